From an optimization exercise on the open Yosys and OpenROAD flow, aimed at small area and a short achievable clock period; shortcuts taken in it are not production practice.
At most, simulation tests tie the RTL to the original design; equivalence was not proved.
The runs stand in the order in which they began. Some may have run side by side, so a run need not build on the results above it, and the first need not be the original design.
Not every run is shown, and edits may drop behaviour that the tests do not exercise.
For runs 4 to 8, 12, 16, 24 and 25, only the layout was checked, not whether the RTL still works.
Power is estimated from default activity; no workload was simulated.

==> flow/design.v <==
module fir_15 #
  (
    parameter integer C_S00_AXIS_TDATA_WIDTH  = 32,
    parameter integer C_M00_AXIS_TDATA_WIDTH  = 32
  )
  (
  input wire  s00_axis_aclk, s00_axis_aresetn,
  input wire  s00_axis_tlast, s00_axis_tvalid,
  input wire [C_S00_AXIS_TDATA_WIDTH-1 : 0] s00_axis_tdata,
  input wire [(C_S00_AXIS_TDATA_WIDTH/8)-1: 0] s00_axis_tstrb,
  output logic  s00_axis_tready,
  input wire  m00_axis_tready,
  output logic  m00_axis_tvalid, m00_axis_tlast,
  output logic [C_M00_AXIS_TDATA_WIDTH-1 : 0] m00_axis_tdata,
  output logic [(C_M00_AXIS_TDATA_WIDTH/8)-1: 0] m00_axis_tstrb
  );
  localparam NUM_COEFFS = 15;
  logic signed [NUM_COEFFS-1 : 0][7:0] coeffs;
  logic signed [NUM_COEFFS - 1:0][C_S00_AXIS_TDATA_WIDTH - 1:0] intmdt_term;
  logic [NUM_COEFFS - 1:0] m00_axis_tvalid_reg;
  logic [NUM_COEFFS - 1:0] m00_axis_tlast_reg;
  logic [NUM_COEFFS - 1:0][(C_S00_AXIS_TDATA_WIDTH/8)-1: 0] m00_axis_tstrb_reg;
  assign s00_axis_tready = m00_axis_tready;
  assign m00_axis_tvalid = m00_axis_tvalid_reg[NUM_COEFFS-1];
  assign m00_axis_tlast = m00_axis_tlast_reg[NUM_COEFFS-1];
  assign m00_axis_tstrb = m00_axis_tstrb_reg[NUM_COEFFS-1];
  assign m00_axis_tdata = intmdt_term[NUM_COEFFS-1];
  assign coeffs[0] = -8'sd2;
  assign coeffs[1] = -8'sd3;
  assign coeffs[2] = -8'sd4;
  assign coeffs[3] = 8'sd0;
  assign coeffs[4] = 8'sd9;
  assign coeffs[5] = 8'sd21;
  assign coeffs[6] = 8'sd32;
  assign coeffs[7] = 8'sd36;
  assign coeffs[8] = 8'sd32;
  assign coeffs[9] = 8'sd21;
  assign coeffs[10] = 8'sd9;
  assign coeffs[11] = 8'sd0;
  assign coeffs[12] = -8'sd4;
  assign coeffs[13] = -8'sd3;
  assign coeffs[14] = -8'sd2;
  always_ff @(posedge s00_axis_aclk) begin
    if (s00_axis_aresetn == 0)begin
        m00_axis_tvalid_reg <= 0;
        m00_axis_tlast_reg <= 0;
        m00_axis_tstrb_reg <= 0;
        intmdt_term <= 0;
    end else begin
        for (int i = 0; i < NUM_COEFFS; i++) begin
            if (s00_axis_tvalid) begin
                intmdt_term[i] <= (i > 0 && m00_axis_tready)? $signed(intmdt_term[i-1]) + ($signed(s00_axis_tdata) * $signed(coeffs[i])): (i == 0 && m00_axis_tready)? ($signed(s00_axis_tdata) * $signed(coeffs[i])) : $signed(intmdt_term[i]);
            end else begin
                intmdt_term[i] <= (i > 0 && m00_axis_tready)? $signed(intmdt_term[i-1]) + (0 * $signed(coeffs[i])): (i == 0 && m00_axis_tready)? (0 * $signed(coeffs[i])) :intmdt_term[i];
            end
        end
        if (s00_axis_tvalid) begin
            intmdt_term[NUM_COEFFS-1] <= (m00_axis_tready)? $signed(intmdt_term[NUM_COEFFS-2]) + ($signed(s00_axis_tdata) * $signed(coeffs[NUM_COEFFS-1])): $signed(intmdt_term[NUM_COEFFS-1]);
        end else begin
            intmdt_term[NUM_COEFFS-1] <= (m00_axis_tready)? $signed(intmdt_term[NUM_COEFFS-2]) + (0 * $signed(coeffs[NUM_COEFFS-1])): $signed(intmdt_term[NUM_COEFFS-1]);
        end 
        m00_axis_tvalid_reg <= (m00_axis_tready)? {m00_axis_tvalid_reg[NUM_COEFFS-2:0], s00_axis_tvalid}: m00_axis_tvalid_reg;
        m00_axis_tlast_reg <= (m00_axis_tready)? {m00_axis_tlast_reg[NUM_COEFFS-2:0], s00_axis_tlast}: m00_axis_tlast_reg;
        m00_axis_tstrb_reg <= (m00_axis_tready)? {m00_axis_tstrb_reg[NUM_COEFFS-2:0], s00_axis_tstrb}: m00_axis_tstrb_reg;
    end
  end
endmodule
==> flow/run.sh <==
#!/bin/bash
# synth_recipe.tcl (not shown) runs the flow's synth.tcl, then flattens the netlist and writes it again
# the make line also repeats each setting of config.mk as NAME=value (left out here)
make -C /OpenROAD-flow-scripts/flow DESIGN_CONFIG=/design/flow/config.mk WORK_HOME=/design/flow/orfs CLKGATE_MAP_FILE= SYNTH_SCRIPT=/design/flow/synth_recipe.tcl finish
==> flow/config.mk <==
export PLATFORM = sky130hd
export DESIGN_NAME = fir_15
export DESIGN_NICKNAME = fir_15
export VERILOG_FILES = /design/flow/design.v
export SDC_FILE = /design/flow/constraint.sdc
export NUM_CORES = 4
export LEC_CHECK = 0
export CAP_MARGIN = 20
export CORE_MARGIN = 2
export CORE_UTILIZATION = 40
export SETUP_SLACK_MARGIN = 0.2
export SLEW_MARGIN = 20
==> flow/constraint.sdc <==
create_clock -name core_clock -period 7.5 [get_ports {s00_axis_aclk}]
set_input_delay 1.5000 -clock core_clock [delete_from_list [all_inputs] [get_ports {s00_axis_aclk}]]
set_output_delay 1.5000 -clock core_clock [all_outputs]
set_load 0.01 [all_outputs]
==> results of run 1 <==
-- layout make-up --
class / count / area, µm²
Fill cell: 11537 / 61500
Multi-Input combinational cell: 4635 / 33700
Sequential cell: 568 / 11400
Timing Repair Buffer: 698 / 5590
Clock buffer: 99 / 2030
Tap cell: 1536 / 1920
Inverter: 297 / 1130
Clock inverter: 34 / 422
-- final timing paths --
kind	from	end	slack [ns]	depth (start not counted)
worst max register to register	intmdt_term[291]	intmdt_term[351]	3.43	12
worst min register to register	m00_axis_tvalid_reg[0]	m00_axis_tvalid_reg[0]	0.47	2
worst min-delay path	m00_axis_tvalid_reg[0]	m00_axis_tvalid_reg[0]	0.47	2
worst max-delay path	s00_axis_tdata[6]	intmdt_term[319]	0.34	31
-- layout by cell type, fill, tap and decap left out, types with 36 or more instances in the layout --
cell type	count
nor2_1	647
buf_4	608
a21oi_1	593
ha_1	582
dfxtp_1	568
mux2i_1	373
o21ai_0	344
inv_1	292
xnor2_1	264
nand2_1	226
a21o_1	222
a211oi_1	183
xor2_1	129
nand3_1	93
nor3_1	89
clkdlybuf4s50_1	73
clkbuf_16	72
and3_1	67
nor2b_1	66
a31oi_1	66
nand2b_1	56
o21bai_1	53
o21a_1	47
or3_1	46
o211ai_1	46
fa_1	39
a22oi_1	36
-- layer usage --
layer / global-route usage (%) / vias to the layer above
met5: 0 / -
met4: 7.22 / 4
met3: 2.91 / 243
met2: 38.7 / 1117
met1: 34.7 / 20760
li1: - / 21965
-- logic make-up (layout without fill, tap and decap cells) --
kind of cell	after synthesis	count (layout)	share of synthesized area (%)
xor+xnor	397	397	7.43
flops	568	568	24.1
mux	375	375	7.96
buf+inv	595	1128	5.03
simple gates	1413	1413	13.8
fa+ha+maj	626	626	17.2
compound gates	1824	1824	24.5
-- power by group through the flow --
stage | clock (W) | sequential [W] | combinational, W
after floorplan | 0 | 0.00349 | 0.00485
after global placement | 0 | 0.00359 | 0.00755
after detailed placement | 0 | 0.00360 | 0.00763
after CTS | 0.00370 | 0.00353 | 0.00770
after global routing | 0.00381 | 0.00357 | 0.00858
final | 0.00361 | 0.00354 | 0.00785
-- metrics by stage --
step                setup WS (ns)  hold slack [ns]
finish                      0.345            0.467
global placement           -0.653            0.461
global route               0.0618            0.485
detailed placement         -0.690            0.461
CTS                         0.230            0.470
floorplan                   0.702            0.445
-- timing repair --
action,CTS,global route
endpoints found under the setup margin,5,16
buffers inserted,1,2
pin swaps,8,16
resized for setup,8,41
cloned,0,0
hold endpoints to repair,0,0
-- worst min-delay path, delay by kind of cell, from the launching register on --
family	cells	cell delay, ns
flip-flops	1	0.31
AND/OR/NAND/NOR	1	0.06
AO/OA/AOI/OAI	1	0.06
==> notes.md, run 1 <==
status finished clean; maximum clock frequency approximately 0.14 GHz; first-pass GRT wire length around 230000 µm; Required @ worst endpoint ~8.0 ns; CTS Buffer Depth 3; normalized max-slew margin 32.5%; Max-Cap Viols 0; Die H 348 µm; Hold Crit Class flip-flop to flip-flop; CTS tree done; Global Route Usage Sum between 20% and 30%; Post-synth top cells nor2_1 (650), a21oi_1 (596), ha_1 (585), dfxtp_1 (568), mux2i_1 (373); # diodes 0; largest cells by area after synthesis dfxtp_1 (24%), ha_1 (16%), mux2i_1 (7.9%); Worst VDD drop between 0.15 and 0.2 mV; Synth Warn # 3; number of detailed-route iterations in the first pass 5; fin crit period around 7.2 ns; Yosys cell types 85; drt total wl between 150000 and 200000 µm; initial antenna violation count 6; Startpoint Class primary input; max FFs per register about 480; met3 routed WL 9110 µm; nets@finish between 6000 and 7000; Seq/Total Area, Yosys 24.1%; most instantiated library cell after synthesis nor2_1; Max Used Layer met5; crit path max-delay cell type clkdlybuf4s50_1; Mapped Cells about 5800; ys flop type dfxtp_1; DR WL/cell ~19 µm; Flop pwr share a little under a quarter; CP Class primary input to flip-flop; Core Rows roughly 130; Avg Inst Size Synth between 8 and 9 µm²; CP Capture Type flip-flop; drt via density between 5 and 6; port bufs 79; Die ar. 121000 µm²; clock latency on the worst-skew pair 0.67 ns; gpl congestion between 0.9 and 1; Worst EP arrival around 7.7 ns; fin util 47.7%; Final Hold Fails 0; Int Pwr between 0.009 and 0.01 W; clk_skew approximately 0.033 ns; CTS sink cnt between 500 and 600; initial DRC count roughly 3100; Post-Route M1 WL 73700 µm; io pins 80; Root Driver clkbuf_16; Synth top area share between 20 and 25%; CP delay by family, top compound AO/OA/AOI/OAI gates; clock-pin slew on the worst setup and hold paths 0.06 ns; initial core utilization approximately 40%; Static Leak about 27 nW; Worst Path Buf+Inv 9; Antenna Violating Nets Remaining 0; DP Area ~53000 µm²; overflow left after global routing 0; hold_buf cts 0; Logic pwr share between 50% and 60%; final period utilization between 90% and 100%; post-synth top area cell dfxtp_1; largest net degree at the start of global routing 194; worst slew pin tran 1.01 ns; CTS HTree Levels 3; Post-DP HPWL roughly 110000 µm; Post-Layout Cell Count 7867; die width approximately 350 µm; number of flops mapped to enable cells by yosys 0; crit-path max FO 4; drt drc 0; Mapped Area approximately 47000 µm²; final setup fails 0; Sw Pwr between 0.005 and 0.006 W; layout cells sized above 1 13.0%; post-route setup TNS 0 ns; total power around 0.015 W; Clk pwr share between 20% and 30%; PD cells around 270 nW/µm²; Synth Register Bits about 570; P&R area growth vs syn 19.0%; RSZ-0062 raised after global routing true; Met2 Routed Length approximately 65000 µm; number of global-route vias before repair 42506; core area 118000 µm²; Max Slew Vio Count 0; total CTS buffers 72; Async S/R FF share, synth 0%; crit-path max cell delay approximately 0.53 ns; design area 56100 µm²; via count roughly 44000; placed cells roughly 7700; Sw Ratio about two fifths
## Run 2: large edit since run 1, in outline
flow/design.v: 67 -> 2155 lines; modules unchanged: 0
  fir_15: edited, 67 -> 2155 lines, shown in part
==> module fir_15, changes in run 2, first 44 of 2185 lines <==
@@ -16,50 +16,2138 @@
   );
-  localparam NUM_COEFFS = 15;
-  logic signed [NUM_COEFFS-1 : 0][7:0] coeffs;
-  logic signed [NUM_COEFFS - 1:0][C_S00_AXIS_TDATA_WIDTH - 1:0] intmdt_term;
-  logic [NUM_COEFFS - 1:0] m00_axis_tvalid_reg;
-  logic [NUM_COEFFS - 1:0] m00_axis_tlast_reg;
-  logic [NUM_COEFFS - 1:0][(C_S00_AXIS_TDATA_WIDTH/8)-1: 0] m00_axis_tstrb_reg;
+  wire en = m00_axis_tready;
+  wire [31:0] x = s00_axis_tvalid ? s00_axis_tdata : 32'd0;
+  logic [31:0] xr, xrr;
+  logic [14:0] v, l;
+  logic [14:0][3:0] s;
   assign s00_axis_tready = m00_axis_tready;
-  assign m00_axis_tvalid = m00_axis_tvalid_reg[NUM_COEFFS-1];
-  assign m00_axis_tlast = m00_axis_tlast_reg[NUM_COEFFS-1];
-  assign m00_axis_tstrb = m00_axis_tstrb_reg[NUM_COEFFS-1];
-  assign m00_axis_tdata = intmdt_term[NUM_COEFFS-1];
-  assign coeffs[0] = -8'sd2;
-  assign coeffs[1] = -8'sd3;
-  assign coeffs[2] = -8'sd4;
-  assign coeffs[3] = 8'sd0;
-  assign coeffs[4] = 8'sd9;
-  assign coeffs[5] = 8'sd21;
-  assign coeffs[6] = 8'sd32;
-  assign coeffs[7] = 8'sd36;
-  assign coeffs[8] = 8'sd32;
-  assign coeffs[9] = 8'sd21;
-  assign coeffs[10] = 8'sd9;
-  assign coeffs[11] = 8'sd0;
-  assign coeffs[12] = -8'sd4;
-  assign coeffs[13] = -8'sd3;
-  assign coeffs[14] = -8'sd2;
+  assign m00_axis_tvalid = v[14];
+  assign m00_axis_tlast  = l[14];
+  assign m00_axis_tstrb  = s[14];
+  logic [31:0] y1; wire [31:0] y1_d;
+  logic [6:0] c1; wire [6:0] c1_d;
+  wire f1_s = ~xrr[0] ^ ~xr[1] ^ ~xr[0];
+  wire f1_c = (~xrr[0] & ~xr[1]) | (~xrr[0] & ~xr[0]) | (~xr[1] & ~xr[0]);
+  wire f2_s = ~xrr[1] ^ ~xr[2] ^ ~xr[1];
+  wire f2_c = (~xrr[1] & ~xr[2]) | (~xrr[1] & ~xr[1]) | (~xr[2] & ~xr[1]);
+  wire f3_s = ~xrr[2] ^ ~xr[3] ^ ~xr[2];
+  wire f3_c = (~xrr[2] & ~xr[3]) | (~xrr[2] & ~xr[2]) | (~xr[3] & ~xr[2]);
--- a/flow/config.mk
+++ b/flow/config.mk
@@ -9,4 +9,4 @@
 export CORE_MARGIN = 2
-export CORE_UTILIZATION = 40
-export SETUP_SLACK_MARGIN = 0.2
+export CORE_UTILIZATION = 60
+export SETUP_SLACK_MARGIN = 4.0
 export SLEW_MARGIN = 20
==> run 2 against run 1 <==
  * Clock skew is 0.014 ns lower
  * Count of clock-buffer cells in the layout rose by 5
  * Cell area fell by 21%
  * Sequential power grew 16%
  * Via count fell by 45%
  * Critical path type is now flip-flop to primary output
==> notes.md, run 2 <==
most common cell after layout, fill and taps aside nor2_1; Startpoint Class flip-flop; gpl congestion ~0.8; clock latency on the worst-skew pair roughly 0.62 ns; layout cells sized above 1 around 8.6%; status finished clean; # diodes 0; final setup fails 0; Die H about 260 µm; CTS tree done; Seq/Total Area, Yosys between 30% and 40%; core area between 60000 and 70000 µm²; Synth Area in Compound Gates between 3 and 4%; crit-path max FO 3; Max-Cap Viols 0; Post-Synth XOR/XNOR Area under 10%; total CTS buffers 74; post-route setup TNS 0 ns; drt total wl between 70000 and 80000 µm; number of flops mapped to enable cells by yosys 0; CTS Buffer Depth 3; initial core utilization about three fifths; Logic pwr share between 20% and 30%; Avg Inst Size Synth around 11 µm²; io pins 80; clock-pin slew on the worst setup and hold paths ~0.060 ns; number of global-route vias before repair approximately 26000; Hold Crit Class flip-flop to flip-flop; Synth Area in Simple Gates approximately 7.4%; total power around 0.0099 W; crit path max-delay cell type a211oi_4; Post-synth top cells dfxtp_1 (667), nor2_1 (650), inv_1 (620), fa_1 (572), mux2i_1 (473); Synth top area share around a third; largest cells by area after synthesis dfxtp_1 (34%), fa_1 (29%), mux2i_1 (12%); Sw Pwr approximately 0.0029 W; drt via density between 5 and 6; CTS HTree Levels 3; Top reg by flops s; Flop pwr share between 40% and 50%; first-pass GRT wire length 134000 µm; post-synthesis mux area share 12.0%; CP Class flip-flop to primary output; clk_skew roughly 0.019 ns; final period utilization between 50% and 60%; area occupied by multi-input gates between 20000 and 25000 µm²; die width approximately 260 µm; max FFs per register 60; normalized max-slew margin a little under a third; number of detailed-route iterations in the first pass 5; Antenna Violating Nets Remaining 0; adder-cell area share of the yosys netlist between 30% and 40%; PD cells approximately 220 nW/µm²; Die ar. 67800 µm²; most frequent cells in the layout nor2_1 (649), dfxtp_1 (634), inv_1 (601); ys flop type dfxtp_1; Yosys cell types 30; crit-path max cell delay about 0.42 ns; Worst EP arrival between 2 and 3 ns; port bufs 79; Max Slew Vio Count 0; most frequent CP cell a31o_1; Static Leak approximately 20 nW; fin crit period about 4 ns; Clk pwr share about 37%; Post-DP HPWL approximately 56000 µm; CP Capture Type primary output; most instantiated library cell after synthesis dfxtp_1; Final Hold Fails 0; largest net degree at the start of global routing about 200; drt drc 0; combinational family with the most area after synthesis adder cells; nets@finish 4512; worst slew pin tran around 1.0 ns; Mapped Area 39400 µm²; Sw Ratio between 20 and 30%; Required @ worst endpoint about 6.0 ns; Global Route Usage Sum approximately a quarter; overflow left after global routing 0; fin util between 60% and 70%; Synth Warn # 1; Worst VDD drop ~0.18 mV; Core Rows 94; Critical Path, Cell by Cell a31oi_4 > a211oi_4 > buf_4 > buf_6 > a31o_1 > a31o_1 > ha_1 > xor2_1 > buf_2; post-synth top area cell dfxtp_1; Root Driver clkbuf_16; RSZ-0062 raised after global routing true; fillers 5162; Reg area 13400 µm²; Synth Register Bits 667; CTS sink cnt roughly 670; initial antenna violation count 0; DR WL/cell 17.1 µm; via count roughly 24000; Int Pwr around 0.007 W; Hold Slack 0.476 ns; P&R area growth vs syn 12.2%; Mapped Cells between 3000 and 4000; maximum clock frequency 0.250 GHz; Async S/R FF share, synth 0%; initial DRC count about 1100
run 2: cell count changes after synthesis, moves of 197 or more:
| cell | delta |
|---|---|
| ha_1 | -444 |
| a21oi_1 | -569 |
| fa_1 | +531 |
| xnor2_1 | -223 |
| a21o_1 | -221 |
| nand2_1 | -197 |
| inv_1 | +325 |
| o21ai_0 | -350 |
run 2: kinds of logic after synthesis:
| group | after synthesis |
|---|---|
| buffers and inverters | 805 |
| AND/OR/NAND/NOR | 745 |
| adder cells (fa/ha/maj) | 713 |
| flip-flops | 667 |
| multiplexers | 473 |
| AO/OA/AOI/OAI | 214 |
| XOR/XNOR | 59 |
run 2: final cells by class:
| type | count | share of cell area [%] |
|---|---|---|
| clock inverters | 26 | 0.670 |
| well taps | 864 | 2.44 |
| inverters | 621 | 5.44 |
| multi-input cells | 2204 | 52.3 |
| clock buffers | 104 | 4.83 |
| flip-flops and latches | 667 | 30.4 |
| repair buffers | 190 | 3.96 |
run 2: final timing paths:
| check | slack (ns) | end | start | depth (start not counted) |
|---|---|---|---|---|
| worst min-delay path | 0.48 | y2[17] | y2[17] | 2 |
| worst max-delay path | 3.50 | m00_axis_tdata[13] | oc[0] | 9 |
| worst min register to register | 0.48 | y2[17] | y2[17] | 2 |
| worst max register to register | 4.18 | y1[7] | xr[2] | 11 |
run 2: critical path, delay by kind of cell (launching register included):
family | cells | cell delay, ns
xor+xnor | 1 | 0.13
buf+inv | 3 | 0.42
flops | 1 | 0.35
fa+ha+maj | 1 | 0.15
compound gates | 4 | 0.85
run 2: metal layers:
layer	vias up	global-route usage [%]	share of wire [%]
met1	12171	29.4	39
met5	-	0	0
met2	238	46.2	54
met3	154	3.25	2.2
met4	0	8.94	4.0
li1	11654	-	-
run 2: per-stage QoR:
| step | setup WS, ns | cells | instance area, µm² |
|---|---|---|---|
| 4_1_cts | 3.49 | 4643 | 43900 |
| 6_report | 3.50 | 4676 | 44200 |
| 2_1_floorplan | 3.96 | 3676 | 39500 |
| 5_1_grt | 3.39 | 4676 | 44200 |
| 3_5_place_dp | 2.72 | 4461 | 40800 |
| 3_3_place_gp | 2.78 | 4461 | 40800 |
run 2: repair_timing:
action / CTS / global route
resized for setup: 178 / 42
gates cloned: 3 / 0
setup endpoints to repair: 485 / 120
pin swaps: 15 / 14
setup buffers: 49 / 33
hold buffers: 0 / 0
run 2: power groups by stage:
stage	Combinational, W	Sequential [W]	Clock (W)
final	0.00208	0.00409	0.00368
after detailed placement	0.00206	0.00416	0
after global routing	0.00241	0.00413	0.00390
after CTS	0.00209	0.00409	0.00377
after global placement	0.00201	0.00414	0
after floorplan	0.00148	0.00409	0
==> run 3, diff against run 2 <==
--- a/flow/config.mk
+++ b/flow/config.mk
@@ -9,3 +9,3 @@
 export CORE_MARGIN = 2
-export CORE_UTILIZATION = 60
+export CORE_UTILIZATION = 40
 export SETUP_SLACK_MARGIN = 4.0
==> run 3 against run 2 <==
  * Hold slack worse by 0.00059 ns
  * Routed wire length shrank 5.3%
  * Area after synthesis is the same
==> notes.md, run 3 <==
initial core utilization 40.2%; Logic pwr share ~20%; number of global-route vias before repair 24623; Die H 318 µm; fillers just over 9000; hold_buf cts 0; initial DRC count 1137; clk_skew around 0.034 ns; post-synth top area cell dfxtp_1; most instantiated library cell after synthesis dfxtp_1; PD cells 225 nW/µm²; status finished clean; RSZ-0062 raised after global routing true; # diodes 0; post-route setup TNS 0 ns; Synth top area share 33.9%; nets@finish 4515; via count approximately 24000; Core Rows ~120; number of flops mapped to enable cells by yosys 0; Met2 Routed Length approximately 40000 µm; DR WL/cell 14.8 µm; CP Capture Type primary output; Max Used Layer met4; Final Hold Fails 0; drt total wl ~76000 µm; most frequent cells in the layout nor2_1 (650), dfxtp_1 (629), inv_1 (596); placed cells 4882; Static Leak 19.9 nW; Worst VDD drop 0.176 mV; CTS sink cnt approximately 670; CP Class flip-flop to primary output; design area roughly 45000 µm²; layout cells sized above 1 roughly 9.0%; number of detailed-route iterations in the first pass 6; Post-DP HPWL ~51000 µm; Clk pwr share around 39%; io pins 80; Hold Crit Class flip-flop to flip-flop; Flop pwr share 40.5%; Mapped Area 39400 µm²; largest cells by area after synthesis dfxtp_1 (34%), fa_1 (29%), mux2i_1 (12%); Crit. Startpoint o[18]; clock latency on the worst-skew pair around 0.64 ns; DP Area slightly above 40000 µm²; Worst EP arrival roughly 2.5 ns; Startpoint Class flip-flop; Yosys cell types 30; Int Pwr between 0.007 and 0.008 W; fin crit period approximately 4.0 ns; Max-Cap Viols 0; Antenna Violating Nets Remaining 0; final setup fails 0; Sw Pwr between 0.002 and 0.003 W; first-pass GRT wire length 130000 µm; port bufs 79; final period utilization 53.1%; overflow left after global routing 0; Hold Path Origin y2[30]; Post-Layout Cell Count 5108; Sw Ratio between 20% and 30%; clock-pin slew on the worst setup and hold paths around 0.060 ns; die width between 300 and 400 µm; crit-path max FO 5; Synth Warn # 1; Worst Reg2Reg Path Length in Cells 10; most common cell after layout, fill and taps aside nor2_1; core area 98100 µm²; Avg Inst Size Synth approximately 11 µm²; worst slew pin tran 1.04 ns; P&R area growth vs syn 14.1%; Post-synth top cells dfxtp_1 (667), nor2_1 (650), inv_1 (620), fa_1 (572), mux2i_1 (473); maximum clock frequency roughly 0.25 GHz; RR Startpoint xr[17]; ys flop type dfxtp_1; Global Route Usage Sum 15.7%; CTS tree done; Hold Path Depth 2; Required @ worst endpoint about 6.0 ns; drt drc 0; drt via density ~4.6; Top reg by flops s; gpl congestion between 0.7 and 0.8; CTS Buffer Depth 3; Async S/R FF share, synth 0%; total CTS buffers 79; Seq/Total Area, Yosys 33.9%; Die ar. 101000 µm²; CTS HTree Levels 3; max FFs per register 60; Max Slew Vio Count 0; Min-Delay Endpoint y2[30]; Synth Register Bits between 600 and 700; met3 routed WL between 1500 and 2000 µm; setup slack, reg-to-reg roughly 4.2 ns; initial antenna violation count 1; FF-to-FF End y10[23]; Mapped Cells roughly 3700; Root Driver clkbuf_16; Post-Route M1 WL about 32000 µm; normalized max-slew margin 30.5%; largest net degree at the start of global routing 189
[run 3: cell counts after synthesis]
No cell type changed its count.
[run 3: critical path, cell delays in order (launching register included)]
cell and delay (ns):
dfxtp_4 0.36, a31o_4 0.24, a21oi_4 0.11, a21o_1 0.17, nand3_4 0.15, a211o_1 0.33
ha_4 0.17, xor2_1 0.16, buf_2 0.17
[run 3: logic make-up (layout without fill, tap and decap cells)]
logic type               count (synthesis)  in the layout  share of synthesized area (%)
adder cells (fa/ha/maj)                713            713                           33.5
AO/OA/AOI/OAI                          214            214                           3.97
multiplexers                           473            473                           12.0
flip-flops                             667            667                           33.9
XOR/XNOR                                59             59                           1.31
AND/OR/NAND/NOR                        745            745                           7.43
buffers and inverters                  805            950                           7.94
[run 3: power by group through the flow]
stage          clock, W  combinational [W]  sequential, W
6_report        0.00399            0.00203        0.00409
5_1_grt         0.00423            0.00238        0.00414
4_1_cts         0.00411            0.00205        0.00410
3_5_place_dp          0            0.00202        0.00416
3_3_place_gp          0            0.00199        0.00416
2_1_floorplan         0            0.00148        0.00409
[run 3: through the flow]
| step | setup WS, ns | hold slack [ns] | util [%] | power, W |
|---|---|---|---|---|
| 3_3_place_gp | 3.02 | 0.466 | 42.1 | 0.00615 |
| 4_1_cts | 3.46 | 0.478 | 45.6 | 0.0103 |
| 6_report | 3.51 | 0.475 | 45.9 | 0.0101 |
| 5_1_grt | 3.39 | 0.496 | 45.9 | 0.0108 |
| 3_5_place_dp | 3.01 | 0.471 | 42.1 | 0.00617 |
| 2_1_floorplan | 3.96 | 0.456 | - | 0.00557 |
[run 3: layout make-up]
type | instances | area [µm²] | area share (%)
Multi-Input combinational cell | 2204 | 23100 | 51.4
Sequential cell | 667 | 13500 | 29.9
Inverter | 621 | 2420 | 5.39
Clock buffer | 117 | 2370 | 5.27
Timing Repair Buffer | 188 | 1720 | 3.82
Tap cell | 1287 | 1610 | 3.58
Clock inverter | 24 | 320 | 0.711
[run 3: per-layer routing]
metal  vias up  global-route usage (%)
met3       116                    2.20
met4         0                    4.78
li1      11660                       -
met5         -                       0
met2       188                    28.1
met1     11608                    19.5
[run 3: worst max path at each step]
stage / to / slack [ns] / depth (start not counted)
floorplan: o[31] / 3.96 / 11
global placement: s00_axis_tready / 3.02 / 2
detailed placement: s00_axis_tready / 3.01 / 2
CTS: m00_axis_tdata[31] / 3.46 / 8
global route: m00_axis_tdata[31] / 3.39 / 8
finish: m00_axis_tdata[29] / 3.51 / 8
[run 3: repair_timing]
| action | in CTS | in global routing |
|---|---|---|
| gates cloned | 3 | 0 |
| buffers inserted | 62 | 20 |
| pin swaps | 21 | 11 |
| setup endpoints to repair | 432 | 67 |
| gates resized for setup | 193 | 35 |
==> run 4, diff against run 3 <==
--- a/flow/design.v
+++ b/flow/design.v
@@ -1706,4 +1706,4 @@
   assign y12_d[31] = r613_s;
-  logic [31:0] o; wire [31:0] o_d;
-  logic [14:0] oc; wire [14:0] oc_d;
+  logic [3:0][7:0] o0, o1; logic [3:0] og, op;
+  wire [3:0][7:0] o0_d, o1_d; wire [3:0] og_d, op_d;
   wire f614_s = y12[0] ^ ~xr[0] ^ 1'b1;
@@ -1901,243 +1901,236 @@
   wire f709_c = (h677_s & h676_c) | (h677_s & nx2[31]) | (h676_c & nx2[31]);
-  wire r710_s = h678_s ^ 1'b0 ^ 1'b0;
-  wire r710_c = (h678_s & 1'b0) | (h678_s & 1'b0) | (1'b0 & 1'b0);
-  assign o_d[0] = r710_s;
-  wire r711_s = f679_s ^ h678_c ^ r710_c;
-  wire r711_c = (f679_s & h678_c) | (f679_s & r710_c) | (h678_c & r710_c);
-  assign o_d[1] = r711_s;
-  assign oc_d[0] = r711_c;
-  wire r712_s = f680_s ^ f679_c ^ 1'b0;
-  wire r712_c = (f680_s & f679_c) | (f680_s & 1'b0) | (f679_c & 1'b0);
-  assign o_d[2] = r712_s;
-  wire r713_s = f681_s ^ f680_c ^ r712_c;
-  wire r713_c = (f681_s & f680_c) | (f681_s & r712_c) | (f680_c & r712_c);
-  assign o_d[3] = r713_s;
-  assign oc_d[1] = r713_c;
-  wire r714_s = f682_s ^ f681_c ^ 1'b0;
-  wire r714_c = (f682_s & f681_c) | (f682_s & 1'b0) | (f681_c & 1'b0);
-  assign o_d[4] = r714_s;
-  wire r715_s = f683_s ^ f682_c ^ r714_c;
-  wire r715_c = (f683_s & f682_c) | (f683_s & r714_c) | (f682_c & r714_c);
-  assign o_d[5] = r715_s;
-  assign oc_d[2] = r715_c;
-  wire r716_s = f684_s ^ f683_c ^ 1'b0;
-  wire r716_c = (f684_s & f683_c) | (f684_s & 1'b0) | (f683_c & 1'b0);
-  assign o_d[6] = r716_s;
-  wire r717_s = f685_s ^ f684_c ^ r716_c;
-  wire r717_c = (f685_s & f684_c) | (f685_s & r716_c) | (f684_c & r716_c);
-  assign o_d[7] = r717_s;
-  assign oc_d[3] = r717_c;
-  wire r718_s = f686_s ^ f685_c ^ 1'b0;
-  wire r718_c = (f686_s & f685_c) | (f686_s & 1'b0) | (f685_c & 1'b0);
-  assign o_d[8] = r718_s;
-  wire r719_s = f687_s ^ f686_c ^ r718_c;
-  wire r719_c = (f687_s & f686_c) | (f687_s & r718_c) | (f686_c & r718_c);
-  assign o_d[9] = r719_s;
-  assign oc_d[4] = r719_c;
-  wire r720_s = f688_s ^ f687_c ^ 1'b0;
-  wire r720_c = (f688_s & f687_c) | (f688_s & 1'b0) | (f687_c & 1'b0);
-  assign o_d[10] = r720_s;
-  wire r721_s = f689_s ^ f688_c ^ r720_c;
-  wire r721_c = (f689_s & f688_c) | (f689_s & r720_c) | (f688_c & r720_c);
-  assign o_d[11] = r721_s;
-  assign oc_d[5] = r721_c;
-  wire r722_s = f690_s ^ f689_c ^ 1'b0;
-  wire r722_c = (f690_s & f689_c) | (f690_s & 1'b0) | (f689_c & 1'b0);
-  assign o_d[12] = r722_s;
-  wire r723_s = f691_s ^ f690_c ^ r722_c;
-  wire r723_c = (f691_s & f690_c) | (f691_s & r722_c) | (f690_c & r722_c);
-  assign o_d[13] = r723_s;
-  assign oc_d[6] = r723_c;
-  wire r724_s = f692_s ^ f691_c ^ 1'b0;
-  wire r724_c = (f692_s & f691_c) | (f692_s & 1'b0) | (f691_c & 1'b0);
-  assign o_d[14] = r724_s;
-  wire r725_s = f693_s ^ f692_c ^ r724_c;
-  wire r725_c = (f693_s & f692_c) | (f693_s & r724_c) | (f692_c & r724_c);
-  assign o_d[15] = r725_s;
-  assign oc_d[7] = r725_c;
-  wire r726_s = f694_s ^ f693_c ^ 1'b0;
-  wire r726_c = (f694_s & f693_c) | (f694_s & 1'b0) | (f693_c & 1'b0);
-  assign o_d[16] = r726_s;
-  wire r727_s = f695_s ^ f694_c ^ r726_c;
-  wire r727_c = (f695_s & f694_c) | (f695_s & r726_c) | (f694_c & r726_c);
-  assign o_d[17] = r727_s;
-  assign oc_d[8] = r727_c;
-  wire r728_s = f696_s ^ f695_c ^ 1'b0;
-  wire r728_c = (f696_s & f695_c) | (f696_s & 1'b0) | (f695_c & 1'b0);
-  assign o_d[18] = r728_s;
-  wire r729_s = f697_s ^ f696_c ^ r728_c;
-  wire r729_c = (f697_s & f696_c) | (f697_s & r728_c) | (f696_c & r728_c);
-  assign o_d[19] = r729_s;
-  assign oc_d[9] = r729_c;
-  wire r730_s = f698_s ^ f697_c ^ 1'b0;
-  wire r730_c = (f698_s & f697_c) | (f698_s & 1'b0) | (f697_c & 1'b0);
-  assign o_d[20] = r730_s;
-  wire r731_s = f699_s ^ f698_c ^ r730_c;
-  wire r731_c = (f699_s & f698_c) | (f699_s & r730_c) | (f698_c & r730_c);
-  assign o_d[21] = r731_s;
-  assign oc_d[10] = r731_c;
-  wire r732_s = f700_s ^ f699_c ^ 1'b0;
-  wire r732_c = (f700_s & f699_c) | (f700_s & 1'b0) | (f699_c & 1'b0);
-  assign o_d[22] = r732_s;
-  wire r733_s = f701_s ^ f700_c ^ r732_c;
-  wire r733_c = (f701_s & f700_c) | (f701_s & r732_c) | (f700_c & r732_c);
-  assign o_d[23] = r733_s;
-  assign oc_d[11] = r733_c;
-  wire r734_s = f702_s ^ f701_c ^ 1'b0;
-  wire r734_c = (f702_s & f701_c) | (f702_s & 1'b0) | (f701_c & 1'b0);
-  assign o_d[24] = r734_s;
-  wire r735_s = f703_s ^ f702_c ^ r734_c;
-  wire r735_c = (f703_s & f702_c) | (f703_s & r734_c) | (f702_c & r734_c);
-  assign o_d[25] = r735_s;
-  assign oc_d[12] = r735_c;
-  wire r736_s = f704_s ^ f703_c ^ 1'b0;
-  wire r736_c = (f704_s & f703_c) | (f704_s & 1'b0) | (f703_c & 1'b0);
-  assign o_d[26] = r736_s;
-  wire r737_s = f705_s ^ f704_c ^ r736_c;
-  wire r737_c = (f705_s & f704_c) | (f705_s & r736_c) | (f704_c & r736_c);
-  assign o_d[27] = r737_s;
-  assign oc_d[13] = r737_c;
-  wire r738_s = f706_s ^ f705_c ^ 1'b0;
-  wire r738_c = (f706_s & f705_c) | (f706_s & 1'b0) | (f705_c & 1'b0);
-  assign o_d[28] = r738_s;
-  wire r739_s = f707_s ^ f706_c ^ r738_c;
-  wire r739_c = (f707_s & f706_c) | (f707_s & r738_c) | (f706_c & r738_c);
-  assign o_d[29] = r739_s;
-  assign oc_d[14] = r739_c;
-  wire r740_s = f708_s ^ f707_c ^ 1'b0;
-  wire r740_c = (f708_s & f707_c) | (f708_s & 1'b0) | (f707_c & 1'b0);
-  assign o_d[30] = r740_s;
-  wire r741_s = f709_s ^ f708_c ^ r740_c;
-  wire r741_c = (f709_s & f708_c) | (f709_s & r740_c) | (f708_c & r740_c);
-  assign o_d[31] = r741_s;
-  wire [15:0] cb;    
-  wire [15:0] ab;    
-  assign ab[0] = &o[1:0];
-  assign ab[1] = &o[3:2];
-  assign ab[2] = &o[5:4];
-  assign ab[3] = &o[7:6];
-  assign ab[4] = &o[9:8];
-  assign ab[5] = &o[11:10];
-  assign ab[6] = &o[13:12];
-  assign ab[7] = &o[15:14];
-  assign ab[8] = &o[17:16];
-  assign ab[9] = &o[19:18];
-  assign ab[10] = &o[21:20];
-  assign ab[11] = &o[23:22];
-  assign ab[12] = &o[25:24];
-  assign ab[13] = &o[27:26];
-  assign ab[14] = &o[29:28];
-  assign ab[15] = &o[31:30];
-  wire L742_g = oc[0] | (ab[0] & 1'b0);
-  wire L742_p = ab[0] & 1'b0;
-  wire L743_g = oc[2] | (ab[2] & oc[1]);
-  wire L743_p = ab[2] & ab[1];
-  wire L744_g = oc[4] | (ab[4] & oc[3]);
-  wire L744_p = ab[4] & ab[3];
-  wire L745_g = oc[6] | (ab[6] & oc[5]);
-  wire L745_p = ab[6] & ab[5];
-  wire L746_g = oc[8] | (ab[8] & oc[7]);
-  wire L746_p = ab[8] & ab[7];
-  wire L747_g = oc[10] | (ab[10] & oc[9]);
-  wire L747_p = ab[10] & ab[9];
-  wire L748_g = oc[12] | (ab[12] & oc[11]);
-  wire L748_p = ab[12] & ab[11];
-  wire L749_g = oc[14] | (ab[14] & oc[13]);
-  wire L749_p = ab[14] & ab[13];
-  wire L750_g = oc[1] | (ab[1] & L742_g);
-  wire L750_p = ab[1] & L742_p;
-  wire L751_g = L743_g | (L743_p & L742_g);
-  wire L751_p = L743_p & L742_p;
-  wire L752_g = oc[5] | (ab[5] & L744_g);
-  wire L752_p = ab[5] & L744_p;
-  wire L753_g = L745_g | (L745_p & L744_g);
-  wire L753_p = L745_p & L744_p;
-  wire L754_g = oc[9] | (ab[9] & L746_g);
-  wire L754_p = ab[9] & L746_p;
-  wire L755_g = L747_g | (L747_p & L746_g);
-  wire L755_p = L747_p & L746_p;
-  wire L756_g = oc[13] | (ab[13] & L748_g);
-  wire L756_p = ab[13] & L748_p;
-  wire L757_g = L749_g | (L749_p & L748_g);
-  wire L757_p = L749_p & L748_p;
-  wire L758_g = oc[3] | (ab[3] & L751_g);
-  wire L758_p = ab[3] & L751_p;
-  wire L759_g = L744_g | (L744_p & L751_g);
-  wire L759_p = L744_p & L751_p;
-  wire L760_g = L752_g | (L752_p & L751_g);
-  wire L760_p = L752_p & L751_p;
-  wire L761_g = L753_g | (L753_p & L751_g);
-  wire L761_p = L753_p & L751_p;
-  wire L762_g = oc[11] | (ab[11] & L755_g);
-  wire L762_p = ab[11] & L755_p;
-  wire L763_g = L748_g | (L748_p & L755_g);
-  wire L763_p = L748_p & L755_p;
-  wire L764_g = L756_g | (L756_p & L755_g);
-  wire L764_p = L756_p & L755_p;
-  wire L765_g = L757_g | (L757_p & L755_g);
-  wire L765_p = L757_p & L755_p;
-  wire L766_g = oc[7] | (ab[7] & L761_g);
-  wire L766_p = ab[7] & L761_p;
-  wire L767_g = L746_g | (L746_p & L761_g);
-  wire L767_p = L746_p & L761_p;
-  wire L768_g = L754_g | (L754_p & L761_g);
-  wire L768_p = L754_p & L761_p;
-  wire L769_g = L755_g | (L755_p & L761_g);
-  wire L769_p = L755_p & L761_p;
-  wire L770_g = L762_g | (L762_p & L761_g);
-  wire L770_p = L762_p & L761_p;
-  wire L771_g = L763_g | (L763_p & L761_g);
-  wire L771_p = L763_p & L761_p;
-  wire L772_g = L764_g | (L764_p & L761_g);
-  wire L772_p = L764_p & L761_p;
-  wire L773_g = L765_g | (L765_p & L761_g);
-  wire L773_p = L765_p & L761_p;
-  assign cb[0] = 1'b0;
-  assign cb[1] = L742_g;
-  assign cb[2] = L750_g;
-  assign cb[3] = L751_g;
-  assign cb[4] = L758_g;
-  assign cb[5] = L759_g;
-  assign cb[6] = L760_g;
-  assign cb[7] = L761_g;
-  assign cb[8] = L766_g;
-  assign cb[9] = L767_g;
-  assign cb[10] = L768_g;
-  assign cb[11] = L769_g;
-  assign cb[12] = L770_g;
-  assign cb[13] = L771_g;
-  assign cb[14] = L772_g;
-  assign cb[15] = L773_g;
-  assign m00_axis_tdata[0] = o[0];
-  assign m00_axis_tdata[1] = o[1];
-  assign m00_axis_tdata[2] = o[2] ^ cb[1];
-  assign m00_axis_tdata[3] = o[3] ^ (cb[1] & (&o[2:2]));
-  assign m00_axis_tdata[4] = o[4] ^ cb[2];
-  assign m00_axis_tdata[5] = o[5] ^ (cb[2] & (&o[4:4]));
-  assign m00_axis_tdata[6] = o[6] ^ cb[3];
-  assign m00_axis_tdata[7] = o[7] ^ (cb[3] & (&o[6:6]));
-  assign m00_axis_tdata[8] = o[8] ^ cb[4];
-  assign m00_axis_tdata[9] = o[9] ^ (cb[4] & (&o[8:8]));
-  assign m00_axis_tdata[10] = o[10] ^ cb[5];
-  assign m00_axis_tdata[11] = o[11] ^ (cb[5] & (&o[10:10]));
-  assign m00_axis_tdata[12] = o[12] ^ cb[6];
-  assign m00_axis_tdata[13] = o[13] ^ (cb[6] & (&o[12:12]));
-  assign m00_axis_tdata[14] = o[14] ^ cb[7];
-  assign m00_axis_tdata[15] = o[15] ^ (cb[7] & (&o[14:14]));
-  assign m00_axis_tdata[16] = o[16] ^ cb[8];
-  assign m00_axis_tdata[17] = o[17] ^ (cb[8] & (&o[16:16]));
-  assign m00_axis_tdata[18] = o[18] ^ cb[9];
-  assign m00_axis_tdata[19] = o[19] ^ (cb[9] & (&o[18:18]));
-  assign m00_axis_tdata[20] = o[20] ^ cb[10];
-  assign m00_axis_tdata[21] = o[21] ^ (cb[10] & (&o[20:20]));
-  assign m00_axis_tdata[22] = o[22] ^ cb[11];
-  assign m00_axis_tdata[23] = o[23] ^ (cb[11] & (&o[22:22]));
-  assign m00_axis_tdata[24] = o[24] ^ cb[12];
-  assign m00_axis_tdata[25] = o[25] ^ (cb[12] & (&o[24:24]));
-  assign m00_axis_tdata[26] = o[26] ^ cb[13];
-  assign m00_axis_tdata[27] = o[27] ^ (cb[13] & (&o[26:26]));
-  assign m00_axis_tdata[28] = o[28] ^ cb[14];
-  assign m00_axis_tdata[29] = o[29] ^ (cb[14] & (&o[28:28]));
-  assign m00_axis_tdata[30] = o[30] ^ cb[15];
-  assign m00_axis_tdata[31] = o[31] ^ (cb[15] & (&o[30:30]));
+  wire [7:0] k710_p, k710_g;
+  assign k710_p[0] = h678_s ^ 1'b0;
+  assign k710_g[0] = h678_s & 1'b0;
+  assign k710_p[1] = f679_s ^ h678_c;
+  assign k710_g[1] = f679_s & h678_c;
+  assign k710_p[2] = f680_s ^ f679_c;
+  assign k710_g[2] = f680_s & f679_c;
+  assign k710_p[3] = f681_s ^ f680_c;
+  assign k710_g[3] = f681_s & f680_c;
+  assign k710_p[4] = f682_s ^ f681_c;
+  assign k710_g[4] = f682_s & f681_c;
+  assign k710_p[5] = f683_s ^ f682_c;
+  assign k710_g[5] = f683_s & f682_c;
+  assign k710_p[6] = f684_s ^ f683_c;
+  assign k710_g[6] = f684_s & f683_c;
+  assign k710_p[7] = f685_s ^ f684_c;
+  assign k710_g[7] = f685_s & f684_c;
+  wire q711_g = k710_g[1] | (k710_p[1] & k710_g[0]);
+  wire q711_p = k710_p[1] & k710_p[0];
+  wire q712_g = k710_g[3] | (k710_p[3] & k710_g[2]);
+  wire q712_p = k710_p[3] & k710_p[2];
+  wire q713_g = k710_g[5] | (k710_p[5] & k710_g[4]);
+  wire q713_p = k710_p[5] & k710_p[4];
+  wire q714_g = k710_g[7] | (k710_p[7] & k710_g[6]);
+  wire q714_p = k710_p[7] & k710_p[6];
+  wire q715_g = k710_g[2] | (k710_p[2] & q711_g);
+  wire q715_p = k710_p[2] & q711_p;
+  wire q716_g = q712_g | (q712_p & q711_g);
+  wire q716_p = q712_p & q711_p;
+  wire q717_g = k710_g[6] | (k710_p[6] & q713_g);
+  wire q717_p = k710_p[6] & q713_p;
+  wire q718_g = q714_g | (q714_p & q713_g);
+  wire q718_p = q714_p & q713_p;
+  wire q719_g = k710_g[4] | (k710_p[4] & q716_g);
+  wire q719_p = k710_p[4] & q716_p;
+  wire q720_g = q713_g | (q713_p & q716_g);
+  wire q720_p = q713_p & q716_p;
+  wire q721_g = q717_g | (q717_p & q716_g);
+  wire q721_p = q717_p & q716_p;
+  wire q722_g = q718_g | (q718_p & q716_g);
+  wire q722_p = q718_p & q716_p;
+  assign o0_d[0][0] = k710_p[0];
+  assign o0_d[0][1] = k710_p[1] ^ k710_g[0];
+  assign o0_d[0][2] = k710_p[2] ^ q711_g;
+  assign o0_d[0][3] = k710_p[3] ^ q715_g;
+  assign o0_d[0][4] = k710_p[4] ^ q716_g;
+  assign o0_d[0][5] = k710_p[5] ^ q719_g;
+  assign o0_d[0][6] = k710_p[6] ^ q720_g;
+  assign o0_d[0][7] = k710_p[7] ^ q721_g;
+  assign og_d[0] = q722_g;
+  assign o1_d[0] = '0; assign op_d[0] = 1'b0;    
+  wire [7:0] k723_p, k723_g;
+  assign k723_p[0] = f686_s ^ f685_c;
+  assign k723_g[0] = f686_s & f685_c;
+  assign k723_p[1] = f687_s ^ f686_c;
+  assign k723_g[1] = f687_s & f686_c;
+  assign k723_p[2] = f688_s ^ f687_c;
+  assign k723_g[2] = f688_s & f687_c;
+  assign k723_p[3] = f689_s ^ f688_c;
+  assign k723_g[3] = f689_s & f688_c;
+  assign k723_p[4] = f690_s ^ f689_c;
+  assign k723_g[4] = f690_s & f689_c;
+  assign k723_p[5] = f691_s ^ f690_c;
+  assign k723_g[5] = f691_s & f690_c;
+  assign k723_p[6] = f692_s ^ f691_c;
+  assign k723_g[6] = f692_s & f691_c;
+  assign k723_p[7] = f693_s ^ f692_c;
+  assign k723_g[7] = f693_s & f692_c;
+  wire q724_g = k723_g[1] | (k723_p[1] & k723_g[0]);
+  wire q724_p = k723_p[1] & k723_p[0];
+  wire q725_g = k723_g[3] | (k723_p[3] & k723_g[2]);
+  wire q725_p = k723_p[3] & k723_p[2];
+  wire q726_g = k723_g[5] | (k723_p[5] & k723_g[4]);
+  wire q726_p = k723_p[5] & k723_p[4];
+  wire q727_g = k723_g[7] | (k723_p[7] & k723_g[6]);
+  wire q727_p = k723_p[7] & k723_p[6];
+  wire q728_g = k723_g[2] | (k723_p[2] & q724_g);
+  wire q728_p = k723_p[2] & q724_p;
+  wire q729_g = q725_g | (q725_p & q724_g);
+  wire q729_p = q725_p & q724_p;
+  wire q730_g = k723_g[6] | (k723_p[6] & q726_g);
+  wire q730_p = k723_p[6] & q726_p;
+  wire q731_g = q727_g | (q727_p & q726_g);
+  wire q731_p = q727_p & q726_p;
+  wire q732_g = k723_g[4] | (k723_p[4] & q729_g);
+  wire q732_p = k723_p[4] & q729_p;
+  wire q733_g = q726_g | (q726_p & q729_g);
+  wire q733_p = q726_p & q729_p;
+  wire q734_g = q730_g | (q730_p & q729_g);
+  wire q734_p = q730_p & q729_p;
+  wire q735_g = q731_g | (q731_p & q729_g);
+  wire q735_p = q731_p & q729_p;
+  assign o0_d[1][0] = k723_p[0];
+  assign o1_d[1][0] = ~k723_p[0];
+  assign o0_d[1][1] = k723_p[1] ^ k723_g[0];
+  assign o1_d[1][1] = k723_p[1] ^ (k723_g[0] | k723_p[0]);
+  assign o0_d[1][2] = k723_p[2] ^ q724_g;
+  assign o1_d[1][2] = k723_p[2] ^ (q724_g | q724_p);
+  assign o0_d[1][3] = k723_p[3] ^ q728_g;
+  assign o1_d[1][3] = k723_p[3] ^ (q728_g | q728_p);
+  assign o0_d[1][4] = k723_p[4] ^ q729_g;
+  assign o1_d[1][4] = k723_p[4] ^ (q729_g | q729_p);
+  assign o0_d[1][5] = k723_p[5] ^ q732_g;
+  assign o1_d[1][5] = k723_p[5] ^ (q732_g | q732_p);
+  assign o0_d[1][6] = k723_p[6] ^ q733_g;
+  assign o1_d[1][6] = k723_p[6] ^ (q733_g | q733_p);
+  assign o0_d[1][7] = k723_p[7] ^ q734_g;
+  assign o1_d[1][7] = k723_p[7] ^ (q734_g | q734_p);
+  assign og_d[1] = q735_g;
+  assign op_d[1] = q735_g | q735_p;
+  wire [7:0] k736_p, k736_g;
+  assign k736_p[0] = f694_s ^ f693_c;
+  assign k736_g[0] = f694_s & f693_c;
+  assign k736_p[1] = f695_s ^ f694_c;
+  assign k736_g[1] = f695_s & f694_c;
+  assign k736_p[2] = f696_s ^ f695_c;
+  assign k736_g[2] = f696_s & f695_c;
+  assign k736_p[3] = f697_s ^ f696_c;
+  assign k736_g[3] = f697_s & f696_c;
+  assign k736_p[4] = f698_s ^ f697_c;
+  assign k736_g[4] = f698_s & f697_c;
+  assign k736_p[5] = f699_s ^ f698_c;
+  assign k736_g[5] = f699_s & f698_c;
+  assign k736_p[6] = f700_s ^ f699_c;
+  assign k736_g[6] = f700_s & f699_c;
+  assign k736_p[7] = f701_s ^ f700_c;
+  assign k736_g[7] = f701_s & f700_c;
+  wire q737_g = k736_g[1] | (k736_p[1] & k736_g[0]);
+  wire q737_p = k736_p[1] & k736_p[0];
+  wire q738_g = k736_g[3] | (k736_p[3] & k736_g[2]);
+  wire q738_p = k736_p[3] & k736_p[2];
+  wire q739_g = k736_g[5] | (k736_p[5] & k736_g[4]);
+  wire q739_p = k736_p[5] & k736_p[4];
+  wire q740_g = k736_g[7] | (k736_p[7] & k736_g[6]);
+  wire q740_p = k736_p[7] & k736_p[6];
+  wire q741_g = k736_g[2] | (k736_p[2] & q737_g);
+  wire q741_p = k736_p[2] & q737_p;
+  wire q742_g = q738_g | (q738_p & q737_g);
+  wire q742_p = q738_p & q737_p;
+  wire q743_g = k736_g[6] | (k736_p[6] & q739_g);
+  wire q743_p = k736_p[6] & q739_p;
+  wire q744_g = q740_g | (q740_p & q739_g);
+  wire q744_p = q740_p & q739_p;
+  wire q745_g = k736_g[4] | (k736_p[4] & q742_g);
+  wire q745_p = k736_p[4] & q742_p;
+  wire q746_g = q739_g | (q739_p & q742_g);
+  wire q746_p = q739_p & q742_p;
+  wire q747_g = q743_g | (q743_p & q742_g);
+  wire q747_p = q743_p & q742_p;
+  wire q748_g = q744_g | (q744_p & q742_g);
+  wire q748_p = q744_p & q742_p;
+  assign o0_d[2][0] = k736_p[0];
+  assign o1_d[2][0] = ~k736_p[0];
+  assign o0_d[2][1] = k736_p[1] ^ k736_g[0];
+  assign o1_d[2][1] = k736_p[1] ^ (k736_g[0] | k736_p[0]);
+  assign o0_d[2][2] = k736_p[2] ^ q737_g;
+  assign o1_d[2][2] = k736_p[2] ^ (q737_g | q737_p);
+  assign o0_d[2][3] = k736_p[3] ^ q741_g;
+  assign o1_d[2][3] = k736_p[3] ^ (q741_g | q741_p);
+  assign o0_d[2][4] = k736_p[4] ^ q742_g;
+  assign o1_d[2][4] = k736_p[4] ^ (q742_g | q742_p);
+  assign o0_d[2][5] = k736_p[5] ^ q745_g;
+  assign o1_d[2][5] = k736_p[5] ^ (q745_g | q745_p);
+  assign o0_d[2][6] = k736_p[6] ^ q746_g;
+  assign o1_d[2][6] = k736_p[6] ^ (q746_g | q746_p);
+  assign o0_d[2][7] = k736_p[7] ^ q747_g;
+  assign o1_d[2][7] = k736_p[7] ^ (q747_g | q747_p);
+  assign og_d[2] = q748_g;
+  assign op_d[2] = q748_g | q748_p;
+  wire [7:0] k749_p, k749_g;
+  assign k749_p[0] = f702_s ^ f701_c;
+  assign k749_g[0] = f702_s & f701_c;
+  assign k749_p[1] = f703_s ^ f702_c;
+  assign k749_g[1] = f703_s & f702_c;
+  assign k749_p[2] = f704_s ^ f703_c;
+  assign k749_g[2] = f704_s & f703_c;
+  assign k749_p[3] = f705_s ^ f704_c;
+  assign k749_g[3] = f705_s & f704_c;
+  assign k749_p[4] = f706_s ^ f705_c;
+  assign k749_g[4] = f706_s & f705_c;
+  assign k749_p[5] = f707_s ^ f706_c;
+  assign k749_g[5] = f707_s & f706_c;
+  assign k749_p[6] = f708_s ^ f707_c;
+  assign k749_g[6] = f708_s & f707_c;
+  assign k749_p[7] = f709_s ^ f708_c;
+  assign k749_g[7] = f709_s & f708_c;
+  wire q750_g = k749_g[1] | (k749_p[1] & k749_g[0]);
+  wire q750_p = k749_p[1] & k749_p[0];
+  wire q751_g = k749_g[3] | (k749_p[3] & k749_g[2]);
+  wire q751_p = k749_p[3] & k749_p[2];
+  wire q752_g = k749_g[5] | (k749_p[5] & k749_g[4]);
+  wire q752_p = k749_p[5] & k749_p[4];
+  wire q753_g = k749_g[7] | (k749_p[7] & k749_g[6]);
+  wire q753_p = k749_p[7] & k749_p[6];
+  wire q754_g = k749_g[2] | (k749_p[2] & q750_g);
+  wire q754_p = k749_p[2] & q750_p;
+  wire q755_g = q751_g | (q751_p & q750_g);
+  wire q755_p = q751_p & q750_p;
+  wire q756_g = k749_g[6] | (k749_p[6] & q752_g);
+  wire q756_p = k749_p[6] & q752_p;
+  wire q757_g = q753_g | (q753_p & q752_g);
+  wire q757_p = q753_p & q752_p;
+  wire q758_g = k749_g[4] | (k749_p[4] & q755_g);
+  wire q758_p = k749_p[4] & q755_p;
+  wire q759_g = q752_g | (q752_p & q755_g);
+  wire q759_p = q752_p & q755_p;
+  wire q760_g = q756_g | (q756_p & q755_g);
+  wire q760_p = q756_p & q755_p;
+  wire q761_g = q757_g | (q757_p & q755_g);
+  wire q761_p = q757_p & q755_p;
+  assign o0_d[3][0] = k749_p[0];
+  assign o1_d[3][0] = ~k749_p[0];
+  assign o0_d[3][1] = k749_p[1] ^ k749_g[0];
+  assign o1_d[3][1] = k749_p[1] ^ (k749_g[0] | k749_p[0]);
+  assign o0_d[3][2] = k749_p[2] ^ q750_g;
+  assign o1_d[3][2] = k749_p[2] ^ (q750_g | q750_p);
+  assign o0_d[3][3] = k749_p[3] ^ q754_g;
+  assign o1_d[3][3] = k749_p[3] ^ (q754_g | q754_p);
+  assign o0_d[3][4] = k749_p[4] ^ q755_g;
+  assign o1_d[3][4] = k749_p[4] ^ (q755_g | q755_p);
+  assign o0_d[3][5] = k749_p[5] ^ q758_g;
+  assign o1_d[3][5] = k749_p[5] ^ (q758_g | q758_p);
+  assign o0_d[3][6] = k749_p[6] ^ q759_g;
+  assign o1_d[3][6] = k749_p[6] ^ (q759_g | q759_p);
+  assign o0_d[3][7] = k749_p[7] ^ q760_g;
+  assign o1_d[3][7] = k749_p[7] ^ (q760_g | q760_p);
+  assign og_d[3] = q761_g;
+  assign op_d[3] = q761_g | q761_p;
+  wire [3:0] ci;    
+  assign ci[0] = 1'b0;
+  assign ci[1] = (og[0]);
+  assign ci[2] = (og[1]) | (og[0] & op[1]);
+  assign ci[3] = (og[2]) | (og[1] & op[2]) | (og[0] & op[1] & op[2]);
+  assign m00_axis_tdata = {ci[3] ? o1[3] : o0[3], ci[2] ? o1[2] : o0[2], ci[1] ? o1[1] : o0[1], ci[0] ? o1[0] : o0[0]};
   always_ff @(posedge s00_axis_aclk) begin
@@ -2145,3 +2138,3 @@
       xr <= 0; xrr <= 0; v <= 0; l <= 0; s <= 0;
-      y1 <= 0; c1 <= 0; y2 <= 0; c2 <= 0; y3 <= 0; c3 <= 0; y4 <= 0; c4 <= 0; y5 <= 0; c5 <= 0; y6 <= 0; c6 <= 0; y7 <= 0; c7 <= 0; y8 <= 0; c8 <= 0; y9 <= 0; c9 <= 0; y10 <= 0; c10 <= 0; y11 <= 0; c11 <= 0; y12 <= 0; c12 <= 0; o <= 0; oc <= 0;
+      y1 <= 0; c1 <= 0; y2 <= 0; c2 <= 0; y3 <= 0; c3 <= 0; y4 <= 0; c4 <= 0; y5 <= 0; c5 <= 0; y6 <= 0; c6 <= 0; y7 <= 0; c7 <= 0; y8 <= 0; c8 <= 0; y9 <= 0; c9 <= 0; y10 <= 0; c10 <= 0; y11 <= 0; c11 <= 0; y12 <= 0; c12 <= 0; o0 <= 0; o1 <= 0; og <= 0; op <= 0;
     end else if (en) begin
@@ -2151,3 +2144,3 @@
       s <= {s[13:0], s00_axis_tstrb};
-      y1 <= y1_d; c1 <= c1_d; y2 <= y2_d; c2 <= c2_d; y3 <= y3_d; c3 <= c3_d; y4 <= y4_d; c4 <= c4_d; y5 <= y5_d; c5 <= c5_d; y6 <= y6_d; c6 <= c6_d; y7 <= y7_d; c7 <= c7_d; y8 <= y8_d; c8 <= c8_d; y9 <= y9_d; c9 <= c9_d; y10 <= y10_d; c10 <= c10_d; y11 <= y11_d; c11 <= c11_d; y12 <= y12_d; c12 <= c12_d; o <= o_d; oc <= oc_d;
+      y1 <= y1_d; c1 <= c1_d; y2 <= y2_d; c2 <= c2_d; y3 <= y3_d; c3 <= c3_d; y4 <= y4_d; c4 <= c4_d; y5 <= y5_d; c5 <= c5_d; y6 <= y6_d; c6 <= c6_d; y7 <= y7_d; c7 <= c7_d; y8 <= y8_d; c8 <= c8_d; y9 <= y9_d; c9 <= c9_d; y10 <= y10_d; c10 <= c10_d; y11 <= y11_d; c11 <= c11_d; y12 <= y12_d; c12 <= c12_d; o0 <= o0_d; o1 <= o1_d; og <= og_d; op <= op_d;
     end
--- a/flow/config.mk
+++ b/flow/config.mk
@@ -9,4 +9,4 @@
 export CORE_MARGIN = 2
-export CORE_UTILIZATION = 40
-export SETUP_SLACK_MARGIN = 4.0
+export CORE_UTILIZATION = 50
+export SETUP_SLACK_MARGIN = 4.2
 export SLEW_MARGIN = 20
==> run 4 against run 3 <==
  * Still clean
  * Non-clock buffer count grew 43
  * Sequential share of layout area shrank 1.7 points
  * Cell area grew 7.9%
  * Total power grew 17%
  * Die area shrank 14%
  * Global-route usage grew 4.4 points
  * Routed wire length grew 11%
  * Count of clock-buffer cells in the layout grew 3
  * First-iteration DRC count shrank 30%
  * Area after synthesis grew 7.4%
  * Critical path type is now flip-flop to flip-flop
  * Critical endpoint is now o1[11]
  * Largest power group unchanged
==> notes.md, run 4 <==
clk_skew 0.0279 ns; placed cells approximately 5000; post-synth top area cell dfxtp_1; clock-pin slew on the worst setup and hold paths ~0.06 ns; Async S/R FF share, synth 0%; initial DRC count roughly 800; clock latency on the worst-skew pair 0.63 ns; maximum clock frequency approximately 0.26 GHz; CP endpoint o1[11]; CP Capture Type flip-flop; Post-synth top cells dfxtp_1 (681), inv_1 (606), fa_1 (569), nor2b_1 (499), mux2i_1 (497); Clk pwr share between 30% and 40%; Crit. Startpoint xr[8]; Static Leak 22.6 nW; number of detailed-route iterations in the first pass 4; core area approximately 84000 µm²; Die H around 300 µm; Int Pwr a little over 0.008 W; most instantiated library cell after synthesis dfxtp_1; Hold Crit Class flip-flop to flip-flop; drt via density 4.80; FF-to-FF End o1[11]; drt drc 0; CP Class flip-flop to flip-flop; Flop pwr share about a third; Core Rows ~110; Max Slew Vio Count 0; worst slew pin tran 1.26 ns; PD cells approximately 240 nW/µm²; total CTS buffers 80; Top reg by flops s; fillers between 7000 and 8000; overflow left after global routing 0; Avg Inst Size Synth between 10 and 15 µm²; Worst Reg2Reg Path Length in Cells 13; Startpoint Class flip-flop; Yosys cell types 52; normalized max-slew margin between 15 and 20%; crit-path max FO 3; Logic pwr share between 30% and 40%; Synth Warn # 1; Sw Ratio a little under a third; final setup fails 0; io pins 80; nets@finish 4688; Post-Layout Cell Count 5128; max FFs per register 60; Hold Slack 0.459 ns; drt total wl 83800 µm; largest net degree at the start of global routing approximately 250; Worst EP arrival roughly 4.4 ns; Sw Pwr between 0.003 and 0.004 W; largest cells by area after synthesis dfxtp_1 (32%), fa_1 (27%), mux2i_1 (12%); ys flop type dfxtp_1; CTS tree done; Worst VDD drop 0.201 mV; Mapped Area 42400 µm²; P&R area growth vs syn 14.6%; Final Hold Fails 0; most frequent cells in the layout dfxtp_1 (661), inv_1 (581), fa_1 (549); initial core utilization approximately 50%; layout cells sized above 1 11.2%; post-route setup TNS 0 ns; CTS sink cnt slightly below 700; CTS HTree Levels 3; first-pass GRT wire length approximately 140000 µm; Die ar. between 80000 and 90000 µm²; RR Startpoint xr[8]; gpl congestion 0.743; Root Driver clkbuf_16; fin util between 50% and 60%; final period utilization 51.5%; Max-Cap Viols 0; die width 295 µm; RSZ-0062 raised after global routing true; hold_buf cts 0; Mapped Cells between 3000 and 4000; Synth Register Bits 681; port bufs slightly below 80; Post-DP HPWL 55600 µm; Global Route Usage Sum 20.0%; status finished clean; initial antenna violation count 0; number of flops mapped to enable cells by yosys 0; Required @ worst endpoint approximately 8.1 ns; setup slack, reg-to-reg roughly 3.6 ns; number of global-route vias before repair between 20000 and 30000; Seq/Total Area, Yosys 32.2%; most common cell after layout, fill and taps aside dfxtp_1; Antenna Violating Nets Remaining 0; total power roughly 0.012 W; CTS Buffer Depth 3; # diodes 0; fin crit period a little under 4 ns; DR WL/cell between 15 and 20 µm; Synth top area share about 32%; via count approximately 25000
[run 4: cell types whose count changed in the layout (fill, tap and decap cells not counted), sizes merged, moves of 23 or more]
cell | previous run | this run
a211oi | 172 | 3
and2 | 8 | 37
buf | 133 | 176
mux2 | 0 | 24
mux2i | 473 | 497
nand2 | 29 | 171
nand2b | 24 | 1
nor2 | 650 | 11
nor2b | 0 | 499
o211a | 0 | 126
o21ai | 0 | 54
[run 4: worst max-delay path: stages, from the launching register on]
cell	delay [ns]
dfxtp_4	0.37
clkinvlp_4	0.17
fa_1	0.55
fa_1	0.43
fa_1	0.47
ha_2	0.21
fa_2	0.40
buf_4	0.15
buf_6	0.11
fa_2	0.35
a31oi_1	0.21
xnor2_1	0.16
mux2i_1	0.10
nor2b_1	0.10
[run 4: worst min-delay path by stage]
stage            from      to  cells past startpoint
2_1_floorplan  o1[22]  o1[22]                      2
3_3_place_gp   o1[22]  o1[22]                      2
3_5_place_dp   o1[30]  o1[30]                      2
4_1_cts        o1[30]  o1[30]                      2
5_1_grt        o0[11]  o0[11]                      1
6_report       o1[22]  o1[22]                      2
[run 4: per-stage QoR]
step / setup WS, ns / cell area [µm²]
after floorplan: 3.38 / 42500
after global placement: 2.60 / 44000
after detailed placement: 2.58 / 44000
after CTS: 3.64 / 47900
after global routing: 3.51 / 48600
final: 3.64 / 48600
[run 4: area by class of cell]
type	count	area (µm²)	share of cell area [%]
Multi-Input combinational cell	2334	26000	53.6
Inverter	607	2360	4.85
Sequential cell	681	13700	28.2
Clock inverter	21	348	0.716
Tap cell	1134	1420	2.92
Clock buffer	120	2300	4.74
Timing Repair Buffer	231	2420	4.98
[run 4: power groups by stage]
stage               combinational [W]  clock [W]  sequential (W)
CTS                           0.00349    0.00405         0.00415
global placement              0.00312          0         0.00424
detailed placement            0.00315          0         0.00425
global route                  0.00424    0.00419         0.00419
finish                        0.00377    0.00394         0.00415
floorplan                     0.00246          0         0.00419
[run 4: layer usage]
metal / vias to the layer above / part of all wire [%] / GRT usage, %
met2: 167 / 55 / 38.3
met3: 117 / 1.8 / 2.32
met1: 12110 / 40 / 23.4
li1: 12220 / - / -
met4: 0 / 2.8 / 5.84
met5: - / 0 / 0
[run 4: kinds of logic after synthesis]
kind of cell	synth area share, %
buffers and inverters	7.68
and+or+nand+nor	10.5
adders and majority gates	31.1
DFF	32.2
muxes	12.4
AOI/OAI and AO/OA	4.67
xor gates and xnor gates	1.48
[run 4: repair_timing]
item / CTS / global route
buffers inserted: 80 / 37
endpoints found under the setup margin: 338 / 195
gates resized for setup: 243 / 88
pin swaps: 47 / 46
cloned: 3 / 0
--- run 5: outline of the changes from run 4 ---
flow/design.v: 2148 -> 2295 lines; modules unchanged: 0
  fir_15: edited, 2148 -> 2295 lines, shown in part
==> module fir_15, changes in run 5, first 42 of 1339 lines <==
@@ -1542,590 +1542,733 @@
   logic [31:0] y12; wire [31:0] y12_d;
-  logic [6:0] c12; wire [6:0] c12_d;
-  wire f552_s = y11[2] ^ ~xr[0] ^ 1'b1;
-  wire f552_c = (y11[2] & ~xr[0]) | (y11[2] & 1'b1) | (~xr[0] & 1'b1);
-  wire h553_s = y11[3] ^ ~xr[1];
-  wire h553_c = y11[3] & ~xr[1];
-  wire f554_s = y11[4] ^ c11[0] ^ ~xr[2];
-  wire f554_c = (y11[4] & c11[0]) | (y11[4] & ~xr[2]) | (c11[0] & ~xr[2]);
-  wire h555_s = y11[5] ^ ~xr[3];
-  wire h555_c = y11[5] & ~xr[3];
-  wire h556_s = y11[6] ^ ~xr[4];
-  wire h556_c = y11[6] & ~xr[4];
-  wire h557_s = y11[7] ^ ~xr[5];
-  wire h557_c = y11[7] & ~xr[5];
-  wire f558_s = y11[8] ^ c11[1] ^ ~xr[6];
-  wire f558_c = (y11[8] & c11[1]) | (y11[8] & ~xr[6]) | (c11[1] & ~xr[6]);
-  wire h559_s = y11[9] ^ ~xr[7];
-  wire h559_c = y11[9] & ~xr[7];
-  wire h560_s = y11[10] ^ ~xr[8];
-  wire h560_c = y11[10] & ~xr[8];
-  wire h561_s = y11[11] ^ ~xr[9];
-  wire h561_c = y11[11] & ~xr[9];
-  wire f562_s = y11[12] ^ c11[2] ^ ~xr[10];
-  wire f562_c = (y11[12] & c11[2]) | (y11[12] & ~xr[10]) | (c11[2] & ~xr[10]);
-  wire h563_s = y11[13] ^ ~xr[11];
-  wire h563_c = y11[13] & ~xr[11];
-  wire h564_s = y11[14] ^ ~xr[12];
-  wire h564_c = y11[14] & ~xr[12];
-  wire h565_s = y11[15] ^ ~xr[13];
-  wire h565_c = y11[15] & ~xr[13];
-  wire f566_s = y11[16] ^ c11[3] ^ ~xr[14];
-  wire f566_c = (y11[16] & c11[3]) | (y11[16] & ~xr[14]) | (c11[3] & ~xr[14]);
-  wire h567_s = y11[17] ^ ~xr[15];
-  wire h567_c = y11[17] & ~xr[15];
-  wire h568_s = y11[18] ^ ~xr[16];
-  wire h568_c = y11[18] & ~xr[16];
-  wire h569_s = y11[19] ^ ~xr[17];
-  wire h569_c = y11[19] & ~xr[17];
-  wire f570_s = y11[20] ^ c11[4] ^ ~xr[18];
-  wire f570_c = (y11[20] & c11[4]) | (y11[20] & ~xr[18]) | (c11[4] & ~xr[18]);
-  wire h571_s = y11[21] ^ ~xr[19];
--- a/flow/config.mk
+++ b/flow/config.mk
@@ -10,3 +10,3 @@
 export CORE_UTILIZATION = 50
-export SETUP_SLACK_MARGIN = 4.2
+export SETUP_SLACK_MARGIN = 3.9
 export SLEW_MARGIN = 20
==> run 5 against run 4 <==
  * Largest cell class unchanged
  * Routed wire length grew 0.58%
  * Sequential cell count grew 5
  * Critical path depth shrank 4
  * Synthesized cell count grew 5.2%
  * Via count grew 4.1%
  * Combinational power shrank 6.9%
  * Still clean on timing, DRC and antenna
==> notes.md, run 5 <==
status finished clean; Synth top area share a little under a third; Yosys cell types 50; Antenna Violating Nets Remaining 0; Die H 298 µm; post-route setup TNS 0 ns; # diodes 0; die width slightly below 300 µm; Post-Layout Cell Count 5286; CP Class flip-flop to primary output; Hold Path Depth 1; total CTS buffers 83; post-synth top area cell dfxtp_1; P&R area growth vs syn 12.4%; fin crit period 4.24 ns; Worst EP arrival ~2.7 ns; Startpoint Class flip-flop; port bufs between 70 and 80; DR WL/cell 16.0 µm; Async S/R FF share, synth 0%; via count approximately 26000; Root Driver clkbuf_16; most frequent CP cell a21o_4; CTS sink cnt roughly 700; io pins 80; Mapped Area 43100 µm²; CTS tree done; largest net degree at the start of global routing 163; Hold Slack roughly 0.47 ns; Synth Warn # 1; worst slew pin tran 1.20 ns; normalized max-slew margin 19.7%; Required @ worst endpoint 6.00 ns; CTS Buffer Depth 3; Min-Delay Endpoint y2[13]; initial DRC count slightly above 900; initial antenna violation count 0; Seq/Total Area, Yosys approximately a third; Max Slew Vio Count 0; setup slack, reg-to-reg 4.06 ns; nets@finish 4845; Final WS setup 3.26 ns; Global Route Usage Sum 19.7%; Hold Path Origin y2[13]; number of global-route vias before repair roughly 27000; most frequent cells in the layout inv_1 (693), dfxtp_1 (662), fa_1 (535); hold_buf cts 0; ys flop type dfxtp_1; Avg Inst Size Synth roughly 11 µm²; drt via density approximately 4.8; fin util between 50% and 60%; Hold Crit Class flip-flop to flip-flop; Worst VDD drop approximately 0.2 mV; initial core utilization 50.5%; drt drc 0; most instantiated library cell after synthesis inv_1; crit path max-delay cell type dfxtp_4; layout cells sized above 1 roughly 8.5%; Static Leak 22.5 nW; FF-to-FF End y12[16]; CP Capture Type primary output; maximum clock frequency between 0.2 and 0.25 GHz; PD cells 241 nW/µm²; first-pass GRT wire length 141000 µm; Worst Reg2Reg Path Length in Cells 14; Synth Register Bits roughly 690; Final Hold Fails 0; final period utilization between 50% and 60%; RR Startpoint xr[0]; CTS HTree Levels 3; Die ar. 88500 µm²; Post-DP HPWL about 58000 µm; RSZ-0062 raised after global routing true; max FFs per register 60; Post-synth top cells inv_1 (709), dfxtp_1 (686), fa_1 (549), mux2i_1 (460), nor2b_1 (455); Critical Path, Cell by Cell a21o_1 > a21o_4 > a21o_4 > a21o_4 > a21oi_4 > nor2b_2 > nor2_4 > mux2_4 > buf_6; Top reg by flops s; number of detailed-route iterations in the first pass 4; gpl congestion approximately 0.75; final setup fails 0; overflow left after global routing 0; most common cell after layout, fill and taps aside inv_1; clock latency on the worst-skew pair ~0.65 ns; Max-Cap Viols 0; largest cells by area after synthesis dfxtp_1 (32%), fa_1 (26%), mux2i_1 (11%); placed cells 5078; pre-CTS WS around 3.1 ns; Mapped Cells around 4000; Core Rows between 100 and 150; crit-path max cell delay about 0.35 ns; drt total wl 84300 µm; number of flops mapped to enable cells by yosys 0; crit-path max FO 4; clk_skew between 0.015 and 0.02 ns; clock-pin slew on the worst setup and hold paths 0.06 ns; core area 85300 µm²
[run 5: changes by cell type after synthesis, moves of 24 or more]
cell      change
buf_4        -34
mux2i_1      -37
xnor2_1      +24
ha_1         +32
o211a_1      +42
nand2_1      +53
nor2b_1      -44
buf_2        -53
inv_1       +103
nand3_1      -25
clkbuf_1     +81
[run 5: power breakdown]
group	switching (W)	total (W)	internal [W]	leakage, nW
combinational	0.00176	0.00351	0.00175	15.6
sequential	0.000231	0.00423	0.00400	5.63
clock	0.00165	0.00395	0.00230	1.31
total	0.00364	0.0117	0.00805	22.5
[run 5: worst max-delay path, delay by kind of cell (launching register included)]
kind	cells	cell delay [ns]
AND/OR/NAND/NOR	2	0.25
buffers and inverters	1	0.12
flip-flops	1	0.35
multiplexers	1	0.33
AO/OA/AOI/OAI	5	1.02
[run 5: cell families after synthesis]
logic type | Yosys count | synth area share, %
XOR/XNOR | 93 | 1.89
flip-flops | 686 | 31.9
AND/OR/NAND/NOR | 807 | 10.3
AO/OA/AOI/OAI | 321 | 6.06
buffers and inverters | 904 | 7.98
adder cells (fa/ha/maj) | 724 | 30.6
multiplexers | 483 | 11.3
[run 5: through the flow]
stage	power, W	area, µm²
after detailed placement	0.00769	44900
after global routing	0.0125	48400
after floorplan	0.00688	43200
after global placement	0.00766	44900
after CTS	0.0118	48000
final	0.0117	48400
[run 5: worst max path at each step]
stage                               start            endpoint  cells after the start
after floorplan           s00_axis_tvalid              o1[15]                     11
after global placement    m00_axis_tready               y2[0]                      5
after detailed placement  m00_axis_tready               c2[0]                      5
after CTS                           og[0]  m00_axis_tdata[29]                      9
after global routing                og[0]  m00_axis_tdata[30]                      9
final                               og[0]  m00_axis_tdata[31]                      9
[run 5: cell type report]
cell class | count | area (µm²)
clock buffer | 122 | 2400
clock inverter | 25 | 264
fill | 7531 | 36900
inverter | 709 | 2720
multi-input combinational | 2428 | 26100
sequential | 686 | 13800
tap | 1144 | 1430
timing repair buffer | 172 | 1690
[run 5: repair_timing]
item	4_1_cts	5_1_grt
endpoints found under the setup margin	211	43
setup buffers	27	31
gates resized for setup	155	45
pin swaps	7	18
cloned	2	0
[run 5: routing by layer]
layer,GRT usage (%),vias up,routed length [µm]
li1,-,12698,-
met1,23.5,12618,34800
met2,36.7,179,45300
met3,2.60,117,1830
met4,5.87,0,2290
met5,0,-,0
==> run 6, diff against run 5 <==
--- a/flow/config.mk
+++ b/flow/config.mk
@@ -10,3 +10,3 @@
 export CORE_UTILIZATION = 50
-export SETUP_SLACK_MARGIN = 3.9
+export SETUP_SLACK_MARGIN = 4.2
 export SLEW_MARGIN = 20
==> run 6 against run 5 <==
  * Still clean on timing, DRC and antenna
  * Maximum frequency fell by 0.19%
  * Routed wire length rose by 2.8%
  * Global-route usage rose by 0.36 points
  * Final cell count rose by 1.6%
  * Count of clock-buffer cells in the layout rose by 10
  * Critical path type unchanged
  * Critical endpoint unchanged
  * Largest cell class unchanged
==> notes.md, run 6 <==
status finished clean; final period utilization around 57%; Post-DP HPWL about 58000 µm; first-pass GRT wire length 143000 µm; DR WL/cell between 15 and 20 µm; fillers between 7000 and 8000; Hold Crit Class flip-flop to flip-flop; nets@finish 4931; initial antenna violation count 0; most frequent cells in the layout inv_1 (677), dfxtp_1 (654), fa_1 (528); ys flop type dfxtp_1; setup slack, reg-to-reg between 4 and 5 ns; die width just under 300 µm; CP Class flip-flop to primary output; RR Startpoint xr[20]; maximum clock frequency approximately 0.24 GHz; Max Slew Vio Count 0; largest net degree at the start of global routing about 180; drt drc 0; port bufs 79; P&R area growth vs syn 15.3%; Required @ worst endpoint around 6.0 ns; overflow left after global routing 0; Die ar. around 90000 µm²; design area just under 50000 µm²; number of global-route vias before repair about 27000; initial DRC count approximately 1100; Top reg by flops s; Synth Register Bits between 600 and 700; total CTS buffers between 80 and 90; DP Area 45000 µm²; fin crit period around 4.2 ns; Root Driver clkbuf_16; Hold Path Depth 1; CTS tree done; Final Hold Fails 0; largest cells by area after synthesis dfxtp_1 (32%), fa_1 (26%), mux2i_1 (11%); Die H between 200 and 300 µm; final setup fails 0; Sw Pwr between 0.003 and 0.004 W; normalized max-slew margin a little under a third; drt via density 4.82; Avg Inst Size Synth about 11 µm²; Startpoint Class flip-flop; placed cells ~5000; Hold Path Origin o0[7]; Sw Ratio between 30% and 40%; hold_buf cts 0; worst slew pin tran 1.03 ns; io pins 80; clock latency on the worst-skew pair 0.64 ns; FF-to-FF End o1[23]; total power roughly 0.012 W; Seq/Total Area, Yosys between 30% and 40%; Hold Slack 0.476 ns; Worst EP arrival 2.75 ns; post-route setup TNS 0 ns; CTS Buffer Depth 3; Post-synth top cells inv_1 (709), dfxtp_1 (686), fa_1 (549), mux2i_1 (460), nor2b_1 (455); Yosys cell types 50; Global Route Usage Sum approximately a fifth; Flop pwr share approximately a third; gpl congestion 0.746; post-synth top area cell dfxtp_1; most instantiated library cell after synthesis inv_1; PD cells 241 nW/µm²; number of flops mapped to enable cells by yosys 0; Synth Warn # 1; Post-Layout Cell Count about 5400; Worst Reg2Reg Path Length in Cells 12; Async S/R FF share, synth 0%; initial core utilization 50.5%; crit-path max FO 2; Mapped Area approximately 43000 µm²; CP Capture Type primary output; max FFs per register 60; Logic pwr share around a third; clk_skew 0.0192 ns; via count 25893; CTS sink cnt approximately 690; Mapped Cells 4018; Max-Cap Viols 0; RSZ-0062 raised after global routing true; Core Rows 107; Synth top area share between 30% and 40%; CTS HTree Levels 3; Worst VDD drop between 0.2 and 0.25 mV; number of detailed-route iterations in the first pass 4; core area around 85000 µm²; drt total wl a little under 90000 µm; Clk pwr share between 30% and 40%; most common cell after layout, fill and taps aside inv_1; Min-Delay Endpoint o0[7]; layout cells sized above 1 between 10% and 20%; # diodes 0; Int Pwr between 0.008 and 0.009 W; clock-pin slew on the worst setup and hold paths ~0.060 ns; Antenna Violating Nets Remaining 0; Static Leak about 23 nW
## run 6: cell counts after synthesis
No cell type changed its count.
## run 6: cell families after synthesis
group                    count (synthesis)  synth area share (%)
AO/OA/AOI/OAI                          321                  6.06
XOR/XNOR                                93                  1.89
adder cells (fa/ha/maj)                724                  30.6
buffers and inverters                  904                  7.98
flip-flops                             686                  31.9
multiplexers                           483                  11.3
AND/OR/NAND/NOR                        807                  10.3
## run 6: repair_timing
action / CTS / global route
endpoints found under the setup margin: 398 / 182
resized for setup: 216 / 77
hold endpoints to repair: 0 / 0
pin swaps: 42 / 36
cloned: 6 / 1
setup buffers: 96 / 54
## run 6: area by class of cell
class	instances	area [µm²]	share of cell area, %
flip-flops and latches	686	13800	27.9
multi-input cells	2428	26300	53.0
well taps	1144	1430	2.88
repair buffers	259	2630	5.30
clock buffers	132	2530	5.10
inverters	709	2760	5.55
clock inverters	14	133	0.267
## run 6: per-layer routing
layer,track usage (%),up-vias,wire [µm]
met5,0,-,0
met4,5.22,0,2010
met3,2.80,125,1850
met2,37.4,189,46600
met1,24.1,12711,36200
li1,-,12868,-
## run 6: how the worst max path moves through the flow
stage / endpoint / slack, ns / startpoint
after floorplan: o1[15] / 3.71 / s00_axis_tvalid
after global placement: l[10] / 3.17 / m00_axis_tready
after detailed placement: s[18] / 3.14 / m00_axis_tready
after CTS: m00_axis_tdata[29] / 3.15 / og[0]
after global routing: m00_axis_tdata[29] / 3.14 / op[1]
final: m00_axis_tdata[31] / 3.25 / og[0]
## run 6: through the flow
step | worst slack, ns | util, %
after detailed placement | 3.14 | 52.7
final | 3.25 | 58.2
after CTS | 3.15 | 57.3
after floorplan | 3.71 | -
after global routing | 3.14 | 58.2
after global placement | 3.17 | 52.7
## run 6: critical path, stage by stage (launching register included)
cell and delay (ns):
dfxtp_4 0.35, a21o_1 0.19, a21o_4 0.22, a21o_4 0.21
a21o_4 0.21, a21oi_4 0.19, nor2b_2 0.08, nor2_4 0.11
buf_6 0.12, mux2_4 0.30, buf_6 0.12
## run 6: power groups by stage
stage	logic [W]	clock network (W)	registers (W)
floorplan	0.00269	0	0.00425
global placement	0.00340	0	0.00431
detailed placement	0.00343	0	0.00431
CTS	0.00367	0.00406	0.00422
global route	0.00432	0.00419	0.00425
finish	0.00382	0.00393	0.00421
--- run 7: outline of the changes from run 6 ---
flow/design.v: 2295 -> 2277 lines; modules unchanged: 0
  fir_15: edited, 2295 -> 2269 lines, shown in part
  fa1: new, 4 lines
  ha1: new, 4 lines
==> module fir_15 as of run 7, first 46 of 2269 lines <==
module fir_15 #
  (
    parameter integer C_S00_AXIS_TDATA_WIDTH  = 32,
    parameter integer C_M00_AXIS_TDATA_WIDTH  = 32
  )
  (
  input wire  s00_axis_aclk, s00_axis_aresetn,
  input wire  s00_axis_tlast, s00_axis_tvalid,
  input wire [C_S00_AXIS_TDATA_WIDTH-1 : 0] s00_axis_tdata,
  input wire [(C_S00_AXIS_TDATA_WIDTH/8)-1: 0] s00_axis_tstrb,
  output logic  s00_axis_tready,
  input wire  m00_axis_tready,
  output logic  m00_axis_tvalid, m00_axis_tlast,
  output logic [C_M00_AXIS_TDATA_WIDTH-1 : 0] m00_axis_tdata,
  output logic [(C_M00_AXIS_TDATA_WIDTH/8)-1: 0] m00_axis_tstrb
  );
  wire en = m00_axis_tready;
  wire [31:0] x = s00_axis_tvalid ? s00_axis_tdata : 32'd0;
  logic [31:0] xr, xrr;
  logic [14:0] v, l;
  logic [14:0][3:0] s;
  assign s00_axis_tready = m00_axis_tready;
  assign m00_axis_tvalid = v[14];
  assign m00_axis_tlast  = l[14];
  assign m00_axis_tstrb  = s[14];
  logic [31:0] y1; wire [31:0] y1_d;
  logic [6:0] c1; wire [6:0] c1_d;
  wire f1_s, f1_c;
  fa1 f1 (.a(~xrr[0]), .b(~xr[1]), .c(~xr[0]), .s(f1_s), .co(f1_c));
  wire f2_s, f2_c;
  fa1 f2 (.a(~xrr[1]), .b(~xr[2]), .c(~xr[1]), .s(f2_s), .co(f2_c));
  wire f3_s, f3_c;
  fa1 f3 (.a(~xrr[2]), .b(~xr[3]), .c(~xr[2]), .s(f3_s), .co(f3_c));
  wire f4_s, f4_c;
  fa1 f4 (.a(~xrr[3]), .b(~xr[4]), .c(~xr[3]), .s(f4_s), .co(f4_c));
  wire f5_s, f5_c;
  fa1 f5 (.a(~xrr[4]), .b(~xr[5]), .c(~xr[4]), .s(f5_s), .co(f5_c));
  wire f6_s, f6_c;
  fa1 f6 (.a(~xrr[5]), .b(~xr[6]), .c(~xr[5]), .s(f6_s), .co(f6_c));
  wire f7_s, f7_c;
  fa1 f7 (.a(~xrr[6]), .b(~xr[7]), .c(~xr[6]), .s(f7_s), .co(f7_c));
  wire f8_s, f8_c;
  fa1 f8 (.a(~xrr[7]), .b(~xr[8]), .c(~xr[7]), .s(f8_s), .co(f8_c));
  wire f9_s, f9_c;
  fa1 f9 (.a(~xrr[8]), .b(~xr[9]), .c(~xr[8]), .s(f9_s), .co(f9_c));
  wire f10_s, f10_c;
==> module fa1 as of run 7 <==
module fa1 (input wire a, b, c, output wire s, co);
  assign s  = a ^ b ^ c;
  assign co = (a & b) | (a & c) | (b & c);
endmodule
==> module ha1 as of run 7 <==
module ha1 (input wire a, b, output wire s, co);
  assign s  = a ^ b;
  assign co = a & b;
endmodule
--- a/flow/config.mk
+++ b/flow/config.mk
@@ -10,3 +10,5 @@
 export CORE_UTILIZATION = 50
-export SETUP_SLACK_MARGIN = 4.2
+export SETUP_SLACK_MARGIN = 4.0
 export SLEW_MARGIN = 20
+export SYNTH_HIERARCHICAL = 1
+export SYNTH_MINIMUM_KEEP_SIZE = 0
==> run 7 against run 6 <==
  * Still clean
  * Critical path depth fell by 1
  * Routed wire length fell by 2.6%
  * Total power fell by 4.7%
  * Combinational power fell by 14%
  * Sequential cell count did not move
  * Die area fell by 7.8%
  * Register-to-register slack improved by 0.02 ns
  * Highest routed layer unchanged
==> notes.md, run 7 <==
drt total wl 84400 µm; Static Leak 20.8 nW; Mapped Area 39700 µm²; maximum clock frequency 0.242 GHz; largest net degree at the start of global routing slightly above 200; Worst VDD drop around 0.18 mV; number of global-route vias before repair 26857; first-pass GRT wire length roughly 140000 µm; clock latency on the worst-skew pair between 0.6 and 0.7 ns; most frequent cells in the layout dfxtp_1 (660), nor2_1 (641), mux2i_1 (590); Antenna Violating Nets Remaining 0; crit-path max FO 3; nets@finish approximately 4300; io pins 80; Worst Path Buf+Inv 2; Max-Cap Viols 0; CTS Buffer Depth 3; largest cells by area after synthesis dfxtp_1 (35%), fa_1 (29%), mux2i_1 (15%); drt drc 0; clk_skew a little over 0.02 ns; most instantiated library cell after synthesis dfxtp_1; fin crit period approximately 4.1 ns; Die ar. just over 80000 µm²; Seq/Total Area, Yosys between 30% and 40%; die width ~290 µm; clock-pin slew on the worst setup and hold paths ~0.060 ns; Max Slew Vio Count 0; worst slew pin tran ~1.1 ns; Root Driver clkbuf_16; Top reg by flops s; max FFs per register 60; number of flops mapped to enable cells by yosys 0; post-synth top area cell dfxtp_1; # diodes 0; ys flop type dfxtp_1; PD cells about 250 nW/µm²; port bufs 79; overflow left after global routing 0; CP Capture Type primary output; Post-DP HPWL between 50000 and 60000 µm; Final Hold Fails 0; CP Class flip-flop to primary output; total CTS buffers 79; Final WS setup 3.37 ns; Worst EP arrival about 2.6 ns; crit-path max cell delay 0.35 ns; most common cell after layout, fill and taps aside dfxtp_1; final setup fails 0; Post-synth top cells dfxtp_1 (686), nor2_1 (641), mux2i_1 (590), fa_1 (569), ha_1 (178); Async S/R FF share, synth 0%; CP delay by family, top compound AO/OA/AOI/OAI gates; Required @ worst endpoint 6.00 ns; Synth top area share between 30% and 40%; gpl congestion between 0.8 and 0.9; initial DRC count 931; CTS sink cnt 686; RSZ-0062 raised after global routing true; P&R area growth vs syn 14.8%; Synth Register Bits between 600 and 700; Mapped Cells ~3400; Hold Crit Class flip-flop to flip-flop; drt via density between 5 and 6; final period utilization between 50 and 60%; initial core utilization about half; Global Route Usage Sum between 20% and 30%; Synth Warn # 7; fillers 6537; most frequent CP cell a21o_1; number of detailed-route iterations in the first pass 5; DR WL/cell between 15 and 20 µm; CTS HTree Levels 3; Critical Path, Cell by Cell a21o_1 > a21o_1 > a21o_1 > a21oi_4 > o21bai_4 > a21oi_4 > buf_6 > mux2_4 > buf_6; via count 24332; layout cells sized above 1 between 10% and 20%; post-route setup TNS 0 ns; crit path max-delay cell type dfxtp_4; Startpoint Class flip-flop; normalized max-slew margin 25.9%; Die H 286 µm; Yosys cell types between 50 and 60; Avg Inst Size Synth approximately 12 µm²; core area slightly below 80000 µm²; Core Rows between 100 and 150; CTS tree done; initial antenna violation count 0; pre-CTS WS between 2 and 3 ns; status finished clean
-- run 7: cell types whose count changed after synthesis, moves of 51 or more --
cell and delta:
inv_1 -603, clkbuf_1 -59, nor2_1 +625, mux2i_1 +130, o211a_1 -164, and2_1 -51, xnor2_1 -59, nand2_1 -132
nor2b_1 -451
-- run 7: kinds of logic after synthesis --
logic type	count (synthesis)	share of synthesized area (%)
AND/OR/NAND/NOR	829	8.33
flip-flops	686	34.6
other	2	0.0189
buffers and inverters	289	2.82
adder cells (fa/ha/maj)	747	34.3
AO/OA/AOI/OAI	213	3.44
multiplexers	614	15.6
XOR/XNOR	39	0.861
-- run 7: Yosys stat by module (local to each module, per instance) --
module	cells	copies in the design	flops+latches	area [µm²]
fir_15	2761	1	686	27300
fa1	1	551	0	20.0
ha1	1	107	0	12.5
-- run 7: layout make-up --
| type | instances | area [µm²] | share of cell area [%] |
|---|---|---|---|
| Clock inverter | 29 | 292 | 0.640 |
| Inverter | 107 | 518 | 1.14 |
| Sequential cell | 686 | 13800 | 30.4 |
| Tap cell | 1050 | 1310 | 2.89 |
| Multi-Input combinational cell | 2444 | 25100 | 55.2 |
| Clock buffer | 116 | 2340 | 5.14 |
| Timing Repair Buffer | 212 | 2100 | 4.61 |
-- run 7: per-stage QoR --
step	hold WS (ns)	power, W	cells	utilization (%)	area (µm²)
finish	0.485	0.0114	4644	57.8	45500
global placement	0.469	0.00718	4388	52.5	41400
global route	0.506	0.0121	4644	57.8	45500
CTS	0.489	0.0113	4609	57.1	45000
detailed placement	0.480	0.00727	4388	52.5	41400
floorplan	0.453	0.00646	3419	-	39800
-- run 7: path summary, 6_finish.rpt --
kind | start | end | slack, ns | cells past startpoint
min | o0[7] | o0[7] | 0.48 | 2
max reg2reg | xr[6] | o1[11] | 4.10 | 12
max | og[0] | m00_axis_tdata[29] | 3.37 | 9
min reg2reg | o0[7] | o0[7] | 0.48 | 2
-- run 7: worst register-to-register path, cell delays in order (launching register included) --
cell,delay (ns)
dfxtp_4,0.36
clkinvlp_4,0.11
buf_6,0.14
fa_1,0.49
ha_4,0.18
fa_1,0.52
ha_4,0.20
fa_2,0.38
fa_2,0.43
a31oi_4,0.18
xnor2_2,0.08
mux2i_1,0.14
nor2_1,0.05
-- run 7: power by group --
part	internal (W)	total [W]	leakage (nW)	switching, W
clock	0.00234	0.00392	1.31	0.00158
combinational	0.00160	0.00327	13.9	0.00167
sequential	0.00397	0.00420	5.61	0.000232
total	0.00791	0.0114	20.8	0.00348
-- run 7: routing by layer --
metal,part of all wire (%),global-route usage (%),vias to the layer above,wire (µm)
met5,0,0,-,0
met2,54,39.7,293,45500
li1,-,-,11520,-
met1,39,25.2,12366,33300
met4,3.8,7.97,0,3170
met3,2.8,3.16,153,2400
-- run 7: repair_timing --
item | 4_1_cts | 5_1_grt
gates cloned | 4 | 2
gates resized for setup | 176 | 49
pin swaps | 9 | 33
hold buffers | 0 | 0
setup buffers | 72 | 33
setup endpoints to repair | 425 | 42
==> run 8: too many edits to list; what changed since run 7 <==
flow/design.v: 2277 -> 2287 lines; modules unchanged: 2
  fir_15: edited, 2269 -> 1600 lines, shown in part
  cpa32: new, 261 lines, not shown
  ost: new, 406 lines, not shown
  ores: new, 12 lines
==> module fir_15, changes in run 8, first 45 of 686 lines <==
@@ -1580,678 +1580,9 @@
   ha1 h570 (.a(y11[31]), .b(~xr[29]), .s(h570_s), .co(h570_c));
-  wire [31:0] k571_p, k571_g;
-  assign k571_p[0] = f539_s ^ 1'b0;
-  assign k571_g[0] = f539_s & 1'b0;
-  assign k571_p[1] = h540_s ^ f539_c;
-  assign k571_g[1] = h540_s & f539_c;
-  assign k571_p[2] = h541_s ^ h540_c;
-  assign k571_g[2] = h541_s & h540_c;
-  assign k571_p[3] = h542_s ^ h541_c;
-  assign k571_g[3] = h542_s & h541_c;
-  assign k571_p[4] = f543_s ^ h542_c;
-  assign k571_g[4] = f543_s & h542_c;
-  assign k571_p[5] = h544_s ^ f543_c;
-  assign k571_g[5] = h544_s & f543_c;
-  assign k571_p[6] = h545_s ^ h544_c;
-  assign k571_g[6] = h545_s & h544_c;
-  assign k571_p[7] = h546_s ^ h545_c;
-  assign k571_g[7] = h546_s & h545_c;
-  assign k571_p[8] = f547_s ^ h546_c;
-  assign k571_g[8] = f547_s & h546_c;
-  assign k571_p[9] = h548_s ^ f547_c;
-  assign k571_g[9] = h548_s & f547_c;
-  assign k571_p[10] = h549_s ^ h548_c;
-  assign k571_g[10] = h549_s & h548_c;
-  assign k571_p[11] = h550_s ^ h549_c;
-  assign k571_g[11] = h550_s & h549_c;
-  assign k571_p[12] = f551_s ^ h550_c;
-  assign k571_g[12] = f551_s & h550_c;
-  assign k571_p[13] = h552_s ^ f551_c;
-  assign k571_g[13] = h552_s & f551_c;
-  assign k571_p[14] = h553_s ^ h552_c;
-  assign k571_g[14] = h553_s & h552_c;
-  assign k571_p[15] = h554_s ^ h553_c;
-  assign k571_g[15] = h554_s & h553_c;
-  assign k571_p[16] = f555_s ^ h554_c;
-  assign k571_g[16] = f555_s & h554_c;
-  assign k571_p[17] = h556_s ^ f555_c;
-  assign k571_g[17] = h556_s & f555_c;
-  assign k571_p[18] = h557_s ^ h556_c;
-  assign k571_g[18] = h557_s & h556_c;
-  assign k571_p[19] = h558_s ^ h557_c;
-  assign k571_g[19] = h558_s & h557_c;
-  assign k571_p[20] = f559_s ^ h558_c;
-  assign k571_g[20] = f559_s & h558_c;
==> module ores as of run 8 <==
module ores (input wire [7:0][3:0] o0, input wire [7:1][3:0] o1, input wire [7:0] og, input wire [7:1] op, output wire [31:0] m00_axis_tdata);
  wire [7:0] ci;    
  assign ci[0] = 1'b0;    
  assign ci[1] = (og[0]);
  assign ci[2] = (og[1]) | (og[0] & op[1]);
  assign ci[3] = (og[2]) | (og[1] & op[2]) | (og[0] & op[1] & op[2]);
  assign ci[4] = (og[3]) | (og[2] & op[3]) | (og[1] & op[2] & op[3]) | (og[0] & op[1] & op[2] & op[3]);
  assign ci[5] = (og[4]) | (og[3] & op[4]) | (og[2] & op[3] & op[4]) | (og[1] & op[2] & op[3] & op[4]) | (og[0] & op[1] & op[2] & op[3] & op[4]);
  assign ci[6] = (og[5]) | (og[4] & op[5]) | (og[3] & op[4] & op[5]) | (og[2] & op[3] & op[4] & op[5]) | (og[1] & op[2] & op[3] & op[4] & op[5]) | (og[0] & op[1] & op[2] & op[3] & op[4] & op[5]);
  assign ci[7] = (og[6]) | (og[5] & op[6]) | (og[4] & op[5] & op[6]) | (og[3] & op[4] & op[5] & op[6]) | (og[2] & op[3] & op[4] & op[5] & op[6]) | (og[1] & op[2] & op[3] & op[4] & op[5] & op[6]) | (og[0] & op[1] & op[2] & op[3] & op[4] & op[5] & op[6]);
  assign m00_axis_tdata = {ci[7] ? o1[7] : o0[7], ci[6] ? o1[6] : o0[6], ci[5] ? o1[5] : o0[5], ci[4] ? o1[4] : o0[4], ci[3] ? o1[3] : o0[3], ci[2] ? o1[2] : o0[2], ci[1] ? o1[1] : o0[1], o0[0]};
endmodule
==> run 8 against run 7 <==
  * Area after synthesis up 6.7%
  * Sequential share of layout area down 1.8 points
  * Count of clock-buffer cells in the layout up 5
  * Register-to-register slack about the same
  * Critical endpoint is now m00_axis_tdata[31]
==> notes.md, run 8 <==
status finished clean; CTS tree done; post-route setup TNS 0 ns; crit-path max FO 4; most frequent cells in the layout nor2b_1 (694), dfxtp_1 (672), mux2i_1 (654); Worst VDD drop 0.191 mV; placed cells approximately 4500; CTS HTree Levels 3; Worst EP arrival about 2.3 ns; Reg area ~14000 µm²; total power 0.0123 W; Mapped Area approximately 42000 µm²; initial DRC count roughly 850; Synth Warn # 7; most frequent CP cell buf_6; fin crit period approximately 3.8 ns; layout cells sized above 1 between 10 and 15%; area occupied by multi-input gates roughly 27000 µm²; Root Driver clkbuf_16; fillers 6885; Levels on crit path 6; FF-to-FF End y1[11]; Hold Slack 0.493 ns; drt drc 0; Worst Reg2Reg Path Length in Cells 11; P&R area growth vs syn 13.7%; maximum clock frequency about 0.27 GHz; drt total wl 86400 µm; Top reg by flops s; clock latency on the worst-skew pair approximately 0.63 ns; nets@finish around 4400; overflow left after global routing 0; CTS Buffer Depth 3; number of global-route vias before repair about 27000; core area about 84000 µm²; Worst Path Buf+Inv 2; CP endpoint m00_axis_tdata[31]; CP Capture Type primary output; final setup fails 0; Global Route Usage Sum 20.8%; setup slack, reg-to-reg 4.09 ns; port bufs just under 80; Die ar. a little under 90000 µm²; initial antenna violation count 0; RR Startpoint xr[8]; Max-Cap Viols 0; Antenna Violating Nets Remaining 0; Post-DP HPWL 59500 µm; crit-path max cell delay ~0.38 ns; largest net degree at the start of global routing roughly 260; Max Slew Vio Count 0; Hold Crit Class flip-flop to flip-flop; Required @ worst endpoint about 6.0 ns; Static Leak roughly 21 nW; initial core utilization between 50% and 60%; fin util between 50 and 60%; normalized max-slew margin 30.5%; max FFs per register 60; first-pass GRT wire length approximately 140000 µm; number of detailed-route iterations in the first pass 4; Final Hold Fails 0; Avg Inst Size Synth 12.2 µm²; Core Rows approximately 110; clk_skew roughly 0.026 ns; via count 23866; CP delay by family, top compound AO/OA/AOI/OAI gates; Post-Layout Cell Count ~4800; Critical Path, Cell by Cell a21oi_4 > o221a_4 > o21ai_4 > buf_6 > mux2_4 > buf_6; crit path max-delay cell type dfxtp_4; RSZ-0062 raised after global routing true; gpl congestion between 0.8 and 0.9; die width between 200 and 300 µm; final period utilization between 50 and 60%; worst slew pin tran about 1.0 ns; Mapped Cells 3471; DR WL/cell between 15 and 20 µm; io pins 80; Die H 295 µm; clock-pin slew on the worst setup and hold paths ~0.060 ns; PD cells between 200 and 300 nW/µm²; CP Class flip-flop to primary output; Crit. Startpoint og[0]; most common cell after layout, fill and taps aside nor2b_1; total CTS buffers 83; drt via density 5.00; Startpoint Class flip-flop; CTS sink cnt 686
==> run 8: area by class of cell <==
type	instances	area share, %
clock buffer	121	5.05
antenna	1	0.00520
clock inverter	29	0.759
inverter	192	1.55
tap	1134	2.95
timing repair buffer	196	4.61
sequential	686	28.6
multi-input combinational	2417	56.5
==> run 8: what timing repair did <==
action / in CTS / in global routing
pin swaps: 30 / 30
hold buffers: 0 / 0
setup buffers: 39 / 38
gates cloned: 2 / 1
resized for setup: 242 / 72
endpoints found under the setup margin: 230 / 111
==> run 8: per-layer routing <==
metal,vias up,global-route usage [%],part of all wire [%]
li1,11480,-,-
met1,12013,24.7,41
met2,224,38.7,54
met3,149,2.70,2.4
met4,0,7.08,3.0
met5,-,0,0
==> run 8: how the worst min path moves through the flow <==
stage / from / to / slack [ns] / cells past startpoint
after CTS: y2[2] / y2[2] / 0.49 / 1
after global routing: y2[2] / y2[2] / 0.51 / 1
after floorplan: y2[2] / y2[2] / 0.45 / 1
after global placement: y2[2] / y2[2] / 0.47 / 1
final: y2[2] / y2[2] / 0.49 / 1
after detailed placement: y2[2] / y2[2] / 0.47 / 1
==> run 8: power breakdown <==
group          total [W]  internal (W)  switching, W
logic            0.00391       0.00196       0.00196
clock network    0.00410       0.00249       0.00161
registers        0.00426       0.00400      0.000262
==> run 8: worst register-to-register path, cell delays in order, from the launching register on <==
cell        delay [ns]
dfxtp_1           0.35
buf_12            0.11
buf_4             0.30
clkinvlp_4        0.22
buf_4             0.19
fa_1              0.46
ha_1              0.22
fa_1              0.39
fa_1              0.41
fa_1              0.50
mux2i_1           0.07
nor2b_1           0.13
==> run 8: metrics by stage <==
| stage | setup slack [ns] | cell area, µm² |
|---|---|---|
| after floorplan | 3.84 | 42400 |
| after global placement | 2.36 | 43900 |
| after detailed placement | 2.72 | 43900 |
| after CTS | 3.71 | 47500 |
| after global routing | 3.64 | 48100 |
| final | 3.74 | 48100 |
==> run 9: too many edits to list; what changed since run 8 <==
flow/design.v: 2287 -> 2353 lines; modules unchanged: 2
  fir_15: edited, 1600 -> 1913 lines, shown in part
  ost: edited, 406 -> 422 lines, not shown
  ores: edited, 12 -> 7 lines
  rg: new, 3 lines
  removed: cpa32
==> module fir_15, changes in run 9, first 41 of 469 lines <==
@@ -16,3 +16,4 @@
   );
-  wire en = m00_axis_tready;
+  wire en  = m00_axis_tready;
+  wire rst = ~s00_axis_aresetn;
   wire [31:0] x = s00_axis_tvalid ? s00_axis_tdata : 32'd0;
@@ -1516,84 +1517,396 @@
   logic [31:0] y12; wire [31:0] y12_d;
-  wire f539_s = y11[0] ^ 1'b1 ^ 1'b1;
-  wire f539_c = (y11[0] & 1'b1) | (y11[0] & 1'b1) | (1'b1 & 1'b1);
-  wire h540_s = y11[1] ^ 1'b1;
-  wire h540_c = y11[1] & 1'b1;
-  wire h541_s, h541_c;
-  ha1 h541 (.a(y11[2]), .b(~xr[0]), .s(h541_s), .co(h541_c));
+  logic [6:0] c12; wire [6:0] c12_d;
+  wire f539_s = y11[2] ^ ~xr[0] ^ 1'b1;
+  wire f539_c = (y11[2] & ~xr[0]) | (y11[2] & 1'b1) | (~xr[0] & 1'b1);
+  wire h540_s, h540_c;
+  ha1 h540 (.a(y11[3]), .b(~xr[1]), .s(h540_s), .co(h540_c));
+  wire f541_s, f541_c;
+  fa1 f541 (.a(y11[4]), .b(c11[0]), .c(~xr[2]), .s(f541_s), .co(f541_c));
   wire h542_s, h542_c;
-  ha1 h542 (.a(y11[3]), .b(~xr[1]), .s(h542_s), .co(h542_c));
-  wire f543_s, f543_c;
-  fa1 f543 (.a(y11[4]), .b(c11[0]), .c(~xr[2]), .s(f543_s), .co(f543_c));
+  ha1 h542 (.a(y11[5]), .b(~xr[3]), .s(h542_s), .co(h542_c));
+  wire h543_s, h543_c;
+  ha1 h543 (.a(y11[6]), .b(~xr[4]), .s(h543_s), .co(h543_c));
   wire h544_s, h544_c;
-  ha1 h544 (.a(y11[5]), .b(~xr[3]), .s(h544_s), .co(h544_c));
-  wire h545_s, h545_c;
-  ha1 h545 (.a(y11[6]), .b(~xr[4]), .s(h545_s), .co(h545_c));
+  ha1 h544 (.a(y11[7]), .b(~xr[5]), .s(h544_s), .co(h544_c));
+  wire f545_s, f545_c;
+  fa1 f545 (.a(y11[8]), .b(c11[1]), .c(~xr[6]), .s(f545_s), .co(f545_c));
   wire h546_s, h546_c;
-  ha1 h546 (.a(y11[7]), .b(~xr[5]), .s(h546_s), .co(h546_c));
-  wire f547_s, f547_c;
-  fa1 f547 (.a(y11[8]), .b(c11[1]), .c(~xr[6]), .s(f547_s), .co(f547_c));
+  ha1 h546 (.a(y11[9]), .b(~xr[7]), .s(h546_s), .co(h546_c));
+  wire h547_s, h547_c;
==> module ores as of run 9 <==
module ores (input wire [3:0][7:0] o0, input wire [3:1][7:0] o1, input wire [3:0] og, input wire [3:1] op, output wire [31:0] m00_axis_tdata);
  wire [3:1] ci;    
  assign ci[1] = (og[0]);
  assign ci[2] = (og[1]) | (og[0] & op[1]);
  assign ci[3] = (og[2]) | (og[1] & op[2]) | (og[0] & op[1] & op[2]);
  assign m00_axis_tdata = {ci[3] ? o1[3] : o0[3], ci[2] ? o1[2] : o0[2], ci[1] ? o1[1] : o0[1], o0[0]};
endmodule
==> module rg as of run 9 <==
module rg (input wire rst, en, n, q, output wire d);
  assign d = ~rst & (en ? n : q);
endmodule
removed: flow/run.sh
==> flow/flow/run.sh (new file) <==
#!/bin/bash
# The standard layout (standard.sh, unchanged synthesis and steps), except that
# the port buffers that global placement inserts are plain sky130_fd_sc_hd__buf_4 cells.
# make's full output goes to standard.log here; each ORFS step keeps its own log under orfs/logs/.
set -euo pipefail
export BUFFER_PORTS_ARGS="-buffer_cell sky130_fd_sc_hd__buf_4"
bash standard.sh > standard.log 2>&1
==> flow/standard.sh (new file) <==
#!/bin/bash
# synth_recipe.tcl (not shown) runs the flow's synth.tcl, then flattens the netlist and writes it again
# the make line also repeats each setting of config.mk as NAME=value (left out here)
make -C /OpenROAD-flow-scripts/flow DESIGN_CONFIG=/design/flow/config.mk WORK_HOME=/design/flow/orfs CLKGATE_MAP_FILE= SYNTH_SCRIPT=/design/flow/synth_recipe.tcl "${@:-finish}"
==> run 9 against run 8 <==
  * Still clean
  * Maximum frequency up 4.0%
  * Area after synthesis down 8.5%
  * Cell area down 8.0%
  * Combinational power down 19%
  * First-iteration DRC count up 35%
  * Core utilization about the same
  * Hold slack worse by 0.0016 ns
  * Register-to-register slack worse by 0.21 ns
  * Count of clock-buffer cells in the layout down 3
  * Global-route usage up 0.35 points
  * Largest power group unchanged
==> notes.md, run 9 <==
most common cell after layout, fill and taps aside nor2_1; Startpoint Class flip-flop; PD cells about 250 nW/µm²; clock-pin slew on the worst setup and hold paths approximately 0.060 ns; Worst EP arrival 4.15 ns; FF-to-FF End o1[11]; Clk pwr share approximately 35%; maximum clock frequency roughly 0.28 GHz; DP Area between 40000 and 50000 µm²; fin crit period ~3.6 ns; crit-path max FO 3; clk_skew 0.0188 ns; Crit. Startpoint xr[15]; initial core utilization between 50% and 60%; first-pass GRT wire length roughly 130000 µm; Root Driver clkbuf_16; Core Rows roughly 100; Worst VDD drop roughly 0.17 mV; CP Class flip-flop to flip-flop; Flop pwr share between 30% and 40%; CP Capture Type flip-flop; CTS Buffer Depth 3; Sw Pwr 0.00344 W; final period utilization 48.3%; drt total wl around 80000 µm; setup slack, reg-to-reg between 3 and 4 ns; Top reg by flops s; design area ~44000 µm²; Required @ worst endpoint approximately 8 ns; clock latency on the worst-skew pair roughly 0.62 ns; drt via density approximately 5.1; CTS sink cnt around 700; Die ar. roughly 80000 µm²; DR WL/cell approximately 18 µm; core area between 70000 and 80000 µm²; port bufs 79; Worst Reg2Reg Path Length in Cells 12; Logic pwr share around 28%; Die H ~280 µm; normalized max-slew margin around 24%; most frequent cells in the layout nor2_1 (686), mux2i_1 (683), dfxtp_1 (664); status finished clean; Post-Layout Cell Count roughly 4500; CTS HTree Levels 3; P&R area growth vs syn 14.4%; total CTS buffers 80; Sw Ratio about 31%; drt drc 0; layout cells sized above 1 12.0%; initial DRC count approximately 1100; CTS tree done; largest net degree at the start of global routing roughly 220; nets@finish 4138; fillers 6507; overflow left after global routing 0; Mapped Cells 3144; die width approximately 280 µm; Post-DP HPWL 55800 µm; RR Startpoint xr[15]; Avg Inst Size Synth 12.3 µm²; Max Slew Vio Count 0; io pins 80; Global Route Usage Sum 21.2%; Hold Crit Class flip-flop to flip-flop; Hold Slack a little under 0.5 ns; Int Pwr just under 0.008 W; placed cells between 4000 and 5000; Max-Cap Viols 0; hold_buf cts 0; Final Hold Fails 0; total power ~0.011 W; number of global-route vias before repair roughly 25000; Synth Warn # 7; worst slew pin tran between 1 and 1.5 ns; CP endpoint o1[11]; # diodes 0; Mapped Area a little under 40000 µm²; initial antenna violation count 3; number of detailed-route iterations in the first pass 6; Static Leak a little over 20 nW; gpl congestion ~0.8; final setup fails 0; RSZ-0062 raised after global routing true; via count between 20000 and 25000; Antenna Violating Nets Remaining 0; max FFs per register 60
-- run 9: worst max-delay path, cell delays in order (launching register included) --
cell     delay [ns]
dfxtp_2        0.34
inv_4          0.04
fa_1           0.56
fa_1           0.45
fa_1           0.52
ha_2           0.20
fa_2           0.37
buf_4          0.15
fa_2           0.36
a31oi_2        0.17
xnor2_1        0.15
mux2i_1        0.10
nor2_1         0.13
-- run 9: power by group through the flow --
stage	clock network [W]	registers [W]	logic, W
2_1_floorplan	0	0.00421	0.00209
3_3_place_gp	0	0.00423	0.00281
3_5_place_dp	0	0.00424	0.00289
4_1_cts	0.00397	0.00416	0.00309
5_1_grt	0.00412	0.00420	0.00356
6_report	0.00386	0.00415	0.00317
-- run 9: timing repair --
item	4_1_cts	5_1_grt
buffers inserted	25	18
endpoints found under the setup margin	86	36
gates cloned	1	0
pin swaps	23	25
gates resized for setup	116	34
-- run 9: worst min path at each step --
| stage | startpoint | end | cells after the start |
|---|---|---|---|
| floorplan | o0[24] | o0[24] | 2 |
| global placement | o0[25] | o0[25] | 2 |
| detailed placement | o1[0] | o1[0] | 2 |
| CTS | l[2] | l[3] | 2 |
| global route | y12[0] | y12[0] | 2 |
| finish | l[2] | l[3] | 2 |
-- run 9: area by class of cell --
class,instances,area (µm²),area share (%)
multi-input cells,2278,24600,55.4
flip-flops and latches,683,13700,31.0
clock buffers,118,2360,5.32
repair buffers,160,1520,3.42
well taps,1040,1300,2.94
inverters,158,607,1.37
clock inverters,23,244,0.551
-- run 9: routing by layer --
layer | GRT usage (%) | vias up | wire (µm)
met3 | 2.99 | 104 | 2430
met5 | 0 | - | 0
met2 | 36.7 | 229 | 41200
met4 | 4.92 | 0 | 1550
li1 | - | 10751 | -
met1 | 28.2 | 11547 | 35200
-- run 9: metrics by stage --
| step | setup WS [ns] | utilization, % | setup TNS, ns |
|---|---|---|---|
| final | 3.88 | 57.5 | 0 |
| after global placement | 2.92 | 53.0 | 0 |
| after CTS | 3.93 | 57.1 | 0 |
| after global routing | 3.79 | 57.5 | 0 |
| after detailed placement | 2.83 | 53.0 | 0 |
| after floorplan | -0.502 | - | -342.84 |
==> run 10, diff against run 9 <==
==> flow/run.sh (new file) <==
#!/bin/bash
# synth_recipe.tcl (not shown) runs the flow's synth.tcl, then flattens the netlist and writes it again
# the make line also repeats each setting of config.mk as NAME=value (left out here)
make -C /OpenROAD-flow-scripts/flow DESIGN_CONFIG=/design/flow/config.mk WORK_HOME=/design/flow/orfs CLKGATE_MAP_FILE= SYNTH_SCRIPT=/design/flow/synth_recipe.tcl finish
removed: flow/flow/run.sh
removed: flow/standard.sh
==> run 10 against run 9 <==
  * Routed wire length increased by 0.59%
  * Core utilization up 0.80 points
  * Sequential cell count unchanged
  * Sequential share of layout area down 0.43 points
  * Cell area rose by 1.4%
  * Clock skew is 0.0032 ns higher
  * Via count rose by 0.27%
  * Critical path type is now primary input to flip-flop
  * Largest power group unchanged
==> notes.md, run 10 <==
Mapped Area just under 40000 µm²; first-pass GRT wire length roughly 130000 µm; Root Driver clkbuf_16; via count around 23000; Max-Cap Viols 0; Worst Reg2Reg Path Length in Cells 12; Top reg by flops s; number of global-route vias before repair around 25000; most frequent cells in the layout nor2_1 (686), mux2i_1 (683), dfxtp_1 (664); fillers between 6000 and 7000; nets@finish around 4100; largest net degree at the start of global routing 231; DR WL/cell 18.1 µm; port bufs 79; initial core utilization between 50% and 60%; clk_skew roughly 0.022 ns; Worst VDD drop about 0.16 mV; Worst EP arrival between 4 and 5 ns; normalized max-slew margin ~22%; RSZ-0062 raised after global routing true; total power 0.0116 W; crit-path max cell delay ~0.52 ns; CTS sink cnt 683; status finished clean; Mapped Cells between 3000 and 4000; crit path max-delay cell type fa_1; setup slack, reg-to-reg roughly 3.9 ns; Antenna Violating Nets Remaining 0; number of detailed-route iterations in the first pass 5; core area 77100 µm²; max FFs per register 60; gpl congestion approximately 0.80; Core Rows approximately 100; final period utilization between 40% and 50%; crit-path max FO 3; drt via density around 5.1; clock latency on the worst-skew pair roughly 0.63 ns; Required @ worst endpoint about 8.0 ns; Worst Path Buf+Inv 3; PD cells ~260 nW/µm²; drt drc 0; Avg Inst Size Synth approximately 12 µm²; initial antenna violation count 1; Global Route Usage Sum about a fifth; Post-DP HPWL approximately 55000 µm; CTS Buffer Depth 3; Die ar. 79700 µm²; die width between 200 and 300 µm; fin crit period about 3.6 ns; io pins 80; maximum clock frequency approximately 0.28 GHz; worst slew pin tran about 1.2 ns; Hold Crit Class flip-flop to flip-flop; Max Slew Vio Count 0; initial DRC count around 900; CTS tree done; FF-to-FF End o1[19]; final setup fails 0; Final Hold Fails 0; Hold Slack 0.487 ns; Hold Path Origin y2[4]; clock-pin slew on the worst setup and hold paths about 0.060 ns; CP Class primary input to flip-flop; most common cell after layout, fill and taps aside nor2_1; Hold Path Depth 2; P&R area growth vs syn 16.0%; CP delay by family, top adder cells; most frequent CP cell fa_2; overflow left after global routing 0; total CTS buffers between 80 and 90; Min-Delay Endpoint y3[4]; Critical Path, Cell by Cell dlygate4sd2_1 > and2_2 > inv_1 > fa_1 > ha_2 > fa_2 > buf_4 > fa_2 > a31oi_1 > xnor2_1 > mux2i_1 > nor2_1; Die H between 200 and 300 µm; Static Leak between 20 and 25 nW; layout cells sized above 1 11.3%; RR Startpoint xr[24]; drt total wl approximately 81000 µm; Startpoint Class primary input; CP Capture Type flip-flop; Synth Warn # 7; CTS HTree Levels 3
-- run 10: cell count changes in the layout (fill, tap and decap cells not counted), moves of 7 or more --
| cell | previous run | this run |
|---|---|---|
| buf_4 | 129 | 60 |
| clkdlybuf4s50_1 | 0 | 31 |
| dlygate4sd2_1 | 0 | 30 |
| ha_1 | 135 | 126 |
| ha_4 | 3 | 12 |
| clkbuf_1 | 18 | 11 |
-- run 10: area by class of cell --
cell class,count,area [µm²],area share [%]
well taps,1040,1300,2.90
repair buffers,169,1790,3.98
clock inverters,31,360,0.802
flip-flops and latches,683,13700,30.5
multi-input cells,2278,24700,55.1
inverters,158,612,1.36
clock buffers,116,2410,5.36
diodes,1,2.50,0.00557
-- run 10: per-stage QoR --
stage	std cells	util, %	setup TNS [ns]	area, µm²	setup WS (ns)
floorplan	3144	-	-342.84	38700	-0.502
CTS	4450	57.7	0	44400	3.83
finish	4476	58.3	0	44900	3.90
global placement	4272	53.2	0	41000	2.73
detailed placement	4272	53.2	0	41000	2.70
global route	4475	58.3	0	44900	3.79
-- run 10: repair_timing --
| action | 4_1_cts | 5_1_grt |
|---|---|---|
| pin swaps | 26 | 44 |
| resized for setup | 191 | 78 |
| buffers inserted | 29 | 25 |
| gates cloned | 2 | 0 |
| endpoints found under the setup margin | 252 | 47 |
| hold buffers | 0 | 0 |
-- run 10: routing by layer --
| metal | track usage (%) | wire [µm] | share of wire (%) | up-vias |
|---|---|---|---|---|
| met4 | 5.63 | 1530 | 1.9 | 0 |
| met2 | 37.4 | 41500 | 51 | 237 |
| met1 | 27.7 | 35100 | 43 | 11559 |
| met3 | 3.32 | 2780 | 3.4 | 94 |
| li1 | - | - | - | 10802 |
| met5 | 0 | 0 | 0 | - |
-- run 10: worst max-delay path by stage --
| stage | startpoint | to | slack (ns) | depth (start not counted) |
|---|---|---|---|---|
| 5_1_grt | xr[14] | o1[13] | 3.79 | 14 |
| 3_3_place_gp | s00_axis_tvalid | o1[5] | 2.73 | 13 |
| 3_5_place_dp | s00_axis_tvalid | o1[5] | 2.70 | 13 |
| 4_1_cts | og[0] | m00_axis_tdata[25] | 3.83 | 5 |
| 6_report | s00_axis_tdata[23] | o1[19] | 3.90 | 12 |
| 2_1_floorplan | s00_axis_aresetn | c10[0] | -0.50 | 2 |
-- run 10: worst reg2reg max path: stages, from the launching register on --
cell,delay [ns]
dfxtp_2,0.32
inv_1,0.10
fa_1,0.45
fa_1,0.53
fa_1,0.45
ha_2,0.21
fa_2,0.40
buf_4,0.16
fa_2,0.34
a31oi_1,0.18
xnor2_1,0.10
mux2i_1,0.13
nor2_1,0.05
-- run 10: power breakdown --
group	total, W	internal, W	leakage (nW)	switching (W)
Clock	0.00405	0.00244	1.37	0.00161
Combinational	0.00334	0.00163	13.9	0.00171
Sequential	0.00416	0.00394	5.58	0.000217
==> run 11, diff against run 10 <==
==> flow/flow/run.sh (new file) <==
#!/bin/bash
# The standard layout (standard.sh, unchanged synthesis and steps), except that
# the port buffers that global placement inserts are plain sky130_fd_sc_hd__buf_4 cells.
# make's full output goes to standard.log here; each ORFS step keeps its own log under orfs/logs/.
set -euo pipefail
export BUFFER_PORTS_ARGS="-buffer_cell sky130_fd_sc_hd__buf_4"
bash standard.sh > standard.log 2>&1
==> flow/standard.sh (new file) <==
#!/bin/bash
# synth_recipe.tcl (not shown) runs the flow's synth.tcl, then flattens the netlist and writes it again
# the make line also repeats each setting of config.mk as NAME=value (left out here)
make -C /OpenROAD-flow-scripts/flow DESIGN_CONFIG=/design/flow/config.mk WORK_HOME=/design/flow/orfs CLKGATE_MAP_FILE= SYNTH_SCRIPT=/design/flow/synth_recipe.tcl "${@:-finish}"
--- a/flow/config.mk
+++ b/flow/config.mk
@@ -10,2 +10,3 @@
 export CORE_UTILIZATION = 50
+export CTS_BUF_LIST = sky130_fd_sc_hd__clkbuf_8
 export SETUP_SLACK_MARGIN = 4.0
removed: flow/run.sh
==> run 11 against run 10 <==
  * Total power decreased by 6.9%
  * Sequential cell count unchanged
  * Clock power decreased by 16%
  * Non-clock buffer count decreased by 8
  * Global-route usage decreased by 0.17 points
  * Sequential power about the same
  * Synthesized cell count unchanged
  * Area after synthesis unchanged
  * Sequential share of layout area increased by 0.54 points
  * Highest routed layer unchanged
==> notes.md, run 11 <==
status finished clean; drt total wl roughly 80000 µm; Avg Inst Size Synth about 12 µm²; largest net degree at the start of global routing between 200 and 250; Die H around 280 µm; first-pass GRT wire length roughly 130000 µm; total power between 0.01 and 0.015 W; most common cell after layout, fill and taps aside nor2_1; die width between 200 and 300 µm; Mapped Cells 3144; layout cells sized above 1 a little over an eighth; worst slew pin tran ~1.1 ns; Hold Crit Class flip-flop to flip-flop; final period utilization about 48%; Final WS setup 3.93 ns; DP Area 40800 µm²; Static Leak between 20 and 25 nW; io pins 80; P&R area growth vs syn 14.0%; clk_skew between 0.02 and 0.03 ns; Final Hold Fails 0; number of detailed-route iterations in the first pass 5; via count between 20000 and 25000; Post-DP HPWL 55800 µm; Max Slew Vio Count 0; CTS HTree Levels 3; Worst EP arrival approximately 2.1 ns; total CTS buffers 120; max FFs per register 60; Mapped Area about 39000 µm²; fin crit period 3.57 ns; nets@finish around 4200; fillers between 6000 and 7000; clock latency on the worst-skew pair approximately 0.73 ns; CTS tree done; drt via density approximately 5; RSZ-0062 raised after global routing true; PD cells about 240 nW/µm²; gpl congestion ~0.8; overflow left after global routing 0; core area between 70000 and 80000 µm²; pre-CTS WS ~2.8 ns; Root Driver clkbuf_8; Global Route Usage Sum around a fifth; normalized max-slew margin roughly 25%; Max-Cap Viols 0; port bufs between 70 and 80; most frequent cells in the layout nor2_1 (686), mux2i_1 (683), dfxtp_1 (662); CP Class flip-flop to primary output; maximum clock frequency 0.280 GHz; number of global-route vias before repair around 25000; Reg area between 10000 and 15000 µm²; Core Rows between 100 and 150; area occupied by multi-input gates between 20000 and 25000 µm²; crit-path max FO 8; design area approximately 44000 µm²; Top reg by flops s; drt drc 0; Startpoint Class flip-flop; initial core utilization 50.3%; hold_buf cts 0; Synth Warn # 7; initial antenna violation count 4; final setup fails 0; Worst VDD drop roughly 0.17 mV; Die ar. 79700 µm²; clock-pin slew on the worst setup and hold paths roughly 0.06 ns; CP Capture Type primary output; DR WL/cell between 15 and 20 µm; CTS Buffer Depth 3; Antenna Violating Nets Remaining 0; Required @ worst endpoint approximately 6 ns; initial DRC count 1087; CTS sink cnt about 700
-- run 11: area by class of cell --
type | count | area share, %
sequential | 683 | 31.1
timing repair buffer | 161 | 3.44
antenna | 2 | 0.0113
multi-input combinational | 2278 | 55.7
tap | 1040 | 2.95
clock inverter | 59 | 0.646
clock buffer | 156 | 4.86
inverter | 158 | 1.37
-- run 11: power breakdown --
| group | internal [W] | leakage (nW) | total [W] | switching [W] |
|---|---|---|---|---|
| logic | 0.00153 | 13.7 | 0.00317 | 0.00164 |
| clock network | 0.00186 | 1.42 | 0.00342 | 0.00157 |
| registers | 0.00394 | 5.58 | 0.00416 | 0.000215 |
-- run 11: stage by stage --
step	instances	setup TNS [ns]	hold WS (ns)	utilization, %
after CTS	4515	0	0.495	56.9
after global placement	4275	0	0.468	53.0
final	4537	0	0.491	57.3
after detailed placement	4275	0	0.479	53.0
after floorplan	3144	-342.84	0.454	-
after global routing	4536	0	0.511	57.3
-- run 11: path summary, 6_finish.rpt --
path	startpoint	end	slack, ns	cells after the start
worst max-delay path	og[0]	m00_axis_tdata[25]	3.93	5
worst min-delay path	y2[10]	y2[10]	0.49	2
worst max register to register	xr[16]	o1[11]	3.95	12
worst min register to register	y2[10]	y2[10]	0.49	2
-- run 11: what timing repair did --
action / in CTS / in global routing
gates cloned: 1 / 0
endpoints found under the setup margin: 93 / 46
pin swaps: 24 / 16
setup buffers: 24 / 20
resized for setup: 116 / 39
-- run 11: worst max-delay path, cell delays in order, from the launching register on --
cell and delay (ns):
dfxtp_4 0.37, a21o_4 0.23, a21oi_4 0.14, buf_12 0.15
mux2_4 0.32, buf_6 0.13
-- run 11: layer usage --
metal	up-vias	routed length [µm]	share of wire, %	GRT usage [%]
li1	10849	-	-	-
met1	11615	35200	44	27.9
met2	259	41200	51	36.7
met3	122	2520	3.1	3.30
met4	0	1590	2.0	5.40
met5	-	0	0	0
==> run 12, diff against run 11 <==
--- a/flow/design.v
+++ b/flow/design.v
@@ -1675,4 +1675,4 @@
   assign y12_d[31] = r597_s;
-  logic [3:0][7:0] o0; logic [3:1][7:0] o1; logic [3:0] og; logic [3:1] op;
-  wire [3:0][7:0] o0_d; wire [3:1][7:0] o1_d; wire [3:0] og_d; wire [3:1] op_d;
+  logic [7:0][3:0] o0; logic [7:1][3:0] o1; logic [7:0] og; logic [7:1] op;
+  wire [7:0][3:0] o0_d; wire [7:1][3:0] o1_d; wire [7:0] og_d; wire [7:1] op_d;
   ost u_ost (.y12(y12), .c12(c12), .xr(xr), .x(x), .o0_d(o0_d), .o1_d(o1_d), .og_d(og_d), .op_d(op_d));
@@ -1859,18 +1859,18 @@
   end
-  wire [23:0] o1_n = o1_d;
-  wire [23:0] o1_q = o1;
-  wire [23:0] o1_r;
-  for (genvar i = 0; i < 24; i++) begin : g_o1
+  wire [27:0] o1_n = o1_d;
+  wire [27:0] o1_q = o1;
+  wire [27:0] o1_r;
+  for (genvar i = 0; i < 28; i++) begin : g_o1
     rg u (.rst(rst), .en(en), .n(o1_n[i]), .q(o1_q[i]), .d(o1_r[i]));
   end
-  wire [3:0] og_n = og_d;
-  wire [3:0] og_q = og;
-  wire [3:0] og_r;
-  for (genvar i = 0; i < 4; i++) begin : g_og
+  wire [7:0] og_n = og_d;
+  wire [7:0] og_q = og;
+  wire [7:0] og_r;
+  for (genvar i = 0; i < 8; i++) begin : g_og
     rg u (.rst(rst), .en(en), .n(og_n[i]), .q(og_q[i]), .d(og_r[i]));
   end
-  wire [2:0] op_n = op_d;
-  wire [2:0] op_q = op;
-  wire [2:0] op_r;
-  for (genvar i = 0; i < 3; i++) begin : g_op
+  wire [6:0] op_n = op_d;
+  wire [6:0] op_q = op;
+  wire [6:0] op_r;
+  for (genvar i = 0; i < 7; i++) begin : g_op
     rg u (.rst(rst), .en(en), .n(op_n[i]), .q(op_q[i]), .d(op_r[i]));
@@ -1913,3 +1913,3 @@
 endmodule
-module ost (input wire [31:0] y12, input wire [6:0] c12, input wire [31:0] xr, x, output wire [3:0][7:0] o0_d, output wire [3:1][7:0] o1_d, output wire [3:0] og_d, output wire [3:1] op_d);
+module ost (input wire [31:0] y12, input wire [6:0] c12, input wire [31:0] xr, x, output wire [7:0][3:0] o0_d, output wire [7:1][3:0] o1_d, output wire [7:0] og_d, output wire [7:1] op_d);
   wire f1_s = y12[0] ^ ~xr[0] ^ 1'b1;
@@ -2107,3 +2107,3 @@
   fa1 f96 (.a(h64_s), .b(h63_c), .c(nx2[31]), .s(f96_s), .co(f96_c));
-  wire [7:0] k97_p, k97_g;
+  wire [3:0] k97_p, k97_g;
   assign k97_p[0] = h65_s ^ 1'b0;
@@ -2116,10 +2116,2 @@
   assign k97_g[3] = f68_s & f67_c;
-  assign k97_p[4] = f69_s ^ f68_c;
-  assign k97_g[4] = f69_s & f68_c;
-  assign k97_p[5] = f70_s ^ f69_c;
-  assign k97_g[5] = f70_s & f69_c;
-  assign k97_p[6] = f71_s ^ f70_c;
-  assign k97_g[6] = f71_s & f70_c;
-  assign k97_p[7] = f72_s ^ f71_c;
-  assign k97_g[7] = f72_s & f71_c;
   wire q98_g = k97_g[1] | (k97_p[1] & k97_g[0]);
@@ -2128,22 +2120,6 @@
   wire q99_p = k97_p[3] & k97_p[2];
-  wire q100_g = k97_g[5] | (k97_p[5] & k97_g[4]);
-  wire q100_p = k97_p[5] & k97_p[4];
-  wire q101_g = k97_g[7] | (k97_p[7] & k97_g[6]);
-  wire q101_p = k97_p[7] & k97_p[6];
-  wire q102_g = k97_g[2] | (k97_p[2] & q98_g);
-  wire q102_p = k97_p[2] & q98_p;
-  wire q103_g = q99_g | (q99_p & q98_g);
-  wire q103_p = q99_p & q98_p;
-  wire q104_g = k97_g[6] | (k97_p[6] & q100_g);
-  wire q104_p = k97_p[6] & q100_p;
-  wire q105_g = q101_g | (q101_p & q100_g);
-  wire q105_p = q101_p & q100_p;
-  wire q106_g = k97_g[4] | (k97_p[4] & q103_g);
-  wire q106_p = k97_p[4] & q103_p;
-  wire q107_g = q100_g | (q100_p & q103_g);
-  wire q107_p = q100_p & q103_p;
-  wire q108_g = q104_g | (q104_p & q103_g);
-  wire q108_p = q104_p & q103_p;
-  wire q109_g = q105_g | (q105_p & q103_g);
-  wire q109_p = q105_p & q103_p;
+  wire q100_g = k97_g[2] | (k97_p[2] & q98_g);
+  wire q100_p = k97_p[2] & q98_p;
+  wire q101_g = q99_g | (q99_p & q98_g);
+  wire q101_p = q99_p & q98_p;
   assign o0_d[0][0] = k97_p[0];
@@ -2151,188 +2127,196 @@
   assign o0_d[0][2] = k97_p[2] ^ q98_g;
-  assign o0_d[0][3] = k97_p[3] ^ q102_g;
-  assign o0_d[0][4] = k97_p[4] ^ q103_g;
-  assign o0_d[0][5] = k97_p[5] ^ q106_g;
-  assign o0_d[0][6] = k97_p[6] ^ q107_g;
-  assign o0_d[0][7] = k97_p[7] ^ q108_g;
-  assign og_d[0] = q109_g;
-  wire [7:0] k110_p, k110_g;
-  assign k110_p[0] = f73_s ^ f72_c;
-  assign k110_g[0] = f73_s & f72_c;
-  assign k110_p[1] = f74_s ^ f73_c;
-  assign k110_g[1] = f74_s & f73_c;
-  assign k110_p[2] = f75_s ^ f74_c;
-  assign k110_g[2] = f75_s & f74_c;
-  assign k110_p[3] = f76_s ^ f75_c;
-  assign k110_g[3] = f76_s & f75_c;
-  assign k110_p[4] = f77_s ^ f76_c;
-  assign k110_g[4] = f77_s & f76_c;
-  assign k110_p[5] = f78_s ^ f77_c;
-  assign k110_g[5] = f78_s & f77_c;
-  assign k110_p[6] = f79_s ^ f78_c;
-  assign k110_g[6] = f79_s & f78_c;
-  assign k110_p[7] = f80_s ^ f79_c;
-  assign k110_g[7] = f80_s & f79_c;
-  wire q111_g = k110_g[1] | (k110_p[1] & k110_g[0]);
-  wire q111_p = k110_p[1] & k110_p[0];
-  wire q112_g = k110_g[3] | (k110_p[3] & k110_g[2]);
-  wire q112_p = k110_p[3] & k110_p[2];
-  wire q113_g = k110_g[5] | (k110_p[5] & k110_g[4]);
-  wire q113_p = k110_p[5] & k110_p[4];
-  wire q114_g = k110_g[7] | (k110_p[7] & k110_g[6]);
-  wire q114_p = k110_p[7] & k110_p[6];
-  wire q115_g = k110_g[2] | (k110_p[2] & q111_g);
-  wire q115_p = k110_p[2] & q111_p;
-  wire q116_g = q112_g | (q112_p & q111_g);
-  wire q116_p = q112_p & q111_p;
-  wire q117_g = k110_g[6] | (k110_p[6] & q113_g);
-  wire q117_p = k110_p[6] & q113_p;
-  wire q118_g = q114_g | (q114_p & q113_g);
-  wire q118_p = q114_p & q113_p;
-  wire q119_g = k110_g[4] | (k110_p[4] & q116_g);
-  wire q119_p = k110_p[4] & q116_p;
-  wire q120_g = q113_g | (q113_p & q116_g);
-  wire q120_p = q113_p & q116_p;
-  wire q121_g = q117_g | (q117_p & q116_g);
-  wire q121_p = q117_p & q116_p;
-  wire q122_g = q118_g | (q118_p & q116_g);
-  wire q122_p = q118_p & q116_p;
-  assign o0_d[1][0] = k110_p[0];
-  assign o1_d[1][0] = ~k110_p[0];
-  assign o0_d[1][1] = k110_p[1] ^ k110_g[0];
-  assign o1_d[1][1] = k110_p[1] ^ (k110_g[0] | k110_p[0]);
-  assign o0_d[1][2] = k110_p[2] ^ q111_g;
-  assign o1_d[1][2] = k110_p[2] ^ (q111_g | q111_p);
-  assign o0_d[1][3] = k110_p[3] ^ q115_g;
-  assign o1_d[1][3] = k110_p[3] ^ (q115_g | q115_p);
-  assign o0_d[1][4] = k110_p[4] ^ q116_g;
-  assign o1_d[1][4] = k110_p[4] ^ (q116_g | q116_p);
-  assign o0_d[1][5] = k110_p[5] ^ q119_g;
-  assign o1_d[1][5] = k110_p[5] ^ (q119_g | q119_p);
-  assign o0_d[1][6] = k110_p[6] ^ q120_g;
-  assign o1_d[1][6] = k110_p[6] ^ (q120_g | q120_p);
-  assign o0_d[1][7] = k110_p[7] ^ q121_g;
-  assign o1_d[1][7] = k110_p[7] ^ (q121_g | q121_p);
-  assign og_d[1] = q122_g;
-  assign op_d[1] = q122_g | q122_p;
-  wire [7:0] k123_p, k123_g;
-  assign k123_p[0] = f81_s ^ f80_c;
-  assign k123_g[0] = f81_s & f80_c;
-  assign k123_p[1] = f82_s ^ f81_c;
-  assign k123_g[1] = f82_s & f81_c;
-  assign k123_p[2] = f83_s ^ f82_c;
-  assign k123_g[2] = f83_s & f82_c;
-  assign k123_p[3] = f84_s ^ f83_c;
-  assign k123_g[3] = f84_s & f83_c;
-  assign k123_p[4] = f85_s ^ f84_c;
-  assign k123_g[4] = f85_s & f84_c;
-  assign k123_p[5] = f86_s ^ f85_c;
-  assign k123_g[5] = f86_s & f85_c;
-  assign k123_p[6] = f87_s ^ f86_c;
-  assign k123_g[6] = f87_s & f86_c;
-  assign k123_p[7] = f88_s ^ f87_c;
-  assign k123_g[7] = f88_s & f87_c;
-  wire q124_g = k123_g[1] | (k123_p[1] & k123_g[0]);
-  wire q124_p = k123_p[1] & k123_p[0];
-  wire q125_g = k123_g[3] | (k123_p[3] & k123_g[2]);
-  wire q125_p = k123_p[3] & k123_p[2];
-  wire q126_g = k123_g[5] | (k123_p[5] & k123_g[4]);
-  wire q126_p = k123_p[5] & k123_p[4];
-  wire q127_g = k123_g[7] | (k123_p[7] & k123_g[6]);
-  wire q127_p = k123_p[7] & k123_p[6];
-  wire q128_g = k123_g[2] | (k123_p[2] & q124_g);
-  wire q128_p = k123_p[2] & q124_p;
-  wire q129_g = q125_g | (q125_p & q124_g);
-  wire q129_p = q125_p & q124_p;
-  wire q130_g = k123_g[6] | (k123_p[6] & q126_g);
-  wire q130_p = k123_p[6] & q126_p;
-  wire q131_g = q127_g | (q127_p & q126_g);
-  wire q131_p = q127_p & q126_p;
-  wire q132_g = k123_g[4] | (k123_p[4] & q129_g);
-  wire q132_p = k123_p[4] & q129_p;
-  wire q133_g = q126_g | (q126_p & q129_g);
-  wire q133_p = q126_p & q129_p;
-  wire q134_g = q130_g | (q130_p & q129_g);
-  wire q134_p = q130_p & q129_p;
-  wire q135_g = q131_g | (q131_p & q129_g);
-  wire q135_p = q131_p & q129_p;
-  assign o0_d[2][0] = k123_p[0];
-  assign o1_d[2][0] = ~k123_p[0];
-  assign o0_d[2][1] = k123_p[1] ^ k123_g[0];
-  assign o1_d[2][1] = k123_p[1] ^ (k123_g[0] | k123_p[0]);
-  assign o0_d[2][2] = k123_p[2] ^ q124_g;
-  assign o1_d[2][2] = k123_p[2] ^ (q124_g | q124_p);
-  assign o0_d[2][3] = k123_p[3] ^ q128_g;
-  assign o1_d[2][3] = k123_p[3] ^ (q128_g | q128_p);
-  assign o0_d[2][4] = k123_p[4] ^ q129_g;
-  assign o1_d[2][4] = k123_p[4] ^ (q129_g | q129_p);
-  assign o0_d[2][5] = k123_p[5] ^ q132_g;
-  assign o1_d[2][5] = k123_p[5] ^ (q132_g | q132_p);
-  assign o0_d[2][6] = k123_p[6] ^ q133_g;
-  assign o1_d[2][6] = k123_p[6] ^ (q133_g | q133_p);
-  assign o0_d[2][7] = k123_p[7] ^ q134_g;
-  assign o1_d[2][7] = k123_p[7] ^ (q134_g | q134_p);
-  assign og_d[2] = q135_g;
-  assign op_d[2] = q135_g | q135_p;
-  wire [7:0] k136_p, k136_g;
-  assign k136_p[0] = f89_s ^ f88_c;
-  assign k136_g[0] = f89_s & f88_c;
-  assign k136_p[1] = f90_s ^ f89_c;
-  assign k136_g[1] = f90_s & f89_c;
-  assign k136_p[2] = f91_s ^ f90_c;
-  assign k136_g[2] = f91_s & f90_c;
-  assign k136_p[3] = f92_s ^ f91_c;
-  assign k136_g[3] = f92_s & f91_c;
-  assign k136_p[4] = f93_s ^ f92_c;
-  assign k136_g[4] = f93_s & f92_c;
-  assign k136_p[5] = f94_s ^ f93_c;
-  assign k136_g[5] = f94_s & f93_c;
-  assign k136_p[6] = f95_s ^ f94_c;
-  assign k136_g[6] = f95_s & f94_c;
-  assign k136_p[7] = f96_s ^ f95_c;
-  assign k136_g[7] = f96_s & f95_c;
-  wire q137_g = k136_g[1] | (k136_p[1] & k136_g[0]);
-  wire q137_p = k136_p[1] & k136_p[0];
-  wire q138_g = k136_g[3] | (k136_p[3] & k136_g[2]);
-  wire q138_p = k136_p[3] & k136_p[2];
-  wire q139_g = k136_g[5] | (k136_p[5] & k136_g[4]);
-  wire q139_p = k136_p[5] & k136_p[4];
-  wire q140_g = k136_g[7] | (k136_p[7] & k136_g[6]);
-  wire q140_p = k136_p[7] & k136_p[6];
-  wire q141_g = k136_g[2] | (k136_p[2] & q137_g);
-  wire q141_p = k136_p[2] & q137_p;
-  wire q142_g = q138_g | (q138_p & q137_g);
-  wire q142_p = q138_p & q137_p;
-  wire q143_g = k136_g[6] | (k136_p[6] & q139_g);
-  wire q143_p = k136_p[6] & q139_p;
-  wire q144_g = q140_g | (q140_p & q139_g);
-  wire q144_p = q140_p & q139_p;
-  wire q145_g = k136_g[4] | (k136_p[4] & q142_g);
-  wire q145_p = k136_p[4] & q142_p;
-  wire q146_g = q139_g | (q139_p & q142_g);
-  wire q146_p = q139_p & q142_p;
-  wire q147_g = q143_g | (q143_p & q142_g);
-  wire q147_p = q143_p & q142_p;
-  wire q148_g = q144_g | (q144_p & q142_g);
-  wire q148_p = q144_p & q142_p;
-  assign o0_d[3][0] = k136_p[0];
-  assign o1_d[3][0] = ~k136_p[0];
-  assign o0_d[3][1] = k136_p[1] ^ k136_g[0];
-  assign o1_d[3][1] = k136_p[1] ^ (k136_g[0] | k136_p[0]);
-  assign o0_d[3][2] = k136_p[2] ^ q137_g;
-  assign o1_d[3][2] = k136_p[2] ^ (q137_g | q137_p);
-  assign o0_d[3][3] = k136_p[3] ^ q141_g;
-  assign o1_d[3][3] = k136_p[3] ^ (q141_g | q141_p);
-  assign o0_d[3][4] = k136_p[4] ^ q142_g;
-  assign o1_d[3][4] = k136_p[4] ^ (q142_g | q142_p);
-  assign o0_d[3][5] = k136_p[5] ^ q145_g;
-  assign o1_d[3][5] = k136_p[5] ^ (q145_g | q145_p);
-  assign o0_d[3][6] = k136_p[6] ^ q146_g;
-  assign o1_d[3][6] = k136_p[6] ^ (q146_g | q146_p);
-  assign o0_d[3][7] = k136_p[7] ^ q147_g;
-  assign o1_d[3][7] = k136_p[7] ^ (q147_g | q147_p);
-  assign og_d[3] = q148_g;
-  assign op_d[3] = q148_g | q148_p;
+  assign o0_d[0][3] = k97_p[3] ^ q100_g;
+  assign og_d[0] = q101_g;
+  wire [3:0] k102_p, k102_g;
+  assign k102_p[0] = f69_s ^ f68_c;
+  assign k102_g[0] = f69_s & f68_c;
+  assign k102_p[1] = f70_s ^ f69_c;
+  assign k102_g[1] = f70_s & f69_c;
+  assign k102_p[2] = f71_s ^ f70_c;
+  assign k102_g[2] = f71_s & f70_c;
+  assign k102_p[3] = f72_s ^ f71_c;
+  assign k102_g[3] = f72_s & f71_c;
+  wire q103_g = k102_g[1] | (k102_p[1] & k102_g[0]);
+  wire q103_p = k102_p[1] & k102_p[0];
+  wire q104_g = k102_g[3] | (k102_p[3] & k102_g[2]);
+  wire q104_p = k102_p[3] & k102_p[2];
+  wire q105_g = k102_g[2] | (k102_p[2] & q103_g);
+  wire q105_p = k102_p[2] & q103_p;
+  wire q106_g = q104_g | (q104_p & q103_g);
+  wire q106_p = q104_p & q103_p;
+  assign o0_d[1][0] = k102_p[0];
+  assign o1_d[1][0] = ~k102_p[0];
+  assign o0_d[1][1] = k102_p[1] ^ k102_g[0];
+  assign o1_d[1][1] = k102_p[1] ^ (k102_g[0] | k102_p[0]);
+  assign o0_d[1][2] = k102_p[2] ^ q103_g;
+  assign o1_d[1][2] = k102_p[2] ^ (q103_g | q103_p);
+  assign o0_d[1][3] = k102_p[3] ^ q105_g;
+  assign o1_d[1][3] = k102_p[3] ^ (q105_g | q105_p);
+  assign og_d[1] = q106_g;
+  assign op_d[1] = q106_g | q106_p;
+  wire [3:0] k107_p, k107_g;
+  assign k107_p[0] = f73_s ^ f72_c;
+  assign k107_g[0] = f73_s & f72_c;
+  assign k107_p[1] = f74_s ^ f73_c;
+  assign k107_g[1] = f74_s & f73_c;
+  assign k107_p[2] = f75_s ^ f74_c;
+  assign k107_g[2] = f75_s & f74_c;
+  assign k107_p[3] = f76_s ^ f75_c;
+  assign k107_g[3] = f76_s & f75_c;
+  wire q108_g = k107_g[1] | (k107_p[1] & k107_g[0]);
+  wire q108_p = k107_p[1] & k107_p[0];
+  wire q109_g = k107_g[3] | (k107_p[3] & k107_g[2]);
+  wire q109_p = k107_p[3] & k107_p[2];
+  wire q110_g = k107_g[2] | (k107_p[2] & q108_g);
+  wire q110_p = k107_p[2] & q108_p;
+  wire q111_g = q109_g | (q109_p & q108_g);
+  wire q111_p = q109_p & q108_p;
+  assign o0_d[2][0] = k107_p[0];
+  assign o1_d[2][0] = ~k107_p[0];
+  assign o0_d[2][1] = k107_p[1] ^ k107_g[0];
+  assign o1_d[2][1] = k107_p[1] ^ (k107_g[0] | k107_p[0]);
+  assign o0_d[2][2] = k107_p[2] ^ q108_g;
+  assign o1_d[2][2] = k107_p[2] ^ (q108_g | q108_p);
+  assign o0_d[2][3] = k107_p[3] ^ q110_g;
+  assign o1_d[2][3] = k107_p[3] ^ (q110_g | q110_p);
+  assign og_d[2] = q111_g;
+  assign op_d[2] = q111_g | q111_p;
+  wire [3:0] k112_p, k112_g;
+  assign k112_p[0] = f77_s ^ f76_c;
+  assign k112_g[0] = f77_s & f76_c;
+  assign k112_p[1] = f78_s ^ f77_c;
+  assign k112_g[1] = f78_s & f77_c;
+  assign k112_p[2] = f79_s ^ f78_c;
+  assign k112_g[2] = f79_s & f78_c;
+  assign k112_p[3] = f80_s ^ f79_c;
+  assign k112_g[3] = f80_s & f79_c;
+  wire q113_g = k112_g[1] | (k112_p[1] & k112_g[0]);
+  wire q113_p = k112_p[1] & k112_p[0];
+  wire q114_g = k112_g[3] | (k112_p[3] & k112_g[2]);
+  wire q114_p = k112_p[3] & k112_p[2];
+  wire q115_g = k112_g[2] | (k112_p[2] & q113_g);
+  wire q115_p = k112_p[2] & q113_p;
+  wire q116_g = q114_g | (q114_p & q113_g);
+  wire q116_p = q114_p & q113_p;
+  assign o0_d[3][0] = k112_p[0];
+  assign o1_d[3][0] = ~k112_p[0];
+  assign o0_d[3][1] = k112_p[1] ^ k112_g[0];
+  assign o1_d[3][1] = k112_p[1] ^ (k112_g[0] | k112_p[0]);
+  assign o0_d[3][2] = k112_p[2] ^ q113_g;
+  assign o1_d[3][2] = k112_p[2] ^ (q113_g | q113_p);
+  assign o0_d[3][3] = k112_p[3] ^ q115_g;
+  assign o1_d[3][3] = k112_p[3] ^ (q115_g | q115_p);
+  assign og_d[3] = q116_g;
+  assign op_d[3] = q116_g | q116_p;
+  wire [3:0] k117_p, k117_g;
+  assign k117_p[0] = f81_s ^ f80_c;
+  assign k117_g[0] = f81_s & f80_c;
+  assign k117_p[1] = f82_s ^ f81_c;
+  assign k117_g[1] = f82_s & f81_c;
+  assign k117_p[2] = f83_s ^ f82_c;
+  assign k117_g[2] = f83_s & f82_c;
+  assign k117_p[3] = f84_s ^ f83_c;
+  assign k117_g[3] = f84_s & f83_c;
+  wire q118_g = k117_g[1] | (k117_p[1] & k117_g[0]);
+  wire q118_p = k117_p[1] & k117_p[0];
+  wire q119_g = k117_g[3] | (k117_p[3] & k117_g[2]);
+  wire q119_p = k117_p[3] & k117_p[2];
+  wire q120_g = k117_g[2] | (k117_p[2] & q118_g);
+  wire q120_p = k117_p[2] & q118_p;
+  wire q121_g = q119_g | (q119_p & q118_g);
+  wire q121_p = q119_p & q118_p;
+  assign o0_d[4][0] = k117_p[0];
+  assign o1_d[4][0] = ~k117_p[0];
+  assign o0_d[4][1] = k117_p[1] ^ k117_g[0];
+  assign o1_d[4][1] = k117_p[1] ^ (k117_g[0] | k117_p[0]);
+  assign o0_d[4][2] = k117_p[2] ^ q118_g;
+  assign o1_d[4][2] = k117_p[2] ^ (q118_g | q118_p);
+  assign o0_d[4][3] = k117_p[3] ^ q120_g;
+  assign o1_d[4][3] = k117_p[3] ^ (q120_g | q120_p);
+  assign og_d[4] = q121_g;
+  assign op_d[4] = q121_g | q121_p;
+  wire [3:0] k122_p, k122_g;
+  assign k122_p[0] = f85_s ^ f84_c;
+  assign k122_g[0] = f85_s & f84_c;
+  assign k122_p[1] = f86_s ^ f85_c;
+  assign k122_g[1] = f86_s & f85_c;
+  assign k122_p[2] = f87_s ^ f86_c;
+  assign k122_g[2] = f87_s & f86_c;
+  assign k122_p[3] = f88_s ^ f87_c;
+  assign k122_g[3] = f88_s & f87_c;
+  wire q123_g = k122_g[1] | (k122_p[1] & k122_g[0]);
+  wire q123_p = k122_p[1] & k122_p[0];
+  wire q124_g = k122_g[3] | (k122_p[3] & k122_g[2]);
+  wire q124_p = k122_p[3] & k122_p[2];
+  wire q125_g = k122_g[2] | (k122_p[2] & q123_g);
+  wire q125_p = k122_p[2] & q123_p;
+  wire q126_g = q124_g | (q124_p & q123_g);
+  wire q126_p = q124_p & q123_p;
+  assign o0_d[5][0] = k122_p[0];
+  assign o1_d[5][0] = ~k122_p[0];
+  assign o0_d[5][1] = k122_p[1] ^ k122_g[0];
+  assign o1_d[5][1] = k122_p[1] ^ (k122_g[0] | k122_p[0]);
+  assign o0_d[5][2] = k122_p[2] ^ q123_g;
+  assign o1_d[5][2] = k122_p[2] ^ (q123_g | q123_p);
+  assign o0_d[5][3] = k122_p[3] ^ q125_g;
+  assign o1_d[5][3] = k122_p[3] ^ (q125_g | q125_p);
+  assign og_d[5] = q126_g;
+  assign op_d[5] = q126_g | q126_p;
+  wire [3:0] k127_p, k127_g;
+  assign k127_p[0] = f89_s ^ f88_c;
+  assign k127_g[0] = f89_s & f88_c;
+  assign k127_p[1] = f90_s ^ f89_c;
+  assign k127_g[1] = f90_s & f89_c;
+  assign k127_p[2] = f91_s ^ f90_c;
+  assign k127_g[2] = f91_s & f90_c;
+  assign k127_p[3] = f92_s ^ f91_c;
+  assign k127_g[3] = f92_s & f91_c;
+  wire q128_g = k127_g[1] | (k127_p[1] & k127_g[0]);
+  wire q128_p = k127_p[1] & k127_p[0];
+  wire q129_g = k127_g[3] | (k127_p[3] & k127_g[2]);
+  wire q129_p = k127_p[3] & k127_p[2];
+  wire q130_g = k127_g[2] | (k127_p[2] & q128_g);
+  wire q130_p = k127_p[2] & q128_p;
+  wire q131_g = q129_g | (q129_p & q128_g);
+  wire q131_p = q129_p & q128_p;
+  assign o0_d[6][0] = k127_p[0];
+  assign o1_d[6][0] = ~k127_p[0];
+  assign o0_d[6][1] = k127_p[1] ^ k127_g[0];
+  assign o1_d[6][1] = k127_p[1] ^ (k127_g[0] | k127_p[0]);
+  assign o0_d[6][2] = k127_p[2] ^ q128_g;
+  assign o1_d[6][2] = k127_p[2] ^ (q128_g | q128_p);
+  assign o0_d[6][3] = k127_p[3] ^ q130_g;
+  assign o1_d[6][3] = k127_p[3] ^ (q130_g | q130_p);
+  assign og_d[6] = q131_g;
+  assign op_d[6] = q131_g | q131_p;
+  wire [3:0] k132_p, k132_g;
+  assign k132_p[0] = f93_s ^ f92_c;
+  assign k132_g[0] = f93_s & f92_c;
+  assign k132_p[1] = f94_s ^ f93_c;
+  assign k132_g[1] = f94_s & f93_c;
+  assign k132_p[2] = f95_s ^ f94_c;
+  assign k132_g[2] = f95_s & f94_c;
+  assign k132_p[3] = f96_s ^ f95_c;
+  assign k132_g[3] = f96_s & f95_c;
+  wire q133_g = k132_g[1] | (k132_p[1] & k132_g[0]);
+  wire q133_p = k132_p[1] & k132_p[0];
+  wire q134_g = k132_g[3] | (k132_p[3] & k132_g[2]);
+  wire q134_p = k132_p[3] & k132_p[2];
+  wire q135_g = k132_g[2] | (k132_p[2] & q133_g);
+  wire q135_p = k132_p[2] & q133_p;
+  wire q136_g = q134_g | (q134_p & q133_g);
+  wire q136_p = q134_p & q133_p;
+  assign o0_d[7][0] = k132_p[0];
+  assign o1_d[7][0] = ~k132_p[0];
+  assign o0_d[7][1] = k132_p[1] ^ k132_g[0];
+  assign o1_d[7][1] = k132_p[1] ^ (k132_g[0] | k132_p[0]);
+  assign o0_d[7][2] = k132_p[2] ^ q133_g;
+  assign o1_d[7][2] = k132_p[2] ^ (q133_g | q133_p);
+  assign o0_d[7][3] = k132_p[3] ^ q135_g;
+  assign o1_d[7][3] = k132_p[3] ^ (q135_g | q135_p);
+  assign og_d[7] = q136_g;
+  assign op_d[7] = q136_g | q136_p;
 endmodule
-module ores (input wire [3:0][7:0] o0, input wire [3:1][7:0] o1, input wire [3:0] og, input wire [3:1] op, output wire [31:0] m00_axis_tdata);
-  wire [3:1] ci;    
+module ores (input wire [7:0][3:0] o0, input wire [7:1][3:0] o1, input wire [7:0] og, input wire [7:1] op, output wire [31:0] m00_axis_tdata);
+  wire [7:1] ci;    
   assign ci[1] = (og[0]);
@@ -2340,3 +2324,7 @@
   assign ci[3] = (og[2]) | (og[1] & op[2]) | (og[0] & op[1] & op[2]);
-  assign m00_axis_tdata = {ci[3] ? o1[3] : o0[3], ci[2] ? o1[2] : o0[2], ci[1] ? o1[1] : o0[1], o0[0]};
+  assign ci[4] = (og[3]) | (og[2] & op[3]) | (og[1] & op[2] & op[3]) | (og[0] & op[1] & op[2] & op[3]);
+  assign ci[5] = (og[4]) | (og[3] & op[4]) | (og[2] & op[3] & op[4]) | (og[1] & op[2] & op[3] & op[4]) | (og[0] & op[1] & op[2] & op[3] & op[4]);
+  assign ci[6] = (og[5]) | (og[4] & op[5]) | (og[3] & op[4] & op[5]) | (og[2] & op[3] & op[4] & op[5]) | (og[1] & op[2] & op[3] & op[4] & op[5]) | (og[0] & op[1] & op[2] & op[3] & op[4] & op[5]);
+  assign ci[7] = (og[6]) | (og[5] & op[6]) | (og[4] & op[5] & op[6]) | (og[3] & op[4] & op[5] & op[6]) | (og[2] & op[3] & op[4] & op[5] & op[6]) | (og[1] & op[2] & op[3] & op[4] & op[5] & op[6]) | (og[0] & op[1] & op[2] & op[3] & op[4] & op[5] & op[6]);
+  assign m00_axis_tdata = {ci[7] ? o1[7] : o0[7], ci[6] ? o1[6] : o0[6], ci[5] ? o1[5] : o0[5], ci[4] ? o1[4] : o0[4], ci[3] ? o1[3] : o0[3], ci[2] ? o1[2] : o0[2], ci[1] ? o1[1] : o0[1], o0[0]};
 endmodule
--- a/flow/config.mk
+++ b/flow/config.mk
@@ -10,3 +10,2 @@
 export CORE_UTILIZATION = 50
-export CTS_BUF_LIST = sky130_fd_sc_hd__clkbuf_8
 export SETUP_SLACK_MARGIN = 4.0
==> run 12 against run 11 <==
  * Sequential share of layout area is 0.058 points higher
  * Core utilization is 0.54 points higher
  * Count of clock-buffer cells in the layout is 39 lower
  * Clock skew is 0.012 ns lower
  * Non-clock buffer count is 3 lower
  * Routed wire length hardly changed
  * Total power is 5.5% higher
  * Die area is 1.3% higher
  * Synthesized cell count is 1.3% higher
  * Register-to-register slack better by 0.08 ns
  * Via count hardly changed
  * Critical endpoint is now m00_axis_tdata[31]
  * Largest cell class unchanged
==> notes.md, run 12 <==
gpl congestion about 0.8; crit-path max FO 4; clock-pin slew on the worst setup and hold paths approximately 0.06 ns; initial DRC count 1084; CTS sink cnt 695; initial antenna violation count 5; Final Hold Fails 0; Worst VDD drop 0.157 mV; DP Area about 41000 µm²; maximum clock frequency about 0.27 GHz; Static Leak between 20 and 25 nW; Max-Cap Viols 0; worst slew pin tran about 1.1 ns; Required @ worst endpoint 6.00 ns; CTS Buffer Depth 3; CP Capture Type primary output; clock latency on the worst-skew pair between 0.6 and 0.7 ns; post-route setup TNS 0 ns; Top reg by flops s; PD cells around 250 nW/µm²; Global Route Usage Sum 20.8%; via count ~23000; Final WS setup between 3 and 4 ns; drt total wl about 81000 µm; nets@finish 4191; Die ar. between 80000 and 90000 µm²; port bufs 79; CTS HTree Levels 3; first-pass GRT wire length ~130000 µm; Antenna Violating Nets Remaining 0; final setup fails 0; fin crit period 3.64 ns; P&R area growth vs syn 14.4%; final period utilization 48.5%; normalized max-slew margin 25.7%; io pins 80; Startpoint Class flip-flop; RSZ-0062 raised after global routing true; most frequent cells in the layout mux2i_1 (695), nor2_1 (695), dfxtp_1 (672); Die H 284 µm; Mapped Cells about 3200; Worst EP arrival roughly 2.1 ns; design area roughly 45000 µm²; Hold Crit Class flip-flop to flip-flop; Post-DP HPWL between 50000 and 60000 µm; total power approximately 0.011 W; drt drc 0; fin util between 50 and 60%; initial core utilization between 50% and 60%; layout cells sized above 1 between 10% and 20%; overflow left after global routing 0; core area around 78000 µm²; largest net degree at the start of global routing approximately 210; pre-CTS WS about 3.0 ns; die width between 200 and 300 µm; drt via density slightly above 5; clk_skew 0.0175 ns; CTS tree done; DR WL/cell about 18 µm; Synth Warn # 7; Core Rows roughly 100; CP Class flip-flop to primary output; Mapped Area about 39000 µm²; number of global-route vias before repair 25145; total CTS buffers just over 80; Avg Inst Size Synth between 10 and 15 µm²; Root Driver clkbuf_16; Max Slew Vio Count 0; number of detailed-route iterations in the first pass 5; max FFs per register 60; status finished clean
## run 12: path summary, 6_finish.rpt
kind | from | to | slack [ns] | cells past startpoint
min reg2reg | o1[2] | o1[2] | 0.49 | 2
max reg2reg | xr[20] | o1[19] | 4.03 | 11
max | og[0] | m00_axis_tdata[31] | 3.86 | 5
min | o1[2] | o1[2] | 0.49 | 2
## run 12: per-stage QoR
step                hold WS, ns  instances
global placement          0.467       4321
global route              0.513       4509
CTS                       0.496       4495
floorplan                 0.454       3184
finish                    0.490       4509
detailed placement        0.480       4321
## run 12: area by class of cell
cell class                      count  area [µm²]
Timing Repair Buffer              158        1510
Clock buffer                      117        2310
Sequential cell                   695       14000
Multi-Input combinational cell   2299       24800
Antenna cell                        1        2.50
Clock inverter                     29         360
Fill cell                        6557       32700
Tap cell                         1040        1300
Inverter                          170         651
## run 12: where the power goes
part | switching (W) | internal, W
Clock | 0.00163 | 0.00234
Sequential | 0.000245 | 0.00404
Combinational | 0.00160 | 0.00148
Total | 0.00348 | 0.00786
## run 12: repair_timing
| action | in CTS | in global routing |
|---|---|---|
| setup buffers | 28 | 13 |
| hold buffers | 0 | 0 |
| pin swaps | 30 | 17 |
| setup endpoints to repair | 94 | 35 |
| resized for setup | 123 | 32 |
## run 12: critical path: stages (launching register included)
cell and delay (ns):
dfxtp_4 0.38, a21oi_4 0.09, o221a_4 0.29, o21ai_4 0.27, mux2_4 0.35, buf_6 0.12
## run 12: metal layers
| metal | wire length, µm | part of all wire [%] | global-route usage (%) | vias to the layer above |
|---|---|---|---|---|
| met1 | 35500 | 44 | 28.1 | 11574 |
| met2 | 40700 | 51 | 35.1 | 256 |
| met4 | 1840 | 2.3 | 6.12 | 0 |
| li1 | - | - | - | 10903 |
| met5 | 0 | 0 | 0 | - |
| met3 | 2550 | 3.2 | 2.69 | 102 |
==> run 13, diff against run 12 <==
==> flow/design.v: back to that of run 9 <==
--- a/flow/config.mk
+++ b/flow/config.mk
@@ -10,3 +10,4 @@
 export CORE_UTILIZATION = 50
-export SETUP_SLACK_MARGIN = 4.0
+export CTS_BUF_LIST = sky130_fd_sc_hd__clkbuf_8
+export SETUP_SLACK_MARGIN = 3.7
 export SLEW_MARGIN = 20
==> run 13 against run 12 <==
  * Still clean on timing, DRC and antenna
  * Worst setup slack worse by 0.044 ns
  * Non-clock buffer count decreased by 36
  * Routed wire length down 0.84%
  * Critical path depth unchanged
  * Critical endpoint is now m00_axis_tdata[25]
  * Largest cell class unchanged
  * Highest routed layer unchanged
==> notes.md, run 13 <==
worst slew pin tran roughly 1.1 ns; normalized max-slew margin about a quarter; layout cells sized above 1 between 10% and 20%; number of detailed-route iterations in the first pass 5; maximum clock frequency roughly 0.27 GHz; RSZ-0062 raised after global routing true; FF-to-FF End o1[21]; CP Capture Type primary output; CP endpoint m00_axis_tdata[25]; Hold Crit Class flip-flop to flip-flop; max FFs per register 60; Post-Route M1 WL around 35000 µm; most common cell after layout, fill and taps aside nor2_1; die width ~280 µm; Final WS setup roughly 3.8 ns; initial antenna violation count 4; Core Rows 102; final period utilization slightly below 50%; total CTS buffers 120; Die ar. about 80000 µm²; overflow left after global routing 0; status finished clean; P&R area growth vs syn 12.3%; core area just under 80000 µm²; setup slack, reg-to-reg 3.83 ns; CTS tree done; final setup fails 0; crit-path max FO 11; Mapped Cells about 3100; CTS HTree Levels 3; Global Route Usage Sum about a fifth; most frequent cells in the layout nor2_1 (686), mux2i_1 (683), dfxtp_1 (676); met3 routed WL 2440 µm; Synth Warn # 7; clock-pin slew on the worst setup and hold paths ~0.06 ns; Post-DP HPWL 55800 µm; Worst VDD drop 0.165 mV; clock latency on the worst-skew pair roughly 0.74 ns; Startpoint Class flip-flop; Post-Layout Cell Count approximately 4500; Reg area around 14000 µm²; fin crit period roughly 3.7 ns; Worst EP arrival 2.18 ns; Max-Cap Viols 0; Met2 Routed Length 40600 µm; number of global-route vias before repair around 25000; Antenna Violating Nets Remaining 0; largest net degree at the start of global routing approximately 220; initial core utilization between 50% and 60%; placed cells 4275; clk_skew around 0.032 ns; Mapped Area slightly below 40000 µm²; nets@finish just over 4000; PD cells around 240 nW/µm²; fillers between 6000 and 7000; fin util about 56%; Top reg by flops s; Max Slew Vio Count 0; total power roughly 0.011 W; Max Used Layer met4; Final Hold Fails 0; Hold Path Depth 2; drt total wl 79900 µm; port bufs 79; initial DRC count 1009; first-pass GRT wire length ~130000 µm; io pins 80; CTS Buffer Depth 3; area occupied by multi-input gates around 24000 µm²; DR WL/cell ~18 µm; Worst Reg2Reg Path Length in Cells 13; CTS sink cnt between 600 and 700; drt via density about 5.0; Crit. Startpoint og[0]; Required @ worst endpoint 6.00 ns; via count approximately 23000; Avg Inst Size Synth approximately 12 µm²; RR Startpoint xr[24]; Die H 282 µm; Static Leak just over 20 nW; post-route setup TNS 0 ns; pre-CTS WS around 2.8 ns; drt drc 0; CP Class flip-flop to primary output; Root Driver clkbuf_8; gpl congestion between 0.7 and 0.8
[run 13: changes by cell type in the layout (fill, tap and decap cells not counted), moves of 13 or more]
cell	delta
clkbuf_1	-22
buf_4	-13
buf_6	-16
fa_2	-13
mux2_4	-16
inv_1	+38
clkbuf_16	-82
a31oi_1	+13
clkbuf_8	+143
[run 13: metal layers]
layer | GRT usage (%) | vias up
li1 | - | 10770
met1 | 27.7 | 11479
met2 | 36.3 | 231
met3 | 3.38 | 132
met4 | 5.36 | 0
met5 | 0 | -
[run 13: cell type report]
cell class	count	share of cell area [%]
Antenna cell	2	0.0115
Clock buffer	156	4.94
Clock inverter	59	0.656
Inverter	158	1.37
Multi-Input combinational cell	2278	56.0
Sequential cell	683	31.5
Tap cell	1040	2.99
Timing Repair Buffer	122	2.50
[run 13: what timing repair did]
action                                  4_1_cts  5_1_grt
endpoints found under the setup margin       51       16
hold buffers                                  0        0
gates cloned                                  0        0
setup buffers                                 5        1
resized for setup                            27       29
pin swaps                                     3        5
hold endpoints to repair                      0        0
[run 13: where the power goes]
group	internal, W	switching [W]	total [W]
clock network	0.00186	0.00157	0.00342
logic	0.00137	0.00156	0.00293
registers	0.00394	0.000221	0.00416
[run 13: worst min path at each step]
stage                     slack, ns   start     end
after floorplan                0.45  o0[24]  o0[24]
after global placement         0.47  o0[25]  o0[25]
after detailed placement       0.48   o1[0]   o1[0]
after CTS                      0.50  y2[10]  y2[10]
after global routing           0.51  y12[0]  y12[0]
final                          0.49  y2[10]  y2[10]
[run 13: through the flow]
| stage | area [µm²] | hold slack [ns] |
|---|---|---|
| final | 43500 | 0.491 |
| after global routing | 43500 | 0.511 |
| after CTS | 43400 | 0.495 |
| after detailed placement | 40800 | 0.479 |
| after global placement | 40800 | 0.468 |
| after floorplan | 38700 | 0.454 |
[run 13: worst max-delay path, cell delays in order, from the launching register on]
cell     delay, ns
dfxtp_4       0.41
a21o_4        0.24
a21oi_4       0.14
buf_12        0.14
mux2_2        0.36
buf_4         0.16
==> run 14, diff against run 13 <==
--- a/flow/design.v
+++ b/flow/design.v
@@ -1517,163 +1517,72 @@
   logic [31:0] y12; wire [31:0] y12_d;
-  logic [6:0] c12; wire [6:0] c12_d;
-  wire f539_s = y11[2] ^ ~xr[0] ^ 1'b1;
-  wire f539_c = (y11[2] & ~xr[0]) | (y11[2] & 1'b1) | (~xr[0] & 1'b1);
-  wire h540_s, h540_c;
-  ha1 h540 (.a(y11[3]), .b(~xr[1]), .s(h540_s), .co(h540_c));
-  wire f541_s, f541_c;
-  fa1 f541 (.a(y11[4]), .b(c11[0]), .c(~xr[2]), .s(f541_s), .co(f541_c));
+  wire f539_s = y11[0] ^ 1'b1 ^ 1'b1;
+  wire f539_c = (y11[0] & 1'b1) | (y11[0] & 1'b1) | (1'b1 & 1'b1);
+  wire h540_s = y11[1] ^ 1'b1;
+  wire h540_c = y11[1] & 1'b1;
+  wire h541_s, h541_c;
+  ha1 h541 (.a(y11[2]), .b(~xr[0]), .s(h541_s), .co(h541_c));
   wire h542_s, h542_c;
-  ha1 h542 (.a(y11[5]), .b(~xr[3]), .s(h542_s), .co(h542_c));
-  wire h543_s, h543_c;
-  ha1 h543 (.a(y11[6]), .b(~xr[4]), .s(h543_s), .co(h543_c));
+  ha1 h542 (.a(y11[3]), .b(~xr[1]), .s(h542_s), .co(h542_c));
+  wire f543_s, f543_c;
+  fa1 f543 (.a(y11[4]), .b(c11[0]), .c(~xr[2]), .s(f543_s), .co(f543_c));
   wire h544_s, h544_c;
-  ha1 h544 (.a(y11[7]), .b(~xr[5]), .s(h544_s), .co(h544_c));
-  wire f545_s, f545_c;
-  fa1 f545 (.a(y11[8]), .b(c11[1]), .c(~xr[6]), .s(f545_s), .co(f545_c));
+  ha1 h544 (.a(y11[5]), .b(~xr[3]), .s(h544_s), .co(h544_c));
+  wire h545_s, h545_c;
+  ha1 h545 (.a(y11[6]), .b(~xr[4]), .s(h545_s), .co(h545_c));
   wire h546_s, h546_c;
-  ha1 h546 (.a(y11[9]), .b(~xr[7]), .s(h546_s), .co(h546_c));
-  wire h547_s, h547_c;
-  ha1 h547 (.a(y11[10]), .b(~xr[8]), .s(h547_s), .co(h547_c));
+  ha1 h546 (.a(y11[7]), .b(~xr[5]), .s(h546_s), .co(h546_c));
+  wire f547_s, f547_c;
+  fa1 f547 (.a(y11[8]), .b(c11[1]), .c(~xr[6]), .s(f547_s), .co(f547_c));
   wire h548_s, h548_c;
-  ha1 h548 (.a(y11[11]), .b(~xr[9]), .s(h548_s), .co(h548_c));
-  wire f549_s, f549_c;
-  fa1 f549 (.a(y11[12]), .b(c11[2]), .c(~xr[10]), .s(f549_s), .co(f549_c));
+  ha1 h548 (.a(y11[9]), .b(~xr[7]), .s(h548_s), .co(h548_c));
+  wire h549_s, h549_c;
+  ha1 h549 (.a(y11[10]), .b(~xr[8]), .s(h549_s), .co(h549_c));
   wire h550_s, h550_c;
-  ha1 h550 (.a(y11[13]), .b(~xr[11]), .s(h550_s), .co(h550_c));
-  wire h551_s, h551_c;
-  ha1 h551 (.a(y11[14]), .b(~xr[12]), .s(h551_s), .co(h551_c));
+  ha1 h550 (.a(y11[11]), .b(~xr[9]), .s(h550_s), .co(h550_c));
+  wire f551_s, f551_c;
+  fa1 f551 (.a(y11[12]), .b(c11[2]), .c(~xr[10]), .s(f551_s), .co(f551_c));
   wire h552_s, h552_c;
-  ha1 h552 (.a(y11[15]), .b(~xr[13]), .s(h552_s), .co(h552_c));
-  wire f553_s, f553_c;
-  fa1 f553 (.a(y11[16]), .b(c11[3]), .c(~xr[14]), .s(f553_s), .co(f553_c));
+  ha1 h552 (.a(y11[13]), .b(~xr[11]), .s(h552_s), .co(h552_c));
+  wire h553_s, h553_c;
+  ha1 h553 (.a(y11[14]), .b(~xr[12]), .s(h553_s), .co(h553_c));
   wire h554_s, h554_c;
-  ha1 h554 (.a(y11[17]), .b(~xr[15]), .s(h554_s), .co(h554_c));
-  wire h555_s, h555_c;
-  ha1 h555 (.a(y11[18]), .b(~xr[16]), .s(h555_s), .co(h555_c));
+  ha1 h554 (.a(y11[15]), .b(~xr[13]), .s(h554_s), .co(h554_c));
+  wire f555_s, f555_c;
+  fa1 f555 (.a(y11[16]), .b(c11[3]), .c(~xr[14]), .s(f555_s), .co(f555_c));
   wire h556_s, h556_c;
-  ha1 h556 (.a(y11[19]), .b(~xr[17]), .s(h556_s), .co(h556_c));
-  wire f557_s, f557_c;
-  fa1 f557 (.a(y11[20]), .b(c11[4]), .c(~xr[18]), .s(f557_s), .co(f557_c));
+  ha1 h556 (.a(y11[17]), .b(~xr[15]), .s(h556_s), .co(h556_c));
+  wire h557_s, h557_c;
+  ha1 h557 (.a(y11[18]), .b(~xr[16]), .s(h557_s), .co(h557_c));
   wire h558_s, h558_c;
-  ha1 h558 (.a(y11[21]), .b(~xr[19]), .s(h558_s), .co(h558_c));
-  wire h559_s, h559_c;
-  ha1 h559 (.a(y11[22]), .b(~xr[20]), .s(h559_s), .co(h559_c));
+  ha1 h558 (.a(y11[19]), .b(~xr[17]), .s(h558_s), .co(h558_c));
+  wire f559_s, f559_c;
+  fa1 f559 (.a(y11[20]), .b(c11[4]), .c(~xr[18]), .s(f559_s), .co(f559_c));
   wire h560_s, h560_c;
-  ha1 h560 (.a(y11[23]), .b(~xr[21]), .s(h560_s), .co(h560_c));
-  wire f561_s, f561_c;
-  fa1 f561 (.a(y11[24]), .b(c11[5]), .c(~xr[22]), .s(f561_s), .co(f561_c));
+  ha1 h560 (.a(y11[21]), .b(~xr[19]), .s(h560_s), .co(h560_c));
+  wire h561_s, h561_c;
+  ha1 h561 (.a(y11[22]), .b(~xr[20]), .s(h561_s), .co(h561_c));
   wire h562_s, h562_c;
-  ha1 h562 (.a(y11[25]), .b(~xr[23]), .s(h562_s), .co(h562_c));
-  wire h563_s, h563_c;
-  ha1 h563 (.a(y11[26]), .b(~xr[24]), .s(h563_s), .co(h563_c));
+  ha1 h562 (.a(y11[23]), .b(~xr[21]), .s(h562_s), .co(h562_c));
+  wire f563_s, f563_c;
+  fa1 f563 (.a(y11[24]), .b(c11[5]), .c(~xr[22]), .s(f563_s), .co(f563_c));
   wire h564_s, h564_c;
-  ha1 h564 (.a(y11[27]), .b(~xr[25]), .s(h564_s), .co(h564_c));
-  wire f565_s, f565_c;
-  fa1 f565 (.a(y11[28]), .b(c11[6]), .c(~xr[26]), .s(f565_s), .co(f565_c));
+  ha1 h564 (.a(y11[25]), .b(~xr[23]), .s(h564_s), .co(h564_c));
+  wire h565_s, h565_c;
+  ha1 h565 (.a(y11[26]), .b(~xr[24]), .s(h565_s), .co(h565_c));
   wire h566_s, h566_c;
-  ha1 h566 (.a(y11[29]), .b(~xr[27]), .s(h566_s), .co(h566_c));
-  wire h567_s, h567_c;
-  ha1 h567 (.a(y11[30]), .b(~xr[28]), .s(h567_s), .co(h567_c));
+  ha1 h566 (.a(y11[27]), .b(~xr[25]), .s(h566_s), .co(h566_c));
+  wire f567_s, f567_c;
+  fa1 f567 (.a(y11[28]), .b(c11[6]), .c(~xr[26]), .s(f567_s), .co(f567_c));
   wire h568_s, h568_c;
-  ha1 h568 (.a(y11[31]), .b(~xr[29]), .s(h568_s), .co(h568_c));
-  assign y12_d[0] = y11[0];
-  assign y12_d[1] = y11[1];
-  assign y12_d[2] = f539_s;
-  wire r569_s, r569_c;
-  ha1 r569 (.a(f539_c), .b(h540_s), .s(r569_s), .co(r569_c));
-  assign y12_d[3] = r569_s;
-  assign c12_d[0] = r569_c;
-  wire r570_s, r570_c;
-  ha1 r570 (.a(h540_c), .b(f541_s), .s(r570_s), .co(r570_c));
-  assign y12_d[4] = r570_s;
-  wire r571_s, r571_c;
-  fa1 r571 (.a(f541_c), .b(h542_s), .c(r570_c), .s(r571_s), .co(r571_c));
-  assign y12_d[5] = r571_s;
-  wire r572_s, r572_c;
-  fa1 r572 (.a(h542_c), .b(h543_s), .c(r571_c), .s(r572_s), .co(r572_c));
-  assign y12_d[6] = r572_s;
-  wire r573_s, r573_c;
-  fa1 r573 (.a(h543_c), .b(h544_s), .c(r572_c), .s(r573_s), .co(r573_c));
-  assign y12_d[7] = r573_s;
-  assign c12_d[1] = r573_c;
-  wire r574_s, r574_c;
-  ha1 r574 (.a(h544_c), .b(f545_s), .s(r574_s), .co(r574_c));
-  assign y12_d[8] = r574_s;
-  wire r575_s, r575_c;
-  fa1 r575 (.a(f545_c), .b(h546_s), .c(r574_c), .s(r575_s), .co(r575_c));
-  assign y12_d[9] = r575_s;
-  wire r576_s, r576_c;
-  fa1 r576 (.a(h546_c), .b(h547_s), .c(r575_c), .s(r576_s), .co(r576_c));
-  assign y12_d[10] = r576_s;
-  wire r577_s, r577_c;
-  fa1 r577 (.a(h547_c), .b(h548_s), .c(r576_c), .s(r577_s), .co(r577_c));
-  assign y12_d[11] = r577_s;
-  assign c12_d[2] = r577_c;
-  wire r578_s, r578_c;
-  ha1 r578 (.a(h548_c), .b(f549_s), .s(r578_s), .co(r578_c));
-  assign y12_d[12] = r578_s;
-  wire r579_s, r579_c;
-  fa1 r579 (.a(f549_c), .b(h550_s), .c(r578_c), .s(r579_s), .co(r579_c));
-  assign y12_d[13] = r579_s;
-  wire r580_s, r580_c;
-  fa1 r580 (.a(h550_c), .b(h551_s), .c(r579_c), .s(r580_s), .co(r580_c));
-  assign y12_d[14] = r580_s;
-  wire r581_s, r581_c;
-  fa1 r581 (.a(h551_c), .b(h552_s), .c(r580_c), .s(r581_s), .co(r581_c));
-  assign y12_d[15] = r581_s;
-  assign c12_d[3] = r581_c;
-  wire r582_s, r582_c;
-  ha1 r582 (.a(h552_c), .b(f553_s), .s(r582_s), .co(r582_c));
-  assign y12_d[16] = r582_s;
-  wire r583_s, r583_c;
-  fa1 r583 (.a(f553_c), .b(h554_s), .c(r582_c), .s(r583_s), .co(r583_c));
-  assign y12_d[17] = r583_s;
-  wire r584_s, r584_c;
-  fa1 r584 (.a(h554_c), .b(h555_s), .c(r583_c), .s(r584_s), .co(r584_c));
-  assign y12_d[18] = r584_s;
-  wire r585_s, r585_c;
-  fa1 r585 (.a(h555_c), .b(h556_s), .c(r584_c), .s(r585_s), .co(r585_c));
-  assign y12_d[19] = r585_s;
-  assign c12_d[4] = r585_c;
-  wire r586_s, r586_c;
-  ha1 r586 (.a(h556_c), .b(f557_s), .s(r586_s), .co(r586_c));
-  assign y12_d[20] = r586_s;
-  wire r587_s, r587_c;
-  fa1 r587 (.a(f557_c), .b(h558_s), .c(r586_c), .s(r587_s), .co(r587_c));
-  assign y12_d[21] = r587_s;
-  wire r588_s, r588_c;
-  fa1 r588 (.a(h558_c), .b(h559_s), .c(r587_c), .s(r588_s), .co(r588_c));
-  assign y12_d[22] = r588_s;
-  wire r589_s, r589_c;
-  fa1 r589 (.a(h559_c), .b(h560_s), .c(r588_c), .s(r589_s), .co(r589_c));
-  assign y12_d[23] = r589_s;
-  assign c12_d[5] = r589_c;
-  wire r590_s, r590_c;
-  ha1 r590 (.a(h560_c), .b(f561_s), .s(r590_s), .co(r590_c));
-  assign y12_d[24] = r590_s;
-  wire r591_s, r591_c;
-  fa1 r591 (.a(f561_c), .b(h562_s), .c(r590_c), .s(r591_s), .co(r591_c));
-  assign y12_d[25] = r591_s;
-  wire r592_s, r592_c;
-  fa1 r592 (.a(h562_c), .b(h563_s), .c(r591_c), .s(r592_s), .co(r592_c));
-  assign y12_d[26] = r592_s;
-  wire r593_s, r593_c;
-  fa1 r593 (.a(h563_c), .b(h564_s), .c(r592_c), .s(r593_s), .co(r593_c));
-  assign y12_d[27] = r593_s;
-  assign c12_d[6] = r593_c;
-  wire r594_s, r594_c;
-  ha1 r594 (.a(h564_c), .b(f565_s), .s(r594_s), .co(r594_c));
-  assign y12_d[28] = r594_s;
-  wire r595_s, r595_c;
-  fa1 r595 (.a(f565_c), .b(h566_s), .c(r594_c), .s(r595_s), .co(r595_c));
-  assign y12_d[29] = r595_s;
-  wire r596_s, r596_c;
-  fa1 r596 (.a(h566_c), .b(h567_s), .c(r595_c), .s(r596_s), .co(r596_c));
-  assign y12_d[30] = r596_s;
-  wire r597_s, r597_c;
-  fa1 r597 (.a(h567_c), .b(h568_s), .c(r596_c), .s(r597_s), .co(r597_c));
-  assign y12_d[31] = r597_s;
+  ha1 h568 (.a(y11[29]), .b(~xr[27]), .s(h568_s), .co(h568_c));
+  wire h569_s, h569_c;
+  ha1 h569 (.a(y11[30]), .b(~xr[28]), .s(h569_s), .co(h569_c));
+  wire h570_s, h570_c;
+  ha1 h570 (.a(y11[31]), .b(~xr[29]), .s(h570_s), .co(h570_c));
+  wire [31:0] y12_a = {h570_s, h569_s, h568_s, f567_s, h566_s, h565_s, h564_s, f563_s, h562_s, h561_s, h560_s, f559_s, h558_s, h557_s, h556_s, f555_s, h554_s, h553_s, h552_s, f551_s, h550_s, h549_s, h548_s, f547_s, h546_s, h545_s, h544_s, f543_s, h542_s, h541_s, h540_s, f539_s};
+  wire [31:0] y12_b = {h569_c, h568_c, f567_c, h566_c, h565_c, h564_c, f563_c, h562_c, h561_c, h560_c, f559_c, h558_c, h557_c, h556_c, f555_c, h554_c, h553_c, h552_c, f551_c, h550_c, h549_c, h548_c, f547_c, h546_c, h545_c, h544_c, f543_c, h542_c, h541_c, h540_c, f539_c, 1'b0};
+  cpa32 u_y12 (.a(y12_a), .b(y12_b), .s(y12_d));
   logic [3:0][7:0] o0; logic [3:1][7:0] o1; logic [3:0] og; logic [3:1] op;
   wire [3:0][7:0] o0_d; wire [3:1][7:0] o1_d; wire [3:0] og_d; wire [3:1] op_d;
-  ost u_ost (.y12(y12), .c12(c12), .xr(xr), .x(x), .o0_d(o0_d), .o1_d(o1_d), .og_d(og_d), .op_d(op_d));
+  ost u_ost (.y12(y12), .xr(xr), .x(x), .o0_d(o0_d), .o1_d(o1_d), .og_d(og_d), .op_d(op_d));
   ores u_ores (.o0(o0), .o1(o1), .og(og), .op(op), .m00_axis_tdata(m00_axis_tdata));
@@ -1847,8 +1756,2 @@
   end
-  wire [6:0] c12_n = c12_d;
-  wire [6:0] c12_q = c12;
-  wire [6:0] c12_r;
-  for (genvar i = 0; i < 7; i++) begin : g_c12
-    rg u (.rst(rst), .en(en), .n(c12_n[i]), .q(c12_q[i]), .d(c12_r[i]));
-  end
   wire [31:0] o0_n = o0_d;
@@ -1906,3 +1809,2 @@
     y12 <= y12_r;
-    c12 <= c12_r;
     o0 <= o0_r;
@@ -1913,3 +1815,264 @@
 endmodule
-module ost (input wire [31:0] y12, input wire [6:0] c12, input wire [31:0] xr, x, output wire [3:0][7:0] o0_d, output wire [3:1][7:0] o1_d, output wire [3:0] og_d, output wire [3:1] op_d);
+module cpa32 (input wire [31:0] a, b, output wire [31:0] s);
+  wire co;
+  wire [31:0] k1_p, k1_g;
+  assign k1_p[0] = a[0] ^ b[0];
+  assign k1_g[0] = a[0] & b[0];
+  assign k1_p[1] = a[1] ^ b[1];
+  assign k1_g[1] = a[1] & b[1];
+  assign k1_p[2] = a[2] ^ b[2];
+  assign k1_g[2] = a[2] & b[2];
+  assign k1_p[3] = a[3] ^ b[3];
+  assign k1_g[3] = a[3] & b[3];
+  assign k1_p[4] = a[4] ^ b[4];
+  assign k1_g[4] = a[4] & b[4];
+  assign k1_p[5] = a[5] ^ b[5];
+  assign k1_g[5] = a[5] & b[5];
+  assign k1_p[6] = a[6] ^ b[6];
+  assign k1_g[6] = a[6] & b[6];
+  assign k1_p[7] = a[7] ^ b[7];
+  assign k1_g[7] = a[7] & b[7];
+  assign k1_p[8] = a[8] ^ b[8];
+  assign k1_g[8] = a[8] & b[8];
+  assign k1_p[9] = a[9] ^ b[9];
+  assign k1_g[9] = a[9] & b[9];
+  assign k1_p[10] = a[10] ^ b[10];
+  assign k1_g[10] = a[10] & b[10];
+  assign k1_p[11] = a[11] ^ b[11];
+  assign k1_g[11] = a[11] & b[11];
+  assign k1_p[12] = a[12] ^ b[12];
+  assign k1_g[12] = a[12] & b[12];
+  assign k1_p[13] = a[13] ^ b[13];
+  assign k1_g[13] = a[13] & b[13];
+  assign k1_p[14] = a[14] ^ b[14];
+  assign k1_g[14] = a[14] & b[14];
+  assign k1_p[15] = a[15] ^ b[15];
+  assign k1_g[15] = a[15] & b[15];
+  assign k1_p[16] = a[16] ^ b[16];
+  assign k1_g[16] = a[16] & b[16];
+  assign k1_p[17] = a[17] ^ b[17];
+  assign k1_g[17] = a[17] & b[17];
+  assign k1_p[18] = a[18] ^ b[18];
+  assign k1_g[18] = a[18] & b[18];
+  assign k1_p[19] = a[19] ^ b[19];
+  assign k1_g[19] = a[19] & b[19];
+  assign k1_p[20] = a[20] ^ b[20];
+  assign k1_g[20] = a[20] & b[20];
+  assign k1_p[21] = a[21] ^ b[21];
+  assign k1_g[21] = a[21] & b[21];
+  assign k1_p[22] = a[22] ^ b[22];
+  assign k1_g[22] = a[22] & b[22];
+  assign k1_p[23] = a[23] ^ b[23];
+  assign k1_g[23] = a[23] & b[23];
+  assign k1_p[24] = a[24] ^ b[24];
+  assign k1_g[24] = a[24] & b[24];
+  assign k1_p[25] = a[25] ^ b[25];
+  assign k1_g[25] = a[25] & b[25];
+  assign k1_p[26] = a[26] ^ b[26];
+  assign k1_g[26] = a[26] & b[26];
+  assign k1_p[27] = a[27] ^ b[27];
+  assign k1_g[27] = a[27] & b[27];
+  assign k1_p[28] = a[28] ^ b[28];
+  assign k1_g[28] = a[28] & b[28];
+  assign k1_p[29] = a[29] ^ b[29];
+  assign k1_g[29] = a[29] & b[29];
+  assign k1_p[30] = a[30] ^ b[30];
+  assign k1_g[30] = a[30] & b[30];
+  assign k1_p[31] = a[31] ^ b[31];
+  assign k1_g[31] = a[31] & b[31];
+  wire q2_g = k1_g[1] | (k1_p[1] & k1_g[0]);
+  wire q2_p = k1_p[1] & k1_p[0];
+  wire q3_g = k1_g[3] | (k1_p[3] & k1_g[2]);
+  wire q3_p = k1_p[3] & k1_p[2];
+  wire q4_g = k1_g[5] | (k1_p[5] & k1_g[4]);
+  wire q4_p = k1_p[5] & k1_p[4];
+  wire q5_g = k1_g[7] | (k1_p[7] & k1_g[6]);
+  wire q5_p = k1_p[7] & k1_p[6];
+  wire q6_g = k1_g[9] | (k1_p[9] & k1_g[8]);
+  wire q6_p = k1_p[9] & k1_p[8];
+  wire q7_g = k1_g[11] | (k1_p[11] & k1_g[10]);
+  wire q7_p = k1_p[11] & k1_p[10];
+  wire q8_g = k1_g[13] | (k1_p[13] & k1_g[12]);
+  wire q8_p = k1_p[13] & k1_p[12];
+  wire q9_g = k1_g[15] | (k1_p[15] & k1_g[14]);
+  wire q9_p = k1_p[15] & k1_p[14];
+  wire q10_g = k1_g[17] | (k1_p[17] & k1_g[16]);
+  wire q10_p = k1_p[17] & k1_p[16];
+  wire q11_g = k1_g[19] | (k1_p[19] & k1_g[18]);
+  wire q11_p = k1_p[19] & k1_p[18];
+  wire q12_g = k1_g[21] | (k1_p[21] & k1_g[20]);
+  wire q12_p = k1_p[21] & k1_p[20];
+  wire q13_g = k1_g[23] | (k1_p[23] & k1_g[22]);
+  wire q13_p = k1_p[23] & k1_p[22];
+  wire q14_g = k1_g[25] | (k1_p[25] & k1_g[24]);
+  wire q14_p = k1_p[25] & k1_p[24];
+  wire q15_g = k1_g[27] | (k1_p[27] & k1_g[26]);
+  wire q15_p = k1_p[27] & k1_p[26];
+  wire q16_g = k1_g[29] | (k1_p[29] & k1_g[28]);
+  wire q16_p = k1_p[29] & k1_p[28];
+  wire q17_g = k1_g[31] | (k1_p[31] & k1_g[30]);
+  wire q17_p = k1_p[31] & k1_p[30];
+  wire q18_g = k1_g[2] | (k1_p[2] & q2_g);
+  wire q18_p = k1_p[2] & q2_p;
+  wire q19_g = q3_g | (q3_p & q2_g);
+  wire q19_p = q3_p & q2_p;
+  wire q20_g = k1_g[6] | (k1_p[6] & q4_g);
+  wire q20_p = k1_p[6] & q4_p;
+  wire q21_g = q5_g | (q5_p & q4_g);
+  wire q21_p = q5_p & q4_p;
+  wire q22_g = k1_g[10] | (k1_p[10] & q6_g);
+  wire q22_p = k1_p[10] & q6_p;
+  wire q23_g = q7_g | (q7_p & q6_g);
+  wire q23_p = q7_p & q6_p;
+  wire q24_g = k1_g[14] | (k1_p[14] & q8_g);
+  wire q24_p = k1_p[14] & q8_p;
+  wire q25_g = q9_g | (q9_p & q8_g);
+  wire q25_p = q9_p & q8_p;
+  wire q26_g = k1_g[18] | (k1_p[18] & q10_g);
+  wire q26_p = k1_p[18] & q10_p;
+  wire q27_g = q11_g | (q11_p & q10_g);
+  wire q27_p = q11_p & q10_p;
+  wire q28_g = k1_g[22] | (k1_p[22] & q12_g);
+  wire q28_p = k1_p[22] & q12_p;
+  wire q29_g = q13_g | (q13_p & q12_g);
+  wire q29_p = q13_p & q12_p;
+  wire q30_g = k1_g[26] | (k1_p[26] & q14_g);
+  wire q30_p = k1_p[26] & q14_p;
+  wire q31_g = q15_g | (q15_p & q14_g);
+  wire q31_p = q15_p & q14_p;
+  wire q32_g = k1_g[30] | (k1_p[30] & q16_g);
+  wire q32_p = k1_p[30] & q16_p;
+  wire q33_g = q17_g | (q17_p & q16_g);
+  wire q33_p = q17_p & q16_p;
+  wire q34_g = k1_g[4] | (k1_p[4] & q19_g);
+  wire q34_p = k1_p[4] & q19_p;
+  wire q35_g = q4_g | (q4_p & q19_g);
+  wire q35_p = q4_p & q19_p;
+  wire q36_g = q20_g | (q20_p & q19_g);
+  wire q36_p = q20_p & q19_p;
+  wire q37_g = q21_g | (q21_p & q19_g);
+  wire q37_p = q21_p & q19_p;
+  wire q38_g = k1_g[12] | (k1_p[12] & q23_g);
+  wire q38_p = k1_p[12] & q23_p;
+  wire q39_g = q8_g | (q8_p & q23_g);
+  wire q39_p = q8_p & q23_p;
+  wire q40_g = q24_g | (q24_p & q23_g);
+  wire q40_p = q24_p & q23_p;
+  wire q41_g = q25_g | (q25_p & q23_g);
+  wire q41_p = q25_p & q23_p;
+  wire q42_g = k1_g[20] | (k1_p[20] & q27_g);
+  wire q42_p = k1_p[20] & q27_p;
+  wire q43_g = q12_g | (q12_p & q27_g);
+  wire q43_p = q12_p & q27_p;
+  wire q44_g = q28_g | (q28_p & q27_g);
+  wire q44_p = q28_p & q27_p;
+  wire q45_g = q29_g | (q29_p & q27_g);
+  wire q45_p = q29_p & q27_p;
+  wire q46_g = k1_g[28] | (k1_p[28] & q31_g);
+  wire q46_p = k1_p[28] & q31_p;
+  wire q47_g = q16_g | (q16_p & q31_g);
+  wire q47_p = q16_p & q31_p;
+  wire q48_g = q32_g | (q32_p & q31_g);
+  wire q48_p = q32_p & q31_p;
+  wire q49_g = q33_g | (q33_p & q31_g);
+  wire q49_p = q33_p & q31_p;
+  wire q50_g = k1_g[8] | (k1_p[8] & q37_g);
+  wire q50_p = k1_p[8] & q37_p;
+  wire q51_g = q6_g | (q6_p & q37_g);
+  wire q51_p = q6_p & q37_p;
+  wire q52_g = q22_g | (q22_p & q37_g);
+  wire q52_p = q22_p & q37_p;
+  wire q53_g = q23_g | (q23_p & q37_g);
+  wire q53_p = q23_p & q37_p;
+  wire q54_g = q38_g | (q38_p & q37_g);
+  wire q54_p = q38_p & q37_p;
+  wire q55_g = q39_g | (q39_p & q37_g);
+  wire q55_p = q39_p & q37_p;
+  wire q56_g = q40_g | (q40_p & q37_g);
+  wire q56_p = q40_p & q37_p;
+  wire q57_g = q41_g | (q41_p & q37_g);
+  wire q57_p = q41_p & q37_p;
+  wire q58_g = k1_g[24] | (k1_p[24] & q45_g);
+  wire q58_p = k1_p[24] & q45_p;
+  wire q59_g = q14_g | (q14_p & q45_g);
+  wire q59_p = q14_p & q45_p;
+  wire q60_g = q30_g | (q30_p & q45_g);
+  wire q60_p = q30_p & q45_p;
+  wire q61_g = q31_g | (q31_p & q45_g);
+  wire q61_p = q31_p & q45_p;
+  wire q62_g = q46_g | (q46_p & q45_g);
+  wire q62_p = q46_p & q45_p;
+  wire q63_g = q47_g | (q47_p & q45_g);
+  wire q63_p = q47_p & q45_p;
+  wire q64_g = q48_g | (q48_p & q45_g);
+  wire q64_p = q48_p & q45_p;
+  wire q65_g = q49_g | (q49_p & q45_g);
+  wire q65_p = q49_p & q45_p;
+  wire q66_g = k1_g[16] | (k1_p[16] & q57_g);
+  wire q66_p = k1_p[16] & q57_p;
+  wire q67_g = q10_g | (q10_p & q57_g);
+  wire q67_p = q10_p & q57_p;
+  wire q68_g = q26_g | (q26_p & q57_g);
+  wire q68_p = q26_p & q57_p;
+  wire q69_g = q27_g | (q27_p & q57_g);
+  wire q69_p = q27_p & q57_p;
+  wire q70_g = q42_g | (q42_p & q57_g);
+  wire q70_p = q42_p & q57_p;
+  wire q71_g = q43_g | (q43_p & q57_g);
+  wire q71_p = q43_p & q57_p;
+  wire q72_g = q44_g | (q44_p & q57_g);
+  wire q72_p = q44_p & q57_p;
+  wire q73_g = q45_g | (q45_p & q57_g);
+  wire q73_p = q45_p & q57_p;
+  wire q74_g = q58_g | (q58_p & q57_g);
+  wire q74_p = q58_p & q57_p;
+  wire q75_g = q59_g | (q59_p & q57_g);
+  wire q75_p = q59_p & q57_p;
+  wire q76_g = q60_g | (q60_p & q57_g);
+  wire q76_p = q60_p & q57_p;
+  wire q77_g = q61_g | (q61_p & q57_g);
+  wire q77_p = q61_p & q57_p;
+  wire q78_g = q62_g | (q62_p & q57_g);
+  wire q78_p = q62_p & q57_p;
+  wire q79_g = q63_g | (q63_p & q57_g);
+  wire q79_p = q63_p & q57_p;
+  wire q80_g = q64_g | (q64_p & q57_g);
+  wire q80_p = q64_p & q57_p;
+  wire q81_g = q65_g | (q65_p & q57_g);
+  wire q81_p = q65_p & q57_p;
+  assign s[0] = k1_p[0];
+  assign s[1] = k1_p[1] ^ k1_g[0];
+  assign s[2] = k1_p[2] ^ q2_g;
+  assign s[3] = k1_p[3] ^ q18_g;
+  assign s[4] = k1_p[4] ^ q19_g;
+  assign s[5] = k1_p[5] ^ q34_g;
+  assign s[6] = k1_p[6] ^ q35_g;
+  assign s[7] = k1_p[7] ^ q36_g;
+  assign s[8] = k1_p[8] ^ q37_g;
+  assign s[9] = k1_p[9] ^ q50_g;
+  assign s[10] = k1_p[10] ^ q51_g;
+  assign s[11] = k1_p[11] ^ q52_g;
+  assign s[12] = k1_p[12] ^ q53_g;
+  assign s[13] = k1_p[13] ^ q54_g;
+  assign s[14] = k1_p[14] ^ q55_g;
+  assign s[15] = k1_p[15] ^ q56_g;
+  assign s[16] = k1_p[16] ^ q57_g;
+  assign s[17] = k1_p[17] ^ q66_g;
+  assign s[18] = k1_p[18] ^ q67_g;
+  assign s[19] = k1_p[19] ^ q68_g;
+  assign s[20] = k1_p[20] ^ q69_g;
+  assign s[21] = k1_p[21] ^ q70_g;
+  assign s[22] = k1_p[22] ^ q71_g;
+  assign s[23] = k1_p[23] ^ q72_g;
+  assign s[24] = k1_p[24] ^ q73_g;
+  assign s[25] = k1_p[25] ^ q74_g;
+  assign s[26] = k1_p[26] ^ q75_g;
+  assign s[27] = k1_p[27] ^ q76_g;
+  assign s[28] = k1_p[28] ^ q77_g;
+  assign s[29] = k1_p[29] ^ q78_g;
+  assign s[30] = k1_p[30] ^ q79_g;
+  assign s[31] = k1_p[31] ^ q80_g;
+  assign co = q81_g;
+endmodule
+module ost (input wire [31:0] y12, input wire [31:0] xr, x, output wire [3:0][7:0] o0_d, output wire [3:1][7:0] o1_d, output wire [3:0] og_d, output wire [3:1] op_d);
   wire f1_s = y12[0] ^ ~xr[0] ^ 1'b1;
@@ -1986,4 +2149,4 @@
   ha1 h36 (.a(f4_s), .b(f3_c), .s(h36_s), .co(h36_c));
-  wire f37_s, f37_c;
-  fa1 f37 (.a(f5_s), .b(f4_c), .c(c12[0]), .s(f37_s), .co(f37_c));
+  wire h37_s, h37_c;
+  ha1 h37 (.a(f5_s), .b(f4_c), .s(h37_s), .co(h37_c));
   wire h38_s, h38_c;
@@ -1994,4 +2157,4 @@
   ha1 h40 (.a(f8_s), .b(f7_c), .s(h40_s), .co(h40_c));
-  wire f41_s, f41_c;
-  fa1 f41 (.a(f9_s), .b(f8_c), .c(c12[1]), .s(f41_s), .co(f41_c));
+  wire h41_s, h41_c;
+  ha1 h41 (.a(f9_s), .b(f8_c), .s(h41_s), .co(h41_c));
   wire h42_s, h42_c;
@@ -2002,4 +2165,4 @@
   ha1 h44 (.a(f12_s), .b(f11_c), .s(h44_s), .co(h44_c));
-  wire f45_s, f45_c;
-  fa1 f45 (.a(f13_s), .b(f12_c), .c(c12[2]), .s(f45_s), .co(f45_c));
+  wire h45_s, h45_c;
+  ha1 h45 (.a(f13_s), .b(f12_c), .s(h45_s), .co(h45_c));
   wire h46_s, h46_c;
@@ -2010,4 +2173,4 @@
   ha1 h48 (.a(f16_s), .b(f15_c), .s(h48_s), .co(h48_c));
-  wire f49_s, f49_c;
-  fa1 f49 (.a(f17_s), .b(f16_c), .c(c12[3]), .s(f49_s), .co(f49_c));
+  wire h49_s, h49_c;
+  ha1 h49 (.a(f17_s), .b(f16_c), .s(h49_s), .co(h49_c));
   wire h50_s, h50_c;
@@ -2018,4 +2181,4 @@
   ha1 h52 (.a(f20_s), .b(f19_c), .s(h52_s), .co(h52_c));
-  wire f53_s, f53_c;
-  fa1 f53 (.a(f21_s), .b(f20_c), .c(c12[4]), .s(f53_s), .co(f53_c));
+  wire h53_s, h53_c;
+  ha1 h53 (.a(f21_s), .b(f20_c), .s(h53_s), .co(h53_c));
   wire h54_s, h54_c;
@@ -2026,4 +2189,4 @@
   ha1 h56 (.a(f24_s), .b(f23_c), .s(h56_s), .co(h56_c));
-  wire f57_s, f57_c;
-  fa1 f57 (.a(f25_s), .b(f24_c), .c(c12[5]), .s(f57_s), .co(f57_c));
+  wire h57_s, h57_c;
+  ha1 h57 (.a(f25_s), .b(f24_c), .s(h57_s), .co(h57_c));
   wire h58_s, h58_c;
@@ -2034,4 +2197,4 @@
   ha1 h60 (.a(f28_s), .b(f27_c), .s(h60_s), .co(h60_c));
-  wire f61_s, f61_c;
-  fa1 f61 (.a(f29_s), .b(f28_c), .c(c12[6]), .s(f61_s), .co(f61_c));
+  wire h61_s, h61_c;
+  ha1 h61 (.a(f29_s), .b(f28_c), .s(h61_s), .co(h61_c));
   wire h62_s, h62_c;
@@ -2052,5 +2215,5 @@
   wire f69_s, f69_c;
-  fa1 f69 (.a(f37_s), .b(h36_c), .c(nx2[4]), .s(f69_s), .co(f69_c));
+  fa1 f69 (.a(h37_s), .b(h36_c), .c(nx2[4]), .s(f69_s), .co(f69_c));
   wire f70_s, f70_c;
-  fa1 f70 (.a(h38_s), .b(f37_c), .c(nx2[5]), .s(f70_s), .co(f70_c));
+  fa1 f70 (.a(h38_s), .b(h37_c), .c(nx2[5]), .s(f70_s), .co(f70_c));
   wire f71_s, f71_c;
@@ -2060,5 +2223,5 @@
   wire f73_s, f73_c;
-  fa1 f73 (.a(f41_s), .b(h40_c), .c(nx2[8]), .s(f73_s), .co(f73_c));
+  fa1 f73 (.a(h41_s), .b(h40_c), .c(nx2[8]), .s(f73_s), .co(f73_c));
   wire f74_s, f74_c;
-  fa1 f74 (.a(h42_s), .b(f41_c), .c(nx2[9]), .s(f74_s), .co(f74_c));
+  fa1 f74 (.a(h42_s), .b(h41_c), .c(nx2[9]), .s(f74_s), .co(f74_c));
   wire f75_s, f75_c;
@@ -2068,5 +2231,5 @@
   wire f77_s, f77_c;
-  fa1 f77 (.a(f45_s), .b(h44_c), .c(nx2[12]), .s(f77_s), .co(f77_c));
+  fa1 f77 (.a(h45_s), .b(h44_c), .c(nx2[12]), .s(f77_s), .co(f77_c));
   wire f78_s, f78_c;
-  fa1 f78 (.a(h46_s), .b(f45_c), .c(nx2[13]), .s(f78_s), .co(f78_c));
+  fa1 f78 (.a(h46_s), .b(h45_c), .c(nx2[13]), .s(f78_s), .co(f78_c));
   wire f79_s, f79_c;
@@ -2076,5 +2239,5 @@
   wire f81_s, f81_c;
-  fa1 f81 (.a(f49_s), .b(h48_c), .c(nx2[16]), .s(f81_s), .co(f81_c));
+  fa1 f81 (.a(h49_s), .b(h48_c), .c(nx2[16]), .s(f81_s), .co(f81_c));
   wire f82_s, f82_c;
-  fa1 f82 (.a(h50_s), .b(f49_c), .c(nx2[17]), .s(f82_s), .co(f82_c));
+  fa1 f82 (.a(h50_s), .b(h49_c), .c(nx2[17]), .s(f82_s), .co(f82_c));
   wire f83_s, f83_c;
@@ -2084,5 +2247,5 @@
   wire f85_s, f85_c;
-  fa1 f85 (.a(f53_s), .b(h52_c), .c(nx2[20]), .s(f85_s), .co(f85_c));
+  fa1 f85 (.a(h53_s), .b(h52_c), .c(nx2[20]), .s(f85_s), .co(f85_c));
   wire f86_s, f86_c;
-  fa1 f86 (.a(h54_s), .b(f53_c), .c(nx2[21]), .s(f86_s), .co(f86_c));
+  fa1 f86 (.a(h54_s), .b(h53_c), .c(nx2[21]), .s(f86_s), .co(f86_c));
   wire f87_s, f87_c;
@@ -2092,5 +2255,5 @@
   wire f89_s, f89_c;
-  fa1 f89 (.a(f57_s), .b(h56_c), .c(nx2[24]), .s(f89_s), .co(f89_c));
+  fa1 f89 (.a(h57_s), .b(h56_c), .c(nx2[24]), .s(f89_s), .co(f89_c));
   wire f90_s, f90_c;
-  fa1 f90 (.a(h58_s), .b(f57_c), .c(nx2[25]), .s(f90_s), .co(f90_c));
+  fa1 f90 (.a(h58_s), .b(h57_c), .c(nx2[25]), .s(f90_s), .co(f90_c));
   wire f91_s, f91_c;
@@ -2100,5 +2263,5 @@
   wire f93_s, f93_c;
-  fa1 f93 (.a(f61_s), .b(h60_c), .c(nx2[28]), .s(f93_s), .co(f93_c));
+  fa1 f93 (.a(h61_s), .b(h60_c), .c(nx2[28]), .s(f93_s), .co(f93_c));
   wire f94_s, f94_c;
-  fa1 f94 (.a(h62_s), .b(f61_c), .c(nx2[29]), .s(f94_s), .co(f94_c));
+  fa1 f94 (.a(h62_s), .b(h61_c), .c(nx2[29]), .s(f94_s), .co(f94_c));
   wire f95_s, f95_c;
--- a/flow/config.mk
+++ b/flow/config.mk
@@ -11,3 +11,3 @@
 export CTS_BUF_LIST = sky130_fd_sc_hd__clkbuf_8
-export SETUP_SLACK_MARGIN = 3.7
+export SETUP_SLACK_MARGIN = 4.0
 export SLEW_MARGIN = 20
==> run 14 against run 13 <==
  * Clock power decreased by 1%
  * Routed wire length increased by 5.9%
  * Register-to-register slack gained 0.23 ns
  * Global-route usage up 0.45 points
  * Worst setup slack improved by 0.13 ns
  * Non-clock buffer count increased by 41
  * Largest cell class unchanged
==> notes.md, run 14 <==
status finished clean; initial DRC count ~1200; Die H between 200 and 300 µm; hold_buf cts 0; clk_skew just over 0.02 ns; CTS HTree Levels 3; core area just under 80000 µm²; setup slack, reg-to-reg between 4 and 5 ns; maximum clock frequency roughly 0.28 GHz; fin crit period between 3 and 4 ns; max FFs per register 60; RSZ-0062 raised after global routing true; placed cells 4434; drt drc 0; largest net degree at the start of global routing roughly 190; clock-pin slew on the worst setup and hold paths 0.05 ns; Mapped Area 39500 µm²; Die ar. about 80000 µm²; PD cells 250 nW/µm²; initial antenna violation count 3; port bufs just under 80; Worst VDD drop ~0.14 mV; Hold Crit Class flip-flop to flip-flop; Static Leak 21.3 nW; io pins 80; Max-Cap Viols 0; gpl congestion about 0.8; Antenna Violating Nets Remaining 0; final period utilization a little under half; overflow left after global routing 0; total CTS buffers about 120; Final Hold Fails 0; CTS Buffer Depth 3; normalized max-slew margin between 10% and 20%; met3 Track Usage GR roughly 3.3%; Hold Path Depth 2; most common cell after layout, fill and taps aside nor2_1; via count between 20000 and 25000; clock latency on the worst-skew pair 0.74 ns; first-pass GRT wire length about 140000 µm; P&R area growth vs syn 14.3%; DR WL/cell ~18 µm; most frequent cells in the layout nor2_1 (693), mux2i_1 (676), dfxtp_1 (659); Avg Inst Size Synth roughly 12 µm²; Startpoint Class flip-flop; Required @ worst endpoint 6.00 ns; Hold Path Origin v[11]; number of global-route vias before repair approximately 26000; fin util between 50 and 60%; Global Route Usage Sum a little over a fifth; CP Capture Type primary output; Min-Delay Endpoint v[12]; layout cells sized above 1 between 10% and 20%; drt via density slightly above 5; Post-DP HPWL 57900 µm; Top reg by flops s; RR Startpoint xr[7]; worst slew pin tran 1.28 ns; Core Rows between 100 and 150; CP Class flip-flop to primary output; Root Driver clkbuf_8; initial core utilization about half; CTS tree done; Worst EP arrival 2.05 ns; Synth Warn # 7; final setup fails 0; FF-to-FF End o1[5]; met2 GRT Util 37.4%; Max Slew Vio Count 0; met1 usage between 20% and 30%; number of detailed-route iterations in the first pass 5; Mapped Cells 3294; die width between 200 and 300 µm; Worst Reg2Reg Path Length in Cells 14; crit-path max FO 8; drt total wl 84600 µm; Post-Layout Cell Count 4703; nets@finish approximately 4300; grt peak-use layer met2; CTS sink cnt about 680
-- run 14: changes by cell type in the layout (fill, tap and decap cells not counted), sizes merged, moves of 6 or more --
| cell | delta |
|---|---|
| mux2i | -7 |
| inv | +27 |
| xnor2 | +14 |
| nand2 | +11 |
| a21oi | +19 |
| nor3 | +8 |
| nor2 | +7 |
| ha | +29 |
| fa | -23 |
| nand3 | +7 |
| clkinvlp | +6 |
| dfxtp | -7 |
| buf | +40 |
-- run 14: report_power, final --
| part | internal (W) | switching (W) |
|---|---|---|
| sequential | 0.00392 | 0.000228 |
| combinational | 0.00179 | 0.00196 |
| clock | 0.00180 | 0.00158 |
| total | 0.00752 | 0.00377 |
-- run 14: how the worst max path moves through the flow --
stage / end / startpoint / slack, ns
final: m00_axis_tdata[26] / og[0] / 3.95
after detailed placement: o1[13] / s00_axis_tvalid / 2.88
after floorplan: c10[0] / s00_axis_aresetn / -0.44
after global routing: m00_axis_tdata[25] / op[1] / 3.84
after CTS: m00_axis_tdata[26] / og[0] / 3.87
after global placement: o1[13] / s00_axis_tvalid / 2.94
-- run 14: critical path: stages (launching register included) --
cell	delay, ns
dfxtp_4	0.36
a21o_4	0.21
a21oi_4	0.14
buf_12	0.16
mux2_4	0.32
buf_6	0.13
-- run 14: what timing repair did --
action	4_1_cts	5_1_grt
pin swaps	8	35
hold endpoints to repair	0	0
setup buffers	29	19
gates cloned	1	0
endpoints found under the setup margin	121	57
gates resized for setup	110	72
-- run 14: per-layer routing --
layer / vias up / wire (µm)
li1: 11466 / -
met1: 12169 / 37500
met2: 298 / 43000
met3: 133 / 2380
met4: 0 / 1730
met5: - / 0
-- run 14: final cells by class --
cell class                      instances  area [µm²]
Tap cell                             1050        1310
Fill cell                            6692       33500
Inverter                              181         704
Antenna cell                            3        7.51
Multi-Input combinational cell       2413       25400
Clock buffer                          151        2080
Clock inverter                         66         310
Timing Repair Buffer                  163        1740
Sequential cell                       676       13600
-- run 14: per-stage QoR --
stage | instance area, µm² | power [W] | setup WS (ns) | hold slack, ns | TNS, ns
finish | 45100 | 0.0113 | 3.95 | 0.488 | 0
global placement | 41600 | 0.00754 | 2.94 | 0.470 | 0
detailed placement | 41600 | 0.00766 | 2.88 | 0.480 | 0
global route | 45100 | 0.0121 | 3.84 | 0.511 | 0
CTS | 44700 | 0.0113 | 3.87 | 0.496 | 0
floorplan | 39500 | 0.00675 | -0.439 | 0.454 | -296.49
==> run 15, diff against run 14 <==
--- a/flow/config.mk
+++ b/flow/config.mk
@@ -11,3 +11,3 @@
 export CTS_BUF_LIST = sky130_fd_sc_hd__clkbuf_8
-export SETUP_SLACK_MARGIN = 4.0
+export SETUP_SLACK_MARGIN = 4.25
 export SLEW_MARGIN = 20
==> run 15 against run 14 <==
  * Sequential share of layout area is 1.2 points lower
  * Critical path depth stayed put
  * Core utilization is 2.5 points higher
  * Combinational power is 22% higher
  * Area after synthesis stayed put
  * Sequential cell count stayed put
  * Synthesized cell count stayed put
  * Final cell count is 1.6% higher
  * Routed wire length is 3.3% higher
  * Still clean on timing, DRC and antenna
==> notes.md, run 15 <==
status finished clean; post-route setup TNS 0 ns; number of global-route vias before repair 26652; CTS Buffer Depth 3; die width ~280 µm; Global Route Usage Sum ~22%; fin crit period 3.55 ns; Worst Reg2Reg Path Length in Cells 14; max FFs per register 60; worst slew pin tran ~1.2 ns; maximum clock frequency approximately 0.28 GHz; drt via density 5.11; initial antenna violation count 2; Die H ~280 µm; gpl congestion 0.805; hold_buf cts 0; RR Startpoint xr[23]; CP Capture Type primary output; Synth Warn # 7; core area just under 80000 µm²; Startpoint Class flip-flop; Required @ worst endpoint 6.00 ns; most frequent cells in the layout nor2_1 (689), mux2i_1 (676), dfxtp_1 (646); Worst VDD drop about 0.17 mV; clk_skew approximately 0.021 ns; initial core utilization 50.2%; Max-Cap Viols 0; CTS HTree Levels 3; Mapped Cells ~3300; Core Rows ~100; Critical Path, Cell by Cell a21o_4 > a21oi_4 > buf_12 > mux2_4 > buf_6; final setup fails 0; nets@finish around 4400; Antenna Violating Nets Remaining 0; fin util approximately three fifths; Worst EP arrival between 2 and 2.5 ns; Sw Ratio roughly a third; Hold Crit Class flip-flop to flip-flop; most common cell after layout, fill and taps aside nor2_1; final period utilization ~47%; clock-pin slew on the worst setup and hold paths approximately 0.05 ns; Max Slew Vio Count 0; Final WS setup around 3.9 ns; Top reg by flops s; layout cells sized above 1 between 10% and 20%; CTS tree done; port bufs between 70 and 80; Hold Path Depth 2; CP delay by family, top flip-flops; total CTS buffers 121; drt total wl approximately 87000 µm; io pins 80; CTS sink cnt between 600 and 700; normalized max-slew margin 18.0%; CP Class flip-flop to primary output; number of detailed-route iterations in the first pass 5; DR WL/cell between 15 and 20 µm; Post-DP HPWL slightly below 60000 µm; Sw Pwr 0.00410 W; Root Driver clkbuf_8; drt drc 0; DP Area 41600 µm²; Crit. Startpoint og[0]; Flop pwr share around a third; Static Leak around 22 nW; overflow left after global routing 0; crit-path max FO 8; Int Pwr between 0.008 and 0.009 W; Worst Path Buf+Inv 2; initial DRC count ~1100; via count between 20000 and 25000; RSZ-0062 raised after global routing true; Mapped Area a little under 40000 µm²; clock latency on the worst-skew pair between 0.7 and 0.8 ns; Final Hold Fails 0; Clk pwr share between 20 and 30%; crit path max-delay cell type dfxtp_4; crit-path max cell delay between 0.3 and 0.4 ns; Logic pwr share roughly 38%; first-pass GRT wire length about 140000 µm; Hold Path Origin v[11]; P&R area growth vs syn 19.2%; Levels on crit path 5; design area ~47000 µm²; Die ar. 81200 µm²; Avg Inst Size Synth 12.0 µm²; PD cells 258 nW/µm²; pre-CTS WS around 2.9 ns; largest net degree at the start of global routing 191
==> run 15: power groups by stage <==
stage	clock, W	sequential, W	combinational [W]
after detailed placement	0	0.00423	0.00343
after global placement	0	0.00421	0.00333
after CTS	0.00350	0.00415	0.00398
after global routing	0.00366	0.00420	0.00507
after floorplan	0	0.00419	0.00257
final	0.00338	0.00415	0.00459
==> run 15: final timing paths <==
path	to	slack [ns]
worst max-delay path	m00_axis_tdata[27]	3.95
worst min-delay path	v[12]	0.49
worst max register to register	o1[21]	4.07
worst min register to register	v[12]	0.49
==> run 15: metrics by stage <==
stage / power, W / std cells / hold WS, ns
after floorplan: 0.00675 / 3295 / 0.454
after global placement: 0.00754 / 4434 / 0.470
after detailed placement: 0.00766 / 4434 / 0.480
after CTS: 0.0116 / 4726 / 0.496
after global routing: 0.0129 / 4778 / 0.511
final: 0.0121 / 4778 / 0.488
==> run 15: cell type report <==
cell class | instances | area (µm²)
Clock buffer | 151 | 2080
Clock inverter | 66 | 310
Antenna cell | 2 | 5.00
Sequential cell | 676 | 13600
Inverter | 181 | 758
Tap cell | 1050 | 1310
Timing Repair Buffer | 239 | 2680
Fill cell | 6428 | 31600
Multi-Input combinational cell | 2413 | 26300
==> run 15: worst reg2reg max path, cell delays in order, from the launching register on <==
cell     delay (ns)
dfxtp_2        0.34
buf_12         0.10
inv_6          0.03
fa_1           0.53
ha_4           0.22
fa_1           0.47
ha_2           0.19
fa_2           0.39
nand3_2        0.11
nand2_2        0.08
fa_2           0.37
a21oi_2        0.15
xnor2_1        0.13
mux2i_1        0.09
nor2_1         0.13
==> run 15: timing repair <==
action,CTS,global route
resized for setup,267,225
setup endpoints to repair,210,131
setup buffers,73,50
hold endpoints to repair,0,0
cloned,2,0
pin swaps,70,103
==> run 15: layer usage <==
metal | share of wire, % | global-route usage [%] | vias up
met3 | 2.7 | 3.11 | 145
met4 | 2.3 | 5.47 | 0
met2 | 51 | 38.3 | 320
li1 | - | - | 11602
met1 | 44 | 28.7 | 12361
met5 | 0 | 0 | -
==> run 16, diff against run 15 <==
--- a/flow/design.v
+++ b/flow/design.v
@@ -1581,9 +1581,135 @@
   ha1 h570 (.a(y11[31]), .b(~xr[29]), .s(h570_s), .co(h570_c));
-  wire [31:0] y12_a = {h570_s, h569_s, h568_s, f567_s, h566_s, h565_s, h564_s, f563_s, h562_s, h561_s, h560_s, f559_s, h558_s, h557_s, h556_s, f555_s, h554_s, h553_s, h552_s, f551_s, h550_s, h549_s, h548_s, f547_s, h546_s, h545_s, h544_s, f543_s, h542_s, h541_s, h540_s, f539_s};
-  wire [31:0] y12_b = {h569_c, h568_c, f567_c, h566_c, h565_c, h564_c, f563_c, h562_c, h561_c, h560_c, f559_c, h558_c, h557_c, h556_c, f555_c, h554_c, h553_c, h552_c, f551_c, h550_c, h549_c, h548_c, f547_c, h546_c, h545_c, h544_c, f543_c, h542_c, h541_c, h540_c, f539_c, 1'b0};
-  cpa32 u_y12 (.a(y12_a), .b(y12_b), .s(y12_d));
-  logic [3:0][7:0] o0; logic [3:1][7:0] o1; logic [3:0] og; logic [3:1] op;
-  wire [3:0][7:0] o0_d; wire [3:1][7:0] o1_d; wire [3:0] og_d; wire [3:1] op_d;
-  ost u_ost (.y12(y12), .xr(xr), .x(x), .o0_d(o0_d), .o1_d(o1_d), .og_d(og_d), .op_d(op_d));
-  ores u_ores (.o0(o0), .o1(o1), .og(og), .op(op), .m00_axis_tdata(m00_axis_tdata));
+  wire [31:0] y12_p, y12_g; wire y12_co;
+  assign y12_p[0] = f539_s;
+  assign y12_g[0] = 1'b0;
+  wire h571_s, h571_c;
+  ha1 h571 (.a(h540_s), .b(f539_c), .s(h571_s), .co(h571_c));
+  assign y12_p[1] = h571_s;
+  assign y12_g[1] = h571_c;
+  wire h572_s, h572_c;
+  ha1 h572 (.a(h541_s), .b(h540_c), .s(h572_s), .co(h572_c));
+  assign y12_p[2] = h572_s;
+  assign y12_g[2] = h572_c;
+  wire h573_s, h573_c;
+  ha1 h573 (.a(h542_s), .b(h541_c), .s(h573_s), .co(h573_c));
+  assign y12_p[3] = h573_s;
+  assign y12_g[3] = h573_c;
+  wire h574_s, h574_c;
+  ha1 h574 (.a(f543_s), .b(h542_c), .s(h574_s), .co(h574_c));
+  assign y12_p[4] = h574_s;
+  assign y12_g[4] = h574_c;
+  wire h575_s, h575_c;
+  ha1 h575 (.a(h544_s), .b(f543_c), .s(h575_s), .co(h575_c));
+  assign y12_p[5] = h575_s;
+  assign y12_g[5] = h575_c;
+  wire h576_s, h576_c;
+  ha1 h576 (.a(h545_s), .b(h544_c), .s(h576_s), .co(h576_c));
+  assign y12_p[6] = h576_s;
+  assign y12_g[6] = h576_c;
+  wire h577_s, h577_c;
+  ha1 h577 (.a(h546_s), .b(h545_c), .s(h577_s), .co(h577_c));
+  assign y12_p[7] = h577_s;
+  assign y12_g[7] = h577_c;
+  wire h578_s, h578_c;
+  ha1 h578 (.a(f547_s), .b(h546_c), .s(h578_s), .co(h578_c));
+  assign y12_p[8] = h578_s;
+  assign y12_g[8] = h578_c;
+  wire h579_s, h579_c;
+  ha1 h579 (.a(h548_s), .b(f547_c), .s(h579_s), .co(h579_c));
+  assign y12_p[9] = h579_s;
+  assign y12_g[9] = h579_c;
+  wire h580_s, h580_c;
+  ha1 h580 (.a(h549_s), .b(h548_c), .s(h580_s), .co(h580_c));
+  assign y12_p[10] = h580_s;
+  assign y12_g[10] = h580_c;
+  wire h581_s, h581_c;
+  ha1 h581 (.a(h550_s), .b(h549_c), .s(h581_s), .co(h581_c));
+  assign y12_p[11] = h581_s;
+  assign y12_g[11] = h581_c;
+  wire h582_s, h582_c;
+  ha1 h582 (.a(f551_s), .b(h550_c), .s(h582_s), .co(h582_c));
+  assign y12_p[12] = h582_s;
+  assign y12_g[12] = h582_c;
+  wire h583_s, h583_c;
+  ha1 h583 (.a(h552_s), .b(f551_c), .s(h583_s), .co(h583_c));
+  assign y12_p[13] = h583_s;
+  assign y12_g[13] = h583_c;
+  wire h584_s, h584_c;
+  ha1 h584 (.a(h553_s), .b(h552_c), .s(h584_s), .co(h584_c));
+  assign y12_p[14] = h584_s;
+  assign y12_g[14] = h584_c;
+  wire h585_s, h585_c;
+  ha1 h585 (.a(h554_s), .b(h553_c), .s(h585_s), .co(h585_c));
+  assign y12_p[15] = h585_s;
+  assign y12_g[15] = h585_c;
+  wire h586_s, h586_c;
+  ha1 h586 (.a(f555_s), .b(h554_c), .s(h586_s), .co(h586_c));
+  assign y12_p[16] = h586_s;
+  assign y12_g[16] = h586_c;
+  wire h587_s, h587_c;
+  ha1 h587 (.a(h556_s), .b(f555_c), .s(h587_s), .co(h587_c));
+  assign y12_p[17] = h587_s;
+  assign y12_g[17] = h587_c;
+  wire h588_s, h588_c;
+  ha1 h588 (.a(h557_s), .b(h556_c), .s(h588_s), .co(h588_c));
+  assign y12_p[18] = h588_s;
+  assign y12_g[18] = h588_c;
+  wire h589_s, h589_c;
+  ha1 h589 (.a(h558_s), .b(h557_c), .s(h589_s), .co(h589_c));
+  assign y12_p[19] = h589_s;
+  assign y12_g[19] = h589_c;
+  wire h590_s, h590_c;
+  ha1 h590 (.a(f559_s), .b(h558_c), .s(h590_s), .co(h590_c));
+  assign y12_p[20] = h590_s;
+  assign y12_g[20] = h590_c;
+  wire h591_s, h591_c;
+  ha1 h591 (.a(h560_s), .b(f559_c), .s(h591_s), .co(h591_c));
+  assign y12_p[21] = h591_s;
+  assign y12_g[21] = h591_c;
+  wire h592_s, h592_c;
+  ha1 h592 (.a(h561_s), .b(h560_c), .s(h592_s), .co(h592_c));
+  assign y12_p[22] = h592_s;
+  assign y12_g[22] = h592_c;
+  wire h593_s, h593_c;
+  ha1 h593 (.a(h562_s), .b(h561_c), .s(h593_s), .co(h593_c));
+  assign y12_p[23] = h593_s;
+  assign y12_g[23] = h593_c;
+  wire h594_s, h594_c;
+  ha1 h594 (.a(f563_s), .b(h562_c), .s(h594_s), .co(h594_c));
+  assign y12_p[24] = h594_s;
+  assign y12_g[24] = h594_c;
+  wire h595_s, h595_c;
+  ha1 h595 (.a(h564_s), .b(f563_c), .s(h595_s), .co(h595_c));
+  assign y12_p[25] = h595_s;
+  assign y12_g[25] = h595_c;
+  wire h596_s, h596_c;
+  ha1 h596 (.a(h565_s), .b(h564_c), .s(h596_s), .co(h596_c));
+  assign y12_p[26] = h596_s;
+  assign y12_g[26] = h596_c;
+  wire h597_s, h597_c;
+  ha1 h597 (.a(h566_s), .b(h565_c), .s(h597_s), .co(h597_c));
+  assign y12_p[27] = h597_s;
+  assign y12_g[27] = h597_c;
+  wire h598_s, h598_c;
+  ha1 h598 (.a(f567_s), .b(h566_c), .s(h598_s), .co(h598_c));
+  assign y12_p[28] = h598_s;
+  assign y12_g[28] = h598_c;
+  wire h599_s, h599_c;
+  ha1 h599 (.a(h568_s), .b(f567_c), .s(h599_s), .co(h599_c));
+  assign y12_p[29] = h599_s;
+  assign y12_g[29] = h599_c;
+  wire h600_s, h600_c;
+  ha1 h600 (.a(h569_s), .b(h568_c), .s(h600_s), .co(h600_c));
+  assign y12_p[30] = h600_s;
+  assign y12_g[30] = h600_c;
+  wire h601_s, h601_c;
+  ha1 h601 (.a(h570_s), .b(h569_c), .s(h601_s), .co(h601_c));
+  assign y12_p[31] = h601_s;
+  assign y12_g[31] = h601_c;
+  pfx32 u_y12 (.p(y12_p), .g(y12_g), .s0(y12_d), .co0(y12_co));
+  logic [3:0][7:0] o0; logic [3:1][7:0] o1; logic [3:1] ci;
+  wire [3:0][7:0] o0_d; wire [3:1][7:0] o1_d; wire [3:1] ci_d;
+  wire [31:0] nx2 = ~{x[30:0], 1'b0};   
+  ost u_ost (.y12(y12), .xr(xr), .nx2(nx2), .o0_d(o0_d), .o1_d(o1_d), .ci_d(ci_d));
+  assign m00_axis_tdata = {ci[3] ? o1[3] : o0[3], ci[2] ? o1[2] : o0[2], ci[1] ? o1[1] : o0[1], o0[0]};
   wire [31:0] xr_n = x;
@@ -1768,13 +1894,7 @@
   end
-  wire [3:0] og_n = og_d;
-  wire [3:0] og_q = og;
-  wire [3:0] og_r;
-  for (genvar i = 0; i < 4; i++) begin : g_og
-    rg u (.rst(rst), .en(en), .n(og_n[i]), .q(og_q[i]), .d(og_r[i]));
-  end
-  wire [2:0] op_n = op_d;
-  wire [2:0] op_q = op;
-  wire [2:0] op_r;
-  for (genvar i = 0; i < 3; i++) begin : g_op
-    rg u (.rst(rst), .en(en), .n(op_n[i]), .q(op_q[i]), .d(op_r[i]));
+  wire [2:0] ci_n = ci_d;
+  wire [2:0] ci_q = ci;
+  wire [2:0] ci_r;
+  for (genvar i = 0; i < 3; i++) begin : g_ci
+    rg u (.rst(rst), .en(en), .n(ci_n[i]), .q(ci_q[i]), .d(ci_r[i]));
   end
@@ -1811,268 +1931,201 @@
     o1 <= o1_r;
-    og <= og_r;
-    op <= op_r;
+    ci <= ci_r;
   end
 endmodule
-module cpa32 (input wire [31:0] a, b, output wire [31:0] s);
-  wire co;
-  wire [31:0] k1_p, k1_g;
-  assign k1_p[0] = a[0] ^ b[0];
-  assign k1_g[0] = a[0] & b[0];
-  assign k1_p[1] = a[1] ^ b[1];
-  assign k1_g[1] = a[1] & b[1];
-  assign k1_p[2] = a[2] ^ b[2];
-  assign k1_g[2] = a[2] & b[2];
-  assign k1_p[3] = a[3] ^ b[3];
-  assign k1_g[3] = a[3] & b[3];
-  assign k1_p[4] = a[4] ^ b[4];
-  assign k1_g[4] = a[4] & b[4];
-  assign k1_p[5] = a[5] ^ b[5];
-  assign k1_g[5] = a[5] & b[5];
-  assign k1_p[6] = a[6] ^ b[6];
-  assign k1_g[6] = a[6] & b[6];
-  assign k1_p[7] = a[7] ^ b[7];
-  assign k1_g[7] = a[7] & b[7];
-  assign k1_p[8] = a[8] ^ b[8];
-  assign k1_g[8] = a[8] & b[8];
-  assign k1_p[9] = a[9] ^ b[9];
-  assign k1_g[9] = a[9] & b[9];
-  assign k1_p[10] = a[10] ^ b[10];
-  assign k1_g[10] = a[10] & b[10];
-  assign k1_p[11] = a[11] ^ b[11];
-  assign k1_g[11] = a[11] & b[11];
-  assign k1_p[12] = a[12] ^ b[12];
-  assign k1_g[12] = a[12] & b[12];
-  assign k1_p[13] = a[13] ^ b[13];
-  assign k1_g[13] = a[13] & b[13];
-  assign k1_p[14] = a[14] ^ b[14];
-  assign k1_g[14] = a[14] & b[14];
-  assign k1_p[15] = a[15] ^ b[15];
-  assign k1_g[15] = a[15] & b[15];
-  assign k1_p[16] = a[16] ^ b[16];
-  assign k1_g[16] = a[16] & b[16];
-  assign k1_p[17] = a[17] ^ b[17];
-  assign k1_g[17] = a[17] & b[17];
-  assign k1_p[18] = a[18] ^ b[18];
-  assign k1_g[18] = a[18] & b[18];
-  assign k1_p[19] = a[19] ^ b[19];
-  assign k1_g[19] = a[19] & b[19];
-  assign k1_p[20] = a[20] ^ b[20];
-  assign k1_g[20] = a[20] & b[20];
-  assign k1_p[21] = a[21] ^ b[21];
-  assign k1_g[21] = a[21] & b[21];
-  assign k1_p[22] = a[22] ^ b[22];
-  assign k1_g[22] = a[22] & b[22];
-  assign k1_p[23] = a[23] ^ b[23];
-  assign k1_g[23] = a[23] & b[23];
-  assign k1_p[24] = a[24] ^ b[24];
-  assign k1_g[24] = a[24] & b[24];
-  assign k1_p[25] = a[25] ^ b[25];
-  assign k1_g[25] = a[25] & b[25];
-  assign k1_p[26] = a[26] ^ b[26];
-  assign k1_g[26] = a[26] & b[26];
-  assign k1_p[27] = a[27] ^ b[27];
-  assign k1_g[27] = a[27] & b[27];
-  assign k1_p[28] = a[28] ^ b[28];
-  assign k1_g[28] = a[28] & b[28];
-  assign k1_p[29] = a[29] ^ b[29];
-  assign k1_g[29] = a[29] & b[29];
-  assign k1_p[30] = a[30] ^ b[30];
-  assign k1_g[30] = a[30] & b[30];
-  assign k1_p[31] = a[31] ^ b[31];
-  assign k1_g[31] = a[31] & b[31];
-  wire q2_g = k1_g[1] | (k1_p[1] & k1_g[0]);
-  wire q2_p = k1_p[1] & k1_p[0];
-  wire q3_g = k1_g[3] | (k1_p[3] & k1_g[2]);
-  wire q3_p = k1_p[3] & k1_p[2];
-  wire q4_g = k1_g[5] | (k1_p[5] & k1_g[4]);
-  wire q4_p = k1_p[5] & k1_p[4];
-  wire q5_g = k1_g[7] | (k1_p[7] & k1_g[6]);
-  wire q5_p = k1_p[7] & k1_p[6];
-  wire q6_g = k1_g[9] | (k1_p[9] & k1_g[8]);
-  wire q6_p = k1_p[9] & k1_p[8];
-  wire q7_g = k1_g[11] | (k1_p[11] & k1_g[10]);
-  wire q7_p = k1_p[11] & k1_p[10];
-  wire q8_g = k1_g[13] | (k1_p[13] & k1_g[12]);
-  wire q8_p = k1_p[13] & k1_p[12];
-  wire q9_g = k1_g[15] | (k1_p[15] & k1_g[14]);
-  wire q9_p = k1_p[15] & k1_p[14];
-  wire q10_g = k1_g[17] | (k1_p[17] & k1_g[16]);
-  wire q10_p = k1_p[17] & k1_p[16];
-  wire q11_g = k1_g[19] | (k1_p[19] & k1_g[18]);
-  wire q11_p = k1_p[19] & k1_p[18];
-  wire q12_g = k1_g[21] | (k1_p[21] & k1_g[20]);
-  wire q12_p = k1_p[21] & k1_p[20];
-  wire q13_g = k1_g[23] | (k1_p[23] & k1_g[22]);
-  wire q13_p = k1_p[23] & k1_p[22];
-  wire q14_g = k1_g[25] | (k1_p[25] & k1_g[24]);
-  wire q14_p = k1_p[25] & k1_p[24];
-  wire q15_g = k1_g[27] | (k1_p[27] & k1_g[26]);
-  wire q15_p = k1_p[27] & k1_p[26];
-  wire q16_g = k1_g[29] | (k1_p[29] & k1_g[28]);
-  wire q16_p = k1_p[29] & k1_p[28];
-  wire q17_g = k1_g[31] | (k1_p[31] & k1_g[30]);
-  wire q17_p = k1_p[31] & k1_p[30];
-  wire q18_g = k1_g[2] | (k1_p[2] & q2_g);
-  wire q18_p = k1_p[2] & q2_p;
-  wire q19_g = q3_g | (q3_p & q2_g);
-  wire q19_p = q3_p & q2_p;
-  wire q20_g = k1_g[6] | (k1_p[6] & q4_g);
-  wire q20_p = k1_p[6] & q4_p;
-  wire q21_g = q5_g | (q5_p & q4_g);
-  wire q21_p = q5_p & q4_p;
-  wire q22_g = k1_g[10] | (k1_p[10] & q6_g);
-  wire q22_p = k1_p[10] & q6_p;
-  wire q23_g = q7_g | (q7_p & q6_g);
-  wire q23_p = q7_p & q6_p;
-  wire q24_g = k1_g[14] | (k1_p[14] & q8_g);
-  wire q24_p = k1_p[14] & q8_p;
-  wire q25_g = q9_g | (q9_p & q8_g);
-  wire q25_p = q9_p & q8_p;
-  wire q26_g = k1_g[18] | (k1_p[18] & q10_g);
-  wire q26_p = k1_p[18] & q10_p;
-  wire q27_g = q11_g | (q11_p & q10_g);
-  wire q27_p = q11_p & q10_p;
-  wire q28_g = k1_g[22] | (k1_p[22] & q12_g);
-  wire q28_p = k1_p[22] & q12_p;
-  wire q29_g = q13_g | (q13_p & q12_g);
-  wire q29_p = q13_p & q12_p;
-  wire q30_g = k1_g[26] | (k1_p[26] & q14_g);
-  wire q30_p = k1_p[26] & q14_p;
-  wire q31_g = q15_g | (q15_p & q14_g);
-  wire q31_p = q15_p & q14_p;
-  wire q32_g = k1_g[30] | (k1_p[30] & q16_g);
-  wire q32_p = k1_p[30] & q16_p;
-  wire q33_g = q17_g | (q17_p & q16_g);
-  wire q33_p = q17_p & q16_p;
-  wire q34_g = k1_g[4] | (k1_p[4] & q19_g);
-  wire q34_p = k1_p[4] & q19_p;
-  wire q35_g = q4_g | (q4_p & q19_g);
-  wire q35_p = q4_p & q19_p;
-  wire q36_g = q20_g | (q20_p & q19_g);
-  wire q36_p = q20_p & q19_p;
-  wire q37_g = q21_g | (q21_p & q19_g);
-  wire q37_p = q21_p & q19_p;
-  wire q38_g = k1_g[12] | (k1_p[12] & q23_g);
-  wire q38_p = k1_p[12] & q23_p;
-  wire q39_g = q8_g | (q8_p & q23_g);
-  wire q39_p = q8_p & q23_p;
-  wire q40_g = q24_g | (q24_p & q23_g);
-  wire q40_p = q24_p & q23_p;
-  wire q41_g = q25_g | (q25_p & q23_g);
-  wire q41_p = q25_p & q23_p;
-  wire q42_g = k1_g[20] | (k1_p[20] & q27_g);
-  wire q42_p = k1_p[20] & q27_p;
-  wire q43_g = q12_g | (q12_p & q27_g);
-  wire q43_p = q12_p & q27_p;
-  wire q44_g = q28_g | (q28_p & q27_g);
-  wire q44_p = q28_p & q27_p;
-  wire q45_g = q29_g | (q29_p & q27_g);
-  wire q45_p = q29_p & q27_p;
-  wire q46_g = k1_g[28] | (k1_p[28] & q31_g);
-  wire q46_p = k1_p[28] & q31_p;
-  wire q47_g = q16_g | (q16_p & q31_g);
-  wire q47_p = q16_p & q31_p;
-  wire q48_g = q32_g | (q32_p & q31_g);
-  wire q48_p = q32_p & q31_p;
-  wire q49_g = q33_g | (q33_p & q31_g);
-  wire q49_p = q33_p & q31_p;
-  wire q50_g = k1_g[8] | (k1_p[8] & q37_g);
-  wire q50_p = k1_p[8] & q37_p;
-  wire q51_g = q6_g | (q6_p & q37_g);
-  wire q51_p = q6_p & q37_p;
-  wire q52_g = q22_g | (q22_p & q37_g);
-  wire q52_p = q22_p & q37_p;
-  wire q53_g = q23_g | (q23_p & q37_g);
-  wire q53_p = q23_p & q37_p;
-  wire q54_g = q38_g | (q38_p & q37_g);
-  wire q54_p = q38_p & q37_p;
-  wire q55_g = q39_g | (q39_p & q37_g);
-  wire q55_p = q39_p & q37_p;
-  wire q56_g = q40_g | (q40_p & q37_g);
-  wire q56_p = q40_p & q37_p;
-  wire q57_g = q41_g | (q41_p & q37_g);
-  wire q57_p = q41_p & q37_p;
-  wire q58_g = k1_g[24] | (k1_p[24] & q45_g);
-  wire q58_p = k1_p[24] & q45_p;
-  wire q59_g = q14_g | (q14_p & q45_g);
-  wire q59_p = q14_p & q45_p;
-  wire q60_g = q30_g | (q30_p & q45_g);
-  wire q60_p = q30_p & q45_p;
-  wire q61_g = q31_g | (q31_p & q45_g);
-  wire q61_p = q31_p & q45_p;
-  wire q62_g = q46_g | (q46_p & q45_g);
-  wire q62_p = q46_p & q45_p;
-  wire q63_g = q47_g | (q47_p & q45_g);
-  wire q63_p = q47_p & q45_p;
-  wire q64_g = q48_g | (q48_p & q45_g);
-  wire q64_p = q48_p & q45_p;
-  wire q65_g = q49_g | (q49_p & q45_g);
-  wire q65_p = q49_p & q45_p;
-  wire q66_g = k1_g[16] | (k1_p[16] & q57_g);
-  wire q66_p = k1_p[16] & q57_p;
-  wire q67_g = q10_g | (q10_p & q57_g);
-  wire q67_p = q10_p & q57_p;
-  wire q68_g = q26_g | (q26_p & q57_g);
-  wire q68_p = q26_p & q57_p;
-  wire q69_g = q27_g | (q27_p & q57_g);
-  wire q69_p = q27_p & q57_p;
-  wire q70_g = q42_g | (q42_p & q57_g);
-  wire q70_p = q42_p & q57_p;
-  wire q71_g = q43_g | (q43_p & q57_g);
-  wire q71_p = q43_p & q57_p;
-  wire q72_g = q44_g | (q44_p & q57_g);
-  wire q72_p = q44_p & q57_p;
-  wire q73_g = q45_g | (q45_p & q57_g);
-  wire q73_p = q45_p & q57_p;
-  wire q74_g = q58_g | (q58_p & q57_g);
-  wire q74_p = q58_p & q57_p;
-  wire q75_g = q59_g | (q59_p & q57_g);
-  wire q75_p = q59_p & q57_p;
-  wire q76_g = q60_g | (q60_p & q57_g);
-  wire q76_p = q60_p & q57_p;
-  wire q77_g = q61_g | (q61_p & q57_g);
-  wire q77_p = q61_p & q57_p;
-  wire q78_g = q62_g | (q62_p & q57_g);
-  wire q78_p = q62_p & q57_p;
-  wire q79_g = q63_g | (q63_p & q57_g);
-  wire q79_p = q63_p & q57_p;
-  wire q80_g = q64_g | (q64_p & q57_g);
-  wire q80_p = q64_p & q57_p;
-  wire q81_g = q65_g | (q65_p & q57_g);
-  wire q81_p = q65_p & q57_p;
-  assign s[0] = k1_p[0];
-  assign s[1] = k1_p[1] ^ k1_g[0];
-  assign s[2] = k1_p[2] ^ q2_g;
-  assign s[3] = k1_p[3] ^ q18_g;
-  assign s[4] = k1_p[4] ^ q19_g;
-  assign s[5] = k1_p[5] ^ q34_g;
-  assign s[6] = k1_p[6] ^ q35_g;
-  assign s[7] = k1_p[7] ^ q36_g;
-  assign s[8] = k1_p[8] ^ q37_g;
-  assign s[9] = k1_p[9] ^ q50_g;
-  assign s[10] = k1_p[10] ^ q51_g;
-  assign s[11] = k1_p[11] ^ q52_g;
-  assign s[12] = k1_p[12] ^ q53_g;
-  assign s[13] = k1_p[13] ^ q54_g;
-  assign s[14] = k1_p[14] ^ q55_g;
-  assign s[15] = k1_p[15] ^ q56_g;
-  assign s[16] = k1_p[16] ^ q57_g;
-  assign s[17] = k1_p[17] ^ q66_g;
-  assign s[18] = k1_p[18] ^ q67_g;
-  assign s[19] = k1_p[19] ^ q68_g;
-  assign s[20] = k1_p[20] ^ q69_g;
-  assign s[21] = k1_p[21] ^ q70_g;
-  assign s[22] = k1_p[22] ^ q71_g;
-  assign s[23] = k1_p[23] ^ q72_g;
-  assign s[24] = k1_p[24] ^ q73_g;
-  assign s[25] = k1_p[25] ^ q74_g;
-  assign s[26] = k1_p[26] ^ q75_g;
-  assign s[27] = k1_p[27] ^ q76_g;
-  assign s[28] = k1_p[28] ^ q77_g;
-  assign s[29] = k1_p[29] ^ q78_g;
-  assign s[30] = k1_p[30] ^ q79_g;
-  assign s[31] = k1_p[31] ^ q80_g;
-  assign co = q81_g;
+module pfx32 (input wire [31:0] p, g, output wire [31:0] s0, output wire co0);
+  wire q1_g = g[1] | (p[1] & g[0]);
+  wire q1_p = p[1] & p[0];
+  wire q2_g = g[3] | (p[3] & g[2]);
+  wire q2_p = p[3] & p[2];
+  wire q3_g = g[5] | (p[5] & g[4]);
+  wire q3_p = p[5] & p[4];
+  wire q4_g = g[7] | (p[7] & g[6]);
+  wire q4_p = p[7] & p[6];
+  wire q5_g = g[9] | (p[9] & g[8]);
+  wire q5_p = p[9] & p[8];
+  wire q6_g = g[11] | (p[11] & g[10]);
+  wire q6_p = p[11] & p[10];
+  wire q7_g = g[13] | (p[13] & g[12]);
+  wire q7_p = p[13] & p[12];
+  wire q8_g = g[15] | (p[15] & g[14]);
+  wire q8_p = p[15] & p[14];
+  wire q9_g = g[17] | (p[17] & g[16]);
+  wire q9_p = p[17] & p[16];
+  wire q10_g = g[19] | (p[19] & g[18]);
+  wire q10_p = p[19] & p[18];
+  wire q11_g = g[21] | (p[21] & g[20]);
+  wire q11_p = p[21] & p[20];
+  wire q12_g = g[23] | (p[23] & g[22]);
+  wire q12_p = p[23] & p[22];
+  wire q13_g = g[25] | (p[25] & g[24]);
+  wire q13_p = p[25] & p[24];
+  wire q14_g = g[27] | (p[27] & g[26]);
+  wire q14_p = p[27] & p[26];
+  wire q15_g = g[29] | (p[29] & g[28]);
+  wire q15_p = p[29] & p[28];
+  wire q16_g = g[31] | (p[31] & g[30]);
+  wire q16_p = p[31] & p[30];
+  wire q17_g = g[2] | (p[2] & q1_g);
+  wire q17_p = p[2] & q1_p;
+  wire q18_g = q2_g | (q2_p & q1_g);
+  wire q18_p = q2_p & q1_p;
+  wire q19_g = g[6] | (p[6] & q3_g);
+  wire q19_p = p[6] & q3_p;
+  wire q20_g = q4_g | (q4_p & q3_g);
+  wire q20_p = q4_p & q3_p;
+  wire q21_g = g[10] | (p[10] & q5_g);
+  wire q21_p = p[10] & q5_p;
+  wire q22_g = q6_g | (q6_p & q5_g);
+  wire q22_p = q6_p & q5_p;
+  wire q23_g = g[14] | (p[14] & q7_g);
+  wire q23_p = p[14] & q7_p;
+  wire q24_g = q8_g | (q8_p & q7_g);
+  wire q24_p = q8_p & q7_p;
+  wire q25_g = g[18] | (p[18] & q9_g);
+  wire q25_p = p[18] & q9_p;
+  wire q26_g = q10_g | (q10_p & q9_g);
+  wire q26_p = q10_p & q9_p;
+  wire q27_g = g[22] | (p[22] & q11_g);
+  wire q27_p = p[22] & q11_p;
+  wire q28_g = q12_g | (q12_p & q11_g);
+  wire q28_p = q12_p & q11_p;
+  wire q29_g = g[26] | (p[26] & q13_g);
+  wire q29_p = p[26] & q13_p;
+  wire q30_g = q14_g | (q14_p & q13_g);
+  wire q30_p = q14_p & q13_p;
+  wire q31_g = g[30] | (p[30] & q15_g);
+  wire q31_p = p[30] & q15_p;
+  wire q32_g = q16_g | (q16_p & q15_g);
+  wire q32_p = q16_p & q15_p;
+  wire q33_g = g[4] | (p[4] & q18_g);
+  wire q33_p = p[4] & q18_p;
+  wire q34_g = q3_g | (q3_p & q18_g);
+  wire q34_p = q3_p & q18_p;
+  wire q35_g = q19_g | (q19_p & q18_g);
+  wire q35_p = q19_p & q18_p;
+  wire q36_g = q20_g | (q20_p & q18_g);
+  wire q36_p = q20_p & q18_p;
+  wire q37_g = g[12] | (p[12] & q22_g);
+  wire q37_p = p[12] & q22_p;
+  wire q38_g = q7_g | (q7_p & q22_g);
+  wire q38_p = q7_p & q22_p;
+  wire q39_g = q23_g | (q23_p & q22_g);
+  wire q39_p = q23_p & q22_p;
+  wire q40_g = q24_g | (q24_p & q22_g);
+  wire q40_p = q24_p & q22_p;
+  wire q41_g = g[20] | (p[20] & q26_g);
+  wire q41_p = p[20] & q26_p;
+  wire q42_g = q11_g | (q11_p & q26_g);
+  wire q42_p = q11_p & q26_p;
+  wire q43_g = q27_g | (q27_p & q26_g);
+  wire q43_p = q27_p & q26_p;
+  wire q44_g = q28_g | (q28_p & q26_g);
+  wire q44_p = q28_p & q26_p;
+  wire q45_g = g[28] | (p[28] & q30_g);
+  wire q45_p = p[28] & q30_p;
+  wire q46_g = q15_g | (q15_p & q30_g);
+  wire q46_p = q15_p & q30_p;
+  wire q47_g = q31_g | (q31_p & q30_g);
+  wire q47_p = q31_p & q30_p;
+  wire q48_g = q32_g | (q32_p & q30_g);
+  wire q48_p = q32_p & q30_p;
+  wire q49_g = g[8] | (p[8] & q36_g);
+  wire q49_p = p[8] & q36_p;
+  wire q50_g = q5_g | (q5_p & q36_g);
+  wire q50_p = q5_p & q36_p;
+  wire q51_g = q21_g | (q21_p & q36_g);
+  wire q51_p = q21_p & q36_p;
+  wire q52_g = q22_g | (q22_p & q36_g);
+  wire q52_p = q22_p & q36_p;
+  wire q53_g = q37_g | (q37_p & q36_g);
+  wire q53_p = q37_p & q36_p;
+  wire q54_g = q38_g | (q38_p & q36_g);
+  wire q54_p = q38_p & q36_p;
+  wire q55_g = q39_g | (q39_p & q36_g);
+  wire q55_p = q39_p & q36_p;
+  wire q56_g = q40_g | (q40_p & q36_g);
+  wire q56_p = q40_p & q36_p;
+  wire q57_g = g[24] | (p[24] & q44_g);
+  wire q57_p = p[24] & q44_p;
+  wire q58_g = q13_g | (q13_p & q44_g);
+  wire q58_p = q13_p & q44_p;
+  wire q59_g = q29_g | (q29_p & q44_g);
+  wire q59_p = q29_p & q44_p;
+  wire q60_g = q30_g | (q30_p & q44_g);
+  wire q60_p = q30_p & q44_p;
+  wire q61_g = q45_g | (q45_p & q44_g);
+  wire q61_p = q45_p & q44_p;
+  wire q62_g = q46_g | (q46_p & q44_g);
+  wire q62_p = q46_p & q44_p;
+  wire q63_g = q47_g | (q47_p & q44_g);
+  wire q63_p = q47_p & q44_p;
+  wire q64_g = q48_g | (q48_p & q44_g);
+  wire q64_p = q48_p & q44_p;
+  wire q65_g = g[16] | (p[16] & q56_g);
+  wire q65_p = p[16] & q56_p;
+  wire q66_g = q9_g | (q9_p & q56_g);
+  wire q66_p = q9_p & q56_p;
+  wire q67_g = q25_g | (q25_p & q56_g);
+  wire q67_p = q25_p & q56_p;
+  wire q68_g = q26_g | (q26_p & q56_g);
+  wire q68_p = q26_p & q56_p;
+  wire q69_g = q41_g | (q41_p & q56_g);
+  wire q69_p = q41_p & q56_p;
+  wire q70_g = q42_g | (q42_p & q56_g);
+  wire q70_p = q42_p & q56_p;
+  wire q71_g = q43_g | (q43_p & q56_g);
+  wire q71_p = q43_p & q56_p;
+  wire q72_g = q44_g | (q44_p & q56_g);
+  wire q72_p = q44_p & q56_p;
+  wire q73_g = q57_g | (q57_p & q56_g);
+  wire q73_p = q57_p & q56_p;
+  wire q74_g = q58_g | (q58_p & q56_g);
+  wire q74_p = q58_p & q56_p;
+  wire q75_g = q59_g | (q59_p & q56_g);
+  wire q75_p = q59_p & q56_p;
+  wire q76_g = q60_g | (q60_p & q56_g);
+  wire q76_p = q60_p & q56_p;
+  wire q77_g = q61_g | (q61_p & q56_g);
+  wire q77_p = q61_p & q56_p;
+  wire q78_g = q62_g | (q62_p & q56_g);
+  wire q78_p = q62_p & q56_p;
+  wire q79_g = q63_g | (q63_p & q56_g);
+  wire q79_p = q63_p & q56_p;
+  wire q80_g = q64_g | (q64_p & q56_g);
+  wire q80_p = q64_p & q56_p;
+  assign s0[0] = p[0];
+  assign s0[1] = p[1] ^ g[0];
+  assign s0[2] = p[2] ^ q1_g;
+  assign s0[3] = p[3] ^ q17_g;
+  assign s0[4] = p[4] ^ q18_g;
+  assign s0[5] = p[5] ^ q33_g;
+  assign s0[6] = p[6] ^ q34_g;
+  assign s0[7] = p[7] ^ q35_g;
+  assign s0[8] = p[8] ^ q36_g;
+  assign s0[9] = p[9] ^ q49_g;
+  assign s0[10] = p[10] ^ q50_g;
+  assign s0[11] = p[11] ^ q51_g;
+  assign s0[12] = p[12] ^ q52_g;
+  assign s0[13] = p[13] ^ q53_g;
+  assign s0[14] = p[14] ^ q54_g;
+  assign s0[15] = p[15] ^ q55_g;
+  assign s0[16] = p[16] ^ q56_g;
+  assign s0[17] = p[17] ^ q65_g;
+  assign s0[18] = p[18] ^ q66_g;
+  assign s0[19] = p[19] ^ q67_g;
+  assign s0[20] = p[20] ^ q68_g;
+  assign s0[21] = p[21] ^ q69_g;
+  assign s0[22] = p[22] ^ q70_g;
+  assign s0[23] = p[23] ^ q71_g;
+  assign s0[24] = p[24] ^ q72_g;
+  assign s0[25] = p[25] ^ q73_g;
+  assign s0[26] = p[26] ^ q74_g;
+  assign s0[27] = p[27] ^ q75_g;
+  assign s0[28] = p[28] ^ q76_g;
+  assign s0[29] = p[29] ^ q77_g;
+  assign s0[30] = p[30] ^ q78_g;
+  assign s0[31] = p[31] ^ q79_g;
+  assign co0 = q80_g;
 endmodule
-module ost (input wire [31:0] y12, input wire [31:0] xr, x, output wire [3:0][7:0] o0_d, output wire [3:1][7:0] o1_d, output wire [3:0] og_d, output wire [3:1] op_d);
+module ost (input wire [31:0] y12, input wire [31:0] xr, nx2, output wire [3:0][7:0] o0_d, output wire [3:1][7:0] o1_d, output wire [3:1] ci_d);
   wire f1_s = y12[0] ^ ~xr[0] ^ 1'b1;
@@ -2205,297 +2258,267 @@
   ha1 h64 (.a(f32_s), .b(f31_c), .s(h64_s), .co(h64_c));
-  wire [31:0] nx2 = ~{x[30:0], 1'b0};   
+  wire [31:0] ep, eg, et, ls, lc;    
+  assign ep[0] = h33_s ^ 1'b0;
+  assign eg[0] = h33_s & 1'b0;
+  assign et[0] = h33_s | 1'b0;
+  lfa u_l0 (.p(ep[0]), .g(eg[0]), .t(et[0]), .x(nx2[0]), .s(ls[0]), .c(lc[0]));
+  assign ep[1] = f34_s ^ h33_c;
+  assign eg[1] = f34_s & h33_c;
+  assign et[1] = f34_s | h33_c;
+  lfa u_l1 (.p(ep[1]), .g(eg[1]), .t(et[1]), .x(nx2[1]), .s(ls[1]), .c(lc[1]));
+  assign ep[2] = h35_s ^ f34_c;
+  assign eg[2] = h35_s & f34_c;
+  assign et[2] = h35_s | f34_c;
+  lfa u_l2 (.p(ep[2]), .g(eg[2]), .t(et[2]), .x(nx2[2]), .s(ls[2]), .c(lc[2]));
+  assign ep[3] = h36_s ^ h35_c;
+  assign eg[3] = h36_s & h35_c;
+  assign et[3] = h36_s | h35_c;
+  lfa u_l3 (.p(ep[3]), .g(eg[3]), .t(et[3]), .x(nx2[3]), .s(ls[3]), .c(lc[3]));
+  assign ep[4] = h37_s ^ h36_c;
+  assign eg[4] = h37_s & h36_c;
+  assign et[4] = h37_s | h36_c;
+  lfa u_l4 (.p(ep[4]), .g(eg[4]), .t(et[4]), .x(nx2[4]), .s(ls[4]), .c(lc[4]));
+  assign ep[5] = h38_s ^ h37_c;
+  assign eg[5] = h38_s & h37_c;
+  assign et[5] = h38_s | h37_c;
+  lfa u_l5 (.p(ep[5]), .g(eg[5]), .t(et[5]), .x(nx2[5]), .s(ls[5]), .c(lc[5]));
+  assign ep[6] = h39_s ^ h38_c;
+  assign eg[6] = h39_s & h38_c;
+  assign et[6] = h39_s | h38_c;
+  lfa u_l6 (.p(ep[6]), .g(eg[6]), .t(et[6]), .x(nx2[6]), .s(ls[6]), .c(lc[6]));
+  assign ep[7] = h40_s ^ h39_c;
+  assign eg[7] = h40_s & h39_c;
+  assign et[7] = h40_s | h39_c;
+  lfa u_l7 (.p(ep[7]), .g(eg[7]), .t(et[7]), .x(nx2[7]), .s(ls[7]), .c(lc[7]));
+  assign ep[8] = h41_s ^ h40_c;
+  assign eg[8] = h41_s & h40_c;
+  assign et[8] = h41_s | h40_c;
+  lfa u_l8 (.p(ep[8]), .g(eg[8]), .t(et[8]), .x(nx2[8]), .s(ls[8]), .c(lc[8]));
+  assign ep[9] = h42_s ^ h41_c;
+  assign eg[9] = h42_s & h41_c;
+  assign et[9] = h42_s | h41_c;
+  lfa u_l9 (.p(ep[9]), .g(eg[9]), .t(et[9]), .x(nx2[9]), .s(ls[9]), .c(lc[9]));
+  assign ep[10] = h43_s ^ h42_c;
+  assign eg[10] = h43_s & h42_c;
+  assign et[10] = h43_s | h42_c;
+  lfa u_l10 (.p(ep[10]), .g(eg[10]), .t(et[10]), .x(nx2[10]), .s(ls[10]), .c(lc[10]));
+  assign ep[11] = h44_s ^ h43_c;
+  assign eg[11] = h44_s & h43_c;
+  assign et[11] = h44_s | h43_c;
+  lfa u_l11 (.p(ep[11]), .g(eg[11]), .t(et[11]), .x(nx2[11]), .s(ls[11]), .c(lc[11]));
+  assign ep[12] = h45_s ^ h44_c;
+  assign eg[12] = h45_s & h44_c;
+  assign et[12] = h45_s | h44_c;
+  lfa u_l12 (.p(ep[12]), .g(eg[12]), .t(et[12]), .x(nx2[12]), .s(ls[12]), .c(lc[12]));
+  assign ep[13] = h46_s ^ h45_c;
+  assign eg[13] = h46_s & h45_c;
+  assign et[13] = h46_s | h45_c;
+  lfa u_l13 (.p(ep[13]), .g(eg[13]), .t(et[13]), .x(nx2[13]), .s(ls[13]), .c(lc[13]));
+  assign ep[14] = h47_s ^ h46_c;
+  assign eg[14] = h47_s & h46_c;
+  assign et[14] = h47_s | h46_c;
+  lfa u_l14 (.p(ep[14]), .g(eg[14]), .t(et[14]), .x(nx2[14]), .s(ls[14]), .c(lc[14]));
+  assign ep[15] = h48_s ^ h47_c;
+  assign eg[15] = h48_s & h47_c;
+  assign et[15] = h48_s | h47_c;
+  lfa u_l15 (.p(ep[15]), .g(eg[15]), .t(et[15]), .x(nx2[15]), .s(ls[15]), .c(lc[15]));
+  assign ep[16] = h49_s ^ h48_c;
+  assign eg[16] = h49_s & h48_c;
+  assign et[16] = h49_s | h48_c;
+  lfa u_l16 (.p(ep[16]), .g(eg[16]), .t(et[16]), .x(nx2[16]), .s(ls[16]), .c(lc[16]));
+  assign ep[17] = h50_s ^ h49_c;
+  assign eg[17] = h50_s & h49_c;
+  assign et[17] = h50_s | h49_c;
+  lfa u_l17 (.p(ep[17]), .g(eg[17]), .t(et[17]), .x(nx2[17]), .s(ls[17]), .c(lc[17]));
+  assign ep[18] = h51_s ^ h50_c;
+  assign eg[18] = h51_s & h50_c;
+  assign et[18] = h51_s | h50_c;
+  lfa u_l18 (.p(ep[18]), .g(eg[18]), .t(et[18]), .x(nx2[18]), .s(ls[18]), .c(lc[18]));
+  assign ep[19] = h52_s ^ h51_c;
+  assign eg[19] = h52_s & h51_c;
+  assign et[19] = h52_s | h51_c;
+  lfa u_l19 (.p(ep[19]), .g(eg[19]), .t(et[19]), .x(nx2[19]), .s(ls[19]), .c(lc[19]));
+  assign ep[20] = h53_s ^ h52_c;
+  assign eg[20] = h53_s & h52_c;
+  assign et[20] = h53_s | h52_c;
+  lfa u_l20 (.p(ep[20]), .g(eg[20]), .t(et[20]), .x(nx2[20]), .s(ls[20]), .c(lc[20]));
+  assign ep[21] = h54_s ^ h53_c;
+  assign eg[21] = h54_s & h53_c;
+  assign et[21] = h54_s | h53_c;
+  lfa u_l21 (.p(ep[21]), .g(eg[21]), .t(et[21]), .x(nx2[21]), .s(ls[21]), .c(lc[21]));
+  assign ep[22] = h55_s ^ h54_c;
+  assign eg[22] = h55_s & h54_c;
+  assign et[22] = h55_s | h54_c;
+  lfa u_l22 (.p(ep[22]), .g(eg[22]), .t(et[22]), .x(nx2[22]), .s(ls[22]), .c(lc[22]));
+  assign ep[23] = h56_s ^ h55_c;
+  assign eg[23] = h56_s & h55_c;
+  assign et[23] = h56_s | h55_c;
+  lfa u_l23 (.p(ep[23]), .g(eg[23]), .t(et[23]), .x(nx2[23]), .s(ls[23]), .c(lc[23]));
+  assign ep[24] = h57_s ^ h56_c;
+  assign eg[24] = h57_s & h56_c;
+  assign et[24] = h57_s | h56_c;
+  lfa u_l24 (.p(ep[24]), .g(eg[24]), .t(et[24]), .x(nx2[24]), .s(ls[24]), .c(lc[24]));
+  assign ep[25] = h58_s ^ h57_c;
+  assign eg[25] = h58_s & h57_c;
+  assign et[25] = h58_s | h57_c;
+  lfa u_l25 (.p(ep[25]), .g(eg[25]), .t(et[25]), .x(nx2[25]), .s(ls[25]), .c(lc[25]));
+  assign ep[26] = h59_s ^ h58_c;
+  assign eg[26] = h59_s & h58_c;
+  assign et[26] = h59_s | h58_c;
+  lfa u_l26 (.p(ep[26]), .g(eg[26]), .t(et[26]), .x(nx2[26]), .s(ls[26]), .c(lc[26]));
+  assign ep[27] = h60_s ^ h59_c;
+  assign eg[27] = h60_s & h59_c;
+  assign et[27] = h60_s | h59_c;
+  lfa u_l27 (.p(ep[27]), .g(eg[27]), .t(et[27]), .x(nx2[27]), .s(ls[27]), .c(lc[27]));
+  assign ep[28] = h61_s ^ h60_c;
+  assign eg[28] = h61_s & h60_c;
+  assign et[28] = h61_s | h60_c;
+  lfa u_l28 (.p(ep[28]), .g(eg[28]), .t(et[28]), .x(nx2[28]), .s(ls[28]), .c(lc[28]));
+  assign ep[29] = h62_s ^ h61_c;
+  assign eg[29] = h62_s & h61_c;
+  assign et[29] = h62_s | h61_c;
+  lfa u_l29 (.p(ep[29]), .g(eg[29]), .t(et[29]), .x(nx2[29]), .s(ls[29]), .c(lc[29]));
+  assign ep[30] = h63_s ^ h62_c;
+  assign eg[30] = h63_s & h62_c;
+  assign et[30] = h63_s | h62_c;
+  lfa u_l30 (.p(ep[30]), .g(eg[30]), .t(et[30]), .x(nx2[30]), .s(ls[30]), .c(lc[30]));
+  assign ep[31] = h64_s ^ h63_c;
+  assign eg[31] = h64_s & h63_c;
+  assign et[31] = h64_s | h63_c;
+  lfa u_l31 (.p(ep[31]), .g(eg[31]), .t(et[31]), .x(nx2[31]), .s(ls[31]), .c(lc[31]));
+  wire [31:0] bp, bg;    
+  assign bp[0] = ls[0];
+  assign bg[0] = 1'b0;
   wire h65_s, h65_c;
-  ha1 h65 (.a(h33_s), .b(nx2[0]), .s(h65_s), .co(h65_c));
-  wire f66_s, f66_c;
-  fa1 f66 (.a(f34_s), .b(h33_c), .c(nx2[1]), .s(f66_s), .co(f66_c));
-  wire f67_s, f67_c;
-  fa1 f67 (.a(h35_s), .b(f34_c), .c(nx2[2]), .s(f67_s), .co(f67_c));
-  wire f68_s, f68_c;
-  fa1 f68 (.a(h36_s), .b(h35_c), .c(nx2[3]), .s(f68_s), .co(f68_c));
-  wire f69_s, f69_c;
-  fa1 f69 (.a(h37_s), .b(h36_c), .c(nx2[4]), .s(f69_s), .co(f69_c));
-  wire f70_s, f70_c;
-  fa1 f70 (.a(h38_s), .b(h37_c), .c(nx2[5]), .s(f70_s), .co(f70_c));
-  wire f71_s, f71_c;
-  fa1 f71 (.a(h39_s), .b(h38_c), .c(nx2[6]), .s(f71_s), .co(f71_c));
-  wire f72_s, f72_c;
-  fa1 f72 (.a(h40_s), .b(h39_c), .c(nx2[7]), .s(f72_s), .co(f72_c));
-  wire f73_s, f73_c;
-  fa1 f73 (.a(h41_s), .b(h40_c), .c(nx2[8]), .s(f73_s), .co(f73_c));
-  wire f74_s, f74_c;
-  fa1 f74 (.a(h42_s), .b(h41_c), .c(nx2[9]), .s(f74_s), .co(f74_c));
-  wire f75_s, f75_c;
-  fa1 f75 (.a(h43_s), .b(h42_c), .c(nx2[10]), .s(f75_s), .co(f75_c));
-  wire f76_s, f76_c;
-  fa1 f76 (.a(h44_s), .b(h43_c), .c(nx2[11]), .s(f76_s), .co(f76_c));
-  wire f77_s, f77_c;
-  fa1 f77 (.a(h45_s), .b(h44_c), .c(nx2[12]), .s(f77_s), .co(f77_c));
-  wire f78_s, f78_c;
-  fa1 f78 (.a(h46_s), .b(h45_c), .c(nx2[13]), .s(f78_s), .co(f78_c));
-  wire f79_s, f79_c;
-  fa1 f79 (.a(h47_s), .b(h46_c), .c(nx2[14]), .s(f79_s), .co(f79_c));
-  wire f80_s, f80_c;
-  fa1 f80 (.a(h48_s), .b(h47_c), .c(nx2[15]), .s(f80_s), .co(f80_c));
-  wire f81_s, f81_c;
-  fa1 f81 (.a(h49_s), .b(h48_c), .c(nx2[16]), .s(f81_s), .co(f81_c));
-  wire f82_s, f82_c;
-  fa1 f82 (.a(h50_s), .b(h49_c), .c(nx2[17]), .s(f82_s), .co(f82_c));
-  wire f83_s, f83_c;
-  fa1 f83 (.a(h51_s), .b(h50_c), .c(nx2[18]), .s(f83_s), .co(f83_c));
-  wire f84_s, f84_c;
-  fa1 f84 (.a(h52_s), .b(h51_c), .c(nx2[19]), .s(f84_s), .co(f84_c));
-  wire f85_s, f85_c;
-  fa1 f85 (.a(h53_s), .b(h52_c), .c(nx2[20]), .s(f85_s), .co(f85_c));
-  wire f86_s, f86_c;
-  fa1 f86 (.a(h54_s), .b(h53_c), .c(nx2[21]), .s(f86_s), .co(f86_c));
-  wire f87_s, f87_c;
-  fa1 f87 (.a(h55_s), .b(h54_c), .c(nx2[22]), .s(f87_s), .co(f87_c));
-  wire f88_s, f88_c;
-  fa1 f88 (.a(h56_s), .b(h55_c), .c(nx2[23]), .s(f88_s), .co(f88_c));
-  wire f89_s, f89_c;
-  fa1 f89 (.a(h57_s), .b(h56_c), .c(nx2[24]), .s(f89_s), .co(f89_c));
-  wire f90_s, f90_c;
-  fa1 f90 (.a(h58_s), .b(h57_c), .c(nx2[25]), .s(f90_s), .co(f90_c));
-  wire f91_s, f91_c;
-  fa1 f91 (.a(h59_s), .b(h58_c), .c(nx2[26]), .s(f91_s), .co(f91_c));
-  wire f92_s, f92_c;
-  fa1 f92 (.a(h60_s), .b(h59_c), .c(nx2[27]), .s(f92_s), .co(f92_c));
-  wire f93_s, f93_c;
-  fa1 f93 (.a(h61_s), .b(h60_c), .c(nx2[28]), .s(f93_s), .co(f93_c));
-  wire f94_s, f94_c;
-  fa1 f94 (.a(h62_s), .b(h61_c), .c(nx2[29]), .s(f94_s), .co(f94_c));
-  wire f95_s, f95_c;
-  fa1 f95 (.a(h63_s), .b(h62_c), .c(nx2[30]), .s(f95_s), .co(f95_c));
-  wire f96_s, f96_c;
-  fa1 f96 (.a(h64_s), .b(h63_c), .c(nx2[31]), .s(f96_s), .co(f96_c));
-  wire [7:0] k97_p, k97_g;
-  assign k97_p[0] = h65_s ^ 1'b0;
-  assign k97_g[0] = h65_s & 1'b0;
-  assign k97_p[1] = f66_s ^ h65_c;
-  assign k97_g[1] = f66_s & h65_c;
-  assign k97_p[2] = f67_s ^ f66_c;
-  assign k97_g[2] = f67_s & f66_c;
-  assign k97_p[3] = f68_s ^ f67_c;
-  assign k97_g[3] = f68_s & f67_c;
-  assign k97_p[4] = f69_s ^ f68_c;
-  assign k97_g[4] = f69_s & f68_c;
-  assign k97_p[5] = f70_s ^ f69_c;
-  assign k97_g[5] = f70_s & f69_c;
-  assign k97_p[6] = f71_s ^ f70_c;
-  assign k97_g[6] = f71_s & f70_c;
-  assign k97_p[7] = f72_s ^ f71_c;
-  assign k97_g[7] = f72_s & f71_c;
-  wire q98_g = k97_g[1] | (k97_p[1] & k97_g[0]);
-  wire q98_p = k97_p[1] & k97_p[0];
-  wire q99_g = k97_g[3] | (k97_p[3] & k97_g[2]);
-  wire q99_p = k97_p[3] & k97_p[2];
-  wire q100_g = k97_g[5] | (k97_p[5] & k97_g[4]);
-  wire q100_p = k97_p[5] & k97_p[4];
-  wire q101_g = k97_g[7] | (k97_p[7] & k97_g[6]);
-  wire q101_p = k97_p[7] & k97_p[6];
-  wire q102_g = k97_g[2] | (k97_p[2] & q98_g);
-  wire q102_p = k97_p[2] & q98_p;
-  wire q103_g = q99_g | (q99_p & q98_g);
-  wire q103_p = q99_p & q98_p;
-  wire q104_g = k97_g[6] | (k97_p[6] & q100_g);
-  wire q104_p = k97_p[6] & q100_p;
-  wire q105_g = q101_g | (q101_p & q100_g);
-  wire q105_p = q101_p & q100_p;
-  wire q106_g = k97_g[4] | (k97_p[4] & q103_g);
-  wire q106_p = k97_p[4] & q103_p;
-  wire q107_g = q100_g | (q100_p & q103_g);
-  wire q107_p = q100_p & q103_p;
-  wire q108_g = q104_g | (q104_p & q103_g);
-  wire q108_p = q104_p & q103_p;
-  wire q109_g = q105_g | (q105_p & q103_g);
-  wire q109_p = q105_p & q103_p;
-  assign o0_d[0][0] = k97_p[0];
-  assign o0_d[0][1] = k97_p[1] ^ k97_g[0];
-  assign o0_d[0][2] = k97_p[2] ^ q98_g;
-  assign o0_d[0][3] = k97_p[3] ^ q102_g;
-  assign o0_d[0][4] = k97_p[4] ^ q103_g;
-  assign o0_d[0][5] = k97_p[5] ^ q106_g;
-  assign o0_d[0][6] = k97_p[6] ^ q107_g;
-  assign o0_d[0][7] = k97_p[7] ^ q108_g;
-  assign og_d[0] = q109_g;
-  wire [7:0] k110_p, k110_g;
-  assign k110_p[0] = f73_s ^ f72_c;
-  assign k110_g[0] = f73_s & f72_c;
-  assign k110_p[1] = f74_s ^ f73_c;
-  assign k110_g[1] = f74_s & f73_c;
-  assign k110_p[2] = f75_s ^ f74_c;
-  assign k110_g[2] = f75_s & f74_c;
-  assign k110_p[3] = f76_s ^ f75_c;
-  assign k110_g[3] = f76_s & f75_c;
-  assign k110_p[4] = f77_s ^ f76_c;
-  assign k110_g[4] = f77_s & f76_c;
-  assign k110_p[5] = f78_s ^ f77_c;
-  assign k110_g[5] = f78_s & f77_c;
-  assign k110_p[6] = f79_s ^ f78_c;
-  assign k110_g[6] = f79_s & f78_c;
-  assign k110_p[7] = f80_s ^ f79_c;
-  assign k110_g[7] = f80_s & f79_c;
-  wire q111_g = k110_g[1] | (k110_p[1] & k110_g[0]);
-  wire q111_p = k110_p[1] & k110_p[0];
-  wire q112_g = k110_g[3] | (k110_p[3] & k110_g[2]);
-  wire q112_p = k110_p[3] & k110_p[2];
-  wire q113_g = k110_g[5] | (k110_p[5] & k110_g[4]);
-  wire q113_p = k110_p[5] & k110_p[4];
-  wire q114_g = k110_g[7] | (k110_p[7] & k110_g[6]);
-  wire q114_p = k110_p[7] & k110_p[6];
-  wire q115_g = k110_g[2] | (k110_p[2] & q111_g);
-  wire q115_p = k110_p[2] & q111_p;
-  wire q116_g = q112_g | (q112_p & q111_g);
-  wire q116_p = q112_p & q111_p;
-  wire q117_g = k110_g[6] | (k110_p[6] & q113_g);
-  wire q117_p = k110_p[6] & q113_p;
-  wire q118_g = q114_g | (q114_p & q113_g);
-  wire q118_p = q114_p & q113_p;
-  wire q119_g = k110_g[4] | (k110_p[4] & q116_g);
-  wire q119_p = k110_p[4] & q116_p;
-  wire q120_g = q113_g | (q113_p & q116_g);
-  wire q120_p = q113_p & q116_p;
-  wire q121_g = q117_g | (q117_p & q116_g);
-  wire q121_p = q117_p & q116_p;
-  wire q122_g = q118_g | (q118_p & q116_g);
-  wire q122_p = q118_p & q116_p;
-  assign o0_d[1][0] = k110_p[0];
-  assign o1_d[1][0] = ~k110_p[0];
-  assign o0_d[1][1] = k110_p[1] ^ k110_g[0];
-  assign o1_d[1][1] = k110_p[1] ^ (k110_g[0] | k110_p[0]);
-  assign o0_d[1][2] = k110_p[2] ^ q111_g;
-  assign o1_d[1][2] = k110_p[2] ^ (q111_g | q111_p);
-  assign o0_d[1][3] = k110_p[3] ^ q115_g;
-  assign o1_d[1][3] = k110_p[3] ^ (q115_g | q115_p);
-  assign o0_d[1][4] = k110_p[4] ^ q116_g;
-  assign o1_d[1][4] = k110_p[4] ^ (q116_g | q116_p);
-  assign o0_d[1][5] = k110_p[5] ^ q119_g;
-  assign o1_d[1][5] = k110_p[5] ^ (q119_g | q119_p);
-  assign o0_d[1][6] = k110_p[6] ^ q120_g;
-  assign o1_d[1][6] = k110_p[6] ^ (q120_g | q120_p);
-  assign o0_d[1][7] = k110_p[7] ^ q121_g;
-  assign o1_d[1][7] = k110_p[7] ^ (q121_g | q121_p);
-  assign og_d[1] = q122_g;
-  assign op_d[1] = q122_g | q122_p;
-  wire [7:0] k123_p, k123_g;
-  assign k123_p[0] = f81_s ^ f80_c;
-  assign k123_g[0] = f81_s & f80_c;
-  assign k123_p[1] = f82_s ^ f81_c;
-  assign k123_g[1] = f82_s & f81_c;
-  assign k123_p[2] = f83_s ^ f82_c;
-  assign k123_g[2] = f83_s & f82_c;
-  assign k123_p[3] = f84_s ^ f83_c;
-  assign k123_g[3] = f84_s & f83_c;
-  assign k123_p[4] = f85_s ^ f84_c;
-  assign k123_g[4] = f85_s & f84_c;
-  assign k123_p[5] = f86_s ^ f85_c;
-  assign k123_g[5] = f86_s & f85_c;
-  assign k123_p[6] = f87_s ^ f86_c;
-  assign k123_g[6] = f87_s & f86_c;
-  assign k123_p[7] = f88_s ^ f87_c;
-  assign k123_g[7] = f88_s & f87_c;
-  wire q124_g = k123_g[1] | (k123_p[1] & k123_g[0]);
-  wire q124_p = k123_p[1] & k123_p[0];
-  wire q125_g = k123_g[3] | (k123_p[3] & k123_g[2]);
-  wire q125_p = k123_p[3] & k123_p[2];
-  wire q126_g = k123_g[5] | (k123_p[5] & k123_g[4]);
-  wire q126_p = k123_p[5] & k123_p[4];
-  wire q127_g = k123_g[7] | (k123_p[7] & k123_g[6]);
-  wire q127_p = k123_p[7] & k123_p[6];
-  wire q128_g = k123_g[2] | (k123_p[2] & q124_g);
-  wire q128_p = k123_p[2] & q124_p;
-  wire q129_g = q125_g | (q125_p & q124_g);
-  wire q129_p = q125_p & q124_p;
-  wire q130_g = k123_g[6] | (k123_p[6] & q126_g);
-  wire q130_p = k123_p[6] & q126_p;
-  wire q131_g = q127_g | (q127_p & q126_g);
-  wire q131_p = q127_p & q126_p;
-  wire q132_g = k123_g[4] | (k123_p[4] & q129_g);
-  wire q132_p = k123_p[4] & q129_p;
-  wire q133_g = q126_g | (q126_p & q129_g);
-  wire q133_p = q126_p & q129_p;
-  wire q134_g = q130_g | (q130_p & q129_g);
-  wire q134_p = q130_p & q129_p;
-  wire q135_g = q131_g | (q131_p & q129_g);
-  wire q135_p = q131_p & q129_p;
-  assign o0_d[2][0] = k123_p[0];
-  assign o1_d[2][0] = ~k123_p[0];
-  assign o0_d[2][1] = k123_p[1] ^ k123_g[0];
-  assign o1_d[2][1] = k123_p[1] ^ (k123_g[0] | k123_p[0]);
-  assign o0_d[2][2] = k123_p[2] ^ q124_g;
-  assign o1_d[2][2] = k123_p[2] ^ (q124_g | q124_p);
-  assign o0_d[2][3] = k123_p[3] ^ q128_g;
-  assign o1_d[2][3] = k123_p[3] ^ (q128_g | q128_p);
-  assign o0_d[2][4] = k123_p[4] ^ q129_g;
-  assign o1_d[2][4] = k123_p[4] ^ (q129_g | q129_p);
-  assign o0_d[2][5] = k123_p[5] ^ q132_g;
-  assign o1_d[2][5] = k123_p[5] ^ (q132_g | q132_p);
-  assign o0_d[2][6] = k123_p[6] ^ q133_g;
-  assign o1_d[2][6] = k123_p[6] ^ (q133_g | q133_p);
-  assign o0_d[2][7] = k123_p[7] ^ q134_g;
-  assign o1_d[2][7] = k123_p[7] ^ (q134_g | q134_p);
-  assign og_d[2] = q135_g;
-  assign op_d[2] = q135_g | q135_p;
-  wire [7:0] k136_p, k136_g;
-  assign k136_p[0] = f89_s ^ f88_c;
-  assign k136_g[0] = f89_s & f88_c;
-  assign k136_p[1] = f90_s ^ f89_c;
-  assign k136_g[1] = f90_s & f89_c;
-  assign k136_p[2] = f91_s ^ f90_c;
-  assign k136_g[2] = f91_s & f90_c;
-  assign k136_p[3] = f92_s ^ f91_c;
-  assign k136_g[3] = f92_s & f91_c;
-  assign k136_p[4] = f93_s ^ f92_c;
-  assign k136_g[4] = f93_s & f92_c;
-  assign k136_p[5] = f94_s ^ f93_c;
-  assign k136_g[5] = f94_s & f93_c;
-  assign k136_p[6] = f95_s ^ f94_c;
-  assign k136_g[6] = f95_s & f94_c;
-  assign k136_p[7] = f96_s ^ f95_c;
-  assign k136_g[7] = f96_s & f95_c;
-  wire q137_g = k136_g[1] | (k136_p[1] & k136_g[0]);
-  wire q137_p = k136_p[1] & k136_p[0];
-  wire q138_g = k136_g[3] | (k136_p[3] & k136_g[2]);
-  wire q138_p = k136_p[3] & k136_p[2];
-  wire q139_g = k136_g[5] | (k136_p[5] & k136_g[4]);
-  wire q139_p = k136_p[5] & k136_p[4];
-  wire q140_g = k136_g[7] | (k136_p[7] & k136_g[6]);
-  wire q140_p = k136_p[7] & k136_p[6];
-  wire q141_g = k136_g[2] | (k136_p[2] & q137_g);
-  wire q141_p = k136_p[2] & q137_p;
-  wire q142_g = q138_g | (q138_p & q137_g);
-  wire q142_p = q138_p & q137_p;
-  wire q143_g = k136_g[6] | (k136_p[6] & q139_g);
-  wire q143_p = k136_p[6] & q139_p;
-  wire q144_g = q140_g | (q140_p & q139_g);
-  wire q144_p = q140_p & q139_p;
-  wire q145_g = k136_g[4] | (k136_p[4] & q142_g);
-  wire q145_p = k136_p[4] & q142_p;
-  wire q146_g = q139_g | (q139_p & q142_g);
-  wire q146_p = q139_p & q142_p;
-  wire q147_g = q143_g | (q143_p & q142_g);
-  wire q147_p = q143_p & q142_p;
-  wire q148_g = q144_g | (q144_p & q142_g);
-  wire q148_p = q144_p & q142_p;
-  assign o0_d[3][0] = k136_p[0];
-  assign o1_d[3][0] = ~k136_p[0];
-  assign o0_d[3][1] = k136_p[1] ^ k136_g[0];
-  assign o1_d[3][1] = k136_p[1] ^ (k136_g[0] | k136_p[0]);
-  assign o0_d[3][2] = k136_p[2] ^ q137_g;
-  assign o1_d[3][2] = k136_p[2] ^ (q137_g | q137_p);
-  assign o0_d[3][3] = k136_p[3] ^ q141_g;
-  assign o1_d[3][3] = k136_p[3] ^ (q141_g | q141_p);
-  assign o0_d[3][4] = k136_p[4] ^ q142_g;
-  assign o1_d[3][4] = k136_p[4] ^ (q142_g | q142_p);
-  assign o0_d[3][5] = k136_p[5] ^ q145_g;
-  assign o1_d[3][5] = k136_p[5] ^ (q145_g | q145_p);
-  assign o0_d[3][6] = k136_p[6] ^ q146_g;
-  assign o1_d[3][6] = k136_p[6] ^ (q146_g | q146_p);
-  assign o0_d[3][7] = k136_p[7] ^ q147_g;
-  assign o1_d[3][7] = k136_p[7] ^ (q147_g | q147_p);
-  assign og_d[3] = q148_g;
-  assign op_d[3] = q148_g | q148_p;
+  ha1 h65 (.a(ls[1]), .b(lc[0]), .s(h65_s), .co(h65_c));
+  assign bp[1] = h65_s;
+  assign bg[1] = h65_c;
+  wire h66_s, h66_c;
+  ha1 h66 (.a(ls[2]), .b(lc[1]), .s(h66_s), .co(h66_c));
+  assign bp[2] = h66_s;
+  assign bg[2] = h66_c;
+  wire h67_s, h67_c;
+  ha1 h67 (.a(ls[3]), .b(lc[2]), .s(h67_s), .co(h67_c));
+  assign bp[3] = h67_s;
+  assign bg[3] = h67_c;
+  wire h68_s, h68_c;
+  ha1 h68 (.a(ls[4]), .b(lc[3]), .s(h68_s), .co(h68_c));
+  assign bp[4] = h68_s;
+  assign bg[4] = h68_c;
+  wire h69_s, h69_c;
+  ha1 h69 (.a(ls[5]), .b(lc[4]), .s(h69_s), .co(h69_c));
+  assign bp[5] = h69_s;
+  assign bg[5] = h69_c;
+  wire h70_s, h70_c;
+  ha1 h70 (.a(ls[6]), .b(lc[5]), .s(h70_s), .co(h70_c));
+  assign bp[6] = h70_s;
+  assign bg[6] = h70_c;
+  wire h71_s, h71_c;
+  ha1 h71 (.a(ls[7]), .b(lc[6]), .s(h71_s), .co(h71_c));
+  assign bp[7] = h71_s;
+  assign bg[7] = h71_c;
+  wire h72_s, h72_c;
+  ha1 h72 (.a(ls[8]), .b(lc[7]), .s(h72_s), .co(h72_c));
+  assign bp[8] = h72_s;
+  assign bg[8] = h72_c;
+  wire h73_s, h73_c;
+  ha1 h73 (.a(ls[9]), .b(lc[8]), .s(h73_s), .co(h73_c));
+  assign bp[9] = h73_s;
+  assign bg[9] = h73_c;
+  wire h74_s, h74_c;
+  ha1 h74 (.a(ls[10]), .b(lc[9]), .s(h74_s), .co(h74_c));
+  assign bp[10] = h74_s;
+  assign bg[10] = h74_c;
+  wire h75_s, h75_c;
+  ha1 h75 (.a(ls[11]), .b(lc[10]), .s(h75_s), .co(h75_c));
+  assign bp[11] = h75_s;
+  assign bg[11] = h75_c;
+  wire h76_s, h76_c;
+  ha1 h76 (.a(ls[12]), .b(lc[11]), .s(h76_s), .co(h76_c));
+  assign bp[12] = h76_s;
+  assign bg[12] = h76_c;
+  wire h77_s, h77_c;
+  ha1 h77 (.a(ls[13]), .b(lc[12]), .s(h77_s), .co(h77_c));
+  assign bp[13] = h77_s;
+  assign bg[13] = h77_c;
+  wire h78_s, h78_c;
+  ha1 h78 (.a(ls[14]), .b(lc[13]), .s(h78_s), .co(h78_c));
+  assign bp[14] = h78_s;
+  assign bg[14] = h78_c;
+  wire h79_s, h79_c;
+  ha1 h79 (.a(ls[15]), .b(lc[14]), .s(h79_s), .co(h79_c));
+  assign bp[15] = h79_s;
+  assign bg[15] = h79_c;
+  wire h80_s, h80_c;
+  ha1 h80 (.a(ls[16]), .b(lc[15]), .s(h80_s), .co(h80_c));
+  assign bp[16] = h80_s;
+  assign bg[16] = h80_c;
+  wire h81_s, h81_c;
+  ha1 h81 (.a(ls[17]), .b(lc[16]), .s(h81_s), .co(h81_c));
+  assign bp[17] = h81_s;
+  assign bg[17] = h81_c;
+  wire h82_s, h82_c;
+  ha1 h82 (.a(ls[18]), .b(lc[17]), .s(h82_s), .co(h82_c));
+  assign bp[18] = h82_s;
+  assign bg[18] = h82_c;
+  wire h83_s, h83_c;
+  ha1 h83 (.a(ls[19]), .b(lc[18]), .s(h83_s), .co(h83_c));
+  assign bp[19] = h83_s;
+  assign bg[19] = h83_c;
+  wire h84_s, h84_c;
+  ha1 h84 (.a(ls[20]), .b(lc[19]), .s(h84_s), .co(h84_c));
+  assign bp[20] = h84_s;
+  assign bg[20] = h84_c;
+  wire h85_s, h85_c;
+  ha1 h85 (.a(ls[21]), .b(lc[20]), .s(h85_s), .co(h85_c));
+  assign bp[21] = h85_s;
+  assign bg[21] = h85_c;
+  wire h86_s, h86_c;
+  ha1 h86 (.a(ls[22]), .b(lc[21]), .s(h86_s), .co(h86_c));
+  assign bp[22] = h86_s;
+  assign bg[22] = h86_c;
+  wire h87_s, h87_c;
+  ha1 h87 (.a(ls[23]), .b(lc[22]), .s(h87_s), .co(h87_c));
+  assign bp[23] = h87_s;
+  assign bg[23] = h87_c;
+  wire h88_s, h88_c;
+  ha1 h88 (.a(ls[24]), .b(lc[23]), .s(h88_s), .co(h88_c));
+  assign bp[24] = h88_s;
+  assign bg[24] = h88_c;
+  wire h89_s, h89_c;
+  ha1 h89 (.a(ls[25]), .b(lc[24]), .s(h89_s), .co(h89_c));
+  assign bp[25] = h89_s;
+  assign bg[25] = h89_c;
+  wire h90_s, h90_c;
+  ha1 h90 (.a(ls[26]), .b(lc[25]), .s(h90_s), .co(h90_c));
+  assign bp[26] = h90_s;
+  assign bg[26] = h90_c;
+  wire h91_s, h91_c;
+  ha1 h91 (.a(ls[27]), .b(lc[26]), .s(h91_s), .co(h91_c));
+  assign bp[27] = h91_s;
+  assign bg[27] = h91_c;
+  wire h92_s, h92_c;
+  ha1 h92 (.a(ls[28]), .b(lc[27]), .s(h92_s), .co(h92_c));
+  assign bp[28] = h92_s;
+  assign bg[28] = h92_c;
+  wire h93_s, h93_c;
+  ha1 h93 (.a(ls[29]), .b(lc[28]), .s(h93_s), .co(h93_c));
+  assign bp[29] = h93_s;
+  assign bg[29] = h93_c;
+  wire h94_s, h94_c;
+  ha1 h94 (.a(ls[30]), .b(lc[29]), .s(h94_s), .co(h94_c));
+  assign bp[30] = h94_s;
+  assign bg[30] = h94_c;
+  wire h95_s, h95_c;
+  ha1 h95 (.a(ls[31]), .b(lc[30]), .s(h95_s), .co(h95_c));
+  assign bp[31] = h95_s;
+  assign bg[31] = h95_c;
+  wire [3:0] og, op;    
+  pfx8 u_b0 (.p(bp[7:0]), .g(bg[7:0]), .s0(o0_d[0]), .co0(og[0]));
+  assign op[0] = og[0];
+  pfx8d u_b1 (.p(bp[15:8]), .g(bg[15:8]), .s0(o0_d[1]), .s1(o1_d[1]), .co0(og[1]), .co1(op[1]));
+  pfx8d u_b2 (.p(bp[23:16]), .g(bg[23:16]), .s0(o0_d[2]), .s1(o1_d[2]), .co0(og[2]), .co1(op[2]));
+  pfx8d u_b3 (.p(bp[31:24]), .g(bg[31:24]), .s0(o0_d[3]), .s1(o1_d[3]), .co0(og[3]), .co1(op[3]));
+  look u_look (.og(og), .op(op), .ci(ci_d));
 endmodule
-module ores (input wire [3:0][7:0] o0, input wire [3:1][7:0] o1, input wire [3:0] og, input wire [3:1] op, output wire [31:0] m00_axis_tdata);
-  wire [3:1] ci;    
+module look (input wire [3:0] og, op, output wire [3:1] ci);    
   assign ci[1] = (og[0]);
@@ -2503,3 +2526,81 @@
   assign ci[3] = (og[2]) | (og[1] & op[2]) | (og[0] & op[1] & op[2]);
-  assign m00_axis_tdata = {ci[3] ? o1[3] : o0[3], ci[2] ? o1[2] : o0[2], ci[1] ? o1[1] : o0[1], o0[0]};
+endmodule
+module pfx8 (input wire [7:0] p, g, output wire [7:0] s0, output wire co0);
+  wire q1_g = g[1] | (p[1] & g[0]);
+  wire q1_p = p[1] & p[0];
+  wire q2_g = g[3] | (p[3] & g[2]);
+  wire q2_p = p[3] & p[2];
+  wire q3_g = g[5] | (p[5] & g[4]);
+  wire q3_p = p[5] & p[4];
+  wire q4_g = g[7] | (p[7] & g[6]);
+  wire q4_p = p[7] & p[6];
+  wire q5_g = g[2] | (p[2] & q1_g);
+  wire q5_p = p[2] & q1_p;
+  wire q6_g = q2_g | (q2_p & q1_g);
+  wire q6_p = q2_p & q1_p;
+  wire q7_g = g[6] | (p[6] & q3_g);
+  wire q7_p = p[6] & q3_p;
+  wire q8_g = q4_g | (q4_p & q3_g);
+  wire q8_p = q4_p & q3_p;
+  wire q9_g = g[4] | (p[4] & q6_g);
+  wire q9_p = p[4] & q6_p;
+  wire q10_g = q3_g | (q3_p & q6_g);
+  wire q10_p = q3_p & q6_p;
+  wire q11_g = q7_g | (q7_p & q6_g);
+  wire q11_p = q7_p & q6_p;
+  wire q12_g = q8_g | (q8_p & q6_g);
+  wire q12_p = q8_p & q6_p;
+  assign s0[0] = p[0];
+  assign s0[1] = p[1] ^ g[0];
+  assign s0[2] = p[2] ^ q1_g;
+  assign s0[3] = p[3] ^ q5_g;
+  assign s0[4] = p[4] ^ q6_g;
+  assign s0[5] = p[5] ^ q9_g;
+  assign s0[6] = p[6] ^ q10_g;
+  assign s0[7] = p[7] ^ q11_g;
+  assign co0 = q12_g;
+endmodule
+module pfx8d (input wire [7:0] p, g, output wire [7:0] s0, s1, output wire co0, co1);
+  wire q1_g = g[1] | (p[1] & g[0]);
+  wire q1_p = p[1] & p[0];
+  wire q2_g = g[3] | (p[3] & g[2]);
+  wire q2_p = p[3] & p[2];
+  wire q3_g = g[5] | (p[5] & g[4]);
+  wire q3_p = p[5] & p[4];
+  wire q4_g = g[7] | (p[7] & g[6]);
+  wire q4_p = p[7] & p[6];
+  wire q5_g = g[2] | (p[2] & q1_g);
+  wire q5_p = p[2] & q1_p;
+  wire q6_g = q2_g | (q2_p & q1_g);
+  wire q6_p = q2_p & q1_p;
+  wire q7_g = g[6] | (p[6] & q3_g);
+  wire q7_p = p[6] & q3_p;
+  wire q8_g = q4_g | (q4_p & q3_g);
+  wire q8_p = q4_p & q3_p;
+  wire q9_g = g[4] | (p[4] & q6_g);
+  wire q9_p = p[4] & q6_p;
+  wire q10_g = q3_g | (q3_p & q6_g);
+  wire q10_p = q3_p & q6_p;
+  wire q11_g = q7_g | (q7_p & q6_g);
+  wire q11_p = q7_p & q6_p;
+  wire q12_g = q8_g | (q8_p & q6_g);
+  wire q12_p = q8_p & q6_p;
+  assign s0[0] = p[0];
+  assign s1[0] = p[0] ^ 1'b1;
+  assign s0[1] = p[1] ^ g[0];
+  assign s1[1] = p[1] ^ (g[0] | p[0]);
+  assign s0[2] = p[2] ^ q1_g;
+  assign s1[2] = p[2] ^ (q1_g | q1_p);
+  assign s0[3] = p[3] ^ q5_g;
+  assign s1[3] = p[3] ^ (q5_g | q5_p);
+  assign s0[4] = p[4] ^ q6_g;
+  assign s1[4] = p[4] ^ (q6_g | q6_p);
+  assign s0[5] = p[5] ^ q9_g;
+  assign s1[5] = p[5] ^ (q9_g | q9_p);
+  assign s0[6] = p[6] ^ q10_g;
+  assign s1[6] = p[6] ^ (q10_g | q10_p);
+  assign s0[7] = p[7] ^ q11_g;
+  assign s1[7] = p[7] ^ (q11_g | q11_p);
+  assign co0 = q12_g;
+  assign co1 = q12_g | q12_p;
 endmodule
@@ -2508,2 +2609,6 @@
 endmodule
+module lfa (input wire p, g, t, x, output wire s, c);
+  assign s = p ^ x;
+  assign c = x ? t : g;
+endmodule
 module fa1 (input wire a, b, c, output wire s, co);
--- a/flow/config.mk
+++ b/flow/config.mk
@@ -9,5 +9,5 @@
 export CORE_MARGIN = 2
-export CORE_UTILIZATION = 50
+export CORE_UTILIZATION = 65
 export CTS_BUF_LIST = sky130_fd_sc_hd__clkbuf_8
-export SETUP_SLACK_MARGIN = 4.25
+export SETUP_SLACK_MARGIN = 4.0
 export SLEW_MARGIN = 20
==> run 16 against run 15 <==
  * Still clean on timing, DRC and antenna
  * Total power is 0.71% lower
  * Cell area is 2.3% lower
  * Non-clock buffer count is 68 lower
  * Critical path depth is 13 higher
==> notes.md, run 16 <==
status finished clean; Clk pwr share slightly below 30%; overflow left after global routing 0; met1 usage between 30% and 40%; first-pass GRT wire length 138000 µm; total CTS buffers between 100 and 150; Worst EP arrival about 4.3 ns; Sw Pwr roughly 0.004 W; port bufs about 80; core area around 62000 µm²; CP Capture Type flip-flop; Post-Layout Cell Count between 4000 and 5000; crit-path max FO 2; clk_skew between 0.04 and 0.05 ns; clock latency on the worst-skew pair roughly 0.75 ns; final period utilization about half; DP Area between 40000 and 50000 µm²; Root Driver clkbuf_8; Final Hold Fails 0; gpl congestion around 0.86; largest net degree at the start of global routing roughly 210; Static Leak ~22 nW; max FFs per register 60; Logic pwr share 36.3%; Core Rows 91; grt peak-use layer met2; Synth Warn # 7; layout cells sized above 1 14.1%; most frequent CP cell ha_4; Mapped Cells about 3400; crit-path max cell delay between 0.5 and 0.6 ns; CTS HTree Levels 3; CTS sink cnt between 600 and 700; PD cells about 260 nW/µm²; Die H around 250 µm; RSZ-0062 raised after global routing true; post-route setup TNS 0 ns; normalized max-slew margin 22.2%; final setup fails 0; clock-pin slew on the worst setup and hold paths 0.06 ns; maximum clock frequency ~0.27 GHz; met2 GRT Util a little under half; Required @ worst endpoint between 8 and 9 ns; CP Class flip-flop to flip-flop; Reg area about 14000 µm²; most frequent cells in the layout nor2_1 (696), mux2i_1 (676), dfxtp_1 (655); Top reg by flops s; Max Slew Vio Count 0; Sw Ratio roughly a third; worst slew pin tran between 1 and 1.5 ns; Hold Slack 0.476 ns; Die ar. approximately 64000 µm²; number of detailed-route iterations in the first pass 6; number of global-route vias before repair ~27000; P&R area growth vs syn 13.6%; fin crit period roughly 3.7 ns; Int Pwr 0.00800 W; Antenna Violating Nets Remaining 0; DR WL/cell between 15 and 20 µm; initial DRC count ~1200; Mapped Area just over 40000 µm²; drt via density 5.42; drt drc 0; placed cells around 4300; Global Route Usage Sum between 20% and 30%; Hold Crit Class flip-flop to flip-flop; crit path max-delay cell type fa_1; nets@finish between 4000 and 5000; via count between 20000 and 25000; initial antenna violation count 1; CP delay by family, top adder cells; CTS Buffer Depth 3; Worst Path Buf+Inv 4; io pins 80; met3 Track Usage GR 3.83%; fillers ~4200; most common cell after layout, fill and taps aside nor2_1; Critical Path, Cell by Cell buf_12 > inv_6 > fa_1 > ha_4 > inv_4 > ha_4 > inv_2 > mux2_4 > ha_4 > ha_4 > o211ai_1 > nand3_2 > a41o_1 > a21o_1 > a21o_4 > a21o_1 > mux2i_1 > nor2_1; area occupied by multi-input gates approximately 26000 µm²; Startpoint Class flip-flop; die width 253 µm; Max-Cap Viols 0; Post-DP HPWL 57700 µm; CTS tree done; Worst VDD drop roughly 0.18 mV; drt total wl 84300 µm; fin util around three quarters; Flop pwr share approximately a third; design area approximately 46000 µm²; Avg Inst Size Synth roughly 12 µm²; initial core utilization about 66%
[run 16: path summary, 6_finish.rpt]
| kind | startpoint | endpoint | slack (ns) | cells past startpoint |
|---|---|---|---|---|
| worst max-delay path | xr[7] | ci[3] | 3.82 | 18 |
| worst min-delay path | y2[27] | y3[27] | 0.48 | 2 |
| worst max register to register | xr[7] | ci[3] | 3.82 | 18 |
| worst min register to register | y2[27] | y3[27] | 0.48 | 2 |
[run 16: cell type report]
cell class	count	area share (%)
clock buffer	155	4.64
antenna	1	0.00545
timing repair buffer	171	3.61
clock inverter	53	0.776
tap	837	2.28
sequential	674	29.4
multi-input combinational	2509	57.5
inverter	209	1.78
[run 16: repair_timing]
| action | in CTS | in global routing |
|---|---|---|
| cloned | 2 | 0 |
| setup buffers | 19 | 32 |
| pin swaps | 24 | 32 |
| resized for setup | 90 | 96 |
| hold buffers | 0 | 0 |
| setup endpoints to repair | 70 | 58 |
[run 16: tightest hold or removal path, cell delays in order (launching register included)]
cell and delay (ns):
dfxtp_1 0.33, mux2i_1 0.07, nor2_1 0.07
[run 16: through the flow]
step	setup WS (ns)	power, W
5_1_grt	3.69	0.0128
6_report	3.82	0.0120
3_5_place_dp	2.67	0.00810
4_1_cts	3.86	0.0118
2_1_floorplan	-0.420	0.00715
3_3_place_gp	2.66	0.00794
[run 16: metal layers]
layer	vias up	wire length (µm)
li1	11848	-
met1	12721	36500
met2	288	43200
met3	140	2210
met4	0	2430
met5	-	0
[run 16: power groups by stage]
stage	Combinational, W	Clock (W)	Sequential (W)
after floorplan	0.00298	0	0.00417
after global placement	0.00372	0	0.00422
after detailed placement	0.00387	0	0.00423
after CTS	0.00408	0.00359	0.00416
after global routing	0.00485	0.00374	0.00420
final	0.00437	0.00351	0.00415
==> run 17, diff against run 16 <==
==> flow/design.v: back to that of run 14 <==
--- a/flow/config.mk
+++ b/flow/config.mk
@@ -9,3 +9,3 @@
 export CORE_MARGIN = 2
-export CORE_UTILIZATION = 65
+export CORE_UTILIZATION = 75
 export CTS_BUF_LIST = sky130_fd_sc_hd__clkbuf_8
==> run 17 against run 16 <==
  * Register-to-register slack improved by 0.16 ns
  * Critical path depth fell by 13
  * Area after synthesis fell by 2.4%
  * Final cell count fell by 6.4%
  * Sequential power barely moved
  * Cell area fell by 3.4%
  * Critical path type is now flip-flop to primary output
==> notes.md, run 17 <==
gpl congestion ~0.83; # diodes 0; Max Slew Vio Count 0; most common cell after layout, fill and taps aside nor2_1; Crit. Startpoint og[0]; maximum clock frequency roughly 0.28 GHz; Worst Path Buf+Inv 2; via count ~25000; Worst Reg2Reg Path Length in Cells 12; Min-Delay Endpoint y3[27]; layout cells sized above 1 roughly an eighth; CP Capture Type primary output; Post-DP HPWL 56800 µm; FF-to-FF End o1[11]; fin crit period around 3.6 ns; core area ~52000 µm²; Mapped Cells between 3000 and 4000; hold_buf cts 0; Top reg by flops s; fin util 85.0%; total CTS buffers between 100 and 150; Hold Path Depth 2; max FFs per register 60; CTS HTree Levels 3; Hold Crit Class flip-flop to flip-flop; Die H roughly 230 µm; CP Class flip-flop to primary output; P&R area growth vs syn 12.5%; drt via density between 5 and 6; Synth Warn # 7; port bufs 79; drt total wl 86200 µm; clock latency on the worst-skew pair 0.73 ns; Antenna Violating Nets Remaining 0; Hold Path Origin y2[27]; setup slack, reg-to-reg a little under 4 ns; nets@finish approximately 4300; most frequent cells in the layout nor2_1 (693), mux2i_1 (676), dfxtp_1 (655); number of detailed-route iterations in the first pass 5; Avg Inst Size Synth 12.0 µm²; Root Driver clkbuf_8; initial core utilization 75.5%; Global Route Usage Sum 32.7%; first-pass GRT wire length 139000 µm; Startpoint Class flip-flop; final setup fails 0; die width roughly 230 µm; Required @ worst endpoint about 6.0 ns; normalized max-slew margin approximately a fifth; RR Startpoint xr[15]; Worst VDD drop 0.198 mV; clock-pin slew on the worst setup and hold paths around 0.06 ns; CTS tree done; Worst EP arrival 2.07 ns; Mapped Area 39500 µm²; RSZ-0062 raised after global routing true; design area around 44000 µm²; Core Rows 84; number of global-route vias before repair around 27000; initial DRC count around 1400; Die ar. around 54000 µm²; DR WL/cell 20.0 µm; drt drc 0; CP delay by family, top flip-flops; Max-Cap Viols 0; io pins 80; status finished clean; Static Leak 21.1 nW; clk_skew around 0.033 ns; Critical Path, Cell by Cell a21o_4 > a21oi_4 > buf_12 > mux2_4 > buf_6; final period utilization roughly 48%; largest net degree at the start of global routing 214; worst slew pin tran about 1.2 ns; PD cells about 260 nW/µm²; Levels on crit path 5; overflow left after global routing 0; crit-path max FO 8; Final Hold Fails 0; crit path max-delay cell type dfxtp_4; initial antenna violation count 1; CTS Buffer Depth 3; crit-path max cell delay ~0.38 ns; CTS sink cnt ~680; DP Area 41000 µm²
-- run 17: where the power goes --
part | internal [W] | leakage [nW] | switching [W] | total (W)
Clock | 0.00182 | 1.34 | 0.00152 | 0.00334
Combinational | 0.00181 | 14.2 | 0.00207 | 0.00387
Sequential | 0.00391 | 5.52 | 0.000233 | 0.00414
Total | 0.00754 | 21.1 | 0.00382 | 0.0114
-- run 17: area by class of cell --
cell class / count / area (µm²)
multi-input cells: 2413 / 25400
flip-flops and latches: 676 / 13600
fillers: 2704 / 7840
clock buffers: 151 / 2080
repair buffers: 152 / 1540
well taps: 688 / 861
inverters: 181 / 696
clock inverters: 51 / 263
-- run 17: worst register-to-register path: cells and delay by family, from the launching register on --
family | cells | cell delay [ns]
flip-flops | 1 | 0.35
adder cells (fa/ha/maj) | 6 | 2.30
multiplexers | 1 | 0.17
AND/OR/NAND/NOR | 1 | 0.07
XOR/XNOR | 1 | 0.11
AO/OA/AOI/OAI | 1 | 0.24
buffers and inverters | 2 | 0.15
-- run 17: timing repair --
item,4_1_cts,5_1_grt
gates cloned,2,1
pin swaps,10,35
setup endpoints to repair,200,50
resized for setup,101,62
setup buffers,31,11
-- run 17: metal layers --
layer	GRT usage [%]	share of wire, %	vias up
li1	-	-	11433
met1	40.5	40	12813
met2	58.3	53	559
met3	4.71	3.7	217
met4	12.0	3.7	0
met5	0	0	-
-- run 17: worst max-delay path by stage --
| stage | end | slack, ns |
|---|---|---|
| after floorplan | c10[0] | -0.44 |
| after global routing | o1[13] | 3.88 |
| final | m00_axis_tdata[25] | 3.93 |
| after detailed placement | o1[21] | 2.90 |
| after CTS | m00_axis_tdata[25] | 3.89 |
| after global placement | o1[13] | 3.01 |
-- run 17: per-stage QoR --
step	TNS (ns)	hold slack (ns)	std cells	total power (W)	setup slack, ns
after detailed placement	0	0.481	4065	0.00765	2.90
after floorplan	-296.49	0.454	3295	0.00675	-0.439
final	0	0.487	4312	0.0114	3.93
after global placement	0	0.467	4065	0.00745	3.01
after global routing	0	0.511	4312	0.0120	3.88
after CTS	0	0.490	4300	0.0112	3.89
==> run 18, diff against run 17 <==
--- a/flow/config.mk
+++ b/flow/config.mk
@@ -9,3 +9,3 @@
 export CORE_MARGIN = 2
-export CORE_UTILIZATION = 75
+export CORE_UTILIZATION = 65
 export CTS_BUF_LIST = sky130_fd_sc_hd__clkbuf_8
==> run 18 against run 17 <==
  * Worst setup slack improved by 0.027 ns
  * Via count fell by 2.9%
  * Clock skew rose by 0.0051 ns
  * Total power shrank 2.1%
  * Still clean
  * Global-route usage decreased by 5.4 points
==> notes.md, run 18 <==
maximum clock frequency around 0.28 GHz; Hold Crit Class flip-flop to flip-flop; CTS Buffer Depth 3; drt via density ~5.5; initial antenna violation count 4; Global Route Usage Sum a little over a quarter; final period utilization 47.2%; die width approximately 250 µm; DR WL/cell 18.6 µm; Root Driver clkbuf_8; total power about 0.011 W; Int Pwr ~0.0075 W; Mapped Area 39500 µm²; crit-path max FO 8; most common cell after layout, fill and taps aside nor2_1; Flop pwr share around 37%; clk_skew between 0.03 and 0.04 ns; Clk pwr share approximately 29%; Required @ worst endpoint approximately 6 ns; Avg Inst Size Synth around 12 µm²; crit-path max cell delay 0.34 ns; layout cells sized above 1 12.7%; Mapped Cells between 3000 and 4000; Die H 250 µm; via count between 20000 and 25000; CTS sink cnt 676; Worst EP arrival roughly 2.0 ns; Max Slew Vio Count 0; Synth Warn # 7; number of detailed-route iterations in the first pass 5; Final Hold Fails 0; overflow left after global routing 0; normalized max-slew margin 16.7%; Static Leak around 21 nW; Worst VDD drop around 0.18 mV; max FFs per register 60; CP Class flip-flop to primary output; post-route setup TNS 0 ns; drt total wl a little over 80000 µm; Critical Path, Cell by Cell a21o_4 > a21oi_4 > buf_12 > mux2_4 > buf_6; fin crit period between 3 and 4 ns; Worst Path Buf+Inv 2; PD cells around 250 nW/µm²; largest net degree at the start of global routing about 250; status finished clean; first-pass GRT wire length ~140000 µm; Top reg by flops s; clock-pin slew on the worst setup and hold paths 0.06 ns; P&R area growth vs syn 12.9%; Startpoint Class flip-flop; Sw Pwr roughly 0.0037 W; number of global-route vias before repair around 26000; CP delay by family, top compound AO/OA/AOI/OAI gates; Max-Cap Viols 0; drt drc 0; core area roughly 60000 µm²; Die ar. 62700 µm²; initial core utilization about two thirds; most frequent cells in the layout nor2_1 (693), mux2i_1 (676), dfxtp_1 (657); CTS tree done; final setup fails 0; Antenna Violating Nets Remaining 0; total CTS buffers ~110; clock latency on the worst-skew pair ~0.72 ns; Core Rows 90; Sw Ratio between 30% and 40%; port bufs between 70 and 80; hold_buf cts 0; io pins 80; nets@finish 4328; CTS HTree Levels 3; gpl congestion 0.792; Logic pwr share about 33%; initial DRC count 1225; crit path max-delay cell type dfxtp_2; Post-DP HPWL about 56000 µm; RSZ-0062 raised after global routing true; worst slew pin tran about 1.2 ns; CP Capture Type primary output
-- run 18: changes by cell type in the layout (fill, tap and decap cells not counted), moves of 4 or more --
cell	change
ha_2	+5
buf_12	+4
clkbuf_8	-10
clkinv_2	-6
ha_1	-5
buf_4	+5
dfxtp_4	-5
-- run 18: worst paths after layout --
path / to / depth (start not counted) / slack, ns / from
worst max-delay path: m00_axis_tdata[25] / 5 / 3.96 / op[1]
worst min register to register: c3[1] / 2 / 0.49 / c2[1]
worst min-delay path: c3[1] / 2 / 0.49 / c2[1]
worst max register to register: o0[7] / 12 / 4.07 / xr[4]
-- run 18: worst register-to-register path: stages, from the launching register on --
cell,delay [ns]
dfxtp_2,0.35
buf_12,0.10
inv_2,0.04
fa_1,0.48
ha_1,0.32
fa_1,0.54
ha_4,0.22
and2_4,0.16
a221o_1,0.32
a221o_1,0.38
xor2_1,0.16
mux2i_1,0.14
nor2_1,0.06
-- run 18: layer usage --
| metal | global-route usage, % | share of wire [%] | up-vias |
|---|---|---|---|
| met1 | 35.8 | 43 | 12369 |
| li1 | - | - | 11440 |
| met3 | 3.78 | 3.2 | 142 |
| met5 | 0 | 0 | - |
| met4 | 6.76 | 2.3 | 0 |
| met2 | 47.7 | 52 | 356 |
-- run 18: cell type report --
class                           count  area (µm²)
Fill cell                        4234       15600
Multi-Input combinational cell   2413       25400
Sequential cell                   676       13600
Antenna cell                        1        2.50
Inverter                          181         698
Clock buffer                      141        1940
Timing Repair Buffer              161        1640
Clock inverter                     52         310
Tap cell                          782         978
-- run 18: repair_timing --
action,CTS,global route
setup buffers,22,23
endpoints found under the setup margin,116,46
resized for setup,109,73
cloned,1,1
pin swaps,7,30
-- run 18: power by group through the flow --
stage	combinational, W	clock [W]	sequential, W
after floorplan	0.00257	0	0.00419
after global placement	0.00326	0	0.00421
after detailed placement	0.00339	0	0.00423
after CTS	0.00359	0.00334	0.00415
after global routing	0.00417	0.00351	0.00419
final	0.00371	0.00327	0.00414
-- run 18: stage by stage --
step	cells	hold WS [ns]	setup slack (ns)	util [%]	instance area [µm²]
finish	4407	0.492	3.96	74.1	44600
CTS	4382	0.496	3.91	73.3	44100
global placement	4166	0.466	2.98	68.5	41200
global route	4407	0.512	3.88	74.1	44600
floorplan	3295	0.454	-0.439	-	39500
detailed placement	4166	0.482	2.91	68.5	41200
==> run 19, diff against run 18 <==
--- a/flow/config.mk
+++ b/flow/config.mk
@@ -10,3 +10,4 @@
 export CORE_UTILIZATION = 65
-export CTS_BUF_LIST = sky130_fd_sc_hd__clkbuf_8
+export CTS_CLUSTER_DIAMETER = 80
+export CTS_CLUSTER_SIZE = 32
 export SETUP_SLACK_MARGIN = 4.0
==> run 19 against run 18 <==
  * Still clean on timing, DRC and antenna
  * Worst setup slack improved by 0.054 ns
  * Routed wire length down 0.87%
  * Die area stayed put
  * Sequential power is essentially flat
  * Critical endpoint is now o1[13]
  * Largest cell class unchanged
  * Highest routed layer unchanged
==> notes.md, run 19 <==
final setup fails 0; PD cells roughly 240 nW/µm²; CTS sink cnt about 680; final period utilization a little under half; number of global-route vias before repair between 20000 and 30000; clk_skew around 0.024 ns; port bufs 79; max FFs per register 60; Reg area 13600 µm²; DR WL/cell between 15 and 20 µm; first-pass GRT wire length about 130000 µm; Max Slew Vio Count 0; normalized max-slew margin about 17%; Required @ worst endpoint around 8.0 ns; most frequent CP cell fa_2; total CTS buffers 37; fin util between 70% and 80%; layout cells sized above 1 a little under an eighth; io pins 80; gpl congestion slightly below 0.8; Worst VDD drop 0.176 mV; Flop pwr share about two fifths; Die H 250 µm; via count ~24000; initial core utilization 65.6%; Mapped Area just under 40000 µm²; Crit. Startpoint s00_axis_tvalid; CP endpoint o1[13]; most common cell after layout, fill and taps aside nor2_1; Clk pwr share 23.7%; Static Leak a little over 20 nW; Int Pwr just under 0.007 W; CP Capture Type flip-flop; # diodes 0; Worst EP arrival 3.95 ns; Hold Path Depth 2; total power ~0.010 W; Post-DP HPWL 56100 µm; core area ~60000 µm²; fillers ~4300; nets@finish ~4300; Logic pwr share a little over a third; area occupied by multi-input gates ~25000 µm²; setup slack, reg-to-reg 4.02 ns; largest net degree at the start of global routing around 250; die width about 250 µm; Global Route Usage Sum 26.8%; number of detailed-route iterations in the first pass 5; worst slew pin tran 1.24 ns; Avg Inst Size Synth between 10 and 15 µm²; RR Startpoint xr[2]; Die ar. 62700 µm²; Core Rows 90; clock-pin slew on the worst setup and hold paths roughly 0.10 ns; RSZ-0062 raised after global routing true; Critical Path, Cell by Cell buf_16 > and2_4 > inv_1 > fa_1 > ha_2 > fa_2 > nand3_4 > nand2_2 > fa_2 > a21oi_2 > xnor2_1 > mux2i_1 > nor2_1; CTS Buffer Depth 3; overflow left after global routing 0; crit path max-delay cell type fa_1; CP Class primary input to flip-flop; Startpoint Class primary input; FF-to-FF End y12[30]; Sw Ratio 34.4%; Final Hold Fails 0; Root Driver clkbuf_16; CTS tree done; fin crit period roughly 3.5 ns; initial DRC count roughly 1200; drt total wl approximately 81000 µm; drt via density 5.53; Top reg by flops s; maximum clock frequency 0.287 GHz; initial antenna violation count 2; Mapped Cells ~3300; CTS HTree Levels 2; Sw Pwr 0.00358 W; status finished clean; crit-path max FO 8; P&R area growth vs syn 11.3%; Synth Warn # 7; Worst Reg2Reg Path Length in Cells 16; most frequent cells in the layout nor2_1 (693), mux2i_1 (676), dfxtp_1 (654); clock latency on the worst-skew pair 0.61 ns; Hold Crit Class flip-flop to flip-flop; crit-path max cell delay 0.50 ns; drt drc 0; Max-Cap Viols 0; Antenna Violating Nets Remaining 0
==> run 19: how the worst min path moves through the flow <==
stage	start	end	slack, ns
floorplan	o0[24]	o0[24]	0.45
global placement	o1[4]	o1[4]	0.47
detailed placement	o1[7]	o1[7]	0.48
CTS	o1[7]	o1[7]	0.51
global route	s[45]	s[45]	0.52
finish	c2[1]	c2[1]	0.50
==> run 19: what timing repair did <==
action / 4_1_cts / 5_1_grt
resized for setup: 104 / 92
buffers inserted: 27 / 43
endpoints found under the hold margin: 0 / 0
cloned: 2 / 1
hold buffers: 0 / 0
endpoints found under the setup margin: 171 / 48
pin swaps: 8 / 51
==> run 19: power by group through the flow <==
stage	combinational [W]	sequential [W]	clock, W
finish	0.00381	0.00413	0.00247
global route	0.00427	0.00418	0.00265
CTS	0.00360	0.00414	0.00254
detailed placement	0.00339	0.00423	0
global placement	0.00326	0.00421	0
floorplan	0.00257	0.00419	0
==> run 19: area by class of cell <==
cell class,instances,share of cell area [%]
Tap cell,782,2.23
Clock buffer,39,2.22
Timing Repair Buffer,187,4.28
Inverter,181,1.61
Clock inverter,27,0.803
Multi-Input combinational cell,2413,57.9
Sequential cell,676,30.9
==> run 19: through the flow <==
| step | instance area [µm²] | setup WS, ns | setup TNS (ns) | hold slack [ns] | instances |
|---|---|---|---|---|---|
| final | 43900 | 4.01 | 0 | 0.504 | 4305 |
| after global routing | 43900 | 3.87 | 0 | 0.524 | 4305 |
| after CTS | 43200 | 3.93 | 0 | 0.507 | 4261 |
| after detailed placement | 41200 | 2.91 | 0 | 0.482 | 4166 |
| after global placement | 41200 | 2.98 | 0 | 0.466 | 4166 |
| after floorplan | 39500 | -0.439 | -296.49 | 0.454 | 3295 |
==> run 19: routing by layer <==
metal / up-vias / wire length [µm] / part of all wire (%) / global-route usage [%]
met1: 12113 / 34900 / 43 / 35.6
met4: 0 / 1960 / 2.4 / 6.54
li1: 11287 / - / - / -
met3: 106 / 2510 / 3.1 / 3.16
met2: 281 / 41900 / 52 / 47.2
met5: - / 0 / 0 / 0
==> run 19: worst max-delay path, delay by kind of cell <==
kind,cells,cell delay (ns)
muxes,1,0.15
xor gates and xnor gates,1,0.07
AOI/OAI and AO/OA,1,0.13
buffers and inverters,2,0.17
adders and majority gates,4,1.50
and+or+nand+nor,4,0.39
==> run 20, diff against run 19 <==
--- a/flow/design.v
+++ b/flow/design.v
@@ -26,2 +26,3 @@
   assign m00_axis_tstrb  = s[14];
+  logic [31:0] xrrr;
   logic [31:0] y1; wire [31:0] y1_d;
@@ -29,63 +30,63 @@
   wire f1_s, f1_c;
-  fa1 f1 (.a(~xrr[0]), .b(~xr[1]), .c(~xr[0]), .s(f1_s), .co(f1_c));
+  fa1 f1 (.a(~xrrr[0]), .b(~xrr[1]), .c(~xrr[0]), .s(f1_s), .co(f1_c));
   wire f2_s, f2_c;
-  fa1 f2 (.a(~xrr[1]), .b(~xr[2]), .c(~xr[1]), .s(f2_s), .co(f2_c));
+  fa1 f2 (.a(~xrrr[1]), .b(~xrr[2]), .c(~xrr[1]), .s(f2_s), .co(f2_c));
   wire f3_s, f3_c;
-  fa1 f3 (.a(~xrr[2]), .b(~xr[3]), .c(~xr[2]), .s(f3_s), .co(f3_c));
+  fa1 f3 (.a(~xrrr[2]), .b(~xrr[3]), .c(~xrr[2]), .s(f3_s), .co(f3_c));
   wire f4_s, f4_c;
-  fa1 f4 (.a(~xrr[3]), .b(~xr[4]), .c(~xr[3]), .s(f4_s), .co(f4_c));
+  fa1 f4 (.a(~xrrr[3]), .b(~xrr[4]), .c(~xrr[3]), .s(f4_s), .co(f4_c));
   wire f5_s, f5_c;
-  fa1 f5 (.a(~xrr[4]), .b(~xr[5]), .c(~xr[4]), .s(f5_s), .co(f5_c));
+  fa1 f5 (.a(~xrrr[4]), .b(~xrr[5]), .c(~xrr[4]), .s(f5_s), .co(f5_c));
   wire f6_s, f6_c;
-  fa1 f6 (.a(~xrr[5]), .b(~xr[6]), .c(~xr[5]), .s(f6_s), .co(f6_c));
+  fa1 f6 (.a(~xrrr[5]), .b(~xrr[6]), .c(~xrr[5]), .s(f6_s), .co(f6_c));
   wire f7_s, f7_c;
-  fa1 f7 (.a(~xrr[6]), .b(~xr[7]), .c(~xr[6]), .s(f7_s), .co(f7_c));
+  fa1 f7 (.a(~xrrr[6]), .b(~xrr[7]), .c(~xrr[6]), .s(f7_s), .co(f7_c));
   wire f8_s, f8_c;
-  fa1 f8 (.a(~xrr[7]), .b(~xr[8]), .c(~xr[7]), .s(f8_s), .co(f8_c));
+  fa1 f8 (.a(~xrrr[7]), .b(~xrr[8]), .c(~xrr[7]), .s(f8_s), .co(f8_c));
   wire f9_s, f9_c;
-  fa1 f9 (.a(~xrr[8]), .b(~xr[9]), .c(~xr[8]), .s(f9_s), .co(f9_c));
+  fa1 f9 (.a(~xrrr[8]), .b(~xrr[9]), .c(~xrr[8]), .s(f9_s), .co(f9_c));
   wire f10_s, f10_c;
-  fa1 f10 (.a(~xrr[9]), .b(~xr[10]), .c(~xr[9]), .s(f10_s), .co(f10_c));
+  fa1 f10 (.a(~xrrr[9]), .b(~xrr[10]), .c(~xrr[9]), .s(f10_s), .co(f10_c));
   wire f11_s, f11_c;
-  fa1 f11 (.a(~xrr[10]), .b(~xr[11]), .c(~xr[10]), .s(f11_s), .co(f11_c));
+  fa1 f11 (.a(~xrrr[10]), .b(~xrr[11]), .c(~xrr[10]), .s(f11_s), .co(f11_c));
   wire f12_s, f12_c;
-  fa1 f12 (.a(~xrr[11]), .b(~xr[12]), .c(~xr[11]), .s(f12_s), .co(f12_c));
+  fa1 f12 (.a(~xrrr[11]), .b(~xrr[12]), .c(~xrr[11]), .s(f12_s), .co(f12_c));
   wire f13_s, f13_c;
-  fa1 f13 (.a(~xrr[12]), .b(~xr[13]), .c(~xr[12]), .s(f13_s), .co(f13_c));
+  fa1 f13 (.a(~xrrr[12]), .b(~xrr[13]), .c(~xrr[12]), .s(f13_s), .co(f13_c));
   wire f14_s, f14_c;
-  fa1 f14 (.a(~xrr[13]), .b(~xr[14]), .c(~xr[13]), .s(f14_s), .co(f14_c));
+  fa1 f14 (.a(~xrrr[13]), .b(~xrr[14]), .c(~xrr[13]), .s(f14_s), .co(f14_c));
   wire f15_s, f15_c;
-  fa1 f15 (.a(~xrr[14]), .b(~xr[15]), .c(~xr[14]), .s(f15_s), .co(f15_c));
+  fa1 f15 (.a(~xrrr[14]), .b(~xrr[15]), .c(~xrr[14]), .s(f15_s), .co(f15_c));
   wire f16_s, f16_c;
-  fa1 f16 (.a(~xrr[15]), .b(~xr[16]), .c(~xr[15]), .s(f16_s), .co(f16_c));
+  fa1 f16 (.a(~xrrr[15]), .b(~xrr[16]), .c(~xrr[15]), .s(f16_s), .co(f16_c));
   wire f17_s, f17_c;
-  fa1 f17 (.a(~xrr[16]), .b(~xr[17]), .c(~xr[16]), .s(f17_s), .co(f17_c));
+  fa1 f17 (.a(~xrrr[16]), .b(~xrr[17]), .c(~xrr[16]), .s(f17_s), .co(f17_c));
   wire f18_s, f18_c;
-  fa1 f18 (.a(~xrr[17]), .b(~xr[18]), .c(~xr[17]), .s(f18_s), .co(f18_c));
+  fa1 f18 (.a(~xrrr[17]), .b(~xrr[18]), .c(~xrr[17]), .s(f18_s), .co(f18_c));
   wire f19_s, f19_c;
-  fa1 f19 (.a(~xrr[18]), .b(~xr[19]), .c(~xr[18]), .s(f19_s), .co(f19_c));
+  fa1 f19 (.a(~xrrr[18]), .b(~xrr[19]), .c(~xrr[18]), .s(f19_s), .co(f19_c));
   wire f20_s, f20_c;
-  fa1 f20 (.a(~xrr[19]), .b(~xr[20]), .c(~xr[19]), .s(f20_s), .co(f20_c));
+  fa1 f20 (.a(~xrrr[19]), .b(~xrr[20]), .c(~xrr[19]), .s(f20_s), .co(f20_c));
   wire f21_s, f21_c;
-  fa1 f21 (.a(~xrr[20]), .b(~xr[21]), .c(~xr[20]), .s(f21_s), .co(f21_c));
+  fa1 f21 (.a(~xrrr[20]), .b(~xrr[21]), .c(~xrr[20]), .s(f21_s), .co(f21_c));
   wire f22_s, f22_c;
-  fa1 f22 (.a(~xrr[21]), .b(~xr[22]), .c(~xr[21]), .s(f22_s), .co(f22_c));
+  fa1 f22 (.a(~xrrr[21]), .b(~xrr[22]), .c(~xrr[21]), .s(f22_s), .co(f22_c));
   wire f23_s, f23_c;
-  fa1 f23 (.a(~xrr[22]), .b(~xr[23]), .c(~xr[22]), .s(f23_s), .co(f23_c));
+  fa1 f23 (.a(~xrrr[22]), .b(~xrr[23]), .c(~xrr[22]), .s(f23_s), .co(f23_c));
   wire f24_s, f24_c;
-  fa1 f24 (.a(~xrr[23]), .b(~xr[24]), .c(~xr[23]), .s(f24_s), .co(f24_c));
+  fa1 f24 (.a(~xrrr[23]), .b(~xrr[24]), .c(~xrr[23]), .s(f24_s), .co(f24_c));
   wire f25_s, f25_c;
-  fa1 f25 (.a(~xrr[24]), .b(~xr[25]), .c(~xr[24]), .s(f25_s), .co(f25_c));
+  fa1 f25 (.a(~xrrr[24]), .b(~xrr[25]), .c(~xrr[24]), .s(f25_s), .co(f25_c));
   wire f26_s, f26_c;
-  fa1 f26 (.a(~xrr[25]), .b(~xr[26]), .c(~xr[25]), .s(f26_s), .co(f26_c));
+  fa1 f26 (.a(~xrrr[25]), .b(~xrr[26]), .c(~xrr[25]), .s(f26_s), .co(f26_c));
   wire f27_s, f27_c;
-  fa1 f27 (.a(~xrr[26]), .b(~xr[27]), .c(~xr[26]), .s(f27_s), .co(f27_c));
+  fa1 f27 (.a(~xrrr[26]), .b(~xrr[27]), .c(~xrr[26]), .s(f27_s), .co(f27_c));
   wire f28_s, f28_c;
-  fa1 f28 (.a(~xrr[27]), .b(~xr[28]), .c(~xr[27]), .s(f28_s), .co(f28_c));
+  fa1 f28 (.a(~xrrr[27]), .b(~xrr[28]), .c(~xrr[27]), .s(f28_s), .co(f28_c));
   wire f29_s, f29_c;
-  fa1 f29 (.a(~xrr[28]), .b(~xr[29]), .c(~xr[28]), .s(f29_s), .co(f29_c));
+  fa1 f29 (.a(~xrrr[28]), .b(~xrr[29]), .c(~xrr[28]), .s(f29_s), .co(f29_c));
   wire f30_s, f30_c;
-  fa1 f30 (.a(~xrr[29]), .b(~xr[30]), .c(~xr[29]), .s(f30_s), .co(f30_c));
+  fa1 f30 (.a(~xrrr[29]), .b(~xrr[30]), .c(~xrr[29]), .s(f30_s), .co(f30_c));
   wire f31_s, f31_c;
-  fa1 f31 (.a(~xrr[30]), .b(~xr[31]), .c(~xr[30]), .s(f31_s), .co(f31_c));
+  fa1 f31 (.a(~xrrr[30]), .b(~xrr[31]), .c(~xrr[30]), .s(f31_s), .co(f31_c));
   wire f32_s = f1_c ^ f2_s ^ 1'b1;
@@ -94,4 +95,4 @@
   ha1 h33 (.a(f2_c), .b(f3_s), .s(h33_s), .co(h33_c));
-  wire r34_s = ~xr[0] ^ 1'b1;
-  wire r34_c = ~xr[0] & 1'b1;
+  wire r34_s = ~xrr[0] ^ 1'b1;
+  wire r34_c = ~xrr[0] & 1'b1;
   assign y1_d[0] = r34_s;
@@ -199,62 +200,62 @@
   logic [6:0] c2; wire [6:0] c2_d;
-  wire f66_s = y1[2] ^ ~xr[0] ^ 1'b1;
-  wire f66_c = (y1[2] & ~xr[0]) | (y1[2] & 1'b1) | (~xr[0] & 1'b1);
+  wire f66_s = y1[2] ^ ~xrr[0] ^ 1'b1;
+  wire f66_c = (y1[2] & ~xrr[0]) | (y1[2] & 1'b1) | (~xrr[0] & 1'b1);
   wire h67_s, h67_c;
-  ha1 h67 (.a(y1[3]), .b(~xr[1]), .s(h67_s), .co(h67_c));
+  ha1 h67 (.a(y1[3]), .b(~xrr[1]), .s(h67_s), .co(h67_c));
   wire f68_s, f68_c;
-  fa1 f68 (.a(y1[4]), .b(c1[0]), .c(~xr[2]), .s(f68_s), .co(f68_c));
+  fa1 f68 (.a(y1[4]), .b(c1[0]), .c(~xrr[2]), .s(f68_s), .co(f68_c));
   wire h69_s, h69_c;
-  ha1 h69 (.a(y1[5]), .b(~xr[3]), .s(h69_s), .co(h69_c));
+  ha1 h69 (.a(y1[5]), .b(~xrr[3]), .s(h69_s), .co(h69_c));
   wire h70_s, h70_c;
-  ha1 h70 (.a(y1[6]), .b(~xr[4]), .s(h70_s), .co(h70_c));
+  ha1 h70 (.a(y1[6]), .b(~xrr[4]), .s(h70_s), .co(h70_c));
   wire h71_s, h71_c;
-  ha1 h71 (.a(y1[7]), .b(~xr[5]), .s(h71_s), .co(h71_c));
+  ha1 h71 (.a(y1[7]), .b(~xrr[5]), .s(h71_s), .co(h71_c));
   wire f72_s, f72_c;
-  fa1 f72 (.a(y1[8]), .b(c1[1]), .c(~xr[6]), .s(f72_s), .co(f72_c));
+  fa1 f72 (.a(y1[8]), .b(c1[1]), .c(~xrr[6]), .s(f72_s), .co(f72_c));
   wire h73_s, h73_c;
-  ha1 h73 (.a(y1[9]), .b(~xr[7]), .s(h73_s), .co(h73_c));
+  ha1 h73 (.a(y1[9]), .b(~xrr[7]), .s(h73_s), .co(h73_c));
   wire h74_s, h74_c;
-  ha1 h74 (.a(y1[10]), .b(~xr[8]), .s(h74_s), .co(h74_c));
+  ha1 h74 (.a(y1[10]), .b(~xrr[8]), .s(h74_s), .co(h74_c));
   wire h75_s, h75_c;
-  ha1 h75 (.a(y1[11]), .b(~xr[9]), .s(h75_s), .co(h75_c));
+  ha1 h75 (.a(y1[11]), .b(~xrr[9]), .s(h75_s), .co(h75_c));
   wire f76_s, f76_c;
-  fa1 f76 (.a(y1[12]), .b(c1[2]), .c(~xr[10]), .s(f76_s), .co(f76_c));
+  fa1 f76 (.a(y1[12]), .b(c1[2]), .c(~xrr[10]), .s(f76_s), .co(f76_c));
   wire h77_s, h77_c;
-  ha1 h77 (.a(y1[13]), .b(~xr[11]), .s(h77_s), .co(h77_c));
+  ha1 h77 (.a(y1[13]), .b(~xrr[11]), .s(h77_s), .co(h77_c));
   wire h78_s, h78_c;
-  ha1 h78 (.a(y1[14]), .b(~xr[12]), .s(h78_s), .co(h78_c));
+  ha1 h78 (.a(y1[14]), .b(~xrr[12]), .s(h78_s), .co(h78_c));
   wire h79_s, h79_c;
-  ha1 h79 (.a(y1[15]), .b(~xr[13]), .s(h79_s), .co(h79_c));
+  ha1 h79 (.a(y1[15]), .b(~xrr[13]), .s(h79_s), .co(h79_c));
   wire f80_s, f80_c;
-  fa1 f80 (.a(y1[16]), .b(c1[3]), .c(~xr[14]), .s(f80_s), .co(f80_c));
+  fa1 f80 (.a(y1[16]), .b(c1[3]), .c(~xrr[14]), .s(f80_s), .co(f80_c));
   wire h81_s, h81_c;
-  ha1 h81 (.a(y1[17]), .b(~xr[15]), .s(h81_s), .co(h81_c));
+  ha1 h81 (.a(y1[17]), .b(~xrr[15]), .s(h81_s), .co(h81_c));
   wire h82_s, h82_c;
-  ha1 h82 (.a(y1[18]), .b(~xr[16]), .s(h82_s), .co(h82_c));
+  ha1 h82 (.a(y1[18]), .b(~xrr[16]), .s(h82_s), .co(h82_c));
   wire h83_s, h83_c;
-  ha1 h83 (.a(y1[19]), .b(~xr[17]), .s(h83_s), .co(h83_c));
+  ha1 h83 (.a(y1[19]), .b(~xrr[17]), .s(h83_s), .co(h83_c));
   wire f84_s, f84_c;
-  fa1 f84 (.a(y1[20]), .b(c1[4]), .c(~xr[18]), .s(f84_s), .co(f84_c));
+  fa1 f84 (.a(y1[20]), .b(c1[4]), .c(~xrr[18]), .s(f84_s), .co(f84_c));
   wire h85_s, h85_c;
-  ha1 h85 (.a(y1[21]), .b(~xr[19]), .s(h85_s), .co(h85_c));
+  ha1 h85 (.a(y1[21]), .b(~xrr[19]), .s(h85_s), .co(h85_c));
   wire h86_s, h86_c;
-  ha1 h86 (.a(y1[22]), .b(~xr[20]), .s(h86_s), .co(h86_c));
+  ha1 h86 (.a(y1[22]), .b(~xrr[20]), .s(h86_s), .co(h86_c));
   wire h87_s, h87_c;
-  ha1 h87 (.a(y1[23]), .b(~xr[21]), .s(h87_s), .co(h87_c));
+  ha1 h87 (.a(y1[23]), .b(~xrr[21]), .s(h87_s), .co(h87_c));
   wire f88_s, f88_c;
-  fa1 f88 (.a(y1[24]), .b(c1[5]), .c(~xr[22]), .s(f88_s), .co(f88_c));
+  fa1 f88 (.a(y1[24]), .b(c1[5]), .c(~xrr[22]), .s(f88_s), .co(f88_c));
   wire h89_s, h89_c;
-  ha1 h89 (.a(y1[25]), .b(~xr[23]), .s(h89_s), .co(h89_c));
+  ha1 h89 (.a(y1[25]), .b(~xrr[23]), .s(h89_s), .co(h89_c));
   wire h90_s, h90_c;
-  ha1 h90 (.a(y1[26]), .b(~xr[24]), .s(h90_s), .co(h90_c));
+  ha1 h90 (.a(y1[26]), .b(~xrr[24]), .s(h90_s), .co(h90_c));
   wire h91_s, h91_c;
-  ha1 h91 (.a(y1[27]), .b(~xr[25]), .s(h91_s), .co(h91_c));
+  ha1 h91 (.a(y1[27]), .b(~xrr[25]), .s(h91_s), .co(h91_c));
   wire f92_s, f92_c;
-  fa1 f92 (.a(y1[28]), .b(c1[6]), .c(~xr[26]), .s(f92_s), .co(f92_c));
+  fa1 f92 (.a(y1[28]), .b(c1[6]), .c(~xrr[26]), .s(f92_s), .co(f92_c));
   wire h93_s, h93_c;
-  ha1 h93 (.a(y1[29]), .b(~xr[27]), .s(h93_s), .co(h93_c));
+  ha1 h93 (.a(y1[29]), .b(~xrr[27]), .s(h93_s), .co(h93_c));
   wire h94_s, h94_c;
-  ha1 h94 (.a(y1[30]), .b(~xr[28]), .s(h94_s), .co(h94_c));
+  ha1 h94 (.a(y1[30]), .b(~xrr[28]), .s(h94_s), .co(h94_c));
   wire h95_s, h95_c;
-  ha1 h95 (.a(y1[31]), .b(~xr[29]), .s(h95_s), .co(h95_c));
+  ha1 h95 (.a(y1[31]), .b(~xrr[29]), .s(h95_s), .co(h95_c));
   assign y2_d[0] = y1[0];
@@ -356,6 +357,2 @@
   assign y2_d[31] = r124_s;
-  logic [31:0] y3; wire [31:0] y3_d;
-  logic [6:0] c3; wire [6:0] c3_d;
-  assign y3_d = y2;
-  assign c3_d = c2;
   logic [31:0] y4; wire [31:0] y4_d;
@@ -363,67 +360,67 @@
   wire f125_s, f125_c;
-  fa1 f125 (.a(y3[3]), .b(xr[3]), .c(xr[0]), .s(f125_s), .co(f125_c));
+  fa1 f125 (.a(y2[3]), .b(xr[3]), .c(xr[0]), .s(f125_s), .co(f125_c));
   wire f126_s, f126_c;
-  fa1 f126 (.a(y3[4]), .b(c3[0]), .c(xr[4]), .s(f126_s), .co(f126_c));
+  fa1 f126 (.a(y2[4]), .b(c2[0]), .c(xr[4]), .s(f126_s), .co(f126_c));
   wire f127_s, f127_c;
-  fa1 f127 (.a(y3[5]), .b(xr[5]), .c(xr[2]), .s(f127_s), .co(f127_c));
+  fa1 f127 (.a(y2[5]), .b(xr[5]), .c(xr[2]), .s(f127_s), .co(f127_c));
   wire f128_s, f128_c;
-  fa1 f128 (.a(y3[6]), .b(xr[6]), .c(xr[3]), .s(f128_s), .co(f128_c));
+  fa1 f128 (.a(y2[6]), .b(xr[6]), .c(xr[3]), .s(f128_s), .co(f128_c));
   wire f129_s, f129_c;
-  fa1 f129 (.a(y3[7]), .b(xr[7]), .c(xr[4]), .s(f129_s), .co(f129_c));
+  fa1 f129 (.a(y2[7]), .b(xr[7]), .c(xr[4]), .s(f129_s), .co(f129_c));
   wire f130_s, f130_c;
-  fa1 f130 (.a(y3[8]), .b(c3[1]), .c(xr[8]), .s(f130_s), .co(f130_c));
+  fa1 f130 (.a(y2[8]), .b(c2[1]), .c(xr[8]), .s(f130_s), .co(f130_c));
   wire f131_s, f131_c;
-  fa1 f131 (.a(y3[9]), .b(xr[9]), .c(xr[6]), .s(f131_s), .co(f131_c));
+  fa1 f131 (.a(y2[9]), .b(xr[9]), .c(xr[6]), .s(f131_s), .co(f131_c));
   wire f132_s, f132_c;
-  fa1 f132 (.a(y3[10]), .b(xr[10]), .c(xr[7]), .s(f132_s), .co(f132_c));
+  fa1 f132 (.a(y2[10]), .b(xr[10]), .c(xr[7]), .s(f132_s), .co(f132_c));
   wire f133_s, f133_c;
-  fa1 f133 (.a(y3[11]), .b(xr[11]), .c(xr[8]), .s(f133_s), .co(f133_c));
+  fa1 f133 (.a(y2[11]), .b(xr[11]), .c(xr[8]), .s(f133_s), .co(f133_c));
   wire f134_s, f134_c;
-  fa1 f134 (.a(y3[12]), .b(c3[2]), .c(xr[12]), .s(f134_s), .co(f134_c));
+  fa1 f134 (.a(y2[12]), .b(c2[2]), .c(xr[12]), .s(f134_s), .co(f134_c));
   wire f135_s, f135_c;
-  fa1 f135 (.a(y3[13]), .b(xr[13]), .c(xr[10]), .s(f135_s), .co(f135_c));
+  fa1 f135 (.a(y2[13]), .b(xr[13]), .c(xr[10]), .s(f135_s), .co(f135_c));
   wire f136_s, f136_c;
-  fa1 f136 (.a(y3[14]), .b(xr[14]), .c(xr[11]), .s(f136_s), .co(f136_c));
+  fa1 f136 (.a(y2[14]), .b(xr[14]), .c(xr[11]), .s(f136_s), .co(f136_c));
   wire f137_s, f137_c;
-  fa1 f137 (.a(y3[15]), .b(xr[15]), .c(xr[12]), .s(f137_s), .co(f137_c));
+  fa1 f137 (.a(y2[15]), .b(xr[15]), .c(xr[12]), .s(f137_s), .co(f137_c));
   wire f138_s, f138_c;
-  fa1 f138 (.a(y3[16]), .b(c3[3]), .c(xr[16]), .s(f138_s), .co(f138_c));
+  fa1 f138 (.a(y2[16]), .b(c2[3]), .c(xr[16]), .s(f138_s), .co(f138_c));
   wire f139_s, f139_c;
-  fa1 f139 (.a(y3[17]), .b(xr[17]), .c(xr[14]), .s(f139_s), .co(f139_c));
+  fa1 f139 (.a(y2[17]), .b(xr[17]), .c(xr[14]), .s(f139_s), .co(f139_c));
   wire f140_s, f140_c;
-  fa1 f140 (.a(y3[18]), .b(xr[18]), .c(xr[15]), .s(f140_s), .co(f140_c));
+  fa1 f140 (.a(y2[18]), .b(xr[18]), .c(xr[15]), .s(f140_s), .co(f140_c));
   wire f141_s, f141_c;
-  fa1 f141 (.a(y3[19]), .b(xr[19]), .c(xr[16]), .s(f141_s), .co(f141_c));
+  fa1 f141 (.a(y2[19]), .b(xr[19]), .c(xr[16]), .s(f141_s), .co(f141_c));
   wire f142_s, f142_c;
-  fa1 f142 (.a(y3[20]), .b(c3[4]), .c(xr[20]), .s(f142_s), .co(f142_c));
+  fa1 f142 (.a(y2[20]), .b(c2[4]), .c(xr[20]), .s(f142_s), .co(f142_c));
   wire f143_s, f143_c;
-  fa1 f143 (.a(y3[21]), .b(xr[21]), .c(xr[18]), .s(f143_s), .co(f143_c));
+  fa1 f143 (.a(y2[21]), .b(xr[21]), .c(xr[18]), .s(f143_s), .co(f143_c));
   wire f144_s, f144_c;
-  fa1 f144 (.a(y3[22]), .b(xr[22]), .c(xr[19]), .s(f144_s), .co(f144_c));
+  fa1 f144 (.a(y2[22]), .b(xr[22]), .c(xr[19]), .s(f144_s), .co(f144_c));
   wire f145_s, f145_c;
-  fa1 f145 (.a(y3[23]), .b(xr[23]), .c(xr[20]), .s(f145_s), .co(f145_c));
+  fa1 f145 (.a(y2[23]), .b(xr[23]), .c(xr[20]), .s(f145_s), .co(f145_c));
   wire f146_s, f146_c;
-  fa1 f146 (.a(y3[24]), .b(c3[5]), .c(xr[24]), .s(f146_s), .co(f146_c));
+  fa1 f146 (.a(y2[24]), .b(c2[5]), .c(xr[24]), .s(f146_s), .co(f146_c));
   wire f147_s, f147_c;
-  fa1 f147 (.a(y3[25]), .b(xr[25]), .c(xr[22]), .s(f147_s), .co(f147_c));
+  fa1 f147 (.a(y2[25]), .b(xr[25]), .c(xr[22]), .s(f147_s), .co(f147_c));
   wire f148_s, f148_c;
-  fa1 f148 (.a(y3[26]), .b(xr[26]), .c(xr[23]), .s(f148_s), .co(f148_c));
+  fa1 f148 (.a(y2[26]), .b(xr[26]), .c(xr[23]), .s(f148_s), .co(f148_c));
   wire f149_s, f149_c;
-  fa1 f149 (.a(y3[27]), .b(xr[27]), .c(xr[24]), .s(f149_s), .co(f149_c));
+  fa1 f149 (.a(y2[27]), .b(xr[27]), .c(xr[24]), .s(f149_s), .co(f149_c));
   wire f150_s, f150_c;
-  fa1 f150 (.a(y3[28]), .b(c3[6]), .c(xr[28]), .s(f150_s), .co(f150_c));
+  fa1 f150 (.a(y2[28]), .b(c2[6]), .c(xr[28]), .s(f150_s), .co(f150_c));
   wire f151_s, f151_c;
-  fa1 f151 (.a(y3[29]), .b(xr[29]), .c(xr[26]), .s(f151_s), .co(f151_c));
+  fa1 f151 (.a(y2[29]), .b(xr[29]), .c(xr[26]), .s(f151_s), .co(f151_c));
   wire f152_s, f152_c;
-  fa1 f152 (.a(y3[30]), .b(xr[30]), .c(xr[27]), .s(f152_s), .co(f152_c));
+  fa1 f152 (.a(y2[30]), .b(xr[30]), .c(xr[27]), .s(f152_s), .co(f152_c));
   wire f153_s, f153_c;
-  fa1 f153 (.a(y3[31]), .b(xr[31]), .c(xr[28]), .s(f153_s), .co(f153_c));
+  fa1 f153 (.a(y2[31]), .b(xr[31]), .c(xr[28]), .s(f153_s), .co(f153_c));
   wire r154_s, r154_c;
-  ha1 r154 (.a(y3[0]), .b(xr[0]), .s(r154_s), .co(r154_c));
+  ha1 r154 (.a(y2[0]), .b(xr[0]), .s(r154_s), .co(r154_c));
   assign y4_d[0] = r154_s;
   wire r155_s, r155_c;
-  fa1 r155 (.a(y3[1]), .b(xr[1]), .c(r154_c), .s(r155_s), .co(r155_c));
+  fa1 r155 (.a(y2[1]), .b(xr[1]), .c(r154_c), .s(r155_s), .co(r155_c));
   assign y4_d[1] = r155_s;
   wire r156_s, r156_c;
-  fa1 r156 (.a(y3[2]), .b(xr[2]), .c(r155_c), .s(r156_s), .co(r156_c));
+  fa1 r156 (.a(y2[2]), .b(xr[2]), .c(r155_c), .s(r156_s), .co(r156_c));
   assign y4_d[2] = r156_s;
@@ -1618,2 +1615,8 @@
   end
+  wire [31:0] xrrr_n = xrr;
+  wire [31:0] xrrr_q = xrrr;
+  wire [31:0] xrrr_r;
+  for (genvar i = 0; i < 32; i++) begin : g_xrrr
+    rg u (.rst(rst), .en(en), .n(xrrr_n[i]), .q(xrrr_q[i]), .d(xrrr_r[i]));
+  end
   wire [31:0] y1_n = y1_d;
@@ -1642,14 +1645,2 @@
   end
-  wire [31:0] y3_n = y3_d;
-  wire [31:0] y3_q = y3;
-  wire [31:0] y3_r;
-  for (genvar i = 0; i < 32; i++) begin : g_y3
-    rg u (.rst(rst), .en(en), .n(y3_n[i]), .q(y3_q[i]), .d(y3_r[i]));
-  end
-  wire [6:0] c3_n = c3_d;
-  wire [6:0] c3_q = c3;
-  wire [6:0] c3_r;
-  for (genvar i = 0; i < 7; i++) begin : g_c3
-    rg u (.rst(rst), .en(en), .n(c3_n[i]), .q(c3_q[i]), .d(c3_r[i]));
-  end
   wire [31:0] y4_n = y4_d;
@@ -1786,2 +1777,3 @@
     s <= s_r;
+    xrrr <= xrrr_r;
     y1 <= y1_r;
@@ -1790,4 +1782,2 @@
     c2 <= c2_r;
-    y3 <= y3_r;
-    c3 <= c3_r;
     y4 <= y4_r;
--- a/flow/config.mk
+++ b/flow/config.mk
@@ -10,4 +10,4 @@
 export CORE_UTILIZATION = 65
-export CTS_CLUSTER_DIAMETER = 80
-export CTS_CLUSTER_SIZE = 32
+export CTS_CLUSTER_DIAMETER = 60
+export CTS_CLUSTER_SIZE = 24
 export SETUP_SLACK_MARGIN = 4.0
==> run 20 against run 19 <==
  * Cell area fell by 0.72%
  * Core utilization is 0.39 points lower
  * Clock power is 16% higher
  * Hold slack got worse by 0.0089 ns
  * Worst setup slack worse by 0.0085 ns
  * Critical path depth shrank 11
  * Maximum frequency fell by 0.24%
  * Critical endpoint is now s00_axis_tready
==> notes.md, run 20 <==
Core Rows 90; CTS HTree Levels 2; final period utilization a little under half; number of detailed-route iterations in the first pass 5; fin util 72.6%; overflow left after global routing 0; number of global-route vias before repair ~26000; initial antenna violation count 4; drt drc 0; crit-path max FO 45; Die H around 250 µm; FF-to-FF End o0[13]; drt via density 5.49; Worst Path Buf+Inv 2; # diodes 0; Min-Delay Endpoint o1[0]; Die ar. around 62000 µm²; final setup fails 0; nets@finish roughly 4300; most common cell after layout, fill and taps aside nor2_1; gpl congestion 0.817; Sw Pwr 0.00358 W; maximum clock frequency 0.286 GHz; Worst EP arrival about 2 ns; crit path max-delay cell type buf_12; core area ~60000 µm²; Max-Cap Viols 0; CP delay by family, top buffers and inverters; setup slack, reg-to-reg a little over 4 ns; Synth Warn # 7; Clk pwr share between 20% and 30%; layout cells sized above 1 a little over a tenth; Startpoint Class primary input; fin crit period 3.49 ns; Sw Ratio about a third; hold_buf cts 0; pre-CTS WS around 3.0 ns; status finished clean; normalized max-slew margin 16.0%; P&R area growth vs syn 11.1%; worst slew pin tran around 1.3 ns; CTS sink cnt between 600 and 700; Critical Path, Cell by Cell buf_12 > buf_4; Final WS setup 4.01 ns; Worst Reg2Reg Path Length in Cells 12; initial core utilization between 60% and 70%; total CTS buffers 49; Mapped Cells between 3000 and 4000; Static Leak about 20 nW; largest net degree at the start of global routing around 230; CTS Buffer Depth 3; Hold Path Origin o1[0]; Required @ worst endpoint roughly 6 ns; PD cells 244 nW/µm²; clock latency on the worst-skew pair 0.61 ns; Avg Inst Size Synth 11.9 µm²; Final Hold Fails 0; Hold Crit Class flip-flop to flip-flop; Top reg by flops s; port bufs between 70 and 80; Logic pwr share 34.5%; initial DRC count 1043; post-route setup TNS 0 ns; Root Driver clkbuf_16; clock-pin slew on the worst setup and hold paths 0.08 ns; CP Class primary input to primary output; CTS tree done; Post-DP HPWL around 54000 µm; CP Capture Type primary output; clk_skew 0.0160 ns; Global Route Usage Sum about a quarter; Int Pwr just over 0.007 W; RSZ-0062 raised after global routing true; Flop pwr share 38.5%; drt total wl 77200 µm; Worst VDD drop around 0.18 mV; most frequent cells in the layout nor2_1 (684), mux2i_1 (668), dfxtp_1 (646); first-pass GRT wire length ~130000 µm; via count between 20000 and 25000; DR WL/cell 18.0 µm; RR Startpoint xr[11]; Max Slew Vio Count 0; crit-path max cell delay around 0.26 ns; max FFs per register 60; io pins 80; Mapped Area slightly below 40000 µm²; Hold Path Depth 2; Antenna Violating Nets Remaining 0; die width about 250 µm
-- run 20: cell count changes in the layout (fill, tap and decap cells not counted), sizes merged, moves of 5 or more --
cell,change
inv,+40
or3,+5
dfxtp,-8
clkbuf,+13
buf,-32
mux2i,-8
nor2,-9
-- run 20: metal layers --
layer,wire length [µm],global-route usage (%),vias up
met2,39800,45.1,259
li1,-,-,11244
met3,1950,2.61,97
met4,1860,6.61,0
met5,0,0,-
met1,33500,34.5,11981
-- run 20: stage by stage --
step	total power, W	hold WS (ns)	cells	cell area [µm²]
CTS	0.0106	0.500	4279	43200
finish	0.0106	0.495	4296	43600
global placement	0.00743	0.467	4166	41000
global route	0.0113	0.521	4296	43600
detailed placement	0.00757	0.479	4166	41000
floorplan	0.00671	0.454	3296	39300
-- run 20: how the worst max path moves through the flow --
| stage | startpoint | slack [ns] | cells past startpoint | endpoint |
|---|---|---|---|---|
| 6_report | m00_axis_tready | 4.01 | 2 | s00_axis_tready |
| 3_3_place_gp | s00_axis_tvalid | 3.03 | 13 | o1[13] |
| 3_5_place_dp | s00_axis_tvalid | 3.02 | 13 | o1[13] |
| 4_1_cts | xr[26] | 3.79 | 13 | o1[21] |
| 2_1_floorplan | s00_axis_aresetn | -0.37 | 2 | c10[0] |
| 5_1_grt | xr[7] | 3.96 | 14 | o1[5] |
-- run 20: area by class of cell --
type | instances | area (µm²)
Clock inverter | 37 | 464
Tap cell | 782 | 978
Inverter | 210 | 795
Multi-Input combinational cell | 2393 | 25200
Clock buffer | 51 | 1250
Sequential cell | 668 | 13400
Fill cell | 4228 | 16400
Timing Repair Buffer | 155 | 1520
-- run 20: power by group through the flow --
stage	combinational (W)	clock (W)	sequential, W
6_report	0.00366	0.00287	0.00409
5_1_grt	0.00410	0.00308	0.00414
4_1_cts	0.00352	0.00296	0.00409
3_5_place_dp	0.00339	0	0.00419
3_3_place_gp	0.00325	0	0.00417
2_1_floorplan	0.00257	0	0.00414
-- run 20: what timing repair did --
action                     CTS  global route
setup endpoints to repair   89            49
cloned                       0             2
resized for setup           85            58
pin swaps                    5            26
buffers inserted            25            14
==> run 21, diff against run 20 <==
--- a/flow/config.mk
+++ b/flow/config.mk
@@ -10,4 +10,4 @@
 export CORE_UTILIZATION = 65
-export CTS_CLUSTER_DIAMETER = 60
-export CTS_CLUSTER_SIZE = 24
+export CTS_CLUSTER_DIAMETER = 80
+export CTS_CLUSTER_SIZE = 32
 export SETUP_SLACK_MARGIN = 4.0
==> run 21 against run 20 <==
  * Core utilization is 0.64 points lower
  * Synthesized cell count stayed put
  * Critical path depth is 3 higher
  * First-iteration DRC count is 4.6% higher
  * Cell area is 0.88% lower
  * Sequential cell count stayed put
  * Sequential power hardly changed
  * Worst setup slack better by 0.015 ns
  * Sequential share of layout area is 0.27 points higher
  * Total power is 4.5% lower
==> notes.md, run 21 <==
hold_buf cts 0; initial antenna violation count 4; fillers about 4300; layout cells sized above 1 10.1%; Clk pwr share between 20% and 30%; Static Leak 20.2 nW; Die H around 250 µm; core area around 60000 µm²; DR WL/cell between 15 and 20 µm; Flop pwr share 40.3%; CTS sink cnt 668; Global Route Usage Sum 25.7%; met2 GRT Util between 40% and 50%; Sw Ratio between 30% and 40%; number of global-route vias before repair approximately 26000; Mapped Cells 3295; Post-DP HPWL 54300 µm; Reg area about 13000 µm²; overflow left after global routing 0; nets@finish roughly 4300; crit-path max FO 8; number of detailed-route iterations in the first pass 5; Avg Inst Size Synth between 10 and 15 µm²; die width 250 µm; most common cell after layout, fill and taps aside nor2_1; via count ~24000; Worst VDD drop between 0.15 and 0.2 mV; port bufs 79; CTS Buffer Depth 3; area occupied by multi-input gates 25200 µm²; maximum clock frequency 0.287 GHz; RSZ-0062 raised after global routing true; design area approximately 43000 µm²; total CTS buffers 37; Core Rows 90; fin crit period ~3.5 ns; max FFs per register 60; Final WS setup 4.02 ns; CTS tree done; placed cells 4166; Die ar. approximately 62000 µm²; Startpoint Class flip-flop; clk_skew ~0.028 ns; total power ~0.01 W; drt total wl 77200 µm; Post-Layout Cell Count 4278; gpl congestion approximately 0.8; drt drc 0; CP Class flip-flop to primary output; status finished clean; Max-Cap Viols 0; Worst EP arrival approximately 2.0 ns; Max Slew Vio Count 0; Synth Warn # 7; post-route setup TNS 0 ns; grt peak-use layer met2; pre-CTS WS about 3.0 ns; # diodes 0; Final Hold Fails 0; met3 Track Usage GR under 10%; worst slew pin tran around 1.1 ns; Sw Pwr between 0.003 and 0.004 W; CP Capture Type primary output; PD cells around 230 nW/µm²; largest net degree at the start of global routing about 230; Hold Crit Class flip-flop to flip-flop; clock latency on the worst-skew pair about 0.59 ns; drt via density around 5.5; initial DRC count 1091; clock-pin slew on the worst setup and hold paths about 0.11 ns; normalized max-slew margin 27.9%; final setup fails 0; P&R area growth vs syn 10.1%; Required @ worst endpoint approximately 6 ns; Logic pwr share 36.6%; initial core utilization 65.4%; final period utilization 46.4%; Root Driver clkbuf_16; DP Area between 40000 and 50000 µm²; Top reg by flops s; CTS HTree Levels 2; first-pass GRT wire length 130000 µm; Mapped Area about 40000 µm²; met1 usage 34.2%; most frequent cells in the layout nor2_1 (684), mux2i_1 (668), dfxtp_1 (648); io pins 80; Antenna Violating Nets Remaining 0; Int Pwr around 0.0066 W
run 21: power groups by stage:
| stage | Sequential, W | Clock (W) | Combinational [W] |
|---|---|---|---|
| final | 0.00409 | 0.00235 | 0.00371 |
| after CTS | 0.00410 | 0.00242 | 0.00354 |
| after global routing | 0.00414 | 0.00253 | 0.00416 |
| after global placement | 0.00417 | 0 | 0.00325 |
| after detailed placement | 0.00419 | 0 | 0.00339 |
| after floorplan | 0.00414 | 0 | 0.00257 |
run 21: layout make-up:
| cell class | instances | area share (%) |
|---|---|---|
| Timing Repair Buffer | 160 | 3.69 |
| Tap cell | 782 | 2.26 |
| Clock buffer | 41 | 2.22 |
| Inverter | 210 | 1.84 |
| Multi-Input combinational cell | 2393 | 58.3 |
| Clock inverter | 24 | 0.631 |
| Sequential cell | 668 | 31.1 |
run 21: final timing paths:
| path | start | endpoint | slack (ns) | cells past startpoint |
|---|---|---|---|---|
| worst min-delay path | l[5] | l[6] | 0.49 | 2 |
| worst min register to register | l[5] | l[6] | 0.49 | 2 |
| worst max register to register | xr[16] | o1[11] | 4.09 | 12 |
| worst max-delay path | og[0] | m00_axis_tdata[28] | 4.02 | 5 |
run 21: critical path, stage by stage (launching register included):
cell     delay (ns)
dfxtp_4        0.37
a21o_4         0.22
a21oi_4        0.16
buf_12         0.15
mux2_2         0.35
buf_4          0.15
run 21: stage by stage:
| step | utilization (%) | hold WS, ns |
|---|---|---|
| after global placement | 68.3 | 0.467 |
| after floorplan | - | 0.454 |
| after global routing | 72.0 | 0.527 |
| after detailed placement | 68.3 | 0.479 |
| after CTS | 71.2 | 0.498 |
| final | 72.0 | 0.489 |
run 21: what timing repair did:
action | 4_1_cts | 5_1_grt
buffers inserted | 27 | 16
cloned | 0 | 3
resized for setup | 91 | 57
pin swaps | 5 | 31
endpoints found under the hold margin | 0 | 0
endpoints found under the setup margin | 88 | 46
run 21: routing by layer:
metal  vias up  part of all wire [%]
li1      11208                     -
met1     11950                    43
met2       254                    52
met3        93                   2.8
met4         0                   2.4
met5         -                     0
==> run 22, diff against run 21 <==
--- a/flow/config.mk
+++ b/flow/config.mk
@@ -9,3 +9,3 @@
 export CORE_MARGIN = 2
-export CORE_UTILIZATION = 65
+export CORE_UTILIZATION = 72
 export CTS_CLUSTER_DIAMETER = 80
==> run 22 against run 21 <==
  * Total power grew 0.54%
  * Sequential cell count did not move
  * Clock power barely moved
  * Non-clock buffer count fell by 4
  * Register-to-register slack worse by 0.09 ns
  * Cell area is 0.35% lower
  * Synthesized cell count unchanged
  * Sequential power is essentially flat
  * First-iteration DRC count rose by 27%
  * Die area decreased by 9.6%
  * Highest routed layer unchanged
  * Area after synthesis stayed put
==> notes.md, run 22 <==
status finished clean; normalized max-slew margin around a fifth; clk_skew around 0.026 ns; first-pass GRT wire length 130000 µm; Final Hold Fails 0; # diodes 0; Root Driver clkbuf_16; Max-Cap Viols 0; Max Slew Vio Count 0; CTS Buffer Depth 3; RSZ-0062 raised after global routing true; Core Rows 85; most frequent cells in the layout nor2_1 (684), mux2i_1 (668), dfxtp_1 (645); Avg Inst Size Synth about 12 µm²; Top reg by flops s; Post-Layout Cell Count 4185; Die ar. 56400 µm²; io pins 80; Static Leak between 20 and 25 nW; FF-to-FF End o1[13]; setup slack, reg-to-reg around 4 ns; Mapped Area 39300 µm²; max FFs per register 60; Max Used Layer met4; CTS HTree Levels 2; number of detailed-route iterations in the first pass 5; overflow left after global routing 0; P&R area growth vs syn 9.71%; worst slew pin tran about 1.2 ns; drt total wl slightly below 80000 µm; CP endpoint o1[13]; largest net degree at the start of global routing ~250; design area about 43000 µm²; Final WS setup ~3.9 ns; fin crit period around 3.6 ns; via count 23777; nets@finish about 4200; clock-pin slew on the worst setup and hold paths 0.09 ns; DR WL/cell roughly 19 µm; Synth Warn # 7; clock latency on the worst-skew pair approximately 0.59 ns; Hold Path Depth 2; drt drc 0; Crit. Startpoint s00_axis_tvalid; Startpoint Class primary input; layout cells sized above 1 approximately a tenth; Hold Slack roughly 0.5 ns; Post-Route M1 WL around 32000 µm; Post-DP HPWL about 54000 µm; placed cells just over 4000; PD cells 237 nW/µm²; gpl congestion 0.817; core area 53800 µm²; pre-CTS WS between 2 and 3 ns; port bufs between 70 and 80; Worst Reg2Reg Path Length in Cells 14; initial antenna violation count 6; die width about 240 µm; total CTS buffers 37; drt via density about 5.7; initial DRC count roughly 1400; Antenna Violating Nets Remaining 0; maximum clock frequency around 0.28 GHz; CTS sink cnt between 600 and 700; hold_buf cts 0; met3 routed WL 2490 µm; Global Route Usage Sum between 20 and 30%; Met2 Routed Length between 40000 and 50000 µm; Mapped Cells ~3300; Hold Crit Class flip-flop to flip-flop; final setup fails 0; Die H about 240 µm; initial core utilization between 70% and 80%; crit-path max FO 8; RR Startpoint xr[15]; most common cell after layout, fill and taps aside nor2_1; number of global-route vias before repair approximately 26000; CP Capture Type flip-flop; DP Area about 41000 µm²; CTS tree done; Required @ worst endpoint roughly 8 ns; CP Class primary input to flip-flop; final period utilization a little under half; Worst EP arrival 4.07 ns; Worst VDD drop between 0.15 and 0.2 mV
[run 22: worst min path at each step]
stage	startpoint	end	slack, ns
6_report	xrrr[15]	xrrr[15]	0.50
5_1_grt	xrrr[27]	xrrr[27]	0.52
4_1_cts	o0[31]	o0[31]	0.50
3_5_place_dp	o0[31]	o0[31]	0.48
3_3_place_gp	o0[24]	o0[24]	0.47
2_1_floorplan	o0[24]	o0[24]	0.45
[run 22: power breakdown]
group          internal, W  switching [W]  leakage (nW)
clock network      0.00103        0.00128         0.589
logic              0.00180        0.00200          14.1
registers          0.00385       0.000236          5.46
[run 22: what timing repair did]
item,in CTS,in global routing
buffers inserted,28,17
pin swaps,8,31
endpoints found under the hold margin,0,0
resized for setup,98,62
gates cloned,1,2
endpoints found under the setup margin,104,51
[run 22: stage by stage]
step | util (%) | power [W] | TNS (ns)
after CTS | 79.3 | 0.0100 | 0
final | 80.0 | 0.0102 | 0
after detailed placement | 75.9 | 0.00757 | 0
after global routing | 80.0 | 0.0108 | 0
after floorplan | - | 0.00671 | -244.60
after global placement | 75.9 | 0.00739 | 0
[run 22: cell type report]
class	count	area, µm²
timing repair buffer	156	1560
inverter	210	798
clock inverter	18	224
fill	3264	10700
sequential	668	13400
clock buffer	44	992
tap	696	871
multi-input combinational	2393	25200
[run 22: routing by layer]
layer  vias up  track usage (%)
met5         -                0
met2       305             51.9
met1     12179             36.9
met3       130             2.94
li1      11163                -
met4         0             8.33
[run 22: worst max-delay path, stage by stage]
cell and delay, ns:
buf_16 0.12, and2_2 0.16, inv_1 0.06, fa_1 0.51, ha_2 0.21, fa_2 0.40
nand3_2 0.12, nand2_2 0.10, fa_2 0.38, a21oi_2 0.13, xnor2_1 0.14, mux2i_1 0.10
nor2_1 0.15
==> run 23, diff against run 22 <==
--- a/flow/config.mk
+++ b/flow/config.mk
@@ -9,6 +9,6 @@
 export CORE_MARGIN = 2
-export CORE_UTILIZATION = 72
+export CORE_UTILIZATION = 65
 export CTS_CLUSTER_DIAMETER = 80
 export CTS_CLUSTER_SIZE = 32
-export SETUP_SLACK_MARGIN = 4.0
+export SETUP_SLACK_MARGIN = 3.9
 export SLEW_MARGIN = 20
==> run 23 against run 22 <==
  * Still clean on timing, DRC and antenna
  * Clock skew is 0.0013 ns higher
  * Area after synthesis stayed put
  * Sequential cell count stayed put
  * Count of clock-buffer cells in the layout is 3 lower
  * Hold slack worse by 0.0071 ns
  * Total power is 2.3% lower
  * Clock power hardly changed
  * Register-to-register slack better by 0.03 ns
  * Routed wire length is 3.1% lower
  * Sequential share of layout area is 0.11 points higher
  * Final cell count is 1.9% higher
  * First-iteration DRC count is 19% lower
  * Critical path type is now flip-flop to primary output
==> notes.md, run 23 <==
Mapped Cells about 3300; clk_skew between 0.02 and 0.03 ns; design area between 40000 and 50000 µm²; Min-Delay Endpoint l[6]; status finished clean; CP Capture Type primary output; FF-to-FF End o0[13]; CTS tree done; Reg area 13400 µm²; crit path max-delay cell type dfxtp_4; grt peak-use layer met2; Avg Inst Size Synth 11.9 µm²; Synth Warn # 7; crit-path max cell delay 0.38 ns; largest net degree at the start of global routing between 200 and 250; clock-pin slew on the worst setup and hold paths 0.11 ns; drt total wl 75600 µm; via count about 23000; final period utilization 47.0%; gpl congestion 0.817; overflow left after global routing 0; total power 0.00997 W; Post-DP HPWL ~54000 µm; DR WL/cell between 15 and 20 µm; Required @ worst endpoint 6.00 ns; nets@finish roughly 4200; met2 GRT Util 45.1%; Worst Reg2Reg Path Length in Cells 13; CTS sink cnt ~670; CP Class flip-flop to primary output; Die ar. 62400 µm²; Startpoint Class flip-flop; Final Hold Fails 0; setup slack, reg-to-reg ~4.0 ns; first-pass GRT wire length ~130000 µm; Antenna Violating Nets Remaining 0; Max-Cap Viols 0; fin util a little under three quarters; io pins 80; drt drc 0; area occupied by multi-input gates between 20000 and 30000 µm²; max FFs per register 60; normalized max-slew margin 27.8%; Global Route Usage Sum roughly 26%; post-route setup TNS 0 ns; most common cell after layout, fill and taps aside nor2_1; crit-path max FO 9; Max Slew Vio Count 0; CTS Buffer Depth 3; Worst VDD drop around 0.17 mV; Root Driver clkbuf_16; core area around 60000 µm²; maximum clock frequency between 0.2 and 0.3 GHz; CTS HTree Levels 2; met3 Track Usage GR under 10%; P&R area growth vs syn 9.13%; Worst EP arrival just over 2 ns; Mapped Area 39300 µm²; Top reg by flops s; pre-CTS WS 3.02 ns; total CTS buffers 37; RSZ-0062 raised after global routing true; Hold Path Origin l[5]; Final WS setup between 3 and 4 ns; clock latency on the worst-skew pair 0.59 ns; Hold Crit Class flip-flop to flip-flop; Core Rows 90; Hold Path Depth 2; initial DRC count ~1100; Die H approximately 250 µm; met1 usage between 30% and 40%; Critical Path, Cell by Cell a21o_4 > a21oi_4 > buf_12 > mux2_2 > buf_4; port bufs 79; fillers between 4000 and 5000; layout cells sized above 1 9.08%; RR Startpoint xr[8]; fin crit period 3.52 ns; number of global-route vias before repair between 20000 and 30000; initial antenna violation count 4; initial core utilization approximately 65%; drt via density approximately 5.5; number of detailed-route iterations in the first pass 5; final setup fails 0; die width ~250 µm; # diodes 0; DP Area roughly 41000 µm²; Static Leak ~20 nW; PD cells 233 nW/µm²; worst slew pin tran roughly 1.1 ns; most frequent cells in the layout nor2_1 (684), mux2i_1 (668), dfxtp_1 (651)
-- run 23: worst max-delay path: cells and delay by family, from the launching register on --
kind | cells | cell delay [ns]
compound gates | 2 | 0.40
mux | 1 | 0.37
flops | 1 | 0.38
buf+inv | 2 | 0.29
-- run 23: how the worst max path moves through the flow --
stage | start | endpoint | slack (ns) | cells after the start
floorplan | s00_axis_aresetn | c10[0] | -0.37 | 2
global placement | s00_axis_tvalid | o1[13] | 3.03 | 13
detailed placement | s00_axis_tvalid | o1[13] | 3.02 | 13
CTS | xr[26] | o1[21] | 3.84 | 13
global route | xr[5] | y12[31] | 3.84 | 13
finish | og[0] | m00_axis_tdata[26] | 3.98 | 5
-- run 23: final cells by class --
class | count | share of cell area (%)
multi-input combinational | 2393 | 58.4
sequential | 668 | 31.3
timing repair buffer | 145 | 3.24
tap | 782 | 2.28
clock buffer | 41 | 2.24
inverter | 210 | 1.85
clock inverter | 24 | 0.637
-- run 23: per-stage QoR --
| stage | instances | hold slack, ns |
|---|---|---|
| 3_5_place_dp | 4166 | 0.479 |
| 4_1_cts | 4244 | 0.498 |
| 3_3_place_gp | 4166 | 0.467 |
| 2_1_floorplan | 3296 | 0.454 |
| 6_report | 4263 | 0.493 |
| 5_1_grt | 4263 | 0.527 |
-- run 23: power breakdown --
group	switching, W	internal, W
registers	0.000233	0.00386
clock network	0.00134	0.00100
logic	0.00187	0.00166
-- run 23: routing by layer --
layer	routed length, µm	share of wire [%]	up-vias
li1	-	-	11171
met1	32800	43	11890
met2	39200	52	222
met3	1930	2.6	86
met4	1650	2.2	0
met5	0	0	-
-- run 23: repair_timing --
action / 4_1_cts / 5_1_grt
setup endpoints to repair: 80 / 39
hold endpoints to repair: 0 / 0
setup buffers: 13 / 18
resized for setup: 66 / 36
pin swaps: 1 / 8
hold buffers: 0 / 0
==> run 24, diff against run 23 <==
--- a/flow/design.v
+++ b/flow/design.v
@@ -1583,3 +1583,4 @@
   wire [3:0][7:0] o0_d; wire [3:1][7:0] o1_d; wire [3:0] og_d; wire [3:1] op_d;
-  ost u_ost (.y12(y12), .xr(xr), .x(x), .o0_d(o0_d), .o1_d(o1_d), .og_d(og_d), .op_d(op_d));
+  wire [31:0] nxr = ~xr;
+  ost u_ost (.y12(y12), .nxr(nxr), .x(x), .o0_d(o0_d), .o1_d(o1_d), .og_d(og_d), .op_d(op_d));
   ores u_ores (.o0(o0), .o1(o1), .og(og), .op(op), .m00_axis_tdata(m00_axis_tdata));
@@ -2066,67 +2067,67 @@
 endmodule
-module ost (input wire [31:0] y12, input wire [31:0] xr, x, output wire [3:0][7:0] o0_d, output wire [3:1][7:0] o1_d, output wire [3:0] og_d, output wire [3:1] op_d);
-  wire f1_s = y12[0] ^ ~xr[0] ^ 1'b1;
-  wire f1_c = (y12[0] & ~xr[0]) | (y12[0] & 1'b1) | (~xr[0] & 1'b1);
+module ost (input wire [31:0] y12, input wire [31:0] nxr, x, output wire [3:0][7:0] o0_d, output wire [3:1][7:0] o1_d, output wire [3:0] og_d, output wire [3:1] op_d);
+  wire f1_s = y12[0] ^ nxr[0] ^ 1'b1;
+  wire f1_c = (y12[0] & nxr[0]) | (y12[0] & 1'b1) | (nxr[0] & 1'b1);
   wire f2_s, f2_c;
-  fa1 f2 (.a(y12[1]), .b(~xr[1]), .c(~xr[0]), .s(f2_s), .co(f2_c));
+  fa1 f2 (.a(y12[1]), .b(nxr[1]), .c(nxr[0]), .s(f2_s), .co(f2_c));
   wire f3_s, f3_c;
-  fa1 f3 (.a(y12[2]), .b(~xr[2]), .c(~xr[1]), .s(f3_s), .co(f3_c));
+  fa1 f3 (.a(y12[2]), .b(nxr[2]), .c(nxr[1]), .s(f3_s), .co(f3_c));
   wire f4_s, f4_c;
-  fa1 f4 (.a(y12[3]), .b(~xr[3]), .c(~xr[2]), .s(f4_s), .co(f4_c));
+  fa1 f4 (.a(y12[3]), .b(nxr[3]), .c(nxr[2]), .s(f4_s), .co(f4_c));
   wire f5_s, f5_c;
-  fa1 f5 (.a(y12[4]), .b(~xr[4]), .c(~xr[3]), .s(f5_s), .co(f5_c));
+  fa1 f5 (.a(y12[4]), .b(nxr[4]), .c(nxr[3]), .s(f5_s), .co(f5_c));
   wire f6_s, f6_c;
-  fa1 f6 (.a(y12[5]), .b(~xr[5]), .c(~xr[4]), .s(f6_s), .co(f6_c));
+  fa1 f6 (.a(y12[5]), .b(nxr[5]), .c(nxr[4]), .s(f6_s), .co(f6_c));
   wire f7_s, f7_c;
-  fa1 f7 (.a(y12[6]), .b(~xr[6]), .c(~xr[5]), .s(f7_s), .co(f7_c));
+  fa1 f7 (.a(y12[6]), .b(nxr[6]), .c(nxr[5]), .s(f7_s), .co(f7_c));
   wire f8_s, f8_c;
-  fa1 f8 (.a(y12[7]), .b(~xr[7]), .c(~xr[6]), .s(f8_s), .co(f8_c));
+  fa1 f8 (.a(y12[7]), .b(nxr[7]), .c(nxr[6]), .s(f8_s), .co(f8_c));
   wire f9_s, f9_c;
-  fa1 f9 (.a(y12[8]), .b(~xr[8]), .c(~xr[7]), .s(f9_s), .co(f9_c));
+  fa1 f9 (.a(y12[8]), .b(nxr[8]), .c(nxr[7]), .s(f9_s), .co(f9_c));
   wire f10_s, f10_c;
-  fa1 f10 (.a(y12[9]), .b(~xr[9]), .c(~xr[8]), .s(f10_s), .co(f10_c));
+  fa1 f10 (.a(y12[9]), .b(nxr[9]), .c(nxr[8]), .s(f10_s), .co(f10_c));
   wire f11_s, f11_c;
-  fa1 f11 (.a(y12[10]), .b(~xr[10]), .c(~xr[9]), .s(f11_s), .co(f11_c));
+  fa1 f11 (.a(y12[10]), .b(nxr[10]), .c(nxr[9]), .s(f11_s), .co(f11_c));
   wire f12_s, f12_c;
-  fa1 f12 (.a(y12[11]), .b(~xr[11]), .c(~xr[10]), .s(f12_s), .co(f12_c));
+  fa1 f12 (.a(y12[11]), .b(nxr[11]), .c(nxr[10]), .s(f12_s), .co(f12_c));
   wire f13_s, f13_c;
-  fa1 f13 (.a(y12[12]), .b(~xr[12]), .c(~xr[11]), .s(f13_s), .co(f13_c));
+  fa1 f13 (.a(y12[12]), .b(nxr[12]), .c(nxr[11]), .s(f13_s), .co(f13_c));
   wire f14_s, f14_c;
-  fa1 f14 (.a(y12[13]), .b(~xr[13]), .c(~xr[12]), .s(f14_s), .co(f14_c));
+  fa1 f14 (.a(y12[13]), .b(nxr[13]), .c(nxr[12]), .s(f14_s), .co(f14_c));
   wire f15_s, f15_c;
-  fa1 f15 (.a(y12[14]), .b(~xr[14]), .c(~xr[13]), .s(f15_s), .co(f15_c));
+  fa1 f15 (.a(y12[14]), .b(nxr[14]), .c(nxr[13]), .s(f15_s), .co(f15_c));
   wire f16_s, f16_c;
-  fa1 f16 (.a(y12[15]), .b(~xr[15]), .c(~xr[14]), .s(f16_s), .co(f16_c));
+  fa1 f16 (.a(y12[15]), .b(nxr[15]), .c(nxr[14]), .s(f16_s), .co(f16_c));
   wire f17_s, f17_c;
-  fa1 f17 (.a(y12[16]), .b(~xr[16]), .c(~xr[15]), .s(f17_s), .co(f17_c));
+  fa1 f17 (.a(y12[16]), .b(nxr[16]), .c(nxr[15]), .s(f17_s), .co(f17_c));
   wire f18_s, f18_c;
-  fa1 f18 (.a(y12[17]), .b(~xr[17]), .c(~xr[16]), .s(f18_s), .co(f18_c));
+  fa1 f18 (.a(y12[17]), .b(nxr[17]), .c(nxr[16]), .s(f18_s), .co(f18_c));
   wire f19_s, f19_c;
-  fa1 f19 (.a(y12[18]), .b(~xr[18]), .c(~xr[17]), .s(f19_s), .co(f19_c));
+  fa1 f19 (.a(y12[18]), .b(nxr[18]), .c(nxr[17]), .s(f19_s), .co(f19_c));
   wire f20_s, f20_c;
-  fa1 f20 (.a(y12[19]), .b(~xr[19]), .c(~xr[18]), .s(f20_s), .co(f20_c));
+  fa1 f20 (.a(y12[19]), .b(nxr[19]), .c(nxr[18]), .s(f20_s), .co(f20_c));
   wire f21_s, f21_c;
-  fa1 f21 (.a(y12[20]), .b(~xr[20]), .c(~xr[19]), .s(f21_s), .co(f21_c));
+  fa1 f21 (.a(y12[20]), .b(nxr[20]), .c(nxr[19]), .s(f21_s), .co(f21_c));
   wire f22_s, f22_c;
-  fa1 f22 (.a(y12[21]), .b(~xr[21]), .c(~xr[20]), .s(f22_s), .co(f22_c));
+  fa1 f22 (.a(y12[21]), .b(nxr[21]), .c(nxr[20]), .s(f22_s), .co(f22_c));
   wire f23_s, f23_c;
-  fa1 f23 (.a(y12[22]), .b(~xr[22]), .c(~xr[21]), .s(f23_s), .co(f23_c));
+  fa1 f23 (.a(y12[22]), .b(nxr[22]), .c(nxr[21]), .s(f23_s), .co(f23_c));
   wire f24_s, f24_c;
-  fa1 f24 (.a(y12[23]), .b(~xr[23]), .c(~xr[22]), .s(f24_s), .co(f24_c));
+  fa1 f24 (.a(y12[23]), .b(nxr[23]), .c(nxr[22]), .s(f24_s), .co(f24_c));
   wire f25_s, f25_c;
-  fa1 f25 (.a(y12[24]), .b(~xr[24]), .c(~xr[23]), .s(f25_s), .co(f25_c));
+  fa1 f25 (.a(y12[24]), .b(nxr[24]), .c(nxr[23]), .s(f25_s), .co(f25_c));
   wire f26_s, f26_c;
-  fa1 f26 (.a(y12[25]), .b(~xr[25]), .c(~xr[24]), .s(f26_s), .co(f26_c));
+  fa1 f26 (.a(y12[25]), .b(nxr[25]), .c(nxr[24]), .s(f26_s), .co(f26_c));
   wire f27_s, f27_c;
-  fa1 f27 (.a(y12[26]), .b(~xr[26]), .c(~xr[25]), .s(f27_s), .co(f27_c));
+  fa1 f27 (.a(y12[26]), .b(nxr[26]), .c(nxr[25]), .s(f27_s), .co(f27_c));
   wire f28_s, f28_c;
-  fa1 f28 (.a(y12[27]), .b(~xr[27]), .c(~xr[26]), .s(f28_s), .co(f28_c));
+  fa1 f28 (.a(y12[27]), .b(nxr[27]), .c(nxr[26]), .s(f28_s), .co(f28_c));
   wire f29_s, f29_c;
-  fa1 f29 (.a(y12[28]), .b(~xr[28]), .c(~xr[27]), .s(f29_s), .co(f29_c));
+  fa1 f29 (.a(y12[28]), .b(nxr[28]), .c(nxr[27]), .s(f29_s), .co(f29_c));
   wire f30_s, f30_c;
-  fa1 f30 (.a(y12[29]), .b(~xr[29]), .c(~xr[28]), .s(f30_s), .co(f30_c));
+  fa1 f30 (.a(y12[29]), .b(nxr[29]), .c(nxr[28]), .s(f30_s), .co(f30_c));
   wire f31_s, f31_c;
-  fa1 f31 (.a(y12[30]), .b(~xr[30]), .c(~xr[29]), .s(f31_s), .co(f31_c));
+  fa1 f31 (.a(y12[30]), .b(nxr[30]), .c(nxr[29]), .s(f31_s), .co(f31_c));
   wire f32_s, f32_c;
-  fa1 f32 (.a(y12[31]), .b(~xr[31]), .c(~xr[30]), .s(f32_s), .co(f32_c));
+  fa1 f32 (.a(y12[31]), .b(nxr[31]), .c(nxr[30]), .s(f32_s), .co(f32_c));
   wire h33_s = f1_s ^ 1'b1;
--- a/flow/config.mk
+++ b/flow/config.mk
@@ -12,3 +12,3 @@
 export CTS_CLUSTER_SIZE = 32
-export SETUP_SLACK_MARGIN = 3.9
+export SETUP_SLACK_MARGIN = 4.2
 export SLEW_MARGIN = 20
==> run 24 against run 23 <==
  * Still clean
  * Routed wire length up 5.7%
  * Register-to-register slack worse by 0.08 ns
  * Core utilization up 2.2 points
  * Clock skew up 0.00087 ns
  * Sequential power about the same
  * Die area down 0.16%
  * Maximum frequency down 0.73%
  * Total power up 8.5%
  * Hold slack better by 0.0099 ns
  * Global-route usage up 0.84 points
==> notes.md, run 24 <==
Mapped Area slightly below 40000 µm²; Post-DP HPWL between 50000 and 60000 µm; initial core utilization between 60% and 70%; Die ar. around 62000 µm²; first-pass GRT wire length 133000 µm; number of global-route vias before repair 25523; crit-path max FO 3; nets@finish around 4300; clk_skew between 0.02 and 0.03 ns; CTS HTree Levels 2; Static Leak between 20 and 25 nW; grt peak-use layer met2; layout cells sized above 1 around an eighth; hold_buf cts 0; drt via density between 5 and 6; met3 Track Usage GR roughly 2.4%; clock-pin slew on the worst setup and hold paths 0.11 ns; Die H approximately 250 µm; Top reg by flops s; Post-Layout Cell Count ~4300; Worst EP arrival 4.07 ns; overflow left after global routing 0; DR WL/cell approximately 19 µm; initial antenna violation count 0; design area ~44000 µm²; normalized max-slew margin about 23%; Core Rows 90; Hold Crit Class flip-flop to flip-flop; CP Capture Type flip-flop; Root Driver clkbuf_16; core area roughly 60000 µm²; io pins 80; most common cell after layout, fill and taps aside nor2_1; Mapped Cells about 3300; P&R area growth vs syn 12.6%; placed cells approximately 4100; worst slew pin tran roughly 1.2 ns; Max Slew Vio Count 0; met2 GRT Util between 40% and 50%; fin crit period about 3.6 ns; Final WS setup approximately 3.9 ns; clock latency on the worst-skew pair around 0.6 ns; Final Hold Fails 0; CTS Buffer Depth 3; drt drc 0; fillers between 4000 and 5000; Global Route Usage Sum a little over a quarter; max FFs per register 60; CP Class flip-flop to flip-flop; DP Area 40900 µm²; Avg Inst Size Synth 12.0 µm²; pre-CTS WS 2.96 ns; total CTS buffers 36; PD cells roughly 250 nW/µm²; most frequent cells in the layout nor2_1 (685), mux2i_1 (668), dfxtp_1 (637); via count ~24000; Synth Warn # 7; port bufs roughly 80; Reg area around 13000 µm²; status finished clean; Worst VDD drop ~0.2 mV; CTS sink cnt about 670; maximum clock frequency ~0.28 GHz; die width between 200 and 250 µm; Max-Cap Viols 0; RSZ-0062 raised after global routing true; number of detailed-route iterations in the first pass 5; CTS tree done; total power around 0.011 W; met1 usage between 30% and 40%; post-route setup TNS 0 ns; largest net degree at the start of global routing a little over 200; initial DRC count between 1000 and 1500; Antenna Violating Nets Remaining 0; final setup fails 0; drt total wl 79900 µm; Startpoint Class flip-flop; gpl congestion about 0.84; final period utilization 47.3%; area occupied by multi-input gates approximately 26000 µm²; Required @ worst endpoint 8.02 ns
-- run 24: cell types whose count changed in the layout (fill, tap and decap cells not counted), sizes merged, moves of 3 or more --
cell / change
a21oi: +3
buf: +36
bufbuf: +3
clkinv: +6
inv: -37
nor3: +4
o21bai: +3
or2: -4
or3: -5
or4: +3
-- run 24: cell type report --
class,instances,area share (%)
Clock buffer,39,2.14
Multi-Input combinational cell,2397,58.6
Tap cell,782,2.22
Antenna cell,1,0.00567
Inverter,182,1.60
Clock inverter,22,0.723
Sequential cell,668,30.5
Timing Repair Buffer,184,4.25
-- run 24: power breakdown --
part | internal (W) | switching (W) | leakage, nW
Combinational | 0.00215 | 0.00220 | 14.3
Clock | 0.00100 | 0.00137 | 0.612
Sequential | 0.00385 | 0.000241 | 5.46
Total | 0.00701 | 0.00381 | 20.4
-- run 24: timing repair --
item | in CTS | in global routing
resized for setup | 171 | 150
pin swaps | 48 | 82
cloned | 4 | 0
setup buffers | 45 | 28
setup endpoints to repair | 218 | 95
-- run 24: worst max-delay path, stage by stage (launching register included) --
cell and delay (ns):
dfxtp_2 0.36, buf_12 0.11, inv_6 0.03, fa_2 0.55
ha_4 0.22, fa_1 0.51, ha_2 0.20, fa_2 0.39
nand3_4 0.09, nand2_2 0.08, fa_2 0.38, xor2_1 0.27
mux2i_1 0.14, nor2_1 0.14
-- run 24: per-stage QoR --
stage	hold WS (ns)	util, %
final	0.503	73.5
after CTS	0.508	72.0
after floorplan	0.454	-
after detailed placement	0.480	68.1
after global routing	0.522	73.5
after global placement	0.468	68.1
-- run 24: worst paths after layout --
kind	slack [ns]	end	start	depth (start not counted)
setup / recovery	3.95	o0[21]	xr[15]	13
setup reg to reg	3.95	o0[21]	xr[15]	13
hold reg to reg	0.50	s[56]	s[56]	2
hold / removal	0.50	s[56]	s[56]	2
-- run 24: routing by layer --
layer  vias to the layer above  routed length [µm]  part of all wire, %
met2                       234               42400                   53
met4                         0                1620                  2.0
met3                        87                1820                  2.3
met1                     12158               34100                   43
li1                      11175                   -                    -
met5                         -                   0                    0
==> run 25, diff against run 24 <==
--- a/flow/config.mk
+++ b/flow/config.mk
@@ -12,3 +12,3 @@
 export CTS_CLUSTER_SIZE = 32
-export SETUP_SLACK_MARGIN = 4.2
+export SETUP_SLACK_MARGIN = 4.1
 export SLEW_MARGIN = 20
==> run 25 against run 24 <==
  * Critical endpoint is now o1[11]
  * Largest power group is now sequential cells
  * Count of clock-buffer cells in the layout did not move
  * Synthesized cell count did not move
  * Combinational power fell by 12%
  * Final cell count fell by 0.56%
  * Largest cell class unchanged
  * First-iteration DRC count fell by 1.3%
  * Area after synthesis did not move
  * Maximum frequency rose by 2.3%
  * Die area did not move
  * Non-clock buffer count fell by 23
  * Still clean on timing, DRC and antenna
==> notes.md, run 25 <==
clk_skew around 0.027 ns; final period utilization a little under half; crit path max-delay cell type fa_2; worst slew pin tran ~1.1 ns; total power roughly 0.010 W; port bufs ~80; Antenna Violating Nets Remaining 0; Mapped Area ~39000 µm²; layout cells sized above 1 a little over a tenth; drt drc 0; maximum clock frequency 0.288 GHz; Avg Inst Size Synth ~12 µm²; RSZ-0062 raised after global routing true; Final Hold Fails 0; Worst Reg2Reg Path Length in Cells 12; Die H 250 µm; CP Class flip-flop to flip-flop; gpl congestion 0.836; via count approximately 23000; status finished clean; crit-path max FO 3; Worst VDD drop between 0.15 and 0.2 mV; drt total wl approximately 79000 µm; CP delay by family, top adder cells; total CTS buffers 36; Die ar. between 60000 and 70000 µm²; most frequent CP cell fa_2; P&R area growth vs syn 10.5%; first-pass GRT wire length 131000 µm; largest net degree at the start of global routing 206; Worst EP arrival ~4.0 ns; number of global-route vias before repair ~25000; most frequent cells in the layout nor2_1 (685), mux2i_1 (668), dfxtp_1 (640); Global Route Usage Sum 26.1%; Root Driver clkbuf_16; Max-Cap Viols 0; max FFs per register 60; PD cells between 200 and 250 nW/µm²; initial DRC count about 1200; Synth Warn # 7; clock latency on the worst-skew pair 0.60 ns; initial core utilization between 60% and 70%; overflow left after global routing 0; Hold Crit Class flip-flop to flip-flop; Startpoint Class flip-flop; DR WL/cell 18.6 µm; Required @ worst endpoint around 8 ns; Mapped Cells about 3300; FF-to-FF End o1[11]; Static Leak 20.2 nW; RR Startpoint xr[15]; Hold Slack around 0.50 ns; die width about 250 µm; Worst Path Buf+Inv 2; CP endpoint o1[11]; fin crit period 3.47 ns; number of detailed-route iterations in the first pass 5; CP Capture Type flip-flop; Core Rows 90; Levels on crit path 12; core area about 60000 µm²; CTS sink cnt approximately 670; drt via density 5.52; io pins 80; normalized max-slew margin a little under a quarter; Max Slew Vio Count 0; CTS Buffer Depth 3; CTS HTree Levels 2; setup slack, reg-to-reg around 4.0 ns; Critical Path, Cell by Cell buf_12 > inv_4 > fa_2 > ha_4 > fa_1 > ha_2 > fa_2 > fa_2 > a31oi_1 > xnor2_1 > mux2i_1 > nor2_1; nets@finish between 4000 and 5000; Crit. Startpoint xr[15]; # diodes 0; CTS tree done; clock-pin slew on the worst setup and hold paths 0.11 ns; final setup fails 0; most common cell after layout, fill and taps aside nor2_1; initial antenna violation count 1; Post-DP HPWL between 50000 and 60000 µm; Top reg by flops s; hold_buf cts 0; crit-path max cell delay between 0.5 and 0.6 ns
run 25: worst reg2reg max path, cell delays in order, from the launching register on:
cell,delay (ns)
dfxtp_2,0.36
buf_12,0.10
inv_4,0.04
fa_2,0.56
ha_4,0.22
fa_1,0.52
ha_2,0.21
fa_2,0.38
fa_2,0.37
a31oi_1,0.19
xnor2_1,0.16
mux2i_1,0.11
nor2_1,0.19
run 25: metal layers:
| layer | up-vias | wire (µm) | global-route usage (%) |
|---|---|---|---|
| li1 | 11120 | - | - |
| met1 | 12038 | 34200 | 34.8 |
| met2 | 234 | 41400 | 46.5 |
| met3 | 90 | 1690 | 2.27 |
| met4 | 0 | 1650 | 6.02 |
| met5 | - | 0 | 0 |
run 25: worst min-delay path by stage:
stage            from      to  slack (ns)  cells after the start
6_report        o1[2]   o1[2]        0.50                      2
5_1_grt         y7[0]   y8[0]        0.52                      2
4_1_cts          s[1]    s[5]        0.51                      2
3_5_place_dp    o1[2]   o1[2]        0.48                      2
3_3_place_gp   o0[25]  o0[25]        0.47                      2
2_1_floorplan  o0[24]  o0[24]        0.45                      2
run 25: where the power goes:
part           leakage, nW  switching, W  internal (W)
sequential            5.46      0.000234       0.00385
combinational         14.1       0.00199       0.00185
clock                0.612       0.00137       0.00100
run 25: final cells by class:
class	count	area, µm²
well taps	782	978
multi-input cells	2397	25400
clock inverters	22	319
inverters	182	704
flip-flops and latches	668	13500
repair buffers	161	1530
fillers	4333	16700
clock buffers	39	943
run 25: what timing repair did:
action | in CTS | in global routing
gates resized for setup | 127 | 59
setup buffers | 32 | 19
gates cloned | 2 | 1
pin swaps | 29 | 44
endpoints found under the setup margin | 130 | 54
endpoints found under the hold margin | 0 | 0
run 25: per-stage QoR:
step | cells | TNS (ns) | util [%] | area [µm²] | setup slack, ns
CTS | 4231 | 0 | 71.4 | 42900 | 3.99
floorplan | 3272 | -244.60 | - | 39200 | -0.366
global placement | 4136 | 0 | 68.1 | 40900 | 3.04
global route | 4251 | 0 | 72.2 | 43300 | 3.92
finish | 4251 | 0 | 72.2 | 43300 | 4.03
detailed placement | 4136 | 0 | 68.1 | 40900 | 2.96
==> run 26, diff against run 25 <==
==> flow/design.v: back to that of run 20 <==
==> run 26 against run 25 <==
  * Synthesized cell count up 0.73%
  * Maximum frequency increased by 1.6%
  * Core utilization is 0.14 points higher
  * Non-clock buffer count grew 2
  * Cell area grew 0.20%
  * Register-to-register slack better by 0.09 ns
  * Hold slack got worse by 0.012 ns
  * Total power shrank 0.48%
  * Still clean on timing, DRC and antenna
  * Sequential power about the same
  * Clock power barely moved
  * Routed wire length fell by 2.3%
==> notes.md, run 26 <==
status finished clean; P&R area growth vs syn 10.6%; initial core utilization about two thirds; pre-CTS WS 3.02 ns; Top reg by flops s; Global Route Usage Sum approximately 26%; drt drc 0; Hold Crit Class flip-flop to flip-flop; CP Class primary input to flip-flop; Flop pwr share approximately two fifths; Core Rows 90; Die H approximately 250 µm; CTS sink cnt approximately 670; RSZ-0062 raised after global routing true; clock-pin slew on the worst setup and hold paths 0.11 ns; Mapped Area slightly below 40000 µm²; Worst VDD drop 0.173 mV; total CTS buffers 37; port bufs 79; fillers 4223; drt total wl 77100 µm; Max Slew Vio Count 0; gpl congestion 0.817; Clk pwr share 22.9%; most common cell after layout, fill and taps aside nor2_1; first-pass GRT wire length between 100000 and 150000 µm; io pins 80; Final WS setup between 4 and 5 ns; via count between 20000 and 25000; area occupied by multi-input gates roughly 25000 µm²; max FFs per register 60; number of global-route vias before repair approximately 26000; Synth Warn # 7; layout cells sized above 1 roughly 11%; # diodes 0; largest net degree at the start of global routing approximately 230; CTS HTree Levels 2; hold_buf cts 0; initial antenna violation count 4; worst slew pin tran ~1.2 ns; initial DRC count around 1200; number of detailed-route iterations in the first pass 5; PD cells 236 nW/µm²; most frequent cells in the layout nor2_1 (684), mux2i_1 (668), dfxtp_1 (642); normalized max-slew margin ~23%; Logic pwr share a little under two fifths; CP Capture Type flip-flop; Root Driver clkbuf_16; crit-path max FO 8; Int Pwr ~0.0067 W; Sw Ratio about 35%; Worst EP arrival approximately 3.9 ns; clock latency on the worst-skew pair approximately 0.59 ns; Required @ worst endpoint around 8 ns; overflow left after global routing 0; final period utilization 45.5%; Startpoint Class primary input; post-route setup TNS 0 ns; Max-Cap Viols 0; Mapped Cells 3295; CTS tree done; drt via density between 5 and 6; Final Hold Fails 0; CTS Buffer Depth 3; nets@finish about 4300; DR WL/cell roughly 18 µm; Static Leak slightly above 20 nW; maximum clock frequency about 0.3 GHz; Antenna Violating Nets Remaining 0; Reg area 13400 µm²; clk_skew about 0.027 ns; core area roughly 60000 µm²; Sw Pwr ~0.0035 W; Post-DP HPWL about 54000 µm; final setup fails 0; fin crit period between 3 and 4 ns; Avg Inst Size Synth around 12 µm²; die width between 200 and 250 µm; Die ar. a little over 60000 µm²
[run 26: area by class of cell]
type                       instances  share of cell area, %
clock buffer                      41                   2.21
clock inverter                    24                  0.628
inverter                         210                   1.85
multi-input combinational       2393                   58.2
sequential                       668                   31.0
tap                              782                   2.25
timing repair buffer             163                   3.86
[run 26: worst paths after layout]
check                  start  endpoint  slack (ns)  cells after the start
min reg2reg             l[5]      l[6]        0.49                      2
max          s00_axis_tvalid    o0[13]        4.08                     12
min                     l[5]      l[6]        0.49                      2
max reg2reg            xr[8]    o0[13]        4.12                     13
[run 26: stage by stage]
| stage | hold slack, ns | power (W) | area [µm²] | instances | util (%) |
|---|---|---|---|---|---|
| after floorplan | 0.454 | 0.00671 | 39300 | 3296 | - |
| after global placement | 0.467 | 0.00743 | 41000 | 4166 | 68.3 |
| after detailed placement | 0.479 | 0.00757 | 41000 | 4166 | 68.3 |
| after CTS | 0.498 | 0.0102 | 43100 | 4273 | 71.8 |
| after global routing | 0.527 | 0.0109 | 43400 | 4281 | 72.3 |
| final | 0.491 | 0.0102 | 43400 | 4281 | 72.3 |
[run 26: critical path, stage by stage]
cell and delay [ns]:
buf_16 0.12, and2_4 0.15, inv_2 0.04, fa_1 0.50
ha_2 0.21, fa_2 0.38, nand3_2 0.11, nand2_2 0.09
fa_2 0.36, xor2_1 0.18, mux2i_1 0.16, nor2_1 0.07
[run 26: layer usage]
metal / share of wire, % / global-route usage [%]
met3: 2.7 / 2.94
met5: 0 / 0
met2: 52 / 45.9
met4: 2.4 / 6.37
met1: 43 / 34.5
[run 26: power groups by stage]
stage	clock (W)	combinational, W	sequential, W
finish	0.00235	0.00381	0.00409
CTS	0.00242	0.00365	0.00410
detailed placement	0	0.00339	0.00419
global placement	0	0.00325	0.00417
floorplan	0	0.00257	0.00414
global route	0.00253	0.00425	0.00414
[run 26: timing repair]
item | CTS | global route
gates cloned | 3 | 0
setup buffers | 39 | 7
setup endpoints to repair | 134 | 61
pin swaps | 34 | 36
gates resized for setup | 137 | 61

separate check: timing with driven ports:
How much do the figures lean on ideal ports? The routed layouts below were timed once more, with nothing changed but the port constraints.
Step 1, drivers: a clkbuf_16 drives s00_axis_aclk and a buf_2 each remaining input, both assumed.
Step 2 also shifts input and output timing later by t, the mid clock arrival at the registers, as if the neighbouring blocks saw the same clock.
Three values: no drivers, after step 1, after step 2; two values: the first two.
run | shift t [ns] | slack for setup (ns) | worst data-port slew with drivers (ns)
run 1 | 0.728 | 0.345 / 0.392 / -0.337 | 0.11
run 2 | 0.673 | 3.495 / 3.431 / 3.301 | 0.24
run 3 | 0.682 | 3.515 / 3.452 / 3.516 | 0.16
run 4 | 0.684 | 3.636 / 3.636 / 3.042 | 0.22
run 5 | 0.707 | 3.259 / 3.194 / 3.308 | 0.20
run 6 | 0.698 | 3.252 / 3.184 / 3.410 | 0.20
run 7 | 0.686 | 3.375 / 3.303 / 3.300 | 0.22
run 8 | 0.690 | 3.737 / 3.667 / 3.406 | 0.31
run 9 | 0.673 | 3.880 / 3.880 / 3.324 | 0.13
run 10 | 0.685 | 3.900 / 3.846 / 3.261 | 0.16
run 11 | 0.782 | 3.930 / 3.869 / 3.182 | 0.13
run 12 | 0.692 | 3.863 / 3.802 / 3.357 | 0.11
run 13 | 0.781 | 3.820 / 3.759 / 3.173 | 0.10
run 14 | 0.793 | 3.949 / 3.883 / 3.215 | 0.17
run 15 | 0.795 | 3.946 / 3.880 / 3.229 | 0.24
run 16 | 0.782 | 3.822 / 3.822 / 3.113 | 0.22
run 17 | 0.770 | 3.933 / 3.874 / 3.106 | 0.22
run 18 | 0.768 | 3.960 / 3.897 / 3.170 | 0.23
run 19 | 0.659 | 4.015 / 3.787 / 3.128 | 0.32
run 20 | 0.665 | 4.006 / 3.919 / 3.255 | 0.24
run 21 | 0.644 | 4.021 / 3.843 / 3.199 | 0.27
run 22 | 0.643 | 3.929 / 3.795 / 3.153 | 0.20
run 23 | 0.643 | 3.976 / 3.911 / 3.338 | 0.08
run 24 | 0.651 | 3.950 / 3.745 / 3.093 | 0.29
run 25 | 0.653 | 4.030 / 3.902 / 3.249 | 0.24
run 26 | 0.645 | 4.084 / 3.883 / 3.238 | 0.28
With both steps, setup timing fails in run 1, where it was met with ideal ports. The setup slack of run 19, which loses most, moves by -0.228 ns with the drivers and by -0.887 ns with both steps.
